From an optimization exercise on the open Yosys and OpenROAD flow, aimed at small area; shortcuts taken in it are not production practice.
Where RTL was checked, it was by simulation tests only, not by an equivalence proof against the original.
The runs stand in the order in which they began. Some may have run side by side, so a run need not build on the results above it, and the first need not be the original design.
Some runs may be left out. An edit can pass the tests and still lose a function that they never use.
For runs 3, 4, 6, 7, 11, 18 and 25, only the layout was checked, not whether the RTL still works.
The clock cells of runs 14 and 16 to 26 come from the design's own scripts or RTL, not from TritonCTS.
The clock port is modelled as an ideal driver, which makes a skipped or thinned clock tree look cheaper than it is; a real chip needs a root buffer or a tree.
Power and IR drop assume default switching activity.

`flow/config.mk`:
```
export PLATFORM = sky130hd
export DESIGN_NAME = cajero
export DESIGN_NICKNAME = cajero
export VERILOG_FILES = /design/flow/design.v
export SDC_FILE = /design/flow/constraint.sdc
export NUM_CORES = 4
export LEC_CHECK = 0
export CAP_MARGIN = 20
export CORE_MARGIN = 2
export CORE_UTILIZATION = 40
export SLEW_MARGIN = 20
```
`flow/constraint.sdc`:
```
create_clock -name core_clock -period 6.0 [get_ports {Clk}]
set_input_delay 1.2000 -clock core_clock [delete_from_list [all_inputs] [get_ports {Clk}]]
set_output_delay 1.2000 -clock core_clock [all_outputs]
set_load 0.01 [all_outputs]
```
`flow/design.v`:
```
module cajero(
	Clk, Reset, PIN, TARJETA_RECIBIDA, TIPO_TRANS, DIGITO, DIGITO_STB, 
  MONTO, MONTO_STB, BALANCE_ACTUALIZADO, ENTREGAR_DINERO, FONDOS_INSUFICIENTES,
  PIN_INCORRECTO, ADVERTENCIA, Bloqueo, TIPO_STB
);
input Clk, Reset, TARJETA_RECIBIDA, TIPO_TRANS, DIGITO_STB, MONTO_STB, TIPO_STB;
input [15:0] PIN;
input [3:0] DIGITO;
input [31:0] MONTO;
output reg BALANCE_ACTUALIZADO, ENTREGAR_DINERO, FONDOS_INSUFICIENTES, PIN_INCORRECTO, ADVERTENCIA, Bloqueo;
reg [3:0] state;
reg [3:0] nxt_state;
reg [1:0] incorrecto; 
reg [1:0] nxt_incorrecto;
reg [3:0] n_dig; 
reg [3:0] nxt_n_dig; 
reg [31:0] balance; 
reg [31:0] nxt_balance; 
reg [15:0] pinCOMPLETO; 
reg [15:0] nxt_pinCOMPLETO; 
parameter	IDLE =4'b0001;
parameter	RETIRO =4'b0010;
parameter	DEPOSITO=4'b0100;
parameter	BLOQUEADO=4'b1000;
always @(posedge Clk) begin
  if (Reset==0)begin
    state  <= IDLE;  
    incorrecto <= 0;  
    n_dig <= 0; 
    balance <= 0;  
    pinCOMPLETO <= 0; 
  end else begin
    state  <= nxt_state;   
    incorrecto <= nxt_incorrecto;  
    n_dig <= nxt_n_dig;  
    balance <= nxt_balance;  
    pinCOMPLETO <= nxt_pinCOMPLETO;  
  end
end
always @(*) begin
  nxt_state = state;  
  nxt_incorrecto = incorrecto;
  nxt_n_dig = n_dig;  
  nxt_balance = balance;  
  nxt_pinCOMPLETO = pinCOMPLETO;  
  BALANCE_ACTUALIZADO = 1'b0;
  ENTREGAR_DINERO = 1'b0;
  FONDOS_INSUFICIENTES = 1'b0;
  PIN_INCORRECTO = 1'b0;
  ADVERTENCIA = 1'b0;
  Bloqueo = 1'b0;
  case (state)
    IDLE: begin 
      BALANCE_ACTUALIZADO = 1'b0;
      ENTREGAR_DINERO = 1'b0;
      FONDOS_INSUFICIENTES = 1'b0;
      PIN_INCORRECTO = 1'b0;
      ADVERTENCIA = 1'b0;
      Bloqueo = 1'b0;
        if (TARJETA_RECIBIDA) begin
          if ((DIGITO_STB) && (n_dig<4)) begin  
              nxt_pinCOMPLETO = pinCOMPLETO+(DIGITO << (12-n_dig * 4)); 
              nxt_n_dig=n_dig+1;      
            end    
          else if ((pinCOMPLETO==PIN)&&(n_dig==4)) begin
            nxt_incorrecto = 2'b00;  
            if (TIPO_STB==1'b1) begin  
              nxt_n_dig=0;
              nxt_pinCOMPLETO=0;  
              if (TIPO_TRANS==1'b0) nxt_state = DEPOSITO;
              else nxt_state = RETIRO;
            end
            end 
          else if ((pinCOMPLETO!=PIN)&&(n_dig==4)) begin
            nxt_incorrecto = incorrecto+1;
            PIN_INCORRECTO = 1'b1;
            nxt_n_dig=0;
            nxt_pinCOMPLETO=0;
            end
          if (incorrecto==2) ADVERTENCIA = 1'b1; 
          if (incorrecto>=3) begin  
            nxt_state = BLOQUEADO;  
            Bloqueo=1'b1;  
            nxt_incorrecto=2'b0; 
            end   
          end
        end
    DEPOSITO:	begin
      BALANCE_ACTUALIZADO = 1'b0;
      ENTREGAR_DINERO = 1'b0;
      FONDOS_INSUFICIENTES = 1'b0;
      PIN_INCORRECTO = 1'b0;
      ADVERTENCIA = 1'b0;
      Bloqueo = 1'b0;
      nxt_incorrecto = 2'b00;  
      if (MONTO_STB)
        begin
          nxt_balance=balance+MONTO;
          BALANCE_ACTUALIZADO=1'b1;
          nxt_state=IDLE;
        end
    end
    RETIRO:	begin
      BALANCE_ACTUALIZADO = 1'b0;
      ENTREGAR_DINERO = 1'b0;
      FONDOS_INSUFICIENTES = 1'b0;
      PIN_INCORRECTO = 1'b0;
      ADVERTENCIA = 1'b0;
      Bloqueo = 1'b0;
      nxt_incorrecto = 2'b00;  
      if (MONTO_STB)begin
        if (MONTO<=balance)begin
          nxt_balance=balance-MONTO; 
          BALANCE_ACTUALIZADO=1'b1;
          ENTREGAR_DINERO=1'b1;
          nxt_state=IDLE;
        end else begin
          FONDOS_INSUFICIENTES=1'b1;
          nxt_state=IDLE;
        end
      end
    end
    BLOQUEADO: begin
      BALANCE_ACTUALIZADO = 1'b0;
      ENTREGAR_DINERO = 1'b0;
      FONDOS_INSUFICIENTES = 1'b0;
      PIN_INCORRECTO = 1'b0;
      ADVERTENCIA = 1'b0;
      Bloqueo = 1'b1;
      nxt_incorrecto = 2'b00;
    end
    default nxt_state = state;
  endcase  
end
endmodule
```
`flow/run.sh`:
```
#!/bin/bash
# synth_recipe.tcl (not shown) runs the flow's synth.tcl, then flattens the netlist and writes it again
# the make line also repeats each setting of config.mk as NAME=value (left out here)
make -C /OpenROAD-flow-scripts/flow DESIGN_CONFIG=/design/flow/config.mk WORK_HOME=/design/flow/orfs CLKGATE_MAP_FILE= SYNTH_SCRIPT=/design/flow/synth_recipe.tcl finish
```
==> results.txt, run 1 <==
status no timing/DRC/antenna violations; Non-Filler Instances roughly 1200; Post-Route WL 20900 µm; post-CTS setup buffer count 0; drc violations 0; htree depth 3; Syn Nets 1107; largest net degree at the start of global routing 41; Logic pwr share 15.4%; worst skew pair latency 0.35 ns; Final ANT Viol Nets 0; Syn Area/Cell 7.10 µm²; DP Area 7610 µm²; most common cell after layout, fill and taps aside nor2_1; final setup vio count 0; Hold Crit Depth 2; most frequent cells in the layout 107 x nor2_1, 103 x a21oi_1, 82 x ha_1; CTS Buf Count 9; final period utilization 90.8%; M1 GR Usage 32.5%; GRT overflow 0; antenna violations before repair 0; Leak 3.36 nW; Critical Path Fanout Max 11; Yosys warning count 1; routing usage on met3 4.09%; RSZ-0062 raised after global routing false; layout overhead on the synthesized area 16.2%; GRT Overall Usage 23.4%; Slew HR about two fifths; Post-synth ARST share 0%; sw power 0.310 mW; buffers added on ports 64; CTS tree yes; first-pass GRT wire length 34300 µm; post-synth top area share 17.0%; area of the core roughly 17000 µm²; CP endpoint kind output pin; post-synth top area cell dfxtp_1; Sw Share 26.1%; FILL cells 1750; die span in x 135 µm; #FFs+latches synth 58; Rows 47; clock skew 0.0140 ns; PwrDens 149 nW/µm²; Max Clk Rate ~0.18 GHz; post-CTS resize count 0; Power Internal 0.875 mW; CTS Sinks a little under 60; CP required approximately 4.8 ns; register share of total power 33.2%; Reg2Reg Depth 14; Most used DFF post-synth dfxtp_1; vias per cell 5.78; Initial Util 41.1%; fraction of final layout cells sized beyond drive strength 1 under 10%; final net count roughly 1100; Post-Synthesis Cells just under 1000; hold_buf cts 0; fin area 7950 µm²; Max Cap Viol 0; GR peak layer met2; final slew viol count 0; number of enable flip-flop cells after synthesis 0; HPWL Detailed 15900 µm; Bufs on Longest Clock Path 2; crit path DAT between 4 and 5 ns; worst slew pin tran 0.915 ns; PnR Total Power 1.18 mW; full die area 18200 µm²; Netlist cell types 67; GR Util met2 about 38%; root buffer selected by CTS clkbuf_16; Worst-path clk slew 0.06 ns; startpoint class of the critical path input pin; gp weighted congestion 0.927; Synth area leaders dfxtp_1 17%, ha_1 15%, a21oi_1 7.5%; post-synthesis sequential area ratio 17.0%; critical setup path kind input pin to output pin; Post-Place Cells 1209; first-pass detailed-route iteration total 6; Clk pwr share 51.4%; die height 135 µm; Fin. Hold Viols 0; Ant. Diodes 0; Mapped Area between 6000 and 7000 µm²; HP Class flip-flop to flip-flop; setup TNS 0 ns; min Tclk post-route between 5 and 6 ns; total number of vias 7083; WL/cell 17.0 µm; vias in the first global route 6670; post-layout util 47.8%; initial drt markers 595; I/O pins 65; Max VDD drop 0.000128 V
==> registers in the layout (all words and copies together) (netlist names) <==
register	cells
incorrecto	2
balance	32
pinCOMPLETO	16
n_dig	4
state	4
==> worst paths after layout <==
kind | startpoint | end | slack, ns
setup / recovery | MONTO[13] | BALANCE_ACTUALIZADO | 0.55
hold / removal | balance[31]$_SDFFE_PN0P_ | balance[31]$_SDFFE_PN0P_ | 0.47
setup reg to reg | n_dig[3]$_SDFFE_PN0P_ | pinCOMPLETO[14]$_SDFFE_PN0P_ | 2.46
hold reg to reg | balance[31]$_SDFFE_PN0P_ | balance[31]$_SDFFE_PN0P_ | 0.47
==> worst max-delay path, stage by stage <==
cell and delay [ns]:
clkdlybuf4s50_1 0.48, inv_1 0.05, ha_1 0.46, a21oi_1 0.12, o31ai_1 0.48, o2111ai_1 0.21
a31oi_1 0.25, o221ai_1 0.14, a21o_1 0.22, inv_2 0.09, clkdlybuf4s50_1 0.54
==> synth_stat cells (5+ instances only) <==
library cell  count
nor2_1          107
a21oi_1         103
ha_1             82
inv_1            67
nand2_1          64
o21ai_0          62
dfxtp_1          58
xnor2_1          40
nand3_1          30
nor3_1           29
clkbuf_1         23
and2_1           21
buf_2            18
a211oi_1         16
o211ai_1         15
a21o_1           14
nand2b_1         13
nor2b_1          13
and3_1           12
o21bai_1         12
o31ai_1          12
xor2_1           12
a31oi_1          11
nand4_1          11
nor4_1           11
a22oi_1           9
or3_1             9
mux2i_1           7
o22ai_1           6
o41ai_1           5
==> layer usage <==
layer	wire [µm]	part of all wire [%]	up-vias
met5	0	0	-
met1	9950	48	3289
li1	-	-	3541
met4	374	1.8	0
met2	9420	45	223
met3	1130	5.4	30
==> power groups by stage <==
| stage | registers (mW) | logic (mW) | clock network, mW |
|---|---|---|---|
| after floorplan | 0.399 | 0.108 | 0 |
| final | 0.393 | 0.183 | 0.609 |
| after CTS | 0.393 | 0.182 | 0.623 |
| after global placement | 0.401 | 0.181 | 0 |
| after detailed placement | 0.401 | 0.181 | 0 |
| after global routing | 0.393 | 0.202 | 0.638 |
==> cell type report <==
type                       instances  area [µm²]  area share, %
timing repair buffer              73         708           8.91
sequential                        58        1160           14.6
inverter                          69         259           3.26
clock inverter                     5         103           1.29
multi-input combinational        789        5210           65.5
clock buffer                      11         233           2.93
tap                              220         275           3.46
==> cells by family after synthesis <==
| logic type | synth area share, % |
|---|---|
| simple gates | 23.8 |
| flops | 17.0 |
| fa+ha+maj | 15.9 |
| xor+xnor | 6.66 |
| compound gates | 28.8 |
| mux | 1.02 |
| buf+inv | 6.93 |
==> stage by stage <==
| stage | hold WS [ns] | setup WS [ns] |
|---|---|---|
| finish | 0.468 | 0.555 |
| global route | 0.490 | 0.342 |
| CTS | 0.468 | 0.579 |
| detailed placement | 0.460 | 0.586 |
| global placement | 0.453 | 0.642 |
| floorplan | 0.444 | 1.64 |
==> inputs of run 2 (changes only) <==
==> flow/design.v (replaced) <==
module cajero(
  Clk, Reset, PIN, TARJETA_RECIBIDA, TIPO_TRANS, DIGITO, DIGITO_STB,
  MONTO, MONTO_STB, BALANCE_ACTUALIZADO, ENTREGAR_DINERO, FONDOS_INSUFICIENTES,
  PIN_INCORRECTO, ADVERTENCIA, Bloqueo, TIPO_STB
);
input Clk, Reset, TARJETA_RECIBIDA, TIPO_TRANS, DIGITO_STB, MONTO_STB, TIPO_STB;
input [15:0] PIN;
input [3:0] DIGITO;
input [31:0] MONTO;
output reg BALANCE_ACTUALIZADO, ENTREGAR_DINERO, FONDOS_INSUFICIENTES, PIN_INCORRECTO, ADVERTENCIA, Bloqueo;
reg [2:0] q, nq;
reg [1:0] w, nw;           
reg [15:0] dig;            
reg [31:0] bal, nbal;
wire idle  = ~q[2] | (~q[1] & ~q[0]);
wire n4    = q[2] & ~q[1] & ~q[0];
wire dep   = q[2] & ~q[1] &  q[0];
wire wd    = q[2] &  q[1] & ~q[0];
wire lock  = q[2] &  q[1] &  q[0];
wire shift = idle & TARJETA_RECIBIDA & DIGITO_STB & ~q[2];
wire match = (dig == PIN);
wire sub = q[1];
wire [32:0] sum = {1'b0, bal} + {1'b0, MONTO ^ {32{sub}}} + {32'd0, sub};
wire ge = sum[32];
always @(posedge Clk)
  if (shift) dig <= {dig[11:0], DIGITO};
always @(*) begin
  nq = q; nw = w; nbal = bal;
  BALANCE_ACTUALIZADO = 1'b0;
  ENTREGAR_DINERO = 1'b0;
  FONDOS_INSUFICIENTES = 1'b0;
  PIN_INCORRECTO = 1'b0;
  ADVERTENCIA = 1'b0;
  Bloqueo = lock;
  if (idle) begin
    if (TARJETA_RECIBIDA) begin
      if (DIGITO_STB && !q[2]) nq = q + 3'd1;
      else if (n4 && match) begin
        nw = 2'd0;
        if (TIPO_STB) nq = TIPO_TRANS ? 3'd6 : 3'd5;
      end else if (n4) begin
        PIN_INCORRECTO = 1'b1;
        nw = w + 2'd1;
        nq = 3'd0;
      end
      if (w == 2'd2) ADVERTENCIA = 1'b1;
      if (w == 2'd3) begin
        Bloqueo = 1'b1;
        nq = 3'd7;
        nw = 2'd0;
      end
    end
  end else if (MONTO_STB && !lock) begin
    nq = 3'd0;
    if (dep) begin
      nbal = sum[31:0];
      BALANCE_ACTUALIZADO = 1'b1;
    end else if (ge) begin
      nbal = sum[31:0];
      BALANCE_ACTUALIZADO = 1'b1;
      ENTREGAR_DINERO = 1'b1;
    end else
      FONDOS_INSUFICIENTES = 1'b1;
  end
end
always @(posedge Clk) begin
  if (!Reset) begin
    q <= 3'd0;
    w <= 2'd0;
    bal <= 32'd0;
  end else begin
    q <= nq;
    w <= nw;
    bal <= nbal;
  end
end
endmodule
==> results.txt, run 2 <==
post-synthesis sequential area ratio 28.8% (was 17.0%); Max Cap Viol 0 (unchanged); first-pass GRT wire length 17600 µm (was 34300 µm); PwrDens 144 nW/µm² (was 149 nW/µm²); worst skew pair latency 0.32 ns (was 0.35 ns); GRT Overall Usage 18.8% (was 23.4%); Yosys warning count 1 (unchanged); CP endpoint kind output pin (unchanged); Max VDD drop 0.0000899 V (was 0.000128 V); total number of vias 3825 (was 7083); Final ANT Viol Nets 0 (unchanged); Max Clk Rate 0.171 GHz (was 0.184 GHz); Post-synth ARST share 0% (unchanged); number of enable flip-flop cells after synthesis 16 (was 0); DP Area 5030 µm² (was 7610 µm²); CP required 4.80 ns (about the same); die height 107 µm (was 135 µm); Slew HR 38.0% (was 38.8%); Synth area leaders dfxtp_1 17%, edfxtp_1 11%, ha_1 10% (was dfxtp_1 17%, ha_1 15%, a21oi_1 7.5%); Netlist cell types 60 (was 67); WP buf/inv 4 (unchanged); setup TNS 0 ns (unchanged); Mapped Area 4230 µm² (was 6840 µm²); Max stage delay cell, worst path clkdlybuf4s50_1 (unchanged); layout overhead on the synthesized area 21.6% (was 16.2%); final setup vio count 0 (unchanged); critical path's top delay family compound AO/OA/AOI/OAI gates (unchanged); #FFs+latches synth 53 (was 58); Most flops, register bal (was balance); worst slew pin tran 0.918 ns (was 0.915 ns); Ant. Diodes 0 (unchanged); Bufs on Longest Clock Path 2 (unchanged); fraction of final layout cells sized beyond drive strength 1 7.51% (was 3.88%); CTS tree yes (unchanged); clock skew 0.0101 ns (was 0.0140 ns); HPWL Detailed 7540 µm (was 15900 µm); post-layout util 49.9% (was 47.8%); vias per cell 5.50 (was 5.78); startpoint class of the critical path input pin (unchanged); setup ws final 0.143 ns (was 0.555 ns); Post-Route WL 10400 µm (was 20900 µm); setup slack, reg-to-reg 2.08 ns (was 2.46 ns); Most used DFF post-synth dfxtp_1 (unchanged); htree depth 2 (was 3); root buffer selected by CTS clkbuf_8 (was clkbuf_16); crit path cell chain clkdlybuf4s50_1 -> mux2i_1 -> inv_1 -> fa_1 -> a211oi_2 -> o21ai_2 -> o211ai_2 -> a31oi_2 -> a221o_1 -> a31o_4 -> buf_4 -> a21boi_4 -> nor2_2 -> clkdlybuf4s50_1 (was clkdlybuf4s50_1 -> inv_1 -> ha_1 -> a21oi_1 -> o31ai_1 -> o2111ai_1 -> a31oi_1 -> o221ai_1 -> a21o_1 -> inv_2 -> clkdlybuf4s50_1); top cells by count, synth 62 x a21oi_1, 45 x xor2_1, 37 x dfxtp_1, 35 x ha_1 (was 107 x nor2_1, 103 x a21oi_1, 82 x ha_1, 67 x inv_1, 64 x nand2_1); final period utilization 97.6% (was 90.8%); buffers added on ports 64 (unchanged); Non-Filler Instances 695 (was 1225); Fin. Hold Viols 0 (unchanged); vias in the first global route 3799 (was 6670); crit path DAT 4.66 ns (was 4.25 ns); Post-Synthesis Cells 495 (was 963); largest net degree at the start of global routing 34 (was 41); first-pass detailed-route iteration total 4 (was 6); most common cell after layout, fill and taps aside clkdlybuf4s50_1 (was nor2_1); largest stage delay on the critical path 0.53 ns (was 0.54 ns); fin area 5150 µm² (was 7950 µm²); post-synth top area share 17.5% (was 17.0%); most frequent cell after synthesis a21oi_1 (was nor2_1); Critical Path Fanout Max 2 (was 11); Rows 37 (was 47); most frequent cells in the layout 63 x clkdlybuf4s50_1, 61 x a21oi_1, 45 x xor2_1 (was 107 x nor2_1, 103 x a21oi_1, 82 x ha_1); Syn Nets 590 (was 1107); final slew viol count 0 (unchanged); CTS Sinks 53 (was 58); post-synth top area cell dfxtp_1 (unchanged); biggest regs bal: 32 flops, dig: 16 flops, q: 3 flops (was balance: 32 flops, pinCOMPLETO: 16 flops); antenna violations before repair 0 (unchanged); die span in x 107 µm (was 135 µm); PnR Total Power 0.740 mW (was 1.18 mW); Leak 2.20 nW (was 3.36 nW); gp weighted congestion 0.881 (was 0.927); max FFs per register 32 (unchanged); area of the core 10300 µm² (was 16600 µm²); final net count 653 (was 1144); GRT overflow 0 (unchanged); critical setup path kind input pin to output pin (unchanged); critical path's most frequent cell clkdlybuf4s50_1 (unchanged); Syn Area/Cell 8.55 µm² (was 7.10 µm²); Post-Place Cells 685 (was 1209); Initial Util 41.0% (was 41.1%); drc violations 0 (unchanged); status no timing/DRC/antenna violations (unchanged); Place WS -0.00625 ns (was 0.586 ns); initial drt markers 216 (was 595); WL/cell 15.0 µm (was 17.0 µm); CTS Buf Count 5 (was 9); Worst-path clk slew 0.10 ns (was 0.06 ns); full die area 11400 µm² (was 18200 µm²); hold slack 0.487 ns (was 0.468 ns); I/O pins 65 (unchanged); HP Class flip-flop to flip-flop (unchanged); min Tclk post-route 5.86 ns (was 5.45 ns)
[run 2: cell types whose count changed after synthesis, sizes merged, moves of 18 or more]
cell,before,now
ha,82,35
dfxtp,58,37
a21oi,105,66
nor3,29,8
xor2,12,45
nor2,108,25
and2,21,3
nand2,64,29
o21ai,64,41
inv,69,7
[run 2: worst register-to-register path, cell delays in order, from the launching register on]
cell	delay [ns]
dfxtp_2	0.80
xor2_1	0.28
fa_1	0.48
a211oi_2	0.25
o21ai_2	0.10
o211ai_2	0.18
a31oi_2	0.14
a221o_1	0.41
a31o_4	0.24
buf_4	0.14
a21bo_2	0.44
nand3_1	0.20
mux2i_1	0.19
[run 2: cell type report]
cell class,instances,area [µm²]
Clock buffer,5,68.8
Clock inverter,3,28.8
Fill cell,1010,5170
Inverter,7,26.3
Multi-Input combinational cell,412,2880
Sequential cell,53,1220
Tap cell,136,170
Timing Repair Buffer,79,756
[run 2: logic make-up after synthesis]
| logic type | Yosys count | synth area share (%) |
|---|---|---|
| compound gates | 175 | 26.6 |
| xor+xnor | 73 | 15.1 |
| fa+ha+maj | 36 | 10.8 |
| buf+inv | 30 | 3.46 |
| flops | 53 | 28.8 |
| mux | 4 | 0.975 |
| simple gates | 124 | 14.2 |
[run 2: report_power, final]
group          switching, mW  internal [mW]
Combinational         0.0641         0.0689
Clock                  0.141         0.0878
Sequential           0.00410          0.374
Total                  0.209          0.531
[run 2: final timing paths]
| check | start | end | cells past startpoint |
|---|---|---|---|
| max | MONTO[0] | BALANCE_ACTUALIZADO | 14 |
| min | bal[16]$_SDFFE_PN0P_ | bal[16]$_SDFFE_PN0P_ | 2 |
| max reg2reg | q[1]$_SDFFE_PN0P_ | bal[0]$_SDFFE_PN0P_ | 12 |
| min reg2reg | bal[16]$_SDFFE_PN0P_ | bal[16]$_SDFFE_PN0P_ | 2 |
[run 2: what timing repair did]
item	4_1_cts	5_1_grt
hold endpoints to repair	0	0
setup buffers	1	1
gates resized for setup	0	2
gates cloned	0	0
setup endpoints to repair	1	2
hold buffers	0	0
[run 2: layer usage]
layer	GRT usage (%)	share of wire (%)
met1	24.7	48
met3	2.31	3.4
met2	32.4	47
met4	5.10	1.4
met5	0	0
==> inputs of run 3 (changes only) <==
--- a/flow/design.v
+++ b/flow/design.v
@@ -11,7 +11,8 @@
 reg [2:0] q, nq;
 reg [1:0] w, nw;           
 reg [15:0] dig;            
-reg [31:0] bal, nbal;
+reg [31:0] r;              
+wire [31:0] nr;
 wire idle  = ~q[2] | (~q[1] & ~q[0]);
 wire n4    = q[2] & ~q[1] & ~q[0];
 wire dep   = q[2] & ~q[1] &  q[0];
@@ -20,12 +21,113 @@
 wire shift = idle & TARJETA_RECIBIDA & DIGITO_STB & ~q[2];
 wire match = (dig == PIN);
 wire sub = q[1];
-wire [32:0] sum = {1'b0, bal} + {1'b0, MONTO ^ {32{sub}}} + {32'd0, sub};
-wire ge = sum[32];
+wire rst = ~Reset;
+wire [31:0] e;
+wire [32:0] c;
+wire ge = c[32];
+wire upd = MONTO_STB & (dep | (wd & ge));
+assign c[0] = sub;
+cj_bit_e b0 (.r(r[0]), .m(MONTO[0]), .sub(sub), .c(c[0]), .upd(upd), .rst(rst), .e(e[0]), .nr(nr[0]));
+cj_cmx k0 (.s(e[0]), .a1(c[0]), .a0(r[0]), .y(c[1]));
+cj_bit_o b1 (.r(r[1]), .m(MONTO[1]), .sub(sub), .nc(c[1]), .upd(upd), .rn(Reset), .e(e[1]), .nr(nr[1]));
+cj_cmx k1 (.s(e[1]), .a1(c[1]), .a0(r[1]), .y(c[2]));
+cj_bit_e b2 (.r(r[2]), .m(MONTO[2]), .sub(sub), .c(c[2]), .upd(upd), .rst(rst), .e(e[2]), .nr(nr[2]));
+cj_cmx k2 (.s(e[2]), .a1(c[2]), .a0(r[2]), .y(c[3]));
+cj_bit_o b3 (.r(r[3]), .m(MONTO[3]), .sub(sub), .nc(c[3]), .upd(upd), .rn(Reset), .e(e[3]), .nr(nr[3]));
+cj_cmx k3 (.s(e[3]), .a1(c[3]), .a0(r[3]), .y(c[4]));
+cj_bit_e b4 (.r(r[4]), .m(MONTO[4]), .sub(sub), .c(c[4]), .upd(upd), .rst(rst), .e(e[4]), .nr(nr[4]));
+cj_cmx k4 (.s(e[4]), .a1(c[4]), .a0(r[4]), .y(c[5]));
+cj_bit_o b5 (.r(r[5]), .m(MONTO[5]), .sub(sub), .nc(c[5]), .upd(upd), .rn(Reset), .e(e[5]), .nr(nr[5]));
+cj_cmx k5 (.s(e[5]), .a1(c[5]), .a0(r[5]), .y(c[6]));
+cj_bit_e b6 (.r(r[6]), .m(MONTO[6]), .sub(sub), .c(c[6]), .upd(upd), .rst(rst), .e(e[6]), .nr(nr[6]));
+cj_cmx k6 (.s(e[6]), .a1(c[6]), .a0(r[6]), .y(c[7]));
+cj_bit_o b7 (.r(r[7]), .m(MONTO[7]), .sub(sub), .nc(c[7]), .upd(upd), .rn(Reset), .e(e[7]), .nr(nr[7]));
+cj_cmx k7 (.s(e[7]), .a1(c[7]), .a0(r[7]), .y(c[8]));
+cj_bit_e b8 (.r(r[8]), .m(MONTO[8]), .sub(sub), .c(c[8]), .upd(upd), .rst(rst), .e(e[8]), .nr(nr[8]));
+cj_cmx k8 (.s(e[8]), .a1(c[8]), .a0(r[8]), .y(c[9]));
+cj_bit_o b9 (.r(r[9]), .m(MONTO[9]), .sub(sub), .nc(c[9]), .upd(upd), .rn(Reset), .e(e[9]), .nr(nr[9]));
+cj_cmx k9 (.s(e[9]), .a1(c[9]), .a0(r[9]), .y(c[10]));
+cj_bit_e b10 (.r(r[10]), .m(MONTO[10]), .sub(sub), .c(c[10]), .upd(upd), .rst(rst), .e(e[10]), .nr(nr[10]));
+cj_cmx k10 (.s(e[10]), .a1(c[10]), .a0(r[10]), .y(c[11]));
+cj_bit_o b11 (.r(r[11]), .m(MONTO[11]), .sub(sub), .nc(c[11]), .upd(upd), .rn(Reset), .e(e[11]), .nr(nr[11]));
+cj_cmx k11 (.s(e[11]), .a1(c[11]), .a0(r[11]), .y(c[12]));
+cj_bit_e b12 (.r(r[12]), .m(MONTO[12]), .sub(sub), .c(c[12]), .upd(upd), .rst(rst), .e(e[12]), .nr(nr[12]));
+cj_cmx k12 (.s(e[12]), .a1(c[12]), .a0(r[12]), .y(c[13]));
+cj_bit_o b13 (.r(r[13]), .m(MONTO[13]), .sub(sub), .nc(c[13]), .upd(upd), .rn(Reset), .e(e[13]), .nr(nr[13]));
+cj_cmx k13 (.s(e[13]), .a1(c[13]), .a0(r[13]), .y(c[14]));
+cj_bit_e b14 (.r(r[14]), .m(MONTO[14]), .sub(sub), .c(c[14]), .upd(upd), .rst(rst), .e(e[14]), .nr(nr[14]));
+cj_cmx k14 (.s(e[14]), .a1(c[14]), .a0(r[14]), .y(c[15]));
+cj_bit_o b15 (.r(r[15]), .m(MONTO[15]), .sub(sub), .nc(c[15]), .upd(upd), .rn(Reset), .e(e[15]), .nr(nr[15]));
+wire [8:1] g1;
+wire p1;
+cj_gen gg1_0 (.e(e[8]), .r(r[8]), .y(g1[1]));
+cj_cmx gg1_1 (.s(e[9]), .a1(g1[1]), .a0(r[9]), .y(g1[2]));
+cj_cmx gg1_2 (.s(e[10]), .a1(g1[2]), .a0(r[10]), .y(g1[3]));
+cj_cmx gg1_3 (.s(e[11]), .a1(g1[3]), .a0(r[11]), .y(g1[4]));
+cj_cmx gg1_4 (.s(e[12]), .a1(g1[4]), .a0(r[12]), .y(g1[5]));
+cj_cmx gg1_5 (.s(e[13]), .a1(g1[5]), .a0(r[13]), .y(g1[6]));
+cj_cmx gg1_6 (.s(e[14]), .a1(g1[6]), .a0(r[14]), .y(g1[7]));
+cj_cmx gg1_7 (.s(e[15]), .a1(g1[7]), .a0(r[15]), .y(g1[8]));
+cj_and8 pp1 (.a(e[15:8]), .y(p1));
+cj_skip sk1 (.s(p1), .a1(c[8]), .a0(g1[8]), .y(c[16]));
+cj_bit_e b16 (.r(r[16]), .m(MONTO[16]), .sub(sub), .c(c[16]), .upd(upd), .rst(rst), .e(e[16]), .nr(nr[16]));
+cj_cmx k16 (.s(e[16]), .a1(c[16]), .a0(r[16]), .y(c[17]));
+cj_bit_o b17 (.r(r[17]), .m(MONTO[17]), .sub(sub), .nc(c[17]), .upd(upd), .rn(Reset), .e(e[17]), .nr(nr[17]));
+cj_cmx k17 (.s(e[17]), .a1(c[17]), .a0(r[17]), .y(c[18]));
+cj_bit_e b18 (.r(r[18]), .m(MONTO[18]), .sub(sub), .c(c[18]), .upd(upd), .rst(rst), .e(e[18]), .nr(nr[18]));
+cj_cmx k18 (.s(e[18]), .a1(c[18]), .a0(r[18]), .y(c[19]));
+cj_bit_o b19 (.r(r[19]), .m(MONTO[19]), .sub(sub), .nc(c[19]), .upd(upd), .rn(Reset), .e(e[19]), .nr(nr[19]));
+cj_cmx k19 (.s(e[19]), .a1(c[19]), .a0(r[19]), .y(c[20]));
+cj_bit_e b20 (.r(r[20]), .m(MONTO[20]), .sub(sub), .c(c[20]), .upd(upd), .rst(rst), .e(e[20]), .nr(nr[20]));
+cj_cmx k20 (.s(e[20]), .a1(c[20]), .a0(r[20]), .y(c[21]));
+cj_bit_o b21 (.r(r[21]), .m(MONTO[21]), .sub(sub), .nc(c[21]), .upd(upd), .rn(Reset), .e(e[21]), .nr(nr[21]));
+cj_cmx k21 (.s(e[21]), .a1(c[21]), .a0(r[21]), .y(c[22]));
+cj_bit_e b22 (.r(r[22]), .m(MONTO[22]), .sub(sub), .c(c[22]), .upd(upd), .rst(rst), .e(e[22]), .nr(nr[22]));
+cj_cmx k22 (.s(e[22]), .a1(c[22]), .a0(r[22]), .y(c[23]));
+cj_bit_o b23 (.r(r[23]), .m(MONTO[23]), .sub(sub), .nc(c[23]), .upd(upd), .rn(Reset), .e(e[23]), .nr(nr[23]));
+wire [8:1] g2;
+wire p2;
+cj_gen gg2_0 (.e(e[16]), .r(r[16]), .y(g2[1]));
+cj_cmx gg2_1 (.s(e[17]), .a1(g2[1]), .a0(r[17]), .y(g2[2]));
+cj_cmx gg2_2 (.s(e[18]), .a1(g2[2]), .a0(r[18]), .y(g2[3]));
+cj_cmx gg2_3 (.s(e[19]), .a1(g2[3]), .a0(r[19]), .y(g2[4]));
+cj_cmx gg2_4 (.s(e[20]), .a1(g2[4]), .a0(r[20]), .y(g2[5]));
+cj_cmx gg2_5 (.s(e[21]), .a1(g2[5]), .a0(r[21]), .y(g2[6]));
+cj_cmx gg2_6 (.s(e[22]), .a1(g2[6]), .a0(r[22]), .y(g2[7]));
+cj_cmx gg2_7 (.s(e[23]), .a1(g2[7]), .a0(r[23]), .y(g2[8]));
+cj_and8 pp2 (.a(e[23:16]), .y(p2));
+cj_skip sk2 (.s(p2), .a1(c[16]), .a0(g2[8]), .y(c[24]));
+cj_bit_e b24 (.r(r[24]), .m(MONTO[24]), .sub(sub), .c(c[24]), .upd(upd), .rst(rst), .e(e[24]), .nr(nr[24]));
+cj_cmx k24 (.s(e[24]), .a1(c[24]), .a0(r[24]), .y(c[25]));
+cj_bit_o b25 (.r(r[25]), .m(MONTO[25]), .sub(sub), .nc(c[25]), .upd(upd), .rn(Reset), .e(e[25]), .nr(nr[25]));
+cj_cmx k25 (.s(e[25]), .a1(c[25]), .a0(r[25]), .y(c[26]));
+cj_bit_e b26 (.r(r[26]), .m(MONTO[26]), .sub(sub), .c(c[26]), .upd(upd), .rst(rst), .e(e[26]), .nr(nr[26]));
+cj_cmx k26 (.s(e[26]), .a1(c[26]), .a0(r[26]), .y(c[27]));
+cj_bit_o b27 (.r(r[27]), .m(MONTO[27]), .sub(sub), .nc(c[27]), .upd(upd), .rn(Reset), .e(e[27]), .nr(nr[27]));
+cj_cmx k27 (.s(e[27]), .a1(c[27]), .a0(r[27]), .y(c[28]));
+cj_bit_e b28 (.r(r[28]), .m(MONTO[28]), .sub(sub), .c(c[28]), .upd(upd), .rst(rst), .e(e[28]), .nr(nr[28]));
+cj_cmx k28 (.s(e[28]), .a1(c[28]), .a0(r[28]), .y(c[29]));
+cj_bit_o b29 (.r(r[29]), .m(MONTO[29]), .sub(sub), .nc(c[29]), .upd(upd), .rn(Reset), .e(e[29]), .nr(nr[29]));
+cj_cmx k29 (.s(e[29]), .a1(c[29]), .a0(r[29]), .y(c[30]));
+cj_bit_e b30 (.r(r[30]), .m(MONTO[30]), .sub(sub), .c(c[30]), .upd(upd), .rst(rst), .e(e[30]), .nr(nr[30]));
+cj_cmx k30 (.s(e[30]), .a1(c[30]), .a0(r[30]), .y(c[31]));
+cj_bit_o b31 (.r(r[31]), .m(MONTO[31]), .sub(sub), .nc(c[31]), .upd(upd), .rn(Reset), .e(e[31]), .nr(nr[31]));
+wire [8:1] g3;
+wire p3;
+cj_gen gg3_0 (.e(e[24]), .r(r[24]), .y(g3[1]));
+cj_cmx gg3_1 (.s(e[25]), .a1(g3[1]), .a0(r[25]), .y(g3[2]));
+cj_cmx gg3_2 (.s(e[26]), .a1(g3[2]), .a0(r[26]), .y(g3[3]));
+cj_cmx gg3_3 (.s(e[27]), .a1(g3[3]), .a0(r[27]), .y(g3[4]));
+cj_cmx gg3_4 (.s(e[28]), .a1(g3[4]), .a0(r[28]), .y(g3[5]));
+cj_cmx gg3_5 (.s(e[29]), .a1(g3[5]), .a0(r[29]), .y(g3[6]));
+cj_cmx gg3_6 (.s(e[30]), .a1(g3[6]), .a0(r[30]), .y(g3[7]));
+cj_cmx gg3_7 (.s(e[31]), .a1(g3[7]), .a0(r[31]), .y(g3[8]));
+cj_and8 pp3 (.a(e[31:24]), .y(p3));
+cj_skip sk3 (.s(p3), .a1(c[24]), .a0(g3[8]), .y(c[32]));
 always @(posedge Clk)
   if (shift) dig <= {dig[11:0], DIGITO};
 always @(*) begin
-  nq = q; nw = w; nbal = bal;
+  nq = q; nw = w;
   BALANCE_ACTUALIZADO = 1'b0;
   ENTREGAR_DINERO = 1'b0;
   FONDOS_INSUFICIENTES = 1'b0;
@@ -52,11 +154,8 @@
     end
   end else if (MONTO_STB && !lock) begin
     nq = 3'd0;
-    if (dep) begin
-      nbal = sum[31:0];
-      BALANCE_ACTUALIZADO = 1'b1;
-    end else if (ge) begin
-      nbal = sum[31:0];
+    if (dep) BALANCE_ACTUALIZADO = 1'b1;
+    else if (ge) begin
       BALANCE_ACTUALIZADO = 1'b1;
       ENTREGAR_DINERO = 1'b1;
     end else
@@ -67,11 +166,32 @@
   if (!Reset) begin
     q <= 3'd0;
     w <= 2'd0;
-    bal <= 32'd0;
   end else begin
     q <= nq;
     w <= nw;
-    bal <= nbal;
   end
+  r <= nr;    
 end
 endmodule
+module cj_bit_e(input r, input m, input sub, input c, input upd, input rst,
+                output e, output nr);
+  assign e = r ^ m ^ sub;
+  assign nr = ~rst & (upd ? (e ^ c) : r);
+endmodule
+module cj_bit_o(input r, input m, input sub, input nc, input upd, input rn,
+                output e, output nr);
+  assign e = ~(r ^ m ^ sub);
+  assign nr = ~rn | (upd ? (e ^ nc) : r);
+endmodule
+module cj_cmx(input s, input a1, input a0, output y);
+  assign y = ~(s ? a1 : a0);
+endmodule
+module cj_gen(input e, input r, output y);
+  assign y = e | ~r;
+endmodule
+module cj_skip(input s, input a1, input a0, output y);
+  assign y = s ? a1 : a0;
+endmodule
+module cj_and8(input [7:0] a, output y);
+  assign y = &a;
+endmodule
==> flow/flow/run.sh (new file) <==
#!/bin/bash
# Own layout flow: the standard ORFS flow with two changes:
#  - synthesis maps the logic with an area-oriented ABC script (flow/abc_area.script),
#  - ports are buffered with sky130_fd_sc_hd__buf_1 instead of the default buffer.
# Each tool's output goes to the ORFS logs under orfs/logs; make's own output to make_*.log.
set -euo pipefail
work=$(pwd)
rm -rf "$work/scripts_area"
cp -r "$FLOW_HOME/scripts" "$work/scripts_area"
cp "$work/flow/abc_area.script" "$work/scripts_area/abc_area.script"
bash standard.sh SCRIPTS_DIR="$work/scripts_area" ABC_AREA=1 \
  "BUFFER_PORTS_ARGS=-buffer_cell sky130_fd_sc_hd__buf_1" finish > "$work/make_finish.log" 2>&1
==> flow/flow/abc_area.script (new file) <==
strash
dch
amap
topo
stime -c
==> flow/standard.sh (new file) <==
#!/bin/bash
# synth_recipe.tcl (not shown) runs the flow's synth.tcl, then flattens the netlist and writes it again
# the make line also repeats each setting of config.mk as NAME=value (left out here)
make -C /OpenROAD-flow-scripts/flow DESIGN_CONFIG=/design/flow/config.mk WORK_HOME=/design/flow/orfs CLKGATE_MAP_FILE= SYNTH_SCRIPT=/design/flow/synth_recipe.tcl "${@:-finish}"
--- a/flow/config.mk
+++ b/flow/config.mk
@@ -9,3 +9,5 @@
 export CORE_MARGIN = 2
 export CORE_UTILIZATION = 40
 export SLEW_MARGIN = 20
+export SYNTH_HIERARCHICAL = 1
+export SYNTH_MINIMUM_KEEP_SIZE = 0
removed: flow/run.sh
==> results.txt, run 3 <==
most frequent cells in the layout 109 x nor2_1, 99 x clkinv_1, 78 x a21oi_1 (was 63 x clkdlybuf4s50_1, 61 x a21oi_1, 45 x xor2_1); PnR Total Power 0.783 mW (was 0.740 mW); PwrDens 184 nW/µm² (was 144 nW/µm²); min Tclk post-route 5.56 ns (was 5.86 ns); Max Clk Rate 0.180 GHz (was 0.171 GHz); number of enable flip-flop cells after synthesis 16 (unchanged); WL/cell 11.0 µm (was 15.0 µm); top cells by count, synth 110 x nor2_1, 99 x clkinv_1, 78 x a21oi_1, 50 x o22ai_1, 38 x nand2_1 (was 62 x a21oi_1, 45 x xor2_1, 37 x dfxtp_1, 35 x ha_1); Post-Synthesis Cells 538 (was 495); worst slew pin tran 0.721 ns (was 0.918 ns); post-synth top area cell dfxtp_1 (unchanged); RSZ-0062 raised after global routing false; Mapped Area 3650 µm² (was 4230 µm²); GRT Overall Usage 16.7% (was 18.8%); CTS tree yes (unchanged); total number of vias 3620 (was 3825); Critical Path Fanout Max 4 (was 2); initial drt markers 90 (was 216); final period utilization 92.6% (was 97.6%); GRT overflow 0 (unchanged); startpoint class of the critical path input pin (unchanged); post-synth top area share 20.3% (was 17.5%); CP required 4.80 ns (about the same); hold_buf cts 0 (unchanged); Most flops, register r (was bal); crit path DAT 4.36 ns (was 4.66 ns); area of the core 8760 µm² (was 10300 µm²); gp weighted congestion 0.826 (was 0.881); post-CTS resize count 0 (unchanged); Reg area 1220 µm² (unchanged); CTS Buf Count 5 (unchanged); Rows 34 (was 37); most frequent cell after synthesis nor2_1 (was a21oi_1); buffers added on ports 64 (unchanged); setup TNS 0 ns (unchanged); Syn Area/Cell 6.78 µm² (was 8.55 µm²); layout overhead on the synthesized area 16.6% (was 21.6%); #FFs+latches synth 53 (unchanged); Post-Route WL 7970 µm (was 10400 µm); critical setup path kind input pin to output pin (unchanged); root buffer selected by CTS clkbuf_8 (unchanged); Netlist cell types 25 (was 60); CP endpoint kind output pin (unchanged); htree depth 2 (unchanged); clock skew 0.00556 ns (was 0.0101 ns); most common cell after layout, fill and taps aside nor2_1 (was clkdlybuf4s50_1); antenna violations before repair 0 (unchanged); vias in the first global route 3242 (was 3799); Initial Util 41.6% (was 41.0%); FILL cells 915 (was 1010); Ant. Diodes 0 (unchanged); die height 99.5 µm (was 107 µm); Most used DFF post-synth dfxtp_1 (unchanged); largest net degree at the start of global routing 43 (was 34); die span in x 99.5 µm (was 107 µm); final net count 679 (was 653); Slew HR 51.4% (was 38.0%); biggest regs r: 32 flops, dig: 16 flops, q: 3 flops (was bal: 32 flops, dig: 16 flops, q: 3 flops); vias per cell 4.99 (was 5.50); Post-synth ARST share 0% (unchanged); HPWL Detailed 5890 µm (was 7540 µm); HP Class flip-flop to flip-flop (unchanged); Syn Nets 601 (was 590); first-pass GRT wire length 13700 µm (was 17600 µm); Yosys warning count 7 (was 1); fraction of final layout cells sized beyond drive strength 1 3.24% (was 7.51%); drc violations 0 (unchanged); setup slack, reg-to-reg 1.11 ns (was 2.08 ns); post-layout util 48.5% (was 49.9%); Synth area leaders dfxtp_1 20%, edfxtp_1 13%, nor2_1 11% (was dfxtp_1 17%, edfxtp_1 11%, ha_1 10%); status no timing/DRC/antenna violations (unchanged); first-pass detailed-route iteration total 4 (unchanged); Leak 1.49 nW (was 2.20 nW); Worst-path clk slew 0.10 ns (about the same); Bufs on Longest Clock Path 2 (unchanged); Max Cap Viol 0 (unchanged); Fin. Hold Viols 0 (unchanged); Multi-input gate area 2080 µm² (was 2880 µm²); I/O pins 65 (unchanged); CTS Sinks 53 (unchanged); max FFs per register 32 (unchanged); final setup vio count 0 (unchanged); post-CTS setup buffer count 0 (was 1); Final ANT Viol Nets 0 (unchanged); final slew viol count 0 (unchanged); post-synthesis sequential area ratio 33.5% (was 28.8%); worst skew pair latency 0.31 ns (was 0.32 ns); Max VDD drop 0.000106 V (was 0.0000899 V); full die area 9890 µm² (was 11400 µm²)
## run 3: layer usage
metal | part of all wire [%] | vias to the layer above | wire, µm | global-route usage (%)
li1 | - | 2040 | - | -
met1 | 47 | 1523 | 3770 | 21.3
met2 | 48 | 51 | 3800 | 29.8
met3 | 4.0 | 6 | 316 | 2.25
met4 | 0.97 | 0 | 77 | 3.90
met5 | 0 | - | 0 | 0
## run 3: modules after synthesis (local to each module, per instance)
module | times used | flip-flops and latches
cj_gen | 3 | 0
cj_cmx | 50 | 0
cj_and8 | 3 | 0
cj_bit_e | 16 | 0
cj_bit_o | 16 | 0
cj_skip | 3 | 0
cajero | 1 | 53
## run 3: where the power goes
group          switching, mW  internal (mW)  total (mW)
Clock                  0.125          0.168       0.293
Sequential           0.00308          0.374       0.377
Combinational         0.0721         0.0414       0.114
## run 3: cell families after synthesis
| logic type | after synthesis | share of synthesized area [%] |
|---|---|---|
| xor+xnor | 23 | 5.52 |
| simple gates | 172 | 19.3 |
| compound gates | 187 | 30.1 |
| fa+ha+maj | 4 | 1.37 |
| buf+inv | 99 | 10.2 |
| flops | 53 | 33.5 |
## run 3: final cells by class
| cell class | instances | area share (%) |
|---|---|---|
| Tap cell | 108 | 3.18 |
| Inverter | 99 | 8.74 |
| Clock buffer | 5 | 1.62 |
| Clock inverter | 3 | 1.62 |
| Multi-Input combinational cell | 386 | 48.9 |
| Timing Repair Buffer | 71 | 7.18 |
| Sequential cell | 53 | 28.8 |
## run 3: worst paths after layout
kind,from,endpoint,cells past startpoint
min reg2reg,dig[3]$_DFFE_PP_,dig[7]$_DFFE_PP_,0
max reg2reg,q[1]$_SDFFE_PN0P_,r[31]$_DFF_P_,26
max,MONTO[0],FONDOS_INSUFICIENTES,20
min,dig[3]$_DFFE_PP_,dig[7]$_DFFE_PP_,0
## run 3: through the flow
stage	worst slack, ns	hold WS (ns)	cell area [µm²]	std cells
3_5_place_dp	0.274	0.466	4100	717
2_1_floorplan	0.240	0.445	3650	538
5_1_grt	0.00420	0.502	4250	725
3_3_place_gp	0.391	0.455	4100	717
4_1_cts	0.235	0.486	4230	725
6_report	0.443	0.484	4250	725
## run 3: critical path, stage by stage
cell and delay, ns:
buf_1 0.09, nor2_1 0.05, a21oi_1 0.25, clkinv_1 0.11, o22ai_1 0.22, o22ai_1 0.14
o22ai_1 0.22, o22ai_1 0.15, o22ai_1 0.26, o22ai_2 0.14, o22ai_2 0.18, o22ai_2 0.12
nand2_1 0.08, o21ai_0 0.16, nand2_1 0.10, o21ai_0 0.19, nand2_1 0.10, o21ai_0 0.19
nor3_1 0.23, buf_1 0.17
==> inputs of run 4 (changes only) <==
==> flow/flow/run.sh (replaced) <==
#!/bin/bash
# Own layout flow: the standard ORFS flow with two changes:
#  - synthesis maps the logic with an area-oriented ABC script (flow/abc_area.script),
#  - ports are buffered with sky130_fd_sc_hd__buf_1 instead of the default buffer,
#  - clock tree synthesis uses clkbuf_8 and adds no dummy loads.
# Each tool's output goes to the ORFS logs under orfs/logs; make's own output to make_*.log.
set -euo pipefail
work=$(pwd)
rm -rf "$work/scripts_area"
cp -r "$FLOW_HOME/scripts" "$work/scripts_area"
cp "$work/flow/abc_area.script" "$work/scripts_area/abc_area.script"
bash standard.sh SCRIPTS_DIR="$work/scripts_area" ABC_AREA=1 \
  "BUFFER_PORTS_ARGS=-buffer_cell sky130_fd_sc_hd__buf_1" \
  "CTS_ARGS=-sink_clustering_enable -repair_clock_nets -dont_use_dummy_load -buf_list sky130_fd_sc_hd__clkbuf_8" \
  finish > "$work/make_finish.log" 2>&1
==> results.txt, run 4 <==
Most flops, register r (unchanged); first-pass GRT wire length 13700 µm (about the same); WP buf/inv 3 (unchanged); final slew viol count 0 (unchanged); vias per cell 5.00 (was 4.99); Post-Place Cells 717 (unchanged); Initial Util 41.6% (unchanged); Fin. Hold Viols 0 (unchanged); root buffer selected by CTS clkbuf_8 (unchanged); CP startpoint MONTO[0] (unchanged); critical path's most frequent cell o22ai_1 (unchanged); Non-Filler Instances 722 (was 725); CTS Buf Count 5 (unchanged); top cells by count, synth 110 x nor2_1, 99 x clkinv_1, 78 x a21oi_1, 50 x o22ai_1, 38 x nand2_1 (unchanged); status no timing/DRC/antenna violations (unchanged); reg-to-reg critical path endpoint r[31]$_DFF_P_ (unchanged); GRT Overall Usage 16.5% (was 16.7%); critical path's top delay family compound AO/OA/AOI/OAI gates (unchanged); gp weighted congestion 0.826 (unchanged); Rows 34 (unchanged); biggest regs r: 32 flops, dig: 16 flops, q: 3 flops (unchanged); post-synth top area cell dfxtp_1 (unchanged); Synth area leaders dfxtp_1 20%, edfxtp_1 13%, nor2_1 11% (unchanged); Syn Area/Cell 6.78 µm² (unchanged); Slew HR 51.4% (about the same); min Tclk post-route 5.55 ns (was 5.56 ns); Max Clk Rate 0.180 GHz (about the same); final period utilization 92.5% (was 92.6%); GRT overflow 0 (unchanged); Max stage delay cell, worst path o22ai_1 (unchanged); most frequent cells in the layout 109 x nor2_1, 99 x clkinv_1, 78 x a21oi_1 (unchanged); largest stage delay on the critical path 0.26 ns (about the same); PnR Total Power 0.674 mW (was 0.783 mW); fin area 4180 µm² (was 4250 µm²); Post-Synthesis Cells 538 (unchanged); max FFs per register 32 (unchanged); Crit path depth 20 (unchanged); drc violations 0 (unchanged); Ant. Diodes 0 (unchanged); critical setup path kind input pin to output pin (unchanged); full die area 9890 µm² (unchanged); worst slew pin tran 0.721 ns (about the same); Bufs on Longest Clock Path 2 (unchanged); Post-Route WL 7960 µm (was 7970 µm); CP required 4.80 ns (about the same); I/O pins 65 (unchanged); post-synthesis sequential area ratio 33.5% (unchanged); HP Class flip-flop to flip-flop (unchanged); RSZ-0062 raised after global routing false (unchanged); Netlist cell types 25 (unchanged); PwrDens 161 nW/µm² (was 184 nW/µm²); Reg2Reg Depth 26 (unchanged); most common cell after layout, fill and taps aside nor2_1 (unchanged); HPWL Detailed 5890 µm (unchanged); hold_buf cts 0 (unchanged); Setup crit end FONDOS_INSUFICIENTES (unchanged); Critical Path Fanout Max 4 (unchanged); Yosys warning count 7 (unchanged); post-CTS setup buffer count 0 (unchanged); Mapped Area 3650 µm² (unchanged); crit path cell chain buf_1 -> nor2_1 -> a21oi_1 -> clkinv_1 -> o22ai_1 -> o22ai_1 -> o22ai_1 -> o22ai_1 -> o22ai_1 -> o22ai_2 -> o22ai_2 -> o22ai_2 -> nand2_1 -> o21ai_0 -> nand2_1 -> o21ai_0 -> nand2_1 -> o21ai_0 -> nor3_1 -> buf_1 (unchanged); worst reg2reg startpoint q[1]$_SDFFE_PN0P_ (unchanged); WL/cell 11.0 µm (about the same); buffers added on ports 64 (unchanged); CTS Sinks 53 (unchanged); final setup vio count 0 (unchanged); setup slack, reg-to-reg 1.12 ns (was 1.11 ns); CP endpoint kind output pin (unchanged); layout overhead on the synthesized area 14.7% (was 16.6%); post-synth top area share 20.3% (unchanged); die height 99.5 µm (unchanged); setup TNS 0 ns (unchanged); DP Area 4100 µm² (unchanged); Syn Nets 601 (unchanged); most frequent cell after synthesis nor2_1 (unchanged); crit path DAT 4.35 ns (was 4.36 ns); hold slack 0.473 ns (was 0.484 ns); total number of vias 3611 (was 3620); fraction of final layout cells sized beyond drive strength 1 2.77% (was 3.24%); largest net degree at the start of global routing 43 (unchanged); startpoint class of the critical path input pin (unchanged); Worst-path clk slew 0.10 ns (about the same); die span in x 99.5 µm (unchanged); #FFs+latches synth 53 (unchanged); worst skew pair latency 0.30 ns (was 0.31 ns); Hold Crit Depth 0 (unchanged); Final ANT Viol Nets 0 (unchanged); Max Cap Viol 0 (unchanged); htree depth 2 (unchanged); clock skew 0.0245 ns (was 0.00556 ns); Post-synth ARST share 0% (unchanged); antenna violations before repair 0 (unchanged); Most used DFF post-synth dfxtp_1 (unchanged); vias in the first global route 3225 (was 3242); CTS tree yes (unchanged); Leak 1.46 nW (was 1.49 nW); area of the core 8760 µm² (unchanged); final net count 679 (unchanged); initial drt markers 92 (was 90); number of enable flip-flop cells after synthesis 16 (unchanged); first-pass detailed-route iteration total 4 (unchanged); Max VDD drop 0.000101 V (was 0.000106 V)
[run 4: cell count changes in the layout (fill, tap and decap cells not counted)]
cell       change
bufinv_16      -2
inv_6          -1
[run 4: what timing repair did]
item / in CTS / in global routing
resized for setup: 0 / 4
hold endpoints to repair: 0 / 0
endpoints found under the setup margin: 0 / 4
[run 4: logic make-up (layout without fill, tap and decap cells)]
family	count (synthesis)	count (layout)	synth area share [%]
xor gates and xnor gates	23	23	5.52
DFF	53	53	33.5
and+or+nand+nor	172	172	19.3
AOI/OAI and AO/OA	187	187	30.1
adders and majority gates	4	4	1.37
buffers and inverters	99	175	10.2
[run 4: metal layers]
layer	share of wire (%)	track usage (%)	up-vias
met5	0	0	-
met4	0.78	3.58	0
met3	3.9	2.25	4
met2	48	29.5	51
met1	48	21.3	1521
li1	-	-	2035
[run 4: worst min path at each step]
stage | from | to | slack, ns
finish | dig[3]$_DFFE_PP_ | dig[7]$_DFFE_PP_ | 0.47
detailed placement | dig[3]$_DFFE_PP_ | dig[7]$_DFFE_PP_ | 0.47
CTS | dig[3]$_DFFE_PP_ | dig[7]$_DFFE_PP_ | 0.48
global route | dig[1]$_DFFE_PP_ | dig[5]$_DFFE_PP_ | 0.49
floorplan | dig[3]$_DFFE_PP_ | dig[7]$_DFFE_PP_ | 0.44
global placement | dig[1]$_DFFE_PP_ | dig[5]$_DFFE_PP_ | 0.45
[run 4: through the flow]
step / util (%) / setup slack (ns)
after floorplan: - / 0.240
after global routing: 47.7 / 0.00420
after global placement: 46.7 / 0.391
final: 47.7 / 0.450
after CTS: 47.5 / 0.235
after detailed placement: 46.7 / 0.274
[run 4: layout make-up]
type | count | area, µm²
clock buffers | 5 | 68.8
fillers | 923 | 4580
inverters | 99 | 372
multi-input cells | 386 | 2080
flip-flops and latches | 53 | 1220
well taps | 108 | 135
repair buffers | 71 | 305
[run 4: power breakdown]
group,leakage (nW),internal [mW],switching (mW)
logic,0.971,0.0414,0.0721
registers,0.449,0.374,0.00309
clock network,0.0359,0.0757,0.108
total,1.46,0.491,0.184
[run 4: modules after synthesis (local to each module, per instance)]
module | copies in the design | cells inside
cj_skip | 3 | 3
cj_bit_e | 16 | 8
cj_cmx | 50 | 2
cj_bit_o | 16 | 9
cajero | 1 | 145
cj_and8 | 3 | 3
cj_gen | 3 | 1
==> inputs of run 5 (changes only) <==
==> flow/design.v (replaced) <==
module cajero(
  Clk, Reset, PIN, TARJETA_RECIBIDA, TIPO_TRANS, DIGITO, DIGITO_STB,
  MONTO, MONTO_STB, BALANCE_ACTUALIZADO, ENTREGAR_DINERO, FONDOS_INSUFICIENTES,
  PIN_INCORRECTO, ADVERTENCIA, Bloqueo, TIPO_STB
);
input Clk, Reset, TARJETA_RECIBIDA, TIPO_TRANS, DIGITO_STB, MONTO_STB, TIPO_STB;
input [15:0] PIN;
input [3:0] DIGITO;
input [31:0] MONTO;
output reg BALANCE_ACTUALIZADO, ENTREGAR_DINERO, FONDOS_INSUFICIENTES, PIN_INCORRECTO, ADVERTENCIA, Bloqueo;
localparam [2:0] N0 = 3'd0, N1 = 3'd1, N2 = 3'd3, N3 = 3'd2, N4 = 3'd6,
                 DEP = 3'd5, WD = 3'd7, LOCK = 3'd4;
localparam [1:0] W0 = 2'd0, W1 = 2'd1, W2 = 2'd3, W3 = 2'd2;
reg [2:0] q, nq;
reg [1:0] w, nw;
reg [15:0] dig;            
reg [31:0] r;              
wire [31:0] nr;
wire idle = (q==N0)|(q==N1)|(q==N2)|(q==N3)|(q==N4);
wire lt4  = (q==N0)|(q==N1)|(q==N2)|(q==N3);
wire n4   = (q==N4);
wire dep  = (q==DEP);
wire wd   = (q==WD);
wire lock = (q==LOCK);
reg [2:0] inc;             
always @(*)
  case (q)
    N0: inc = N1;
    N1: inc = N2;
    N2: inc = N3;
    default: inc = N4;
  endcase
reg [1:0] winc;            
always @(*)
  case (w)
    W0: winc = W1;
    W1: winc = W2;
    default: winc = W3;
  endcase
wire shift = TARJETA_RECIBIDA & DIGITO_STB & lt4;
wire match = (dig == PIN);
wire sub = q[1];             
wire rst = ~Reset;
wire [31:0] e, ne;        
wire [32:0] c;
wire ge = c[32];
wire upd = MONTO_STB & (dep | (wd & ge));
assign c[0] = sub;
cj_bit_e b0 (.r(r[0]), .m(MONTO[0]), .sub(sub), .c(c[0]), .upd(upd), .rst(rst), .e(e[0]), .ne(ne[0]), .nr(nr[0]));
cj_cmx k0 (.s(e[0]), .ns(ne[0]), .a1(c[0]), .a0(r[0]), .y(c[1]));
cj_bit_o b1 (.r(r[1]), .m(MONTO[1]), .sub(sub), .nc(c[1]), .upd(upd), .rn(Reset), .e(e[1]), .ne(ne[1]), .nr(nr[1]));
cj_cmx k1 (.s(e[1]), .ns(ne[1]), .a1(c[1]), .a0(r[1]), .y(c[2]));
cj_bit_e b2 (.r(r[2]), .m(MONTO[2]), .sub(sub), .c(c[2]), .upd(upd), .rst(rst), .e(e[2]), .ne(ne[2]), .nr(nr[2]));
cj_cmx k2 (.s(e[2]), .ns(ne[2]), .a1(c[2]), .a0(r[2]), .y(c[3]));
cj_bit_o b3 (.r(r[3]), .m(MONTO[3]), .sub(sub), .nc(c[3]), .upd(upd), .rn(Reset), .e(e[3]), .ne(ne[3]), .nr(nr[3]));
cj_cmx k3 (.s(e[3]), .ns(ne[3]), .a1(c[3]), .a0(r[3]), .y(c[4]));
cj_bit_e b4 (.r(r[4]), .m(MONTO[4]), .sub(sub), .c(c[4]), .upd(upd), .rst(rst), .e(e[4]), .ne(ne[4]), .nr(nr[4]));
cj_cmx k4 (.s(e[4]), .ns(ne[4]), .a1(c[4]), .a0(r[4]), .y(c[5]));
cj_bit_o b5 (.r(r[5]), .m(MONTO[5]), .sub(sub), .nc(c[5]), .upd(upd), .rn(Reset), .e(e[5]), .ne(ne[5]), .nr(nr[5]));
cj_cmx k5 (.s(e[5]), .ns(ne[5]), .a1(c[5]), .a0(r[5]), .y(c[6]));
cj_bit_e b6 (.r(r[6]), .m(MONTO[6]), .sub(sub), .c(c[6]), .upd(upd), .rst(rst), .e(e[6]), .ne(ne[6]), .nr(nr[6]));
cj_cmx k6 (.s(e[6]), .ns(ne[6]), .a1(c[6]), .a0(r[6]), .y(c[7]));
cj_bit_o b7 (.r(r[7]), .m(MONTO[7]), .sub(sub), .nc(c[7]), .upd(upd), .rn(Reset), .e(e[7]), .ne(ne[7]), .nr(nr[7]));
cj_cmx k7 (.s(e[7]), .ns(ne[7]), .a1(c[7]), .a0(r[7]), .y(c[8]));
cj_bit_e b8 (.r(r[8]), .m(MONTO[8]), .sub(sub), .c(c[8]), .upd(upd), .rst(rst), .e(e[8]), .ne(ne[8]), .nr(nr[8]));
cj_cmx k8 (.s(e[8]), .ns(ne[8]), .a1(c[8]), .a0(r[8]), .y(c[9]));
cj_bit_o b9 (.r(r[9]), .m(MONTO[9]), .sub(sub), .nc(c[9]), .upd(upd), .rn(Reset), .e(e[9]), .ne(ne[9]), .nr(nr[9]));
cj_cmx k9 (.s(e[9]), .ns(ne[9]), .a1(c[9]), .a0(r[9]), .y(c[10]));
cj_bit_e b10 (.r(r[10]), .m(MONTO[10]), .sub(sub), .c(c[10]), .upd(upd), .rst(rst), .e(e[10]), .ne(ne[10]), .nr(nr[10]));
cj_cmx k10 (.s(e[10]), .ns(ne[10]), .a1(c[10]), .a0(r[10]), .y(c[11]));
cj_bit_o b11 (.r(r[11]), .m(MONTO[11]), .sub(sub), .nc(c[11]), .upd(upd), .rn(Reset), .e(e[11]), .ne(ne[11]), .nr(nr[11]));
cj_cmx k11 (.s(e[11]), .ns(ne[11]), .a1(c[11]), .a0(r[11]), .y(c[12]));
cj_bit_e b12 (.r(r[12]), .m(MONTO[12]), .sub(sub), .c(c[12]), .upd(upd), .rst(rst), .e(e[12]), .ne(ne[12]), .nr(nr[12]));
cj_cmx k12 (.s(e[12]), .ns(ne[12]), .a1(c[12]), .a0(r[12]), .y(c[13]));
cj_bit_o b13 (.r(r[13]), .m(MONTO[13]), .sub(sub), .nc(c[13]), .upd(upd), .rn(Reset), .e(e[13]), .ne(ne[13]), .nr(nr[13]));
cj_cmx k13 (.s(e[13]), .ns(ne[13]), .a1(c[13]), .a0(r[13]), .y(c[14]));
cj_bit_e b14 (.r(r[14]), .m(MONTO[14]), .sub(sub), .c(c[14]), .upd(upd), .rst(rst), .e(e[14]), .ne(ne[14]), .nr(nr[14]));
cj_cmx k14 (.s(e[14]), .ns(ne[14]), .a1(c[14]), .a0(r[14]), .y(c[15]));
cj_bit_o b15 (.r(r[15]), .m(MONTO[15]), .sub(sub), .nc(c[15]), .upd(upd), .rn(Reset), .e(e[15]), .ne(ne[15]), .nr(nr[15]));
wire [8:1] g1;
wire p1;
cj_gen gg1_0 (.ne(ne[8]), .r(r[8]), .y(g1[1]));
cj_cmx gg1_1 (.s(e[9]), .ns(ne[9]), .a1(g1[1]), .a0(r[9]), .y(g1[2]));
cj_cmx gg1_2 (.s(e[10]), .ns(ne[10]), .a1(g1[2]), .a0(r[10]), .y(g1[3]));
cj_cmx gg1_3 (.s(e[11]), .ns(ne[11]), .a1(g1[3]), .a0(r[11]), .y(g1[4]));
cj_cmx gg1_4 (.s(e[12]), .ns(ne[12]), .a1(g1[4]), .a0(r[12]), .y(g1[5]));
cj_cmx gg1_5 (.s(e[13]), .ns(ne[13]), .a1(g1[5]), .a0(r[13]), .y(g1[6]));
cj_cmx gg1_6 (.s(e[14]), .ns(ne[14]), .a1(g1[6]), .a0(r[14]), .y(g1[7]));
cj_cmx gg1_7 (.s(e[15]), .ns(ne[15]), .a1(g1[7]), .a0(r[15]), .y(g1[8]));
cj_and8 pp1 (.a(e[15:8]), .y(p1));
cj_skip sk1 (.s(p1), .a1(c[8]), .a0(g1[8]), .y(c[16]));
cj_bit_e b16 (.r(r[16]), .m(MONTO[16]), .sub(sub), .c(c[16]), .upd(upd), .rst(rst), .e(e[16]), .ne(ne[16]), .nr(nr[16]));
cj_cmx k16 (.s(e[16]), .ns(ne[16]), .a1(c[16]), .a0(r[16]), .y(c[17]));
cj_bit_o b17 (.r(r[17]), .m(MONTO[17]), .sub(sub), .nc(c[17]), .upd(upd), .rn(Reset), .e(e[17]), .ne(ne[17]), .nr(nr[17]));
cj_cmx k17 (.s(e[17]), .ns(ne[17]), .a1(c[17]), .a0(r[17]), .y(c[18]));
cj_bit_e b18 (.r(r[18]), .m(MONTO[18]), .sub(sub), .c(c[18]), .upd(upd), .rst(rst), .e(e[18]), .ne(ne[18]), .nr(nr[18]));
cj_cmx k18 (.s(e[18]), .ns(ne[18]), .a1(c[18]), .a0(r[18]), .y(c[19]));
cj_bit_o b19 (.r(r[19]), .m(MONTO[19]), .sub(sub), .nc(c[19]), .upd(upd), .rn(Reset), .e(e[19]), .ne(ne[19]), .nr(nr[19]));
cj_cmx k19 (.s(e[19]), .ns(ne[19]), .a1(c[19]), .a0(r[19]), .y(c[20]));
cj_bit_e b20 (.r(r[20]), .m(MONTO[20]), .sub(sub), .c(c[20]), .upd(upd), .rst(rst), .e(e[20]), .ne(ne[20]), .nr(nr[20]));
cj_cmx k20 (.s(e[20]), .ns(ne[20]), .a1(c[20]), .a0(r[20]), .y(c[21]));
cj_bit_o b21 (.r(r[21]), .m(MONTO[21]), .sub(sub), .nc(c[21]), .upd(upd), .rn(Reset), .e(e[21]), .ne(ne[21]), .nr(nr[21]));
cj_cmx k21 (.s(e[21]), .ns(ne[21]), .a1(c[21]), .a0(r[21]), .y(c[22]));
cj_bit_e b22 (.r(r[22]), .m(MONTO[22]), .sub(sub), .c(c[22]), .upd(upd), .rst(rst), .e(e[22]), .ne(ne[22]), .nr(nr[22]));
cj_cmx k22 (.s(e[22]), .ns(ne[22]), .a1(c[22]), .a0(r[22]), .y(c[23]));
cj_bit_o b23 (.r(r[23]), .m(MONTO[23]), .sub(sub), .nc(c[23]), .upd(upd), .rn(Reset), .e(e[23]), .ne(ne[23]), .nr(nr[23]));
wire [8:1] g2;
wire p2;
cj_gen gg2_0 (.ne(ne[16]), .r(r[16]), .y(g2[1]));
cj_cmx gg2_1 (.s(e[17]), .ns(ne[17]), .a1(g2[1]), .a0(r[17]), .y(g2[2]));
cj_cmx gg2_2 (.s(e[18]), .ns(ne[18]), .a1(g2[2]), .a0(r[18]), .y(g2[3]));
cj_cmx gg2_3 (.s(e[19]), .ns(ne[19]), .a1(g2[3]), .a0(r[19]), .y(g2[4]));
cj_cmx gg2_4 (.s(e[20]), .ns(ne[20]), .a1(g2[4]), .a0(r[20]), .y(g2[5]));
cj_cmx gg2_5 (.s(e[21]), .ns(ne[21]), .a1(g2[5]), .a0(r[21]), .y(g2[6]));
cj_cmx gg2_6 (.s(e[22]), .ns(ne[22]), .a1(g2[6]), .a0(r[22]), .y(g2[7]));
cj_cmx gg2_7 (.s(e[23]), .ns(ne[23]), .a1(g2[7]), .a0(r[23]), .y(g2[8]));
cj_and8 pp2 (.a(e[23:16]), .y(p2));
cj_skip sk2 (.s(p2), .a1(c[16]), .a0(g2[8]), .y(c[24]));
cj_bit_e b24 (.r(r[24]), .m(MONTO[24]), .sub(sub), .c(c[24]), .upd(upd), .rst(rst), .e(e[24]), .ne(ne[24]), .nr(nr[24]));
cj_cmx k24 (.s(e[24]), .ns(ne[24]), .a1(c[24]), .a0(r[24]), .y(c[25]));
cj_bit_o b25 (.r(r[25]), .m(MONTO[25]), .sub(sub), .nc(c[25]), .upd(upd), .rn(Reset), .e(e[25]), .ne(ne[25]), .nr(nr[25]));
cj_cmx k25 (.s(e[25]), .ns(ne[25]), .a1(c[25]), .a0(r[25]), .y(c[26]));
cj_bit_e b26 (.r(r[26]), .m(MONTO[26]), .sub(sub), .c(c[26]), .upd(upd), .rst(rst), .e(e[26]), .ne(ne[26]), .nr(nr[26]));
cj_cmx k26 (.s(e[26]), .ns(ne[26]), .a1(c[26]), .a0(r[26]), .y(c[27]));
cj_bit_o b27 (.r(r[27]), .m(MONTO[27]), .sub(sub), .nc(c[27]), .upd(upd), .rn(Reset), .e(e[27]), .ne(ne[27]), .nr(nr[27]));
cj_cmx k27 (.s(e[27]), .ns(ne[27]), .a1(c[27]), .a0(r[27]), .y(c[28]));
cj_bit_e b28 (.r(r[28]), .m(MONTO[28]), .sub(sub), .c(c[28]), .upd(upd), .rst(rst), .e(e[28]), .ne(ne[28]), .nr(nr[28]));
cj_cmx k28 (.s(e[28]), .ns(ne[28]), .a1(c[28]), .a0(r[28]), .y(c[29]));
cj_bit_o b29 (.r(r[29]), .m(MONTO[29]), .sub(sub), .nc(c[29]), .upd(upd), .rn(Reset), .e(e[29]), .ne(ne[29]), .nr(nr[29]));
cj_cmx k29 (.s(e[29]), .ns(ne[29]), .a1(c[29]), .a0(r[29]), .y(c[30]));
cj_bit_e b30 (.r(r[30]), .m(MONTO[30]), .sub(sub), .c(c[30]), .upd(upd), .rst(rst), .e(e[30]), .ne(ne[30]), .nr(nr[30]));
cj_cmx k30 (.s(e[30]), .ns(ne[30]), .a1(c[30]), .a0(r[30]), .y(c[31]));
cj_bit_o b31 (.r(r[31]), .m(MONTO[31]), .sub(sub), .nc(c[31]), .upd(upd), .rn(Reset), .e(e[31]), .ne(ne[31]), .nr(nr[31]));
wire [8:1] g3;
wire p3;
cj_gen gg3_0 (.ne(ne[24]), .r(r[24]), .y(g3[1]));
cj_cmx gg3_1 (.s(e[25]), .ns(ne[25]), .a1(g3[1]), .a0(r[25]), .y(g3[2]));
cj_cmx gg3_2 (.s(e[26]), .ns(ne[26]), .a1(g3[2]), .a0(r[26]), .y(g3[3]));
cj_cmx gg3_3 (.s(e[27]), .ns(ne[27]), .a1(g3[3]), .a0(r[27]), .y(g3[4]));
cj_cmx gg3_4 (.s(e[28]), .ns(ne[28]), .a1(g3[4]), .a0(r[28]), .y(g3[5]));
cj_cmx gg3_5 (.s(e[29]), .ns(ne[29]), .a1(g3[5]), .a0(r[29]), .y(g3[6]));
cj_cmx gg3_6 (.s(e[30]), .ns(ne[30]), .a1(g3[6]), .a0(r[30]), .y(g3[7]));
cj_cmx gg3_7 (.s(e[31]), .ns(ne[31]), .a1(g3[7]), .a0(r[31]), .y(g3[8]));
cj_and8 pp3 (.a(e[31:24]), .y(p3));
cj_skip sk3 (.s(p3), .a1(c[24]), .a0(g3[8]), .y(c[32]));
always @(posedge Clk)
  if (shift) dig <= {dig[11:0], DIGITO};
always @(*) begin
  nq = q; nw = w;
  BALANCE_ACTUALIZADO = 1'b0;
  ENTREGAR_DINERO = 1'b0;
  FONDOS_INSUFICIENTES = 1'b0;
  PIN_INCORRECTO = 1'b0;
  ADVERTENCIA = 1'b0;
  Bloqueo = lock;
  if (idle) begin
    if (TARJETA_RECIBIDA) begin
      if (DIGITO_STB && lt4) nq = inc;
      else if (n4 && match) begin
        nw = W0;
        if (TIPO_STB) nq = TIPO_TRANS ? WD : DEP;
      end else if (n4) begin
        PIN_INCORRECTO = 1'b1;
        nw = winc;
        nq = N0;
      end
      if (w == W2) ADVERTENCIA = 1'b1;
      if (w == W3) begin
        Bloqueo = 1'b1;
        nq = LOCK;
        nw = W0;
      end
    end
  end else if (MONTO_STB && !lock) begin
    nq = N0;
    if (dep) BALANCE_ACTUALIZADO = 1'b1;
    else if (ge) begin
      BALANCE_ACTUALIZADO = 1'b1;
      ENTREGAR_DINERO = 1'b1;
    end else
      FONDOS_INSUFICIENTES = 1'b1;
  end
end
always @(posedge Clk) begin
  if (!Reset) begin
    q <= N0;
    w <= W0;
  end else begin
    q <= nq;
    w <= nw;
  end
  r <= nr;    
end
endmodule
module cj_bit_e(input r, input m, input sub, input c, input upd, input rst,
                output e, output ne, output nr);
  assign e = r ^ m ^ sub;
  assign ne = ~e;
  assign nr = ~rst & (upd ? (e ^ c) : r);
endmodule
module cj_bit_o(input r, input m, input sub, input nc, input upd, input rn,
                output e, output ne, output nr);
  assign e = ~(r ^ m ^ sub);
  assign ne = ~e;
  assign nr = ~rn | (upd ? (e ^ nc) : r);
endmodule
module cj_cmx(input s, input ns, input a1, input a0, output y);
  assign y = ~((ns | a1) & (s | a0));
endmodule
module cj_gen(input ne, input r, output y);
  assign y = ~(ne & r);
endmodule
module cj_skip(input s, input a1, input a0, output y);
  assign y = s ? a1 : a0;
endmodule
module cj_and8(input [7:0] a, output y);
  assign y = &a;
endmodule
==> flow/flow/abc_area.script (replaced) <==
strash
dch
map -a
topo
stime -c
==> results.txt, run 5 <==
status no timing/DRC/antenna violations (unchanged); CTS Buf Count 5 (unchanged); setup ws final 0.317 ns (was 0.450 ns); Most flops, register r (unchanged); Critical Path Fanout Max 3 (was 4); number of enable flip-flop cells after synthesis 16 (unchanged); FILL cells 831 (was 923); setup TNS 0 ns (unchanged); top cells by count, synth 80 x xnor2_1, 56 x clkinv_1, 50 x o22ai_1, 37 x dfxtp_1, 29 x nand2_1 (was 110 x nor2_1, 99 x clkinv_1, 78 x a21oi_1, 50 x o22ai_1, 38 x nand2_1); #FFs+latches synth 53 (unchanged); vias per cell 5.10 (was 5.00); post-synth top area share 21.8% (was 20.3%); root buffer selected by CTS clkbuf_8 (unchanged); min Tclk post-route 5.68 ns (was 5.55 ns); max FFs per register 32 (unchanged); GRT Overall Usage 16.5% (about the same); Syn Nets 474 (was 601); layout overhead on the synthesized area 15.5% (was 14.7%); Slew HR 58.0% (was 51.4%); PwrDens 231 nW/µm² (was 161 nW/µm²); initial drt markers 80 (was 92); first-pass detailed-route iteration total 4 (unchanged); Reg2Reg Depth 22 (was 26); CP required 4.80 ns (about the same); critical setup path kind input pin to output pin (unchanged); post-layout util 47.7% (about the same); Worst-path clk slew 0.09 ns (was 0.10 ns); most frequent cell after synthesis xnor2_1 (was nor2_1); htree depth 2 (unchanged); worst slew pin tran 0.626 ns (was 0.721 ns); Ant. Diodes 0 (unchanged); Most used DFF post-synth dfxtp_1 (unchanged); area of the core 8220 µm² (was 8760 µm²); worst reg2reg startpoint q[1]$_SDFFE_PN0P_ (unchanged); Post-Synthesis Cells 415 (was 538); gp weighted congestion 0.774 (was 0.826); most frequent cells in the layout 79 x xnor2_1, 64 x buf_1, 56 x clkinv_1 (was 109 x nor2_1, 99 x clkinv_1, 78 x a21oi_1); WL/cell 12.5 µm (was 11.0 µm); most common cell after layout, fill and taps aside xnor2_1 (was nor2_1); biggest regs r: 32 flops, dig: 16 flops, q: 3 flops (unchanged); reg-to-reg critical path endpoint r[31]$_DFF_P_ (unchanged); Max Clk Rate 0.176 GHz (was 0.180 GHz); CP startpoint MONTO[0] (unchanged); I/O pins 65 (unchanged); final net count 549 (was 679); startpoint class of the critical path input pin (unchanged); Max VDD drop 0.0000994 V (was 0.000101 V); final period utilization 94.7% (was 92.5%); Post-synth ARST share 0% (unchanged); largest net degree at the start of global routing 49 (was 43); CP endpoint kind output pin (unchanged); RSZ-0062 raised after global routing false (unchanged); Max Cap Viol 0 (unchanged); Fin. Hold Viols 0 (unchanged); HP Class flip-flop to flip-flop (unchanged); buffers added on ports 64 (unchanged); antenna violations before repair 0 (unchanged); Bufs on Longest Clock Path 2 (unchanged); Synth area leaders dfxtp_1 22%, xnor2_1 21%, edfxtp_1 14% (was dfxtp_1 20%, edfxtp_1 13%, nor2_1 11%); fraction of final layout cells sized beyond drive strength 1 4.30% (was 2.77%); Netlist cell types 17 (was 25); Reg area 1220 µm² (unchanged); Syn Area/Cell 8.17 µm² (was 6.78 µm²); crit path DAT 4.48 ns (was 4.35 ns); HPWL Detailed 5410 µm (was 5890 µm); Place WS 0.0970 ns (was 0.274 ns); GRT overflow 0 (unchanged); drc violations 0 (unchanged); post-synthesis sequential area ratio 36.0% (was 33.5%); Rows 33 (was 34); final setup vio count 0 (unchanged); die height 96.1 µm (was 99.5 µm); post-synth top area cell dfxtp_1 (unchanged); total number of vias 3024 (was 3611); final slew viol count 0 (unchanged); Leak 1.24 nW (was 1.46 nW); vias in the first global route 2737 (was 3225); die span in x 96.1 µm (was 99.5 µm); full die area 9230 µm² (was 9890 µm²); Yosys warning count 7 (unchanged); CTS Sinks 53 (unchanged); hold_buf cts 0 (unchanged); Post-Route WL 7400 µm (was 7960 µm); Mapped Area 3390 µm² (was 3650 µm²); clock skew 0.00644 ns (was 0.0245 ns); Setup crit end FONDOS_INSUFICIENTES (unchanged); Final ANT Viol Nets 0 (unchanged); Multi-input gate area 2010 µm² (was 2080 µm²); worst skew pair latency 0.30 ns (about the same); first-pass GRT wire length 12200 µm (was 13700 µm); CTS tree yes (unchanged); setup slack, reg-to-reg 1.10 ns (was 1.12 ns); Initial Util 41.3% (was 41.6%)
==> run 5: cell type report <==
type	instances	area share, %
clock buffer	5	1.76
multi-input combinational	305	51.2
timing repair buffer	69	7.09
tap	105	3.35
sequential	53	31.2
inverter	56	5.37
==> run 5: kinds of logic after synthesis <==
group                     synth area share (%)
AOI/OAI and AO/OA                         20.3
xor gates and xnor gates                  24.8
buffers and inverters                     6.31
DFF                                       36.0
muxes                                    0.996
and+or+nand+nor                           11.6
==> run 5: worst max-delay path: stages <==
cell      delay [ns]
buf_1           0.10
xnor2_2         0.24
clkinv_1        0.12
o22ai_2         0.18
o22ai_1         0.16
o22ai_2         0.23
o22ai_1         0.17
o22ai_2         0.23
o22ai_1         0.16
o22ai_2         0.25
o22ai_2         0.14
mux2_2          0.32
mux2_2          0.31
mux2_2          0.28
nor3_1          0.22
buf_1           0.18
==> run 5: per-module statistics from Yosys (local to each module, per instance) <==
| module | cells | flops+latches |
|---|---|---|
| cj_bit_e | 6 | 0 |
| cj_and8 | 3 | 0 |
| cj_cmx | 1 | 0 |
| cj_bit_o | 8 | 0 |
| cj_gen | 1 | 0 |
| cajero | 126 | 53 |
| cj_skip | 1 | 0 |
==> run 5: how the worst min path moves through the flow <==
| stage | startpoint | endpoint | slack (ns) | depth (start not counted) |
|---|---|---|---|---|
| 2_1_floorplan | dig[6]$_DFFE_PP_ | dig[10]$_DFFE_PP_ | 0.45 | 0 |
| 3_3_place_gp | dig[2]$_DFFE_PP_ | dig[6]$_DFFE_PP_ | 0.45 | 0 |
| 3_5_place_dp | dig[3]$_DFFE_PP_ | dig[7]$_DFFE_PP_ | 0.46 | 0 |
| 4_1_cts | dig[3]$_DFFE_PP_ | dig[7]$_DFFE_PP_ | 0.48 | 0 |
| 5_1_grt | dig[4]$_DFFE_PP_ | dig[8]$_DFFE_PP_ | 0.49 | 0 |
| 6_report | dig[3]$_DFFE_PP_ | dig[7]$_DFFE_PP_ | 0.47 | 0 |
==> run 5: metrics by stage <==
| stage | instances | hold WS, ns | power (mW) | cell area [µm²] |
|---|---|---|---|---|
| CTS | 593 | 0.478 | 0.911 | 3880 |
| finish | 593 | 0.473 | 0.905 | 3920 |
| global route | 593 | 0.492 | 0.974 | 3920 |
| global placement | 588 | 0.453 | 0.718 | 3810 |
| detailed placement | 588 | 0.455 | 0.723 | 3810 |
| floorplan | 415 | 0.447 | 0.656 | 3400 |
==> run 5: report_power, final <==
part           internal, mW  total (mW)  switching, mW
Sequential            0.384       0.396         0.0122
Clock                0.0756       0.182          0.106
Combinational         0.138       0.328          0.190
Total                 0.597       0.905          0.308
==> run 5: per-layer routing <==
metal	track usage [%]	share of wire, %
met1	22.8	49
met2	26.8	46
met3	2.35	3.2
met4	4.64	1.5
met5	0	0
==> run 5: repair_timing <==
item / in CTS / in global routing
endpoints found under the setup margin: 0 / 4
setup buffers: 0 / 0
resized for setup: 0 / 6
==> inputs of run 6 (changes only) <==
==> flow/design.v (replaced) <==
module cajero(
  Clk, Reset, PIN, TARJETA_RECIBIDA, TIPO_TRANS, DIGITO, DIGITO_STB,
  MONTO, MONTO_STB, BALANCE_ACTUALIZADO, ENTREGAR_DINERO, FONDOS_INSUFICIENTES,
  PIN_INCORRECTO, ADVERTENCIA, Bloqueo, TIPO_STB
);
input Clk, Reset, TARJETA_RECIBIDA, TIPO_TRANS, DIGITO_STB, MONTO_STB, TIPO_STB;
input [15:0] PIN;
input [3:0] DIGITO;
input [31:0] MONTO;
output reg BALANCE_ACTUALIZADO, ENTREGAR_DINERO, FONDOS_INSUFICIENTES, PIN_INCORRECTO, ADVERTENCIA, Bloqueo;
localparam [2:0] N0 = 3'd0, N1 = 3'd1, N2 = 3'd3, N3 = 3'd2, N4 = 3'd6,
                 DEP = 3'd5, WD = 3'd7, LOCK = 3'd4;
localparam [1:0] W0 = 2'd0, W1 = 2'd1, W2 = 2'd3, W3 = 2'd2;
reg [2:0] q, nq;
reg [1:0] w, nw;
reg [15:0] dig;            
reg [31:0] r;              
wire [31:0] nr;
wire idle = (q==N0)|(q==N1)|(q==N2)|(q==N3)|(q==N4);
wire lt4  = (q==N0)|(q==N1)|(q==N2)|(q==N3);
wire n4   = (q==N4);
wire dep  = (q==DEP);
wire wd   = (q==WD);
wire lock = (q==LOCK);
reg [2:0] inc;             
always @(*)
  case (q)
    N0: inc = N1;
    N1: inc = N2;
    N2: inc = N3;
    default: inc = N4;
  endcase
reg [1:0] winc;            
always @(*)
  case (w)
    W0: winc = W1;
    W1: winc = W2;
    default: winc = W3;
  endcase
wire shift = TARJETA_RECIBIDA & DIGITO_STB & lt4;
wire match = (dig == PIN);
wire sub = q[1];             
wire rst = ~Reset;
wire [31:0] rs = r ^ {32{sub}};    
wire [31:0] e, ne;        
wire [32:0] c;
wire ge = c[32];
wire upd = MONTO_STB & (dep | (wd & ge));
assign c[0] = sub;
cj_bit_e b0 (.r(r[0]), .rs(rs[0]), .m(MONTO[0]), .c(c[0]), .upd(upd), .rst(rst), .e(e[0]), .ne(ne[0]), .nr(nr[0]));
cj_cmx k0 (.s(e[0]), .ns(ne[0]), .a1(c[0]), .a0(r[0]), .y(c[1]));
cj_bit_o b1 (.r(r[1]), .rs(rs[1]), .m(MONTO[1]), .nc(c[1]), .upd(upd), .rn(Reset), .e(e[1]), .ne(ne[1]), .nr(nr[1]));
cj_cmx k1 (.s(e[1]), .ns(ne[1]), .a1(c[1]), .a0(r[1]), .y(c[2]));
cj_bit_e b2 (.r(r[2]), .rs(rs[2]), .m(MONTO[2]), .c(c[2]), .upd(upd), .rst(rst), .e(e[2]), .ne(ne[2]), .nr(nr[2]));
cj_cmx k2 (.s(e[2]), .ns(ne[2]), .a1(c[2]), .a0(r[2]), .y(c[3]));
cj_bit_o b3 (.r(r[3]), .rs(rs[3]), .m(MONTO[3]), .nc(c[3]), .upd(upd), .rn(Reset), .e(e[3]), .ne(ne[3]), .nr(nr[3]));
cj_cmx k3 (.s(e[3]), .ns(ne[3]), .a1(c[3]), .a0(r[3]), .y(c[4]));
cj_bit_e b4 (.r(r[4]), .rs(rs[4]), .m(MONTO[4]), .c(c[4]), .upd(upd), .rst(rst), .e(e[4]), .ne(ne[4]), .nr(nr[4]));
cj_cmx k4 (.s(e[4]), .ns(ne[4]), .a1(c[4]), .a0(r[4]), .y(c[5]));
cj_bit_o b5 (.r(r[5]), .rs(rs[5]), .m(MONTO[5]), .nc(c[5]), .upd(upd), .rn(Reset), .e(e[5]), .ne(ne[5]), .nr(nr[5]));
cj_cmx k5 (.s(e[5]), .ns(ne[5]), .a1(c[5]), .a0(r[5]), .y(c[6]));
cj_bit_e b6 (.r(r[6]), .rs(rs[6]), .m(MONTO[6]), .c(c[6]), .upd(upd), .rst(rst), .e(e[6]), .ne(ne[6]), .nr(nr[6]));
cj_cmx k6 (.s(e[6]), .ns(ne[6]), .a1(c[6]), .a0(r[6]), .y(c[7]));
cj_bit_o b7 (.r(r[7]), .rs(rs[7]), .m(MONTO[7]), .nc(c[7]), .upd(upd), .rn(Reset), .e(e[7]), .ne(ne[7]), .nr(nr[7]));
cj_cmx k7 (.s(e[7]), .ns(ne[7]), .a1(c[7]), .a0(r[7]), .y(c[8]));
cj_bit_e b8 (.r(r[8]), .rs(rs[8]), .m(MONTO[8]), .c(c[8]), .upd(upd), .rst(rst), .e(e[8]), .ne(ne[8]), .nr(nr[8]));
cj_cmx k8 (.s(e[8]), .ns(ne[8]), .a1(c[8]), .a0(r[8]), .y(c[9]));
cj_bit_o b9 (.r(r[9]), .rs(rs[9]), .m(MONTO[9]), .nc(c[9]), .upd(upd), .rn(Reset), .e(e[9]), .ne(ne[9]), .nr(nr[9]));
cj_cmx k9 (.s(e[9]), .ns(ne[9]), .a1(c[9]), .a0(r[9]), .y(c[10]));
cj_bit_e b10 (.r(r[10]), .rs(rs[10]), .m(MONTO[10]), .c(c[10]), .upd(upd), .rst(rst), .e(e[10]), .ne(ne[10]), .nr(nr[10]));
cj_cmx k10 (.s(e[10]), .ns(ne[10]), .a1(c[10]), .a0(r[10]), .y(c[11]));
cj_bit_o b11 (.r(r[11]), .rs(rs[11]), .m(MONTO[11]), .nc(c[11]), .upd(upd), .rn(Reset), .e(e[11]), .ne(ne[11]), .nr(nr[11]));
cj_cmx k11 (.s(e[11]), .ns(ne[11]), .a1(c[11]), .a0(r[11]), .y(c[12]));
cj_bit_e b12 (.r(r[12]), .rs(rs[12]), .m(MONTO[12]), .c(c[12]), .upd(upd), .rst(rst), .e(e[12]), .ne(ne[12]), .nr(nr[12]));
cj_cmx k12 (.s(e[12]), .ns(ne[12]), .a1(c[12]), .a0(r[12]), .y(c[13]));
cj_bit_o b13 (.r(r[13]), .rs(rs[13]), .m(MONTO[13]), .nc(c[13]), .upd(upd), .rn(Reset), .e(e[13]), .ne(ne[13]), .nr(nr[13]));
cj_cmx k13 (.s(e[13]), .ns(ne[13]), .a1(c[13]), .a0(r[13]), .y(c[14]));
cj_bit_e b14 (.r(r[14]), .rs(rs[14]), .m(MONTO[14]), .c(c[14]), .upd(upd), .rst(rst), .e(e[14]), .ne(ne[14]), .nr(nr[14]));
cj_cmx k14 (.s(e[14]), .ns(ne[14]), .a1(c[14]), .a0(r[14]), .y(c[15]));
cj_bit_o b15 (.r(r[15]), .rs(rs[15]), .m(MONTO[15]), .nc(c[15]), .upd(upd), .rn(Reset), .e(e[15]), .ne(ne[15]), .nr(nr[15]));
wire [8:1] g1;
wire p1;
cj_gen gg1_0 (.ne(ne[8]), .r(r[8]), .y(g1[1]));
cj_cmx gg1_1 (.s(e[9]), .ns(ne[9]), .a1(g1[1]), .a0(r[9]), .y(g1[2]));
cj_cmx gg1_2 (.s(e[10]), .ns(ne[10]), .a1(g1[2]), .a0(r[10]), .y(g1[3]));
cj_cmx gg1_3 (.s(e[11]), .ns(ne[11]), .a1(g1[3]), .a0(r[11]), .y(g1[4]));
cj_cmx gg1_4 (.s(e[12]), .ns(ne[12]), .a1(g1[4]), .a0(r[12]), .y(g1[5]));
cj_cmx gg1_5 (.s(e[13]), .ns(ne[13]), .a1(g1[5]), .a0(r[13]), .y(g1[6]));
cj_cmx gg1_6 (.s(e[14]), .ns(ne[14]), .a1(g1[6]), .a0(r[14]), .y(g1[7]));
cj_cmx gg1_7 (.s(e[15]), .ns(ne[15]), .a1(g1[7]), .a0(r[15]), .y(g1[8]));
cj_and8 pp1 (.a(e[15:8]), .y(p1));
cj_skip sk1 (.s(p1), .a1(c[8]), .a0(g1[8]), .y(c[16]));
cj_bit_e b16 (.r(r[16]), .rs(rs[16]), .m(MONTO[16]), .c(c[16]), .upd(upd), .rst(rst), .e(e[16]), .ne(ne[16]), .nr(nr[16]));
cj_cmx k16 (.s(e[16]), .ns(ne[16]), .a1(c[16]), .a0(r[16]), .y(c[17]));
cj_bit_o b17 (.r(r[17]), .rs(rs[17]), .m(MONTO[17]), .nc(c[17]), .upd(upd), .rn(Reset), .e(e[17]), .ne(ne[17]), .nr(nr[17]));
cj_cmx k17 (.s(e[17]), .ns(ne[17]), .a1(c[17]), .a0(r[17]), .y(c[18]));
cj_bit_e b18 (.r(r[18]), .rs(rs[18]), .m(MONTO[18]), .c(c[18]), .upd(upd), .rst(rst), .e(e[18]), .ne(ne[18]), .nr(nr[18]));
cj_cmx k18 (.s(e[18]), .ns(ne[18]), .a1(c[18]), .a0(r[18]), .y(c[19]));
cj_bit_o b19 (.r(r[19]), .rs(rs[19]), .m(MONTO[19]), .nc(c[19]), .upd(upd), .rn(Reset), .e(e[19]), .ne(ne[19]), .nr(nr[19]));
cj_cmx k19 (.s(e[19]), .ns(ne[19]), .a1(c[19]), .a0(r[19]), .y(c[20]));
cj_bit_e b20 (.r(r[20]), .rs(rs[20]), .m(MONTO[20]), .c(c[20]), .upd(upd), .rst(rst), .e(e[20]), .ne(ne[20]), .nr(nr[20]));
cj_cmx k20 (.s(e[20]), .ns(ne[20]), .a1(c[20]), .a0(r[20]), .y(c[21]));
cj_bit_o b21 (.r(r[21]), .rs(rs[21]), .m(MONTO[21]), .nc(c[21]), .upd(upd), .rn(Reset), .e(e[21]), .ne(ne[21]), .nr(nr[21]));
cj_cmx k21 (.s(e[21]), .ns(ne[21]), .a1(c[21]), .a0(r[21]), .y(c[22]));
cj_bit_e b22 (.r(r[22]), .rs(rs[22]), .m(MONTO[22]), .c(c[22]), .upd(upd), .rst(rst), .e(e[22]), .ne(ne[22]), .nr(nr[22]));
cj_cmx k22 (.s(e[22]), .ns(ne[22]), .a1(c[22]), .a0(r[22]), .y(c[23]));
cj_bit_o b23 (.r(r[23]), .rs(rs[23]), .m(MONTO[23]), .nc(c[23]), .upd(upd), .rn(Reset), .e(e[23]), .ne(ne[23]), .nr(nr[23]));
wire [8:1] g2;
wire p2;
cj_gen gg2_0 (.ne(ne[16]), .r(r[16]), .y(g2[1]));
cj_cmx gg2_1 (.s(e[17]), .ns(ne[17]), .a1(g2[1]), .a0(r[17]), .y(g2[2]));
cj_cmx gg2_2 (.s(e[18]), .ns(ne[18]), .a1(g2[2]), .a0(r[18]), .y(g2[3]));
cj_cmx gg2_3 (.s(e[19]), .ns(ne[19]), .a1(g2[3]), .a0(r[19]), .y(g2[4]));
cj_cmx gg2_4 (.s(e[20]), .ns(ne[20]), .a1(g2[4]), .a0(r[20]), .y(g2[5]));
cj_cmx gg2_5 (.s(e[21]), .ns(ne[21]), .a1(g2[5]), .a0(r[21]), .y(g2[6]));
cj_cmx gg2_6 (.s(e[22]), .ns(ne[22]), .a1(g2[6]), .a0(r[22]), .y(g2[7]));
cj_cmx gg2_7 (.s(e[23]), .ns(ne[23]), .a1(g2[7]), .a0(r[23]), .y(g2[8]));
cj_and8 pp2 (.a(e[23:16]), .y(p2));
cj_skip sk2 (.s(p2), .a1(c[16]), .a0(g2[8]), .y(c[24]));
cj_bit_e b24 (.r(r[24]), .rs(rs[24]), .m(MONTO[24]), .c(c[24]), .upd(upd), .rst(rst), .e(e[24]), .ne(ne[24]), .nr(nr[24]));
cj_cmx k24 (.s(e[24]), .ns(ne[24]), .a1(c[24]), .a0(r[24]), .y(c[25]));
cj_bit_o b25 (.r(r[25]), .rs(rs[25]), .m(MONTO[25]), .nc(c[25]), .upd(upd), .rn(Reset), .e(e[25]), .ne(ne[25]), .nr(nr[25]));
cj_cmx k25 (.s(e[25]), .ns(ne[25]), .a1(c[25]), .a0(r[25]), .y(c[26]));
cj_bit_e b26 (.r(r[26]), .rs(rs[26]), .m(MONTO[26]), .c(c[26]), .upd(upd), .rst(rst), .e(e[26]), .ne(ne[26]), .nr(nr[26]));
cj_cmx k26 (.s(e[26]), .ns(ne[26]), .a1(c[26]), .a0(r[26]), .y(c[27]));
cj_bit_o b27 (.r(r[27]), .rs(rs[27]), .m(MONTO[27]), .nc(c[27]), .upd(upd), .rn(Reset), .e(e[27]), .ne(ne[27]), .nr(nr[27]));
cj_cmx k27 (.s(e[27]), .ns(ne[27]), .a1(c[27]), .a0(r[27]), .y(c[28]));
cj_bit_e b28 (.r(r[28]), .rs(rs[28]), .m(MONTO[28]), .c(c[28]), .upd(upd), .rst(rst), .e(e[28]), .ne(ne[28]), .nr(nr[28]));
cj_cmx k28 (.s(e[28]), .ns(ne[28]), .a1(c[28]), .a0(r[28]), .y(c[29]));
cj_bit_o b29 (.r(r[29]), .rs(rs[29]), .m(MONTO[29]), .nc(c[29]), .upd(upd), .rn(Reset), .e(e[29]), .ne(ne[29]), .nr(nr[29]));
cj_cmx k29 (.s(e[29]), .ns(ne[29]), .a1(c[29]), .a0(r[29]), .y(c[30]));
cj_bit_e b30 (.r(r[30]), .rs(rs[30]), .m(MONTO[30]), .c(c[30]), .upd(upd), .rst(rst), .e(e[30]), .ne(ne[30]), .nr(nr[30]));
cj_cmx k30 (.s(e[30]), .ns(ne[30]), .a1(c[30]), .a0(r[30]), .y(c[31]));
cj_bit_o b31 (.r(r[31]), .rs(rs[31]), .m(MONTO[31]), .nc(c[31]), .upd(upd), .rn(Reset), .e(e[31]), .ne(ne[31]), .nr(nr[31]));
wire [8:1] g3;
wire p3;
cj_gen gg3_0 (.ne(ne[24]), .r(r[24]), .y(g3[1]));
cj_cmx gg3_1 (.s(e[25]), .ns(ne[25]), .a1(g3[1]), .a0(r[25]), .y(g3[2]));
cj_cmx gg3_2 (.s(e[26]), .ns(ne[26]), .a1(g3[2]), .a0(r[26]), .y(g3[3]));
cj_cmx gg3_3 (.s(e[27]), .ns(ne[27]), .a1(g3[3]), .a0(r[27]), .y(g3[4]));
cj_cmx gg3_4 (.s(e[28]), .ns(ne[28]), .a1(g3[4]), .a0(r[28]), .y(g3[5]));
cj_cmx gg3_5 (.s(e[29]), .ns(ne[29]), .a1(g3[5]), .a0(r[29]), .y(g3[6]));
cj_cmx gg3_6 (.s(e[30]), .ns(ne[30]), .a1(g3[6]), .a0(r[30]), .y(g3[7]));
cj_cmx gg3_7 (.s(e[31]), .ns(ne[31]), .a1(g3[7]), .a0(r[31]), .y(g3[8]));
cj_and8 pp3 (.a(e[31:24]), .y(p3));
cj_skip sk3 (.s(p3), .a1(c[24]), .a0(g3[8]), .y(c[32]));
always @(posedge Clk)
  if (shift) dig <= {dig[11:0], DIGITO};
always @(*) begin
  nq = q; nw = w;
  BALANCE_ACTUALIZADO = 1'b0;
  ENTREGAR_DINERO = 1'b0;
  FONDOS_INSUFICIENTES = 1'b0;
  PIN_INCORRECTO = 1'b0;
  ADVERTENCIA = 1'b0;
  Bloqueo = lock;
  if (idle) begin
    if (TARJETA_RECIBIDA) begin
      if (DIGITO_STB && lt4) nq = inc;
      else if (n4 && match) begin
        nw = W0;
        if (TIPO_STB) nq = TIPO_TRANS ? WD : DEP;
      end else if (n4) begin
        PIN_INCORRECTO = 1'b1;
        nw = winc;
        nq = N0;
      end
      if (w == W2) ADVERTENCIA = 1'b1;
      if (w == W3) begin
        Bloqueo = 1'b1;
        nq = LOCK;
        nw = W0;
      end
    end
  end else if (MONTO_STB && !lock) begin
    nq = N0;
    if (dep) BALANCE_ACTUALIZADO = 1'b1;
    else if (ge) begin
      BALANCE_ACTUALIZADO = 1'b1;
      ENTREGAR_DINERO = 1'b1;
    end else
      FONDOS_INSUFICIENTES = 1'b1;
  end
end
always @(posedge Clk) begin
  if (!Reset) begin
    q <= N0;
    w <= W0;
  end else begin
    q <= nq;
    w <= nw;
  end
  r <= nr;    
end
endmodule
module cj_bit_e(input r, input rs, input m, input c, input upd, input rst,
                output e, output ne, output nr);
  assign e = rs ^ m;
  assign ne = ~e;
  assign nr = ~rst & (upd ? (e ^ c) : r);
endmodule
module cj_bit_o(input r, input rs, input m, input nc, input upd, input rn,
                output e, output ne, output nr);
  assign e = ~(rs ^ m);
  assign ne = ~e;
  assign nr = ~rn | (upd ? (e ^ nc) : r);
endmodule
module cj_cmx(input s, input ns, input a1, input a0, output y);
  assign y = ~((ns | a1) & (s | a0));
endmodule
module cj_gen(input ne, input r, output y);
  assign y = ~(ne & r);
endmodule
module cj_skip(input s, input a1, input a0, output y);
  assign y = s ? a1 : a0;
endmodule
module cj_and8(input [7:0] a, output y);
  assign y = &a;
endmodule
==> results.txt, run 6 <==
status no timing/DRC/antenna violations (unchanged); layout overhead on the synthesized area 15.4% (was 15.5%); hold slack 0.462 ns (was 0.473 ns); final setup vio count 0 (unchanged); mux cell area share after synthesis 0.990% (was 0.996%); simple-gate area share of the yosys netlist 9.20% (was 11.6%); post-synthesis xor/xnor area fraction 28.7% (was 24.8%); startpoint class of the critical path input pin (unchanged); Post-Synth Adder-Cell Area 0% (unchanged); top cells by count, synth 64 x xor2_1, 56 x clkinv_1, 50 x o22ai_1, 48 x xnor2_1, 37 x dfxtp_1 (was 80 x xnor2_1, 56 x clkinv_1, 50 x o22ai_1, 37 x dfxtp_1, 29 x nand2_1); Post-synth ARST share 0% (unchanged); compound-cell area share of the yosys netlist 19.0% (was 20.3%); Bufs on Longest Clock Path 2 (unchanged); Final ANT Viol Nets 0 (unchanged); Max VDD drop 0.000100 V (was 0.0000994 V); fin area 3940 µm² (was 3920 µm²); Rows 33 (unchanged); Ant. Diodes 0 (unchanged); final slew viol count 0 (unchanged); largest family of logic cells by synthesized area XOR/XNOR gates (unchanged); drc violations 0 (unchanged); critical setup path kind input pin to output pin (unchanged); total number of vias 2889 (was 3024); number of enable flip-flop cells after synthesis 16 (unchanged); root buffer selected by CTS clkbuf_8 (unchanged); die height 96.4 µm (was 96.1 µm); largest net degree at the start of global routing 49 (unchanged); Synth area leaders dfxtp_1 22%, xor2_1 16%, edfxtp_1 14% (was dfxtp_1 22%, xnor2_1 21%, edfxtp_1 14%); Netlist cell types 18 (was 17); GRT overflow 0 (unchanged); post-layout util 47.7% (about the same); Leak 1.44 nW (was 1.24 nW); CTS Buf Count 5 (unchanged); full die area 9290 µm² (was 9230 µm²); post-synth top area cell dfxtp_1 (unchanged); PnR Total Power 0.938 mW (was 0.905 mW); Worst-path clk slew 0.10 ns (was 0.09 ns); worst skew pair latency 0.31 ns (was 0.30 ns); htree depth 2 (unchanged); Yosys warning count 7 (unchanged); min Tclk post-route 5.81 ns (was 5.68 ns); most frequent cells in the layout 63 x xor2_1, 63 x buf_1, 56 x clkinv_1 (was 79 x xnor2_1, 64 x buf_1, 56 x clkinv_1); first-pass GRT wire length 12000 µm (was 12200 µm); vias per cell 5.01 (was 5.10); Critical Path Fanout Max 3 (unchanged); die span in x 96.4 µm (was 96.1 µm); max FFs per register 32 (unchanged); PwrDens 238 nW/µm² (was 231 nW/µm²); Post-Route WL 7280 µm (was 7400 µm); HPWL Detailed 5350 µm (was 5410 µm); post-synth top area share 21.7% (was 21.8%); Syn Area/Cell 8.55 µm² (was 8.17 µm²); DP Area 3830 µm² (was 3810 µm²); WL/cell 12.6 µm (was 12.5 µm); first-pass detailed-route iteration total 4 (unchanged); buffers added on ports 64 (unchanged); most frequent cell after synthesis xor2_1 (was xnor2_1); Max Clk Rate 0.172 GHz (was 0.176 GHz); final period utilization 96.8% (was 94.7%); Slew HR 58.5% (was 58.0%); Post-Synthesis Cells 399 (was 415); CTS Sinks 53 (unchanged); worst slew pin tran 0.618 ns (was 0.626 ns); gp weighted congestion 0.859 (was 0.774); CTS tree yes (unchanged); Most flops, register r (unchanged); CP endpoint kind output pin (unchanged); Syn Nets 458 (was 474); antenna violations before repair 0 (unchanged); Most used DFF post-synth dfxtp_1 (unchanged); final net count 533 (was 549); Initial Util 41.3% (about the same); post-synthesis sequential area ratio 35.8% (was 36.0%); clock skew 0.0135 ns (was 0.00644 ns); fraction of final layout cells sized beyond drive strength 1 4.66% (was 4.30%); Max Cap Viol 0 (unchanged); area of the core 8260 µm² (was 8220 µm²); biggest regs r: 32 flops, dig: 16 flops, q: 3 flops (unchanged); initial drt markers 75 (was 80); #FFs+latches synth 53 (unchanged); GRT Overall Usage 16.4% (was 16.5%); crit path DAT 4.61 ns (was 4.48 ns); I/O pins 65 (unchanged); Fin. Hold Viols 0 (unchanged); CP required 4.80 ns (about the same); Mapped Area 3410 µm² (was 3390 µm²); HP Class flip-flop to flip-flop (unchanged); vias in the first global route 2717 (was 2737)
-- run 6: cell count changes after synthesis --
cell	before	now
o211ai_1	0	16
nand3_1	19	3
xor2_1	16	64
a21oi_1	24	8
xnor2_1	80	48
o21ai_0	24	8
-- run 6: report_power, final --
part	leakage (nW)	switching, mW	internal (mW)
Clock	0.0359	0.111	0.0757
Sequential	0.449	0.0120	0.384
Combinational	0.953	0.203	0.152
Total	1.44	0.326	0.612
-- run 6: cell type report --
| cell class | count | area (µm²) |
|---|---|---|
| Clock buffer | 5 | 68.8 |
| Fill cell | 848 | 4320 |
| Inverter | 56 | 210 |
| Multi-Input combinational cell | 289 | 2030 |
| Sequential cell | 53 | 1220 |
| Tap cell | 105 | 131 |
| Timing Repair Buffer | 69 | 279 |
-- run 6: Yosys stat by module (local to each module, per instance) --
module / flip-flops and latches / times used
cj_and8: 0 / 3
cj_gen: 0 / 3
cj_bit_e: 0 / 16
cj_skip: 0 / 3
cajero: 53 / 1
cj_bit_o: 0 / 16
cj_cmx: 0 / 50
-- run 6: cell families (layout without fill, tap and decap cells) --
kind of cell | Yosys count | after routing
AOI/OAI and AO/OA | 100 | 100
xor gates and xnor gates | 112 | 112
buffers and inverters | 57 | 130
DFF | 53 | 53
muxes | 3 | 3
and+or+nand+nor | 74 | 74
-- run 6: worst max-delay path, stage by stage --
cell	delay, ns
buf_1	0.12
xor2_2	0.24
clkinv_1	0.13
o22ai_2	0.22
o22ai_2	0.15
o22ai_2	0.22
o22ai_1	0.15
o22ai_2	0.23
o22ai_1	0.16
o22ai_2	0.23
o22ai_1	0.18
mux2_2	0.34
mux2_2	0.31
mux2_2	0.30
nor3_1	0.24
clkbuf_2	0.17
-- run 6: final timing paths --
kind	from	to	slack, ns	depth (start not counted)
worst max register to register	r[0]$_DFF_P_	r[31]$_DFF_P_	0.85	22
worst min register to register	dig[4]$_DFFE_PP_	dig[8]$_DFFE_PP_	0.46	0
worst min-delay path	dig[4]$_DFFE_PP_	dig[8]$_DFFE_PP_	0.46	0
worst max-delay path	MONTO[0]	FONDOS_INSUFICIENTES	0.19	16
-- run 6: per-stage QoR --
stage / TNS [ns] / setup slack, ns / instances
after floorplan: 0 / 0.203 / 399
after global placement: 0 / 0.131 / 572
after detailed placement: 0 / 0.0607 / 572
after CTS: 0 / 0.0213 / 577
after global routing: -0.0583 / -0.0583 / 577
final: 0 / 0.192 / 577
-- run 6: metal layers --
metal / wire length (µm) / global-route usage (%)
met1: 3430 / 20.3
met2: 3460 / 28.6
met3: 291 / 3.52
met4: 98 / 4.46
met5: 0 / 0
-- run 6: what timing repair did --
action	CTS	global route
gates resized for setup	0	7
setup endpoints to repair	0	4
hold buffers	0	0
setup buffers	0	0
==> inputs of run 7 (changes only) <==
--- a/flow/design.v
+++ b/flow/design.v
@@ -74,22 +74,22 @@
 cj_bit_e b12 (.r(r[12]), .rs(rs[12]), .m(MONTO[12]), .c(c[12]), .upd(upd), .rst(rst), .e(e[12]), .ne(ne[12]), .nr(nr[12]));
 cj_cmx k12 (.s(e[12]), .ns(ne[12]), .a1(c[12]), .a0(r[12]), .y(c[13]));
 cj_bit_o b13 (.r(r[13]), .rs(rs[13]), .m(MONTO[13]), .nc(c[13]), .upd(upd), .rn(Reset), .e(e[13]), .ne(ne[13]), .nr(nr[13]));
-cj_cmx k13 (.s(e[13]), .ns(ne[13]), .a1(c[13]), .a0(r[13]), .y(c[14]));
+wire [8:1] g1;
+wire p1;
+cj_gen gg1_0 (.ne(ne[6]), .r(r[6]), .y(g1[1]));
+cj_cmx gg1_1 (.s(e[7]), .ns(ne[7]), .a1(g1[1]), .a0(r[7]), .y(g1[2]));
+cj_cmx gg1_2 (.s(e[8]), .ns(ne[8]), .a1(g1[2]), .a0(r[8]), .y(g1[3]));
+cj_cmx gg1_3 (.s(e[9]), .ns(ne[9]), .a1(g1[3]), .a0(r[9]), .y(g1[4]));
+cj_cmx gg1_4 (.s(e[10]), .ns(ne[10]), .a1(g1[4]), .a0(r[10]), .y(g1[5]));
+cj_cmx gg1_5 (.s(e[11]), .ns(ne[11]), .a1(g1[5]), .a0(r[11]), .y(g1[6]));
+cj_cmx gg1_6 (.s(e[12]), .ns(ne[12]), .a1(g1[6]), .a0(r[12]), .y(g1[7]));
+cj_cmx gg1_7 (.s(e[13]), .ns(ne[13]), .a1(g1[7]), .a0(r[13]), .y(g1[8]));
+cj_and8 pp1 (.a(e[13:6]), .y(p1));
+cj_skip sk1 (.s(p1), .a1(c[6]), .a0(g1[8]), .y(c[14]));
 cj_bit_e b14 (.r(r[14]), .rs(rs[14]), .m(MONTO[14]), .c(c[14]), .upd(upd), .rst(rst), .e(e[14]), .ne(ne[14]), .nr(nr[14]));
 cj_cmx k14 (.s(e[14]), .ns(ne[14]), .a1(c[14]), .a0(r[14]), .y(c[15]));
 cj_bit_o b15 (.r(r[15]), .rs(rs[15]), .m(MONTO[15]), .nc(c[15]), .upd(upd), .rn(Reset), .e(e[15]), .ne(ne[15]), .nr(nr[15]));
-wire [8:1] g1;
-wire p1;
-cj_gen gg1_0 (.ne(ne[8]), .r(r[8]), .y(g1[1]));
-cj_cmx gg1_1 (.s(e[9]), .ns(ne[9]), .a1(g1[1]), .a0(r[9]), .y(g1[2]));
-cj_cmx gg1_2 (.s(e[10]), .ns(ne[10]), .a1(g1[2]), .a0(r[10]), .y(g1[3]));
-cj_cmx gg1_3 (.s(e[11]), .ns(ne[11]), .a1(g1[3]), .a0(r[11]), .y(g1[4]));
-cj_cmx gg1_4 (.s(e[12]), .ns(ne[12]), .a1(g1[4]), .a0(r[12]), .y(g1[5]));
-cj_cmx gg1_5 (.s(e[13]), .ns(ne[13]), .a1(g1[5]), .a0(r[13]), .y(g1[6]));
-cj_cmx gg1_6 (.s(e[14]), .ns(ne[14]), .a1(g1[6]), .a0(r[14]), .y(g1[7]));
-cj_cmx gg1_7 (.s(e[15]), .ns(ne[15]), .a1(g1[7]), .a0(r[15]), .y(g1[8]));
-cj_and8 pp1 (.a(e[15:8]), .y(p1));
-cj_skip sk1 (.s(p1), .a1(c[8]), .a0(g1[8]), .y(c[16]));
+cj_cmx k15 (.s(e[15]), .ns(ne[15]), .a1(c[15]), .a0(r[15]), .y(c[16]));
 cj_bit_e b16 (.r(r[16]), .rs(rs[16]), .m(MONTO[16]), .c(c[16]), .upd(upd), .rst(rst), .e(e[16]), .ne(ne[16]), .nr(nr[16]));
 cj_cmx k16 (.s(e[16]), .ns(ne[16]), .a1(c[16]), .a0(r[16]), .y(c[17]));
 cj_bit_o b17 (.r(r[17]), .rs(rs[17]), .m(MONTO[17]), .nc(c[17]), .upd(upd), .rn(Reset), .e(e[17]), .ne(ne[17]), .nr(nr[17]));
@@ -101,22 +101,22 @@
 cj_bit_e b20 (.r(r[20]), .rs(rs[20]), .m(MONTO[20]), .c(c[20]), .upd(upd), .rst(rst), .e(e[20]), .ne(ne[20]), .nr(nr[20]));
 cj_cmx k20 (.s(e[20]), .ns(ne[20]), .a1(c[20]), .a0(r[20]), .y(c[21]));
 cj_bit_o b21 (.r(r[21]), .rs(rs[21]), .m(MONTO[21]), .nc(c[21]), .upd(upd), .rn(Reset), .e(e[21]), .ne(ne[21]), .nr(nr[21]));
-cj_cmx k21 (.s(e[21]), .ns(ne[21]), .a1(c[21]), .a0(r[21]), .y(c[22]));
+wire [8:1] g2;
+wire p2;
+cj_gen gg2_0 (.ne(ne[14]), .r(r[14]), .y(g2[1]));
+cj_cmx gg2_1 (.s(e[15]), .ns(ne[15]), .a1(g2[1]), .a0(r[15]), .y(g2[2]));
+cj_cmx gg2_2 (.s(e[16]), .ns(ne[16]), .a1(g2[2]), .a0(r[16]), .y(g2[3]));
+cj_cmx gg2_3 (.s(e[17]), .ns(ne[17]), .a1(g2[3]), .a0(r[17]), .y(g2[4]));
+cj_cmx gg2_4 (.s(e[18]), .ns(ne[18]), .a1(g2[4]), .a0(r[18]), .y(g2[5]));
+cj_cmx gg2_5 (.s(e[19]), .ns(ne[19]), .a1(g2[5]), .a0(r[19]), .y(g2[6]));
+cj_cmx gg2_6 (.s(e[20]), .ns(ne[20]), .a1(g2[6]), .a0(r[20]), .y(g2[7]));
+cj_cmx gg2_7 (.s(e[21]), .ns(ne[21]), .a1(g2[7]), .a0(r[21]), .y(g2[8]));
+cj_and8 pp2 (.a(e[21:14]), .y(p2));
+cj_skip sk2 (.s(p2), .a1(c[14]), .a0(g2[8]), .y(c[22]));
 cj_bit_e b22 (.r(r[22]), .rs(rs[22]), .m(MONTO[22]), .c(c[22]), .upd(upd), .rst(rst), .e(e[22]), .ne(ne[22]), .nr(nr[22]));
 cj_cmx k22 (.s(e[22]), .ns(ne[22]), .a1(c[22]), .a0(r[22]), .y(c[23]));
 cj_bit_o b23 (.r(r[23]), .rs(rs[23]), .m(MONTO[23]), .nc(c[23]), .upd(upd), .rn(Reset), .e(e[23]), .ne(ne[23]), .nr(nr[23]));
-wire [8:1] g2;
-wire p2;
-cj_gen gg2_0 (.ne(ne[16]), .r(r[16]), .y(g2[1]));
-cj_cmx gg2_1 (.s(e[17]), .ns(ne[17]), .a1(g2[1]), .a0(r[17]), .y(g2[2]));
-cj_cmx gg2_2 (.s(e[18]), .ns(ne[18]), .a1(g2[2]), .a0(r[18]), .y(g2[3]));
-cj_cmx gg2_3 (.s(e[19]), .ns(ne[19]), .a1(g2[3]), .a0(r[19]), .y(g2[4]));
-cj_cmx gg2_4 (.s(e[20]), .ns(ne[20]), .a1(g2[4]), .a0(r[20]), .y(g2[5]));
-cj_cmx gg2_5 (.s(e[21]), .ns(ne[21]), .a1(g2[5]), .a0(r[21]), .y(g2[6]));
-cj_cmx gg2_6 (.s(e[22]), .ns(ne[22]), .a1(g2[6]), .a0(r[22]), .y(g2[7]));
-cj_cmx gg2_7 (.s(e[23]), .ns(ne[23]), .a1(g2[7]), .a0(r[23]), .y(g2[8]));
-cj_and8 pp2 (.a(e[23:16]), .y(p2));
-cj_skip sk2 (.s(p2), .a1(c[16]), .a0(g2[8]), .y(c[24]));
+cj_cmx k23 (.s(e[23]), .ns(ne[23]), .a1(c[23]), .a0(r[23]), .y(c[24]));
 cj_bit_e b24 (.r(r[24]), .rs(rs[24]), .m(MONTO[24]), .c(c[24]), .upd(upd), .rst(rst), .e(e[24]), .ne(ne[24]), .nr(nr[24]));
 cj_cmx k24 (.s(e[24]), .ns(ne[24]), .a1(c[24]), .a0(r[24]), .y(c[25]));
 cj_bit_o b25 (.r(r[25]), .rs(rs[25]), .m(MONTO[25]), .nc(c[25]), .upd(upd), .rn(Reset), .e(e[25]), .ne(ne[25]), .nr(nr[25]));
@@ -132,18 +132,20 @@
 cj_bit_e b30 (.r(r[30]), .rs(rs[30]), .m(MONTO[30]), .c(c[30]), .upd(upd), .rst(rst), .e(e[30]), .ne(ne[30]), .nr(nr[30]));
 cj_cmx k30 (.s(e[30]), .ns(ne[30]), .a1(c[30]), .a0(r[30]), .y(c[31]));
 cj_bit_o b31 (.r(r[31]), .rs(rs[31]), .m(MONTO[31]), .nc(c[31]), .upd(upd), .rn(Reset), .e(e[31]), .ne(ne[31]), .nr(nr[31]));
-wire [8:1] g3;
+wire [10:1] g3;
 wire p3;
-cj_gen gg3_0 (.ne(ne[24]), .r(r[24]), .y(g3[1]));
-cj_cmx gg3_1 (.s(e[25]), .ns(ne[25]), .a1(g3[1]), .a0(r[25]), .y(g3[2]));
-cj_cmx gg3_2 (.s(e[26]), .ns(ne[26]), .a1(g3[2]), .a0(r[26]), .y(g3[3]));
-cj_cmx gg3_3 (.s(e[27]), .ns(ne[27]), .a1(g3[3]), .a0(r[27]), .y(g3[4]));
-cj_cmx gg3_4 (.s(e[28]), .ns(ne[28]), .a1(g3[4]), .a0(r[28]), .y(g3[5]));
-cj_cmx gg3_5 (.s(e[29]), .ns(ne[29]), .a1(g3[5]), .a0(r[29]), .y(g3[6]));
-cj_cmx gg3_6 (.s(e[30]), .ns(ne[30]), .a1(g3[6]), .a0(r[30]), .y(g3[7]));
-cj_cmx gg3_7 (.s(e[31]), .ns(ne[31]), .a1(g3[7]), .a0(r[31]), .y(g3[8]));
-cj_and8 pp3 (.a(e[31:24]), .y(p3));
-cj_skip sk3 (.s(p3), .a1(c[24]), .a0(g3[8]), .y(c[32]));
+cj_gen gg3_0 (.ne(ne[22]), .r(r[22]), .y(g3[1]));
+cj_cmx gg3_1 (.s(e[23]), .ns(ne[23]), .a1(g3[1]), .a0(r[23]), .y(g3[2]));
+cj_cmx gg3_2 (.s(e[24]), .ns(ne[24]), .a1(g3[2]), .a0(r[24]), .y(g3[3]));
+cj_cmx gg3_3 (.s(e[25]), .ns(ne[25]), .a1(g3[3]), .a0(r[25]), .y(g3[4]));
+cj_cmx gg3_4 (.s(e[26]), .ns(ne[26]), .a1(g3[4]), .a0(r[26]), .y(g3[5]));
+cj_cmx gg3_5 (.s(e[27]), .ns(ne[27]), .a1(g3[5]), .a0(r[27]), .y(g3[6]));
+cj_cmx gg3_6 (.s(e[28]), .ns(ne[28]), .a1(g3[6]), .a0(r[28]), .y(g3[7]));
+cj_cmx gg3_7 (.s(e[29]), .ns(ne[29]), .a1(g3[7]), .a0(r[29]), .y(g3[8]));
+cj_cmx gg3_8 (.s(e[30]), .ns(ne[30]), .a1(g3[8]), .a0(r[30]), .y(g3[9]));
+cj_cmx gg3_9 (.s(e[31]), .ns(ne[31]), .a1(g3[9]), .a0(r[31]), .y(g3[10]));
+cj_and10 pp3 (.a(e[31:22]), .y(p3));
+cj_skip sk3 (.s(p3), .a1(c[22]), .a0(g3[10]), .y(c[32]));
 always @(posedge Clk)
   if (shift) dig <= {dig[11:0], DIGITO};
 always @(*) begin
@@ -217,3 +219,6 @@
 module cj_and8(input [7:0] a, output y);
   assign y = &a;
 endmodule
+module cj_and10(input [9:0] a, output y);
+  assign y = &a;
+endmodule
==> results.txt, run 7 <==
layout overhead on the synthesized area 15.2% (was 15.4%); Post-synth ARST share 0% (unchanged); final net count 537 (was 533); die span in x 96.6 µm (was 96.4 µm); GRT Overall Usage 16.5% (was 16.4%); Netlist cell types 18 (unchanged); RSZ-0062 raised after global routing false; Most flops, register r (unchanged); Initial Util 41.5% (was 41.3%); post-CTS resize count 0 (unchanged); Leak 1.43 nW (was 1.44 nW); CP required 6.17 ns (was 4.80 ns); Ant. Diodes 0 (unchanged); #FFs+latches synth 53 (unchanged); final period utilization 91.7% (was 96.8%); Max stage delay cell, worst path mux2_2 (unchanged); WL/cell 12.7 µm (was 12.6 µm); min Tclk post-route 5.50 ns (was 5.81 ns); most common cell after layout, fill and taps aside buf_1; WP buf/inv 2 (was 3); Reg area 1220 µm² (unchanged); CTS tree yes (unchanged); Worst-path clk slew 0.10 ns (about the same); Synth area leaders dfxtp_1 22%, xor2_1 16%, edfxtp_1 14% (unchanged); status no timing/DRC/antenna violations (unchanged); I/O pins 65 (unchanged); biggest regs r: 32 flops, dig: 16 flops, q: 3 flops (unchanged); post-synth top area cell dfxtp_1 (unchanged); Bufs on Longest Clock Path 2 (unchanged); largest stage delay on the critical path 0.33 ns (was 0.34 ns); GRT overflow 0 (unchanged); Rows 33 (unchanged); Yosys warning count 7 (unchanged); critical path's most frequent cell o22ai_1 (was o22ai_2); HP Class flip-flop to flip-flop (unchanged); full die area 9330 µm² (was 9290 µm²); FILL cells 828 (was 848); hold_buf cts 0 (unchanged); PwrDens 238 nW/µm² (about the same); Max Cap Viol 0 (unchanged); final slew viol count 0 (unchanged); most frequent cell after synthesis xor2_1 (unchanged); first-pass GRT wire length 12200 µm (was 12000 µm); Multi-input gate area 2020 µm² (was 2030 µm²); drc violations 0 (unchanged); vias per cell 5.09 (was 5.01); Critical Path Fanout Max 3 (unchanged); critical setup path kind input pin to flip-flop (was input pin to output pin); crit path DAT 5.67 ns (was 4.61 ns); top cells by count, synth 64 x xor2_1, 56 x clkinv_1, 52 x o22ai_1, 48 x xnor2_1, 37 x dfxtp_1 (was 64 x xor2_1, 56 x clkinv_1, 50 x o22ai_1, 48 x xnor2_1, 37 x dfxtp_1); root buffer selected by CTS clkbuf_8 (unchanged); post-CTS setup buffer count 0 (unchanged); buffers added on ports 64 (unchanged); critical path's top delay family compound AO/OA/AOI/OAI gates (unchanged); post-synth top area share 21.6% (was 21.7%); die height 96.6 µm (was 96.4 µm); htree depth 2 (unchanged); Syn Nets 461 (was 458); Most used DFF post-synth dfxtp_1 (unchanged); most frequent cells in the layout 64 x buf_1, 63 x xor2_1, 56 x clkinv_1 (was 63 x xor2_1, 63 x buf_1, 56 x clkinv_1); Fin. Hold Viols 0 (unchanged); fraction of final layout cells sized beyond drive strength 1 3.78% (was 4.66%); max FFs per register 32 (unchanged); number of enable flip-flop cells after synthesis 16 (unchanged); Max VDD drop 0.0000865 V (was 0.000100 V); initial drt markers 92 (was 75); vias in the first global route 2675 (was 2717); CTS Buf Count 5 (unchanged); HPWL Detailed 5420 µm (was 5350 µm); hold slack 0.456 ns (was 0.462 ns); final setup vio count 0 (unchanged); post-synthesis sequential area ratio 35.6% (was 35.8%); Syn Area/Cell 8.53 µm² (was 8.55 µm²); crit path cell chain buf_1 -> xor2_2 -> clkinv_1 -> o22ai_1 -> o22ai_1 -> o22ai_1 -> o22ai_1 -> o22ai_1 -> o22ai_1 -> mux2_2 -> mux2_2 -> o22ai_1 -> o22ai_1 -> o22ai_2 -> o22ai_1 -> o22ai_1 -> o22ai_1 -> o22ai_1 -> o22ai_1 -> o22ai_1 -> xnor2_1 -> o211ai_1 (was buf_1 -> xor2_2 -> clkinv_1 -> o22ai_2 -> o22ai_2 -> o22ai_2 -> o22ai_1 -> o22ai_2 -> o22ai_1 -> o22ai_2 -> o22ai_1 -> mux2_2 -> mux2_2 -> mux2_2 -> nor3_1 -> clkbuf_2); gp weighted congestion 0.840 (was 0.859); Mapped Area 3430 µm² (was 3410 µm²); area of the core 8260 µm² (unchanged); Final ANT Viol Nets 0 (unchanged); CTS Sinks 53 (unchanged); setup TNS 0 ns (unchanged); largest net degree at the start of global routing 49 (unchanged); first-pass detailed-route iteration total 5 (was 4); Post-Synthesis Cells 402 (was 399); Post-Place Cells 576 (was 572); startpoint class of the critical path input pin (unchanged); clock skew 0.0202 ns (was 0.0135 ns); CP endpoint kind flip-flop (was output pin); total number of vias 2957 (was 2889); Slew HR 56.2% (was 58.5%); worst slew pin tran 0.653 ns (was 0.618 ns); Post-Route WL 7390 µm (was 7280 µm); Non-Filler Instances 581 (was 577); antenna violations before repair 0 (unchanged); worst skew pair latency 0.31 ns (about the same); Max Clk Rate 0.182 GHz (was 0.172 GHz)
-- run 7: cell type report --
class	instances	share of cell area, %
inverter	56	5.32
clock buffer	5	1.74
tap	105	3.33
timing repair buffer	70	7.54
multi-input combinational	292	51.1
sequential	53	30.9
-- run 7: final timing paths --
check	start	endpoint	slack [ns]	cells after the start
max	MONTO[0]	r[31]$_DFF_P_	0.50	22
min	dig[2]$_DFFE_PP_	dig[6]$_DFFE_PP_	0.46	0
max reg2reg	q[1]$_SDFFE_PN0P_	r[31]$_DFF_P_	0.71	22
min reg2reg	dig[2]$_DFFE_PP_	dig[6]$_DFFE_PP_	0.46	0
-- run 7: where the power goes --
group | total [mW] | switching, mW | leakage, nW | internal [mW]
sequential | 0.399 | 0.0156 | 0.449 | 0.384
clock | 0.185 | 0.109 | 0.0359 | 0.0757
combinational | 0.354 | 0.199 | 0.945 | 0.155
total | 0.939 | 0.324 | 1.43 | 0.615
-- run 7: modules after synthesis (local to each module, per instance) --
module    cells  cell area [µm²]  flip-flops and latches
cajero      158             1900                      53
cj_and10      4             21.3                       0
cj_and8       3             16.3                       0
cj_bit_e      5             32.5                       0
cj_bit_o      6             36.3                       0
cj_cmx        1             6.26                       0
cj_gen        1             3.75                       0
cj_skip       1             11.3                       0
-- run 7: per-layer routing --
layer  track usage (%)  vias to the layer above  wire, µm
li1                  -                     1560         -
met1              23.3                     1340      3590
met2              26.4                       51      3420
met3              2.64                        6       290
met4              4.23                        0        87
met5                 0                        -         0
-- run 7: through the flow --
step | util (%) | power [mW] | worst slack, ns | area [µm²]
after global routing | 47.8 | 1.00 | 0.0149 | 3950
after global placement | 46.8 | 0.753 | 0.300 | 3870
after CTS | 47.7 | 0.950 | 0.409 | 3940
after detailed placement | 46.8 | 0.759 | 0.111 | 3870
final | 47.8 | 0.939 | 0.498 | 3950
after floorplan | - | 0.683 | 0.212 | 3430
-- run 7: cells by family after synthesis --
kind of cell           share of synthesized area (%)
multiplexers                                   0.985
XOR/XNOR                                        28.6
AND/OR/NAND/NOR                                 9.30
AO/OA/AOI/OAI                                   19.3
buffers and inverters                           6.24
flip-flops                                      35.6
-- run 7: worst register-to-register path: cells and delay by family, from the launching register on --
family | cells | cell delay (ns)
mux | 2 | 0.64
flops | 1 | 0.55
compound gates | 16 | 3.28
buf+inv | 1 | 0.09
xor+xnor | 3 | 0.61
==> inputs of run 8 (changes only) <==
==> flow/design.v (replaced) <==
module cajero(
  Clk, Reset, PIN, TARJETA_RECIBIDA, TIPO_TRANS, DIGITO, DIGITO_STB,
  MONTO, MONTO_STB, BALANCE_ACTUALIZADO, ENTREGAR_DINERO, FONDOS_INSUFICIENTES,
  PIN_INCORRECTO, ADVERTENCIA, Bloqueo, TIPO_STB
);
input Clk, Reset, TARJETA_RECIBIDA, TIPO_TRANS, DIGITO_STB, MONTO_STB, TIPO_STB;
input [15:0] PIN;
input [3:0] DIGITO;
input [31:0] MONTO;
output reg BALANCE_ACTUALIZADO, ENTREGAR_DINERO, FONDOS_INSUFICIENTES, PIN_INCORRECTO, ADVERTENCIA, Bloqueo;
reg [2:0] q, nq;
reg [1:0] w, nw;
reg [15:0] dig;            
reg [31:0] r;              
wire [31:0] nr;
wire C     = TARJETA_RECIBIDA;
wire lt4   = ~q[2];                      
wire n4    = q[2] & q[1] & ~q[0];        
wire trans = q[2] & q[0];                
wire lock  = q[2] & ~q[1] & ~q[0];
wire match = (dig == PIN);
wire shift = C & DIGITO_STB & lt4;       
wire ok    = C & n4 & match;             
wire go    = ok & TIPO_STB;              
wire bad   = C & n4 & ~match;            
wire L3    = C & w[1] & ~w[0];           
wire tm    = trans & MONTO_STB;          
wire sub = q[1];             
wire rst = ~Reset;
wire [31:0] e, ne;        
wire [32:0] c;
wire ge = c[32];
wire upd = tm & (~q[1] | ge);
assign c[0] = sub;
cj_bit_e b0 (.r(r[0]), .m(MONTO[0]), .sub(sub), .c(c[0]), .upd(upd), .rst(rst), .e(e[0]), .ne(ne[0]), .nr(nr[0]));
cj_cmx k0 (.s(e[0]), .ns(ne[0]), .a1(c[0]), .a0(r[0]), .y(c[1]));
cj_bit_o b1 (.r(r[1]), .m(MONTO[1]), .sub(sub), .nc(c[1]), .upd(upd), .rn(Reset), .e(e[1]), .ne(ne[1]), .nr(nr[1]));
cj_cmx k1 (.s(e[1]), .ns(ne[1]), .a1(c[1]), .a0(r[1]), .y(c[2]));
cj_bit_e b2 (.r(r[2]), .m(MONTO[2]), .sub(sub), .c(c[2]), .upd(upd), .rst(rst), .e(e[2]), .ne(ne[2]), .nr(nr[2]));
cj_cmx k2 (.s(e[2]), .ns(ne[2]), .a1(c[2]), .a0(r[2]), .y(c[3]));
cj_bit_o b3 (.r(r[3]), .m(MONTO[3]), .sub(sub), .nc(c[3]), .upd(upd), .rn(Reset), .e(e[3]), .ne(ne[3]), .nr(nr[3]));
cj_cmx k3 (.s(e[3]), .ns(ne[3]), .a1(c[3]), .a0(r[3]), .y(c[4]));
cj_bit_e b4 (.r(r[4]), .m(MONTO[4]), .sub(sub), .c(c[4]), .upd(upd), .rst(rst), .e(e[4]), .ne(ne[4]), .nr(nr[4]));
cj_cmx k4 (.s(e[4]), .ns(ne[4]), .a1(c[4]), .a0(r[4]), .y(c[5]));
cj_bit_o b5 (.r(r[5]), .m(MONTO[5]), .sub(sub), .nc(c[5]), .upd(upd), .rn(Reset), .e(e[5]), .ne(ne[5]), .nr(nr[5]));
cj_cmx k5 (.s(e[5]), .ns(ne[5]), .a1(c[5]), .a0(r[5]), .y(c[6]));
cj_bit_e b6 (.r(r[6]), .m(MONTO[6]), .sub(sub), .c(c[6]), .upd(upd), .rst(rst), .e(e[6]), .ne(ne[6]), .nr(nr[6]));
cj_cmx k6 (.s(e[6]), .ns(ne[6]), .a1(c[6]), .a0(r[6]), .y(c[7]));
cj_bit_o b7 (.r(r[7]), .m(MONTO[7]), .sub(sub), .nc(c[7]), .upd(upd), .rn(Reset), .e(e[7]), .ne(ne[7]), .nr(nr[7]));
cj_cmx k7 (.s(e[7]), .ns(ne[7]), .a1(c[7]), .a0(r[7]), .y(c[8]));
cj_bit_e b8 (.r(r[8]), .m(MONTO[8]), .sub(sub), .c(c[8]), .upd(upd), .rst(rst), .e(e[8]), .ne(ne[8]), .nr(nr[8]));
cj_cmx k8 (.s(e[8]), .ns(ne[8]), .a1(c[8]), .a0(r[8]), .y(c[9]));
cj_bit_o b9 (.r(r[9]), .m(MONTO[9]), .sub(sub), .nc(c[9]), .upd(upd), .rn(Reset), .e(e[9]), .ne(ne[9]), .nr(nr[9]));
cj_cmx k9 (.s(e[9]), .ns(ne[9]), .a1(c[9]), .a0(r[9]), .y(c[10]));
cj_bit_e b10 (.r(r[10]), .m(MONTO[10]), .sub(sub), .c(c[10]), .upd(upd), .rst(rst), .e(e[10]), .ne(ne[10]), .nr(nr[10]));
cj_cmx k10 (.s(e[10]), .ns(ne[10]), .a1(c[10]), .a0(r[10]), .y(c[11]));
cj_bit_o b11 (.r(r[11]), .m(MONTO[11]), .sub(sub), .nc(c[11]), .upd(upd), .rn(Reset), .e(e[11]), .ne(ne[11]), .nr(nr[11]));
cj_cmx k11 (.s(e[11]), .ns(ne[11]), .a1(c[11]), .a0(r[11]), .y(c[12]));
cj_bit_e b12 (.r(r[12]), .m(MONTO[12]), .sub(sub), .c(c[12]), .upd(upd), .rst(rst), .e(e[12]), .ne(ne[12]), .nr(nr[12]));
cj_cmx k12 (.s(e[12]), .ns(ne[12]), .a1(c[12]), .a0(r[12]), .y(c[13]));
cj_bit_o b13 (.r(r[13]), .m(MONTO[13]), .sub(sub), .nc(c[13]), .upd(upd), .rn(Reset), .e(e[13]), .ne(ne[13]), .nr(nr[13]));
cj_cmx k13 (.s(e[13]), .ns(ne[13]), .a1(c[13]), .a0(r[13]), .y(c[14]));
cj_bit_e b14 (.r(r[14]), .m(MONTO[14]), .sub(sub), .c(c[14]), .upd(upd), .rst(rst), .e(e[14]), .ne(ne[14]), .nr(nr[14]));
cj_cmx k14 (.s(e[14]), .ns(ne[14]), .a1(c[14]), .a0(r[14]), .y(c[15]));
cj_bit_o b15 (.r(r[15]), .m(MONTO[15]), .sub(sub), .nc(c[15]), .upd(upd), .rn(Reset), .e(e[15]), .ne(ne[15]), .nr(nr[15]));
wire [8:1] g1;
wire p1;
cj_gen gg1_0 (.ne(ne[8]), .r(r[8]), .y(g1[1]));
cj_cmx gg1_1 (.s(e[9]), .ns(ne[9]), .a1(g1[1]), .a0(r[9]), .y(g1[2]));
cj_cmx gg1_2 (.s(e[10]), .ns(ne[10]), .a1(g1[2]), .a0(r[10]), .y(g1[3]));
cj_cmx gg1_3 (.s(e[11]), .ns(ne[11]), .a1(g1[3]), .a0(r[11]), .y(g1[4]));
cj_cmx gg1_4 (.s(e[12]), .ns(ne[12]), .a1(g1[4]), .a0(r[12]), .y(g1[5]));
cj_cmx gg1_5 (.s(e[13]), .ns(ne[13]), .a1(g1[5]), .a0(r[13]), .y(g1[6]));
cj_cmx gg1_6 (.s(e[14]), .ns(ne[14]), .a1(g1[6]), .a0(r[14]), .y(g1[7]));
cj_cmx gg1_7 (.s(e[15]), .ns(ne[15]), .a1(g1[7]), .a0(r[15]), .y(g1[8]));
cj_and8 pp1 (.a(e[15:8]), .y(p1));
cj_skip sk1 (.s(p1), .a1(c[8]), .a0(g1[8]), .y(c[16]));
cj_bit_e b16 (.r(r[16]), .m(MONTO[16]), .sub(sub), .c(c[16]), .upd(upd), .rst(rst), .e(e[16]), .ne(ne[16]), .nr(nr[16]));
cj_cmx k16 (.s(e[16]), .ns(ne[16]), .a1(c[16]), .a0(r[16]), .y(c[17]));
cj_bit_o b17 (.r(r[17]), .m(MONTO[17]), .sub(sub), .nc(c[17]), .upd(upd), .rn(Reset), .e(e[17]), .ne(ne[17]), .nr(nr[17]));
cj_cmx k17 (.s(e[17]), .ns(ne[17]), .a1(c[17]), .a0(r[17]), .y(c[18]));
cj_bit_e b18 (.r(r[18]), .m(MONTO[18]), .sub(sub), .c(c[18]), .upd(upd), .rst(rst), .e(e[18]), .ne(ne[18]), .nr(nr[18]));
cj_cmx k18 (.s(e[18]), .ns(ne[18]), .a1(c[18]), .a0(r[18]), .y(c[19]));
cj_bit_o b19 (.r(r[19]), .m(MONTO[19]), .sub(sub), .nc(c[19]), .upd(upd), .rn(Reset), .e(e[19]), .ne(ne[19]), .nr(nr[19]));
cj_cmx k19 (.s(e[19]), .ns(ne[19]), .a1(c[19]), .a0(r[19]), .y(c[20]));
cj_bit_e b20 (.r(r[20]), .m(MONTO[20]), .sub(sub), .c(c[20]), .upd(upd), .rst(rst), .e(e[20]), .ne(ne[20]), .nr(nr[20]));
cj_cmx k20 (.s(e[20]), .ns(ne[20]), .a1(c[20]), .a0(r[20]), .y(c[21]));
cj_bit_o b21 (.r(r[21]), .m(MONTO[21]), .sub(sub), .nc(c[21]), .upd(upd), .rn(Reset), .e(e[21]), .ne(ne[21]), .nr(nr[21]));
cj_cmx k21 (.s(e[21]), .ns(ne[21]), .a1(c[21]), .a0(r[21]), .y(c[22]));
cj_bit_e b22 (.r(r[22]), .m(MONTO[22]), .sub(sub), .c(c[22]), .upd(upd), .rst(rst), .e(e[22]), .ne(ne[22]), .nr(nr[22]));
cj_cmx k22 (.s(e[22]), .ns(ne[22]), .a1(c[22]), .a0(r[22]), .y(c[23]));
cj_bit_o b23 (.r(r[23]), .m(MONTO[23]), .sub(sub), .nc(c[23]), .upd(upd), .rn(Reset), .e(e[23]), .ne(ne[23]), .nr(nr[23]));
wire [8:1] g2;
wire p2;
cj_gen gg2_0 (.ne(ne[16]), .r(r[16]), .y(g2[1]));
cj_cmx gg2_1 (.s(e[17]), .ns(ne[17]), .a1(g2[1]), .a0(r[17]), .y(g2[2]));
cj_cmx gg2_2 (.s(e[18]), .ns(ne[18]), .a1(g2[2]), .a0(r[18]), .y(g2[3]));
cj_cmx gg2_3 (.s(e[19]), .ns(ne[19]), .a1(g2[3]), .a0(r[19]), .y(g2[4]));
cj_cmx gg2_4 (.s(e[20]), .ns(ne[20]), .a1(g2[4]), .a0(r[20]), .y(g2[5]));
cj_cmx gg2_5 (.s(e[21]), .ns(ne[21]), .a1(g2[5]), .a0(r[21]), .y(g2[6]));
cj_cmx gg2_6 (.s(e[22]), .ns(ne[22]), .a1(g2[6]), .a0(r[22]), .y(g2[7]));
cj_cmx gg2_7 (.s(e[23]), .ns(ne[23]), .a1(g2[7]), .a0(r[23]), .y(g2[8]));
cj_and8 pp2 (.a(e[23:16]), .y(p2));
cj_skip sk2 (.s(p2), .a1(c[16]), .a0(g2[8]), .y(c[24]));
cj_bit_e b24 (.r(r[24]), .m(MONTO[24]), .sub(sub), .c(c[24]), .upd(upd), .rst(rst), .e(e[24]), .ne(ne[24]), .nr(nr[24]));
cj_cmx k24 (.s(e[24]), .ns(ne[24]), .a1(c[24]), .a0(r[24]), .y(c[25]));
cj_bit_o b25 (.r(r[25]), .m(MONTO[25]), .sub(sub), .nc(c[25]), .upd(upd), .rn(Reset), .e(e[25]), .ne(ne[25]), .nr(nr[25]));
cj_cmx k25 (.s(e[25]), .ns(ne[25]), .a1(c[25]), .a0(r[25]), .y(c[26]));
cj_bit_e b26 (.r(r[26]), .m(MONTO[26]), .sub(sub), .c(c[26]), .upd(upd), .rst(rst), .e(e[26]), .ne(ne[26]), .nr(nr[26]));
cj_cmx k26 (.s(e[26]), .ns(ne[26]), .a1(c[26]), .a0(r[26]), .y(c[27]));
cj_bit_o b27 (.r(r[27]), .m(MONTO[27]), .sub(sub), .nc(c[27]), .upd(upd), .rn(Reset), .e(e[27]), .ne(ne[27]), .nr(nr[27]));
cj_cmx k27 (.s(e[27]), .ns(ne[27]), .a1(c[27]), .a0(r[27]), .y(c[28]));
cj_bit_e b28 (.r(r[28]), .m(MONTO[28]), .sub(sub), .c(c[28]), .upd(upd), .rst(rst), .e(e[28]), .ne(ne[28]), .nr(nr[28]));
cj_cmx k28 (.s(e[28]), .ns(ne[28]), .a1(c[28]), .a0(r[28]), .y(c[29]));
cj_bit_o b29 (.r(r[29]), .m(MONTO[29]), .sub(sub), .nc(c[29]), .upd(upd), .rn(Reset), .e(e[29]), .ne(ne[29]), .nr(nr[29]));
cj_cmx k29 (.s(e[29]), .ns(ne[29]), .a1(c[29]), .a0(r[29]), .y(c[30]));
cj_bit_e b30 (.r(r[30]), .m(MONTO[30]), .sub(sub), .c(c[30]), .upd(upd), .rst(rst), .e(e[30]), .ne(ne[30]), .nr(nr[30]));
cj_cmx k30 (.s(e[30]), .ns(ne[30]), .a1(c[30]), .a0(r[30]), .y(c[31]));
cj_bit_o b31 (.r(r[31]), .m(MONTO[31]), .sub(sub), .nc(c[31]), .upd(upd), .rn(Reset), .e(e[31]), .ne(ne[31]), .nr(nr[31]));
wire [8:1] g3;
wire p3;
cj_gen gg3_0 (.ne(ne[24]), .r(r[24]), .y(g3[1]));
cj_cmx gg3_1 (.s(e[25]), .ns(ne[25]), .a1(g3[1]), .a0(r[25]), .y(g3[2]));
cj_cmx gg3_2 (.s(e[26]), .ns(ne[26]), .a1(g3[2]), .a0(r[26]), .y(g3[3]));
cj_cmx gg3_3 (.s(e[27]), .ns(ne[27]), .a1(g3[3]), .a0(r[27]), .y(g3[4]));
cj_cmx gg3_4 (.s(e[28]), .ns(ne[28]), .a1(g3[4]), .a0(r[28]), .y(g3[5]));
cj_cmx gg3_5 (.s(e[29]), .ns(ne[29]), .a1(g3[5]), .a0(r[29]), .y(g3[6]));
cj_cmx gg3_6 (.s(e[30]), .ns(ne[30]), .a1(g3[6]), .a0(r[30]), .y(g3[7]));
cj_cmx gg3_7 (.s(e[31]), .ns(ne[31]), .a1(g3[7]), .a0(r[31]), .y(g3[8]));
cj_and8 pp3 (.a(e[31:24]), .y(p3));
cj_skip sk3 (.s(p3), .a1(c[24]), .a0(g3[8]), .y(c[32]));
always @(posedge Clk)
  if (shift) dig <= {dig[11:0], DIGITO};
always @(*) begin
  BALANCE_ACTUALIZADO = upd;
  ENTREGAR_DINERO = tm & q[1] & ge;
  FONDOS_INSUFICIENTES = tm & q[1] & ~ge;
  PIN_INCORRECTO = bad;
  ADVERTENCIA = C & w[1] & w[0];
  Bloqueo = lock | L3;
end
always @(*) begin
  nq = q; nw = w;
  if (shift) nq = {q[1] & ~q[0], q[1] | q[0], ~q[1]};    
  if (go) nq = {1'b1, TIPO_TRANS, 1'b1};
  if (bad | tm) nq = 3'b000;
  if (ok) nw = 2'b00;
  if (bad) nw = {w[0], ~w[1]};                          
  if (L3) begin
    nq = 3'b100;
    nw = 2'b00;
  end
end
always @(posedge Clk) begin
  if (!Reset) begin
    q <= 3'b000;
    w <= 2'b00;
  end else begin
    q <= nq;
    w <= nw;
  end
  r <= nr;    
end
endmodule
module cj_bit_e(input r, input m, input sub, input c, input upd, input rst,
                output e, output ne, output nr);
  assign e = r ^ m ^ sub;
  assign ne = ~e;
  assign nr = ~rst & (upd ? (e ^ c) : r);
endmodule
module cj_bit_o(input r, input m, input sub, input nc, input upd, input rn,
                output e, output ne, output nr);
  assign e = ~(r ^ m ^ sub);
  assign ne = ~e;
  assign nr = ~rn | (upd ? (e ^ nc) : r);
endmodule
module cj_cmx(input s, input ns, input a1, input a0, output y);
  assign y = ~((ns | a1) & (s | a0));
endmodule
module cj_gen(input ne, input r, output y);
  assign y = ~(ne & r);
endmodule
module cj_skip(input s, input a1, input a0, output y);
  assign y = s ? a1 : a0;
endmodule
module cj_and8(input [7:0] a, output y);
  assign y = &a;
endmodule
--- a/flow/flow/run.sh
+++ b/flow/flow/run.sh
@@ -11,5 +11,5 @@
 cp "$work/flow/abc_area.script" "$work/scripts_area/abc_area.script"
 bash standard.sh SCRIPTS_DIR="$work/scripts_area" ABC_AREA=1 \
   "BUFFER_PORTS_ARGS=-buffer_cell sky130_fd_sc_hd__buf_1" \
-  "CTS_ARGS=-sink_clustering_enable -repair_clock_nets -dont_use_dummy_load -buf_list sky130_fd_sc_hd__clkbuf_8" \
+  "CTS_ARGS=-sink_clustering_enable -repair_clock_nets -dont_use_dummy_load -sink_clustering_size 30 -sink_clustering_max_diameter 300 -buf_list sky130_fd_sc_hd__clkbuf_8" \
   finish > "$work/make_finish.log" 2>&1
==> results.txt, run 8 <==
status no timing/DRC/antenna violations (unchanged); Leak 1.19 nW (was 1.43 nW); max FFs per register 32 (unchanged); GRT overflow 0 (unchanged); PnR Total Power 0.750 mW (was 0.939 mW); most frequent cells in the layout 85 x xnor2_1, 64 x buf_1, 60 x clkinv_1 (was 64 x buf_1, 63 x xor2_1, 56 x clkinv_1); Ant. Diodes 0 (unchanged); area of the core 8180 µm² (was 8260 µm²); Max Cap Viol 0 (unchanged); I/O pins 65 (unchanged); min Tclk post-route 5.68 ns (was 5.50 ns); Syn Area/Cell 8.26 µm² (was 8.53 µm²); CP endpoint kind output pin (was flip-flop); Post-Synthesis Cells 408 (was 402); Mapped Area 3370 µm² (was 3430 µm²); Final ANT Viol Nets 0 (unchanged); WP buf/inv 3 (was 2); GR Util met2 27.7% (was 26.4%); drc violations 0 (unchanged); total number of vias 2939 (was 2957); htree depth 2 (unchanged); PwrDens 193 nW/µm² (was 238 nW/µm²); Critical Path Fanout Max 3 (unchanged); biggest regs r: 32 flops, dig: 16 flops, q: 3 flops (unchanged); Slew HR 34.8% (was 56.2%); vias per cell 5.02 (was 5.09); layout overhead on the synthesized area 14.9% (was 15.2%); most frequent cell after synthesis xnor2_1 (was xor2_1); GR peak layer met2 (unchanged); antenna violations before repair 0 (unchanged); post-synthesis sequential area ratio 36.2% (was 35.6%); Most flops, register r (unchanged); final net count 542 (was 537); post-synth top area cell xnor2_1 (was dfxtp_1); CTS Sinks 53 (unchanged); first-pass GRT wire length 11800 µm (was 12200 µm); first-pass detailed-route iteration total 6 (was 5); fin area 3870 µm² (was 3950 µm²); largest stage delay on the critical path 0.33 ns (about the same); M1 GR Usage 20.9% (was 23.3%); critical setup path kind input pin to output pin (was input pin to flip-flop); root buffer selected by CTS clkbuf_8 (unchanged); CTS tree yes (unchanged); crit path DAT 4.48 ns (was 5.67 ns); setup TNS 0 ns (unchanged); post-CTS resize count 0 (unchanged); die span in x 95.8 µm (was 96.6 µm); Max stage delay cell, worst path mux2_2 (unchanged); post-synth top area share 22.3% (was 21.6%); critical path's most frequent cell o22ai_1 (unchanged); clock skew 0.0146 ns (was 0.0202 ns); most common cell after layout, fill and taps aside xnor2_1 (was buf_1); gp weighted congestion 0.765 (was 0.840); Bufs on Longest Clock Path 2 (unchanged); hold slack 0.475 ns (was 0.456 ns); Fin. Hold Viols 0 (unchanged); Most used DFF post-synth dfxtp_1 (unchanged); CP required 4.80 ns (was 6.17 ns); crit path cell chain buf_1 -> xnor2_2 -> clkinv_1 -> o22ai_1 -> o22ai_1 -> o22ai_2 -> o22ai_1 -> o22ai_1 -> o22ai_1 -> o22ai_2 -> o22ai_1 -> mux2_2 -> mux2_2 -> mux2_2 -> nor3_1 -> buf_1 (was buf_1 -> xor2_2 -> clkinv_1 -> o22ai_1 -> o22ai_1 -> o22ai_1 -> o22ai_1 -> o22ai_1 -> o22ai_1 -> mux2_2 -> mux2_2 -> o22ai_1 -> o22ai_1 -> o22ai_2 -> o22ai_1 -> o22ai_1 -> o22ai_1 -> o22ai_1 -> o22ai_1 -> o22ai_1 -> xnor2_1 -> o211ai_1); HP Class flip-flop to flip-flop (unchanged); Yosys warning count 7 (unchanged); GRT Overall Usage 16.2% (was 16.5%); Initial Util 41.2% (was 41.5%); WL/cell 12.4 µm (was 12.7 µm); worst slew pin tran 0.953 ns (was 0.653 ns); Synth area leaders xnor2_1 22%, dfxtp_1 22%, edfxtp_1 14% (was dfxtp_1 22%, xor2_1 16%, edfxtp_1 14%); full die area 9180 µm² (was 9330 µm²); RSZ-0062 raised after global routing false (unchanged); fraction of final layout cells sized beyond drive strength 1 4.37% (was 3.78%); vias in the first global route 2594 (was 2675); Post-Route WL 7270 µm (was 7390 µm); Max VDD drop 0.0000773 V (was 0.0000865 V); startpoint class of the critical path input pin (unchanged); final setup vio count 0 (unchanged); routing usage on met3 2.66% (was 2.64%); worst skew pair latency 0.31 ns (about the same); Rows 33 (unchanged); final slew viol count 0 (unchanged); Post-synth ARST share 0% (unchanged); largest net degree at the start of global routing 49 (unchanged); initial drt markers 87 (was 92); Syn Nets 467 (was 461); Max Clk Rate 0.176 GHz (was 0.182 GHz); buffers added on ports 64 (unchanged); #FFs+latches synth 53 (unchanged); number of enable flip-flop cells after synthesis 16 (unchanged); Place WS 0.182 ns (was 0.111 ns); CTS Buf Count 5 (unchanged); critical path's top delay family compound AO/OA/AOI/OAI gates (unchanged); final period utilization 94.7% (was 91.7%); setup ws final 0.316 ns (was 0.498 ns); Netlist cell types 25 (was 18); post-CTS setup buffer count 0 (unchanged); hold_buf cts 0 (unchanged); Worst-path clk slew 0.10 ns (about the same); HPWL Detailed 5420 µm (about the same); top cells by count, synth 86 x xnor2_1, 60 x clkinv_1, 50 x o22ai_1, 37 x dfxtp_1, 26 x nand2_1 (was 64 x xor2_1, 56 x clkinv_1, 52 x o22ai_1, 48 x xnor2_1, 37 x dfxtp_1); DP Area 3780 µm² (was 3870 µm²); die height 95.8 µm (was 96.6 µm)
run 8: cell types whose count changed after synthesis, sizes merged, moves of 8 or more:
cell    before  now
xor2        64    7
xnor2       48   86
nand3        3   20
o211ai      16    1
a21oi        8   21
o21ai        8   16
run 8: kinds of logic (layout without fill, tap and decap cells):
| logic type | Yosys count | count (layout) | share of synthesized area (%) |
|---|---|---|---|
| XOR/XNOR | 93 | 93 | 24.2 |
| multiplexers | 3 | 3 | 1.00 |
| flip-flops | 53 | 53 | 36.2 |
| AO/OA/AOI/OAI | 111 | 111 | 20.1 |
| buffers and inverters | 60 | 133 | 6.68 |
| AND/OR/NAND/NOR | 88 | 88 | 11.8 |
run 8: layout make-up:
class | count | area [µm²]
Inverter | 60 | 225
Fill cell | 820 | 4300
Sequential cell | 53 | 1220
Tap cell | 105 | 131
Multi-Input combinational cell | 295 | 1960
Clock buffer | 5 | 68.8
Timing Repair Buffer | 68 | 270
run 8: per-layer routing:
layer	part of all wire, %	wire, µm
met1	48	3480
met2	48	3490
met3	2.9	211
met4	1.2	89
met5	0	0
run 8: power breakdown:
group	switching, mW	leakage [nW]	internal (mW)
registers	0.00756	0.449	0.378
clock network	0.111	0.0359	0.0757
logic	0.102	0.707	0.0747
total	0.221	1.19	0.529
run 8: per-stage QoR:
step	util, %	std cells
2_1_floorplan	-	408
3_3_place_gp	46.3	581
3_5_place_dp	46.3	581
4_1_cts	47.1	586
5_1_grt	47.4	586
6_report	47.4	586
run 8: path summary, 6_finish.rpt:
kind	startpoint	end	slack [ns]	cells after the start
setup / recovery	MONTO[0]	FONDOS_INSUFICIENTES	0.32	16
hold / removal	dig[3]$_DFFE_PP_	dig[7]$_DFFE_PP_	0.48	0
setup reg to reg	q[1]$_SDFFE_PP0P_	r[31]$_DFF_P_	1.10	22
hold reg to reg	dig[3]$_DFFE_PP_	dig[7]$_DFFE_PP_	0.48	0
run 8: modules after synthesis (local to each module, per instance):
module    cells inside  copies in the design
cj_cmx               1                    50
cj_bit_o             8                    16
cj_and8              3                     3
cj_gen               1                     3
cj_bit_e             6                    16
cj_skip              1                     3
cajero             119                     1
==> inputs of run 9 (changes only) <==
--- a/flow/flow/run.sh
+++ b/flow/flow/run.sh
@@ -11,5 +11,5 @@
 cp "$work/flow/abc_area.script" "$work/scripts_area/abc_area.script"
 bash standard.sh SCRIPTS_DIR="$work/scripts_area" ABC_AREA=1 \
   "BUFFER_PORTS_ARGS=-buffer_cell sky130_fd_sc_hd__buf_1" \
-  "CTS_ARGS=-sink_clustering_enable -repair_clock_nets -dont_use_dummy_load -sink_clustering_size 30 -sink_clustering_max_diameter 300 -buf_list sky130_fd_sc_hd__clkbuf_8" \
+  "CTS_ARGS=-sink_clustering_enable -repair_clock_nets -dont_use_dummy_load -buf_list sky130_fd_sc_hd__clkbuf_8" \
   finish > "$work/make_finish.log" 2>&1
--- a/flow/config.mk
+++ b/flow/config.mk
@@ -7,7 +7,7 @@
 export LEC_CHECK = 0
 export CAP_MARGIN = 20
 export CORE_MARGIN = 2
-export CORE_UTILIZATION = 40
+export CORE_UTILIZATION = 65
 export SLEW_MARGIN = 20
 export SYNTH_HIERARCHICAL = 1
 export SYNTH_MINIMUM_KEEP_SIZE = 0
==> results.txt, run 9 <==
status no timing/DRC/antenna violations (unchanged); GRT Overall Usage 24.2% (was 16.2%); total number of vias 3088 (was 2939); PwrDens 196 nW/µm² (was 193 nW/µm²); Syn Nets 467 (unchanged); Final ANT Viol Nets 0 (unchanged); RSZ-0062 raised after global routing false (unchanged); Max stage delay cell, worst path mux2_2 (unchanged); setup TNS 0 ns (unchanged); initial drt markers 150 (was 87); Most used DFF post-synth dfxtp_1 (unchanged); Ant. Diodes 0 (unchanged); Bufs on Longest Clock Path 2 (unchanged); first-pass GRT wire length 11600 µm (was 11800 µm); Critical Path Fanout Max 3 (unchanged); Post-Place Cells 546 (was 581); critical setup path kind input pin to output pin (unchanged); Max VDD drop 0.000107 V (was 0.0000773 V); fraction of final layout cells sized beyond drive strength 1 4.37% (unchanged); Max Clk Rate 0.175 GHz (was 0.176 GHz); die height 76.0 µm (was 95.8 µm); htree depth 2 (unchanged); Non-Filler Instances 551 (was 586); critical path's top delay family compound AO/OA/AOI/OAI gates (unchanged); #FFs+latches synth 53 (unchanged); Most flops, register r (unchanged); Netlist cell types 25 (unchanged); HP Class flip-flop to flip-flop (unchanged); Initial Util 66.8% (was 41.2%); biggest regs r: 32 flops, dig: 16 flops, q: 3 flops (unchanged); CTS Buf Count 5 (unchanged); most common cell after layout, fill and taps aside xnor2_1 (unchanged); WL/cell 12.6 µm (was 12.4 µm); WP buf/inv 3 (unchanged); crit path DAT 4.50 ns (was 4.48 ns); final period utilization 95.1% (was 94.7%); vias per cell 5.60 (was 5.02); max FFs per register 32 (unchanged); final net count 542 (unchanged); Fin. Hold Viols 0 (unchanged); CP endpoint kind output pin (unchanged); top cells by count, synth 86 x xnor2_1, 60 x clkinv_1, 50 x o22ai_1, 37 x dfxtp_1, 26 x nand2_1 (unchanged); post-synth top area cell xnor2_1 (unchanged); Max Cap Viol 0 (unchanged); number of enable flip-flop cells after synthesis 16 (unchanged); HPWL Detailed 5080 µm (was 5420 µm); full die area 5780 µm² (was 9180 µm²); Worst-path clk slew 0.09 ns (was 0.10 ns); Post-Route WL 6960 µm (was 7270 µm); most frequent cell after synthesis xnor2_1 (unchanged); antenna violations before repair 0 (unchanged); clock skew 0.0157 ns (was 0.0146 ns); critical path's most frequent cell o22ai_1 (unchanged); I/O pins 65 (unchanged); hold_buf cts 0 (unchanged); Syn Area/Cell 8.26 µm² (unchanged); worst skew pair latency 0.30 ns (was 0.31 ns); vias in the first global route 2762 (was 2594); Post-synth ARST share 0% (unchanged); first-pass detailed-route iteration total 4 (was 6); Yosys warning count 7 (unchanged); Slew HR 28.2% (was 34.8%); most frequent cells in the layout 85 x xnor2_1, 64 x buf_1, 60 x clkinv_1 (unchanged); startpoint class of the critical path input pin (unchanged); buffers added on ports 64 (unchanged); CTS Sinks 53 (unchanged); Post-Synthesis Cells 408 (unchanged); GRT overflow 0 (unchanged); crit path cell chain buf_1 -> xnor2_2 -> clkinv_1 -> o22ai_1 -> o22ai_1 -> o22ai_2 -> o22ai_1 -> o22ai_2 -> o22ai_1 -> o22ai_1 -> o22ai_1 -> mux2_2 -> mux2_2 -> mux2_2 -> nor3_1 -> buf_1 (was buf_1 -> xnor2_2 -> clkinv_1 -> o22ai_1 -> o22ai_1 -> o22ai_2 -> o22ai_1 -> o22ai_1 -> o22ai_1 -> o22ai_2 -> o22ai_1 -> mux2_2 -> mux2_2 -> mux2_2 -> nor3_1 -> buf_1); Mapped Area 3370 µm² (unchanged); CP required 4.80 ns (about the same); die span in x 76.0 µm (was 95.8 µm); Leak 1.19 nW (about the same); final setup vio count 0 (unchanged); CTS tree yes (unchanged); min Tclk post-route 5.70 ns (was 5.68 ns); drc violations 0 (unchanged); area of the core 5040 µm² (was 8180 µm²); Synth area leaders xnor2_1 22%, dfxtp_1 22%, edfxtp_1 14% (unchanged); post-synthesis sequential area ratio 36.2% (unchanged); final slew viol count 0 (unchanged); root buffer selected by CTS clkbuf_8 (unchanged); worst slew pin tran 1.05 ns (was 0.953 ns); layout overhead on the synthesized area 13.6% (was 14.9%); largest stage delay on the critical path 0.33 ns (about the same); largest net degree at the start of global routing 49 (unchanged); Rows 26 (was 33); post-synth top area share 22.3% (unchanged); gp weighted congestion 0.833 (was 0.765)
-- run 9: cell counts after synthesis --
No cell type changed its count.
-- run 9: stage by stage --
step / total power, mW / cell area [µm²] / worst slack (ns) / util, % / hold WS, ns
final: 0.750 / 3830 / 0.296 / 76.0 / 0.479
after global routing: 0.786 / 3830 / 0.0276 / 76.0 / 0.487
after CTS: 0.748 / 3810 / 0.180 / 75.6 / 0.478
after detailed placement: 0.567 / 3740 / 0.187 / 74.2 / 0.454
after global placement: 0.562 / 3740 / 0.280 / 74.2 / 0.446
after floorplan: 0.523 / 3380 / 0.370 / - / 0.435
-- run 9: final timing paths --
kind | from | end | slack (ns) | cells past startpoint
hold / removal | dig[8]$_DFFE_PP_ | dig[12]$_DFFE_PP_ | 0.48 | 0
setup / recovery | MONTO[0] | FONDOS_INSUFICIENTES | 0.30 | 16
setup reg to reg | q[1]$_SDFFE_PP0P_ | r[31]$_DFF_P_ | 0.93 | 22
hold reg to reg | dig[8]$_DFFE_PP_ | dig[12]$_DFFE_PP_ | 0.48 | 0
-- run 9: metal layers --
metal / vias up / track usage [%] / part of all wire, %
met5: - / 0 / 0
met4: 0 / 5.82 / 0.36
met3: 2 / 4.15 / 4.4
met1: 1414 / 31.0 / 46
li1: 1597 / - / -
met2: 75 / 42.9 / 49
-- run 9: repair_timing --
action | in CTS | in global routing
endpoints found under the setup margin | 0 | 2
setup buffers | 0 | 0
gates resized for setup | 0 | 3
-- run 9: cells by family after synthesis --
logic type             synth area share, %
flip-flops                            36.2
AND/OR/NAND/NOR                       11.8
buffers and inverters                 6.68
multiplexers                          1.00
XOR/XNOR                              24.2
AO/OA/AOI/OAI                         20.1
-- run 9: modules after synthesis, one instance, submodules excluded --
module    flops+latches  cell area, µm²  times used  cells
cj_skip               0            11.3           3      1
cj_bit_e              0            41.3          16      6
cajero               53            1600           1    119
cj_cmx                0            6.26          50      1
cj_gen                0            3.75           3      1
cj_bit_o              0            43.8          16      8
cj_and8               0            16.3           3      3
-- run 9: layout make-up --
type | instances | area [µm²]
Inverter | 60 | 225
Multi-Input combinational cell | 295 | 1960
Timing Repair Buffer | 68 | 270
Clock buffer | 5 | 68.8
Sequential cell | 53 | 1220
Fill cell | 410 | 1210
Tap cell | 70 | 87.6
-- run 9: power by group --
group	total, mW	switching [mW]	internal (mW)
combinational	0.177	0.102	0.0748
sequential	0.386	0.00740	0.378
clock	0.187	0.111	0.0758
==> inputs of run 10 (changes only) <==
--- a/flow/config.mk
+++ b/flow/config.mk
@@ -7,7 +7,7 @@
 export LEC_CHECK = 0
 export CAP_MARGIN = 20
 export CORE_MARGIN = 2
-export CORE_UTILIZATION = 65
+export CORE_UTILIZATION = 40
 export SLEW_MARGIN = 20
 export SYNTH_HIERARCHICAL = 1
 export SYNTH_MINIMUM_KEEP_SIZE = 0
==> results.txt, run 10 <==
Hold EP dig[7]$_DFFE_PP_ (was dig[12]$_DFFE_PP_); Bufs on Longest Clock Path 2 (unchanged); Syn Nets 467 (unchanged); hold wc startpoint dig[3]$_DFFE_PP_ (was dig[8]$_DFFE_PP_); htree depth 2 (unchanged); antenna violations before repair 0 (unchanged); GRT Overall Usage 16.2% (was 24.2%); Post-Place Cells 581 (was 546); worst skew pair latency 0.31 ns (was 0.30 ns); Non-Filler Instances 586 (was 551); min Tclk post-route 5.68 ns (was 5.70 ns); critical setup path kind input pin to output pin (unchanged); Post-synth ARST share 0% (unchanged); reg-to-reg critical path endpoint r[31]$_DFF_P_ (unchanged); Worst-path clk slew 0.10 ns (was 0.09 ns); post-synth top area share 22.3% (unchanged); first-pass GRT wire length 11800 µm (was 11600 µm); buffers added on ports 64 (unchanged); Place WS 0.182 ns (was 0.187 ns); most frequent cells in the layout 85 x xnor2_1, 64 x buf_1, 60 x clkinv_1 (unchanged); number of enable flip-flop cells after synthesis 16 (unchanged); top cells by count, synth 86 x xnor2_1, 60 x clkinv_1, 50 x o22ai_1, 37 x dfxtp_1, 26 x nand2_1 (unchanged); Max Clk Rate 0.176 GHz (was 0.175 GHz); Post-Route WL 7270 µm (was 6960 µm); HPWL Detailed 5420 µm (was 5080 µm); largest net degree at the start of global routing 49 (unchanged); Post-Synthesis Cells 408 (unchanged); die span in x 95.8 µm (was 76.0 µm); Logic pwr share 23.5% (was 23.6%); final setup vio count 0 (unchanged); GRT overflow 0 (unchanged); worst slew pin tran 0.953 ns (was 1.05 ns); fraction of final layout cells sized beyond drive strength 1 4.37% (unchanged); worst reg2reg startpoint q[1]$_SDFFE_PP0P_ (unchanged); post-layout util 47.4% (was 76.0%); Rows 33 (was 26); Max Cap Viol 0 (unchanged); Slew HR 34.8% (was 28.2%); Max VDD drop 0.0000773 V (was 0.000107 V); Critical Path Fanout Max 3 (unchanged); register share of total power 51.5% (about the same); FILL cells 820 (was 410); Yosys warning count 7 (unchanged); Netlist cell types 25 (unchanged); Power Internal 0.529 mW (about the same); setup TNS 0 ns (unchanged); fin area 3870 µm² (was 3830 µm²); Ant. Diodes 0 (unchanged); Synth area leaders xnor2_1 22%, dfxtp_1 22%, edfxtp_1 14% (unchanged); status no timing/DRC/antenna violations (unchanged); most common cell after layout, fill and taps aside xnor2_1 (unchanged); Reg2Reg Depth 22 (unchanged); #FFs+latches synth 53 (unchanged); Mapped Area 3370 µm² (unchanged); layout overhead on the synthesized area 14.9% (was 13.6%); Most used DFF post-synth dfxtp_1 (unchanged); initial drt markers 87 (was 150); crit path DAT 4.48 ns (was 4.50 ns); total number of vias 2939 (was 3088); DP Area 3780 µm² (was 3740 µm²); vias in the first global route 2594 (was 2762); CTS Sinks 53 (unchanged); Syn Area/Cell 8.26 µm² (unchanged); final slew viol count 0 (unchanged); post-synthesis sequential area ratio 36.2% (unchanged); PwrDens 193 nW/µm² (was 196 nW/µm²); Sw Share 29.4% (was 29.5%); CTS tree yes (unchanged); final net count 542 (unchanged); I/O pins 65 (unchanged); setup slack, reg-to-reg 1.10 ns (was 0.93 ns); biggest regs r: 32 flops, dig: 16 flops, q: 3 flops (unchanged); HP Class flip-flop to flip-flop (unchanged); clock skew 0.0146 ns (was 0.0157 ns); Most flops, register r (unchanged); CP required 4.80 ns (about the same); first-pass detailed-route iteration total 6 (was 4); most frequent cell after synthesis xnor2_1 (unchanged); setup ws final 0.316 ns (was 0.296 ns); CTS Buf Count 5 (unchanged); post-synth top area cell xnor2_1 (unchanged); die height 95.8 µm (was 76.0 µm); area of the core 8180 µm² (was 5040 µm²); Hold Crit Depth 0 (unchanged); drc violations 0 (unchanged); Multi-input gate area 1960 µm² (unchanged); CP endpoint kind output pin (unchanged); final period utilization 94.7% (was 95.1%); Leak 1.19 nW (about the same); gp weighted congestion 0.765 (was 0.833); root buffer selected by CTS clkbuf_8 (unchanged); max FFs per register 32 (unchanged); PnR Total Power 0.750 mW (about the same); hold slack 0.475 ns (was 0.479 ns); startpoint class of the critical path input pin (unchanged); vias per cell 5.02 (was 5.60); WL/cell 12.4 µm (was 12.6 µm); Clk pwr share 25.0% (was 24.9%); Final ANT Viol Nets 0 (unchanged); Fin. Hold Viols 0 (unchanged); full die area 9180 µm² (was 5780 µm²); Reg area 1220 µm² (unchanged); sw power 0.221 mW (about the same); RSZ-0062 raised after global routing false (unchanged); Initial Util 41.2% (was 66.8%)
==> run 10: cell counts after synthesis <==
Identical to the previous run, type by type.
==> run 10: layout make-up <==
type                       instances  share of cell area, %
multi-input combinational        295                   50.5
clock buffer                       5                   1.78
sequential                        53                   31.6
timing repair buffer              68                   6.98
tap                              105                   3.39
inverter                          60                   5.81
==> run 10: critical path, cell delays in order <==
cell      delay [ns]
buf_1           0.10
xnor2_2         0.22
clkinv_1        0.09
o22ai_1         0.22
o22ai_1         0.17
o22ai_2         0.23
o22ai_1         0.14
o22ai_1         0.26
o22ai_1         0.17
o22ai_2         0.22
o22ai_1         0.17
mux2_2          0.33
mux2_2          0.31
mux2_2          0.29
nor3_1          0.19
buf_1           0.17
==> run 10: cells by family after synthesis <==
logic type / synth area share, %
compound gates: 20.1
simple gates: 11.8
xor+xnor: 24.2
buf+inv: 6.68
flops: 36.2
mux: 1.00
==> run 10: what timing repair did <==
| action | CTS | global route |
|---|---|---|
| buffers inserted | 0 | 0 |
| gates resized for setup | 0 | 3 |
| hold buffers | 0 | 0 |
| setup endpoints to repair | 0 | 3 |
==> run 10: routing by layer <==
metal / GRT usage, % / part of all wire, % / up-vias
met3: 2.66 / 2.9 / 6
met1: 20.9 / 48 / 1310
met2: 27.7 / 48 / 33
li1: - / - / 1590
met4: 4.88 / 1.2 / 0
met5: 0 / 0 / -
==> run 10: per-module statistics from Yosys (local to each module, per instance) <==
| module | area, µm² | copies in the design | flops+latches | cells inside |
|---|---|---|---|---|
| cj_bit_e | 41.3 | 16 | 0 | 6 |
| cj_gen | 3.75 | 3 | 0 | 1 |
| cj_bit_o | 43.8 | 16 | 0 | 8 |
| cj_cmx | 6.26 | 50 | 0 | 1 |
| cj_and8 | 16.3 | 3 | 0 | 3 |
| cajero | 1600 | 1 | 53 | 119 |
| cj_skip | 11.3 | 3 | 0 | 1 |
==> run 10: power by group through the flow <==
| stage | logic [mW] | registers, mW | clock network, mW |
|---|---|---|---|
| 2_1_floorplan | 0.128 | 0.395 | 0 |
| 3_3_place_gp | 0.171 | 0.394 | 0 |
| 3_5_place_dp | 0.174 | 0.394 | 0 |
| 4_1_cts | 0.175 | 0.386 | 0.191 |
| 5_1_grt | 0.196 | 0.387 | 0.204 |
| 6_report | 0.176 | 0.386 | 0.187 |
==> run 10: worst max-delay path by stage <==
stage / start / endpoint / slack (ns) / cells past startpoint
floorplan: MONTO[0] / BALANCE_ACTUALIZADO / 0.37 / 14
global placement: MONTO[0] / FONDOS_INSUFICIENTES / 0.26 / 16
detailed placement: MONTO[0] / FONDOS_INSUFICIENTES / 0.18 / 16
CTS: MONTO[0] / FONDOS_INSUFICIENTES / 0.15 / 16
global route: MONTO[0] / FONDOS_INSUFICIENTES / 0.01 / 16
finish: MONTO[0] / FONDOS_INSUFICIENTES / 0.32 / 16
==> inputs of run 11 (changes only) <==
==> flow/design.v (replaced) <==
module cajero(
  Clk, Reset, PIN, TARJETA_RECIBIDA, TIPO_TRANS, DIGITO, DIGITO_STB,
  MONTO, MONTO_STB, BALANCE_ACTUALIZADO, ENTREGAR_DINERO, FONDOS_INSUFICIENTES,
  PIN_INCORRECTO, ADVERTENCIA, Bloqueo, TIPO_STB
);
input Clk, Reset, TARJETA_RECIBIDA, TIPO_TRANS, DIGITO_STB, MONTO_STB, TIPO_STB;
input [15:0] PIN;
input [3:0] DIGITO;
input [31:0] MONTO;
output reg BALANCE_ACTUALIZADO, ENTREGAR_DINERO, FONDOS_INSUFICIENTES, PIN_INCORRECTO, ADVERTENCIA, Bloqueo;
reg [2:0] q, nq;
reg [1:0] w, nw;
reg [15:0] dig;            
reg [31:0] r;              
wire [31:0] nr;
wire C     = TARJETA_RECIBIDA;
wire lt4   = ~q[2];                      
wire n4    = q[2] & q[1] & ~q[0];        
wire trans = q[2] & q[0];                
wire lock  = q[2] & ~q[1] & ~q[0];
wire match = (dig == PIN);
wire shift = C & DIGITO_STB & lt4;       
wire ok    = C & n4 & match;             
wire go    = ok & TIPO_STB;              
wire bad   = C & n4 & ~match;            
wire L3    = C & w[1] & ~w[0];           
wire tm    = trans & MONTO_STB;          
wire sub = q[1];             
wire rst = ~Reset;
wire [31:0] p, g;         
wire [32:0] c;
wire ge = c[32];
wire upd = tm & (~q[1] | ge);
assign c[0] = sub;
cj_bit_e b0 (.r(r[0]), .m(MONTO[0]), .sub(sub), .c(c[0]), .upd(upd), .rst(rst), .p(p[0]), .g(g[0]), .nr(nr[0]));
cj_ce k0 (.p(p[0]), .g(g[0]), .c(c[0]), .y(c[1]));
cj_bit_o b1 (.r(r[1]), .m(MONTO[1]), .sub(sub), .nc(c[1]), .upd(upd), .rn(Reset), .p(p[1]), .tq(g[1]), .nr(nr[1]));
cj_co k1 (.p(p[1]), .r(r[1]), .tq(g[1]), .c(c[1]), .y(c[2]));
cj_bit_e b2 (.r(r[2]), .m(MONTO[2]), .sub(sub), .c(c[2]), .upd(upd), .rst(rst), .p(p[2]), .g(g[2]), .nr(nr[2]));
cj_ce k2 (.p(p[2]), .g(g[2]), .c(c[2]), .y(c[3]));
cj_bit_o b3 (.r(r[3]), .m(MONTO[3]), .sub(sub), .nc(c[3]), .upd(upd), .rn(Reset), .p(p[3]), .tq(g[3]), .nr(nr[3]));
cj_co k3 (.p(p[3]), .r(r[3]), .tq(g[3]), .c(c[3]), .y(c[4]));
cj_bit_e b4 (.r(r[4]), .m(MONTO[4]), .sub(sub), .c(c[4]), .upd(upd), .rst(rst), .p(p[4]), .g(g[4]), .nr(nr[4]));
cj_ce k4 (.p(p[4]), .g(g[4]), .c(c[4]), .y(c[5]));
cj_bit_o b5 (.r(r[5]), .m(MONTO[5]), .sub(sub), .nc(c[5]), .upd(upd), .rn(Reset), .p(p[5]), .tq(g[5]), .nr(nr[5]));
cj_co k5 (.p(p[5]), .r(r[5]), .tq(g[5]), .c(c[5]), .y(c[6]));
cj_bit_e b6 (.r(r[6]), .m(MONTO[6]), .sub(sub), .c(c[6]), .upd(upd), .rst(rst), .p(p[6]), .g(g[6]), .nr(nr[6]));
cj_ce k6 (.p(p[6]), .g(g[6]), .c(c[6]), .y(c[7]));
cj_bit_o b7 (.r(r[7]), .m(MONTO[7]), .sub(sub), .nc(c[7]), .upd(upd), .rn(Reset), .p(p[7]), .tq(g[7]), .nr(nr[7]));
cj_co k7 (.p(p[7]), .r(r[7]), .tq(g[7]), .c(c[7]), .y(c[8]));
cj_bit_e b8 (.r(r[8]), .m(MONTO[8]), .sub(sub), .c(c[8]), .upd(upd), .rst(rst), .p(p[8]), .g(g[8]), .nr(nr[8]));
cj_ce k8 (.p(p[8]), .g(g[8]), .c(c[8]), .y(c[9]));
cj_bit_o b9 (.r(r[9]), .m(MONTO[9]), .sub(sub), .nc(c[9]), .upd(upd), .rn(Reset), .p(p[9]), .tq(g[9]), .nr(nr[9]));
cj_co k9 (.p(p[9]), .r(r[9]), .tq(g[9]), .c(c[9]), .y(c[10]));
cj_bit_e b10 (.r(r[10]), .m(MONTO[10]), .sub(sub), .c(c[10]), .upd(upd), .rst(rst), .p(p[10]), .g(g[10]), .nr(nr[10]));
cj_ce k10 (.p(p[10]), .g(g[10]), .c(c[10]), .y(c[11]));
cj_bit_o b11 (.r(r[11]), .m(MONTO[11]), .sub(sub), .nc(c[11]), .upd(upd), .rn(Reset), .p(p[11]), .tq(g[11]), .nr(nr[11]));
cj_co k11 (.p(p[11]), .r(r[11]), .tq(g[11]), .c(c[11]), .y(c[12]));
cj_bit_e b12 (.r(r[12]), .m(MONTO[12]), .sub(sub), .c(c[12]), .upd(upd), .rst(rst), .p(p[12]), .g(g[12]), .nr(nr[12]));
cj_ce k12 (.p(p[12]), .g(g[12]), .c(c[12]), .y(c[13]));
cj_bit_o b13 (.r(r[13]), .m(MONTO[13]), .sub(sub), .nc(c[13]), .upd(upd), .rn(Reset), .p(p[13]), .tq(g[13]), .nr(nr[13]));
cj_co k13 (.p(p[13]), .r(r[13]), .tq(g[13]), .c(c[13]), .y(c[14]));
cj_bit_e b14 (.r(r[14]), .m(MONTO[14]), .sub(sub), .c(c[14]), .upd(upd), .rst(rst), .p(p[14]), .g(g[14]), .nr(nr[14]));
cj_ce k14 (.p(p[14]), .g(g[14]), .c(c[14]), .y(c[15]));
cj_bit_o b15 (.r(r[15]), .m(MONTO[15]), .sub(sub), .nc(c[15]), .upd(upd), .rn(Reset), .p(p[15]), .tq(g[15]), .nr(nr[15]));
wire [8:1] g1;
wire p1;
cj_inv gg1_0 (.a(g[8]), .y(g1[1]));
cj_co gg1_1 (.p(p[9]), .r(r[9]), .tq(g[9]), .c(g1[1]), .y(g1[2]));
cj_ce gg1_2 (.p(p[10]), .g(g[10]), .c(g1[2]), .y(g1[3]));
cj_co gg1_3 (.p(p[11]), .r(r[11]), .tq(g[11]), .c(g1[3]), .y(g1[4]));
cj_ce gg1_4 (.p(p[12]), .g(g[12]), .c(g1[4]), .y(g1[5]));
cj_co gg1_5 (.p(p[13]), .r(r[13]), .tq(g[13]), .c(g1[5]), .y(g1[6]));
cj_ce gg1_6 (.p(p[14]), .g(g[14]), .c(g1[6]), .y(g1[7]));
cj_co gg1_7 (.p(p[15]), .r(r[15]), .tq(g[15]), .c(g1[7]), .y(g1[8]));
cj_and8 pp1 (.a(p[15:8]), .y(p1));
cj_skip sk1 (.s(p1), .a1(c[8]), .a0(g1[8]), .y(c[16]));
cj_bit_e b16 (.r(r[16]), .m(MONTO[16]), .sub(sub), .c(c[16]), .upd(upd), .rst(rst), .p(p[16]), .g(g[16]), .nr(nr[16]));
cj_ce k16 (.p(p[16]), .g(g[16]), .c(c[16]), .y(c[17]));
cj_bit_o b17 (.r(r[17]), .m(MONTO[17]), .sub(sub), .nc(c[17]), .upd(upd), .rn(Reset), .p(p[17]), .tq(g[17]), .nr(nr[17]));
cj_co k17 (.p(p[17]), .r(r[17]), .tq(g[17]), .c(c[17]), .y(c[18]));
cj_bit_e b18 (.r(r[18]), .m(MONTO[18]), .sub(sub), .c(c[18]), .upd(upd), .rst(rst), .p(p[18]), .g(g[18]), .nr(nr[18]));
cj_ce k18 (.p(p[18]), .g(g[18]), .c(c[18]), .y(c[19]));
cj_bit_o b19 (.r(r[19]), .m(MONTO[19]), .sub(sub), .nc(c[19]), .upd(upd), .rn(Reset), .p(p[19]), .tq(g[19]), .nr(nr[19]));
cj_co k19 (.p(p[19]), .r(r[19]), .tq(g[19]), .c(c[19]), .y(c[20]));
cj_bit_e b20 (.r(r[20]), .m(MONTO[20]), .sub(sub), .c(c[20]), .upd(upd), .rst(rst), .p(p[20]), .g(g[20]), .nr(nr[20]));
cj_ce k20 (.p(p[20]), .g(g[20]), .c(c[20]), .y(c[21]));
cj_bit_o b21 (.r(r[21]), .m(MONTO[21]), .sub(sub), .nc(c[21]), .upd(upd), .rn(Reset), .p(p[21]), .tq(g[21]), .nr(nr[21]));
cj_co k21 (.p(p[21]), .r(r[21]), .tq(g[21]), .c(c[21]), .y(c[22]));
cj_bit_e b22 (.r(r[22]), .m(MONTO[22]), .sub(sub), .c(c[22]), .upd(upd), .rst(rst), .p(p[22]), .g(g[22]), .nr(nr[22]));
cj_ce k22 (.p(p[22]), .g(g[22]), .c(c[22]), .y(c[23]));
cj_bit_o b23 (.r(r[23]), .m(MONTO[23]), .sub(sub), .nc(c[23]), .upd(upd), .rn(Reset), .p(p[23]), .tq(g[23]), .nr(nr[23]));
wire [8:1] g2;
wire p2;
cj_inv gg2_0 (.a(g[16]), .y(g2[1]));
cj_co gg2_1 (.p(p[17]), .r(r[17]), .tq(g[17]), .c(g2[1]), .y(g2[2]));
cj_ce gg2_2 (.p(p[18]), .g(g[18]), .c(g2[2]), .y(g2[3]));
cj_co gg2_3 (.p(p[19]), .r(r[19]), .tq(g[19]), .c(g2[3]), .y(g2[4]));
cj_ce gg2_4 (.p(p[20]), .g(g[20]), .c(g2[4]), .y(g2[5]));
cj_co gg2_5 (.p(p[21]), .r(r[21]), .tq(g[21]), .c(g2[5]), .y(g2[6]));
cj_ce gg2_6 (.p(p[22]), .g(g[22]), .c(g2[6]), .y(g2[7]));
cj_co gg2_7 (.p(p[23]), .r(r[23]), .tq(g[23]), .c(g2[7]), .y(g2[8]));
cj_and8 pp2 (.a(p[23:16]), .y(p2));
cj_skip sk2 (.s(p2), .a1(c[16]), .a0(g2[8]), .y(c[24]));
cj_bit_e b24 (.r(r[24]), .m(MONTO[24]), .sub(sub), .c(c[24]), .upd(upd), .rst(rst), .p(p[24]), .g(g[24]), .nr(nr[24]));
cj_ce k24 (.p(p[24]), .g(g[24]), .c(c[24]), .y(c[25]));
cj_bit_o b25 (.r(r[25]), .m(MONTO[25]), .sub(sub), .nc(c[25]), .upd(upd), .rn(Reset), .p(p[25]), .tq(g[25]), .nr(nr[25]));
cj_co k25 (.p(p[25]), .r(r[25]), .tq(g[25]), .c(c[25]), .y(c[26]));
cj_bit_e b26 (.r(r[26]), .m(MONTO[26]), .sub(sub), .c(c[26]), .upd(upd), .rst(rst), .p(p[26]), .g(g[26]), .nr(nr[26]));
cj_ce k26 (.p(p[26]), .g(g[26]), .c(c[26]), .y(c[27]));
cj_bit_o b27 (.r(r[27]), .m(MONTO[27]), .sub(sub), .nc(c[27]), .upd(upd), .rn(Reset), .p(p[27]), .tq(g[27]), .nr(nr[27]));
cj_co k27 (.p(p[27]), .r(r[27]), .tq(g[27]), .c(c[27]), .y(c[28]));
cj_bit_e b28 (.r(r[28]), .m(MONTO[28]), .sub(sub), .c(c[28]), .upd(upd), .rst(rst), .p(p[28]), .g(g[28]), .nr(nr[28]));
cj_ce k28 (.p(p[28]), .g(g[28]), .c(c[28]), .y(c[29]));
cj_bit_o b29 (.r(r[29]), .m(MONTO[29]), .sub(sub), .nc(c[29]), .upd(upd), .rn(Reset), .p(p[29]), .tq(g[29]), .nr(nr[29]));
cj_co k29 (.p(p[29]), .r(r[29]), .tq(g[29]), .c(c[29]), .y(c[30]));
cj_bit_e b30 (.r(r[30]), .m(MONTO[30]), .sub(sub), .c(c[30]), .upd(upd), .rst(rst), .p(p[30]), .g(g[30]), .nr(nr[30]));
cj_ce k30 (.p(p[30]), .g(g[30]), .c(c[30]), .y(c[31]));
cj_bit_o b31 (.r(r[31]), .m(MONTO[31]), .sub(sub), .nc(c[31]), .upd(upd), .rn(Reset), .p(p[31]), .tq(g[31]), .nr(nr[31]));
wire [8:1] g3;
wire p3;
cj_inv gg3_0 (.a(g[24]), .y(g3[1]));
cj_co gg3_1 (.p(p[25]), .r(r[25]), .tq(g[25]), .c(g3[1]), .y(g3[2]));
cj_ce gg3_2 (.p(p[26]), .g(g[26]), .c(g3[2]), .y(g3[3]));
cj_co gg3_3 (.p(p[27]), .r(r[27]), .tq(g[27]), .c(g3[3]), .y(g3[4]));
cj_ce gg3_4 (.p(p[28]), .g(g[28]), .c(g3[4]), .y(g3[5]));
cj_co gg3_5 (.p(p[29]), .r(r[29]), .tq(g[29]), .c(g3[5]), .y(g3[6]));
cj_ce gg3_6 (.p(p[30]), .g(g[30]), .c(g3[6]), .y(g3[7]));
cj_co gg3_7 (.p(p[31]), .r(r[31]), .tq(g[31]), .c(g3[7]), .y(g3[8]));
cj_and8 pp3 (.a(p[31:24]), .y(p3));
cj_skip sk3 (.s(p3), .a1(c[24]), .a0(g3[8]), .y(c[32]));
always @(posedge Clk)
  if (shift) dig <= {dig[11:0], DIGITO};
always @(*) begin
  BALANCE_ACTUALIZADO = upd;
  ENTREGAR_DINERO = tm & q[1] & ge;
  FONDOS_INSUFICIENTES = tm & q[1] & ~ge;
  PIN_INCORRECTO = bad;
  ADVERTENCIA = C & w[1] & w[0];
  Bloqueo = lock | L3;
end
always @(*) begin
  nq = q; nw = w;
  if (shift) nq = {q[1] & ~q[0], q[1] | q[0], ~q[1]};    
  if (go) nq = {1'b1, TIPO_TRANS, 1'b1};
  if (bad | tm) nq = 3'b000;
  if (ok) nw = 2'b00;
  if (bad) nw = {w[0], ~w[1]};                          
  if (L3) begin
    nq = 3'b100;
    nw = 2'b00;
  end
end
always @(posedge Clk) begin
  if (!Reset) begin
    q <= 3'b000;
    w <= 2'b00;
  end else begin
    q <= nq;
    w <= nw;
  end
  r <= nr;    
end
endmodule
module cj_bit_e(input r, input m, input sub, input c, input upd, input rst,
                output p, output g, output nr);
  wire t = m ^ sub;
  assign p = r ^ t;
  assign g = r & t;
  assign nr = ~rst & (upd ? (p ^ c) : r);
endmodule
module cj_bit_o(input r, input m, input sub, input nc, input upd, input rn,
                output p, output tq, output nr);
  assign tq = ~(m ^ sub);
  assign p = ~(r ^ tq);
  assign nr = ~rn | (upd ? ~(p ^ nc) : r);
endmodule
module cj_ce(input p, input g, input c, output y);
  assign y = ~(g | (p & c));
endmodule
module cj_co(input p, input r, input tq, input c, output y);
  assign y = ~((r | tq) & (p | c));
endmodule
module cj_inv(input a, output y);
  assign y = ~a;
endmodule
module cj_skip(input s, input a1, input a0, output y);
  assign y = s ? a1 : a0;
endmodule
module cj_and8(input [7:0] a, output y);
  assign y = a[0] & a[2] & a[4] & a[6] & ~(a[1] | a[3] | a[5] | a[7]);
endmodule
==> results.txt, run 11 <==
number of enable flip-flop cells after synthesis 16 (unchanged); Fin. Hold Viols 0 (unchanged); post-CTS resize count 0 (unchanged); layout overhead on the synthesized area 14.7% (was 14.9%); Bufs on Longest Clock Path 2 (unchanged); clock skew 0.0139 ns (was 0.0146 ns); Final ANT Viol Nets 0 (unchanged); Netlist cell types 25 (unchanged); Syn Nets 435 (was 467); post-synth top area cell dfxtp_1 (was xnor2_1); die span in x 94.9 µm (was 95.8 µm); initial drt markers 81 (was 87); Max Cap Viol 0 (unchanged); CP required 4.80 ns (about the same); HPWL Detailed 5010 µm (was 5420 µm); Most flops, register r (unchanged); worst slew pin tran 0.664 ns (was 0.953 ns); post-CTS setup buffer count 0 (unchanged); final slew viol count 0 (unchanged); Max VDD drop 0.0000813 V (was 0.0000773 V); Initial Util 40.7% (was 41.2%); most frequent cells in the layout 64 x buf_1, 54 x xnor2_1, 39 x xor2_1 (was 85 x xnor2_1, 64 x buf_1, 60 x clkinv_1); status no timing/DRC/antenna violations (unchanged); crit path cell chain buf_1 -> xor2_1 -> ha_1 -> a21oi_1 -> o22ai_1 -> a21oi_2 -> o22ai_1 -> a21oi_2 -> o22ai_1 -> a21oi_2 -> o22ai_1 -> mux2_2 -> mux2_2 -> mux2_2 -> nor3_1 -> buf_1 (was buf_1 -> xnor2_2 -> clkinv_1 -> o22ai_1 -> o22ai_1 -> o22ai_2 -> o22ai_1 -> o22ai_1 -> o22ai_1 -> o22ai_2 -> o22ai_1 -> mux2_2 -> mux2_2 -> mux2_2 -> nor3_1 -> buf_1); most common cell after layout, fill and taps aside buf_1 (was xnor2_1); largest stage delay on the critical path 0.33 ns (about the same); vias in the first global route 2453 (was 2594); final setup vio count 0 (unchanged); min Tclk post-route 5.61 ns (was 5.68 ns); buffers added on ports 64 (unchanged); hold_buf cts 0 (unchanged); Mapped Area 3310 µm² (was 3370 µm²); setup TNS 0 ns (unchanged); I/O pins 65 (unchanged); post-synthesis sequential area ratio 36.9% (was 36.2%); worst reg2reg startpoint q[1]$_SDFFE_PP0P_ (unchanged); largest net degree at the start of global routing 49 (unchanged); Post-Place Cells 532 (was 581); total number of vias 2689 (was 2939); Non-Filler Instances 537 (was 586); top cells by count, synth 54 x xnor2_1, 39 x xor2_1, 37 x dfxtp_1, 31 x clkinv_1, 30 x a21oi_1 (was 86 x xnor2_1, 60 x clkinv_1, 50 x o22ai_1, 37 x dfxtp_1, 26 x nand2_1); Yosys warning count 7 (unchanged); Post-synth ARST share 0% (unchanged); post-synth top area share 22.4% (was 22.3%); GRT Overall Usage 15.8% (was 16.2%); max FFs per register 32 (unchanged); drc violations 0 (unchanged); full die area 9010 µm² (was 9180 µm²); CP startpoint MONTO[0] (unchanged); Max Clk Rate 0.178 GHz (was 0.176 GHz); critical path's most frequent cell o22ai_1 (unchanged); Syn Area/Cell 9.19 µm² (was 8.26 µm²); Post-Synthesis Cells 360 (was 408); final period utilization 93.4% (was 94.7%); fraction of final layout cells sized beyond drive strength 1 4.63% (was 4.37%); gp weighted congestion 0.761 (was 0.765); GRT overflow 0 (unchanged); Synth area leaders dfxtp_1 22%, edfxtp_1 15%, xnor2_1 14% (was xnor2_1 22%, dfxtp_1 22%, edfxtp_1 14%); antenna violations before repair 0 (unchanged); Slew HR 54.6% (was 34.8%); area of the core 8130 µm² (was 8180 µm²); WL/cell 12.7 µm (was 12.4 µm); Ant. Diodes 0 (unchanged); Rows 33 (unchanged); Worst-path clk slew 0.10 ns (about the same); CTS Buf Count 5 (unchanged); root buffer selected by CTS clkbuf_8 (unchanged); most frequent cell after synthesis xnor2_1 (unchanged); PwrDens 185 nW/µm² (was 193 nW/µm²); die height 94.9 µm (was 95.8 µm); Max stage delay cell, worst path mux2_2 (unchanged); first-pass GRT wire length 11300 µm (was 11800 µm); startpoint class of the critical path input pin (unchanged); critical setup path kind input pin to output pin (unchanged); vias per cell 5.01 (was 5.02); first-pass detailed-route iteration total 4 (was 6); Post-Route WL 6820 µm (was 7270 µm); CP endpoint kind output pin (unchanged); worst skew pair latency 0.30 ns (was 0.31 ns); Critical Path Fanout Max 3 (unchanged); hold wc startpoint dig[7]$_DFFE_PP_ (was dig[3]$_DFFE_PP_); CTS tree yes (unchanged); Leak 1.31 nW (was 1.19 nW); Most used DFF post-synth dfxtp_1 (unchanged); biggest regs r: 32 flops, dig: 16 flops, q: 3 flops (unchanged); RSZ-0062 raised after global routing false (unchanged); htree depth 2 (unchanged); #FFs+latches synth 53 (unchanged); final net count 509 (was 542); HP Class flip-flop to flip-flop (unchanged); crit path DAT 4.41 ns (was 4.48 ns); CTS Sinks 53 (unchanged)
-- run 11: cell count changes in the layout (fill, tap and decap cells not counted), moves of 6 or more --
cell      delta
o21ai_0     -16
nand3_1     -16
ha_1        +16
o211ai_1    +16
o22ai_1     -23
xor2_1      +32
clkinv_1    -29
xnor2_1     -31
a21oi_1      +6
-- run 11: through the flow --
stage,util [%],hold WS (ns),power [mW],area (µm²),worst slack [ns]
after CTS,46.5,0.468,0.714,3780,0.206
final,46.6,0.466,0.703,3790,0.393
after global placement,45.7,0.446,0.524,3710,0.287
after global routing,46.6,0.479,0.742,3790,0.0115
after detailed placement,45.7,0.454,0.526,3710,0.231
after floorplan,-,0.435,0.487,3310,0.0145
-- run 11: kinds of logic (layout without fill, tap and decap cells) --
logic type      Yosys count  count (layout)  share of synthesized area (%)
compound gates           95              95                           18.4
xor+xnor                 93              93                           24.6
simple gates             69              69                           9.50
flops                    53              53                           36.9
buf+inv                  31             103                           3.52
fa+ha+maj                16              16                           6.05
mux                       3               3                           1.02
-- run 11: path summary, 6_finish.rpt --
kind | end | slack, ns | cells past startpoint
worst max-delay path | FONDOS_INSUFICIENTES | 0.39 | 16
worst min-delay path | dig[11]$_DFFE_PP_ | 0.47 | 0
worst max register to register | r[31]$_DFF_P_ | 1.29 | 21
worst min register to register | dig[11]$_DFFE_PP_ | 0.47 | 0
-- run 11: per-module statistics from Yosys, one instance, submodules excluded --
module	flip-flops and latches	times used	cells inside
cj_skip	0	3	1
cj_bit_e	0	16	5
cj_inv	0	3	1
cajero	53	1	119
cj_bit_o	0	16	6
cj_and8	0	3	3
cj_co	0	25	1
cj_ce	0	25	1
-- run 11: cell type report --
type                    count  area [µm²]
inverters                  31         116
fillers                   792        4340
clock buffers               5        68.8
flip-flops and latches     53        1220
multi-input cells         276        1990
repair buffers             67         263
well taps                 105         131
-- run 11: critical path, delay by kind of cell --
kind	cells	cell delay, ns
xor gates and xnor gates	1	0.14
buffers and inverters	2	0.27
and+or+nand+nor	1	0.19
muxes	3	0.93
adders and majority gates	1	0.31
AOI/OAI and AO/OA	8	1.36
-- run 11: per-layer routing --
metal	GRT usage [%]	up-vias	wire length, µm
li1	-	1431	-
met1	21.7	1209	3360
met2	25.9	43	3150
met3	2.55	6	235
met4	3.99	0	69
met5	0	-	0
-- run 11: power by group --
part / leakage [nW] / switching, mW / internal, mW / total (mW)
clock network: 0.0359 / 0.110 / 0.0757 / 0.185
logic: 0.821 / 0.0745 / 0.0585 / 0.133
registers: 0.449 / 0.00665 / 0.378 / 0.385
==> inputs of run 12 (changes only) <==
--- a/flow/design.v
+++ b/flow/design.v
@@ -31,38 +31,39 @@
 wire [32:0] c;
 wire ge = c[32];
 wire upd = tm & (~q[1] | ge);
+wire nupd = ~upd;
 assign c[0] = sub;
 cj_bit_e b0 (.r(r[0]), .m(MONTO[0]), .sub(sub), .c(c[0]), .upd(upd), .rst(rst), .p(p[0]), .g(g[0]), .nr(nr[0]));
 cj_ce k0 (.p(p[0]), .g(g[0]), .c(c[0]), .y(c[1]));
-cj_bit_o b1 (.r(r[1]), .m(MONTO[1]), .sub(sub), .nc(c[1]), .upd(upd), .rn(Reset), .p(p[1]), .tq(g[1]), .nr(nr[1]));
+cj_bit_o b1 (.r(r[1]), .m(MONTO[1]), .sub(sub), .nc(c[1]), .upd(upd), .nupd(nupd), .rn(Reset), .p(p[1]), .tq(g[1]), .nr(nr[1]));
 cj_co k1 (.p(p[1]), .r(r[1]), .tq(g[1]), .c(c[1]), .y(c[2]));
 cj_bit_e b2 (.r(r[2]), .m(MONTO[2]), .sub(sub), .c(c[2]), .upd(upd), .rst(rst), .p(p[2]), .g(g[2]), .nr(nr[2]));
 cj_ce k2 (.p(p[2]), .g(g[2]), .c(c[2]), .y(c[3]));
-cj_bit_o b3 (.r(r[3]), .m(MONTO[3]), .sub(sub), .nc(c[3]), .upd(upd), .rn(Reset), .p(p[3]), .tq(g[3]), .nr(nr[3]));
+cj_bit_o b3 (.r(r[3]), .m(MONTO[3]), .sub(sub), .nc(c[3]), .upd(upd), .nupd(nupd), .rn(Reset), .p(p[3]), .tq(g[3]), .nr(nr[3]));
 cj_co k3 (.p(p[3]), .r(r[3]), .tq(g[3]), .c(c[3]), .y(c[4]));
 cj_bit_e b4 (.r(r[4]), .m(MONTO[4]), .sub(sub), .c(c[4]), .upd(upd), .rst(rst), .p(p[4]), .g(g[4]), .nr(nr[4]));
 cj_ce k4 (.p(p[4]), .g(g[4]), .c(c[4]), .y(c[5]));
-cj_bit_o b5 (.r(r[5]), .m(MONTO[5]), .sub(sub), .nc(c[5]), .upd(upd), .rn(Reset), .p(p[5]), .tq(g[5]), .nr(nr[5]));
+cj_bit_o b5 (.r(r[5]), .m(MONTO[5]), .sub(sub), .nc(c[5]), .upd(upd), .nupd(nupd), .rn(Reset), .p(p[5]), .tq(g[5]), .nr(nr[5]));
 cj_co k5 (.p(p[5]), .r(r[5]), .tq(g[5]), .c(c[5]), .y(c[6]));
 cj_bit_e b6 (.r(r[6]), .m(MONTO[6]), .sub(sub), .c(c[6]), .upd(upd), .rst(rst), .p(p[6]), .g(g[6]), .nr(nr[6]));
 cj_ce k6 (.p(p[6]), .g(g[6]), .c(c[6]), .y(c[7]));
-cj_bit_o b7 (.r(r[7]), .m(MONTO[7]), .sub(sub), .nc(c[7]), .upd(upd), .rn(Reset), .p(p[7]), .tq(g[7]), .nr(nr[7]));
+cj_bit_o b7 (.r(r[7]), .m(MONTO[7]), .sub(sub), .nc(c[7]), .upd(upd), .nupd(nupd), .rn(Reset), .p(p[7]), .tq(g[7]), .nr(nr[7]));
 cj_co k7 (.p(p[7]), .r(r[7]), .tq(g[7]), .c(c[7]), .y(c[8]));
 cj_bit_e b8 (.r(r[8]), .m(MONTO[8]), .sub(sub), .c(c[8]), .upd(upd), .rst(rst), .p(p[8]), .g(g[8]), .nr(nr[8]));
 cj_ce k8 (.p(p[8]), .g(g[8]), .c(c[8]), .y(c[9]));
-cj_bit_o b9 (.r(r[9]), .m(MONTO[9]), .sub(sub), .nc(c[9]), .upd(upd), .rn(Reset), .p(p[9]), .tq(g[9]), .nr(nr[9]));
+cj_bit_o b9 (.r(r[9]), .m(MONTO[9]), .sub(sub), .nc(c[9]), .upd(upd), .nupd(nupd), .rn(Reset), .p(p[9]), .tq(g[9]), .nr(nr[9]));
 cj_co k9 (.p(p[9]), .r(r[9]), .tq(g[9]), .c(c[9]), .y(c[10]));
 cj_bit_e b10 (.r(r[10]), .m(MONTO[10]), .sub(sub), .c(c[10]), .upd(upd), .rst(rst), .p(p[10]), .g(g[10]), .nr(nr[10]));
 cj_ce k10 (.p(p[10]), .g(g[10]), .c(c[10]), .y(c[11]));
-cj_bit_o b11 (.r(r[11]), .m(MONTO[11]), .sub(sub), .nc(c[11]), .upd(upd), .rn(Reset), .p(p[11]), .tq(g[11]), .nr(nr[11]));
+cj_bit_o b11 (.r(r[11]), .m(MONTO[11]), .sub(sub), .nc(c[11]), .upd(upd), .nupd(nupd), .rn(Reset), .p(p[11]), .tq(g[11]), .nr(nr[11]));
 cj_co k11 (.p(p[11]), .r(r[11]), .tq(g[11]), .c(c[11]), .y(c[12]));
 cj_bit_e b12 (.r(r[12]), .m(MONTO[12]), .sub(sub), .c(c[12]), .upd(upd), .rst(rst), .p(p[12]), .g(g[12]), .nr(nr[12]));
 cj_ce k12 (.p(p[12]), .g(g[12]), .c(c[12]), .y(c[13]));
-cj_bit_o b13 (.r(r[13]), .m(MONTO[13]), .sub(sub), .nc(c[13]), .upd(upd), .rn(Reset), .p(p[13]), .tq(g[13]), .nr(nr[13]));
+cj_bit_o b13 (.r(r[13]), .m(MONTO[13]), .sub(sub), .nc(c[13]), .upd(upd), .nupd(nupd), .rn(Reset), .p(p[13]), .tq(g[13]), .nr(nr[13]));
 cj_co k13 (.p(p[13]), .r(r[13]), .tq(g[13]), .c(c[13]), .y(c[14]));
 cj_bit_e b14 (.r(r[14]), .m(MONTO[14]), .sub(sub), .c(c[14]), .upd(upd), .rst(rst), .p(p[14]), .g(g[14]), .nr(nr[14]));
 cj_ce k14 (.p(p[14]), .g(g[14]), .c(c[14]), .y(c[15]));
-cj_bit_o b15 (.r(r[15]), .m(MONTO[15]), .sub(sub), .nc(c[15]), .upd(upd), .rn(Reset), .p(p[15]), .tq(g[15]), .nr(nr[15]));
+cj_bit_o b15 (.r(r[15]), .m(MONTO[15]), .sub(sub), .nc(c[15]), .upd(upd), .nupd(nupd), .rn(Reset), .p(p[15]), .tq(g[15]), .nr(nr[15]));
 wire [8:1] g1;
 wire p1;
 cj_inv gg1_0 (.a(g[8]), .y(g1[1]));
@@ -77,19 +78,19 @@
 cj_skip sk1 (.s(p1), .a1(c[8]), .a0(g1[8]), .y(c[16]));
 cj_bit_e b16 (.r(r[16]), .m(MONTO[16]), .sub(sub), .c(c[16]), .upd(upd), .rst(rst), .p(p[16]), .g(g[16]), .nr(nr[16]));
 cj_ce k16 (.p(p[16]), .g(g[16]), .c(c[16]), .y(c[17]));
-cj_bit_o b17 (.r(r[17]), .m(MONTO[17]), .sub(sub), .nc(c[17]), .upd(upd), .rn(Reset), .p(p[17]), .tq(g[17]), .nr(nr[17]));
+cj_bit_o b17 (.r(r[17]), .m(MONTO[17]), .sub(sub), .nc(c[17]), .upd(upd), .nupd(nupd), .rn(Reset), .p(p[17]), .tq(g[17]), .nr(nr[17]));
 cj_co k17 (.p(p[17]), .r(r[17]), .tq(g[17]), .c(c[17]), .y(c[18]));
 cj_bit_e b18 (.r(r[18]), .m(MONTO[18]), .sub(sub), .c(c[18]), .upd(upd), .rst(rst), .p(p[18]), .g(g[18]), .nr(nr[18]));
 cj_ce k18 (.p(p[18]), .g(g[18]), .c(c[18]), .y(c[19]));
-cj_bit_o b19 (.r(r[19]), .m(MONTO[19]), .sub(sub), .nc(c[19]), .upd(upd), .rn(Reset), .p(p[19]), .tq(g[19]), .nr(nr[19]));
+cj_bit_o b19 (.r(r[19]), .m(MONTO[19]), .sub(sub), .nc(c[19]), .upd(upd), .nupd(nupd), .rn(Reset), .p(p[19]), .tq(g[19]), .nr(nr[19]));
 cj_co k19 (.p(p[19]), .r(r[19]), .tq(g[19]), .c(c[19]), .y(c[20]));
 cj_bit_e b20 (.r(r[20]), .m(MONTO[20]), .sub(sub), .c(c[20]), .upd(upd), .rst(rst), .p(p[20]), .g(g[20]), .nr(nr[20]));
 cj_ce k20 (.p(p[20]), .g(g[20]), .c(c[20]), .y(c[21]));
-cj_bit_o b21 (.r(r[21]), .m(MONTO[21]), .sub(sub), .nc(c[21]), .upd(upd), .rn(Reset), .p(p[21]), .tq(g[21]), .nr(nr[21]));
+cj_bit_o b21 (.r(r[21]), .m(MONTO[21]), .sub(sub), .nc(c[21]), .upd(upd), .nupd(nupd), .rn(Reset), .p(p[21]), .tq(g[21]), .nr(nr[21]));
 cj_co k21 (.p(p[21]), .r(r[21]), .tq(g[21]), .c(c[21]), .y(c[22]));
 cj_bit_e b22 (.r(r[22]), .m(MONTO[22]), .sub(sub), .c(c[22]), .upd(upd), .rst(rst), .p(p[22]), .g(g[22]), .nr(nr[22]));
 cj_ce k22 (.p(p[22]), .g(g[22]), .c(c[22]), .y(c[23]));
-cj_bit_o b23 (.r(r[23]), .m(MONTO[23]), .sub(sub), .nc(c[23]), .upd(upd), .rn(Reset), .p(p[23]), .tq(g[23]), .nr(nr[23]));
+cj_bit_o b23 (.r(r[23]), .m(MONTO[23]), .sub(sub), .nc(c[23]), .upd(upd), .nupd(nupd), .rn(Reset), .p(p[23]), .tq(g[23]), .nr(nr[23]));
 wire [8:1] g2;
 wire p2;
 cj_inv gg2_0 (.a(g[16]), .y(g2[1]));
@@ -104,19 +105,19 @@
 cj_skip sk2 (.s(p2), .a1(c[16]), .a0(g2[8]), .y(c[24]));
 cj_bit_e b24 (.r(r[24]), .m(MONTO[24]), .sub(sub), .c(c[24]), .upd(upd), .rst(rst), .p(p[24]), .g(g[24]), .nr(nr[24]));
 cj_ce k24 (.p(p[24]), .g(g[24]), .c(c[24]), .y(c[25]));
-cj_bit_o b25 (.r(r[25]), .m(MONTO[25]), .sub(sub), .nc(c[25]), .upd(upd), .rn(Reset), .p(p[25]), .tq(g[25]), .nr(nr[25]));
+cj_bit_o b25 (.r(r[25]), .m(MONTO[25]), .sub(sub), .nc(c[25]), .upd(upd), .nupd(nupd), .rn(Reset), .p(p[25]), .tq(g[25]), .nr(nr[25]));
 cj_co k25 (.p(p[25]), .r(r[25]), .tq(g[25]), .c(c[25]), .y(c[26]));
 cj_bit_e b26 (.r(r[26]), .m(MONTO[26]), .sub(sub), .c(c[26]), .upd(upd), .rst(rst), .p(p[26]), .g(g[26]), .nr(nr[26]));
 cj_ce k26 (.p(p[26]), .g(g[26]), .c(c[26]), .y(c[27]));
-cj_bit_o b27 (.r(r[27]), .m(MONTO[27]), .sub(sub), .nc(c[27]), .upd(upd), .rn(Reset), .p(p[27]), .tq(g[27]), .nr(nr[27]));
+cj_bit_o b27 (.r(r[27]), .m(MONTO[27]), .sub(sub), .nc(c[27]), .upd(upd), .nupd(nupd), .rn(Reset), .p(p[27]), .tq(g[27]), .nr(nr[27]));
 cj_co k27 (.p(p[27]), .r(r[27]), .tq(g[27]), .c(c[27]), .y(c[28]));
 cj_bit_e b28 (.r(r[28]), .m(MONTO[28]), .sub(sub), .c(c[28]), .upd(upd), .rst(rst), .p(p[28]), .g(g[28]), .nr(nr[28]));
 cj_ce k28 (.p(p[28]), .g(g[28]), .c(c[28]), .y(c[29]));
-cj_bit_o b29 (.r(r[29]), .m(MONTO[29]), .sub(sub), .nc(c[29]), .upd(upd), .rn(Reset), .p(p[29]), .tq(g[29]), .nr(nr[29]));
+cj_bit_o b29 (.r(r[29]), .m(MONTO[29]), .sub(sub), .nc(c[29]), .upd(upd), .nupd(nupd), .rn(Reset), .p(p[29]), .tq(g[29]), .nr(nr[29]));
 cj_co k29 (.p(p[29]), .r(r[29]), .tq(g[29]), .c(c[29]), .y(c[30]));
 cj_bit_e b30 (.r(r[30]), .m(MONTO[30]), .sub(sub), .c(c[30]), .upd(upd), .rst(rst), .p(p[30]), .g(g[30]), .nr(nr[30]));
 cj_ce k30 (.p(p[30]), .g(g[30]), .c(c[30]), .y(c[31]));
-cj_bit_o b31 (.r(r[31]), .m(MONTO[31]), .sub(sub), .nc(c[31]), .upd(upd), .rn(Reset), .p(p[31]), .tq(g[31]), .nr(nr[31]));
+cj_bit_o b31 (.r(r[31]), .m(MONTO[31]), .sub(sub), .nc(c[31]), .upd(upd), .nupd(nupd), .rn(Reset), .p(p[31]), .tq(g[31]), .nr(nr[31]));
 wire [8:1] g3;
 wire p3;
 cj_inv gg3_0 (.a(g[24]), .y(g3[1]));
@@ -169,11 +170,11 @@
   assign g = r & t;
   assign nr = ~rst & (upd ? (p ^ c) : r);
 endmodule
-module cj_bit_o(input r, input m, input sub, input nc, input upd, input rn,
+module cj_bit_o(input r, input m, input sub, input nc, input upd, input nupd, input rn,
                 output p, output tq, output nr);
   assign tq = ~(m ^ sub);
   assign p = ~(r ^ tq);
-  assign nr = ~rn | (upd ? ~(p ^ nc) : r);
+  assign nr = ~(rn & ~((upd & ~(p ^ nc)) | (nupd & r)));
 endmodule
 module cj_ce(input p, input g, input c, output y);
   assign y = ~(g | (p & c));
==> results.txt, run 12 <==
status no timing/DRC/antenna violations (unchanged); Mapped Area 3250 µm² (was 3310 µm²); CTS Buf Count 5 (unchanged); Non-Filler Instances 521 (was 537); Max VDD drop 0.0000870 V (was 0.0000813 V); WP buf/inv 2 (unchanged); CTS tree yes (unchanged); setup ws final 0.307 ns (was 0.393 ns); top cells by count, synth 70 x xnor2_1, 37 x dfxtp_1, 30 x a21oi_1, 25 x o22ai_1 (was 54 x xnor2_1, 39 x xor2_1, 37 x dfxtp_1, 31 x clkinv_1, 30 x a21oi_1); most frequent cells in the layout 70 x xnor2_1, 64 x buf_1, 36 x dfxtp_1 (was 64 x buf_1, 54 x xnor2_1, 39 x xor2_1); Slew HR 56.7% (was 54.6%); drc violations 0 (unchanged); Ant. Diodes 0 (unchanged); final net count 496 (was 509); hold_buf cts 0 (unchanged); Bufs on Longest Clock Path 2 (unchanged); Post-Synthesis Cells 345 (was 360); die height 94.1 µm (was 94.9 µm); Rows 32 (was 33); CP endpoint kind output pin (unchanged); final period utilization 94.9% (was 93.4%); Leak 1.26 nW (was 1.31 nW); Post-Place Cells 516 (was 532); setup TNS 0 ns (unchanged); full die area 8860 µm² (was 9010 µm²); total number of vias 2638 (was 2689); htree depth 2 (unchanged); Initial Util 41.6% (was 40.7%); post-synth top area share 22.8% (was 22.4%); worst slew pin tran 0.645 ns (was 0.664 ns); DP Area 3670 µm² (was 3710 µm²); CP required 4.80 ns (about the same); initial drt markers 81 (unchanged); number of enable flip-flop cells after synthesis 16 (unchanged); first-pass detailed-route iteration total 6 (was 4); antenna violations before repair 0 (unchanged); Critical Path Fanout Max 3 (unchanged); startpoint class of the critical path input pin (unchanged); Max Cap Viol 0 (unchanged); Syn Area/Cell 9.42 µm² (was 9.19 µm²); PnR Total Power 0.704 mW (was 0.703 mW); first-pass GRT wire length 11400 µm (was 11300 µm); gp weighted congestion 0.772 (was 0.761); Max Clk Rate 0.176 GHz (was 0.178 GHz); Post-Route WL 6860 µm (was 6820 µm); die span in x 94.1 µm (was 94.9 µm); #FFs+latches synth 53 (unchanged); hold slack 0.465 ns (was 0.466 ns); Final ANT Viol Nets 0 (unchanged); Yosys warning count 7 (unchanged); area of the core 7810 µm² (was 8130 µm²); max FFs per register 32 (unchanged); HP Class flip-flop to flip-flop (unchanged); largest stage delay on the critical path 0.33 ns (about the same); root buffer selected by CTS clkbuf_8 (unchanged); final slew viol count 0 (unchanged); post-layout util 48.0% (was 46.6%); FILL cells 784 (was 792); I/O pins 65 (unchanged); Post-synth ARST share 0% (unchanged); Fin. Hold Viols 0 (unchanged); critical path's most frequent cell o22ai_1 (unchanged); Syn Nets 420 (was 435); most common cell after layout, fill and taps aside xnor2_1 (was buf_1); PwrDens 188 nW/µm² (was 185 nW/µm²); Most used DFF post-synth dfxtp_1 (unchanged); HPWL Detailed 5070 µm (was 5010 µm); buffers added on ports 64 (unchanged); fin area 3740 µm² (was 3790 µm²); post-synthesis sequential area ratio 37.6% (was 36.9%); vias in the first global route 2520 (was 2453); final setup vio count 0 (unchanged); biggest regs r: 32 flops, dig: 16 flops, q: 3 flops (unchanged); most frequent cell after synthesis xnor2_1 (unchanged); fraction of final layout cells sized beyond drive strength 1 5.01% (was 4.63%); GRT overflow 0 (unchanged); post-synth top area cell dfxtp_1 (unchanged); crit path cell chain buf_1 -> xor2_1 -> ha_1 -> a21oi_1 -> o22ai_1 -> a21oi_2 -> o22ai_1 -> a21oi_1 -> o22ai_1 -> a21oi_2 -> o22ai_1 -> mux2_2 -> mux2_2 -> mux2_2 -> nor3_1 -> buf_1 (was buf_1 -> xor2_1 -> ha_1 -> a21oi_1 -> o22ai_1 -> a21oi_2 -> o22ai_1 -> a21oi_2 -> o22ai_1 -> a21oi_2 -> o22ai_1 -> mux2_2 -> mux2_2 -> mux2_2 -> nor3_1 -> buf_1); Max stage delay cell, worst path mux2_2 (unchanged); vias per cell 5.06 (was 5.01); Netlist cell types 25 (unchanged); RSZ-0062 raised after global routing false (unchanged); Place WS 0.187 ns (was 0.231 ns); Worst-path clk slew 0.09 ns (was 0.10 ns); GRT Overall Usage 16.1% (was 15.8%); min Tclk post-route 5.69 ns (was 5.61 ns); WL/cell 13.2 µm (was 12.7 µm); critical path's top delay family compound AO/OA/AOI/OAI gates (unchanged); Most flops, register r (unchanged); largest net degree at the start of global routing 50 (was 49); crit path DAT 4.49 ns (was 4.41 ns); worst skew pair latency 0.30 ns (about the same); clock skew 0.0210 ns (was 0.0139 ns); layout overhead on the synthesized area 15.2% (was 14.7%); CTS Sinks 53 (unchanged); Synth area leaders dfxtp_1 23%, xnor2_1 19%, edfxtp_1 15% (was dfxtp_1 22%, edfxtp_1 15%, xnor2_1 14%); critical setup path kind input pin to output pin (unchanged)
==> run 12: cell count changes after synthesis, sizes merged <==
cell	previous run	this run
a22oi	2	18
clkinv	31	16
o211ai	17	1
xnor2	54	70
xor2	39	23
==> run 12: cell families after synthesis <==
family	synth area share (%)
AO/OA/AOI/OAI	18.7
XOR/XNOR	25.1
adder cells (fa/ha/maj)	6.16
buffers and inverters	1.85
flip-flops	37.6
multiplexers	1.04
AND/OR/NAND/NOR	9.66
==> run 12: repair_timing <==
item / 4_1_cts / 5_1_grt
setup endpoints to repair: 0 / 3
gates resized for setup: 0 / 2
setup buffers: 0 / 0
==> run 12: final cells by class <==
cell class	instances	area, µm²	area share, %
well taps	102	128	3.41
flip-flops and latches	53	1220	32.6
multi-input cells	276	1990	53.1
repair buffers	69	278	7.42
inverters	16	60.1	1.60
clock buffers	5	68.8	1.84
==> run 12: path summary, 6_finish.rpt <==
check | from | end | slack (ns) | cells after the start
setup / recovery | MONTO[0] | FONDOS_INSUFICIENTES | 0.31 | 16
hold / removal | dig[3]$_DFFE_PP_ | dig[7]$_DFFE_PP_ | 0.47 | 0
setup reg to reg | q[1]$_SDFFE_PP0P_ | r[31]$_DFF_P_ | 1.19 | 22
hold reg to reg | dig[3]$_DFFE_PP_ | dig[7]$_DFFE_PP_ | 0.47 | 0
==> run 12: power breakdown <==
| part | internal, mW | total, mW | switching, mW |
|---|---|---|---|
| Sequential | 0.378 | 0.385 | 0.00681 |
| Clock | 0.0756 | 0.183 | 0.108 |
| Combinational | 0.0623 | 0.136 | 0.0735 |
==> run 12: modules after synthesis (local to each module, per instance) <==
module / flip-flops and latches / cell area (µm²)
cj_and8: 0 / 18.8
cj_skip: 0 / 11.3
cj_inv: 0 / 3.75
cj_bit_e: 0 / 41.3
cj_co: 0 / 6.26
cajero: 53 / 1610
cj_bit_o: 0 / 37.5
cj_ce: 0 / 5.00
==> run 12: metal layers <==
metal	part of all wire [%]	routed length, µm	global-route usage [%]	vias to the layer above
li1	-	-	-	1403
met1	44	3030	21.0	1184
met2	51	3470	27.0	45
met3	4.0	274	2.81	6
met4	1.2	85	4.71	0
met5	0	0	0	-
==> inputs of run 13 (changes only) <==
--- a/flow/design.v
+++ b/flow/design.v
@@ -186,7 +186,7 @@
   assign y = ~a;
 endmodule
 module cj_skip(input s, input a1, input a0, output y);
-  assign y = s ? a1 : a0;
+  assign y = a0 | (s & a1);
 endmodule
 module cj_and8(input [7:0] a, output y);
   assign y = a[0] & a[2] & a[4] & a[6] & ~(a[1] | a[3] | a[5] | a[7]);
==> results.txt, run 13 <==
status no timing/DRC/antenna violations (unchanged); Hold Crit Depth 0 (unchanged); DR WL met2 3240 µm (was 3470 µm); post-synth top area share 22.8% (about the same); CP required 4.80 ns (about the same); first-pass GRT wire length 11400 µm (about the same); I/O pins 65 (unchanged); final period utilization 93.0% (was 94.9%); Syn Area/Cell 9.40 µm² (was 9.42 µm²); Ant. Diodes 0 (unchanged); #FFs+latches synth 53 (unchanged); Worst-path clk slew 0.07 ns (was 0.09 ns); htree depth 2 (unchanged); hold_buf cts 0 (unchanged); worst reg2reg startpoint q[1]$_SDFFE_PP0P_ (unchanged); worst skew pair latency 0.31 ns (was 0.30 ns); die span in x 94.0 µm (was 94.1 µm); biggest regs r: 32 flops, dig: 16 flops, q: 3 flops (unchanged); top cells by count, synth 70 x xnor2_1, 37 x dfxtp_1, 30 x a21oi_1, 25 x o22ai_1 (unchanged); Routed met1 length 3450 µm (was 3030 µm); critical path's top delay family compound AO/OA/AOI/OAI gates (unchanged); Max Clk Rate 0.179 GHz (was 0.176 GHz); HP Class flip-flop to flip-flop (unchanged); WL/cell 13.4 µm (was 13.2 µm); PwrDens 189 nW/µm² (was 188 nW/µm²); Rows 32 (unchanged); most common cell after layout, fill and taps aside xnor2_1 (unchanged); CTS tree yes (unchanged); Leak 1.28 nW (was 1.26 nW); GRT Overall Usage 16.2% (was 16.1%); clock skew 0.0271 ns (was 0.0210 ns); post-CTS resize count 0 (unchanged); Hold EP dig[7]$_DFFE_PP_ (unchanged); CP endpoint kind output pin (unchanged); Fin. Hold Viols 0 (unchanged); fraction of final layout cells sized beyond drive strength 1 4.99% (was 5.01%); Final ANT Viol Nets 0 (unchanged); Post-Route WL 7030 µm (was 6860 µm); post-synth top area cell dfxtp_1 (unchanged); Met3 Routed Length 239 µm (was 274 µm); area of the core 7810 µm² (unchanged); crit path cell chain buf_1 -> xor2_1 -> ha_1 -> a21oi_1 -> o22ai_1 -> a21oi_1 -> o22ai_1 -> a21oi_1 -> o22ai_1 -> a21oi_1 -> o22ai_1 -> a21o_2 -> a21o_2 -> a21o_2 -> nor3_1 -> buf_1 (was buf_1 -> xor2_1 -> ha_1 -> a21oi_1 -> o22ai_1 -> a21oi_2 -> o22ai_1 -> a21oi_1 -> o22ai_1 -> a21oi_2 -> o22ai_1 -> mux2_2 -> mux2_2 -> mux2_2 -> nor3_1 -> buf_1); DP Area 3680 µm² (was 3670 µm²); Synth area leaders dfxtp_1 23%, xnor2_1 19%, edfxtp_1 15% (unchanged); layout overhead on the synthesized area 15.5% (was 15.2%); max FFs per register 32 (unchanged); most frequent cell after synthesis xnor2_1 (unchanged); total number of vias 2672 (was 2638); Slew HR 55.5% (was 56.7%); Most flops, register r (unchanged); Post-Synthesis Cells 345 (unchanged); Yosys warning count 7 (unchanged); number of enable flip-flop cells after synthesis 16 (unchanged); HPWL Detailed 5290 µm (was 5070 µm); Mapped Area 3240 µm² (was 3250 µm²); Max stage delay cell, worst path ha_1 (was mux2_2); final setup vio count 0 (unchanged); post-synthesis sequential area ratio 37.7% (was 37.6%); CTS Buf Count 5 (unchanged); hold wc startpoint dig[3]$_DFFE_PP_ (unchanged); Max Cap Viol 0 (unchanged); gp weighted congestion 0.770 (was 0.772); setup TNS 0 ns (unchanged); Most used DFF post-synth dfxtp_1 (unchanged); Netlist cell types 25 (unchanged); largest stage delay on the critical path 0.30 ns (was 0.33 ns); fin area 3740 µm² (unchanged); min Tclk post-route 5.58 ns (was 5.69 ns); first-pass detailed-route iteration total 4 (was 6); full die area 8840 µm² (was 8860 µm²); CTS Sinks 53 (unchanged); die height 94.0 µm (was 94.1 µm); startpoint class of the critical path input pin (unchanged); vias in the first global route 2519 (was 2520); RSZ-0062 raised after global routing false (unchanged); post-CTS setup buffer count 0 (unchanged); uppermost layer routed met4 (unchanged); final net count 498 (was 496); critical setup path kind input pin to output pin (unchanged); vias per cell 5.11 (was 5.06); final slew viol count 0 (unchanged); most frequent cells in the layout 70 x xnor2_1, 64 x buf_1, 36 x dfxtp_1 (unchanged); antenna violations before repair 0 (unchanged); drc violations 0 (unchanged); largest net degree at the start of global routing 27 (was 50); worst slew pin tran 0.650 ns (was 0.645 ns); crit path DAT 4.38 ns (was 4.49 ns); root buffer selected by CTS clkbuf_8 (unchanged); reg-to-reg critical path endpoint r[31]$_DFF_P_ (unchanged); Critical Path Fanout Max 3 (unchanged); Syn Nets 420 (unchanged); initial drt markers 82 (was 81); GRT overflow 0 (unchanged); WP buf/inv 2 (unchanged); buffers added on ports 64 (unchanged); Post-synth ARST share 0% (unchanged); Reg2Reg Depth 22 (unchanged); Bufs on Longest Clock Path 2 (unchanged); Max VDD drop 0.0000813 V (was 0.0000870 V); Initial Util 41.5% (was 41.6%); setup slack, reg-to-reg 1.38 ns (was 1.19 ns)
## run 13: changes by cell type after synthesis, sizes merged
cell | before | now
mux2 | 3 | 0
a21o | 0 | 3
## run 13: kinds of logic (layout without fill, tap and decap cells)
| family | count (synthesis) | after routing | share of synthesized area [%] |
|---|---|---|---|
| AO/OA/AOI/OAI | 98 | 98 | 19.5 |
| XOR/XNOR | 93 | 93 | 25.1 |
| AND/OR/NAND/NOR | 69 | 69 | 9.68 |
| flip-flops | 53 | 53 | 37.7 |
| adder cells (fa/ha/maj) | 16 | 16 | 6.17 |
| buffers and inverters | 16 | 92 | 1.85 |
## run 13: metal layers
metal,up-vias,track usage (%)
li1,1411,-
met1,1211,22.1
met2,42,26.5
met3,8,2.57
met4,0,4.59
met5,-,0
## run 13: worst register-to-register path: cells and delay by family, from the launching register on
| family | cells | cell delay, ns |
|---|---|---|
| compound gates | 18 | 3.54 |
| flops | 1 | 0.37 |
| fa+ha+maj | 1 | 0.30 |
| xor+xnor | 2 | 0.25 |
| simple gates | 1 | 0.07 |
## run 13: modules after synthesis, one instance, submodules excluded
module / times used / flops+latches / cells / area (µm²)
cajero: 1 / 53 / 120 / 1610
cj_bit_e: 16 / 0 / 5 / 41.3
cj_bit_o: 16 / 0 / 5 / 37.5
cj_and8: 3 / 0 / 3 / 18.8
cj_skip: 3 / 0 / 1 / 8.76
cj_co: 25 / 0 / 1 / 6.26
cj_ce: 25 / 0 / 1 / 5.00
cj_inv: 3 / 0 / 1 / 3.75
## run 13: power breakdown
| group | leakage, nW | internal (mW) | total (mW) | switching, mW |
|---|---|---|---|---|
| registers | 0.449 | 0.378 | 0.385 | 0.00637 |
| logic | 0.796 | 0.0625 | 0.137 | 0.0742 |
| clock network | 0.0359 | 0.0757 | 0.185 | 0.110 |
## run 13: cell type report
| class | count | area [µm²] |
|---|---|---|
| repair buffers | 71 | 293 |
| well taps | 102 | 128 |
| fillers | 777 | 4060 |
| clock buffers | 5 | 68.8 |
| multi-input cells | 276 | 1970 |
| flip-flops and latches | 53 | 1220 |
| inverters | 16 | 60.1 |
## run 13: stage by stage
stage | power (mW) | worst slack, ns | hold slack (ns) | instances | util (%)
after global placement | 0.528 | 0.490 | 0.440 | 518 | 47.1
after floorplan | 0.490 | 0.168 | 0.435 | 345 | -
after detailed placement | 0.530 | 0.414 | 0.450 | 518 | 47.1
final | 0.707 | 0.422 | 0.470 | 523 | 48.0
after CTS | 0.717 | 0.393 | 0.469 | 523 | 48.0
after global routing | 0.747 | 0.129 | 0.487 | 523 | 48.0
## run 13: worst max path at each step
stage / start / end / slack (ns) / cells past startpoint
final: MONTO[0] / FONDOS_INSUFICIENTES / 0.42 / 16
after global routing: MONTO[0] / FONDOS_INSUFICIENTES / 0.13 / 16
after CTS: MONTO[0] / FONDOS_INSUFICIENTES / 0.39 / 16
after detailed placement: MONTO[0] / FONDOS_INSUFICIENTES / 0.41 / 16
after global placement: MONTO[0] / FONDOS_INSUFICIENTES / 0.49 / 16
after floorplan: MONTO[0] / r[11]$_DFF_P_ / 0.17 / 18
==> inputs of run 14 (changes only) <==
==> flow/flow/run.sh (replaced) <==
#!/bin/bash
# Own layout flow: the standard ORFS flow with two changes:
#  - synthesis maps the logic with an area-oriented ABC script (flow/abc_area.script),
#  - ports are buffered with sky130_fd_sc_hd__buf_1 instead of the default buffer,
#  - the clock tree is four clkbuf_8 driven by the clock port (flow/my_cts.tcl).
# Each tool's output goes to the ORFS logs under orfs/logs; make's own output to make_*.log.
set -euo pipefail
work=$(pwd)
rm -rf "$work/scripts_area"
cp -r "$FLOW_HOME/scripts" "$work/scripts_area"
cp "$work/flow/abc_area.script" "$work/scripts_area/abc_area.script"
# clock tree: the clock port drives four clkbuf_8, one per cluster of flip-flops
cp "$work/flow/my_cts.tcl" "$work/scripts_area/my_cts.tcl"
sed -i 's|^log_cmd clock_tree_synthesis {\*}\$cts_args$|source $::env(SCRIPTS_DIR)/my_cts.tcl\nmy_cts 4 sky130_fd_sc_hd__clkbuf_8\nset_propagated_clock [all_clocks]|' "$work/scripts_area/cts.tcl"
grep -q "^my_cts 4" "$work/scripts_area/cts.tcl"
bash standard.sh SCRIPTS_DIR="$work/scripts_area" ABC_AREA=1 \
  "BUFFER_PORTS_ARGS=-buffer_cell sky130_fd_sc_hd__buf_1" \
  finish > "$work/make_finish.log" 2>&1
==> flow/flow/my_cts.tcl (new file) <==
# Clock tree: the clock port drives NLEAF clock buffers directly, each driving
# the flip-flops of one cluster (clusters from k-means on the flip-flop locations).
proc my_cts { nleaf buf } {
  set block [ord::get_db_block]
  set pins {}
  set pts {}
  foreach p [get_pins -of_objects [get_nets Clk]] {
    if { [get_property $p direction] != "input" } { continue }
    set inst [[sta::sta_to_db_pin $p] getInst]
    set bb [$inst getBBox]
    lappend pins $p
    lappend pts [list [expr ([$bb xMin] + [$bb xMax]) / 2.0] [expr ([$bb yMin] + [$bb yMax]) / 2.0]]
  }
  set n [llength $pins]
  # initial centers: spread along sorted x+y
  set order [lsort -real -indices [lmap pt $pts { expr [lindex $pt 0] + [lindex $pt 1] }]]
  set centers {}
  for { set k 0 } { $k < $nleaf } { incr k } {
    lappend centers [lindex $pts [lindex $order [expr int(($k + 0.5) * $n / $nleaf)]]]
  }
  for { set it 0 } { $it < 50 } { incr it } {
    set asg {}
    foreach pt $pts {
      set best 0; set bd 1e30
      for { set k 0 } { $k < $nleaf } { incr k } {
        set c [lindex $centers $k]
        set d [expr abs([lindex $pt 0] - [lindex $c 0]) + abs([lindex $pt 1] - [lindex $c 1])]
        if { $d < $bd } { set bd $d; set best $k }
      }
      lappend asg $best
    }
    set nc {}
    for { set k 0 } { $k < $nleaf } { incr k } {
      set sx 0; set sy 0; set cnt 0
      foreach pt $pts a $asg { if { $a == $k } { set sx [expr $sx + [lindex $pt 0]]; set sy [expr $sy + [lindex $pt 1]]; incr cnt } }
      if { $cnt > 0 } { lappend nc [list [expr $sx / $cnt] [expr $sy / $cnt]] } else { lappend nc [lindex $centers $k] }
    }
    set centers $nc
  }
  set dbu [$block getDbUnitsPerMicron]
  for { set k 0 } { $k < $nleaf } { incr k } {
    set grp {}
    foreach p $pins a $asg { if { $a == $k } { lappend grp $p } }
    if { [llength $grp] == 0 } { continue }
    set c [lindex $centers $k]
    puts "clock cluster $k: [llength $grp] flip-flops at [expr [lindex $c 0] / $dbu] [expr [lindex $c 1] / $dbu]"
    insert_buffer -buffer_cell $buf -net Clk -load_pins $grp \
      -location [list [expr [lindex $c 0] / $dbu] [expr [lindex $c 1] / $dbu]] \
      -buffer_name clkbuf_leaf_$k -net_name clknet_leaf_$k
  }
}
==> results.txt, run 14 <==
gp weighted congestion 0.770 (unchanged); Final ANT Viol Nets 0 (unchanged); GRT Overall Usage 15.3% (was 16.2%); Ant. Diodes 0 (unchanged); Multi-input gate area 1970 µm² (unchanged); most frequent cell after synthesis xnor2_1 (unchanged); first-pass GRT wire length 11200 µm (was 11400 µm); PwrDens 181 nW/µm² (was 189 nW/µm²); compound-cell area share of the yosys netlist 19.5% (unchanged); post-CTS resize count 0 (unchanged); I/O pins 65 (unchanged); uppermost layer routed met4 (unchanged); max FFs per register 32 (unchanged); Post-Synthesis Cells 345 (unchanged); CP endpoint kind output pin (unchanged); Initial Util 41.5% (unchanged); top cells by count, synth 70 x xnor2_1, 37 x dfxtp_1, 30 x a21oi_1, 25 x o22ai_1 (unchanged); vias in the first global route 2478 (was 2519); GRT overflow 0 (unchanged); startpoint class of the critical path input pin (unchanged); vias per cell 5.09 (was 5.11); crit path DAT 4.39 ns (was 4.38 ns); full die area 8840 µm² (unchanged); Max VDD drop 0.0000762 V (was 0.0000813 V); post-synth top area share 22.8% (unchanged); Post-Synth Adder-Cell Area 6.17% (unchanged); Yosys warning count 7 (unchanged); Worst-path clk slew 0.07 ns (about the same); DR WL met2 3270 µm (was 3240 µm); Critical Path Fanout Max 3 (unchanged); most common cell after layout, fill and taps aside xnor2_1 (unchanged); clock skew 0.0207 ns (was 0.0271 ns); critical setup path kind input pin to output pin (unchanged); Leak 1.27 nW (was 1.28 nW); post-layout util 47.8% (was 48.0%); Post-synth ARST share 0% (unchanged); layout overhead on the synthesized area 15.0% (was 15.5%); Netlist cell types 25 (unchanged); HPWL Detailed 5290 µm (unchanged); worst slew pin tran 0.632 ns (was 0.650 ns); status no timing/DRC/antenna violations (unchanged); post-CTS setup buffer count 0 (unchanged); most frequent cells in the layout 70 x xnor2_1, 64 x buf_1, 36 x dfxtp_1 (unchanged); Met3 Routed Length 199 µm (was 239 µm); final slew viol count 0 (unchanged); Max Clk Rate 0.179 GHz (about the same); Rows 32 (unchanged); post-synth top area cell dfxtp_1 (unchanged); Slew HR 56.8% (was 55.5%); largest net degree at the start of global routing 27 (unchanged); post-synthesis sequential area ratio 37.7% (unchanged); Synth area leaders dfxtp_1 23%, xnor2_1 19%, edfxtp_1 15% (unchanged); fraction of final layout cells sized beyond drive strength 1 4.76% (was 4.99%); final setup vio count 0 (unchanged); largest family of logic cells by synthesized area XOR/XNOR gates (unchanged); Syn Nets 420 (unchanged); Most used DFF post-synth dfxtp_1 (unchanged); Post-Route WL 6980 µm (was 7030 µm); buffers added on ports 64 (unchanged); Syn Area/Cell 9.40 µm² (unchanged); total number of vias 2655 (was 2672); min Tclk post-route 5.59 ns (was 5.58 ns); final net count 497 (was 498); final period utilization 93.1% (was 93.0%); area of the core 7810 µm² (unchanged); Most flops, register r (unchanged); hold_buf cts 0 (unchanged); HP Class flip-flop to flip-flop (unchanged); die height 94.0 µm (unchanged); die span in x 94.0 µm (unchanged); post-synthesis xor/xnor area fraction 25.1% (unchanged); drc violations 0 (unchanged); setup slack, reg-to-reg 1.36 ns (was 1.38 ns); first-pass detailed-route iteration total 4 (unchanged); CP required 4.80 ns (about the same); simple-gate area share of the yosys netlist 9.68% (unchanged); Fin. Hold Viols 0 (unchanged); biggest regs r: 32 flops, dig: 16 flops, q: 3 flops (unchanged); RSZ-0062 raised after global routing false (unchanged); setup TNS 0 ns (unchanged); worst skew pair latency 0.16 ns (was 0.31 ns); mux cell area share after synthesis 0% (unchanged); #FFs+latches synth 53 (unchanged); initial drt markers 82 (unchanged); number of enable flip-flop cells after synthesis 16 (unchanged); antenna violations before repair 0 (unchanged); Reg area 1220 µm² (unchanged); WL/cell 13.4 µm (about the same); Routed met1 length 3430 µm (was 3450 µm); Mapped Area 3240 µm² (unchanged); Max Cap Viol 0 (unchanged); FILL cells 780 (was 777)
==> run 14: changes by cell type in the layout (fill, tap and decap cells not counted), sizes merged <==
cell    delta
clkbuf     -1
==> run 14: final timing paths <==
path,start,end,cells after the start
setup / recovery,MONTO[0],FONDOS_INSUFICIENTES,16
hold / removal,dig[3]$_DFFE_PP_,dig[7]$_DFFE_PP_,0
setup reg to reg,q[1]$_SDFFE_PP0P_,r[31]$_DFF_P_,22
hold reg to reg,dig[3]$_DFFE_PP_,dig[7]$_DFFE_PP_,0
==> run 14: cell families (layout without fill, tap and decap cells) <==
kind of cell	count (synthesis)	count (layout)
buffers and inverters	16	91
and+or+nand+nor	69	69
xor gates and xnor gates	93	93
AOI/OAI and AO/OA	98	98
adders and majority gates	16	16
DFF	53	53
==> run 14: power breakdown <==
part / total (mW) / leakage (nW) / internal, mW / switching [mW]
Clock: 0.155 / 0.0288 / 0.0615 / 0.0940
Combinational: 0.137 / 0.796 / 0.0625 / 0.0740
Sequential: 0.385 / 0.449 / 0.379 / 0.00637
Total: 0.677 / 1.27 / 0.502 / 0.174
==> run 14: metrics by stage <==
stage          power, mW  hold WS, ns  cells  worst slack (ns)  area (µm²)
6_report           0.677        0.467    522             0.411        3730
5_1_grt            0.711        0.487    522             0.128        3730
2_1_floorplan      0.490        0.435    345             0.168        3250
3_3_place_gp       0.528        0.440    518             0.490        3680
3_5_place_dp       0.530        0.450    518             0.414        3680
4_1_cts            0.685        0.469    522             0.396        3730
==> run 14: modules after synthesis (local to each module, per instance), a selection <==
module | area (µm²) | copies in the design | flip-flops and latches | cells inside
cj_bit_e | 41.3 | 16 | 0 | 5
cj_inv | 3.75 | 3 | 0 | 1
cj_and8 | 18.8 | 3 | 0 | 3
cj_co | 6.26 | 25 | 0 | 1
cj_ce | 5.00 | 25 | 0 | 1
cj_skip | 8.76 | 3 | 0 | 1
==> run 14: layer usage <==
metal | vias to the layer above | GRT usage (%)
li1 | 1408 | -
met1 | 1205 | 22.0
met2 | 37 | 26.5
met3 | 5 | 0.642
met4 | 0 | 1.45
met5 | - | 0
==> run 14: final cells by class, without the clock buffers <==
type                       count  share of cell area, %
timing repair buffer          71                   7.85
inverter                      16                   1.61
tap                          102                   3.42
multi-input combinational    276                   52.9
sequential                    53                   32.8
==> run 14: worst max-delay path: stages <==
cell     delay [ns]
buf_1          0.08
xor2_1         0.13
ha_1           0.30
a21oi_1        0.23
o22ai_1        0.15
a21oi_1        0.23
o22ai_1        0.16
a21oi_1        0.23
o22ai_1        0.15
a21oi_1        0.25
o22ai_1        0.19
a21o_2         0.25
a21o_2         0.22
a21o_2         0.21
nor3_1         0.22
buf_1          0.18
==> inputs of run 15 (changes only) <==
==> flow/flow/run.sh (replaced) <==
#!/bin/bash
# Own layout flow: the standard ORFS flow with two changes:
#  - synthesis maps the logic with an area-oriented ABC script (flow/abc_area.script),
#  - ports are buffered with sky130_fd_sc_hd__buf_1 instead of the default buffer,
#  - clock tree synthesis uses clkbuf_8 and adds no dummy loads.
# Each tool's output goes to the ORFS logs under orfs/logs; make's own output to make_*.log.
set -euo pipefail
work=$(pwd)
rm -rf "$work/scripts_area"
cp -r "$FLOW_HOME/scripts" "$work/scripts_area"
cp "$work/flow/abc_area.script" "$work/scripts_area/abc_area.script"
bash standard.sh SCRIPTS_DIR="$work/scripts_area" ABC_AREA=1 \
  "BUFFER_PORTS_ARGS=-buffer_cell sky130_fd_sc_hd__buf_1" \
  "CTS_ARGS=-sink_clustering_enable -repair_clock_nets -dont_use_dummy_load -buf_list sky130_fd_sc_hd__clkbuf_8" \
  finish > "$work/make_finish.log" 2>&1
--- a/flow/config.mk
+++ b/flow/config.mk
@@ -8,6 +8,7 @@
 export CAP_MARGIN = 20
 export CORE_MARGIN = 2
 export CORE_UTILIZATION = 40
+export GPL_TIMING_DRIVEN = 0
 export SLEW_MARGIN = 20
 export SYNTH_HIERARCHICAL = 1
 export SYNTH_MINIMUM_KEEP_SIZE = 0
removed: flow/flow/my_cts.tcl
==> results.txt, run 15 <==
final slew viol count 0 (unchanged); Leak 1.27 nW (about the same); Reg2Reg Depth 22 (unchanged); HPWL Detailed 4860 µm (was 5290 µm); Max VDD drop 0.0000929 V (was 0.0000762 V); post-synthesis sequential area ratio 37.7% (unchanged); total number of vias 2706 (was 2655); Syn Area/Cell 9.40 µm² (unchanged); Multi-input gate area 2000 µm² (was 1970 µm²); CTS Buf Count 5; root buffer selected by CTS clkbuf_8; GRT overflow 0 (unchanged); Reg area 1220 µm² (about the same); Mapped Area 3240 µm² (unchanged); status no timing/DRC/antenna violations (unchanged); number of enable flip-flop cells after synthesis 16 (unchanged); Post-Place Cells 512 (was 518); crit path DAT 4.50 ns (was 4.39 ns); Slew HR 44.5% (was 56.8%); startpoint class of the critical path input pin (unchanged); htree depth 2; CTS Sinks 53; biggest regs r: 32 flops, dig: 16 flops, q: 3 flops (unchanged); post-layout util 48.1% (was 47.8%); CTS tree yes; first-pass detailed-route iteration total 4 (unchanged); critical setup path kind input pin to output pin (unchanged); full die area 8840 µm² (unchanged); Syn Nets 420 (unchanged); top cells by count, synth 70 x xnor2_1, 37 x dfxtp_1, 30 x a21oi_1, 25 x o22ai_1 (unchanged); Bufs on Longest Clock Path 2; area of the core 7810 µm² (unchanged); RSZ-0062 raised after global routing false (unchanged); critical path's most frequent cell a21o_2; CP endpoint kind output pin (unchanged); CP required 4.80 ns (about the same); hold_buf cts 0 (unchanged); Post-Route WL 6830 µm (was 6980 µm); Netlist cell types 25 (unchanged); initial drt markers 87 (was 82); post-synth top area cell dfxtp_1 (unchanged); WP buf/inv 4 (was 2); I/O pins 65 (unchanged); Crit path depth 18 (was 16); PwrDens 187 nW/µm² (was 181 nW/µm²); Post-Synthesis Cells 345 (unchanged); hold wc startpoint dig[3]$_DFFE_PP_ (unchanged); Rows 32 (unchanged); die height 94.0 µm (unchanged); vias in the first global route 2468 (was 2478); final net count 494 (was 497); Hold Crit Depth 0 (unchanged); final period utilization 95.1% (was 93.1%); crit path cell chain buf_1 -> xor2_1 -> ha_1 -> a21oi_1 -> o22ai_2 -> a21oi_2 -> o22ai_1 -> a21oi_1 -> o22ai_1 -> a21oi_2 -> o22ai_2 -> a21o_2 -> a21o_2 -> a21o_2 -> clkinv_1 -> a21oi_4 -> buf_16 -> buf_1 (was buf_1 -> xor2_1 -> ha_1 -> a21oi_1 -> o22ai_1 -> a21oi_1 -> o22ai_1 -> a21oi_1 -> o22ai_1 -> a21oi_1 -> o22ai_1 -> a21o_2 -> a21o_2 -> a21o_2 -> nor3_1 -> buf_1); Max Cap Viol 0 (unchanged); worst skew pair latency 0.30 ns (was 0.16 ns); fraction of final layout cells sized beyond drive strength 1 5.04% (was 4.76%); largest stage delay on the critical path 0.34 ns (was 0.30 ns); Yosys warning count 7 (unchanged); Post-synth ARST share 0% (unchanged); WL/cell 13.2 µm (was 13.4 µm); final setup vio count 0 (unchanged); Initial Util 41.5% (unchanged); setup TNS 0 ns (unchanged); Critical Path Fanout Max 29 (was 3); drc violations 0 (unchanged); largest net degree at the start of global routing 41 (was 27); vias per cell 5.21 (was 5.09); most frequent cells in the layout 70 x xnor2_1, 64 x buf_1, 36 x dfxtp_1 (unchanged); Synth area leaders dfxtp_1 23%, xnor2_1 19%, edfxtp_1 15% (unchanged); Worst-path clk slew 0.09 ns (was 0.07 ns); Hold EP dig[7]$_DFFE_PP_ (unchanged); antenna violations before repair 0 (unchanged); reg-to-reg critical path endpoint r[31]$_DFF_P_ (unchanged); layout overhead on the synthesized area 15.9% (was 15.0%); HP Class flip-flop to flip-flop (unchanged); Ant. Diodes 0 (unchanged); first-pass GRT wire length 11100 µm (was 11200 µm); Non-Filler Instances 519 (was 522); clock skew 0.00918 ns (was 0.0207 ns); critical path's top delay family compound AO/OA/AOI/OAI gates (unchanged); gp weighted congestion 0.795 (was 0.770); #FFs+latches synth 53 (unchanged); most common cell after layout, fill and taps aside xnor2_1 (unchanged); post-synth top area share 22.8% (unchanged); FILL cells 814 (was 780); Final ANT Viol Nets 0 (unchanged); max FFs per register 32 (unchanged); min Tclk post-route 5.70 ns (was 5.59 ns); most frequent cell after synthesis xnor2_1 (unchanged); die span in x 94.0 µm (unchanged); buffers added on ports 64 (unchanged); Most flops, register r (unchanged); setup slack, reg-to-reg 0.96 ns (was 1.36 ns); Fin. Hold Viols 0 (unchanged); worst reg2reg startpoint q[1]$_SDFFE_PP0P_ (unchanged); GRT Overall Usage 15.6% (was 15.3%); Most used DFF post-synth dfxtp_1 (unchanged); Max stage delay cell, worst path ha_1 (unchanged); worst slew pin tran 0.833 ns (was 0.632 ns); Max Clk Rate 0.175 GHz (was 0.179 GHz)
## run 15: cell counts after synthesis
Identical to the previous run, type by type.
## run 15: repair_timing
action,4_1_cts,5_1_grt
gates cloned,1,0
setup buffers,1,0
endpoints found under the setup margin,1,1
pin swaps,1,0
gates resized for setup,1,4
## run 15: logic make-up after synthesis
kind of cell             after synthesis  synth area share [%]
AO/OA/AOI/OAI                         98                  19.5
XOR/XNOR                              93                  25.1
AND/OR/NAND/NOR                       69                  9.68
flip-flops                            53                  37.7
buffers and inverters                 16                  1.85
adder cells (fa/ha/maj)               16                  6.17
## run 15: worst max-delay path by stage
stage,startpoint,endpoint
2_1_floorplan,MONTO[0],r[11]$_DFF_P_
3_3_place_gp,MONTO[0],r[27]$_DFF_P_
3_5_place_dp,MONTO[0],BALANCE_ACTUALIZADO
4_1_cts,MONTO[0],BALANCE_ACTUALIZADO
5_1_grt,MONTO[0],BALANCE_ACTUALIZADO
6_report,MONTO[0],BALANCE_ACTUALIZADO
## run 15: through the flow
stage	power [mW]	setup slack, ns	hold WS (ns)	instance area (µm²)
final	0.702	0.296	0.463	3760
after global routing	0.736	0.0819	0.483	3760
after CTS	0.710	0.106	0.465	3740
after detailed placement	0.527	-0.244	0.441	3650
after global placement	0.524	-1.43	0.440	3620
after floorplan	0.490	0.168	0.435	3250
## run 15: modules after synthesis, one instance, submodules excluded
module | cells | cell area (µm²) | flip-flops and latches
cj_bit_e | 5 | 41.3 | 0
cj_co | 1 | 6.26 | 0
cj_ce | 1 | 5.00 | 0
cj_bit_o | 5 | 37.5 | 0
cajero | 120 | 1610 | 53
cj_inv | 1 | 3.75 | 0
cj_and8 | 3 | 18.8 | 0
cj_skip | 1 | 8.76 | 0
## run 15: area by class of cell
type	count	area share, %
multi-input combinational	277	53.3
sequential	53	32.6
timing repair buffer	66	7.32
tap	102	3.40
clock buffer	5	1.83
inverter	16	1.60
## run 15: power by group
part	internal (mW)	leakage [nW]	switching, mW	total, mW
Combinational	0.0619	0.785	0.0703	0.132
Clock	0.0756	0.0359	0.107	0.182
Sequential	0.378	0.450	0.00995	0.388
Total	0.516	1.27	0.187	0.702
## run 15: layer usage
layer | up-vias | GRT usage (%) | part of all wire [%]
met3 | 4 | 2.57 | 4.2
li1 | 1408 | - | -
met2 | 46 | 25.6 | 46
met5 | - | 0 | 0
met1 | 1248 | 21.2 | 49
met4 | 0 | 3.99 | 0.76
==> inputs of run 16 (changes only) <==
==> flow/flow/run.sh (replaced) <==
#!/bin/bash
# Own layout flow: the standard ORFS flow with two changes:
#  - synthesis maps the logic with an area-oriented ABC script (flow/abc_area.script),
#  - ports are buffered with sky130_fd_sc_hd__buf_1 instead of the default buffer,
#  - the clock tree is four clkbuf_8 driven by the clock port (flow/my_cts.tcl).
# Each tool's output goes to the ORFS logs under orfs/logs; make's own output to make_*.log.
set -euo pipefail
work=$(pwd)
rm -rf "$work/scripts_area"
cp -r "$FLOW_HOME/scripts" "$work/scripts_area"
cp "$work/flow/abc_area.script" "$work/scripts_area/abc_area.script"
# clock tree: the clock port drives three clkbuf_8, one per cluster of flip-flops
cp "$work/flow/my_cts.tcl" "$work/scripts_area/my_cts.tcl"
sed -i 's|^log_cmd clock_tree_synthesis {\*}\$cts_args$|source $::env(SCRIPTS_DIR)/my_cts.tcl\nmy_cts 3 sky130_fd_sc_hd__clkbuf_8\nset_propagated_clock [all_clocks]|' "$work/scripts_area/cts.tcl"
grep -q "^my_cts 3" "$work/scripts_area/cts.tcl"
bash standard.sh SCRIPTS_DIR="$work/scripts_area" ABC_AREA=1 \
  "BUFFER_PORTS_ARGS=-buffer_cell sky130_fd_sc_hd__buf_1" \
  finish > "$work/make_finish.log" 2>&1
==> flow/flow/my_cts.tcl (new file) <==
# Clock tree: the clock port drives NLEAF clock buffers directly, each driving
# the flip-flops of one cluster (clusters of equal size from k-means on the
# flip-flop locations).
proc my_cts { nleaf buf } {
  set block [ord::get_db_block]
  set pins {}
  set pts {}
  foreach p [get_pins -of_objects [get_nets Clk]] {
    if { [get_property $p direction] != "input" } { continue }
    set inst [[sta::sta_to_db_pin $p] getInst]
    set bb [$inst getBBox]
    lappend pins $p
    lappend pts [list [expr ([$bb xMin] + [$bb xMax]) / 2.0] [expr ([$bb yMin] + [$bb yMax]) / 2.0]]
  }
  set n [llength $pins]
  # initial centers: spread along sorted x+y
  set order [lsort -real -indices [lmap pt $pts { expr [lindex $pt 0] + [lindex $pt 1] }]]
  set centers {}
  for { set k 0 } { $k < $nleaf } { incr k } {
    lappend centers [lindex $pts [lindex $order [expr int(($k + 0.5) * $n / $nleaf)]]]
  }
  for { set it 0 } { $it < 50 } { incr it } {
    # balanced assignment: at most cap flip-flops per cluster, nearest first
    set cap [expr ($n + $nleaf - 1) / $nleaf]
    set cand {}
    for { set i 0 } { $i < $n } { incr i } {
      set pt [lindex $pts $i]
      for { set k 0 } { $k < $nleaf } { incr k } {
        set c [lindex $centers $k]
        lappend cand [list [expr abs([lindex $pt 0] - [lindex $c 0]) + abs([lindex $pt 1] - [lindex $c 1])] $i $k]
      }
    }
    set asg [lrepeat $n -1]
    set fill [lrepeat $nleaf 0]
    foreach cd [lsort -real -index 0 $cand] {
      lassign $cd d i k
      if { [lindex $asg $i] >= 0 || [lindex $fill $k] >= $cap } { continue }
      lset asg $i $k
      lset fill $k [expr [lindex $fill $k] + 1]
    }
    set nc {}
    for { set k 0 } { $k < $nleaf } { incr k } {
      set sx 0; set sy 0; set cnt 0
      foreach pt $pts a $asg { if { $a == $k } { set sx [expr $sx + [lindex $pt 0]]; set sy [expr $sy + [lindex $pt 1]]; incr cnt } }
      if { $cnt > 0 } { lappend nc [list [expr $sx / $cnt] [expr $sy / $cnt]] } else { lappend nc [lindex $centers $k] }
    }
    set centers $nc
  }
  set dbu [$block getDbUnitsPerMicron]
  for { set k 0 } { $k < $nleaf } { incr k } {
    set grp {}
    foreach p $pins a $asg { if { $a == $k } { lappend grp $p } }
    if { [llength $grp] == 0 } { continue }
    set c [lindex $centers $k]
    puts "clock cluster $k: [llength $grp] flip-flops at [expr [lindex $c 0] / $dbu] [expr [lindex $c 1] / $dbu]"
    insert_buffer -buffer_cell $buf -net Clk -load_pins $grp \
      -location [list [expr [lindex $c 0] / $dbu] [expr [lindex $c 1] / $dbu]] \
      -buffer_name clkbuf_leaf_$k -net_name clknet_leaf_$k
  }
}
--- a/flow/config.mk
+++ b/flow/config.mk
@@ -8,7 +8,6 @@
 export CAP_MARGIN = 20
 export CORE_MARGIN = 2
 export CORE_UTILIZATION = 40
-export GPL_TIMING_DRIVEN = 0
 export SLEW_MARGIN = 20
 export SYNTH_HIERARCHICAL = 1
 export SYNTH_MINIMUM_KEEP_SIZE = 0
==> results.txt, run 16 <==
number of enable flip-flop cells after synthesis 16 (unchanged); Yosys warning count 7 (unchanged); Leak 1.27 nW (about the same); area of the core 7810 µm² (unchanged); vias per cell 5.05 (was 5.21); DR WL met2 3220 µm (was 3170 µm); Post-synth ARST share 0% (unchanged); biggest regs r: 32 flops, dig: 16 flops, q: 3 flops (unchanged); Synth area leaders dfxtp_1 23%, xnor2_1 19%, edfxtp_1 15% (unchanged); HP Class flip-flop to flip-flop (unchanged); fraction of final layout cells sized beyond drive strength 1 4.53% (was 5.04%); #FFs+latches synth 53 (unchanged); die span in x 94.0 µm (unchanged); Syn Area/Cell 9.40 µm² (unchanged); Ant. Diodes 0 (unchanged); DP Area 3680 µm² (was 3650 µm²); max FFs per register 32 (unchanged); Reg2Reg Depth 22 (unchanged); critical setup path kind input pin to output pin (unchanged); final setup vio count 0 (unchanged); Netlist cell types 25 (unchanged); post-synthesis sequential area ratio 37.7% (unchanged); FILL cells 779 (was 814); clock skew 0.0124 ns (was 0.00918 ns); setup slack, reg-to-reg 1.38 ns (was 0.96 ns); final period utilization 93.0% (was 95.1%); min Tclk post-route 5.58 ns (was 5.70 ns); post-synth top area cell dfxtp_1 (unchanged); hold_buf cts 0 (unchanged); Max Clk Rate 0.179 GHz (was 0.175 GHz); WL/cell 13.4 µm (was 13.2 µm); antenna violations before repair 0 (unchanged); GRT overflow 0 (unchanged); CP startpoint MONTO[0] (unchanged); reg-to-reg critical path endpoint r[31]$_DFF_P_ (unchanged); post-CTS resize count 0 (was 1); Final ANT Viol Nets 0 (unchanged); most common cell after layout, fill and taps aside xnor2_1 (unchanged); Most used DFF post-synth dfxtp_1 (unchanged); Post-Synthesis Cells 345 (unchanged); Hold Crit Depth 0 (unchanged); largest net degree at the start of global routing 27 (was 41); Post-Route WL 6970 µm (was 6830 µm); Max Cap Viol 0 (unchanged); Met3 Routed Length 213 µm (was 284 µm); Critical Path Fanout Max 3 (was 29); Worst-path clk slew 0.11 ns (was 0.09 ns); Routed met1 length 3490 µm (was 3320 µm); GRT Overall Usage 15.4% (was 15.6%); uppermost layer routed met4 (unchanged); HPWL Detailed 5290 µm (was 4860 µm); worst reg2reg startpoint q[1]$_SDFFE_PP0P_ (unchanged); Fin. Hold Viols 0 (unchanged); full die area 8840 µm² (unchanged); Slew HR 56.4% (was 44.5%); status no timing/DRC/antenna violations (unchanged); drc violations 0 (unchanged); Rows 32 (unchanged); worst slew pin tran 0.637 ns (was 0.833 ns); post-CTS setup buffer count 0 (was 1); CP endpoint kind output pin (unchanged); buffers added on ports 64 (unchanged); Syn Nets 420 (unchanged); final net count 496 (was 494); vias in the first global route 2459 (was 2468); Most flops, register r (unchanged); Initial Util 41.5% (unchanged); Max VDD drop 0.000106 V (was 0.0000929 V); initial drt markers 104 (was 87); first-pass GRT wire length 11300 µm (was 11100 µm); startpoint class of the critical path input pin (unchanged); worst skew pair latency 0.18 ns (was 0.30 ns); PwrDens 179 nW/µm² (was 187 nW/µm²); post-synth top area share 22.8% (unchanged); layout overhead on the synthesized area 14.6% (was 15.9%); RSZ-0062 raised after global routing false (unchanged); total number of vias 2633 (was 2706); first-pass detailed-route iteration total 4 (unchanged); crit path DAT 4.38 ns (was 4.50 ns); fin area 3720 µm² (was 3760 µm²); hold slack 0.476 ns (was 0.463 ns); gp weighted congestion 0.770 (was 0.795); Post-Place Cells 518 (was 512); most frequent cells in the layout 70 x xnor2_1, 64 x buf_1, 36 x dfxtp_1 (unchanged); Mapped Area 3240 µm² (unchanged); die height 94.0 µm (unchanged); Non-Filler Instances 521 (was 519); final slew viol count 0 (unchanged); Setup crit end FONDOS_INSUFICIENTES (was BALANCE_ACTUALIZADO); post-layout util 47.6% (was 48.1%); CP required 4.80 ns (about the same); I/O pins 65 (unchanged); setup TNS 0 ns (unchanged); most frequent cell after synthesis xnor2_1 (unchanged); top cells by count, synth 70 x xnor2_1, 37 x dfxtp_1, 30 x a21oi_1, 25 x o22ai_1 (unchanged)
==> run 16: cell counts after synthesis <==
Identical to the previous run, type by type.
==> run 16: how the worst min path moves through the flow <==
stage	startpoint	to
finish	dig[3]$_DFFE_PP_	dig[7]$_DFFE_PP_
global route	dig[6]$_DFFE_PP_	dig[10]$_DFFE_PP_
CTS	dig[3]$_DFFE_PP_	dig[7]$_DFFE_PP_
detailed placement	dig[3]$_DFFE_PP_	dig[7]$_DFFE_PP_
global placement	dig[3]$_DFFE_PP_	dig[7]$_DFFE_PP_
floorplan	dig[3]$_DFFE_PP_	dig[7]$_DFFE_PP_
==> run 16: worst max-delay path, stage by stage <==
cell and delay, ns:
buf_1 0.08, xor2_1 0.13, ha_1 0.30, a21oi_1 0.23
o22ai_1 0.15, a21oi_1 0.23, o22ai_1 0.15, a21oi_1 0.23
o22ai_1 0.15, a21oi_1 0.25, o22ai_1 0.19, a21o_2 0.25
a21o_2 0.22, a21o_2 0.21, nor3_1 0.22, buf_1 0.18
==> run 16: per-layer routing <==
layer | GRT usage, % | vias up
met4 | 1.09 | 0
met2 | 26.0 | 44
li1 | - | 1406
met5 | 0 | -
met3 | 0.562 | 4
met1 | 23.0 | 1179
==> run 16: per-module statistics from Yosys, one instance, submodules excluded <==
| module | copies in the design | area, µm² | cells |
|---|---|---|---|
| cj_ce | 25 | 5.00 | 1 |
| cj_and8 | 3 | 18.8 | 3 |
| cj_bit_e | 16 | 41.3 | 5 |
| cj_inv | 3 | 3.75 | 1 |
| cj_co | 25 | 6.26 | 1 |
| cajero | 1 | 1610 | 120 |
| cj_bit_o | 16 | 37.5 | 5 |
| cj_skip | 3 | 8.76 | 1 |
==> run 16: cell families after synthesis <==
| family | after synthesis | share of synthesized area [%] |
|---|---|---|
| XOR/XNOR | 93 | 25.1 |
| flip-flops | 53 | 37.7 |
| buffers and inverters | 16 | 1.85 |
| AO/OA/AOI/OAI | 98 | 19.5 |
| AND/OR/NAND/NOR | 69 | 9.68 |
| adder cells (fa/ha/maj) | 16 | 6.17 |
==> run 16: report_power, final <==
part	leakage, nW	switching, mW	total, mW	internal (mW)
sequential	0.449	0.00634	0.385	0.379
clock	0.0216	0.0983	0.145	0.0469
combinational	0.796	0.0741	0.137	0.0625
==> run 16: final cells by class, without the clock buffers <==
class	count	area, µm²	share of cell area (%)
well taps	102	128	3.43
repair buffers	71	293	7.88
inverters	16	60.1	1.62
flip-flops and latches	53	1220	32.9
multi-input cells	276	1970	53.1
==> run 16: per-stage QoR <==
stage	setup slack [ns]	total power, mW
after floorplan	0.168	0.490
after global placement	0.490	0.528
after detailed placement	0.414	0.530
after CTS	0.396	0.673
after global routing	0.128	0.705
final	0.420	0.667
==> inputs of run 17 (changes only) <==
--- a/flow/flow/run.sh
+++ b/flow/flow/run.sh
@@ -9,10 +9,10 @@
 rm -rf "$work/scripts_area"
 cp -r "$FLOW_HOME/scripts" "$work/scripts_area"
 cp "$work/flow/abc_area.script" "$work/scripts_area/abc_area.script"
-# clock tree: the clock port drives three clkbuf_8, one per cluster of flip-flops
+# clock tree: the clock port drives four clkbuf_8, one per cluster of flip-flops
 cp "$work/flow/my_cts.tcl" "$work/scripts_area/my_cts.tcl"
-sed -i 's|^log_cmd clock_tree_synthesis {\*}\$cts_args$|source $::env(SCRIPTS_DIR)/my_cts.tcl\nmy_cts 3 sky130_fd_sc_hd__clkbuf_8\nset_propagated_clock [all_clocks]|' "$work/scripts_area/cts.tcl"
-grep -q "^my_cts 3" "$work/scripts_area/cts.tcl"
+sed -i 's|^log_cmd clock_tree_synthesis {\*}\$cts_args$|source $::env(SCRIPTS_DIR)/my_cts.tcl\nmy_cts 4 sky130_fd_sc_hd__clkbuf_8\nset_propagated_clock [all_clocks]|' "$work/scripts_area/cts.tcl"
+grep -q "^my_cts 4" "$work/scripts_area/cts.tcl"
 bash standard.sh SCRIPTS_DIR="$work/scripts_area" ABC_AREA=1 \
   "BUFFER_PORTS_ARGS=-buffer_cell sky130_fd_sc_hd__buf_1" \
   finish > "$work/make_finish.log" 2>&1
==> results.txt, run 17 <==
status no timing/DRC/antenna violations (unchanged); HP Class flip-flop to flip-flop (unchanged); startpoint class of the critical path input pin (unchanged); post-synthesis sequential area ratio 37.7% (unchanged); antenna violations before repair 0 (unchanged); max FFs per register 32 (unchanged); Post-Synthesis Cells 345 (unchanged); #FFs+latches synth 53 (unchanged); top cells by count, synth 70 x xnor2_1, 37 x dfxtp_1, 30 x a21oi_1, 25 x o22ai_1 (unchanged); Rows 32 (unchanged); post-synth top area cell dfxtp_1 (unchanged); Post-Route WL 6970 µm (unchanged); Leak 1.27 nW (about the same); post-CTS resize count 0 (unchanged); initial drt markers 94 (was 104); layout overhead on the synthesized area 15.0% (was 14.6%); buffers added on ports 64 (unchanged); Final ANT Viol Nets 0 (unchanged); most frequent cell after synthesis xnor2_1 (unchanged); Max Clk Rate 0.179 GHz (about the same); Worst-path clk slew 0.07 ns (was 0.11 ns); vias in the first global route 2479 (was 2459); GRT Overall Usage 15.4% (about the same); PwrDens 181 nW/µm² (was 179 nW/µm²); HPWL Detailed 5290 µm (unchanged); final net count 497 (was 496); vias per cell 5.08 (was 5.05); area of the core 7810 µm² (unchanged); final slew viol count 0 (unchanged); Initial Util 41.5% (unchanged); number of enable flip-flop cells after synthesis 16 (unchanged); crit path DAT 4.39 ns (was 4.38 ns); PnR Total Power 0.676 mW (was 0.667 mW); Mapped Area 3240 µm² (unchanged); die span in x 94.0 µm (unchanged); CP required 4.80 ns (about the same); hold_buf cts 0 (unchanged); I/O pins 65 (unchanged); RSZ-0062 raised after global routing false (unchanged); final setup vio count 0 (unchanged); Syn Area/Cell 9.40 µm² (unchanged); setup TNS 0 ns (unchanged); gp weighted congestion 0.770 (unchanged); Post-synth ARST share 0% (unchanged); Netlist cell types 25 (unchanged); full die area 8840 µm² (unchanged); Yosys warning count 7 (unchanged); Critical Path Fanout Max 3 (unchanged); first-pass detailed-route iteration total 4 (unchanged); clock skew 0.0229 ns (was 0.0124 ns); GRT overflow 0 (unchanged); Max Cap Viol 0 (unchanged); fraction of final layout cells sized beyond drive strength 1 4.76% (was 4.53%); Most flops, register r (unchanged); first-pass GRT wire length 11200 µm (was 11300 µm); post-CTS setup buffer count 0 (unchanged); final period utilization 93.2% (was 93.0%); drc violations 0 (unchanged); post-synth top area share 22.8% (unchanged); Fin. Hold Viols 0 (unchanged); FILL cells 780 (was 779); WL/cell 13.4 µm (about the same); worst slew pin tran 0.632 ns (was 0.637 ns); most common cell after layout, fill and taps aside xnor2_1 (unchanged); critical setup path kind input pin to output pin (unchanged); Slew HR 56.8% (was 56.4%); worst skew pair latency 0.16 ns (was 0.18 ns); Synth area leaders dfxtp_1 23%, xnor2_1 19%, edfxtp_1 15% (unchanged); largest net degree at the start of global routing 27 (unchanged); Ant. Diodes 0 (unchanged); Most used DFF post-synth dfxtp_1 (unchanged); most frequent cells in the layout 70 x xnor2_1, 64 x buf_1, 36 x dfxtp_1 (unchanged); die height 94.0 µm (unchanged); min Tclk post-route 5.59 ns (was 5.58 ns); CP endpoint kind output pin (unchanged); Max VDD drop 0.0000720 V (was 0.000106 V); Syn Nets 420 (unchanged); total number of vias 2650 (was 2633); biggest regs r: 32 flops, dig: 16 flops, q: 3 flops (unchanged)
==> run 17: per-module statistics from Yosys, one instance, submodules excluded <==
module / cells inside / area [µm²]
cj_and8: 3 / 18.8
cj_bit_e: 5 / 41.3
cj_inv: 1 / 3.75
cj_co: 1 / 6.26
cajero: 120 / 1610
cj_ce: 1 / 5.00
cj_bit_o: 5 / 37.5
cj_skip: 1 / 8.76
==> run 17: cell families (layout without fill, tap and decap cells) <==
kind of cell	count (synthesis)	after routing	synth area share [%]
DFF	53	53	37.7
buffers and inverters	16	91	1.85
adders and majority gates	16	16	6.17
and+or+nand+nor	69	69	9.68
AOI/OAI and AO/OA	98	98	19.5
xor gates and xnor gates	93	93	25.1
==> run 17: cell type report, without the clock buffers <==
class | count | area, µm² | area share (%)
Multi-Input combinational cell | 276 | 1970 | 52.9
Sequential cell | 53 | 1220 | 32.8
Timing Repair Buffer | 71 | 293 | 7.85
Tap cell | 102 | 128 | 3.42
Inverter | 16 | 60.1 | 1.61
==> run 17: stage by stage <==
step	instance area (µm²)	setup slack (ns)	instances	hold WS [ns]	utilization (%)
3_5_place_dp	3680	0.414	518	0.450	47.1
5_1_grt	3730	0.128	522	0.487	47.8
2_1_floorplan	3250	0.168	345	0.435	-
6_report	3730	0.408	522	0.467	47.8
3_3_place_gp	3680	0.490	518	0.440	47.1
4_1_cts	3730	0.396	522	0.469	47.8
==> run 17: metal layers <==
| metal | track usage, % | vias up | share of wire, % |
|---|---|---|---|
| li1 | - | 1406 | - |
| met1 | 22.1 | 1204 | 49 |
| met2 | 26.4 | 35 | 47 |
| met3 | 0.642 | 5 | 2.7 |
| met4 | 1.57 | 0 | 1.2 |
| met5 | 0 | - | 0 |
==> run 17: where the power goes <==
group	total (mW)	internal, mW	leakage [nW]	switching (mW)
combinational	0.137	0.0625	0.796	0.0741
sequential	0.385	0.379	0.449	0.00636
clock	0.155	0.0615	0.0288	0.0935
==> run 17: final timing paths <==
| check | from | endpoint | slack (ns) | depth (start not counted) |
|---|---|---|---|---|
| worst max-delay path | MONTO[0] | FONDOS_INSUFICIENTES | 0.41 | 16 |
| worst max register to register | q[1]$_SDFFE_PP0P_ | r[31]$_DFF_P_ | 1.38 | 22 |
| worst min register to register | dig[3]$_DFFE_PP_ | dig[7]$_DFFE_PP_ | 0.47 | 0 |
| worst min-delay path | dig[3]$_DFFE_PP_ | dig[7]$_DFFE_PP_ | 0.47 | 0 |
==> run 17: worst max-delay path: stages <==
cell     delay (ns)
buf_1          0.08
xor2_1         0.13
ha_1           0.30
a21oi_1        0.23
o22ai_1        0.15
a21oi_1        0.23
o22ai_1        0.16
a21oi_1        0.23
o22ai_1        0.16
a21oi_1        0.25
o22ai_1        0.19
a21o_2         0.25
a21o_2         0.22
a21o_2         0.21
nor3_1         0.22
buf_1          0.18
==> inputs of run 18 (changes only) <==
--- a/flow/design.v
+++ b/flow/design.v
@@ -64,18 +64,7 @@
 cj_bit_e b14 (.r(r[14]), .m(MONTO[14]), .sub(sub), .c(c[14]), .upd(upd), .rst(rst), .p(p[14]), .g(g[14]), .nr(nr[14]));
 cj_ce k14 (.p(p[14]), .g(g[14]), .c(c[14]), .y(c[15]));
 cj_bit_o b15 (.r(r[15]), .m(MONTO[15]), .sub(sub), .nc(c[15]), .upd(upd), .nupd(nupd), .rn(Reset), .p(p[15]), .tq(g[15]), .nr(nr[15]));
-wire [8:1] g1;
-wire p1;
-cj_inv gg1_0 (.a(g[8]), .y(g1[1]));
-cj_co gg1_1 (.p(p[9]), .r(r[9]), .tq(g[9]), .c(g1[1]), .y(g1[2]));
-cj_ce gg1_2 (.p(p[10]), .g(g[10]), .c(g1[2]), .y(g1[3]));
-cj_co gg1_3 (.p(p[11]), .r(r[11]), .tq(g[11]), .c(g1[3]), .y(g1[4]));
-cj_ce gg1_4 (.p(p[12]), .g(g[12]), .c(g1[4]), .y(g1[5]));
-cj_co gg1_5 (.p(p[13]), .r(r[13]), .tq(g[13]), .c(g1[5]), .y(g1[6]));
-cj_ce gg1_6 (.p(p[14]), .g(g[14]), .c(g1[6]), .y(g1[7]));
-cj_co gg1_7 (.p(p[15]), .r(r[15]), .tq(g[15]), .c(g1[7]), .y(g1[8]));
-cj_and8 pp1 (.a(p[15:8]), .y(p1));
-cj_skip sk1 (.s(p1), .a1(c[8]), .a0(g1[8]), .y(c[16]));
+cj_co k15 (.p(p[15]), .r(r[15]), .tq(g[15]), .c(c[15]), .y(c[16]));
 cj_bit_e b16 (.r(r[16]), .m(MONTO[16]), .sub(sub), .c(c[16]), .upd(upd), .rst(rst), .p(p[16]), .g(g[16]), .nr(nr[16]));
 cj_ce k16 (.p(p[16]), .g(g[16]), .c(c[16]), .y(c[17]));
 cj_bit_o b17 (.r(r[17]), .m(MONTO[17]), .sub(sub), .nc(c[17]), .upd(upd), .nupd(nupd), .rn(Reset), .p(p[17]), .tq(g[17]), .nr(nr[17]));
@@ -83,7 +72,20 @@
 cj_bit_e b18 (.r(r[18]), .m(MONTO[18]), .sub(sub), .c(c[18]), .upd(upd), .rst(rst), .p(p[18]), .g(g[18]), .nr(nr[18]));
 cj_ce k18 (.p(p[18]), .g(g[18]), .c(c[18]), .y(c[19]));
 cj_bit_o b19 (.r(r[19]), .m(MONTO[19]), .sub(sub), .nc(c[19]), .upd(upd), .nupd(nupd), .rn(Reset), .p(p[19]), .tq(g[19]), .nr(nr[19]));
-cj_co k19 (.p(p[19]), .r(r[19]), .tq(g[19]), .c(c[19]), .y(c[20]));
+wire [10:1] g1;
+wire p1;
+cj_inv gg1_0 (.a(g[10]), .y(g1[1]));
+cj_co gg1_1 (.p(p[11]), .r(r[11]), .tq(g[11]), .c(g1[1]), .y(g1[2]));
+cj_ce gg1_2 (.p(p[12]), .g(g[12]), .c(g1[2]), .y(g1[3]));
+cj_co gg1_3 (.p(p[13]), .r(r[13]), .tq(g[13]), .c(g1[3]), .y(g1[4]));
+cj_ce gg1_4 (.p(p[14]), .g(g[14]), .c(g1[4]), .y(g1[5]));
+cj_co gg1_5 (.p(p[15]), .r(r[15]), .tq(g[15]), .c(g1[5]), .y(g1[6]));
+cj_ce gg1_6 (.p(p[16]), .g(g[16]), .c(g1[6]), .y(g1[7]));
+cj_co gg1_7 (.p(p[17]), .r(r[17]), .tq(g[17]), .c(g1[7]), .y(g1[8]));
+cj_ce gg1_8 (.p(p[18]), .g(g[18]), .c(g1[8]), .y(g1[9]));
+cj_co gg1_9 (.p(p[19]), .r(r[19]), .tq(g[19]), .c(g1[9]), .y(g1[10]));
+cj_and10 pp1 (.a(p[19:10]), .y(p1));
+cj_skip sk1 (.s(p1), .a1(c[10]), .a0(g1[10]), .y(c[20]));
 cj_bit_e b20 (.r(r[20]), .m(MONTO[20]), .sub(sub), .c(c[20]), .upd(upd), .rst(rst), .p(p[20]), .g(g[20]), .nr(nr[20]));
 cj_ce k20 (.p(p[20]), .g(g[20]), .c(c[20]), .y(c[21]));
 cj_bit_o b21 (.r(r[21]), .m(MONTO[21]), .sub(sub), .nc(c[21]), .upd(upd), .nupd(nupd), .rn(Reset), .p(p[21]), .tq(g[21]), .nr(nr[21]));
@@ -91,18 +93,7 @@
 cj_bit_e b22 (.r(r[22]), .m(MONTO[22]), .sub(sub), .c(c[22]), .upd(upd), .rst(rst), .p(p[22]), .g(g[22]), .nr(nr[22]));
 cj_ce k22 (.p(p[22]), .g(g[22]), .c(c[22]), .y(c[23]));
 cj_bit_o b23 (.r(r[23]), .m(MONTO[23]), .sub(sub), .nc(c[23]), .upd(upd), .nupd(nupd), .rn(Reset), .p(p[23]), .tq(g[23]), .nr(nr[23]));
-wire [8:1] g2;
-wire p2;
-cj_inv gg2_0 (.a(g[16]), .y(g2[1]));
-cj_co gg2_1 (.p(p[17]), .r(r[17]), .tq(g[17]), .c(g2[1]), .y(g2[2]));
-cj_ce gg2_2 (.p(p[18]), .g(g[18]), .c(g2[2]), .y(g2[3]));
-cj_co gg2_3 (.p(p[19]), .r(r[19]), .tq(g[19]), .c(g2[3]), .y(g2[4]));
-cj_ce gg2_4 (.p(p[20]), .g(g[20]), .c(g2[4]), .y(g2[5]));
-cj_co gg2_5 (.p(p[21]), .r(r[21]), .tq(g[21]), .c(g2[5]), .y(g2[6]));
-cj_ce gg2_6 (.p(p[22]), .g(g[22]), .c(g2[6]), .y(g2[7]));
-cj_co gg2_7 (.p(p[23]), .r(r[23]), .tq(g[23]), .c(g2[7]), .y(g2[8]));
-cj_and8 pp2 (.a(p[23:16]), .y(p2));
-cj_skip sk2 (.s(p2), .a1(c[16]), .a0(g2[8]), .y(c[24]));
+cj_co k23 (.p(p[23]), .r(r[23]), .tq(g[23]), .c(c[23]), .y(c[24]));
 cj_bit_e b24 (.r(r[24]), .m(MONTO[24]), .sub(sub), .c(c[24]), .upd(upd), .rst(rst), .p(p[24]), .g(g[24]), .nr(nr[24]));
 cj_ce k24 (.p(p[24]), .g(g[24]), .c(c[24]), .y(c[25]));
 cj_bit_o b25 (.r(r[25]), .m(MONTO[25]), .sub(sub), .nc(c[25]), .upd(upd), .nupd(nupd), .rn(Reset), .p(p[25]), .tq(g[25]), .nr(nr[25]));
@@ -118,18 +109,22 @@
 cj_bit_e b30 (.r(r[30]), .m(MONTO[30]), .sub(sub), .c(c[30]), .upd(upd), .rst(rst), .p(p[30]), .g(g[30]), .nr(nr[30]));
 cj_ce k30 (.p(p[30]), .g(g[30]), .c(c[30]), .y(c[31]));
 cj_bit_o b31 (.r(r[31]), .m(MONTO[31]), .sub(sub), .nc(c[31]), .upd(upd), .nupd(nupd), .rn(Reset), .p(p[31]), .tq(g[31]), .nr(nr[31]));
-wire [8:1] g3;
-wire p3;
-cj_inv gg3_0 (.a(g[24]), .y(g3[1]));
-cj_co gg3_1 (.p(p[25]), .r(r[25]), .tq(g[25]), .c(g3[1]), .y(g3[2]));
-cj_ce gg3_2 (.p(p[26]), .g(g[26]), .c(g3[2]), .y(g3[3]));
-cj_co gg3_3 (.p(p[27]), .r(r[27]), .tq(g[27]), .c(g3[3]), .y(g3[4]));
-cj_ce gg3_4 (.p(p[28]), .g(g[28]), .c(g3[4]), .y(g3[5]));
-cj_co gg3_5 (.p(p[29]), .r(r[29]), .tq(g[29]), .c(g3[5]), .y(g3[6]));
-cj_ce gg3_6 (.p(p[30]), .g(g[30]), .c(g3[6]), .y(g3[7]));
-cj_co gg3_7 (.p(p[31]), .r(r[31]), .tq(g[31]), .c(g3[7]), .y(g3[8]));
-cj_and8 pp3 (.a(p[31:24]), .y(p3));
-cj_skip sk3 (.s(p3), .a1(c[24]), .a0(g3[8]), .y(c[32]));
+wire [12:1] g2;
+wire p2;
+cj_inv gg2_0 (.a(g[20]), .y(g2[1]));
+cj_co gg2_1 (.p(p[21]), .r(r[21]), .tq(g[21]), .c(g2[1]), .y(g2[2]));
+cj_ce gg2_2 (.p(p[22]), .g(g[22]), .c(g2[2]), .y(g2[3]));
+cj_co gg2_3 (.p(p[23]), .r(r[23]), .tq(g[23]), .c(g2[3]), .y(g2[4]));
+cj_ce gg2_4 (.p(p[24]), .g(g[24]), .c(g2[4]), .y(g2[5]));
+cj_co gg2_5 (.p(p[25]), .r(r[25]), .tq(g[25]), .c(g2[5]), .y(g2[6]));
+cj_ce gg2_6 (.p(p[26]), .g(g[26]), .c(g2[6]), .y(g2[7]));
+cj_co gg2_7 (.p(p[27]), .r(r[27]), .tq(g[27]), .c(g2[7]), .y(g2[8]));
+cj_ce gg2_8 (.p(p[28]), .g(g[28]), .c(g2[8]), .y(g2[9]));
+cj_co gg2_9 (.p(p[29]), .r(r[29]), .tq(g[29]), .c(g2[9]), .y(g2[10]));
+cj_ce gg2_10 (.p(p[30]), .g(g[30]), .c(g2[10]), .y(g2[11]));
+cj_co gg2_11 (.p(p[31]), .r(r[31]), .tq(g[31]), .c(g2[11]), .y(g2[12]));
+cj_and12 pp2 (.a(p[31:20]), .y(p2));
+cj_skip sk2 (.s(p2), .a1(c[20]), .a0(g2[12]), .y(c[32]));
 always @(posedge Clk)
   if (shift) dig <= {dig[11:0], DIGITO};
 always @(*) begin
@@ -188,6 +183,9 @@
 module cj_skip(input s, input a1, input a0, output y);
   assign y = a0 | (s & a1);
 endmodule
-module cj_and8(input [7:0] a, output y);
-  assign y = a[0] & a[2] & a[4] & a[6] & ~(a[1] | a[3] | a[5] | a[7]);
+module cj_and10(input [9:0] a, output y);
+  assign y = a[0] & a[2] & a[4] & a[6] & a[8] & ~(a[1] | a[3] | a[5] | a[7] | a[9]);
 endmodule
+module cj_and12(input [11:0] a, output y);
+  assign y = a[0] & a[2] & a[4] & a[6] & a[8] & a[10] & ~(a[1] | a[3] | a[5] | a[7] | a[9] | a[11]);
+endmodule
==> results.txt, run 18 <==
status no timing/DRC/antenna violations (unchanged); Yosys warning count 7 (unchanged); largest family of logic cells by synthesized area XOR/XNOR gates (unchanged); Max Cap Viol 0 (unchanged); Initial Util 41.7% (was 41.5%); area of the core 7770 µm² (was 7810 µm²); WL/cell 13.3 µm (was 13.4 µm); GRT Overall Usage 15.9% (was 15.4%); PwrDens 177 nW/µm² (was 181 nW/µm²); CP endpoint kind flip-flop (was output pin); Clk pwr share 22.7% (was 22.9%); vias in the first global route 2626 (was 2479); Sw Share 25.8% (was 25.7%); biggest regs r: 32 flops, dig: 16 flops, q: 3 flops (unchanged); total number of vias 2752 (was 2650); post-synthesis xor/xnor area fraction 25.2% (was 25.1%); HPWL Detailed 5200 µm (was 5290 µm); I/O pins 65 (unchanged); min Tclk post-route 5.57 ns (was 5.59 ns); simple-gate area share of the yosys netlist 9.90% (was 9.68%); #FFs+latches synth 53 (unchanged); first-pass GRT wire length 11900 µm (was 11200 µm); die height 94.0 µm (about the same); most frequent cells in the layout 70 x xnor2_1, 64 x buf_1, 36 x dfxtp_1 (unchanged); Slew HR 47.3% (was 56.8%); number of enable flip-flop cells after synthesis 16 (unchanged); HP Class flip-flop to flip-flop (unchanged); Max VDD drop 0.000128 V (was 0.0000720 V); Leak 1.34 nW (was 1.27 nW); Rows 32 (unchanged); gp weighted congestion 0.856 (was 0.770); startpoint class of the critical path input pin (unchanged); final net count 510 (was 497); Post-Synth Adder-Cell Area 6.18% (was 6.17%); layout overhead on the synthesized area 19.0% (was 15.0%); post-synthesis sequential area ratio 37.7% (about the same); compound-cell area share of the yosys netlist 19.3% (was 19.5%); top cells by count, synth 70 x xnor2_1, 37 x dfxtp_1, 30 x a21oi_1, 25 x nor2_1, 25 x o22ai_1 (was 70 x xnor2_1, 37 x dfxtp_1, 30 x a21oi_1, 25 x o22ai_1); max FFs per register 32 (unchanged); post-synth top area cell dfxtp_1 (unchanged); hold slack 0.471 ns (was 0.467 ns); Post-synth ARST share 0% (unchanged); initial drt markers 72 (was 94); Fin. Hold Viols 0 (unchanged); sw power 0.176 mW (was 0.174 mW); GRT overflow 0 (unchanged); mux cell area share after synthesis 0% (unchanged); Netlist cell types 26 (was 25); most frequent cell after synthesis xnor2_1 (unchanged); final slew viol count 0 (unchanged); Power Internal 0.505 mW (was 0.502 mW); Mapped Area 3240 µm² (about the same); Logic pwr share 20.8% (was 20.2%); Post-Route WL 7110 µm (was 6970 µm); Syn Area/Cell 9.36 µm² (was 9.40 µm²); first-pass detailed-route iteration total 4 (unchanged); Ant. Diodes 0 (unchanged); CP required 6.04 ns (was 4.80 ns); setup ws final 0.427 ns (was 0.408 ns); crit path DAT 5.61 ns (was 4.39 ns); Hold Crit Depth 0 (unchanged); Most flops, register r (unchanged); full die area 8830 µm² (was 8840 µm²); vias per cell 5.14 (was 5.08); PnR Total Power 0.681 mW (was 0.676 mW); critical setup path kind input pin to flip-flop (was input pin to output pin); Post-Synthesis Cells 346 (was 345); Max Clk Rate 0.179 GHz (about the same); Reg2Reg Depth 27 (was 22); final period utilization 92.9% (was 93.2%); worst skew pair latency 0.15 ns (was 0.16 ns); post-synth top area share 22.9% (was 22.8%); die span in x 94.0 µm (about the same); Synth area leaders dfxtp_1 23%, xnor2_1 19%, edfxtp_1 15% (unchanged); largest net degree at the start of global routing 50 (was 27); worst slew pin tran 0.770 ns (was 0.632 ns); antenna violations before repair 0 (unchanged); most common cell after layout, fill and taps aside xnor2_1 (unchanged); drc violations 0 (unchanged); clock skew 0.00864 ns (was 0.0229 ns); Most used DFF post-synth dfxtp_1 (unchanged); hold_buf cts 0 (unchanged); fin area 3850 µm² (was 3730 µm²); register share of total power 56.5% (was 56.9%); final setup vio count 0 (unchanged); fraction of final layout cells sized beyond drive strength 1 9.24% (was 4.76%); Final ANT Viol Nets 0 (unchanged); Critical Path Fanout Max 2 (was 3); Syn Nets 421 (was 420); buffers added on ports 64 (unchanged); Worst-path clk slew 0.09 ns (was 0.07 ns); DP Area 3740 µm² (was 3680 µm²); Place WS -0.0280 ns (was 0.414 ns)
-- run 18: final cells by class, without the clock buffers --
class / count / area, µm²
Tap cell: 102 / 128
Inverter: 15 / 56.3
Multi-Input combinational cell: 278 / 2010
Sequential cell: 53 / 1220
Fill cell: 804 / 3920
Timing Repair Buffer: 83 / 383
-- run 18: worst paths after layout --
check	end	slack (ns)	start
setup / recovery	r[31]$_DFF_P_	0.43	MONTO[0]
hold / removal	dig[5]$_DFFE_PP_	0.47	dig[1]$_DFFE_PP_
setup reg to reg	r[31]$_DFF_P_	1.08	q[1]$_SDFFE_PP0P_
hold reg to reg	dig[5]$_DFFE_PP_	0.47	dig[1]$_DFFE_PP_
-- run 18: through the flow --
| stage | std cells | setup TNS (ns) | util (%) |
|---|---|---|---|
| after floorplan | 346 | 0 | - |
| after global placement | 529 | 0 | 48.2 |
| after detailed placement | 529 | -0.0280 | 48.2 |
| after CTS | 533 | 0 | 48.9 |
| after global routing | 535 | -0.0361 | 49.6 |
| final | 535 | 0 | 49.6 |
-- run 18: kinds of logic after synthesis --
logic type	count (synthesis)
fa+ha+maj	16
xor+xnor	93
compound gates	97
buf+inv	15
flops	53
simple gates	72
-- run 18: critical path, cell delays in order --
cell and delay, ns:
buf_1 0.08, xor2_1 0.14, ha_1 0.31, a21oi_2 0.21, o22ai_2 0.13, a21oi_2 0.18
o22ai_1 0.13, a21oi_2 0.16, o22ai_1 0.11, a21oi_1 0.22, o22ai_1 0.16, a21oi_2 0.18
o22ai_1 0.12, a21o_2 0.22, a21oi_2 0.13, o22ai_1 0.12, a21oi_2 0.19, o22ai_1 0.13
a21oi_2 0.19, o22ai_1 0.13, a21oi_2 0.19, o22ai_1 0.13, a21oi_1 0.22, o22ai_1 0.14
a21oi_1 0.20, xnor2_1 0.09, a22oi_1 0.14, nand2_1 0.07
-- run 18: Yosys stat by module (local to each module, per instance), a selection --
module	flip-flops and latches	area, µm²	copies in the design	cells
cajero	53	1610	1	120
cj_and12	0	33.8	1	6
cj_bit_e	0	41.3	16	5
cj_bit_o	0	37.5	16	5
cj_co	0	6.26	25	1
cj_inv	0	3.75	2	1
cj_skip	0	8.76	2	1
-- run 18: routing by layer --
metal,global-route usage [%],wire length (µm),vias to the layer above
met1,21.5,3330,1261
met4,2.17,119,0
li1,-,-,1431
met5,0,0,-
met3,1.44,328,10
met2,28.1,3340,50
-- run 18: power by group through the flow --
stage          logic (mW)  clock network [mW]  registers, mW
2_1_floorplan      0.0967                   0          0.394
3_3_place_gp        0.137                   0          0.393
3_5_place_dp        0.139                   0          0.393
4_1_cts             0.140               0.162          0.385
5_1_grt             0.159               0.172          0.386
6_report            0.142               0.154          0.385
-- run 18: repair_timing --
action | CTS | global route
setup buffers | 0 | 2
resized for setup | 0 | 9
endpoints found under the hold margin | 0 | 0
setup endpoints to repair | 0 | 5
==> inputs of run 19 (changes only) <==
==> flow/design.v: back to that of run 13 <==
==> flow/flow/run.sh (replaced) <==
#!/bin/bash
# Own layout flow: the standard ORFS flow with two changes:
#  - synthesis maps the logic with an area-oriented ABC script (flow/abc_area.script),
#  - ports are buffered with sky130_fd_sc_hd__buf_1 instead of the default buffer,
#  - the clock tree is three clkbuf_8 driven by the clock port (flow/my_cts.tcl).
# Each tool's output goes to the ORFS logs under orfs/logs; make's own output to make_*.log.
set -euo pipefail
work=$(pwd)
rm -rf "$work/scripts_area"
cp -r "$FLOW_HOME/scripts" "$work/scripts_area"
cp "$work/flow/abc_area.script" "$work/scripts_area/abc_area.script"
# clock tree: the clock port drives three clkbuf_8, one per cluster of flip-flops
cp "$work/flow/my_cts.tcl" "$work/scripts_area/my_cts.tcl"
sed -i 's|^log_cmd clock_tree_synthesis {\*}\$cts_args$|source $::env(SCRIPTS_DIR)/my_cts.tcl\nmy_cts 3 sky130_fd_sc_hd__clkbuf_8\nset_propagated_clock [all_clocks]|' "$work/scripts_area/cts.tcl"
grep -q "^my_cts 3" "$work/scripts_area/cts.tcl"
bash standard.sh SCRIPTS_DIR="$work/scripts_area" ABC_AREA=1 \
  "BUFFER_PORTS_ARGS=-buffer_cell sky130_fd_sc_hd__buf_1" \
  finish > "$work/make_finish.log" 2>&1
==> results.txt, run 19 <==
post-layout util 47.6% (was 49.6%); post-CTS setup buffer count 0 (unchanged); GRT Overall Usage 15.4% (was 15.9%); worst reg2reg startpoint q[1]$_SDFFE_PP0P_ (unchanged); post-synthesis sequential area ratio 37.7% (about the same); Rows 32 (unchanged); first-pass detailed-route iteration total 4 (unchanged); Fin. Hold Viols 0 (unchanged); Final ANT Viol Nets 0 (unchanged); GR peak layer met2 (unchanged); post-synth top area cell dfxtp_1 (unchanged); WL/cell 13.4 µm (was 13.3 µm); Max VDD drop 0.000106 V (was 0.000128 V); Worst-path clk slew 0.11 ns (was 0.09 ns); final net count 496 (was 510); PnR Total Power 0.667 mW (was 0.681 mW); Post-synth ARST share 0% (unchanged); Most used DFF post-synth dfxtp_1 (unchanged); setup TNS 0 ns (unchanged); CP endpoint kind output pin (was flip-flop); I/O pins 65 (unchanged); vias per cell 5.05 (was 5.14); Leak 1.27 nW (was 1.34 nW); hold_buf cts 0 (unchanged); final slew viol count 0 (unchanged); most frequent cells in the layout 70 x xnor2_1, 64 x buf_1, 36 x dfxtp_1 (unchanged); critical setup path kind input pin to output pin (was input pin to flip-flop); M1 GR Usage 23.0% (was 21.5%); worst slew pin tran 0.637 ns (was 0.770 ns); number of enable flip-flop cells after synthesis 16 (unchanged); clock skew 0.0124 ns (was 0.00864 ns); crit path cell chain buf_1 -> xor2_1 -> ha_1 -> a21oi_1 -> o22ai_1 -> a21oi_1 -> o22ai_1 -> a21oi_1 -> o22ai_1 -> a21oi_1 -> o22ai_1 -> a21o_2 -> a21o_2 -> a21o_2 -> nor3_1 -> buf_1; gp weighted congestion 0.770 (was 0.856); post-CTS resize count 0 (unchanged); biggest regs r: 32 flops, dig: 16 flops, q: 3 flops (unchanged); Slew HR 56.4% (was 47.3%); total number of vias 2633 (was 2752); Setup crit end FONDOS_INSUFICIENTES (was r[31]$_DFF_P_); HP Class flip-flop to flip-flop (unchanged); setup slack, reg-to-reg 1.38 ns (was 1.08 ns); most frequent cell after synthesis xnor2_1 (unchanged); FILL cells 779 (was 804); most common cell after layout, fill and taps aside xnor2_1 (unchanged); initial drt markers 104 (was 72); min Tclk post-route 5.58 ns (was 5.57 ns); full die area 8840 µm² (was 8830 µm²); die height 94.0 µm (about the same); Ant. Diodes 0 (unchanged); routing usage on met3 0.562% (was 1.44%); CP required 4.80 ns (was 6.04 ns); crit path DAT 4.38 ns (was 5.61 ns); die span in x 94.0 µm (about the same); buffers added on ports 64 (unchanged); drc violations 0 (unchanged); GRT overflow 0 (unchanged); largest stage delay on the critical path 0.30 ns (was 0.31 ns); Post-Synthesis Cells 345 (was 346); #FFs+latches synth 53 (unchanged); max FFs per register 32 (unchanged); Post-Route WL 6970 µm (was 7110 µm); status no timing/DRC/antenna violations (unchanged); layout overhead on the synthesized area 14.6% (was 19.0%); Netlist cell types 25 (was 26); PwrDens 179 nW/µm² (was 177 nW/µm²); top cells by count, synth 70 x xnor2_1, 37 x dfxtp_1, 30 x a21oi_1, 25 x o22ai_1 (was 70 x xnor2_1, 37 x dfxtp_1, 30 x a21oi_1, 25 x nor2_1, 25 x o22ai_1); hold slack 0.476 ns (was 0.471 ns); startpoint class of the critical path input pin (unchanged); Syn Nets 420 (was 421); vias in the first global route 2459 (was 2626); Critical Path Fanout Max 3 (was 2); hold wc startpoint dig[3]$_DFFE_PP_ (was dig[1]$_DFFE_PP_); reg-to-reg critical path endpoint r[31]$_DFF_P_ (unchanged); post-synth top area share 22.8% (was 22.9%); Multi-input gate area 1970 µm² (was 2010 µm²); HPWL Detailed 5290 µm (was 5200 µm); Reg area 1220 µm² (unchanged); Yosys warning count 7 (unchanged); Reg2Reg Depth 22 (was 27); Synth area leaders dfxtp_1 23%, xnor2_1 19%, edfxtp_1 15% (unchanged); CP startpoint MONTO[0] (unchanged); largest net degree at the start of global routing 27 (was 50); final setup vio count 0 (unchanged); fraction of final layout cells sized beyond drive strength 1 4.53% (was 9.24%); RSZ-0062 raised after global routing false; Syn Area/Cell 9.40 µm² (was 9.36 µm²); GR Util met2 26.0% (was 28.1%); Mapped Area 3240 µm² (about the same); final period utilization 93.0% (was 92.9%); Most flops, register r (unchanged); area of the core 7810 µm² (was 7770 µm²); worst skew pair latency 0.18 ns (was 0.15 ns); Max Clk Rate 0.179 GHz (about the same); first-pass GRT wire length 11300 µm (was 11900 µm); Max stage delay cell, worst path ha_1 (unchanged); Max Cap Viol 0 (unchanged); antenna violations before repair 0 (unchanged); Initial Util 41.5% (was 41.7%)
run 19: kinds of logic after synthesis:
logic type	after synthesis	share of synthesized area [%]
buffers and inverters	16	1.85
AOI/OAI and AO/OA	98	19.5
and+or+nand+nor	69	9.68
DFF	53	37.7
xor gates and xnor gates	93	25.1
adders and majority gates	16	6.17
run 19: where the power goes:
part	total, mW	leakage (nW)	switching, mW	internal, mW
sequential	0.385	0.449	0.00634	0.379
combinational	0.137	0.796	0.0741	0.0625
clock	0.145	0.0216	0.0983	0.0469
run 19: metal layers:
| metal | vias to the layer above | share of wire, % |
|---|---|---|
| met2 | 44 | 46 |
| met4 | 0 | 0.80 |
| met3 | 4 | 3.1 |
| met1 | 1179 | 50 |
| li1 | 1406 | - |
| met5 | - | 0 |
run 19: stage by stage:
stage	instance area [µm²]	setup WS, ns	std cells
5_1_grt	3720	0.128	521
3_5_place_dp	3680	0.414	518
2_1_floorplan	3250	0.168	345
3_3_place_gp	3680	0.490	518
6_report	3720	0.420	521
4_1_cts	3720	0.396	521
run 19: area by class of cell, without the clock buffers:
type	count	area share (%)
inverter	16	1.62
multi-input combinational	276	53.1
sequential	53	32.9
tap	102	3.43
timing repair buffer	71	7.88
run 19: worst min path at each step:
stage,endpoint,depth (start not counted)
2_1_floorplan,dig[7]$_DFFE_PP_,0
6_report,dig[7]$_DFFE_PP_,0
4_1_cts,dig[7]$_DFFE_PP_,0
5_1_grt,dig[10]$_DFFE_PP_,0
3_3_place_gp,dig[7]$_DFFE_PP_,0
3_5_place_dp,dig[7]$_DFFE_PP_,0
run 19: worst max-delay path, delay by kind of cell:
family	cells	cell delay, ns
AOI/OAI and AO/OA	11	2.26
xor gates and xnor gates	1	0.13
adders and majority gates	1	0.30
buffers and inverters	2	0.26
and+or+nand+nor	1	0.22
run 19: Yosys stat by module, one instance, submodules excluded:
module | copies in the design | flip-flops and latches
cj_bit_o | 16 | 0
cj_ce | 25 | 0
cj_skip | 3 | 0
cj_bit_e | 16 | 0
cj_co | 25 | 0
cj_inv | 3 | 0
cajero | 1 | 53
cj_and8 | 3 | 0
==> inputs of run 20 (changes only) <==
--- a/flow/config.mk
+++ b/flow/config.mk
@@ -7,7 +7,7 @@
 export LEC_CHECK = 0
 export CAP_MARGIN = 20
 export CORE_MARGIN = 2
-export CORE_UTILIZATION = 40
+export CORE_UTILIZATION = 65
 export SLEW_MARGIN = 20
 export SYNTH_HIERARCHICAL = 1
 export SYNTH_MINIMUM_KEEP_SIZE = 0
==> results.txt, run 20 <==
largest net degree at the start of global routing 50 (was 27); CP endpoint kind output pin (unchanged); crit path DAT 4.37 ns (was 4.38 ns); layout overhead on the synthesized area 13.0% (was 14.6%); status no timing/DRC/antenna violations (unchanged); WL/cell 13.5 µm (was 13.4 µm); post-CTS resize count 0 (unchanged); clock skew 0.00866 ns (was 0.0124 ns); Most used DFF post-synth dfxtp_1 (unchanged); Syn Nets 420 (unchanged); reg-to-reg critical path endpoint r[31]$_DFF_P_ (unchanged); most common cell after layout, fill and taps aside xnor2_1 (unchanged); final period utilization 92.8% (was 93.0%); hold_buf cts 0 (unchanged); Max VDD drop 0.000115 V (was 0.000106 V); Post-Synthesis Cells 345 (unchanged); Final ANT Viol Nets 0 (unchanged); final net count 495 (was 496); final setup vio count 0 (unchanged); Worst-path clk slew 0.11 ns (about the same); Setup crit end FONDOS_INSUFICIENTES (unchanged); Netlist cell types 25 (unchanged); antenna violations before repair 0 (unchanged); Post-Route WL 6540 µm (was 6970 µm); Syn Area/Cell 9.40 µm² (unchanged); Fin. Hold Viols 0 (unchanged); number of enable flip-flop cells after synthesis 16 (unchanged); Post-Place Cells 482 (was 518); startpoint class of the critical path input pin (unchanged); full die area 5570 µm² (was 8840 µm²); worst reg2reg startpoint q[1]$_SDFFE_PP0P_ (unchanged); Slew HR 56.8% (was 56.4%); vias in the first global route 2474 (was 2459); register share of total power 58.0% (was 57.7%); FILL cells 366 (was 779); Multi-input gate area 1970 µm² (unchanged); #FFs+latches synth 53 (unchanged); Power Internal 0.488 mW (about the same); CP required 4.80 ns (about the same); Post-synth ARST share 0% (unchanged); Rows 25 (was 32); fraction of final layout cells sized beyond drive strength 1 4.31% (was 4.53%); top cells by count, synth 70 x xnor2_1, 37 x dfxtp_1, 30 x a21oi_1, 25 x o22ai_1 (unchanged); Sw Share 26.7% (was 26.8%); area of the core 4750 µm² (was 7810 µm²); post-CTS setup buffer count 0 (unchanged); Reg2Reg Depth 22 (unchanged); total number of vias 2719 (was 2633); I/O pins 65 (unchanged); critical setup path kind input pin to output pin (unchanged); Clk pwr share 21.6% (was 21.8%); Yosys warning count 7 (unchanged); first-pass detailed-route iteration total 4 (unchanged); Most flops, register r (unchanged); PwrDens 182 nW/µm² (was 179 nW/µm²); post-synth top area cell dfxtp_1 (unchanged); initial drt markers 150 (was 104); Critical Path Fanout Max 3 (unchanged); setup slack, reg-to-reg 1.13 ns (was 1.38 ns); sw power 0.178 mW (was 0.179 mW); die height 74.6 µm (was 94.0 µm); Leak 1.26 nW (was 1.27 nW); Initial Util 68.2% (was 41.5%); Synth area leaders dfxtp_1 23%, xnor2_1 19%, edfxtp_1 15% (unchanged); Reg area 1220 µm² (unchanged); setup TNS 0 ns (unchanged); die span in x 74.6 µm (was 94.0 µm); Mapped Area 3240 µm² (unchanged); max FFs per register 32 (unchanged); min Tclk post-route 5.57 ns (was 5.58 ns); most frequent cells in the layout 70 x xnor2_1, 64 x buf_1, 36 x dfxtp_1 (unchanged); post-synthesis sequential area ratio 37.7% (unchanged); Ant. Diodes 0 (unchanged); worst skew pair latency 0.17 ns (was 0.18 ns); Logic pwr share 20.3% (was 20.5%); Max Clk Rate 0.180 GHz (was 0.179 GHz); drc violations 0 (unchanged); Max Cap Viol 0 (unchanged); gp weighted congestion 0.821 (was 0.770); final slew viol count 0 (unchanged); CP startpoint MONTO[0] (unchanged); Non-Filler Instances 485 (was 521); most frequent cell after synthesis xnor2_1 (unchanged); worst slew pin tran 0.632 ns (was 0.637 ns); GRT Overall Usage 23.7% (was 15.4%); vias per cell 5.61 (was 5.05); post-synth top area share 22.8% (unchanged); HP Class flip-flop to flip-flop (unchanged); GRT overflow 0 (unchanged); HPWL Detailed 4950 µm (was 5290 µm); biggest regs r: 32 flops, dig: 16 flops, q: 3 flops (unchanged); first-pass GRT wire length 10800 µm (was 11300 µm); RSZ-0062 raised after global routing false (unchanged); buffers added on ports 64 (unchanged)
[run 20: worst min-delay path by stage]
| stage | startpoint | endpoint | slack [ns] | depth (start not counted) |
|---|---|---|---|---|
| 2_1_floorplan | dig[3]$_DFFE_PP_ | dig[7]$_DFFE_PP_ | 0.43 | 0 |
| 3_3_place_gp | dig[3]$_DFFE_PP_ | dig[7]$_DFFE_PP_ | 0.44 | 0 |
| 3_5_place_dp | dig[3]$_DFFE_PP_ | dig[7]$_DFFE_PP_ | 0.46 | 0 |
| 4_1_cts | dig[3]$_DFFE_PP_ | dig[7]$_DFFE_PP_ | 0.48 | 0 |
| 5_1_grt | dig[1]$_DFFE_PP_ | dig[5]$_DFFE_PP_ | 0.49 | 0 |
| 6_report | dig[3]$_DFFE_PP_ | dig[7]$_DFFE_PP_ | 0.48 | 0 |
[run 20: power by group through the flow]
| stage | Sequential [mW] | Clock, mW | Combinational, mW |
|---|---|---|---|
| final | 0.386 | 0.144 | 0.135 |
| after global routing | 0.388 | 0.157 | 0.150 |
| after CTS | 0.386 | 0.147 | 0.136 |
| after detailed placement | 0.394 | 0 | 0.134 |
| after global placement | 0.394 | 0 | 0.131 |
| after floorplan | 0.394 | 0 | 0.0961 |
[run 20: metal layers]
layer  up-vias  wire length (µm)  GRT usage, %
met5         -                 0             0
met4         0                85          3.17
met3         8               299          1.61
met2        66              3150          42.3
met1      1236              3010          32.7
li1       1409                 -             -
[run 20: area by class of cell, without the clock buffers]
type,count,area share (%)
flip-flops and latches,53,33.3
inverters,16,1.64
multi-input cells,276,53.8
repair buffers,70,7.78
well taps,67,2.29
[run 20: kinds of logic after synthesis]
kind of cell	after synthesis	share of synthesized area, %
compound gates	98	19.5
flops	53	37.7
fa+ha+maj	16	6.17
simple gates	69	9.68
xor+xnor	93	25.1
buf+inv	16	1.85
[run 20: worst max-delay path: stages]
cell	delay [ns]
buf_1	0.08
xor2_1	0.14
ha_1	0.32
a21oi_1	0.24
o22ai_1	0.16
a21oi_1	0.22
o22ai_1	0.15
a21oi_1	0.24
o22ai_1	0.17
a21oi_1	0.23
o22ai_1	0.19
a21o_2	0.26
a21o_2	0.22
a21o_2	0.21
nor3_1	0.18
buf_1	0.17
[run 20: per-stage QoR]
step           util, %  setup slack, ns  hold WS (ns)  instance area [µm²]  power (mW)
2_1_floorplan        -            0.168         0.435                 3250       0.490
3_3_place_gp      76.2            0.574         0.440                 3620       0.525
3_5_place_dp      76.2            0.458         0.456                 3620       0.529
4_1_cts           77.1            0.441         0.483                 3670       0.669
5_1_grt           77.1            0.147         0.492                 3670       0.696
6_report          77.1            0.433         0.482                 3670       0.666
[run 20: Yosys stat by module (local to each module, per instance)]
| module | copies in the design | cells inside |
|---|---|---|
| cajero | 1 | 120 |
| cj_and8 | 3 | 3 |
| cj_bit_e | 16 | 5 |
| cj_bit_o | 16 | 5 |
| cj_ce | 25 | 1 |
| cj_co | 25 | 1 |
| cj_inv | 3 | 1 |
| cj_skip | 3 | 1 |
==> inputs of run 21 (changes only) <==
--- a/flow/design.v
+++ b/flow/design.v
@@ -18,7 +18,8 @@
 wire n4    = q[2] & q[1] & ~q[0];        
 wire trans = q[2] & q[0];                
 wire lock  = q[2] & ~q[1] & ~q[0];
-wire match = (dig == PIN);
+wire match;
+cj_eq eq (.a(dig), .b(PIN), .y(match));
 wire shift = C & DIGITO_STB & lt4;       
 wire ok    = C & n4 & match;             
 wire go    = ok & TIPO_STB;              
@@ -185,6 +186,22 @@
 module cj_inv(input a, output y);
   assign y = ~a;
 endmodule
+module cj_eq(input [15:0] a, input [15:0] b, output y);
+  wire [15:0] x;
+  genvar i;
+  generate
+    for (i = 0; i < 16; i = i + 1) begin : eqb
+      cj_xnor xn (.a(a[i]), .b(b[i]), .y(x[i]));
+    end
+  endgenerate
+  cj_all16 al (.a(x), .y(y));
+endmodule
+module cj_xnor(input a, input b, output y);
+  assign y = ~(a ^ b);
+endmodule
+module cj_all16(input [15:0] a, output y);
+  assign y = &a;
+endmodule
 module cj_skip(input s, input a1, input a0, output y);
   assign y = a0 | (s & a1);
 endmodule
==> flow/flow/run.sh (replaced) <==
#!/bin/bash
# Own layout flow: the standard ORFS flow with two changes:
#  - synthesis maps the logic with an area-oriented ABC script (flow/abc_area.script),
#  - ports are buffered with sky130_fd_sc_hd__buf_1 instead of the default buffer,
#  - the clock tree is four clkbuf_8 driven by the clock port (flow/my_cts.tcl).
# Each tool's output goes to the ORFS logs under orfs/logs; make's own output to make_*.log.
set -euo pipefail
work=$(pwd)
rm -rf "$work/scripts_area"
cp -r "$FLOW_HOME/scripts" "$work/scripts_area"
cp "$work/flow/abc_area.script" "$work/scripts_area/abc_area.script"
# clock tree: the clock port drives four clkbuf_8, one per cluster of flip-flops
cp "$work/flow/my_cts.tcl" "$work/scripts_area/my_cts.tcl"
sed -i 's|^log_cmd clock_tree_synthesis {\*}\$cts_args$|source $::env(SCRIPTS_DIR)/my_cts.tcl\nmy_cts 4 sky130_fd_sc_hd__clkbuf_8\nset_propagated_clock [all_clocks]|' "$work/scripts_area/cts.tcl"
grep -q "^my_cts 4" "$work/scripts_area/cts.tcl"
bash standard.sh SCRIPTS_DIR="$work/scripts_area" ABC_AREA=1 \
  "BUFFER_PORTS_ARGS=-buffer_cell sky130_fd_sc_hd__buf_1" \
  finish > "$work/make_finish.log" 2>&1
==> results.txt, run 21 <==
PnR Total Power 0.678 mW (was 0.666 mW); most common cell after layout, fill and taps aside xnor2_1 (unchanged); DP Area 3590 µm² (was 3620 µm²); GRT overflow 0 (unchanged); Slew HR 41.5% (was 56.8%); post-layout util 76.8% (was 77.1%); Reg area 1220 µm² (unchanged); crit path DAT 4.36 ns (was 4.37 ns); CP endpoint kind output pin (unchanged); final slew viol count 0 (unchanged); post-synth top area cell dfxtp_1 (unchanged); Most used DFF post-synth dfxtp_1 (unchanged); Max VDD drop 0.000129 V (was 0.000115 V); status no timing/DRC/antenna violations (unchanged); Worst-path clk slew 0.09 ns (was 0.11 ns); first-pass GRT wire length 10600 µm (was 10800 µm); drc violations 0 (unchanged); Non-Filler Instances 480 (was 485); worst slew pin tran 0.877 ns (was 0.632 ns); Post-Route WL 6510 µm (was 6540 µm); min Tclk post-route 5.56 ns (was 5.57 ns); top cells by count, synth 80 x xnor2_1, 37 x dfxtp_1, 28 x a21oi_1, 25 x o22ai_1, 24 x nor2_1 (was 70 x xnor2_1, 37 x dfxtp_1, 30 x a21oi_1, 25 x o22ai_1); Hold EP dig[7]$_DFFE_PP_ (unchanged); die span in x 74.5 µm (was 74.6 µm); vias per cell 5.60 (was 5.61); GRT Overall Usage 23.4% (was 23.7%); hold_buf cts 0 (unchanged); Netlist cell types 24 (was 25); setup slack, reg-to-reg 1.19 ns (was 1.13 ns); hold wc startpoint dig[3]$_DFFE_PP_ (unchanged); Post-Synthesis Cells 341 (was 345); gp weighted congestion 0.850 (was 0.821); Yosys warning count 7 (unchanged); Synth area leaders dfxtp_1 23%, xnor2_1 22%, edfxtp_1 15% (was dfxtp_1 23%, xnor2_1 19%, edfxtp_1 15%); layout overhead on the synthesized area 13.1% (was 13.0%); worst reg2reg startpoint q[1]$_SDFFE_PP0P_ (unchanged); post-CTS setup buffer count 0 (unchanged); Most flops, register r (unchanged); HPWL Detailed 4850 µm (was 4950 µm); I/O pins 65 (unchanged); die height 74.5 µm (was 74.6 µm); final setup vio count 0 (unchanged); antenna violations before repair 0 (unchanged); largest net degree at the start of global routing 50 (unchanged); Max Cap Viol 0 (unchanged); RSZ-0062 raised after global routing false (unchanged); Syn Area/Cell 9.47 µm² (was 9.40 µm²); Post-synth ARST share 0% (unchanged); Fin. Hold Viols 0 (unchanged); setup TNS 0 ns (unchanged); FILL cells 386 (was 366); post-synth top area share 22.9% (was 22.8%); CP required 4.80 ns (about the same); post-CTS resize count 0 (unchanged); number of enable flip-flop cells after synthesis 16 (unchanged); Mapped Area 3230 µm² (was 3240 µm²); total number of vias 2690 (was 2719); post-synthesis sequential area ratio 37.8% (was 37.7%); Multi-input gate area 1960 µm² (was 1970 µm²); biggest regs r: 32 flops, dig: 16 flops, q: 3 flops (unchanged); max FFs per register 32 (unchanged); final net count 490 (was 495); Leak 1.24 nW (was 1.26 nW); startpoint class of the critical path input pin (unchanged); final period utilization 92.7% (was 92.8%); area of the core 4750 µm² (unchanged); Initial Util 67.9% (was 68.2%); clock skew 0.0100 ns (was 0.00866 ns); buffers added on ports 64 (unchanged); fin area 3650 µm² (was 3670 µm²); reg-to-reg critical path endpoint r[31]$_DFF_P_ (unchanged); first-pass detailed-route iteration total 4 (unchanged); Rows 25 (unchanged); full die area 5550 µm² (was 5570 µm²); Syn Nets 416 (was 420); critical setup path kind input pin to output pin (unchanged); fraction of final layout cells sized beyond drive strength 1 3.63% (was 4.31%); Ant. Diodes 0 (unchanged); Reg2Reg Depth 22 (unchanged); Critical Path Fanout Max 3 (unchanged); most frequent cells in the layout 80 x xnor2_1, 64 x buf_1, 36 x dfxtp_1 (was 70 x xnor2_1, 64 x buf_1, 36 x dfxtp_1); initial drt markers 118 (was 150); worst skew pair latency 0.15 ns (was 0.17 ns); most frequent cell after synthesis xnor2_1 (unchanged); PwrDens 186 nW/µm² (was 182 nW/µm²); Hold Crit Depth 0 (unchanged); Final ANT Viol Nets 0 (unchanged); Max Clk Rate 0.180 GHz (about the same); WL/cell 13.6 µm (was 13.5 µm); vias in the first global route 2485 (was 2474); HP Class flip-flop to flip-flop (unchanged); Post-Place Cells 476 (was 482); #FFs+latches synth 53 (unchanged)
## run 21: cell types whose count changed in the layout (fill, tap and decap cells not counted), moves of 2 or more
cell     before  now
nand2_1      23   20
xor2_1       23   16
a21oi_1      29   27
buf_4         6    4
or2_2         3    1
xnor2_1      70   80
nor2_1       21   24
nand4_1       5    7
## run 21: cell families (layout without fill, tap and decap cells)
group / after synthesis / in the layout / synth area share [%]
xor+xnor: 96 / 96 / 26.0
flops: 53 / 53 / 37.8
simple gates: 66 / 66 / 9.19
compound gates: 95 / 95 / 19.0
buf+inv: 15 / 87 / 1.74
fa+ha+maj: 16 / 16 / 6.20
## run 21: cell type report, without the clock buffers
type / count / area share [%]
inverter: 15 / 1.54
multi-input combinational: 273 / 53.8
sequential: 53 / 33.5
tap: 67 / 2.30
timing repair buffer: 68 / 7.40
## run 21: routing by layer
metal	up-vias	part of all wire [%]	GRT usage [%]	wire length, µm
met1	1238	45	31.9	2920
met5	-	0	0	0
li1	1384	-	-	-
met4	0	0.81	2.78	53
met3	4	4.3	1.90	279
met2	64	50	41.9	3260
## run 21: worst max-delay path by stage
stage	from	to	slack (ns)	cells past startpoint
global placement	MONTO[0]	FONDOS_INSUFICIENTES	0.59	16
finish	MONTO[0]	FONDOS_INSUFICIENTES	0.44	16
floorplan	MONTO[0]	r[11]$_DFF_P_	0.17	18
detailed placement	MONTO[0]	FONDOS_INSUFICIENTES	0.45	16
global route	MONTO[0]	r[31]$_DFF_P_	0.12	23
CTS	MONTO[0]	FONDOS_INSUFICIENTES	0.44	16
## run 21: metrics by stage
stage               worst slack [ns]  hold slack, ns
floorplan                      0.169           0.449
finish                         0.438           0.482
detailed placement             0.450           0.459
global placement               0.591           0.456
global route                   0.117           0.494
CTS                            0.436           0.479
## run 21: report_power, final
part | total (mW) | switching, mW | internal (mW)
Combinational | 0.135 | 0.0725 | 0.0628
Clock | 0.157 | 0.0952 | 0.0615
Sequential | 0.386 | 0.00755 | 0.378
## run 21: per-module statistics from Yosys (local to each module, per instance), a selection
module	cells	times used	flip-flops and latches	area, µm²
cj_skip	1	3	0	8.76
cj_xnor	1	16	0	8.76
cajero	95	1	53	1420
cj_and8	3	3	0	18.8
cj_inv	1	3	0	3.75
cj_ce	1	25	0	5.00
cj_all16	5	1	0	31.3
cj_bit_o	5	16	0	37.5
cj_co	1	25	0	6.26
cj_bit_e	5	16	0	41.3
## run 21: critical path, stage by stage
cell and delay [ns]:
buf_1 0.08, xor2_1 0.13, ha_1 0.32, a21oi_1 0.23, o22ai_1 0.15, a21oi_1 0.22
o22ai_1 0.15, a21oi_1 0.23, o22ai_1 0.16, a21oi_1 0.24, o22ai_1 0.19, a21o_2 0.25
a21o_2 0.22, a21o_2 0.20, nor3_1 0.19, buf_1 0.18
==> inputs of run 22 (changes only) <==
==> flow/flow/run.sh (replaced) <==
#!/bin/bash
# Own layout flow: the standard ORFS flow with two changes:
#  - synthesis maps the logic with an area-oriented ABC script (flow/abc_area.script),
#  - ports are buffered with sky130_fd_sc_hd__buf_1 instead of the default buffer,
#  - the clock tree is three clkbuf_8 driven by the clock port (flow/my_cts.tcl).
# Each tool's output goes to the ORFS logs under orfs/logs; make's own output to make_*.log.
set -euo pipefail
work=$(pwd)
rm -rf "$work/scripts_area"
cp -r "$FLOW_HOME/scripts" "$work/scripts_area"
cp "$work/flow/abc_area.script" "$work/scripts_area/abc_area.script"
# clock tree: the clock port drives three clkbuf_8, one per cluster of flip-flops
cp "$work/flow/my_cts.tcl" "$work/scripts_area/my_cts.tcl"
sed -i 's|^log_cmd clock_tree_synthesis {\*}\$cts_args$|source $::env(SCRIPTS_DIR)/my_cts.tcl\nmy_cts 3 sky130_fd_sc_hd__clkbuf_8\nset_propagated_clock [all_clocks]|' "$work/scripts_area/cts.tcl"
grep -q "^my_cts 3" "$work/scripts_area/cts.tcl"
bash standard.sh SCRIPTS_DIR="$work/scripts_area" ABC_AREA=1 \
  "BUFFER_PORTS_ARGS=-buffer_cell sky130_fd_sc_hd__buf_1" \
  finish > "$work/make_finish.log" 2>&1
==> results.txt, run 22 <==
largest family of logic cells by synthesized area XOR/XNOR gates (unchanged); HP Class flip-flop to flip-flop (unchanged); number of enable flip-flop cells after synthesis 16 (unchanged); final setup vio count 0 (unchanged); FILL cells 387 (was 386); most common cell after layout, fill and taps aside xnor2_1 (unchanged); PwrDens 183 nW/µm² (was 186 nW/µm²); #FFs+latches synth 53 (unchanged); GRT Overall Usage 23.8% (was 23.4%); Power Internal 0.488 mW (was 0.503 mW); Yosys warning count 7 (unchanged); mux cell area share after synthesis 0% (unchanged); Post-Place Cells 476 (unchanged); I/O pins 65 (unchanged); total number of vias 2713 (was 2690); Final ANT Viol Nets 0 (unchanged); CP endpoint kind output pin (unchanged); die height 74.5 µm (unchanged); die span in x 74.5 µm (unchanged); Non-Filler Instances 479 (was 480); post-synthesis sequential area ratio 37.8% (unchanged); top cells by count, synth 80 x xnor2_1, 37 x dfxtp_1, 28 x a21oi_1, 25 x o22ai_1, 24 x nor2_1 (unchanged); Most flops, register r (unchanged); critical path's top delay family compound AO/OA/AOI/OAI gates (unchanged); vias in the first global route 2515 (was 2485); crit path cell chain buf_1 -> xor2_1 -> ha_1 -> a21oi_1 -> o22ai_1 -> a21oi_1 -> o22ai_1 -> a21oi_1 -> o22ai_1 -> a21oi_1 -> o22ai_1 -> a21o_2 -> a21o_2 -> a21o_2 -> nor3_1 -> buf_1 (unchanged); most frequent cells in the layout 80 x xnor2_1, 64 x buf_1, 36 x dfxtp_1 (unchanged); post-CTS setup buffer count 0 (unchanged); Worst-path clk slew 0.12 ns (was 0.09 ns); Post-Synthesis Cells 341 (unchanged); initial drt markers 124 (was 118); setup TNS 0 ns (unchanged); buffers added on ports 64 (unchanged); clock skew 0.0152 ns (was 0.0100 ns); Post-synth ARST share 0% (unchanged); startpoint class of the critical path input pin (unchanged); worst skew pair latency 0.17 ns (was 0.15 ns); Max stage delay cell, worst path ha_1 (unchanged); first-pass detailed-route iteration total 5 (was 4); status no timing/DRC/antenna violations (unchanged); Rows 25 (unchanged); Slew HR 43.2% (was 41.5%); largest stage delay on the critical path 0.32 ns (about the same); Most used DFF post-synth dfxtp_1 (unchanged); final net count 489 (was 490); Logic pwr share 20.4% (was 20.0%); biggest regs r: 32 flops, dig: 16 flops, q: 3 flops (unchanged); WL/cell 13.9 µm (was 13.6 µm); post-synth top area cell dfxtp_1 (unchanged); Leak 1.23 nW (was 1.24 nW); area of the core 4750 µm² (unchanged); WP buf/inv 2 (unchanged); HPWL Detailed 4850 µm (unchanged); Max VDD drop 0.000125 V (was 0.000129 V); final period utilization 92.5% (was 92.7%); register share of total power 58.0% (was 56.9%); full die area 5550 µm² (unchanged); largest net degree at the start of global routing 50 (unchanged); Post-Synth Adder-Cell Area 6.20% (unchanged); fraction of final layout cells sized beyond drive strength 1 3.40% (was 3.63%); RSZ-0062 raised after global routing false (unchanged); Netlist cell types 24 (unchanged); gp weighted congestion 0.850 (unchanged); Clk pwr share 21.6% (was 23.1%); Syn Nets 416 (unchanged); simple-gate area share of the yosys netlist 9.19% (unchanged); Initial Util 67.9% (unchanged); max FFs per register 32 (unchanged); most frequent cell after synthesis xnor2_1 (unchanged); CP required 4.80 ns (about the same); final slew viol count 0 (unchanged); crit path DAT 4.35 ns (was 4.36 ns); compound-cell area share of the yosys netlist 19.0% (unchanged); min Tclk post-route 5.55 ns (was 5.56 ns); PnR Total Power 0.666 mW (was 0.678 mW); antenna violations before repair 0 (unchanged); Critical Path Fanout Max 3 (unchanged); Synth area leaders dfxtp_1 23%, xnor2_1 22%, edfxtp_1 15% (unchanged); drc violations 0 (unchanged); Ant. Diodes 0 (unchanged); layout overhead on the synthesized area 12.6% (was 13.1%); Post-Route WL 6660 µm (was 6510 µm); post-synth top area share 22.9% (unchanged); hold_buf cts 0 (unchanged); vias per cell 5.66 (was 5.60); worst slew pin tran 0.851 ns (was 0.877 ns); Max Clk Rate 0.180 GHz (about the same); fin area 3640 µm² (was 3650 µm²); post-layout util 76.5% (was 76.8%); critical setup path kind input pin to output pin (unchanged); Mapped Area 3230 µm² (unchanged); DP Area 3590 µm² (unchanged); GRT overflow 0 (unchanged); Sw Share 26.7% (was 25.8%); sw power 0.178 mW (was 0.175 mW); Max Cap Viol 0 (unchanged); post-synthesis xor/xnor area fraction 26.0% (unchanged); post-CTS resize count 0 (unchanged); Syn Area/Cell 9.47 µm² (unchanged); Fin. Hold Viols 0 (unchanged); first-pass GRT wire length 10800 µm (was 10600 µm)
[run 22: power groups by stage]
stage | Clock, mW | Combinational (mW) | Sequential (mW)
2_1_floorplan | 0 | 0.0968 | 0.394
3_3_place_gp | 0 | 0.131 | 0.394
3_5_place_dp | 0 | 0.134 | 0.394
4_1_cts | 0.145 | 0.136 | 0.386
5_1_grt | 0.154 | 0.151 | 0.387
6_report | 0.144 | 0.136 | 0.386
[run 22: cell type report, without the clock buffers]
type	instances	area (µm²)	share of cell area, %
flip-flops and latches	53	1220	33.6
well taps	67	83.8	2.31
inverters	15	56.3	1.55
multi-input cells	273	1960	54.0
repair buffers	68	270	7.43
[run 22: worst paths after layout]
check                                        from              endpoint  slack, ns  cells past startpoint
worst min-delay path             dig[0]$_DFFE_PP_      dig[4]$_DFFE_PP_       0.49                      0
worst max-delay path                     MONTO[0]  FONDOS_INSUFICIENTES       0.45                     16
worst min register to register   dig[0]$_DFFE_PP_      dig[4]$_DFFE_PP_       0.49                      0
worst max register to register  q[1]$_SDFFE_PP0P_         r[31]$_DFF_P_       1.20                     22
[run 22: worst register-to-register path: stages, from the launching register on]
cell and delay (ns):
dfxtp_2 0.58, xor2_1 0.19, ha_1 0.27, a21oi_1 0.23
o22ai_1 0.15, a21oi_1 0.22, o22ai_1 0.15, a21oi_1 0.23
o22ai_1 0.16, a21oi_1 0.25, o22ai_1 0.19, a21o_2 0.25
a21o_2 0.22, a21oi_1 0.21, o22ai_1 0.15, a21oi_1 0.23
o22ai_1 0.16, a21oi_1 0.23, o22ai_1 0.15, a21oi_1 0.18
xnor2_1 0.09, a22oi_1 0.14, nand2_1 0.06
[run 22: layer usage]
metal / track usage (%) / wire (µm)
met4: 2.98 / 70
met1: 32.0 / 2890
met2: 43.4 / 3390
met5: 0 / 0
met3: 1.36 / 308
[run 22: through the flow]
stage / hold slack (ns) / setup WS (ns)
2_1_floorplan: 0.449 / 0.169
5_1_grt: 0.496 / 0.123
4_1_cts: 0.493 / 0.446
6_report: 0.495 / 0.448
3_3_place_gp: 0.456 / 0.591
3_5_place_dp: 0.459 / 0.450
[run 22: cell families after synthesis]
kind of cell | count (synthesis)
compound gates | 95
fa+ha+maj | 16
flops | 53
xor+xnor | 96
buf+inv | 15
simple gates | 66
[run 22: per-module statistics from Yosys (local to each module, per instance), a selection]
module | copies in the design | flops+latches | area (µm²) | cells inside
cj_bit_e | 16 | 0 | 41.3 | 5
cj_co | 25 | 0 | 6.26 | 1
cj_and8 | 3 | 0 | 18.8 | 3
cj_inv | 3 | 0 | 3.75 | 1
cj_all16 | 1 | 0 | 31.3 | 5
cj_ce | 25 | 0 | 5.00 | 1
cj_skip | 3 | 0 | 8.76 | 1
==> inputs of run 23 (changes only) <==
==> flow/flow/abc_area.script (replaced) <==
strash
dch
map -a
strash
dch
map -a
topo
stime -c
==> results.txt, run 23 <==
Max stage delay cell, worst path ha_1 (unchanged); post-synth top area share 23.0% (was 22.9%); largest stage delay on the critical path 0.30 ns (was 0.32 ns); antenna violations before repair 0 (unchanged); Max Cap Viol 0 (unchanged); Fin. Hold Viols 0 (unchanged); die height 74.4 µm (was 74.5 µm); drc violations 0 (unchanged); post-CTS resize count 0 (unchanged); worst skew pair latency 0.16 ns (was 0.17 ns); total number of vias 2630 (was 2713); Synth area leaders dfxtp_1 23%, xnor2_1 22%, edfxtp_1 15% (unchanged); Yosys warning count 7 (unchanged); full die area 5530 µm² (was 5550 µm²); Post-synth ARST share 0% (unchanged); Netlist cell types 21 (was 24); PwrDens 177 nW/µm² (was 183 nW/µm²); CP endpoint kind output pin (unchanged); I/O pins 65 (unchanged); Most flops, register r (unchanged); final slew viol count 0 (unchanged); hold_buf cts 0 (unchanged); first-pass GRT wire length 10000 µm (was 10800 µm); Worst-path clk slew 0.10 ns (was 0.12 ns); final setup vio count 0 (unchanged); setup TNS 0 ns (unchanged); initial drt markers 86 (was 124); Most used DFF post-synth dfxtp_1 (unchanged); HPWL Detailed 4750 µm (was 4850 µm); CP required 4.80 ns (about the same); setup slack, reg-to-reg 1.37 ns (was 1.20 ns); Slew HR 57.7% (was 43.2%); biggest regs r: 32 flops, dig: 16 flops, q: 3 flops (unchanged); layout overhead on the synthesized area 12.7% (was 12.6%); Syn Nets 415 (was 416); critical path's top delay family compound AO/OA/AOI/OAI gates (unchanged); startpoint class of the critical path input pin (unchanged); post-CTS setup buffer count 0 (unchanged); vias per cell 5.50 (was 5.66); Reg2Reg Depth 22 (unchanged); GRT Overall Usage 22.3% (was 23.8%); hold wc startpoint dig[8]$_DFFE_PP_ (was dig[0]$_DFFE_PP_); Max VDD drop 0.000215 V (was 0.000125 V); top cells by count, synth 80 x xnor2_1, 37 x dfxtp_1, 27 x a21oi_1, 27 x o22ai_1, 24 x nor2_1 (was 80 x xnor2_1, 37 x dfxtp_1, 28 x a21oi_1, 25 x o22ai_1, 24 x nor2_1); Initial Util 67.7% (was 67.9%); HP Class flip-flop to flip-flop (unchanged); Critical Path Fanout Max 3 (unchanged); Final ANT Viol Nets 0 (unchanged); largest net degree at the start of global routing 50 (unchanged); RSZ-0062 raised after global routing false (unchanged); most common cell after layout, fill and taps aside xnor2_1 (unchanged); DP Area 3580 µm² (was 3590 µm²); status no timing/DRC/antenna violations (unchanged); GRT overflow 0 (unchanged); worst slew pin tran 0.631 ns (was 0.851 ns); Rows 25 (unchanged); number of enable flip-flop cells after synthesis 16 (unchanged); Hold Crit Depth 0 (unchanged); Ant. Diodes 0 (unchanged); Hold EP dig[12]$_DFFE_PP_ (was dig[4]$_DFFE_PP_); vias in the first global route 2306 (was 2515); most frequent cells in the layout 80 x xnor2_1, 64 x buf_1, 36 x dfxtp_1 (unchanged); min Tclk post-route 5.53 ns (was 5.55 ns); WL/cell 13.2 µm (was 13.9 µm); most frequent cell after synthesis xnor2_1 (unchanged); Max Clk Rate 0.181 GHz (was 0.180 GHz); fraction of final layout cells sized beyond drive strength 1 2.92% (was 3.40%); post-synthesis sequential area ratio 37.9% (was 37.8%); Syn Area/Cell 9.46 µm² (was 9.47 µm²); die span in x 74.4 µm (was 74.5 µm); crit path cell chain buf_1 -> xor2_1 -> ha_1 -> a21oi_1 -> o22ai_1 -> a21oi_1 -> o22ai_1 -> a21oi_1 -> o22ai_1 -> a21oi_1 -> o22ai_1 -> a21o_2 -> a21o_2 -> a21o_2 -> nor3_1 -> buf_1 (unchanged); Post-Route WL 6310 µm (was 6660 µm); final net count 488 (was 489); max FFs per register 32 (unchanged); gp weighted congestion 0.807 (was 0.850); Post-Synthesis Cells 340 (was 341); fin area 3630 µm² (was 3640 µm²); crit path DAT 4.33 ns (was 4.35 ns); reg-to-reg critical path endpoint r[31]$_DFF_P_ (unchanged); worst reg2reg startpoint q[1]$_SDFFE_PP0P_ (unchanged); #FFs+latches synth 53 (unchanged); final period utilization 92.2% (was 92.5%); buffers added on ports 64 (unchanged); critical setup path kind input pin to output pin (unchanged); hold slack 0.482 ns (was 0.495 ns); area of the core 4750 µm² (unchanged); WP buf/inv 2 (unchanged); first-pass detailed-route iteration total 4 (was 5); Mapped Area 3220 µm² (was 3230 µm²); post-synth top area cell dfxtp_1 (unchanged); Leak 1.22 nW (was 1.23 nW); clock skew 0.00884 ns (was 0.0152 ns)
[run 23: cell families (layout without fill, tap and decap cells)]
group,Yosys count,after routing,synth area share (%)
compound gates,94,94,18.9
xor+xnor,96,96,26.1
fa+ha+maj,16,16,6.22
buf+inv,15,86,1.75
flops,53,53,37.9
simple gates,66,66,9.10
[run 23: how the worst max path moves through the flow]
stage	startpoint	to	slack [ns]	cells past startpoint
final	MONTO[0]	FONDOS_INSUFICIENTES	0.47	16
after global placement	MONTO[0]	FONDOS_INSUFICIENTES	0.58	16
after CTS	MONTO[0]	FONDOS_INSUFICIENTES	0.48	16
after global routing	MONTO[0]	FONDOS_INSUFICIENTES	0.14	16
after floorplan	MONTO[0]	r[11]$_DFF_P_	0.17	18
after detailed placement	MONTO[0]	r[31]$_DFF_P_	0.49	23
[run 23: per-stage QoR]
step	setup WS [ns]	utilization (%)	std cells	power, mW
3_5_place_dp	0.486	75.4	475	0.515
3_3_place_gp	0.581	75.4	475	0.513
6_report	0.468	76.3	478	0.643
2_1_floorplan	0.168	-	340	0.480
4_1_cts	0.483	76.3	478	0.649
5_1_grt	0.143	76.3	478	0.672
[run 23: report_power, final]
part	switching [mW]	internal [mW]	leakage, nW
Clock	0.0891	0.0467	0.0216
Sequential	0.00654	0.378	0.449
Combinational	0.0654	0.0573	0.750
Total	0.161	0.482	1.22
[run 23: final cells by class, without the clock buffers]
cell class              count  area, µm²
multi-input cells         272       1950
flip-flops and latches     53       1220
repair buffers             68        270
well taps                  67       83.8
inverters                  15       56.3
fillers                   386       1130
[run 23: Yosys stat by module (local to each module, per instance), a selection]
| module | flip-flops and latches | copies in the design | cell area (µm²) | cells |
|---|---|---|---|---|
| cj_bit_e | 0 | 16 | 41.3 | 5 |
| cj_inv | 0 | 3 | 3.75 | 1 |
| cj_skip | 0 | 3 | 8.76 | 1 |
| cj_all16 | 0 | 1 | 31.3 | 5 |
| cajero | 53 | 1 | 1410 | 94 |
| cj_bit_o | 0 | 16 | 37.5 | 5 |
| cj_ce | 0 | 25 | 5.00 | 1 |
| cj_xnor | 0 | 16 | 8.76 | 1 |
| cj_and8 | 0 | 3 | 18.8 | 3 |
| cj_co | 0 | 25 | 6.26 | 1 |
[run 23: routing by layer]
layer / part of all wire [%] / GRT usage (%) / routed length (µm)
met5: 0 / 0 / 0
met4: 0.97 / 2.98 / 61
met3: 3.4 / 1.49 / 217
met2: 50 / 41.7 / 3160
met1: 46 / 28.9 / 2870
==> inputs of run 24 (changes only) <==
--- a/flow/config.mk
+++ b/flow/config.mk
@@ -5,9 +5,9 @@
 export SDC_FILE = /design/flow/constraint.sdc
 export NUM_CORES = 4
 export LEC_CHECK = 0
-export CAP_MARGIN = 20
+export CAP_MARGIN = 5
 export CORE_MARGIN = 2
 export CORE_UTILIZATION = 65
-export SLEW_MARGIN = 20
+export SLEW_MARGIN = 5
 export SYNTH_HIERARCHICAL = 1
 export SYNTH_MINIMUM_KEEP_SIZE = 0
==> results.txt, run 24 <==
simple-gate area share of the yosys netlist 9.10% (unchanged); Leak 1.22 nW (unchanged); Fin. Hold Viols 0 (unchanged); Syn Nets 415 (unchanged); Reg area 1220 µm² (unchanged); GRT Overall Usage 22.3% (unchanged); Multi-input gate area 1950 µm² (unchanged); Place WS 0.486 ns (unchanged); biggest regs r: 32 flops, dig: 16 flops, q: 3 flops (unchanged); Post-Place Cells 475 (unchanged); FILL cells 386 (unchanged); crit path cell chain buf_1 -> xor2_1 -> ha_1 -> a21oi_1 -> o22ai_1 -> a21oi_1 -> o22ai_1 -> a21oi_1 -> o22ai_1 -> a21oi_1 -> o22ai_1 -> a21o_2 -> a21o_2 -> a21o_2 -> nor3_1 -> buf_1 (unchanged); largest net degree at the start of global routing 50 (unchanged); Max VDD drop 0.000215 V (unchanged); gp weighted congestion 0.807 (unchanged); CP endpoint kind output pin (unchanged); PwrDens 177 nW/µm² (unchanged); Slew HR 57.7% (unchanged); clock skew 0.00884 ns (unchanged); GRT overflow 0 (unchanged); min Tclk post-route 5.53 ns (unchanged); WP buf/inv 2 (unchanged); crit path DAT 4.33 ns (about the same); worst slew pin tran 0.631 ns (unchanged); critical setup path kind input pin to output pin (unchanged); post-CTS setup buffer count 0 (unchanged); Yosys warning count 7 (unchanged); Most used DFF post-synth dfxtp_1 (unchanged); setup TNS 0 ns (unchanged); die span in x 74.4 µm (unchanged); CP required 4.80 ns (about the same); Post-Synthesis Cells 340 (unchanged); compound-cell area share of the yosys netlist 18.9% (unchanged); vias per cell 5.50 (unchanged); Post-Route WL 6310 µm (unchanged); I/O pins 65 (unchanged); Syn Area/Cell 9.46 µm² (unchanged); final period utilization 92.2% (unchanged); total number of vias 2630 (unchanged); HPWL Detailed 4750 µm (unchanged); most frequent cells in the layout 80 x xnor2_1, 64 x buf_1, 36 x dfxtp_1 (unchanged); WL/cell 13.2 µm (unchanged); post-synth top area cell dfxtp_1 (unchanged); Max Cap Viol 0 (unchanged); Mapped Area 3220 µm² (unchanged); largest stage delay on the critical path 0.30 ns (about the same); Final ANT Viol Nets 0 (unchanged); final setup vio count 0 (unchanged); hold_buf cts 0 (unchanged); most common cell after layout, fill and taps aside xnor2_1 (unchanged); Ant. Diodes 0 (unchanged); initial drt markers 86 (unchanged); drc violations 0 (unchanged); PnR Total Power 0.643 mW (unchanged); die height 74.4 µm (unchanged); Critical Path Fanout Max 3 (unchanged); fraction of final layout cells sized beyond drive strength 1 2.92% (unchanged); mux cell area share after synthesis 0% (unchanged); Netlist cell types 21 (unchanged); RSZ-0062 raised after global routing false (unchanged); Post-Synth Adder-Cell Area 6.22% (unchanged); Rows 25 (unchanged); vias in the first global route 2306 (unchanged); post-CTS resize count 0 (unchanged); largest family of logic cells by synthesized area XOR/XNOR gates (unchanged); Max Clk Rate 0.181 GHz (unchanged); max FFs per register 32 (unchanged); Synth area leaders dfxtp_1 23%, xnor2_1 22%, edfxtp_1 15% (unchanged); final slew viol count 0 (unchanged); Max stage delay cell, worst path ha_1 (unchanged); layout overhead on the synthesized area 12.7% (unchanged); top cells by count, synth 80 x xnor2_1, 37 x dfxtp_1, 27 x a21oi_1, 27 x o22ai_1, 24 x nor2_1 (unchanged); full die area 5530 µm² (unchanged); HP Class flip-flop to flip-flop (unchanged); Post-synth ARST share 0% (unchanged); post-synthesis xor/xnor area fraction 26.1% (unchanged); #FFs+latches synth 53 (unchanged); setup ws final 0.468 ns (unchanged); status no timing/DRC/antenna violations (unchanged); worst skew pair latency 0.16 ns (about the same); most frequent cell after synthesis xnor2_1 (unchanged); final net count 488 (unchanged); Non-Filler Instances 478 (unchanged); antenna violations before repair 0 (unchanged); first-pass detailed-route iteration total 4 (unchanged); buffers added on ports 64 (unchanged); first-pass GRT wire length 10000 µm (unchanged); Most flops, register r (unchanged); number of enable flip-flop cells after synthesis 16 (unchanged); area of the core 4750 µm² (unchanged); post-synth top area share 23.0% (unchanged); Worst-path clk slew 0.10 ns (about the same); critical path's top delay family compound AO/OA/AOI/OAI gates (unchanged); Initial Util 67.7% (unchanged); startpoint class of the critical path input pin (unchanged); post-synthesis sequential area ratio 37.9% (unchanged)
-- run 24: kinds of logic (layout without fill, tap and decap cells) --
family	count (synthesis)	in the layout
and+or+nand+nor	66	66
AOI/OAI and AO/OA	94	94
adders and majority gates	16	16
xor gates and xnor gates	96	96
buffers and inverters	15	86
DFF	53	53
-- run 24: report_power, final --
group / total [mW] / internal [mW] / leakage [nW] / switching (mW)
Combinational: 0.123 / 0.0573 / 0.750 / 0.0654
Sequential: 0.385 / 0.378 / 0.449 / 0.00654
Clock: 0.136 / 0.0467 / 0.0216 / 0.0891
Total: 0.643 / 0.482 / 1.22 / 0.161
-- run 24: through the flow --
stage / hold slack, ns / area [µm²] / utilization [%]
floorplan: 0.449 / 3220 / -
detailed placement: 0.459 / 3580 / 75.4
finish: 0.482 / 3630 / 76.3
global route: 0.495 / 3630 / 76.3
CTS: 0.483 / 3630 / 76.3
global placement: 0.453 / 3580 / 75.4
-- run 24: modules after synthesis (local to each module, per instance), excerpt --
| module | copies in the design | flip-flops and latches |
|---|---|---|
| cj_inv | 3 | 0 |
| cj_skip | 3 | 0 |
| cj_xnor | 16 | 0 |
| cj_bit_e | 16 | 0 |
| cajero | 1 | 53 |
| cj_and8 | 3 | 0 |
| cj_ce | 25 | 0 |
| cj_all16 | 1 | 0 |
| cj_co | 25 | 0 |
| cj_bit_o | 16 | 0 |
-- run 24: final timing paths --
kind	slack, ns	end	from	cells after the start
min reg2reg	0.48	dig[12]$_DFFE_PP_	dig[8]$_DFFE_PP_	0
min	0.48	dig[12]$_DFFE_PP_	dig[8]$_DFFE_PP_	0
max	0.47	FONDOS_INSUFICIENTES	MONTO[0]	16
max reg2reg	1.37	r[31]$_DFF_P_	q[1]$_SDFFE_PP0P_	22
-- run 24: layout make-up, without the clock buffers --
type / instances / area share (%)
inverter: 15 / 1.55
sequential: 53 / 33.7
multi-input combinational: 272 / 53.8
timing repair buffer: 68 / 7.45
tap: 67 / 2.31
-- run 24: per-layer routing --
layer | share of wire (%) | global-route usage (%) | vias up
li1 | - | - | 1378
met1 | 46 | 28.9 | 1198
met2 | 50 | 41.7 | 48
met3 | 3.4 | 1.49 | 6
met4 | 0.97 | 2.98 | 0
met5 | 0 | 0 | -
==> inputs of run 25 (changes only) <==
--- a/flow/design.v
+++ b/flow/design.v
@@ -34,35 +34,35 @@
 wire upd = tm & (~q[1] | ge);
 wire nupd = ~upd;
 assign c[0] = sub;
-cj_bit_e b0 (.r(r[0]), .m(MONTO[0]), .sub(sub), .c(c[0]), .upd(upd), .rst(rst), .p(p[0]), .g(g[0]), .nr(nr[0]));
+cj_bit_e b0 (.r(r[0]), .m(MONTO[0]), .sub(sub), .c(c[0]), .upd(upd), .nupd(nupd), .rst(rst), .p(p[0]), .g(g[0]), .nr(nr[0]));
 cj_ce k0 (.p(p[0]), .g(g[0]), .c(c[0]), .y(c[1]));
 cj_bit_o b1 (.r(r[1]), .m(MONTO[1]), .sub(sub), .nc(c[1]), .upd(upd), .nupd(nupd), .rn(Reset), .p(p[1]), .tq(g[1]), .nr(nr[1]));
 cj_co k1 (.p(p[1]), .r(r[1]), .tq(g[1]), .c(c[1]), .y(c[2]));
-cj_bit_e b2 (.r(r[2]), .m(MONTO[2]), .sub(sub), .c(c[2]), .upd(upd), .rst(rst), .p(p[2]), .g(g[2]), .nr(nr[2]));
+cj_bit_e b2 (.r(r[2]), .m(MONTO[2]), .sub(sub), .c(c[2]), .upd(upd), .nupd(nupd), .rst(rst), .p(p[2]), .g(g[2]), .nr(nr[2]));
 cj_ce k2 (.p(p[2]), .g(g[2]), .c(c[2]), .y(c[3]));
 cj_bit_o b3 (.r(r[3]), .m(MONTO[3]), .sub(sub), .nc(c[3]), .upd(upd), .nupd(nupd), .rn(Reset), .p(p[3]), .tq(g[3]), .nr(nr[3]));
 cj_co k3 (.p(p[3]), .r(r[3]), .tq(g[3]), .c(c[3]), .y(c[4]));
-cj_bit_e b4 (.r(r[4]), .m(MONTO[4]), .sub(sub), .c(c[4]), .upd(upd), .rst(rst), .p(p[4]), .g(g[4]), .nr(nr[4]));
+cj_bit_e b4 (.r(r[4]), .m(MONTO[4]), .sub(sub), .c(c[4]), .upd(upd), .nupd(nupd), .rst(rst), .p(p[4]), .g(g[4]), .nr(nr[4]));
 cj_ce k4 (.p(p[4]), .g(g[4]), .c(c[4]), .y(c[5]));
 cj_bit_o b5 (.r(r[5]), .m(MONTO[5]), .sub(sub), .nc(c[5]), .upd(upd), .nupd(nupd), .rn(Reset), .p(p[5]), .tq(g[5]), .nr(nr[5]));
 cj_co k5 (.p(p[5]), .r(r[5]), .tq(g[5]), .c(c[5]), .y(c[6]));
-cj_bit_e b6 (.r(r[6]), .m(MONTO[6]), .sub(sub), .c(c[6]), .upd(upd), .rst(rst), .p(p[6]), .g(g[6]), .nr(nr[6]));
+cj_bit_e b6 (.r(r[6]), .m(MONTO[6]), .sub(sub), .c(c[6]), .upd(upd), .nupd(nupd), .rst(rst), .p(p[6]), .g(g[6]), .nr(nr[6]));
 cj_ce k6 (.p(p[6]), .g(g[6]), .c(c[6]), .y(c[7]));
 cj_bit_o b7 (.r(r[7]), .m(MONTO[7]), .sub(sub), .nc(c[7]), .upd(upd), .nupd(nupd), .rn(Reset), .p(p[7]), .tq(g[7]), .nr(nr[7]));
 cj_co k7 (.p(p[7]), .r(r[7]), .tq(g[7]), .c(c[7]), .y(c[8]));
-cj_bit_e b8 (.r(r[8]), .m(MONTO[8]), .sub(sub), .c(c[8]), .upd(upd), .rst(rst), .p(p[8]), .g(g[8]), .nr(nr[8]));
+cj_bit_e b8 (.r(r[8]), .m(MONTO[8]), .sub(sub), .c(c[8]), .upd(upd), .nupd(nupd), .rst(rst), .p(p[8]), .g(g[8]), .nr(nr[8]));
 cj_ce k8 (.p(p[8]), .g(g[8]), .c(c[8]), .y(c[9]));
 cj_bit_o b9 (.r(r[9]), .m(MONTO[9]), .sub(sub), .nc(c[9]), .upd(upd), .nupd(nupd), .rn(Reset), .p(p[9]), .tq(g[9]), .nr(nr[9]));
 cj_co k9 (.p(p[9]), .r(r[9]), .tq(g[9]), .c(c[9]), .y(c[10]));
-cj_bit_e b10 (.r(r[10]), .m(MONTO[10]), .sub(sub), .c(c[10]), .upd(upd), .rst(rst), .p(p[10]), .g(g[10]), .nr(nr[10]));
+cj_bit_e b10 (.r(r[10]), .m(MONTO[10]), .sub(sub), .c(c[10]), .upd(upd), .nupd(nupd), .rst(rst), .p(p[10]), .g(g[10]), .nr(nr[10]));
 cj_ce k10 (.p(p[10]), .g(g[10]), .c(c[10]), .y(c[11]));
 cj_bit_o b11 (.r(r[11]), .m(MONTO[11]), .sub(sub), .nc(c[11]), .upd(upd), .nupd(nupd), .rn(Reset), .p(p[11]), .tq(g[11]), .nr(nr[11]));
 cj_co k11 (.p(p[11]), .r(r[11]), .tq(g[11]), .c(c[11]), .y(c[12]));
-cj_bit_e b12 (.r(r[12]), .m(MONTO[12]), .sub(sub), .c(c[12]), .upd(upd), .rst(rst), .p(p[12]), .g(g[12]), .nr(nr[12]));
+cj_bit_e b12 (.r(r[12]), .m(MONTO[12]), .sub(sub), .c(c[12]), .upd(upd), .nupd(nupd), .rst(rst), .p(p[12]), .g(g[12]), .nr(nr[12]));
 cj_ce k12 (.p(p[12]), .g(g[12]), .c(c[12]), .y(c[13]));
 cj_bit_o b13 (.r(r[13]), .m(MONTO[13]), .sub(sub), .nc(c[13]), .upd(upd), .nupd(nupd), .rn(Reset), .p(p[13]), .tq(g[13]), .nr(nr[13]));
 cj_co k13 (.p(p[13]), .r(r[13]), .tq(g[13]), .c(c[13]), .y(c[14]));
-cj_bit_e b14 (.r(r[14]), .m(MONTO[14]), .sub(sub), .c(c[14]), .upd(upd), .rst(rst), .p(p[14]), .g(g[14]), .nr(nr[14]));
+cj_bit_e b14 (.r(r[14]), .m(MONTO[14]), .sub(sub), .c(c[14]), .upd(upd), .nupd(nupd), .rst(rst), .p(p[14]), .g(g[14]), .nr(nr[14]));
 cj_ce k14 (.p(p[14]), .g(g[14]), .c(c[14]), .y(c[15]));
 cj_bit_o b15 (.r(r[15]), .m(MONTO[15]), .sub(sub), .nc(c[15]), .upd(upd), .nupd(nupd), .rn(Reset), .p(p[15]), .tq(g[15]), .nr(nr[15]));
 wire [8:1] g1;
@@ -77,19 +77,19 @@
 cj_co gg1_7 (.p(p[15]), .r(r[15]), .tq(g[15]), .c(g1[7]), .y(g1[8]));
 cj_and8 pp1 (.a(p[15:8]), .y(p1));
 cj_skip sk1 (.s(p1), .a1(c[8]), .a0(g1[8]), .y(c[16]));
-cj_bit_e b16 (.r(r[16]), .m(MONTO[16]), .sub(sub), .c(c[16]), .upd(upd), .rst(rst), .p(p[16]), .g(g[16]), .nr(nr[16]));
+cj_bit_e b16 (.r(r[16]), .m(MONTO[16]), .sub(sub), .c(c[16]), .upd(upd), .nupd(nupd), .rst(rst), .p(p[16]), .g(g[16]), .nr(nr[16]));
 cj_ce k16 (.p(p[16]), .g(g[16]), .c(c[16]), .y(c[17]));
 cj_bit_o b17 (.r(r[17]), .m(MONTO[17]), .sub(sub), .nc(c[17]), .upd(upd), .nupd(nupd), .rn(Reset), .p(p[17]), .tq(g[17]), .nr(nr[17]));
 cj_co k17 (.p(p[17]), .r(r[17]), .tq(g[17]), .c(c[17]), .y(c[18]));
-cj_bit_e b18 (.r(r[18]), .m(MONTO[18]), .sub(sub), .c(c[18]), .upd(upd), .rst(rst), .p(p[18]), .g(g[18]), .nr(nr[18]));
+cj_bit_e b18 (.r(r[18]), .m(MONTO[18]), .sub(sub), .c(c[18]), .upd(upd), .nupd(nupd), .rst(rst), .p(p[18]), .g(g[18]), .nr(nr[18]));
 cj_ce k18 (.p(p[18]), .g(g[18]), .c(c[18]), .y(c[19]));
 cj_bit_o b19 (.r(r[19]), .m(MONTO[19]), .sub(sub), .nc(c[19]), .upd(upd), .nupd(nupd), .rn(Reset), .p(p[19]), .tq(g[19]), .nr(nr[19]));
 cj_co k19 (.p(p[19]), .r(r[19]), .tq(g[19]), .c(c[19]), .y(c[20]));
-cj_bit_e b20 (.r(r[20]), .m(MONTO[20]), .sub(sub), .c(c[20]), .upd(upd), .rst(rst), .p(p[20]), .g(g[20]), .nr(nr[20]));
+cj_bit_e b20 (.r(r[20]), .m(MONTO[20]), .sub(sub), .c(c[20]), .upd(upd), .nupd(nupd), .rst(rst), .p(p[20]), .g(g[20]), .nr(nr[20]));
 cj_ce k20 (.p(p[20]), .g(g[20]), .c(c[20]), .y(c[21]));
 cj_bit_o b21 (.r(r[21]), .m(MONTO[21]), .sub(sub), .nc(c[21]), .upd(upd), .nupd(nupd), .rn(Reset), .p(p[21]), .tq(g[21]), .nr(nr[21]));
 cj_co k21 (.p(p[21]), .r(r[21]), .tq(g[21]), .c(c[21]), .y(c[22]));
-cj_bit_e b22 (.r(r[22]), .m(MONTO[22]), .sub(sub), .c(c[22]), .upd(upd), .rst(rst), .p(p[22]), .g(g[22]), .nr(nr[22]));
+cj_bit_e b22 (.r(r[22]), .m(MONTO[22]), .sub(sub), .c(c[22]), .upd(upd), .nupd(nupd), .rst(rst), .p(p[22]), .g(g[22]), .nr(nr[22]));
 cj_ce k22 (.p(p[22]), .g(g[22]), .c(c[22]), .y(c[23]));
 cj_bit_o b23 (.r(r[23]), .m(MONTO[23]), .sub(sub), .nc(c[23]), .upd(upd), .nupd(nupd), .rn(Reset), .p(p[23]), .tq(g[23]), .nr(nr[23]));
 wire [8:1] g2;
@@ -104,19 +104,19 @@
 cj_co gg2_7 (.p(p[23]), .r(r[23]), .tq(g[23]), .c(g2[7]), .y(g2[8]));
 cj_and8 pp2 (.a(p[23:16]), .y(p2));
 cj_skip sk2 (.s(p2), .a1(c[16]), .a0(g2[8]), .y(c[24]));
-cj_bit_e b24 (.r(r[24]), .m(MONTO[24]), .sub(sub), .c(c[24]), .upd(upd), .rst(rst), .p(p[24]), .g(g[24]), .nr(nr[24]));
+cj_bit_e b24 (.r(r[24]), .m(MONTO[24]), .sub(sub), .c(c[24]), .upd(upd), .nupd(nupd), .rst(rst), .p(p[24]), .g(g[24]), .nr(nr[24]));
 cj_ce k24 (.p(p[24]), .g(g[24]), .c(c[24]), .y(c[25]));
 cj_bit_o b25 (.r(r[25]), .m(MONTO[25]), .sub(sub), .nc(c[25]), .upd(upd), .nupd(nupd), .rn(Reset), .p(p[25]), .tq(g[25]), .nr(nr[25]));
 cj_co k25 (.p(p[25]), .r(r[25]), .tq(g[25]), .c(c[25]), .y(c[26]));
-cj_bit_e b26 (.r(r[26]), .m(MONTO[26]), .sub(sub), .c(c[26]), .upd(upd), .rst(rst), .p(p[26]), .g(g[26]), .nr(nr[26]));
+cj_bit_e b26 (.r(r[26]), .m(MONTO[26]), .sub(sub), .c(c[26]), .upd(upd), .nupd(nupd), .rst(rst), .p(p[26]), .g(g[26]), .nr(nr[26]));
 cj_ce k26 (.p(p[26]), .g(g[26]), .c(c[26]), .y(c[27]));
 cj_bit_o b27 (.r(r[27]), .m(MONTO[27]), .sub(sub), .nc(c[27]), .upd(upd), .nupd(nupd), .rn(Reset), .p(p[27]), .tq(g[27]), .nr(nr[27]));
 cj_co k27 (.p(p[27]), .r(r[27]), .tq(g[27]), .c(c[27]), .y(c[28]));
-cj_bit_e b28 (.r(r[28]), .m(MONTO[28]), .sub(sub), .c(c[28]), .upd(upd), .rst(rst), .p(p[28]), .g(g[28]), .nr(nr[28]));
+cj_bit_e b28 (.r(r[28]), .m(MONTO[28]), .sub(sub), .c(c[28]), .upd(upd), .nupd(nupd), .rst(rst), .p(p[28]), .g(g[28]), .nr(nr[28]));
 cj_ce k28 (.p(p[28]), .g(g[28]), .c(c[28]), .y(c[29]));
 cj_bit_o b29 (.r(r[29]), .m(MONTO[29]), .sub(sub), .nc(c[29]), .upd(upd), .nupd(nupd), .rn(Reset), .p(p[29]), .tq(g[29]), .nr(nr[29]));
 cj_co k29 (.p(p[29]), .r(r[29]), .tq(g[29]), .c(c[29]), .y(c[30]));
-cj_bit_e b30 (.r(r[30]), .m(MONTO[30]), .sub(sub), .c(c[30]), .upd(upd), .rst(rst), .p(p[30]), .g(g[30]), .nr(nr[30]));
+cj_bit_e b30 (.r(r[30]), .m(MONTO[30]), .sub(sub), .c(c[30]), .upd(upd), .nupd(nupd), .rst(rst), .p(p[30]), .g(g[30]), .nr(nr[30]));
 cj_ce k30 (.p(p[30]), .g(g[30]), .c(c[30]), .y(c[31]));
 cj_bit_o b31 (.r(r[31]), .m(MONTO[31]), .sub(sub), .nc(c[31]), .upd(upd), .nupd(nupd), .rn(Reset), .p(p[31]), .tq(g[31]), .nr(nr[31]));
 wire [8:1] g3;
@@ -164,12 +164,12 @@
   r <= nr;    
 end
 endmodule
-module cj_bit_e(input r, input m, input sub, input c, input upd, input rst,
+module cj_bit_e(input r, input m, input sub, input c, input upd, input nupd, input rst,
                 output p, output g, output nr);
   wire t = m ^ sub;
   assign p = r ^ t;
   assign g = r & t;
-  assign nr = ~rst & (upd ? (p ^ c) : r);
+  assign nr = ~(rst | ~((upd & (p ^ c)) | (nupd & r)));
 endmodule
 module cj_bit_o(input r, input m, input sub, input nc, input upd, input nupd, input rn,
                 output p, output tq, output nr);
--- a/flow/config.mk
+++ b/flow/config.mk
@@ -5,9 +5,9 @@
 export SDC_FILE = /design/flow/constraint.sdc
 export NUM_CORES = 4
 export LEC_CHECK = 0
-export CAP_MARGIN = 5
+export CAP_MARGIN = 20
 export CORE_MARGIN = 2
 export CORE_UTILIZATION = 65
-export SLEW_MARGIN = 5
+export SLEW_MARGIN = 20
 export SYNTH_HIERARCHICAL = 1
 export SYNTH_MINIMUM_KEEP_SIZE = 0
==> results.txt, run 25 <==
antenna violations before repair 0 (unchanged); I/O pins 65 (unchanged); Max stage delay cell, worst path ha_1 (unchanged); crit path cell chain buf_1 -> xor2_1 -> ha_1 -> a21oi_1 -> o22ai_1 -> a21oi_1 -> o22ai_1 -> a21oi_1 -> o22ai_1 -> a21oi_1 -> o22ai_1 -> a21o_2 -> a21o_2 -> a21o_2 -> nor3_1 -> buf_1 (unchanged); final setup vio count 0 (unchanged); compound-cell area share of the yosys netlist 23.7% (was 18.9%); HPWL Detailed 4730 µm (was 4750 µm); simple-gate area share of the yosys netlist 9.04% (was 9.10%); Syn Area/Cell 9.10 µm² (was 9.46 µm²); #FFs+latches synth 53 (unchanged); GRT Overall Usage 23.2% (was 22.3%); Clk pwr share 21.9% (was 21.1%); mux cell area share after synthesis 0% (unchanged); Critical Path Fanout Max 4 (was 3); GRT overflow 0 (unchanged); Max VDD drop 0.000113 V (was 0.000215 V); area of the core 4750 µm² (unchanged); Worst-path clk slew 0.10 ns (about the same); hold_buf cts 0 (unchanged); post-synthesis sequential area ratio 37.7% (was 37.9%); Post-synth ARST share 0% (unchanged); status no timing/DRC/antenna violations (unchanged); most frequent cells in the layout 64 x xnor2_1, 64 x buf_1, 42 x a21oi_1 (was 80 x xnor2_1, 64 x buf_1, 36 x dfxtp_1); final slew viol count 0 (unchanged); CP endpoint kind output pin (unchanged); gp weighted congestion 0.814 (was 0.807); biggest regs r: 32 flops, dig: 16 flops, q: 3 flops (unchanged); post-synth top area cell dfxtp_1 (unchanged); Synth area leaders dfxtp_1 23%, xnor2_1 17%, edfxtp_1 15% (was dfxtp_1 23%, xnor2_1 22%, edfxtp_1 15%); post-CTS setup buffer count 0 (unchanged); Post-Route WL 6520 µm (was 6310 µm); first-pass detailed-route iteration total 4 (unchanged); initial drt markers 143 (was 86); die height 74.6 µm (was 74.4 µm); Fin. Hold Viols 0 (unchanged); Yosys warning count 7 (unchanged); Post-Synthesis Cells 356 (was 340); Ant. Diodes 0 (unchanged); fraction of final layout cells sized beyond drive strength 1 2.81% (was 2.92%); post-layout util 76.5% (was 76.3%); post-synth top area share 22.9% (was 23.0%); drc violations 0 (unchanged); clock skew 0.0123 ns (was 0.00884 ns); Post-Synth Adder-Cell Area 6.18% (was 6.22%); Most flops, register r (unchanged); Netlist cell types 22 (was 21); critical setup path kind input pin to output pin (unchanged); Max Clk Rate 0.182 GHz (was 0.181 GHz); total number of vias 2770 (was 2630); CP required 4.80 ns (about the same); worst skew pair latency 0.17 ns (was 0.16 ns); largest stage delay on the critical path 0.31 ns (was 0.30 ns); die span in x 74.6 µm (was 74.4 µm); largest family of logic cells by synthesized area compound AO/OA/AOI/OAI gates (was XOR/XNOR gates); Power Internal 0.473 mW (was 0.482 mW); worst slew pin tran 0.888 ns (was 0.631 ns); sw power 0.158 mW (was 0.161 mW); Mapped Area 3240 µm² (was 3220 µm²); Leak 1.23 nW (was 1.22 nW); RSZ-0062 raised after global routing false (unchanged); top cells by count, synth 64 x xnor2_1, 43 x a21oi_1, 37 x dfxtp_1, 36 x nand2_1, 27 x o22ai_1 (was 80 x xnor2_1, 37 x dfxtp_1, 27 x a21oi_1, 27 x o22ai_1, 24 x nor2_1); startpoint class of the critical path input pin (unchanged); post-synthesis xor/xnor area fraction 21.6% (was 26.1%); HP Class flip-flop to flip-flop (unchanged); crit path DAT 4.30 ns (was 4.33 ns); Syn Nets 431 (was 415); post-CTS resize count 0 (unchanged); full die area 5560 µm² (was 5530 µm²); WP buf/inv 2 (unchanged); Initial Util 68.1% (was 67.7%); most frequent cell after synthesis xnor2_1 (unchanged); layout overhead on the synthesized area 12.4% (was 12.7%); Slew HR 40.8% (was 57.7%); largest net degree at the start of global routing 34 (was 50); Rows 25 (unchanged); final net count 504 (was 488); vias per cell 5.61 (was 5.50); Max Cap Viol 0 (unchanged); max FFs per register 32 (unchanged); setup TNS 0 ns (unchanged); first-pass GRT wire length 10500 µm (was 10000 µm); number of enable flip-flop cells after synthesis 16 (unchanged); buffers added on ports 64 (unchanged); vias in the first global route 2384 (was 2306); Most used DFF post-synth dfxtp_1 (unchanged); critical path's top delay family compound AO/OA/AOI/OAI gates (unchanged); PwrDens 174 nW/µm² (was 177 nW/µm²); Sw Share 25.1% (was 25.0%); register share of total power 60.8% (was 59.8%); Final ANT Viol Nets 0 (unchanged); FILL cells 374 (was 386); Logic pwr share 17.3% (was 19.1%); WL/cell 13.2 µm (about the same); final period utilization 91.7% (was 92.2%); min Tclk post-route 5.50 ns (was 5.53 ns)
[run 25: cell count changes in the layout (fill, tap and decap cells not counted), moves of 16 or more]
| cell | previous run | this run |
|---|---|---|
| a211oi_1 | 16 | 0 |
| a21boi_0 | 0 | 16 |
| a21oi_1 | 26 | 42 |
| nand2_1 | 20 | 36 |
| nor2_1 | 24 | 8 |
| o21ai_0 | 0 | 16 |
| xnor2_1 | 80 | 64 |
[run 25: tightest hold or removal path, delay by kind of cell (launching register included)]
family	cells	cell delay, ns
DFF	1	0.33
and+or+nand+nor	1	0.06
AOI/OAI and AO/OA	1	0.05
[run 25: final cells by class, without the clock buffers]
cell class / instances / area (µm²) / area share [%]
Timing Repair Buffer: 68 / 270 / 7.43
Inverter: 15 / 56.3 / 1.55
Multi-Input combinational cell: 288 / 1960 / 54.0
Sequential cell: 53 / 1220 / 33.6
Tap cell: 67 / 83.8 / 2.30
[run 25: per-module statistics from Yosys (local to each module, per instance), excerpt]
module | copies in the design | flops+latches | cells | cell area, µm²
cj_and8 | 3 | 0 | 3 | 18.8
cj_xnor | 16 | 0 | 1 | 8.76
cj_ce | 25 | 0 | 1 | 5.00
cj_bit_o | 16 | 0 | 5 | 37.5
cajero | 1 | 53 | 94 | 1410
cj_all16 | 1 | 0 | 5 | 31.3
cj_inv | 3 | 0 | 1 | 3.75
cj_co | 25 | 0 | 1 | 6.26
cj_bit_e | 16 | 0 | 6 | 42.5
cj_skip | 3 | 0 | 1 | 8.76
[run 25: power by group through the flow]
stage	combinational (mW)	sequential [mW]	clock, mW
6_report	0.109	0.384	0.138
5_1_grt	0.122	0.386	0.154
4_1_cts	0.109	0.384	0.141
3_5_place_dp	0.108	0.393	0
3_3_place_gp	0.105	0.392	0
2_1_floorplan	0.0744	0.392	0
[run 25: metrics by stage]
stage	total power [mW]	worst slack, ns	hold WS (ns)	std cells	area, µm²
after CTS	0.634	0.503	0.477	494	3640
final	0.632	0.498	0.475	494	3640
after detailed placement	0.501	0.543	0.457	491	3600
after floorplan	0.466	0.551	0.449	356	3240
after global placement	0.497	0.619	0.454	491	3600
after global routing	0.662	0.0992	0.485	494	3640
[run 25: worst paths after layout]
check / from / to / slack, ns / cells after the start
hold reg to reg: r[22]$_DFF_P_ / r[22]$_DFF_P_ / 0.47 / 2
setup reg to reg: q[1]$_SDFFE_PP0P_ / r[31]$_DFF_P_ / 1.28 / 22
hold / removal: r[22]$_DFF_P_ / r[22]$_DFF_P_ / 0.47 / 2
setup / recovery: MONTO[0] / FONDOS_INSUFICIENTES / 0.50 / 16
[run 25: layer usage]
metal / part of all wire (%) / up-vias / global-route usage, % / routed length, µm
li1: - / 1451 / - / -
met1: 49 / 1263 / 33.4 / 3170
met2: 47 / 53 / 40.6 / 3090
met3: 3.5 / 3 / 1.22 / 225
met4: 0.60 / 0 / 1.19 / 39
met5: 0 / - / 0 / 0
[run 25: cell families (layout without fill, tap and decap cells)]
family	count (synthesis)	after routing
DFF	53	53
AOI/OAI and AO/OA	126	126
and+or+nand+nor	66	66
xor gates and xnor gates	80	80
adders and majority gates	16	16
buffers and inverters	15	86
==> inputs of run 26 (changes only) <==
--- a/flow/design.v
+++ b/flow/design.v
@@ -8,8 +8,12 @@
 input [3:0] DIGITO;
 input [31:0] MONTO;
 output reg BALANCE_ACTUALIZADO, ENTREGAR_DINERO, FONDOS_INSUFICIENTES, PIN_INCORRECTO, ADVERTENCIA, Bloqueo;
-reg [2:0] q, nq;
-reg [1:0] w, nw;
+reg [2:0] qs;              
+reg [1:0] ws;              
+reg [2:0] nq;
+reg [1:0] nw;
+wire [2:0] q = qs ^ 3'd4;
+wire [1:0] w = ws ^ 2'd1;
 reg [15:0] dig;            
 reg [31:0] r;              
 wire [31:0] nr;
@@ -34,35 +38,35 @@
 wire upd = tm & (~q[1] | ge);
 wire nupd = ~upd;
 assign c[0] = sub;
-cj_bit_e b0 (.r(r[0]), .m(MONTO[0]), .sub(sub), .c(c[0]), .upd(upd), .nupd(nupd), .rst(rst), .p(p[0]), .g(g[0]), .nr(nr[0]));
+cj_bit_e b0 (.r(r[0]), .m(MONTO[0]), .sub(sub), .c(c[0]), .upd(upd), .rst(rst), .p(p[0]), .g(g[0]), .nr(nr[0]));
 cj_ce k0 (.p(p[0]), .g(g[0]), .c(c[0]), .y(c[1]));
 cj_bit_o b1 (.r(r[1]), .m(MONTO[1]), .sub(sub), .nc(c[1]), .upd(upd), .nupd(nupd), .rn(Reset), .p(p[1]), .tq(g[1]), .nr(nr[1]));
 cj_co k1 (.p(p[1]), .r(r[1]), .tq(g[1]), .c(c[1]), .y(c[2]));
-cj_bit_e b2 (.r(r[2]), .m(MONTO[2]), .sub(sub), .c(c[2]), .upd(upd), .nupd(nupd), .rst(rst), .p(p[2]), .g(g[2]), .nr(nr[2]));
+cj_bit_e b2 (.r(r[2]), .m(MONTO[2]), .sub(sub), .c(c[2]), .upd(upd), .rst(rst), .p(p[2]), .g(g[2]), .nr(nr[2]));
 cj_ce k2 (.p(p[2]), .g(g[2]), .c(c[2]), .y(c[3]));
 cj_bit_o b3 (.r(r[3]), .m(MONTO[3]), .sub(sub), .nc(c[3]), .upd(upd), .nupd(nupd), .rn(Reset), .p(p[3]), .tq(g[3]), .nr(nr[3]));
 cj_co k3 (.p(p[3]), .r(r[3]), .tq(g[3]), .c(c[3]), .y(c[4]));
-cj_bit_e b4 (.r(r[4]), .m(MONTO[4]), .sub(sub), .c(c[4]), .upd(upd), .nupd(nupd), .rst(rst), .p(p[4]), .g(g[4]), .nr(nr[4]));
+cj_bit_e b4 (.r(r[4]), .m(MONTO[4]), .sub(sub), .c(c[4]), .upd(upd), .rst(rst), .p(p[4]), .g(g[4]), .nr(nr[4]));
 cj_ce k4 (.p(p[4]), .g(g[4]), .c(c[4]), .y(c[5]));
 cj_bit_o b5 (.r(r[5]), .m(MONTO[5]), .sub(sub), .nc(c[5]), .upd(upd), .nupd(nupd), .rn(Reset), .p(p[5]), .tq(g[5]), .nr(nr[5]));
 cj_co k5 (.p(p[5]), .r(r[5]), .tq(g[5]), .c(c[5]), .y(c[6]));
-cj_bit_e b6 (.r(r[6]), .m(MONTO[6]), .sub(sub), .c(c[6]), .upd(upd), .nupd(nupd), .rst(rst), .p(p[6]), .g(g[6]), .nr(nr[6]));
+cj_bit_e b6 (.r(r[6]), .m(MONTO[6]), .sub(sub), .c(c[6]), .upd(upd), .rst(rst), .p(p[6]), .g(g[6]), .nr(nr[6]));
 cj_ce k6 (.p(p[6]), .g(g[6]), .c(c[6]), .y(c[7]));
 cj_bit_o b7 (.r(r[7]), .m(MONTO[7]), .sub(sub), .nc(c[7]), .upd(upd), .nupd(nupd), .rn(Reset), .p(p[7]), .tq(g[7]), .nr(nr[7]));
 cj_co k7 (.p(p[7]), .r(r[7]), .tq(g[7]), .c(c[7]), .y(c[8]));
-cj_bit_e b8 (.r(r[8]), .m(MONTO[8]), .sub(sub), .c(c[8]), .upd(upd), .nupd(nupd), .rst(rst), .p(p[8]), .g(g[8]), .nr(nr[8]));
+cj_bit_e b8 (.r(r[8]), .m(MONTO[8]), .sub(sub), .c(c[8]), .upd(upd), .rst(rst), .p(p[8]), .g(g[8]), .nr(nr[8]));
 cj_ce k8 (.p(p[8]), .g(g[8]), .c(c[8]), .y(c[9]));
 cj_bit_o b9 (.r(r[9]), .m(MONTO[9]), .sub(sub), .nc(c[9]), .upd(upd), .nupd(nupd), .rn(Reset), .p(p[9]), .tq(g[9]), .nr(nr[9]));
 cj_co k9 (.p(p[9]), .r(r[9]), .tq(g[9]), .c(c[9]), .y(c[10]));
-cj_bit_e b10 (.r(r[10]), .m(MONTO[10]), .sub(sub), .c(c[10]), .upd(upd), .nupd(nupd), .rst(rst), .p(p[10]), .g(g[10]), .nr(nr[10]));
+cj_bit_e b10 (.r(r[10]), .m(MONTO[10]), .sub(sub), .c(c[10]), .upd(upd), .rst(rst), .p(p[10]), .g(g[10]), .nr(nr[10]));
 cj_ce k10 (.p(p[10]), .g(g[10]), .c(c[10]), .y(c[11]));
 cj_bit_o b11 (.r(r[11]), .m(MONTO[11]), .sub(sub), .nc(c[11]), .upd(upd), .nupd(nupd), .rn(Reset), .p(p[11]), .tq(g[11]), .nr(nr[11]));
 cj_co k11 (.p(p[11]), .r(r[11]), .tq(g[11]), .c(c[11]), .y(c[12]));
-cj_bit_e b12 (.r(r[12]), .m(MONTO[12]), .sub(sub), .c(c[12]), .upd(upd), .nupd(nupd), .rst(rst), .p(p[12]), .g(g[12]), .nr(nr[12]));
+cj_bit_e b12 (.r(r[12]), .m(MONTO[12]), .sub(sub), .c(c[12]), .upd(upd), .rst(rst), .p(p[12]), .g(g[12]), .nr(nr[12]));
 cj_ce k12 (.p(p[12]), .g(g[12]), .c(c[12]), .y(c[13]));
 cj_bit_o b13 (.r(r[13]), .m(MONTO[13]), .sub(sub), .nc(c[13]), .upd(upd), .nupd(nupd), .rn(Reset), .p(p[13]), .tq(g[13]), .nr(nr[13]));
 cj_co k13 (.p(p[13]), .r(r[13]), .tq(g[13]), .c(c[13]), .y(c[14]));
-cj_bit_e b14 (.r(r[14]), .m(MONTO[14]), .sub(sub), .c(c[14]), .upd(upd), .nupd(nupd), .rst(rst), .p(p[14]), .g(g[14]), .nr(nr[14]));
+cj_bit_e b14 (.r(r[14]), .m(MONTO[14]), .sub(sub), .c(c[14]), .upd(upd), .rst(rst), .p(p[14]), .g(g[14]), .nr(nr[14]));
 cj_ce k14 (.p(p[14]), .g(g[14]), .c(c[14]), .y(c[15]));
 cj_bit_o b15 (.r(r[15]), .m(MONTO[15]), .sub(sub), .nc(c[15]), .upd(upd), .nupd(nupd), .rn(Reset), .p(p[15]), .tq(g[15]), .nr(nr[15]));
 wire [8:1] g1;
@@ -77,19 +81,19 @@
 cj_co gg1_7 (.p(p[15]), .r(r[15]), .tq(g[15]), .c(g1[7]), .y(g1[8]));
 cj_and8 pp1 (.a(p[15:8]), .y(p1));
 cj_skip sk1 (.s(p1), .a1(c[8]), .a0(g1[8]), .y(c[16]));
-cj_bit_e b16 (.r(r[16]), .m(MONTO[16]), .sub(sub), .c(c[16]), .upd(upd), .nupd(nupd), .rst(rst), .p(p[16]), .g(g[16]), .nr(nr[16]));
+cj_bit_e b16 (.r(r[16]), .m(MONTO[16]), .sub(sub), .c(c[16]), .upd(upd), .rst(rst), .p(p[16]), .g(g[16]), .nr(nr[16]));
 cj_ce k16 (.p(p[16]), .g(g[16]), .c(c[16]), .y(c[17]));
 cj_bit_o b17 (.r(r[17]), .m(MONTO[17]), .sub(sub), .nc(c[17]), .upd(upd), .nupd(nupd), .rn(Reset), .p(p[17]), .tq(g[17]), .nr(nr[17]));
 cj_co k17 (.p(p[17]), .r(r[17]), .tq(g[17]), .c(c[17]), .y(c[18]));
-cj_bit_e b18 (.r(r[18]), .m(MONTO[18]), .sub(sub), .c(c[18]), .upd(upd), .nupd(nupd), .rst(rst), .p(p[18]), .g(g[18]), .nr(nr[18]));
+cj_bit_e b18 (.r(r[18]), .m(MONTO[18]), .sub(sub), .c(c[18]), .upd(upd), .rst(rst), .p(p[18]), .g(g[18]), .nr(nr[18]));
 cj_ce k18 (.p(p[18]), .g(g[18]), .c(c[18]), .y(c[19]));
 cj_bit_o b19 (.r(r[19]), .m(MONTO[19]), .sub(sub), .nc(c[19]), .upd(upd), .nupd(nupd), .rn(Reset), .p(p[19]), .tq(g[19]), .nr(nr[19]));
 cj_co k19 (.p(p[19]), .r(r[19]), .tq(g[19]), .c(c[19]), .y(c[20]));
-cj_bit_e b20 (.r(r[20]), .m(MONTO[20]), .sub(sub), .c(c[20]), .upd(upd), .nupd(nupd), .rst(rst), .p(p[20]), .g(g[20]), .nr(nr[20]));
+cj_bit_e b20 (.r(r[20]), .m(MONTO[20]), .sub(sub), .c(c[20]), .upd(upd), .rst(rst), .p(p[20]), .g(g[20]), .nr(nr[20]));
 cj_ce k20 (.p(p[20]), .g(g[20]), .c(c[20]), .y(c[21]));
 cj_bit_o b21 (.r(r[21]), .m(MONTO[21]), .sub(sub), .nc(c[21]), .upd(upd), .nupd(nupd), .rn(Reset), .p(p[21]), .tq(g[21]), .nr(nr[21]));
 cj_co k21 (.p(p[21]), .r(r[21]), .tq(g[21]), .c(c[21]), .y(c[22]));
-cj_bit_e b22 (.r(r[22]), .m(MONTO[22]), .sub(sub), .c(c[22]), .upd(upd), .nupd(nupd), .rst(rst), .p(p[22]), .g(g[22]), .nr(nr[22]));
+cj_bit_e b22 (.r(r[22]), .m(MONTO[22]), .sub(sub), .c(c[22]), .upd(upd), .rst(rst), .p(p[22]), .g(g[22]), .nr(nr[22]));
 cj_ce k22 (.p(p[22]), .g(g[22]), .c(c[22]), .y(c[23]));
 cj_bit_o b23 (.r(r[23]), .m(MONTO[23]), .sub(sub), .nc(c[23]), .upd(upd), .nupd(nupd), .rn(Reset), .p(p[23]), .tq(g[23]), .nr(nr[23]));
 wire [8:1] g2;
@@ -104,19 +108,19 @@
 cj_co gg2_7 (.p(p[23]), .r(r[23]), .tq(g[23]), .c(g2[7]), .y(g2[8]));
 cj_and8 pp2 (.a(p[23:16]), .y(p2));
 cj_skip sk2 (.s(p2), .a1(c[16]), .a0(g2[8]), .y(c[24]));
-cj_bit_e b24 (.r(r[24]), .m(MONTO[24]), .sub(sub), .c(c[24]), .upd(upd), .nupd(nupd), .rst(rst), .p(p[24]), .g(g[24]), .nr(nr[24]));
+cj_bit_e b24 (.r(r[24]), .m(MONTO[24]), .sub(sub), .c(c[24]), .upd(upd), .rst(rst), .p(p[24]), .g(g[24]), .nr(nr[24]));
 cj_ce k24 (.p(p[24]), .g(g[24]), .c(c[24]), .y(c[25]));
 cj_bit_o b25 (.r(r[25]), .m(MONTO[25]), .sub(sub), .nc(c[25]), .upd(upd), .nupd(nupd), .rn(Reset), .p(p[25]), .tq(g[25]), .nr(nr[25]));
 cj_co k25 (.p(p[25]), .r(r[25]), .tq(g[25]), .c(c[25]), .y(c[26]));
-cj_bit_e b26 (.r(r[26]), .m(MONTO[26]), .sub(sub), .c(c[26]), .upd(upd), .nupd(nupd), .rst(rst), .p(p[26]), .g(g[26]), .nr(nr[26]));
+cj_bit_e b26 (.r(r[26]), .m(MONTO[26]), .sub(sub), .c(c[26]), .upd(upd), .rst(rst), .p(p[26]), .g(g[26]), .nr(nr[26]));
 cj_ce k26 (.p(p[26]), .g(g[26]), .c(c[26]), .y(c[27]));
 cj_bit_o b27 (.r(r[27]), .m(MONTO[27]), .sub(sub), .nc(c[27]), .upd(upd), .nupd(nupd), .rn(Reset), .p(p[27]), .tq(g[27]), .nr(nr[27]));
 cj_co k27 (.p(p[27]), .r(r[27]), .tq(g[27]), .c(c[27]), .y(c[28]));
-cj_bit_e b28 (.r(r[28]), .m(MONTO[28]), .sub(sub), .c(c[28]), .upd(upd), .nupd(nupd), .rst(rst), .p(p[28]), .g(g[28]), .nr(nr[28]));
+cj_bit_e b28 (.r(r[28]), .m(MONTO[28]), .sub(sub), .c(c[28]), .upd(upd), .rst(rst), .p(p[28]), .g(g[28]), .nr(nr[28]));
 cj_ce k28 (.p(p[28]), .g(g[28]), .c(c[28]), .y(c[29]));
 cj_bit_o b29 (.r(r[29]), .m(MONTO[29]), .sub(sub), .nc(c[29]), .upd(upd), .nupd(nupd), .rn(Reset), .p(p[29]), .tq(g[29]), .nr(nr[29]));
 cj_co k29 (.p(p[29]), .r(r[29]), .tq(g[29]), .c(c[29]), .y(c[30]));
-cj_bit_e b30 (.r(r[30]), .m(MONTO[30]), .sub(sub), .c(c[30]), .upd(upd), .nupd(nupd), .rst(rst), .p(p[30]), .g(g[30]), .nr(nr[30]));
+cj_bit_e b30 (.r(r[30]), .m(MONTO[30]), .sub(sub), .c(c[30]), .upd(upd), .rst(rst), .p(p[30]), .g(g[30]), .nr(nr[30]));
 cj_ce k30 (.p(p[30]), .g(g[30]), .c(c[30]), .y(c[31]));
 cj_bit_o b31 (.r(r[31]), .m(MONTO[31]), .sub(sub), .nc(c[31]), .upd(upd), .nupd(nupd), .rn(Reset), .p(p[31]), .tq(g[31]), .nr(nr[31]));
 wire [8:1] g3;
@@ -155,21 +159,21 @@
 end
 always @(posedge Clk) begin
   if (!Reset) begin
-    q <= 3'b000;
-    w <= 2'b00;
+    qs <= 3'd4;
+    ws <= 2'd1;
   end else begin
-    q <= nq;
-    w <= nw;
+    qs <= nq ^ 3'd4;
+    ws <= nw ^ 2'd1;
   end
   r <= nr;    
 end
 endmodule
-module cj_bit_e(input r, input m, input sub, input c, input upd, input nupd, input rst,
+module cj_bit_e(input r, input m, input sub, input c, input upd, input rst,
                 output p, output g, output nr);
   wire t = m ^ sub;
   assign p = r ^ t;
   assign g = r & t;
-  assign nr = ~(rst | ~((upd & (p ^ c)) | (nupd & r)));
+  assign nr = ~rst & (upd ? (p ^ c) : r);
 endmodule
 module cj_bit_o(input r, input m, input sub, input nc, input upd, input nupd, input rn,
                 output p, output tq, output nr);
--- a/flow/flow/run.sh
+++ b/flow/flow/run.sh
@@ -1,5 +1,5 @@
 #!/bin/bash
-# Own layout flow: the standard ORFS flow with two changes:
+# Own layout flow: the standard ORFS flow with these changes:
 #  - synthesis maps the logic with an area-oriented ABC script (flow/abc_area.script),
 #  - ports are buffered with sky130_fd_sc_hd__buf_1 instead of the default buffer,
 #  - the clock tree is three clkbuf_8 driven by the clock port (flow/my_cts.tcl).
==> results.txt, run 26 <==
status no timing/DRC/antenna violations (unchanged); GRT Overall Usage 21.9% (was 23.2%); Rows 25 (unchanged); gp weighted congestion 0.825 (was 0.814); worst slew pin tran 0.592 ns (was 0.888 ns); Yosys warning count 7 (unchanged); post-synthesis sequential area ratio 38.2% (was 37.7%); CP endpoint kind output pin (unchanged); Syn Area/Cell 9.53 µm² (was 9.10 µm²); Max Clk Rate 0.183 GHz (was 0.182 GHz); PnR Total Power 0.622 mW (was 0.632 mW); Critical Path Fanout Max 3 (was 4); largest stage delay on the critical path 0.30 ns (was 0.31 ns); startpoint class of the critical path input pin (unchanged); Syn Nets 411 (was 431); Post-Place Cells 471 (was 491); final net count 484 (was 504); Ant. Diodes 0 (unchanged); first-pass detailed-route iteration total 4 (unchanged); WP buf/inv 2 (unchanged); min Tclk post-route 5.47 ns (was 5.50 ns); hold slack 0.472 ns (was 0.475 ns); die span in x 74.2 µm (was 74.6 µm); hold_buf cts 0 (unchanged); GRT overflow 0 (unchanged); critical setup path kind input pin to output pin (unchanged); area of the core 4720 µm² (was 4750 µm²); Post-synth ARST share 0% (unchanged); largest net degree at the start of global routing 50 (was 34); Most used DFF post-synth dfxtp_1 (unchanged); Max VDD drop 0.000180 V (was 0.000113 V); drc violations 0 (unchanged); Fin. Hold Viols 0 (unchanged); Place WS 0.530 ns (was 0.543 ns); final setup vio count 0 (unchanged); Post-Synthesis Cells 336 (was 356); Netlist cell types 22 (unchanged); HPWL Detailed 4590 µm (was 4730 µm); CP required 4.80 ns (about the same); Non-Filler Instances 474 (was 494); layout overhead on the synthesized area 12.7% (was 12.4%); Initial Util 67.8% (was 68.1%); final period utilization 91.2% (was 91.7%); Final ANT Viol Nets 0 (unchanged); Leak 1.23 nW (about the same); final slew viol count 0 (unchanged); Most flops, register r (unchanged); #FFs+latches synth 53 (unchanged); full die area 5500 µm² (was 5560 µm²); Post-Route WL 6180 µm (was 6520 µm); initial drt markers 98 (was 143); Worst-path clk slew 0.11 ns (was 0.10 ns); PwrDens 172 nW/µm² (was 174 nW/µm²); most frequent cell after synthesis xnor2_1 (unchanged); most common cell after layout, fill and taps aside xnor2_1; crit path DAT 4.27 ns (was 4.30 ns); RSZ-0062 raised after global routing false (unchanged); vias per cell 5.53 (was 5.61); vias in the first global route 2327 (was 2384); WL/cell 13.0 µm (was 13.2 µm); post-synth top area cell dfxtp_1 (unchanged); crit path cell chain buf_1 -> xor2_1 -> ha_1 -> a21oi_1 -> o22ai_1 -> a21oi_1 -> o22ai_1 -> a21oi_1 -> o22ai_1 -> a21oi_1 -> o22ai_1 -> a21o_2 -> a21o_2 -> a21o_2 -> nor3_1 -> buf_1 (unchanged); post-CTS setup buffer count 0 (unchanged); post-CTS resize count 0 (unchanged); HP Class flip-flop to flip-flop (unchanged); first-pass GRT wire length 9830 µm (was 10500 µm); top cells by count, synth 80 x xnor2_1, 37 x dfxtp_1, 27 x a21oi_1, 26 x o22ai_1, 23 x nand2_1 (was 64 x xnor2_1, 43 x a21oi_1, 37 x dfxtp_1, 36 x nand2_1, 27 x o22ai_1); I/O pins 65 (unchanged); total number of vias 2623 (was 2770); setup TNS 0 ns (unchanged); die height 74.2 µm (was 74.6 µm); Mapped Area 3200 µm² (was 3240 µm²); Slew HR 60.3% (was 40.8%); buffers added on ports 64 (unchanged); biggest regs r: 32 flops, dig: 16 flops, qs: 3 flops (was r: 32 flops, dig: 16 flops, q: 3 flops); post-synth top area share 23.1% (was 22.9%); post-layout util 76.4% (was 76.5%); antenna violations before repair 0 (unchanged); most frequent cells in the layout 80 x xnor2_1, 64 x buf_1, 36 x dfxtp_1 (was 64 x xnor2_1, 64 x buf_1, 42 x a21oi_1); number of enable flip-flop cells after synthesis 16 (unchanged); Max Cap Viol 0 (unchanged); critical path's top delay family compound AO/OA/AOI/OAI gates (unchanged); fin area 3610 µm² (was 3640 µm²); max FFs per register 32 (unchanged); clock skew 0.00900 ns (was 0.0123 ns); worst skew pair latency 0.16 ns (was 0.17 ns); Synth area leaders dfxtp_1 23%, xnor2_1 22%, edfxtp_1 15% (was dfxtp_1 23%, xnor2_1 17%, edfxtp_1 15%); DP Area 3570 µm² (was 3600 µm²); fraction of final layout cells sized beyond drive strength 1 2.95% (was 2.81%); setup ws final 0.527 ns (was 0.498 ns); Max stage delay cell, worst path ha_1 (unchanged)
==> run 26: per-layer routing <==
metal	share of wire, %	GRT usage [%]	vias to the layer above
met5	0	0	-
met4	1.2	2.42	0
met3	3.3	0.949	6
met2	48	40.8	46
met1	47	29.1	1198
li1	-	-	1373
==> run 26: worst register-to-register path, delay by kind of cell (launching register included) <==
| kind | cells | cell delay (ns) |
|---|---|---|
| adders and majority gates | 1 | 0.30 |
| DFF | 1 | 0.37 |
| and+or+nand+nor | 1 | 0.06 |
| AOI/OAI and AO/OA | 18 | 3.53 |
| xor gates and xnor gates | 2 | 0.26 |
==> run 26: area by class of cell, without the clock buffers <==
cell class              instances  area, µm²
multi-input cells             272       1950
repair buffers                 68        270
fillers                       382       1110
well taps                      67       83.8
inverters                      11       41.3
flip-flops and latches         53       1220
==> run 26: logic make-up (layout without fill, tap and decap cells) <==
kind of cell | after synthesis | count (layout) | share of synthesized area, %
buf+inv | 11 | 82 | 1.29
fa+ha+maj | 16 | 16 | 6.25
compound gates | 93 | 93 | 18.7
xor+xnor | 96 | 96 | 26.3
flops | 53 | 53 | 38.2
simple gates | 67 | 67 | 9.34
==> run 26: per-module statistics from Yosys (local to each module, per instance), a selection <==
module / times used / cells / flops+latches
cajero: 1 / 90 / 53
cj_bit_e: 16 / 5 / 0
cj_bit_o: 16 / 5 / 0
cj_all16: 1 / 5 / 0
cj_and8: 3 / 3 / 0
cj_skip: 3 / 1 / 0
cj_xnor: 16 / 1 / 0
cj_co: 25 / 1 / 0
cj_ce: 25 / 1 / 0
cj_inv: 3 / 1 / 0
==> run 26: path summary, 6_finish.rpt <==
check / from / to / slack, ns / cells after the start
min reg2reg: dig[5]$_DFFE_PP_ / dig[9]$_DFFE_PP_ / 0.47 / 0
min: dig[5]$_DFFE_PP_ / dig[9]$_DFFE_PP_ / 0.47 / 0
max: MONTO[0] / FONDOS_INSUFICIENTES / 0.53 / 16
max reg2reg: qs[1]$_SDFFE_PP0P_ / r[31]$_DFF_P_ / 1.39 / 22
==> run 26: where the power goes <==
part	switching [mW]	internal [mW]
registers	0.00364	0.374
clock network	0.0891	0.0467
logic	0.0580	0.0499
total	0.151	0.471

static timing again, ports no longer ideal:
In the flow no input, the clock included, has a driving cell. The finished layouts below were timed again as built, in two steps. Step 1, drivers: a clkbuf_16 drives Clk and a buf_2 each remaining input, both assumed. Step 2 adds t to the input delays and takes it off the output delays; t is the mean of the earliest and latest rising clock arrival at the registers after step 1. Input paths then give back, and output paths get back, about the clock's delay inside the block. a / b / c = ideal / step 1 / step 2; a / b = the first two.
run | shift t [ns] | slack for setup (ns) | hold WS [ns] | worst register clock-pin slew, ns | worst slew at a driven data input, ns
run 1 | 0.387 | 0.555 / 0.529 / 0.529 | 0.468 / 0.468 / 0.468 | 0.06 / 0.06 | 0.06
run 2 | 0.350 | 0.143 / 0.120 / 0.120 | 0.487 / 0.487 / 0.487 | 0.11 / 0.11 | 0.05
run 3 | 0.336 | 0.443 / 0.407 / 0.407 | 0.484 / 0.484 / 0.484 | 0.10 / 0.10 | 0.05
run 4 | 0.325 | 0.450 / 0.414 / 0.414 | 0.473 / 0.473 / 0.473 | 0.10 / 0.10 | 0.05
run 5 | 0.322 | 0.317 / 0.298 / 0.298 | 0.473 / 0.473 / 0.473 | 0.09 / 0.09 | 0.04
run 6 | 0.330 | 0.192 / 0.170 / 0.159 | 0.462 / 0.462 / 0.462 | 0.10 / 0.10 | 0.04
run 7 | 0.329 | 0.498 / 0.506 / 0.179 | 0.456 / 0.456 / 0.456 | 0.10 / 0.10 | 0.04
run 8 | 0.331 | 0.316 / 0.296 / 0.296 | 0.475 / 0.475 / 0.475 | 0.10 / 0.10 | 0.04
run 9 | 0.325 | 0.296 / 0.276 / 0.236 | 0.479 / 0.479 / 0.479 | 0.10 / 0.10 | 0.04
run 10 | 0.331 | 0.316 / 0.296 / 0.296 | 0.475 / 0.475 / 0.475 | 0.10 / 0.10 | 0.04
run 11 | 0.326 | 0.393 / 0.374 / 0.374 | 0.466 / 0.466 / 0.466 | 0.10 / 0.10 | 0.04
run 12 | 0.324 | 0.307 / 0.288 / 0.288 | 0.465 / 0.465 / 0.465 | 0.10 / 0.10 | 0.04
run 13 | 0.332 | 0.422 / 0.400 / 0.400 | 0.470 / 0.470 / 0.470 | 0.11 / 0.11 | 0.04
run 14 | 0.204 | 0.411 / 0.390 / 0.390 | 0.467 / 0.467 / 0.467 | 0.10 / 0.10 | 0.04
run 15 | 0.323 | 0.296 / 0.277 / 0.277 | 0.463 / 0.463 / 0.463 | 0.09 / 0.09 | 0.04
run 16 | 0.216 | 0.420 / 0.399 / 0.399 | 0.476 / 0.476 / 0.476 | 0.12 / 0.12 | 0.04
run 17 | 0.207 | 0.408 / 0.386 / 0.386 | 0.467 / 0.467 / 0.467 | 0.10 / 0.10 | 0.04
run 18 | 0.206 | 0.427 / 0.468 / 0.262 | 0.471 / 0.471 / 0.471 | 0.09 / 0.09 | 0.04
run 19 | 0.216 | 0.420 / 0.399 / 0.399 | 0.476 / 0.476 / 0.476 | 0.12 / 0.12 | 0.04
run 20 | 0.210 | 0.433 / 0.414 / 0.414 | 0.482 / 0.482 / 0.482 | 0.12 / 0.12 | 0.04
run 21 | 0.206 | 0.438 / 0.418 / 0.418 | 0.482 / 0.482 / 0.482 | 0.10 / 0.10 | 0.03
run 22 | 0.214 | 0.448 / 0.428 / 0.428 | 0.495 / 0.495 / 0.495 | 0.12 / 0.12 | 0.03
run 23 | 0.204 | 0.468 / 0.448 / 0.448 | 0.482 / 0.482 / 0.482 | 0.11 / 0.11 | 0.03
run 24 | 0.204 | 0.468 / 0.448 / 0.448 | 0.482 / 0.482 / 0.482 | 0.11 / 0.11 | 0.03
run 25 | 0.210 | 0.498 / 0.478 / 0.478 | 0.475 / 0.475 / 0.475 | 0.12 / 0.12 | 0.03
run 26 | 0.207 | 0.527 / 0.508 / 0.495 | 0.472 / 0.472 / 0.472 | 0.11 / 0.11 | 0.04
After both steps setup and hold are still met in every run listed. For run 7, which loses most, drivers alone change the setup slack by +0.008 ns; drivers and shift together by -0.319 ns.
